Background: an optimization exercise with open tools, aiming at small area and a short achievable clock period. Do not read the settings as production practice. RTL that was checked went through simulation tests only; none was proved equivalent to the original. The runs stand in the order in which they began. Some may have run side by side, so a run need not build on the results above it, and the first need not be the original design. The series may have gaps, and a smaller design here may also do less where the tests do not look. Only the layout flow was run in runs 2 to 5, 7, 15 and 19; the RTL was not checked for function there. Power is estimated from default activity; no workload was simulated.

[design/flow/constraint.sdc]
create_clock -name core_clock -period 8.0 [get_ports {clk}]
set_input_delay 1.6000 -clock core_clock [delete_from_list [all_inputs] [get_ports {clk}]]
set_output_delay 1.6000 -clock core_clock [all_outputs]
set_load 0.01 [all_outputs]
[design/flow/config.mk]
export PLATFORM = sky130hd
export DESIGN_NAME = ff_mult32appx
export DESIGN_NICKNAME = ff_mult32appx
export VERILOG_FILES = /design/flow/design.v
export SDC_FILE = /design/flow/constraint.sdc
export NUM_CORES = 4
export LEC_CHECK = 0
export CAP_MARGIN = 20
export CORE_MARGIN = 2
export CORE_UTILIZATION = 40
export SETUP_SLACK_MARGIN = 4
export SLEW_MARGIN = 20
[design/flow/run.sh]
#!/bin/bash
# synth_recipe.tcl (not shown) runs the flow's synth.tcl, then flattens the netlist and writes it again
# the make line also repeats each setting of config.mk as NAME=value (left out here)
make -C /OpenROAD-flow-scripts/flow DESIGN_CONFIG=/design/flow/config.mk WORK_HOME=/design/flow/orfs CLKGATE_MAP_FILE= SYNTH_SCRIPT=/design/flow/synth_recipe.tcl finish
[design/flow/design.v]
module signed_Mult32_3_Y21_final_4 (a,b,y);  
input [31:0] a,b;
output [63:0] y;
reg [63:0] out_y; 
always @(a or b)
begin
out_y=0;
if( (~|a) | (~|b) ) out_y = 0;
else
begin
if ( b == 32'b1)
out_y = a;
else  
out_y = a << 1;
end
end
assign y = out_y;
endmodule
module mult32exact (a,b,y); 
input [31:0] a;
input [31:0] b; 
output [63:0] y; 
assign y = a*b ;
endmodule 
module ff_mult32appx(clk,aa,bb,yy1,yy2);
input clk;
input [31:0] aa;
input [31:0] bb;
output [63:0] yy1,yy2;
reg [63:0] yy1;
reg [63:0] yy2;
reg [31:0] a1;
reg [31:0] b1;
wire [63:0] y1;
wire [63:0] y2;
always @(posedge clk)
begin
a1 <= aa;
b1 <= bb;
yy1 <= y1;
yy2 <= y2;
end
signed_Mult32_3_Y21_final_4 m1 (a1,b1,y1);
mult32exact m2 (a1,b1,y2);
endmodule
==> qor.yml, run 1 <==
status: "finished clean"
fin_crit_ns: 7.162
yosys-top-cells-count: "fa_1 (896), inv_1 (863), and2_1 (600)"
remaining_drc_errors: 0
fin_util: 0.5039
min_period_over_period: 0.8953
holdPathStages: 1
drt_pass1_iterations: 7
async_flop_share: 0
critPathMaxFanout: 6
post_drt_wl_per_cell_um: 21.33
synthTopCellsByArea: "fa_1 (48%), and2_1 (10%), ha_1 (8.8%)"
synth_ff_type: "dfxtp_1"
cp_data_required_time_ns: 8.40
setup-tns-final_ns: 0
finish.net_count: 5499
cts_tree: "yes"
path_class: "reg2reg"
rows: 111
port_buffers: 161
die_h_um: 308.9
cts_root_buf: "clkbuf_16"
worst_path_max_delay_cell: "fa_1"
yosysUniqueCellTypes: 66
start_util: 0.4046
fin_ws_ns: 0.8380
dp_slack_ns: 0.07757
clkLatencyLatePin_ns: 0.52
routed_wl_um: 118000
grt_pass1_wl_um: 175100
maxCapViolations: 0
reg2reg_from: "a1[14]$_DFF_P_"
hpwl_um: 87760
slew_headroom: 0.6073
rrSetupSlack_ns: 0.84
setup-violations-final: 0
syn_area_per_cell_um2: 9.388
drive_gt1_frac: 0.1908
ys_ff_latch: 161
fp.dieArea_um2: 95440
gp_congestion: 0.8578
ys.warnings.count: 2
clk_pin_slew_ns: 0.09
numCtsBuffers: 17
drtIter0Drc: 1648
num_io_pins: 193
synthCells: 3962
r2r_end: "yy2[51]$_DFF_P_"
clockBufferDepth: 2
hold_buffers: 0
cpMostUsedCell: "fa_1"
fp.dieW_um: 308.9
holdPathEnd: "yy1[4]$_SDFF_PP0_"
hold_viol_final: 0
drv_slew: 0
max_stage_delay_ns: 0.61
area.growth.synth_to_final_pct: 24.54
antenna_found_initial: 5
synth_seq_area_share: 0.08665
synth_area_leader_cell: "fa_1"
clock_skew_ns: 0.02371
crit_arrival_ns: 7.56
synth_top_area_share: 0.4822
timing.hold.ws_ns: 0.5656
viasPerCell: 5.038
worstSetupEndpointType: "flop"
syn_area_um2: 37200
rsz0062_at_grt: "yes"
clkSinkCount: 161
hold_path.class: "reg2reg"
grt_pass1_vias: 29850
track_usage: 0.2461
h-tree-depth: 4
synth_edf_count: 0
core_um2: 91940
hp-start: "a1[4]$_DFF_P_"
yosysMostFrequentCell: "fa_1"
ant_nets: 0
clock.fmax_mhz: 139.6
grt_overflow: 0
reg2regPathDepth: 28
worst_slew_pin_slew_ns: 0.5883
start_kind: "flop"
grt_max_degree: 36
vias: 27880
-- worst max-delay path: cells and delay by family (launching register included) --
| family | cells | cell delay, ns |
|---|---|---|
| AOI/OAI and AO/OA | 6 | 1.00 |
| adders and majority gates | 9 | 4.30 |
| xor gates and xnor gates | 1 | 0.16 |
| DFF | 1 | 0.39 |
| and+or+nand+nor | 1 | 0.13 |
| buffers and inverters | 11 | 1.06 |
-- layout by cell type (no fill, tap or decap), drive strengths merged, types with 40 or more instances in the layout --
cell	instances
o21ai	43
and2	600
fa	896
nor2	40
ha	263
buf	375
clkdlybuf4s50	161
nand2	477
inv	871
dfxtp	161
a21oi	73
-- stage by stage --
step | std cells | area [um^2]
after global routing | 5533 | 46320
after CTS | 5429 | 44530
after floorplan | 3992 | 38460
after global placement | 5257 | 41080
after detailed placement | 5257 | 41080
final | 5533 | 46320
-- cell type report --
type,instances,area [um^2]
multi-input cells,2684,31740
inverters,863,3239
clock inverters,14,165.2
well taps,1243,1555
clock buffers,18,439.2
fillers,8428,45620
flip-flops and latches,161,3427
repair buffers,548,5749
diodes,2,5.005
-- logic make-up (layout without fill, tap and decap cells) --
| logic type | after synthesis | count (layout) | share of synthesized area |
|---|---|---|---|
| simple gates | 1199 | 1199 | 0.1671 |
| fa+ha+maj | 1159 | 1159 | 0.5707 |
| xor+xnor | 62 | 62 | 0.01460 |
| mux | 1 | 1 | 0.0002691 |
| buf+inv | 1147 | 1443 | 0.1190 |
| compound gates | 232 | 232 | 0.04158 |
| other cells | 1 | 33 | 0.0001008 |
| flops | 161 | 161 | 0.08665 |
-- state kept, by name, indices dropped and copies added (netlist names) --
| register | count |
|---|---|
| yy1 | 33 |
| yy2 | 64 |
| a1 | 32 |
| b1 | 32 |
-- what timing repair did --
item / CTS / global route
endpoints found under the setup margin: 59 / 57
setup buffers: 131 / 93
resized for setup: 362 / 176
pin swaps: 105 / 138
gates cloned: 9 / 9
-- worst max path at each step --
stage / from / to / slack (ns)
6_report: a1[14]$_DFF_P_ / yy2[51]$_DFF_P_ / 0.84
5_1_grt: a1[14]$_DFF_P_ / yy2[48]$_DFF_P_ / 0.62
2_1_floorplan: a1[11]$_DFF_P_ / yy2[61]$_DFF_P_ / 1.08
3_3_place_gp: b1[16]$_DFF_P_ / yy2[63]$_DFF_P_ / 0.16
4_1_cts: a1[14]$_DFF_P_ / yy2[60]$_DFF_P_ / 0.85
3_5_place_dp: b1[16]$_DFF_P_ / yy2[63]$_DFF_P_ / 0.08
-- metal layers --
layer,global-route usage,wire [um]
met1,0.2869,43290
met2,0.4497,62750
met3,0.03364,6324
met4,0.1085,5623
met5,0,13
Power of run 1 is left out: the tool's default activity adds up to more than one toggle a clock period on the data nets, which glitch-free logic cannot reach.
--- run 2: outline of the changes from run 1 ---
design/flow/design.v: 45 -> 2222 lines; modules unchanged: 0
  signed_Mult32_3_Y21_final_4: edited, 18 -> 6 lines
  mult32_tree: new, 2139 lines, shown in part
  mult32_split: new, 17 lines
  mult32exact: edited, 6 -> 11 lines
  ff_mult32appx: edited, 21 -> 49 lines
==> module signed_Mult32_3_Y21_final_4 as of run 2 <==
module signed_Mult32_3_Y21_final_4(a, zero, one, y);
  input [31:0] a;
  input zero, one;
  output [63:0] y;
  assign y = zero ? 64'd0 : (one ? {32'd0, a} : {31'd0, a, 1'b0});
endmodule
==> module mult32_tree as of run 2, first 128 of 2139 lines <==
module mult32_tree(a1, a3, e1, e2, e3, e4, en, et, s0, pp, bg, bp);
  input [31:0] a1;
  input [33:0] a3;
  input [10:0] e1, e2, e3, e4, en;
  input et;
  output [63:0] s0, pp;
  output [7:0] bg, bp;
  wire pp1;
  wire pp2;
  wire pp3;
  wire pp4;
  wire pp5;
  wire pp6;
  wire pp7;
  wire pp8;
  wire pp9;
  wire pp10;
  wire pp11;
  wire pp12;
  wire pp13;
  wire pp14;
  wire pp15;
  wire pp16;
  wire pp17;
  wire pp18;
  wire pp19;
  wire pp20;
  wire pp21;
  wire pp22;
  wire pp23;
  wire pp24;
  wire pp25;
  wire pp26;
  wire pp27;
  wire pp28;
  wire pp29;
  wire pp30;
  wire pp31;
  wire pp32;
  wire pp33;
  wire pp34;
  wire sb35;
  wire pp36;
  wire pp37;
  wire pp38;
  wire pp39;
  wire pp40;
  wire pp41;
  wire pp42;
  wire pp43;
  wire pp44;
  wire pp45;
  wire pp46;
  wire pp47;
  wire pp48;
  wire pp49;
  wire pp50;
  wire pp51;
  wire pp52;
  wire pp53;
  wire pp54;
  wire pp55;
  wire pp56;
  wire pp57;
  wire pp58;
  wire pp59;
  wire pp60;
  wire pp61;
  wire pp62;
  wire pp63;
  wire pp64;
  wire pp65;
  wire pp66;
  wire pp67;
  wire pp68;
  wire pp69;
  wire sb70;
  wire pp71;
  wire pp72;
  wire pp73;
  wire pp74;
  wire pp75;
  wire pp76;
  wire pp77;
  wire pp78;
  wire pp79;
  wire pp80;
  wire pp81;
  wire pp82;
  wire pp83;
  wire pp84;
  wire pp85;
  wire pp86;
  wire pp87;
  wire pp88;
  wire pp89;
  wire pp90;
  wire pp91;
  wire pp92;
  wire pp93;
  wire pp94;
  wire pp95;
  wire pp96;
  wire pp97;
  wire pp98;
  wire pp99;
  wire pp100;
  wire pp101;
  wire pp102;
  wire pp103;
  wire pp104;
  wire sb105;
  wire pp106;
  wire pp107;
  wire pp108;
  wire pp109;
  wire pp110;
  wire pp111;
  wire pp112;
  wire pp113;
  wire pp114;
  wire pp115;
  wire pp116;
  wire pp117;
  wire pp118;
  wire pp119;
  wire pp120;
  wire pp121;
==> module mult32_split as of run 2 <==
module mult32_split(s, c, s0, pp, bg, bp);
  input [63:0] s, c;
  output [63:0] s0, pp;
  output [7:0] bg, bp;
  wire [63:0] p = s ^ c;
  genvar k, i;
  generate for (k = 0; k < 8; k = k + 1) begin : g_blk
    wire [8:0] sum = {1'b0, s[8*k+7:8*k]} + {1'b0, c[8*k+7:8*k]};
    assign s0[8*k+7:8*k] = sum[7:0];
    assign bg[k] = sum[8];
    assign bp[k] = &p[8*k+7:8*k];
    assign pp[8*k] = 1'b1;
    for (i = 1; i < 8; i = i + 1) begin : g_pp
      assign pp[8*k+i] = &p[8*k+i-1:8*k];
    end
  end endgenerate
endmodule
==> module mult32exact as of run 2 <==
module mult32exact(s0, pp, bg, bp, y);
  input [63:0] s0, pp;
  input [7:0] bg, bp;
  output [63:0] y;
  wire [8:0] t = {1'b0, bg} + {1'b0, bg | bp};
  wire [7:0] cin = {t[7:1] ^ (bp[7:1] & ~bg[7:1]), 1'b0};
  genvar k;
  generate for (k = 0; k < 8; k = k + 1) begin : g_blk
    assign y[8*k+7:8*k] = s0[8*k+7:8*k] ^ ({8{cin[k]}} & pp[8*k+7:8*k]);
  end endgenerate
endmodule
==> module ff_mult32appx as of run 2 <==
module ff_mult32appx(clk, aa, bb, yy1, yy2);
  input clk;
  input [31:0] aa;
  input [31:0] bb;
  output [63:0] yy1, yy2;
  reg [31:0] a1;
  wire [10:0] e1_d, e2_d, e3_d, e4_d, en_d;
  reg  [10:0] e1, e2, e3, e4, en;
  reg et;
  reg  [33:0] a3;
  reg za, zb, b1one;
  always @(posedge clk) begin
    a1 <= aa;
    e1 <= e1_d; e2 <= e2_d; e3 <= e3_d; e4 <= e4_d; en <= en_d; et <= bb[31];
    a3 <= a3_d;
    za <= ~|aa;
    zb <= ~|bb;
    b1one <= (bb == 32'd1);
  end
  wire [36:0] bx = {4'd0, bb, 1'b0};
  genvar j;
  generate for (j = 0; j < 11; j = j + 1) begin : g_enc
    wire [3:0] g = bx[3*j+3:3*j];
    wire [3:0] low = {1'b0, g[2:1]} + {3'd0, g[0]};
    wire [3:0] mag = g[3] ? (4'd4 - low) : low;
    assign e1_d[j] = (mag == 4'd1);
    assign e2_d[j] = (mag == 4'd2);
    assign e3_d[j] = (mag == 4'd3);
    assign e4_d[j] = (mag == 4'd4);
    assign en_d[j] = g[3];
  end endgenerate
  wire [33:0] a3_d = {2'b00, aa} + {1'b0, aa, 1'b0};
  wire [63:0] s0_d, pp_d;
  wire [7:0] bg_d, bp_d;
  reg  [63:0] s0, pp;
  reg  [7:0] bg, bp;
  mult32_tree u_tree (.a1(a1), .a3(a3), .e1(e1), .e2(e2), .e3(e3), .e4(e4), .en(en), .et(et), .s0(s0_d), .pp(pp_d), .bg(bg_d), .bp(bp_d));
  wire [63:0] y1_d;
  signed_Mult32_3_Y21_final_4 u_appx (.a(a1), .zero(za | zb), .one(b1one), .y(y1_d));
  reg [63:0] yy1;
  always @(posedge clk) begin
    s0 <= s0_d;
    pp <= pp_d;
    bg <= bg_d;
    bp <= bp_d;
    yy1 <= y1_d;
  end
  mult32exact u_add (.s0(s0), .pp(pp), .bg(bg), .bp(bp), .y(yy2));
endmodule
--- a/design/flow/config.mk
+++ b/design/flow/config.mk
@@ -6,7 +6,8 @@
 export NUM_CORES = 4
 export LEC_CHECK = 0
+export ABC_CLOCK_PERIOD_IN_PS = 3300
 export CAP_MARGIN = 20
 export CORE_MARGIN = 2
-export CORE_UTILIZATION = 40
-export SETUP_SLACK_MARGIN = 4
+export CORE_UTILIZATION = 50
+export SETUP_SLACK_MARGIN = 4.8
 export SLEW_MARGIN = 20
==> run 2 against run 1 <==
Net effect: still clean; synthesized cell count shrank 17%; sequential share of layout area up 7.2 points; sequential cell count increased by 113; core utilization up 15 points; setup slack better by 2.0 ns; global-route usage increased by 14 points; clock skew fell by 0.0039 ns; final cell count shrank 23%; highest routed layer unchanged.
==> qor.yml, run 2 <==
setup-tns-final_ns: 0  # unchanged
yosysMostFrequentCell: "inv_1"
reg_top3: "s0 x64, pp x42, a3 x34"
top_usage_layer: "met2"
ant_nets: 0  # unchanged
hpwl_um: 83200  # -5.2%
synth.mux.area_fraction: 0.001730  # +0.001461
maxCapViolations: 0  # unchanged
track_usage: 0.3849  # +0.1388
synth_area_leader_cell: "fa_1"
largest_reg_flops: 64  # unchanged
vias: 28360  # +1.7%
syn_area_um2: 30370  # -18%
gp_congestion: 1.046  # +22%
viasPerCell: 6.675  # +32%
grt_pass1_wl_um: 181000  # +3.4%
port_buffers: 161  # unchanged
drt_pass1_iterations: 14  # +7
hold_buffers: 0  # unchanged
post_drt_wl_per_cell_um: 29.61  # +39%
clock.fmax_mhz: 193.8  # +39%
crit_arrival_ns: 5.67  # -1.89 ns
synth-xor-area-share: 0.1360  # +0.1214
clkSinkCount: 274  # +70%
critPathMaxFanout: 5  # -1
syn_area_per_cell_um2: 9.195  # -2.1%
clockBufferDepth: 3  # +1
min_period_over_period: 0.6452  # -0.2501
fp.dieW_um: 250.5  # -19%
layout_common_cells: "inv_1 (353), a22o_1 (348), xnor2_1 (224)"
cpMostUsedCell: "inv_2"
grtUsageMet1: 0.5007  # +0.2138
die_h_um: 250.5  # -19%
rsz0062_at_grt: "yes"
remaining_drc_errors: 0  # unchanged
synth_top_area_share: 0.1951  # -0.2871
setup-violations-final: 0  # unchanged
synth-compound-area-share: 0.2538  # +0.2122
grt_use_met3: 0.1567  # +0.1231
async_flop_share: 0  # unchanged
synth_ff_type: "dfxtp_1"
worstSetupEndpointType: "flop"
grt_use_met2: 0.5437  # +0.09403
synth_top_family_by_area: "adder cells"
ys.warnings.count: 1  # -1
cts_root_buf: "clkbuf_16"
synth_seq_area_share: 0.1806  # +0.09396
synth_edf_count: 0  # unchanged
synth-simple-area-share: 0.05306  # -0.1141
final_common_cell: "inv_1"
drive_gt1_frac: 0.3257  # +0.1350
yosys-top-cells-count: "inv_1 (409), a22o_1 (349), clkbuf_1 (320)"
critPathTopFamily: "adder cells"
hold_viol_final: 0  # unchanged
clock_skew_ns: 0.01976  # -0.003949 ns
rows: 90  # -19%
core_um2: 60250  # -34%
cts_tree: "yes"
synthTopCellsByArea: "fa_1 (20%), dfxtp_1 (18%), a22o_1 (10%)"
hold_path.class: "reg2reg"
antenna_found_initial: 2  # -3
max_stage_delay_ns: 0.56  # -0.05 ns
cp_data_required_time_ns: 8.50  # +0.10 ns
regMostFlops: "s0"
grt_pass1_vias: 27760  # -7.0%
worst_slew_pin_slew_ns: 0.8278  # +0.2395 ns
fp.dieArea_um2: 62730  # -34%
synthAdderAreaFrac: 0.2680  # -0.3027
ys_ff_latch: 274  # +70%
grt_overflow: 0  # unchanged
finish.net_count: 3982  # -28%
routed_wl_um: 125800  # +6.6%
start_kind: "flop"
fin_crit_ns: 5.161  # -2.001 ns
yosysUniqueCellTypes: 69  # +4.5%
h-tree-depth: 2  # -2
status: "finished clean"
synthCells: 3303  # -17%
start_util: 0.5041  # +0.09955
num_io_pins: 193  # unchanged
clkLatencyLatePin_ns: 0.58  # +0.06 ns
drtIter0Drc: 4197  # +150%
area.growth.synth_to_final_pct: 30.05
path_class: "reg2reg"
grt_max_degree: 36  # unchanged
clk_pin_slew_ns: 0.06  # -0.03 ns
drv_slew: 0  # unchanged
cp.buffers_inverters: 5  # -6
numCtsBuffers: 34  # +17
slew_headroom: 0.4474  # -0.1599
crit_chain: "buf_12, a22o_1, a221oi_2, xnor2_1, ha_2, inv_2, fa_2, fa_1, inv_2, fa_1, inv_2, fa_1, inv_2, ha_4, fa_2, ha_4, and3_4, nand2_2, nor2_4, and2_4, nor2b_1"
worst_path_max_delay_cell: "fa_1"
==> run 2: changes by cell type after synthesis, sizes merged, moves of 52 or more <==
| cell | previous run | this run |
|---|---|---|
| xor2 | 26 | 207 |
| buf | 33 | 85 |
| a22o | 31 | 349 |
| ha | 263 | 177 |
| clkbuf | 251 | 321 |
| and2 | 600 | 24 |
| xnor2 | 36 | 262 |
| a221oi | 2 | 317 |
| inv | 863 | 412 |
| nand2 | 477 | 106 |
| fa | 896 | 296 |
| dfxtp | 161 | 274 |
==> run 2: cells by family (layout without fill, tap and decap cells) <==
family,count (synthesis),count (layout)
compound gates,926,926
buf+inv,818,951
fa+ha+maj,473,473
xor+xnor,470,470
simple gates,336,336
flops,274,274
mux,5,5
other cells,1,32
==> run 2: path summary, 6_finish.rpt <==
path | start | endpoint | slack (ns) | cells past startpoint
worst max-delay path | e4[3]$_DFF_P_ | bp[4]$_DFF_P_ | 2.84 | 21
worst min-delay path | a3[0]$_DFF_P_ | yy1[0]$_SDFF_PP0_ | 0.71 | 1
worst min register to register | a3[0]$_DFF_P_ | yy1[0]$_SDFF_PP0_ | 0.71 | 1
worst max register to register | e4[3]$_DFF_P_ | bp[4]$_DFF_P_ | 2.84 | 21
==> run 2: metrics by stage <==
step           instances  hold WS (ns)    util  setup slack, ns  instance area (um^2)
2_1_floorplan       3333        0.5775       -            3.197                 33350
3_3_place_gp        3986        0.8805  0.5671            2.322                 34160
3_5_place_dp        3986        0.8790  0.5671            2.279                 34170
4_1_cts             4179        0.6755  0.6285            2.859                 37860
5_1_grt             4248        0.6947  0.6555            2.714                 39490
6_report            4249        0.7052  0.6556            2.839                 39500
==> run 2: layer usage <==
layer  share of wire  vias up
met2            0.40     2133
li1                -    11810
met1            0.38    13780
met5         0.00082        -
met4           0.071        4
met3            0.15      632
==> run 2: what timing repair did <==
item / 4_1_cts / 5_1_grt
cloned: 5 / 5
pin swaps: 141 / 152
setup endpoints to repair: 197 / 199
buffers inserted: 130 / 64
resized for setup: 749 / 248
==> run 2: layout make-up <==
class / instances / area, um^2
well taps: 782 / 978.4
fillers: 4816 / 20750
diodes: 1 / 2.502
clock inverters: 16 / 195.2
clock buffers: 42 / 910.9
multi-input cells: 2241 / 25300
flip-flops and latches: 274 / 5747
repair buffers: 481 / 4793
inverters: 412 / 1572
Power of run 2 is left out for the same reason.
## Run 3: large edit since run 2, in outline
design/flow/design.v: 2222 -> 3344 lines; modules unchanged: 1
  mult32_tree: edited, 2139 -> 3266 lines, shown in part
  mult32_split: edited, 17 -> 17 lines
  mult32exact: edited, 11 -> 11 lines
  ff_mult32appx: edited, 49 -> 44 lines
==> module mult32_tree, changes in run 3, first 106 of 3797 lines <==
@@ -1,9 +1,8 @@
-module mult32_tree(a1, a3, e1, e2, e3, e4, en, et, s0, pp, bg, bp);
+module mult32_tree(a1, e1, e2, en, et, s0, pp, bg, bp);
   input [31:0] a1;
-  input [33:0] a3;
-  input [10:0] e1, e2, e3, e4, en;
+  input [15:0] e1, e2, en;
   input et;
   output [63:0] s0, pp;
-  output [7:0] bg, bp;
+  output [15:0] bg, bp;
   wire pp1;
   wire pp2;
@@ -39,6 +38,6 @@
   wire pp32;
   wire pp33;
-  wire pp34;
-  wire sb35;
+  wire sb34;
+  wire pp35;
   wire pp36;
   wire pp37;
@@ -73,7 +72,7 @@
   wire pp66;
   wire pp67;
-  wire pp68;
+  wire sb68;
   wire pp69;
-  wire sb70;
+  wire pp70;
   wire pp71;
   wire pp72;
@@ -107,8 +106,8 @@
   wire pp100;
   wire pp101;
-  wire pp102;
+  wire sb102;
   wire pp103;
   wire pp104;
-  wire sb105;
+  wire pp105;
   wire pp106;
   wire pp107;
@@ -141,9 +140,9 @@
   wire pp134;
   wire pp135;
-  wire pp136;
+  wire sb136;
   wire pp137;
   wire pp138;
   wire pp139;
-  wire sb140;
+  wire pp140;
   wire pp141;
   wire pp142;
@@ -175,10 +174,10 @@
   wire pp168;
   wire pp169;
-  wire pp170;
+  wire sb170;
   wire pp171;
   wire pp172;
   wire pp173;
   wire pp174;
-  wire sb175;
+  wire pp175;
   wire pp176;
   wire pp177;
@@ -209,5 +208,5 @@
   wire pp202;
   wire pp203;
-  wire pp204;
+  wire sb204;
   wire pp205;
   wire pp206;
@@ -215,5 +214,5 @@
   wire pp208;
   wire pp209;
-  wire sb210;
+  wire pp210;
   wire pp211;
   wire pp212;
@@ -243,5 +242,5 @@
   wire pp236;
   wire pp237;
-  wire pp238;
+  wire sb238;
   wire pp239;
   wire pp240;
@@ -250,5 +249,5 @@
   wire pp243;
   wire pp244;
-  wire sb245;
+  wire pp245;
   wire pp246;
   wire pp247;
@@ -277,5 +276,5 @@
   wire pp270;
   wire pp271;
-  wire pp272;
+  wire sb272;
   wire pp273;
   wire pp274;
@@ -285,5 +284,5 @@
   wire pp278;
   wire pp279;
==> module mult32_split as of run 3 <==
module mult32_split(s, c, s0, pp, bg, bp);
  input [63:0] s, c;
  output [63:0] s0, pp;
  output [15:0] bg, bp;
  wire [63:0] p = s ^ c;
  genvar k, i;
  generate for (k = 0; k < 16; k = k + 1) begin : g_blk
    wire [4:0] sum = {1'b0, s[4*k+3:4*k]} + {1'b0, c[4*k+3:4*k]};
    assign s0[4*k+3:4*k] = sum[3:0];
    assign bg[k] = sum[4];
    assign bp[k] = &p[4*k+3:4*k];
    assign pp[4*k] = 1'b1;
    for (i = 1; i < 4; i = i + 1) begin : g_pp
      assign pp[4*k+i] = &p[4*k+i-1:4*k];
    end
  end endgenerate
endmodule
==> module mult32exact as of run 3 <==
module mult32exact(s0, pp, bg, bp, y);
  input [63:0] s0, pp;
  input [15:0] bg, bp;
  output [63:0] y;
  wire [16:0] t = {1'b0, bg} + {1'b0, bg | bp};
  wire [15:0] cin = {t[15:1] ^ (bp[15:1] & ~bg[15:1]), 1'b0};
  genvar k;
  generate for (k = 0; k < 16; k = k + 1) begin : g_blk
    assign y[4*k+3:4*k] = s0[4*k+3:4*k] ^ ({4{cin[k]}} & pp[4*k+3:4*k]);
  end endgenerate
endmodule
==> module ff_mult32appx as of run 3 <==
module ff_mult32appx(clk, aa, bb, yy1, yy2);
  input clk;
  input [31:0] aa;
  input [31:0] bb;
  output [63:0] yy1, yy2;
  reg [31:0] a1;
  wire [15:0] e1_d, e2_d, en_d;
  reg  [15:0] e1, e2, en;
  reg et;
  reg za, zb, b1one;
  always @(posedge clk) begin
    a1 <= aa;
    e1 <= e1_d; e2 <= e2_d; en <= en_d; et <= bb[31];
    za <= ~|aa;
    zb <= ~|bb;
    b1one <= (bb == 32'd1);
  end
  wire [34:0] bx = {2'd0, bb, 1'b0};
  genvar j;
  generate for (j = 0; j < 16; j = j + 1) begin : g_enc
    wire [2:0] g = bx[2*j+2:2*j];
    wire [2:0] low = {1'b0, g[1:1]} + {2'd0, g[0]};
    wire [2:0] mag = g[2] ? (3'd2 - low) : low;
    assign e1_d[j] = (mag == 3'd1);
    assign e2_d[j] = (mag == 3'd2);
    assign en_d[j] = g[2];
  end endgenerate
  wire [63:0] s0_d, pp_d;
  wire [15:0] bg_d, bp_d;
  reg  [63:0] s0, pp;
  reg  [15:0] bg, bp;
  mult32_tree u_tree (.a1(a1), .e1(e1), .e2(e2), .en(en), .et(et), .s0(s0_d), .pp(pp_d), .bg(bg_d), .bp(bp_d));
  wire [63:0] y1_d;
  signed_Mult32_3_Y21_final_4 u_appx (.a(a1), .zero(za | zb), .one(b1one), .y(y1_d));
  reg [63:0] yy1;
  always @(posedge clk) begin
    s0 <= s0_d;
    pp <= pp_d;
    bg <= bg_d;
    bp <= bp_d;
    yy1 <= y1_d;
  end
  mult32exact u_add (.s0(s0), .pp(pp), .bg(bg), .bp(bp), .y(yy2));
endmodule
==> run 3 against run 2 <==
Net effect: routed wire length about the same; hold slack lost 0.18 ns; highest routed layer unchanged; critical path depth decreased by 6; register-to-register slack improved by 0.12 ns; synthesized cell count is 1.8% lower; sequential share of layout area is 2.4 points lower; global-route usage about the same; final area grew 5.8%; synthesized area increased by 2.4%; clock-buffer cell count fell by 10; largest cell class unchanged; die area is 2.4% higher.
==> qor.yml, run 3 <==
yosysUniqueCellTypes: 54  # -22%
reg_top3: "s0 x64, yy1 x33, a1 x32"
numCtsBuffers: 28  # -18%
worst_path_max_delay_cell: "fa_2"
setup-tns-final_ns: 0  # unchanged
gp_congestion: 0.9424  # -9.9%
remaining_drc_errors: 0  # unchanged
post_drt_wl_per_cell_um: 28.78  # -2.8%
track_usage: 0.3849  # about the same
rsz0062_at_grt: "yes"
min_period_over_period: 0.6300  # -0.01519
cts_tree: "yes"
h-tree-depth: 1  # -1
crit_arrival_ns: 5.51  # -0.16 ns
synth_seq_area_share: 0.1538  # -0.02680
antenna_found_initial: 1  # -1
cpMostUsedCell: "fa_2"
area.growth.synth_to_final_pct: 34.28
layout_common_cells: "inv_1 (488), xnor2_1 (368), a22oi_1 (355)"
synthTopCellsByArea: "fa_1 (31%), dfxtp_1 (15%), a22oi_1 (12%)"
rows: 91  # +1.1%
worstSetupEndpointType: "flop"
hold_viol_final: 0  # unchanged
cts_root_buf: "clkbuf_16"
maxCapViolations: 0  # unchanged
clkSinkCount: 239  # -13%
vias: 27080  # -4.5%
viasPerCell: 6.191  # -7.3%
cp_data_required_time_ns: 8.47  # -0.03 ns
clock_skew_ns: 0.07977  # +0.06000 ns
ys.warnings.count: 1  # unchanged
ys_ff_latch: 239  # -13%
syn_area_um2: 31110  # +2.4%
ant_nets: 0  # unchanged
slew_headroom: 0.4840  # +0.03668
clkLatencyLatePin_ns: 0.64  # +0.06 ns
start_kind: "flop"
final_common_cell: "inv_1"
hold_buffers: 0  # unchanged
critPathTopFamily: "adder cells"
fp.dieArea_um2: 64230  # +2.4%
start_util: 0.5050  # +0.0008948
yosys-top-cells-count: "inv_1 (563), a22oi_1 (496), fa_1 (485)"
finish.net_count: 4211  # +5.8%
synth_edf_count: 0  # unchanged
fp.dieW_um: 253.4  # +1.2%
path_class: "reg2reg"
yosysMostFrequentCell: "inv_1"
crit_chain: "buf_12, a22oi_1, xnor2_1, fa_2, fa_2, inv_1, fa_2, inv_1, fa_1, fa_2, fa_1, ha_4, inv_2, fa_2, inv_1"
grt_pass1_vias: 28500  # +2.7%
routed_wl_um: 125900  # about the same
critPathMaxFanout: 5  # unchanged
regMostFlops: "s0"
drtIter0Drc: 3853  # -8.2%
grt_pass1_wl_um: 181100  # about the same
port_buffers: 161  # unchanged
hold_path.class: "reg2reg"
hpwl_um: 73850  # -11%
drive_gt1_frac: 0.3389  # +0.01316
core_um2: 61600  # +2.2%
drt_pass1_iterations: 9  # -5
synth_area_leader_cell: "fa_1"
async_flop_share: 0  # unchanged
setup-violations-final: 0  # unchanged
worst_slew_pin_slew_ns: 0.7731  # -0.05472 ns
drv_slew: 0  # unchanged
die_h_um: 253.4  # +1.2%
largest_reg_flops: 64  # unchanged
grt_overflow: 0  # unchanged
synthCells: 3244  # -1.8%
max_stage_delay_ns: 0.55  # about the same
antenna_cells: 0  # -1
clock.fmax_mhz: 198.4  # +2.4%
clk_pin_slew_ns: 0.06  # about the same
synth_top_area_share: 0.3121  # +0.1170
cp.buffers_inverters: 5  # unchanged
syn_area_per_cell_um2: 9.589  # +4.3%
clockBufferDepth: 3  # unchanged
num_io_pins: 193  # unchanged
fill_cells: 4634  # -3.8%
status: "finished clean"
grt_max_degree: 51  # +42%
fin_crit_ns: 5.040  # -0.1215 ns
synth_ff_type: "dfxtp_1"
## run 3: logic make-up (layout without fill, tap and decap cells)
kind of cell,after synthesis,count (layout),synth area share
simple gates,243,243,0.04115
compound gates,622,622,0.1485
other cells,1,31,0.0001206
xor+xnor,604,604,0.1701
buf+inv,900,1164,0.1143
mux,5,5,0.001649
fa+ha+maj,630,630,0.3704
flops,239,239,0.1538
## run 3: final timing paths
check / start / endpoint / slack [ns] / cells after the start
max: a1[10]$_DFF_P_ / s0[33]$_DFF_P_ / 2.96 / 15
min: a1[0]$_DFF_P_ / yy1[0]$_SDFF_PP0_ / 0.53 / 1
max reg2reg: a1[10]$_DFF_P_ / s0[33]$_DFF_P_ / 2.96 / 15
min reg2reg: a1[0]$_DFF_P_ / yy1[0]$_SDFF_PP0_ / 0.53 / 1
## run 3: layout make-up
type                    count  area [um^2]  share of cell area
clock buffers              32        745.7             0.01785
repair inverters            1        8.758           0.0002097
well taps                 837         1047             0.02507
clock inverters            20        244.0            0.005841
multi-input cells        2135        25910              0.6203
flip-flops and latches    239         5060              0.1211
inverters                 570         2212             0.05296
repair buffers            541         6541              0.1566
## run 3: worst register-to-register path, cell delays in order, from the launching register on
cell and delay (ns):
dfxtp_4 0.49, buf_12 0.20, a22oi_1 0.10, xnor2_1 0.27, fa_2 0.55, fa_2 0.54
inv_1 0.05, fa_2 0.51, inv_1 0.05, fa_1 0.47, fa_2 0.38, fa_1 0.55
ha_4 0.15, inv_2 0.03, fa_2 0.51, inv_1 0.04
## run 3: timing repair
action                                  4_1_cts  5_1_grt
endpoints found under the hold margin         0        0
gates cloned                                 24        8
pin swaps                                   169      200
gates resized for setup                     875      309
buffers inserted                            207       58
endpoints found under the setup margin      175      169
## run 3: stage by stage
step                utilization  instances  worst slack (ns)  area [um^2]  hold WS, ns
finish                   0.6781       4375             2.960        41770       0.5284
global route             0.6781       4375             2.872        41770       0.5374
CTS                      0.6472       4309             3.086        39870       0.5301
detailed placement       0.5498       4026             2.188        33870       0.5148
global placement         0.5498       4026             2.294        33870       0.5044
floorplan                     -       3274             3.314        32950       0.5775
## run 3: layer usage
metal,global-route usage,up-vias,part of all wire,wire [um]
met4,0.2375,8,0.085,10640
met3,0.1656,750,0.15,19070
met1,0.4675,13330,0.35,43860
li1,-,10820,-,-
met2,0.5620,2181,0.41,52120
met5,0.001544,-,0.0018,224
Power of run 3 is left out for the same reason.
==> run 4: too many edits to list; what changed since run 3 <==
design/flow/design.v: 3344 -> 2408 lines; modules unchanged: 1
  mult32_low: new, 530 lines, not shown
  mult32_tree: edited, 3266 -> 1125 lines, shown in part
  mult32exact: edited, 11 -> 699 lines, not shown
  ff_mult32appx: edited, 44 -> 48 lines
  removed: mult32_split
==> module mult32_tree as of run 4, first 33 of 1125 lines <==
module mult32_tree(a1, e1, e2, en, cs, g, p);
  input [31:0] a1;
  input [16:6] e1, e2, en;
  input [68:0] cs;
  output [63:0] g;
  output [63:0] p;
  wire pp525 = ((e1[6] & a1[0])) ^ en[6];
  wire pp526 = ((e1[6] & a1[1]) | (e2[6] & a1[0])) ^ en[6];
  wire pp527 = ((e1[6] & a1[2]) | (e2[6] & a1[1])) ^ en[6];
  wire pp528 = ((e1[6] & a1[3]) | (e2[6] & a1[2])) ^ en[6];
  wire pp529 = ((e1[6] & a1[4]) | (e2[6] & a1[3])) ^ en[6];
  wire pp530 = ((e1[6] & a1[5]) | (e2[6] & a1[4])) ^ en[6];
  wire pp531 = ((e1[6] & a1[6]) | (e2[6] & a1[5])) ^ en[6];
  wire pp532 = ((e1[6] & a1[7]) | (e2[6] & a1[6])) ^ en[6];
  wire pp533 = ((e1[6] & a1[8]) | (e2[6] & a1[7])) ^ en[6];
  wire pp534 = ((e1[6] & a1[9]) | (e2[6] & a1[8])) ^ en[6];
  wire pp535 = ((e1[6] & a1[10]) | (e2[6] & a1[9])) ^ en[6];
  wire pp536 = ((e1[6] & a1[11]) | (e2[6] & a1[10])) ^ en[6];
  wire pp537 = ((e1[6] & a1[12]) | (e2[6] & a1[11])) ^ en[6];
  wire pp538 = ((e1[6] & a1[13]) | (e2[6] & a1[12])) ^ en[6];
  wire pp539 = ((e1[6] & a1[14]) | (e2[6] & a1[13])) ^ en[6];
  wire pp540 = ((e1[6] & a1[15]) | (e2[6] & a1[14])) ^ en[6];
  wire pp541 = ((e1[6] & a1[16]) | (e2[6] & a1[15])) ^ en[6];
  wire pp542 = ((e1[6] & a1[17]) | (e2[6] & a1[16])) ^ en[6];
  wire pp543 = ((e1[6] & a1[18]) | (e2[6] & a1[17])) ^ en[6];
  wire pp544 = ((e1[6] & a1[19]) | (e2[6] & a1[18])) ^ en[6];
  wire pp545 = ((e1[6] & a1[20]) | (e2[6] & a1[19])) ^ en[6];
  wire pp546 = ((e1[6] & a1[21]) | (e2[6] & a1[20])) ^ en[6];
  wire pp547 = ((e1[6] & a1[22]) | (e2[6] & a1[21])) ^ en[6];
  wire pp548 = ((e1[6] & a1[23]) | (e2[6] & a1[22])) ^ en[6];
  wire pp549 = ((e1[6] & a1[24]) | (e2[6] & a1[23])) ^ en[6];
  wire pp550 = ((e1[6] & a1[25]) | (e2[6] & a1[24])) ^ en[6];
  wire pp551 = ((e1[6] & a1[26]) | (e2[6] & a1[25])) ^ en[6];
==> module ff_mult32appx as of run 4 <==
module ff_mult32appx(clk, aa, bb, yy1, yy2);
  input clk;
  input [31:0] aa;
  input [31:0] bb;
  output [63:0] yy1, yy2;
  wire [33:0] bx = {1'b0, bb, 1'b0};
  wire [16:0] e1_d, e2_d, en_d;
  genvar j;
  generate for (j = 0; j < 16; j = j + 1) begin : g_enc
    wire hi = bx[2*j+2], mi = bx[2*j+1], lo = bx[2*j];
    assign e1_d[j] = mi ^ lo;
    assign e2_d[j] = (hi & ~mi & ~lo) | (~hi & mi & lo);
    assign en_d[j] = hi;
  end endgenerate
  assign e1_d[16] = bb[31];
  assign e2_d[16] = 1'b0;
  assign en_d[16] = 1'b0;
  wire [68:0] cs_d;
  mult32_low u_low (.aa(aa), .e1_d(e1_d[5:0]), .e2_d(e2_d[5:0]), .en_d(en_d[5:0]), .cs(cs_d));
  reg [31:0] a1;
  reg [16:6] e1, e2, en;
  reg [68:0] cs;
  reg za, zb, b1one;
  always @(posedge clk) begin
    a1 <= aa;
    e1 <= e1_d[16:6];
    e2 <= e2_d[16:6];
    en <= en_d[16:6];
    cs <= cs_d;
    za <= ~|aa;
    zb <= ~|bb;
    b1one <= (bb == 32'd1);
  end
  wire [63:0] g_d;
  wire [63:0] p_d;
  mult32_tree u_tree (.a1(a1), .e1(e1), .e2(e2), .en(en), .cs(cs), .g(g_d), .p(p_d));
  wire [63:0] y1_d;
  signed_Mult32_3_Y21_final_4 u_appx (.a(a1), .zero(za | zb), .one(b1one), .y(y1_d));
  reg  [63:0] g;
  reg  [63:0] p;
  reg [63:0] yy1;
  always @(posedge clk) begin
    g <= g_d;
    p <= p_d;
    yy1 <= y1_d;
  end
  mult32exact u_add (.g(g), .p(p), .y(yy2));
endmodule
--- a/design/flow/config.mk
+++ b/design/flow/config.mk
@@ -6,8 +6,7 @@
 export NUM_CORES = 4
 export LEC_CHECK = 0
-export ABC_CLOCK_PERIOD_IN_PS = 3300
 export CAP_MARGIN = 20
 export CORE_MARGIN = 2
-export CORE_UTILIZATION = 50
-export SETUP_SLACK_MARGIN = 4.8
+export CORE_UTILIZATION = 40
+export SETUP_SLACK_MARGIN = 3.6
 export SLEW_MARGIN = 20
==> run 4 against run 3 <==
Net effect: global-route usage is 12 points lower; die area is 44% higher; largest cell class unchanged; core utilization is 19 points lower; synthesized cell count is 30% higher; maximum frequency is 4.6% higher; final cell count is 24% higher; critical path depth is 2 lower; hold slack worse by 0.20 ns; synthesized area is 16% higher; sequential cell count is 39 higher; non-clock buffer count is 124 lower.
==> qor.yml, run 4 <==
synthCells: 4208  # +30%
rows: 110  # +21%
grt_max_degree: 82  # +61%
reg_top3: "cs x69, p x64, g x47"
synth_top_area_share: 0.2640  # -0.04812
hold_buffers: 0  # unchanged
multi_input_area_um2: 27820  # +7.4%
final_area_um2: 43370  # +3.8%
rsz0062_at_grt: "yes"
post_drt_wl_per_cell_um: 24.00  # -17%
synthTopCellsByArea: "fa_1 (26%), dfxtp_1 (15%), a22oi_1 (7.3%)"
path_class: "reg2out"
h-tree-depth: 1  # unchanged
start_util: 0.4020  # -0.1030
setup-violations-final: 0  # unchanged
routed_wl_um: 129700  # +3.0%
grt_overflow: 0  # unchanged
fp.dieW_um: 304.1  # +20%
gp_congestion: 0.8771  # -6.9%
final_common_cell: "inv_1"
drv_slew: 0  # unchanged
drive_gt1_frac: 0.1606  # -0.1783
yosys-top-cells-count: "inv_1 (570), fa_1 (475), clkbuf_1 (384)"
remaining_drc_errors: 0  # unchanged
grt_pass1_wl_um: 191800  # +5.9%
syn_area_um2: 36020  # +16%
cts_tree: "yes"
p_per_area_nw_per_um2: 411.8
hold_path.class: "reg2reg"
instances_no_fill: 5404  # +24%
critPathMaxFanout: 4  # -1
clkSinkCount: 278  # +16%
power.leakage_uw: 0.01845
grt_pass1_vias: 30390  # +6.6%
reg2regPathDepth: 12  # -3
status: "finished clean"
synth_ff_type: "dfxtp_1"
clock_skew_ns: 0.02922  # -0.05055 ns
core_um2: 89600  # +45%
async_flop_share: 0  # unchanged
maxCapViolations: 0  # unchanged
hpwl_um: 80100  # +8.5%
clk_pin_slew_ns: 0.06  # about the same
clock.fmax_mhz: 207.5  # +4.6%
peakVddDrop_uv: 418.5
yosysMostFrequentCell: "inv_1"
fp.dieArea_um2: 92460  # +44%
ys_ff_latch: 278  # +16%
seq_area_um2: 5708  # +13%
dp_cells: 5200  # +29%
clkLatencyLatePin_ns: 0.60  # -0.04 ns
worst_slew_pin_slew_ns: 0.7495  # -0.02365 ns
ys.warnings.count: 1  # unchanged
synth_seq_area_share: 0.1545  # +0.0006998
fill_cells: 8279  # +79%
finish.net_count: 4847  # +15%
layout_common_cells: "inv_1 (561), fa_1 (449), a22oi_1 (345)"
dpl-instance-area_um2: 38320  # +13%
setup-tns-final_ns: 0  # unchanged
cp_data_required_time_ns: 6.40  # -2.07 ns
crit_arrival_ns: 3.22  # -2.29 ns
syn_area_per_cell_um2: 8.560  # -11%
vias: 31940  # +18%
antenna_found_initial: 2  # +1
drtIter0Drc: 3476  # -9.8%
synth_area_leader_cell: "fa_1"
fin_crit_ns: 4.819  # -0.2212 ns
antenna_cells: 0  # unchanged
viasPerCell: 5.911  # -4.5%
largest_reg_flops: 69  # +7.8%
holdPathStages: 0  # -1
hold_viol_final: 0  # unchanged
cts_root_buf: "clkbuf_16"
drt_pass1_iterations: 7  # -2
synth_edf_count: 0  # unchanged
port_buffers: 161  # unchanged
track_usage: 0.2649  # -0.1200
yosysUniqueCellTypes: 74  # +37%
area.growth.synth_to_final_pct: 20.41
start_kind: "flop"
clockBufferDepth: 3  # unchanged
num_io_pins: 193  # unchanged
slew_headroom: 0.4958  # +0.01171
regMostFlops: "cs"
worstSetupEndpointType: "primary output"
die_h_um: 304.1  # +20%
min_period_over_period: 0.6023  # -0.02765
numCtsBuffers: 30  # +7.1%
ant_nets: 0  # unchanged
==> run 4: cell count changes in the layout (fill, tap and decap cells not counted), moves of 91 or more <==
cell	before	now
xnor2_1	368	173
fa_1	335	449
a21oi_1	22	193
o22ai_1	0	125
nor2_1	12	140
a22oi_2	141	6
maj3_1	0	91
fa_2	150	26
nand2_1	72	208
==> run 4: path summary, 6_finish.rpt <==
kind	from	endpoint	slack [ns]
setup / recovery	p[1]$_DFF_P_	yy2[44]	3.18
setup reg to reg	a1[11]$_DFF_P_	p[36]$_DFF_P_	3.70
hold / removal	cs[9]$_DFF_P_	p[6]$_DFF_P_	0.33
hold reg to reg	cs[9]$_DFF_P_	p[6]$_DFF_P_	0.33
==> run 4: timing repair <==
item	in CTS	in global routing
setup buffers	63	54
gates resized for setup	521	287
endpoints found under the setup margin	157	89
cloned	23	11
pin swaps	71	71
==> run 4: metal layers <==
layer / routed length (um) / track usage / up-vias
met4: 5052 / 0.08041 / 4
met3: 14380 / 0.04847 / 311
li1: - / - / 14090
met2: 57710 / 0.4120 / 1926
met5: 28 / 0 / -
met1: 52550 / 0.3740 / 15620
==> run 4: report_power, final <==
part,switching (uW),total (uW),internal (uW)
clock,610,1430,819
combinational,7680,13600,5950
sequential,574,2800,2220
total,8860,17900,9000
==> run 4: per-stage QoR <==
stage	hold slack, ns	setup slack, ns	util	power (uW)
6_report	0.3258	3.182	0.4841	17860
5_1_grt	0.3295	3.045	0.4841	20110
4_1_cts	0.3257	3.142	0.4655	17540
3_5_place_dp	0.3121	2.045	0.4277	15780
3_3_place_gp	0.3098	1.737	0.4276	15480
2_1_floorplan	0.3096	3.372	-	11190
==> run 4: cells by family after synthesis <==
family | synth area share
and+or+nand+nor | 0.08653
adders and majority gates | 0.3246
DFF | 0.1545
other | 0.0001041
xor gates and xnor gates | 0.09969
AOI/OAI and AO/OA | 0.2202
muxes | 0.0005905
buffers and inverters | 0.1138
==> run 4: layout make-up <==
class	instances	area share
sequential	278	0.1316
multi-input combinational	2906	0.6415
inverter	574	0.05022
tap	1176	0.03392
clock inverter	21	0.005221
timing repair buffer	417	0.1193
clock buffer	32	0.01820
==> run 4: worst max-delay path, stage by stage (launching register included) <==
cell	delay, ns
dfxtp_4	0.36
ha_4	0.13
nand4_1	0.08
buf_6	0.14
a211o_1	0.32
a211o_1	0.37
a21oi_4	0.16
buf_12	0.14
o21ai_4	0.08
a21boi_4	0.22
buf_6	0.13
nor4_2	0.04
a2111oi_2	0.24
buf_2	0.19
## Run 5: large edit since run 4, in outline
design/flow/design.v: 2408 -> 2253 lines; modules unchanged: 1
  mult32_low: edited, 530 -> 749 lines, not shown
  mult32_tree: edited, 1125 -> 1157 lines, shown in part
  mult32exact: edited, 699 -> 287 lines
  ff_mult32appx: edited, 48 -> 54 lines
==> module mult32_tree as of run 5, first 34 of 1157 lines <==
module mult32_tree(a1, e1, e2, en, cs, s0, pp, bg, bp);
  input [31:0] a1;
  input [16:8] e1, e2, en;
  input [102:0] cs;
  output [63:0] s0;
  output [63:0] pp;
  output [31:0] bg;
  output [31:0] bp;
  wire pp273 = ((e1[8] & a1[0])) ^ en[8];
  wire pp274 = ((e1[8] & a1[1]) | (e2[8] & a1[0])) ^ en[8];
  wire pp275 = ((e1[8] & a1[2]) | (e2[8] & a1[1])) ^ en[8];
  wire pp276 = ((e1[8] & a1[3]) | (e2[8] & a1[2])) ^ en[8];
  wire pp277 = ((e1[8] & a1[4]) | (e2[8] & a1[3])) ^ en[8];
  wire pp278 = ((e1[8] & a1[5]) | (e2[8] & a1[4])) ^ en[8];
  wire pp279 = ((e1[8] & a1[6]) | (e2[8] & a1[5])) ^ en[8];
  wire pp280 = ((e1[8] & a1[7]) | (e2[8] & a1[6])) ^ en[8];
  wire pp281 = ((e1[8] & a1[8]) | (e2[8] & a1[7])) ^ en[8];
  wire pp282 = ((e1[8] & a1[9]) | (e2[8] & a1[8])) ^ en[8];
  wire pp283 = ((e1[8] & a1[10]) | (e2[8] & a1[9])) ^ en[8];
  wire pp284 = ((e1[8] & a1[11]) | (e2[8] & a1[10])) ^ en[8];
  wire pp285 = ((e1[8] & a1[12]) | (e2[8] & a1[11])) ^ en[8];
  wire pp286 = ((e1[8] & a1[13]) | (e2[8] & a1[12])) ^ en[8];
  wire pp287 = ((e1[8] & a1[14]) | (e2[8] & a1[13])) ^ en[8];
  wire pp288 = ((e1[8] & a1[15]) | (e2[8] & a1[14])) ^ en[8];
  wire pp289 = ((e1[8] & a1[16]) | (e2[8] & a1[15])) ^ en[8];
  wire pp290 = ((e1[8] & a1[17]) | (e2[8] & a1[16])) ^ en[8];
  wire pp291 = ((e1[8] & a1[18]) | (e2[8] & a1[17])) ^ en[8];
  wire pp292 = ((e1[8] & a1[19]) | (e2[8] & a1[18])) ^ en[8];
  wire pp293 = ((e1[8] & a1[20]) | (e2[8] & a1[19])) ^ en[8];
  wire pp294 = ((e1[8] & a1[21]) | (e2[8] & a1[20])) ^ en[8];
  wire pp295 = ((e1[8] & a1[22]) | (e2[8] & a1[21])) ^ en[8];
  wire pp296 = ((e1[8] & a1[23]) | (e2[8] & a1[22])) ^ en[8];
  wire pp297 = ((e1[8] & a1[24]) | (e2[8] & a1[23])) ^ en[8];
  wire pp298 = ((e1[8] & a1[25]) | (e2[8] & a1[24])) ^ en[8];
==> module mult32exact as of run 5 <==
module mult32exact(s0, pp, bg, bp, y);
  input [63:0] s0;
  input [63:0] pp;
  input [31:0] bg;
  input [31:0] bp;
  output [63:0] y;
  wire xg0_1 = bg[1] | (bp[1] & bg[0]);
  wire xp0_1 = bp[1] & bp[0];
  wire xg0_2 = bg[2] | (bp[2] & bg[1]);
  wire xp0_2 = bp[2] & bp[1];
  wire xg0_3 = bg[3] | (bp[3] & bg[2]);
  wire xp0_3 = bp[3] & bp[2];
  wire xg0_4 = bg[4] | (bp[4] & bg[3]);
  wire xp0_4 = bp[4] & bp[3];
  wire xg0_5 = bg[5] | (bp[5] & bg[4]);
  wire xp0_5 = bp[5] & bp[4];
  wire xg0_6 = bg[6] | (bp[6] & bg[5]);
  wire xp0_6 = bp[6] & bp[5];
  wire xg0_7 = bg[7] | (bp[7] & bg[6]);
  wire xp0_7 = bp[7] & bp[6];
  wire xg0_8 = bg[8] | (bp[8] & bg[7]);
  wire xp0_8 = bp[8] & bp[7];
  wire xg0_9 = bg[9] | (bp[9] & bg[8]);
  wire xp0_9 = bp[9] & bp[8];
  wire xg0_10 = bg[10] | (bp[10] & bg[9]);
  wire xp0_10 = bp[10] & bp[9];
  wire xg0_11 = bg[11] | (bp[11] & bg[10]);
  wire xp0_11 = bp[11] & bp[10];
  wire xg0_12 = bg[12] | (bp[12] & bg[11]);
  wire xp0_12 = bp[12] & bp[11];
  wire xg0_13 = bg[13] | (bp[13] & bg[12]);
  wire xp0_13 = bp[13] & bp[12];
  wire xg0_14 = bg[14] | (bp[14] & bg[13]);
  wire xp0_14 = bp[14] & bp[13];
  wire xg0_15 = bg[15] | (bp[15] & bg[14]);
  wire xp0_15 = bp[15] & bp[14];
  wire xg0_16 = bg[16] | (bp[16] & bg[15]);
  wire xp0_16 = bp[16] & bp[15];
  wire xg0_17 = bg[17] | (bp[17] & bg[16]);
  wire xp0_17 = bp[17] & bp[16];
  wire xg0_18 = bg[18] | (bp[18] & bg[17]);
  wire xp0_18 = bp[18] & bp[17];
  wire xg0_19 = bg[19] | (bp[19] & bg[18]);
  wire xp0_19 = bp[19] & bp[18];
  wire xg0_20 = bg[20] | (bp[20] & bg[19]);
  wire xp0_20 = bp[20] & bp[19];
  wire xg0_21 = bg[21] | (bp[21] & bg[20]);
  wire xp0_21 = bp[21] & bp[20];
  wire xg0_22 = bg[22] | (bp[22] & bg[21]);
  wire xp0_22 = bp[22] & bp[21];
  wire xg0_23 = bg[23] | (bp[23] & bg[22]);
  wire xp0_23 = bp[23] & bp[22];
  wire xg0_24 = bg[24] | (bp[24] & bg[23]);
  wire xp0_24 = bp[24] & bp[23];
  wire xg0_25 = bg[25] | (bp[25] & bg[24]);
  wire xp0_25 = bp[25] & bp[24];
  wire xg0_26 = bg[26] | (bp[26] & bg[25]);
  wire xp0_26 = bp[26] & bp[25];
  wire xg0_27 = bg[27] | (bp[27] & bg[26]);
  wire xp0_27 = bp[27] & bp[26];
  wire xg0_28 = bg[28] | (bp[28] & bg[27]);
  wire xp0_28 = bp[28] & bp[27];
  wire xg0_29 = bg[29] | (bp[29] & bg[28]);
  wire xp0_29 = bp[29] & bp[28];
  wire xg0_30 = bg[30] | (bp[30] & bg[29]);
  wire xp0_30 = bp[30] & bp[29];
  wire xg1_2 = xg0_2 | (xp0_2 & bg[0]);
  wire xp1_2 = xp0_2 & bp[0];
  wire xg1_3 = xg0_3 | (xp0_3 & xg0_1);
  wire xp1_3 = xp0_3 & xp0_1;
  wire xg1_4 = xg0_4 | (xp0_4 & xg0_2);
  wire xp1_4 = xp0_4 & xp0_2;
  wire xg1_5 = xg0_5 | (xp0_5 & xg0_3);
  wire xp1_5 = xp0_5 & xp0_3;
  wire xg1_6 = xg0_6 | (xp0_6 & xg0_4);
  wire xp1_6 = xp0_6 & xp0_4;
  wire xg1_7 = xg0_7 | (xp0_7 & xg0_5);
  wire xp1_7 = xp0_7 & xp0_5;
  wire xg1_8 = xg0_8 | (xp0_8 & xg0_6);
  wire xp1_8 = xp0_8 & xp0_6;
  wire xg1_9 = xg0_9 | (xp0_9 & xg0_7);
  wire xp1_9 = xp0_9 & xp0_7;
  wire xg1_10 = xg0_10 | (xp0_10 & xg0_8);
  wire xp1_10 = xp0_10 & xp0_8;
  wire xg1_11 = xg0_11 | (xp0_11 & xg0_9);
  wire xp1_11 = xp0_11 & xp0_9;
  wire xg1_12 = xg0_12 | (xp0_12 & xg0_10);
  wire xp1_12 = xp0_12 & xp0_10;
  wire xg1_13 = xg0_13 | (xp0_13 & xg0_11);
  wire xp1_13 = xp0_13 & xp0_11;
  wire xg1_14 = xg0_14 | (xp0_14 & xg0_12);
  wire xp1_14 = xp0_14 & xp0_12;
  wire xg1_15 = xg0_15 | (xp0_15 & xg0_13);
  wire xp1_15 = xp0_15 & xp0_13;
  wire xg1_16 = xg0_16 | (xp0_16 & xg0_14);
  wire xp1_16 = xp0_16 & xp0_14;
  wire xg1_17 = xg0_17 | (xp0_17 & xg0_15);
  wire xp1_17 = xp0_17 & xp0_15;
  wire xg1_18 = xg0_18 | (xp0_18 & xg0_16);
  wire xp1_18 = xp0_18 & xp0_16;
  wire xg1_19 = xg0_19 | (xp0_19 & xg0_17);
  wire xp1_19 = xp0_19 & xp0_17;
  wire xg1_20 = xg0_20 | (xp0_20 & xg0_18);
  wire xp1_20 = xp0_20 & xp0_18;
  wire xg1_21 = xg0_21 | (xp0_21 & xg0_19);
  wire xp1_21 = xp0_21 & xp0_19;
  wire xg1_22 = xg0_22 | (xp0_22 & xg0_20);
  wire xp1_22 = xp0_22 & xp0_20;
  wire xg1_23 = xg0_23 | (xp0_23 & xg0_21);
  wire xp1_23 = xp0_23 & xp0_21;
  wire xg1_24 = xg0_24 | (xp0_24 & xg0_22);
  wire xp1_24 = xp0_24 & xp0_22;
  wire xg1_25 = xg0_25 | (xp0_25 & xg0_23);
  wire xp1_25 = xp0_25 & xp0_23;
  wire xg1_26 = xg0_26 | (xp0_26 & xg0_24);
  wire xp1_26 = xp0_26 & xp0_24;
  wire xg1_27 = xg0_27 | (xp0_27 & xg0_25);
  wire xp1_27 = xp0_27 & xp0_25;
  wire xg1_28 = xg0_28 | (xp0_28 & xg0_26);
  wire xp1_28 = xp0_28 & xp0_26;
  wire xg1_29 = xg0_29 | (xp0_29 & xg0_27);
  wire xp1_29 = xp0_29 & xp0_27;
  wire xg1_30 = xg0_30 | (xp0_30 & xg0_28);
  wire xp1_30 = xp0_30 & xp0_28;
  wire xg2_4 = xg1_4 | (xp1_4 & bg[0]);
  wire xp2_4 = xp1_4 & bp[0];
  wire xg2_5 = xg1_5 | (xp1_5 & xg0_1);
  wire xp2_5 = xp1_5 & xp0_1;
  wire xg2_6 = xg1_6 | (xp1_6 & xg1_2);
  wire xp2_6 = xp1_6 & xp1_2;
  wire xg2_7 = xg1_7 | (xp1_7 & xg1_3);
  wire xp2_7 = xp1_7 & xp1_3;
  wire xg2_8 = xg1_8 | (xp1_8 & xg1_4);
  wire xp2_8 = xp1_8 & xp1_4;
  wire xg2_9 = xg1_9 | (xp1_9 & xg1_5);
  wire xp2_9 = xp1_9 & xp1_5;
  wire xg2_10 = xg1_10 | (xp1_10 & xg1_6);
  wire xp2_10 = xp1_10 & xp1_6;
  wire xg2_11 = xg1_11 | (xp1_11 & xg1_7);
  wire xp2_11 = xp1_11 & xp1_7;
  wire xg2_12 = xg1_12 | (xp1_12 & xg1_8);
  wire xp2_12 = xp1_12 & xp1_8;
  wire xg2_13 = xg1_13 | (xp1_13 & xg1_9);
  wire xp2_13 = xp1_13 & xp1_9;
  wire xg2_14 = xg1_14 | (xp1_14 & xg1_10);
  wire xp2_14 = xp1_14 & xp1_10;
  wire xg2_15 = xg1_15 | (xp1_15 & xg1_11);
  wire xp2_15 = xp1_15 & xp1_11;
  wire xg2_16 = xg1_16 | (xp1_16 & xg1_12);
  wire xp2_16 = xp1_16 & xp1_12;
  wire xg2_17 = xg1_17 | (xp1_17 & xg1_13);
  wire xp2_17 = xp1_17 & xp1_13;
  wire xg2_18 = xg1_18 | (xp1_18 & xg1_14);
  wire xp2_18 = xp1_18 & xp1_14;
  wire xg2_19 = xg1_19 | (xp1_19 & xg1_15);
  wire xp2_19 = xp1_19 & xp1_15;
  wire xg2_20 = xg1_20 | (xp1_20 & xg1_16);
  wire xp2_20 = xp1_20 & xp1_16;
  wire xg2_21 = xg1_21 | (xp1_21 & xg1_17);
  wire xp2_21 = xp1_21 & xp1_17;
  wire xg2_22 = xg1_22 | (xp1_22 & xg1_18);
  wire xp2_22 = xp1_22 & xp1_18;
  wire xg2_23 = xg1_23 | (xp1_23 & xg1_19);
  wire xp2_23 = xp1_23 & xp1_19;
  wire xg2_24 = xg1_24 | (xp1_24 & xg1_20);
  wire xp2_24 = xp1_24 & xp1_20;
  wire xg2_25 = xg1_25 | (xp1_25 & xg1_21);
  wire xp2_25 = xp1_25 & xp1_21;
  wire xg2_26 = xg1_26 | (xp1_26 & xg1_22);
  wire xp2_26 = xp1_26 & xp1_22;
  wire xg2_27 = xg1_27 | (xp1_27 & xg1_23);
  wire xp2_27 = xp1_27 & xp1_23;
  wire xg2_28 = xg1_28 | (xp1_28 & xg1_24);
  wire xp2_28 = xp1_28 & xp1_24;
  wire xg2_29 = xg1_29 | (xp1_29 & xg1_25);
  wire xp2_29 = xp1_29 & xp1_25;
  wire xg2_30 = xg1_30 | (xp1_30 & xg1_26);
  wire xp2_30 = xp1_30 & xp1_26;
  wire xg3_8 = xg2_8 | (xp2_8 & bg[0]);
  wire xp3_8 = xp2_8 & bp[0];
  wire xg3_9 = xg2_9 | (xp2_9 & xg0_1);
  wire xp3_9 = xp2_9 & xp0_1;
  wire xg3_10 = xg2_10 | (xp2_10 & xg1_2);
  wire xp3_10 = xp2_10 & xp1_2;
  wire xg3_11 = xg2_11 | (xp2_11 & xg1_3);
  wire xp3_11 = xp2_11 & xp1_3;
  wire xg3_12 = xg2_12 | (xp2_12 & xg2_4);
  wire xp3_12 = xp2_12 & xp2_4;
  wire xg3_13 = xg2_13 | (xp2_13 & xg2_5);
  wire xp3_13 = xp2_13 & xp2_5;
  wire xg3_14 = xg2_14 | (xp2_14 & xg2_6);
  wire xp3_14 = xp2_14 & xp2_6;
  wire xg3_15 = xg2_15 | (xp2_15 & xg2_7);
  wire xp3_15 = xp2_15 & xp2_7;
  wire xg3_16 = xg2_16 | (xp2_16 & xg2_8);
  wire xp3_16 = xp2_16 & xp2_8;
  wire xg3_17 = xg2_17 | (xp2_17 & xg2_9);
  wire xp3_17 = xp2_17 & xp2_9;
  wire xg3_18 = xg2_18 | (xp2_18 & xg2_10);
  wire xp3_18 = xp2_18 & xp2_10;
  wire xg3_19 = xg2_19 | (xp2_19 & xg2_11);
  wire xp3_19 = xp2_19 & xp2_11;
  wire xg3_20 = xg2_20 | (xp2_20 & xg2_12);
  wire xp3_20 = xp2_20 & xp2_12;
  wire xg3_21 = xg2_21 | (xp2_21 & xg2_13);
  wire xp3_21 = xp2_21 & xp2_13;
  wire xg3_22 = xg2_22 | (xp2_22 & xg2_14);
  wire xp3_22 = xp2_22 & xp2_14;
  wire xg3_23 = xg2_23 | (xp2_23 & xg2_15);
  wire xp3_23 = xp2_23 & xp2_15;
  wire xg3_24 = xg2_24 | (xp2_24 & xg2_16);
  wire xp3_24 = xp2_24 & xp2_16;
  wire xg3_25 = xg2_25 | (xp2_25 & xg2_17);
  wire xp3_25 = xp2_25 & xp2_17;
  wire xg3_26 = xg2_26 | (xp2_26 & xg2_18);
  wire xp3_26 = xp2_26 & xp2_18;
  wire xg3_27 = xg2_27 | (xp2_27 & xg2_19);
  wire xp3_27 = xp2_27 & xp2_19;
  wire xg3_28 = xg2_28 | (xp2_28 & xg2_20);
  wire xp3_28 = xp2_28 & xp2_20;
  wire xg3_29 = xg2_29 | (xp2_29 & xg2_21);
  wire xp3_29 = xp2_29 & xp2_21;
  wire xg3_30 = xg2_30 | (xp2_30 & xg2_22);
  wire xp3_30 = xp2_30 & xp2_22;
  wire xg4_16 = xg3_16 | (xp3_16 & bg[0]);
  wire xp4_16 = xp3_16 & bp[0];
  wire xg4_17 = xg3_17 | (xp3_17 & xg0_1);
  wire xp4_17 = xp3_17 & xp0_1;
  wire xg4_18 = xg3_18 | (xp3_18 & xg1_2);
  wire xp4_18 = xp3_18 & xp1_2;
  wire xg4_19 = xg3_19 | (xp3_19 & xg1_3);
  wire xp4_19 = xp3_19 & xp1_3;
  wire xg4_20 = xg3_20 | (xp3_20 & xg2_4);
  wire xp4_20 = xp3_20 & xp2_4;
  wire xg4_21 = xg3_21 | (xp3_21 & xg2_5);
  wire xp4_21 = xp3_21 & xp2_5;
  wire xg4_22 = xg3_22 | (xp3_22 & xg2_6);
  wire xp4_22 = xp3_22 & xp2_6;
  wire xg4_23 = xg3_23 | (xp3_23 & xg2_7);
  wire xp4_23 = xp3_23 & xp2_7;
  wire xg4_24 = xg3_24 | (xp3_24 & xg3_8);
  wire xp4_24 = xp3_24 & xp3_8;
  wire xg4_25 = xg3_25 | (xp3_25 & xg3_9);
  wire xp4_25 = xp3_25 & xp3_9;
  wire xg4_26 = xg3_26 | (xp3_26 & xg3_10);
  wire xp4_26 = xp3_26 & xp3_10;
  wire xg4_27 = xg3_27 | (xp3_27 & xg3_11);
  wire xp4_27 = xp3_27 & xp3_11;
  wire xg4_28 = xg3_28 | (xp3_28 & xg3_12);
  wire xp4_28 = xp3_28 & xp3_12;
  wire xg4_29 = xg3_29 | (xp3_29 & xg3_13);
  wire xp4_29 = xp3_29 & xp3_13;
  wire xg4_30 = xg3_30 | (xp3_30 & xg3_14);
  wire xp4_30 = xp3_30 & xp3_14;
  assign y[1:0] = s0[1:0];
  assign y[3:2] = s0[3:2] ^ ({2{bg[0]}} & pp[3:2]);
  assign y[5:4] = s0[5:4] ^ ({2{xg0_1}} & pp[5:4]);
  assign y[7:6] = s0[7:6] ^ ({2{xg1_2}} & pp[7:6]);
  assign y[9:8] = s0[9:8] ^ ({2{xg1_3}} & pp[9:8]);
  assign y[11:10] = s0[11:10] ^ ({2{xg2_4}} & pp[11:10]);
  assign y[13:12] = s0[13:12] ^ ({2{xg2_5}} & pp[13:12]);
  assign y[15:14] = s0[15:14] ^ ({2{xg2_6}} & pp[15:14]);
  assign y[17:16] = s0[17:16] ^ ({2{xg2_7}} & pp[17:16]);
  assign y[19:18] = s0[19:18] ^ ({2{xg3_8}} & pp[19:18]);
  assign y[21:20] = s0[21:20] ^ ({2{xg3_9}} & pp[21:20]);
  assign y[23:22] = s0[23:22] ^ ({2{xg3_10}} & pp[23:22]);
  assign y[25:24] = s0[25:24] ^ ({2{xg3_11}} & pp[25:24]);
  assign y[27:26] = s0[27:26] ^ ({2{xg3_12}} & pp[27:26]);
  assign y[29:28] = s0[29:28] ^ ({2{xg3_13}} & pp[29:28]);
  assign y[31:30] = s0[31:30] ^ ({2{xg3_14}} & pp[31:30]);
  assign y[33:32] = s0[33:32] ^ ({2{xg3_15}} & pp[33:32]);
  assign y[35:34] = s0[35:34] ^ ({2{xg4_16}} & pp[35:34]);
  assign y[37:36] = s0[37:36] ^ ({2{xg4_17}} & pp[37:36]);
  assign y[39:38] = s0[39:38] ^ ({2{xg4_18}} & pp[39:38]);
  assign y[41:40] = s0[41:40] ^ ({2{xg4_19}} & pp[41:40]);
  assign y[43:42] = s0[43:42] ^ ({2{xg4_20}} & pp[43:42]);
  assign y[45:44] = s0[45:44] ^ ({2{xg4_21}} & pp[45:44]);
  assign y[47:46] = s0[47:46] ^ ({2{xg4_22}} & pp[47:46]);
  assign y[49:48] = s0[49:48] ^ ({2{xg4_23}} & pp[49:48]);
  assign y[51:50] = s0[51:50] ^ ({2{xg4_24}} & pp[51:50]);
  assign y[53:52] = s0[53:52] ^ ({2{xg4_25}} & pp[53:52]);
  assign y[55:54] = s0[55:54] ^ ({2{xg4_26}} & pp[55:54]);
  assign y[57:56] = s0[57:56] ^ ({2{xg4_27}} & pp[57:56]);
  assign y[59:58] = s0[59:58] ^ ({2{xg4_28}} & pp[59:58]);
  assign y[61:60] = s0[61:60] ^ ({2{xg4_29}} & pp[61:60]);
  assign y[63:62] = s0[63:62] ^ ({2{xg4_30}} & pp[63:62]);
endmodule
==> module ff_mult32appx as of run 5 <==
module ff_mult32appx(clk, aa, bb, yy1, yy2);
  input clk;
  input [31:0] aa;
  input [31:0] bb;
  output [63:0] yy1, yy2;
  wire [33:0] bx = {1'b0, bb, 1'b0};
  wire [16:0] e1_d, e2_d, en_d;
  genvar j;
  generate for (j = 0; j < 16; j = j + 1) begin : g_enc
    wire hi = bx[2*j+2], mi = bx[2*j+1], lo = bx[2*j];
    assign e1_d[j] = mi ^ lo;
    assign e2_d[j] = (hi & ~mi & ~lo) | (~hi & mi & lo);
    assign en_d[j] = hi;
  end endgenerate
  assign e1_d[16] = bb[31];
  assign e2_d[16] = 1'b0;
  assign en_d[16] = 1'b0;
  wire [102:0] cs_d;
  mult32_low u_low (.aa(aa), .e1_d(e1_d[7:0]), .e2_d(e2_d[7:0]), .en_d(en_d), .cs(cs_d));
  reg [31:0] a1;
  reg [16:8] e1, e2, en;
  reg [102:0] cs;
  reg za, zb, b1one;
  always @(posedge clk) begin
    a1 <= aa;
    e1 <= e1_d[16:8];
    e2 <= e2_d[16:8];
    en <= en_d[16:8];
    cs <= cs_d;
    za <= ~|aa;
    zb <= ~|bb;
    b1one <= (bb == 32'd1);
  end
  wire [63:0] s0_d;
  wire [63:0] pp_d;
  wire [31:0] bg_d;
  wire [31:0] bp_d;
  mult32_tree u_tree (.a1(a1), .e1(e1), .e2(e2), .en(en), .cs(cs), .s0(s0_d), .pp(pp_d), .bg(bg_d), .bp(bp_d));
  wire [63:0] y1_d;
  signed_Mult32_3_Y21_final_4 u_appx (.a(a1), .zero(za | zb), .one(b1one), .y(y1_d));
  reg  [63:0] s0;
  reg  [63:0] pp;
  reg  [31:0] bg;
  reg  [31:0] bp;
  reg [63:0] yy1;
  always @(posedge clk) begin
    s0 <= s0_d;
    pp <= pp_d;
    bg <= bg_d;
    bp <= bp_d;
    yy1 <= y1_d;
  end
  mult32exact u_add (.s0(s0), .pp(pp), .bg(bg), .bp(bp), .y(yy2));
endmodule
--- a/design/flow/config.mk
+++ b/design/flow/config.mk
@@ -9,4 +9,4 @@
 export CORE_MARGIN = 2
 export CORE_UTILIZATION = 40
-export SETUP_SLACK_MARGIN = 3.6
+export SETUP_SLACK_MARGIN = 4.0
 export SLEW_MARGIN = 20
==> run 5 against run 4 <==
Net effect: sequential cell count rose by 42; sequential power up 8.2%; combinational power increased by about 20%; setup slack better by 0.29 ns; first-iteration DRC count is 50% higher; sequential share of layout area up 0.20 points.
==> qor.yml, run 5 <==
vias: 35830  # +12%
drtIter0Drc: 5219  # +50%
layout_common_cells: "inv_1 (560), fa_1 (352), a21oi_1 (339)"
cts_root_buf: "clkbuf_16"
status: "finished clean"
setup-violations-final: 0  # unchanged
maxCapViolations: 0  # unchanged
synth_top_area_share: 0.2702  # +0.006215
holdPathStages: 1  # +1
syn_area_um2: 36970  # +2.6%
drt_pass1_iterations: 15  # +8
reg2regPathDepth: 17  # +5
cts_tree: "yes"
rrSetupSlack_ns: 3.72  # +0.02 ns
core_um2: 91660  # +2.3%
port_buffers: 161  # unchanged
rsz0062_at_grt: "yes"
comb_power_share: 0.769  # +0.006
crit_arrival_ns: 2.93  # -0.29 ns
clkLatencyLatePin_ns: 0.61  # about the same
regMostFlops: "cs"
yosysUniqueCellTypes: 56  # -24%
synth_top_family_by_area: "adder cells"
critPathTopFamily: "compound AO/OA/AOI/OAI gates"
grt_pass1_wl_um: 225800  # +18%
hold_path.class: "reg2reg"
r2r_end: "s0[37]$_DFF_P_"
max_stage_delay_ns: 0.43  # +0.06 ns
final_area_um2: 49520  # +14%
async_flop_share: 0  # unchanged
start_util: 0.4033  # +0.001306
clkSinkCount: 320  # +15%
synthCells: 4390  # +4.3%
hold_buffers: 0  # unchanged
hpwl_um: 86700  # +8.2%
fin_crit_ns: 4.526  # -0.2926 ns
synth-simple-area-share: 0.07212  # -0.01441
min_period_over_period: 0.5657  # -0.03657
fp.dieArea_um2: 94870  # +2.6%
yosys-top-cells-count: "inv_1 (666), fa_1 (499), a21oi_1 (386)"
cp_data_required_time_ns: 6.40  # about the same
fin_ws_ns: 3.474  # +0.2926 ns
synth-xor-area-share: 0.08363  # -0.01606
clk_pin_slew_ns: 0.06  # about the same
hold_viol_final: 0  # unchanged
grt_overflow: 0  # unchanged
p_clk_frac: 0.089  # +0.009
fp.dieW_um: 308.0  # +1.3%
die_h_um: 308.0  # +1.3%
ys.warnings.count: 1  # unchanged
p_int_uw: 11180  # +24%
instances_no_fill: 5762  # +6.6%
dp_slack_ns: 2.177  # +0.1316 ns
dp_cells: 5346  # +2.8%
rows: 111  # +0.91%
ant_nets: 0  # unchanged
synth_ff_type: "dfxtp_1"
synth_area_leader_cell: "fa_1"
slew_headroom: 0.4861  # -0.009613
worst_path_max_delay_cell: "a21oi_2"
seq_power_share: 0.143  # -0.014
peakVddDrop_uv: 496.5  # +19%
p_switching_uw: 10060  # +14%
syn_area_per_cell_um2: 8.421  # -1.6%
p_per_area_nw_per_um2: 429.1  # +4.2%
final_common_cell: "inv_1"
finish.net_count: 5251  # +8.3%
hp-start: "cs[1]$_DFF_P_"
antenna_cells: 0  # unchanged
track_usage: 0.3150  # +0.05012
crit_chain: "a21oi_1, o211ai_1, a21oi_2, a21oi_4, nand2b_4, a21bo_4, ha_4, xor2_1, buf_2"
num_io_pins: 193  # unchanged
ys_ff_latch: 320  # +15%
clock.fmax_mhz: 220.9  # +6.5%
worstSetupEndpointType: "primary output"
gp_congestion: 0.8944  # +2.0%
grt_pass1_vias: 34800  # +15%
antenna_found_initial: 6  # +4
worst_slew_pin_slew_ns: 0.7637  # +0.01429 ns
reg_top3: "cs x103, s0 x64, yy1 x33"
drv_slew: 0  # unchanged
largest_reg_flops: 103  # +49%
routed_wl_um: 157700  # +22%
start_kind: "flop"
h-tree-depth: 2  # +1
numCtsBuffers: 40  # +33%
synth_edf_count: 0  # unchanged
power.share.switching: 0.4736  # -0.02269
synthAdderAreaFrac: 0.3244  # about the same
setup-tns-final_ns: 0  # unchanged
synth.mux.area_fraction: 0.0002708  # -0.0003198
p_total_uw: 21250  # +19%
synth-compound-area-share: 0.2208  # +0.0005701
area.growth.synth_to_final_pct: 33.94
post_drt_wl_per_cell_um: 27.36  # +14%
clock_skew_ns: 0.03840  # +0.009180 ns
remaining_drc_errors: 0  # unchanged
yosysMostFrequentCell: "inv_1"
power.leakage_uw: 0.02100  # +14%
path_class: "reg2out"
drive_gt1_frac: 0.2872  # +0.1266
holdPathEnd: "s0[0]$_DFF_P_"
synth_seq_area_share: 0.1733  # +0.01877
clockBufferDepth: 3  # unchanged
fill_cells: 7803  # -5.7%
synthTopCellsByArea: "fa_1 (27%), dfxtp_1 (17%), inv_1 (6.8%)"
dpl-instance-area_um2: 39520  # +3.1%
viasPerCell: 6.219  # +5.2%
reg2reg_from: "e2[3]$_DFF_P_"
critPathMaxFanout: 4  # unchanged
grt_max_degree: 66  # -20%
cp.buffers_inverters: 1  # -3
[run 5: layer usage]
| layer | vias to the layer above | GRT usage | part of all wire |
|---|---|---|---|
| met3 | 822 | 0.1050 | 0.14 |
| met5 | - | 0 | 0.00039 |
| met4 | 4 | 0.1841 | 0.075 |
| met2 | 2853 | 0.4663 | 0.42 |
| li1 | 14800 | - | - |
| met1 | 17350 | 0.3996 | 0.37 |
[run 5: worst max path at each step]
stage,from,end,slack (ns),depth (start not counted)
floorplan,bb[5],cs[28]$_DFF_P_,3.51,14
global placement,bb[13],cs[42]$_DFF_P_,2.25,13
detailed placement,bb[13],cs[46]$_DFF_P_,2.18,13
CTS,bp[9]$_DFF_P_,yy2[55],3.47,11
global route,bp[14]$_DFF_P_,yy2[45],3.39,11
finish,bp[18]$_DFF_P_,yy2[47],3.47,9
[run 5: power by group through the flow]
stage / clock [uW] / combinational [uW] / sequential, uW
2_1_floorplan: 0 / 9530 / 2810
3_3_place_gp: 0 / 13700 / 3040
3_5_place_dp: 0 / 14000 / 3040
4_1_cts: 1910 / 15100 / 2990
5_1_grt: 1980 / 18400 / 3080
6_report: 1890 / 16300 / 3030
[run 5: cells by family (layout without fill, tap and decap cells)]
kind of cell	count (synthesis)	in the layout
compound gates	1245	1245
xor+xnor	353	353
fa+ha+maj	664	664
buf+inv	1194	1344
flops	320	320
mux	1	1
other cells	1	31
simple gates	612	618
[run 5: final cells by class]
type,instances,area (um^2),area share
Clock inverter,15,186.4,0.003765
Clock buffer,57,1177,0.02378
Sequential cell,320,6616,0.1336
Timing Repair Buffer,602,8208,0.1658
Tap cell,1186,1484,0.02997
Multi-Input combinational cell,2912,29250,0.5908
Inverter,670,2591,0.05233
[run 5: through the flow]
step / hold slack, ns / util
floorplan: 0.4200 / -
detailed placement: 0.4552 / 0.4312
CTS: 0.4683 / 0.5145
finish: 0.4603 / 0.5402
global placement: 0.4498 / 0.4309
global route: 0.4797 / 0.5402
[run 5: timing repair]
action                                  4_1_cts  5_1_grt
gates cloned                                 67        8
pin swaps                                   197      212
resized for setup                          1076      415
endpoints found under the setup margin      189      141
setup buffers                               189       80
==> run 6, diff against run 5 <==
--- a/design/flow/design.v
+++ b/design/flow/design.v
@@ -760,6 +760,6 @@
   output [63:0] s0;
   output [63:0] pp;
-  output [31:0] bg;
-  output [31:0] bp;
+  output [15:0] bg;
+  output [15:0] bp;
   wire pp273 = ((e1[8] & a1[0])) ^ en[8];
   wire pp274 = ((e1[8] & a1[1]) | (e2[8] & a1[0])) ^ en[8];
@@ -1656,264 +1656,328 @@
   wire b0_g0_1 = g[1] | (p[1] & g[0]);
   wire b0_p0_1 = p[1] & p[0];
+  wire b0_g0_2 = g[2] | (p[2] & g[1]);
+  wire b0_p0_2 = p[2] & p[1];
+  wire b0_g0_3 = g[3] | (p[3] & g[2]);
+  wire b0_p0_3 = p[3] & p[2];
+  wire b0_g1_2 = b0_g0_2 | (b0_p0_2 & g[0]);
+  wire b0_p1_2 = b0_p0_2 & p[0];
+  wire b0_g1_3 = b0_g0_3 | (b0_p0_3 & b0_g0_1);
+  wire b0_p1_3 = b0_p0_3 & b0_p0_1;
   assign s0[0] = p[0];
   assign pp[0] = 1'b1;
   assign s0[1] = p[1] ^ g[0];
   assign pp[1] = p[0];
-  assign bg[0] = b0_g0_1;
-  assign bp[0] = b0_p0_1;
-  wire b1_g0_1 = g[3] | (p[3] & g[2]);
-  wire b1_p0_1 = p[3] & p[2];
-  assign s0[2] = p[2];
-  assign pp[2] = 1'b1;
-  assign s0[3] = p[3] ^ g[2];
-  assign pp[3] = p[2];
-  assign bg[1] = b1_g0_1;
-  assign bp[1] = b1_p0_1;
-  wire b2_g0_1 = g[5] | (p[5] & g[4]);
-  wire b2_p0_1 = p[5] & p[4];
+  assign s0[2] = p[2] ^ b0_g0_1;
+  assign pp[2] = b0_p0_1;
+  assign s0[3] = p[3] ^ b0_g1_2;
+  assign pp[3] = b0_p1_2;
+  assign bg[0] = b0_g1_3;
+  assign bp[0] = b0_p1_3;
+  wire b1_g0_1 = g[5] | (p[5] & g[4]);
+  wire b1_p0_1 = p[5] & p[4];
+  wire b1_g0_2 = g[6] | (p[6] & g[5]);
+  wire b1_p0_2 = p[6] & p[5];
+  wire b1_g0_3 = g[7] | (p[7] & g[6]);
+  wire b1_p0_3 = p[7] & p[6];
+  wire b1_g1_2 = b1_g0_2 | (b1_p0_2 & g[4]);
+  wire b1_p1_2 = b1_p0_2 & p[4];
+  wire b1_g1_3 = b1_g0_3 | (b1_p0_3 & b1_g0_1);
+  wire b1_p1_3 = b1_p0_3 & b1_p0_1;
   assign s0[4] = p[4];
   assign pp[4] = 1'b1;
   assign s0[5] = p[5] ^ g[4];
   assign pp[5] = p[4];
-  assign bg[2] = b2_g0_1;
-  assign bp[2] = b2_p0_1;
-  wire b3_g0_1 = g[7] | (p[7] & g[6]);
-  wire b3_p0_1 = p[7] & p[6];
-  assign s0[6] = p[6];
-  assign pp[6] = 1'b1;
-  assign s0[7] = p[7] ^ g[6];
-  assign pp[7] = p[6];
-  assign bg[3] = b3_g0_1;
-  assign bp[3] = b3_p0_1;
-  wire b4_g0_1 = g[9] | (p[9] & g[8]);
-  wire b4_p0_1 = p[9] & p[8];
+  assign s0[6] = p[6] ^ b1_g0_1;
+  assign pp[6] = b1_p0_1;
+  assign s0[7] = p[7] ^ b1_g1_2;
+  assign pp[7] = b1_p1_2;
+  assign bg[1] = b1_g1_3;
+  assign bp[1] = b1_p1_3;
+  wire b2_g0_1 = g[9] | (p[9] & g[8]);
+  wire b2_p0_1 = p[9] & p[8];
+  wire b2_g0_2 = g[10] | (p[10] & g[9]);
+  wire b2_p0_2 = p[10] & p[9];
+  wire b2_g0_3 = g[11] | (p[11] & g[10]);
+  wire b2_p0_3 = p[11] & p[10];
+  wire b2_g1_2 = b2_g0_2 | (b2_p0_2 & g[8]);
+  wire b2_p1_2 = b2_p0_2 & p[8];
+  wire b2_g1_3 = b2_g0_3 | (b2_p0_3 & b2_g0_1);
+  wire b2_p1_3 = b2_p0_3 & b2_p0_1;
   assign s0[8] = p[8];
   assign pp[8] = 1'b1;
   assign s0[9] = p[9] ^ g[8];
   assign pp[9] = p[8];
-  assign bg[4] = b4_g0_1;
-  assign bp[4] = b4_p0_1;
-  wire b5_g0_1 = g[11] | (p[11] & g[10]);
-  wire b5_p0_1 = p[11] & p[10];
-  assign s0[10] = p[10];
-  assign pp[10] = 1'b1;
-  assign s0[11] = p[11] ^ g[10];
-  assign pp[11] = p[10];
-  assign bg[5] = b5_g0_1;
-  assign bp[5] = b5_p0_1;
-  wire b6_g0_1 = g[13] | (p[13] & g[12]);
-  wire b6_p0_1 = p[13] & p[12];
+  assign s0[10] = p[10] ^ b2_g0_1;
+  assign pp[10] = b2_p0_1;
+  assign s0[11] = p[11] ^ b2_g1_2;
+  assign pp[11] = b2_p1_2;
+  assign bg[2] = b2_g1_3;
+  assign bp[2] = b2_p1_3;
+  wire b3_g0_1 = g[13] | (p[13] & g[12]);
+  wire b3_p0_1 = p[13] & p[12];
+  wire b3_g0_2 = g[14] | (p[14] & g[13]);
+  wire b3_p0_2 = p[14] & p[13];
+  wire b3_g0_3 = g[15] | (p[15] & g[14]);
+  wire b3_p0_3 = p[15] & p[14];
+  wire b3_g1_2 = b3_g0_2 | (b3_p0_2 & g[12]);
+  wire b3_p1_2 = b3_p0_2 & p[12];
+  wire b3_g1_3 = b3_g0_3 | (b3_p0_3 & b3_g0_1);
+  wire b3_p1_3 = b3_p0_3 & b3_p0_1;
   assign s0[12] = p[12];
   assign pp[12] = 1'b1;
   assign s0[13] = p[13] ^ g[12];
   assign pp[13] = p[12];
-  assign bg[6] = b6_g0_1;
-  assign bp[6] = b6_p0_1;
-  wire b7_g0_1 = g[15] | (p[15] & g[14]);
-  wire b7_p0_1 = p[15] & p[14];
-  assign s0[14] = p[14];
-  assign pp[14] = 1'b1;
-  assign s0[15] = p[15] ^ g[14];
-  assign pp[15] = p[14];
-  assign bg[7] = b7_g0_1;
-  assign bp[7] = b7_p0_1;
-  wire b8_g0_1 = g[17] | (p[17] & g[16]);
-  wire b8_p0_1 = p[17] & p[16];
+  assign s0[14] = p[14] ^ b3_g0_1;
+  assign pp[14] = b3_p0_1;
+  assign s0[15] = p[15] ^ b3_g1_2;
+  assign pp[15] = b3_p1_2;
+  assign bg[3] = b3_g1_3;
+  assign bp[3] = b3_p1_3;
+  wire b4_g0_1 = g[17] | (p[17] & g[16]);
+  wire b4_p0_1 = p[17] & p[16];
+  wire b4_g0_2 = g[18] | (p[18] & g[17]);
+  wire b4_p0_2 = p[18] & p[17];
+  wire b4_g0_3 = g[19] | (p[19] & g[18]);
+  wire b4_p0_3 = p[19] & p[18];
+  wire b4_g1_2 = b4_g0_2 | (b4_p0_2 & g[16]);
+  wire b4_p1_2 = b4_p0_2 & p[16];
+  wire b4_g1_3 = b4_g0_3 | (b4_p0_3 & b4_g0_1);
+  wire b4_p1_3 = b4_p0_3 & b4_p0_1;
   assign s0[16] = p[16];
   assign pp[16] = 1'b1;
   assign s0[17] = p[17] ^ g[16];
   assign pp[17] = p[16];
-  assign bg[8] = b8_g0_1;
-  assign bp[8] = b8_p0_1;
-  wire b9_g0_1 = g[19] | (p[19] & g[18]);
-  wire b9_p0_1 = p[19] & p[18];
-  assign s0[18] = p[18];
-  assign pp[18] = 1'b1;
-  assign s0[19] = p[19] ^ g[18];
-  assign pp[19] = p[18];
-  assign bg[9] = b9_g0_1;
-  assign bp[9] = b9_p0_1;
-  wire b10_g0_1 = g[21] | (p[21] & g[20]);
-  wire b10_p0_1 = p[21] & p[20];
+  assign s0[18] = p[18] ^ b4_g0_1;
+  assign pp[18] = b4_p0_1;
+  assign s0[19] = p[19] ^ b4_g1_2;
+  assign pp[19] = b4_p1_2;
+  assign bg[4] = b4_g1_3;
+  assign bp[4] = b4_p1_3;
+  wire b5_g0_1 = g[21] | (p[21] & g[20]);
+  wire b5_p0_1 = p[21] & p[20];
+  wire b5_g0_2 = g[22] | (p[22] & g[21]);
+  wire b5_p0_2 = p[22] & p[21];
+  wire b5_g0_3 = g[23] | (p[23] & g[22]);
+  wire b5_p0_3 = p[23] & p[22];
+  wire b5_g1_2 = b5_g0_2 | (b5_p0_2 & g[20]);
+  wire b5_p1_2 = b5_p0_2 & p[20];
+  wire b5_g1_3 = b5_g0_3 | (b5_p0_3 & b5_g0_1);
+  wire b5_p1_3 = b5_p0_3 & b5_p0_1;
   assign s0[20] = p[20];
   assign pp[20] = 1'b1;
   assign s0[21] = p[21] ^ g[20];
   assign pp[21] = p[20];
-  assign bg[10] = b10_g0_1;
-  assign bp[10] = b10_p0_1;
-  wire b11_g0_1 = g[23] | (p[23] & g[22]);
-  wire b11_p0_1 = p[23] & p[22];
-  assign s0[22] = p[22];
-  assign pp[22] = 1'b1;
-  assign s0[23] = p[23] ^ g[22];
-  assign pp[23] = p[22];
-  assign bg[11] = b11_g0_1;
-  assign bp[11] = b11_p0_1;
-  wire b12_g0_1 = g[25] | (p[25] & g[24]);
-  wire b12_p0_1 = p[25] & p[24];
+  assign s0[22] = p[22] ^ b5_g0_1;
+  assign pp[22] = b5_p0_1;
+  assign s0[23] = p[23] ^ b5_g1_2;
+  assign pp[23] = b5_p1_2;
+  assign bg[5] = b5_g1_3;
+  assign bp[5] = b5_p1_3;
+  wire b6_g0_1 = g[25] | (p[25] & g[24]);
+  wire b6_p0_1 = p[25] & p[24];
+  wire b6_g0_2 = g[26] | (p[26] & g[25]);
+  wire b6_p0_2 = p[26] & p[25];
+  wire b6_g0_3 = g[27] | (p[27] & g[26]);
+  wire b6_p0_3 = p[27] & p[26];
+  wire b6_g1_2 = b6_g0_2 | (b6_p0_2 & g[24]);
+  wire b6_p1_2 = b6_p0_2 & p[24];
+  wire b6_g1_3 = b6_g0_3 | (b6_p0_3 & b6_g0_1);
+  wire b6_p1_3 = b6_p0_3 & b6_p0_1;
   assign s0[24] = p[24];
   assign pp[24] = 1'b1;
   assign s0[25] = p[25] ^ g[24];
   assign pp[25] = p[24];
-  assign bg[12] = b12_g0_1;
-  assign bp[12] = b12_p0_1;
-  wire b13_g0_1 = g[27] | (p[27] & g[26]);
-  wire b13_p0_1 = p[27] & p[26];
-  assign s0[26] = p[26];
-  assign pp[26] = 1'b1;
-  assign s0[27] = p[27] ^ g[26];
-  assign pp[27] = p[26];
-  assign bg[13] = b13_g0_1;
-  assign bp[13] = b13_p0_1;
-  wire b14_g0_1 = g[29] | (p[29] & g[28]);
-  wire b14_p0_1 = p[29] & p[28];
+  assign s0[26] = p[26] ^ b6_g0_1;
+  assign pp[26] = b6_p0_1;
+  assign s0[27] = p[27] ^ b6_g1_2;
+  assign pp[27] = b6_p1_2;
+  assign bg[6] = b6_g1_3;
+  assign bp[6] = b6_p1_3;
+  wire b7_g0_1 = g[29] | (p[29] & g[28]);
+  wire b7_p0_1 = p[29] & p[28];
+  wire b7_g0_2 = g[30] | (p[30] & g[29]);
+  wire b7_p0_2 = p[30] & p[29];
+  wire b7_g0_3 = g[31] | (p[31] & g[30]);
+  wire b7_p0_3 = p[31] & p[30];
+  wire b7_g1_2 = b7_g0_2 | (b7_p0_2 & g[28]);
+  wire b7_p1_2 = b7_p0_2 & p[28];
+  wire b7_g1_3 = b7_g0_3 | (b7_p0_3 & b7_g0_1);
+  wire b7_p1_3 = b7_p0_3 & b7_p0_1;
   assign s0[28] = p[28];
   assign pp[28] = 1'b1;
   assign s0[29] = p[29] ^ g[28];
   assign pp[29] = p[28];
-  assign bg[14] = b14_g0_1;
-  assign bp[14] = b14_p0_1;
-  wire b15_g0_1 = g[31] | (p[31] & g[30]);
-  wire b15_p0_1 = p[31] & p[30];
-  assign s0[30] = p[30];
-  assign pp[30] = 1'b1;
-  assign s0[31] = p[31] ^ g[30];
-  assign pp[31] = p[30];
-  assign bg[15] = b15_g0_1;
-  assign bp[15] = b15_p0_1;
-  wire b16_g0_1 = g[33] | (p[33] & g[32]);
-  wire b16_p0_1 = p[33] & p[32];
+  assign s0[30] = p[30] ^ b7_g0_1;
+  assign pp[30] = b7_p0_1;
+  assign s0[31] = p[31] ^ b7_g1_2;
+  assign pp[31] = b7_p1_2;
+  assign bg[7] = b7_g1_3;
+  assign bp[7] = b7_p1_3;
+  wire b8_g0_1 = g[33] | (p[33] & g[32]);
+  wire b8_p0_1 = p[33] & p[32];
+  wire b8_g0_2 = g[34] | (p[34] & g[33]);
+  wire b8_p0_2 = p[34] & p[33];
+  wire b8_g0_3 = g[35] | (p[35] & g[34]);
+  wire b8_p0_3 = p[35] & p[34];
+  wire b8_g1_2 = b8_g0_2 | (b8_p0_2 & g[32]);
+  wire b8_p1_2 = b8_p0_2 & p[32];
+  wire b8_g1_3 = b8_g0_3 | (b8_p0_3 & b8_g0_1);
+  wire b8_p1_3 = b8_p0_3 & b8_p0_1;
   assign s0[32] = p[32];
   assign pp[32] = 1'b1;
   assign s0[33] = p[33] ^ g[32];
   assign pp[33] = p[32];
-  assign bg[16] = b16_g0_1;
-  assign bp[16] = b16_p0_1;
-  wire b17_g0_1 = g[35] | (p[35] & g[34]);
-  wire b17_p0_1 = p[35] & p[34];
-  assign s0[34] = p[34];
-  assign pp[34] = 1'b1;
-  assign s0[35] = p[35] ^ g[34];
-  assign pp[35] = p[34];
-  assign bg[17] = b17_g0_1;
-  assign bp[17] = b17_p0_1;
-  wire b18_g0_1 = g[37] | (p[37] & g[36]);
-  wire b18_p0_1 = p[37] & p[36];
+  assign s0[34] = p[34] ^ b8_g0_1;
+  assign pp[34] = b8_p0_1;
+  assign s0[35] = p[35] ^ b8_g1_2;
+  assign pp[35] = b8_p1_2;
+  assign bg[8] = b8_g1_3;
+  assign bp[8] = b8_p1_3;
+  wire b9_g0_1 = g[37] | (p[37] & g[36]);
+  wire b9_p0_1 = p[37] & p[36];
+  wire b9_g0_2 = g[38] | (p[38] & g[37]);
+  wire b9_p0_2 = p[38] & p[37];
+  wire b9_g0_3 = g[39] | (p[39] & g[38]);
+  wire b9_p0_3 = p[39] & p[38];
+  wire b9_g1_2 = b9_g0_2 | (b9_p0_2 & g[36]);
+  wire b9_p1_2 = b9_p0_2 & p[36];
+  wire b9_g1_3 = b9_g0_3 | (b9_p0_3 & b9_g0_1);
+  wire b9_p1_3 = b9_p0_3 & b9_p0_1;
   assign s0[36] = p[36];
   assign pp[36] = 1'b1;
   assign s0[37] = p[37] ^ g[36];
   assign pp[37] = p[36];
-  assign bg[18] = b18_g0_1;
-  assign bp[18] = b18_p0_1;
-  wire b19_g0_1 = g[39] | (p[39] & g[38]);
-  wire b19_p0_1 = p[39] & p[38];
-  assign s0[38] = p[38];
-  assign pp[38] = 1'b1;
-  assign s0[39] = p[39] ^ g[38];
-  assign pp[39] = p[38];
-  assign bg[19] = b19_g0_1;
-  assign bp[19] = b19_p0_1;
-  wire b20_g0_1 = g[41] | (p[41] & g[40]);
-  wire b20_p0_1 = p[41] & p[40];
+  assign s0[38] = p[38] ^ b9_g0_1;
+  assign pp[38] = b9_p0_1;
+  assign s0[39] = p[39] ^ b9_g1_2;
+  assign pp[39] = b9_p1_2;
+  assign bg[9] = b9_g1_3;
+  assign bp[9] = b9_p1_3;
+  wire b10_g0_1 = g[41] | (p[41] & g[40]);
+  wire b10_p0_1 = p[41] & p[40];
+  wire b10_g0_2 = g[42] | (p[42] & g[41]);
+  wire b10_p0_2 = p[42] & p[41];
+  wire b10_g0_3 = g[43] | (p[43] & g[42]);
+  wire b10_p0_3 = p[43] & p[42];
+  wire b10_g1_2 = b10_g0_2 | (b10_p0_2 & g[40]);
+  wire b10_p1_2 = b10_p0_2 & p[40];
+  wire b10_g1_3 = b10_g0_3 | (b10_p0_3 & b10_g0_1);
+  wire b10_p1_3 = b10_p0_3 & b10_p0_1;
   assign s0[40] = p[40];
   assign pp[40] = 1'b1;
   assign s0[41] = p[41] ^ g[40];
   assign pp[41] = p[40];
-  assign bg[20] = b20_g0_1;
-  assign bp[20] = b20_p0_1;
-  wire b21_g0_1 = g[43] | (p[43] & g[42]);
-  wire b21_p0_1 = p[43] & p[42];
-  assign s0[42] = p[42];
-  assign pp[42] = 1'b1;
-  assign s0[43] = p[43] ^ g[42];
-  assign pp[43] = p[42];
-  assign bg[21] = b21_g0_1;
-  assign bp[21] = b21_p0_1;
-  wire b22_g0_1 = g[45] | (p[45] & g[44]);
-  wire b22_p0_1 = p[45] & p[44];
+  assign s0[42] = p[42] ^ b10_g0_1;
+  assign pp[42] = b10_p0_1;
+  assign s0[43] = p[43] ^ b10_g1_2;
+  assign pp[43] = b10_p1_2;
+  assign bg[10] = b10_g1_3;
+  assign bp[10] = b10_p1_3;
+  wire b11_g0_1 = g[45] | (p[45] & g[44]);
+  wire b11_p0_1 = p[45] & p[44];
+  wire b11_g0_2 = g[46] | (p[46] & g[45]);
+  wire b11_p0_2 = p[46] & p[45];
+  wire b11_g0_3 = g[47] | (p[47] & g[46]);
+  wire b11_p0_3 = p[47] & p[46];
+  wire b11_g1_2 = b11_g0_2 | (b11_p0_2 & g[44]);
+  wire b11_p1_2 = b11_p0_2 & p[44];
+  wire b11_g1_3 = b11_g0_3 | (b11_p0_3 & b11_g0_1);
+  wire b11_p1_3 = b11_p0_3 & b11_p0_1;
   assign s0[44] = p[44];
   assign pp[44] = 1'b1;
   assign s0[45] = p[45] ^ g[44];
   assign pp[45] = p[44];
-  assign bg[22] = b22_g0_1;
-  assign bp[22] = b22_p0_1;
-  wire b23_g0_1 = g[47] | (p[47] & g[46]);
-  wire b23_p0_1 = p[47] & p[46];
-  assign s0[46] = p[46];
-  assign pp[46] = 1'b1;
-  assign s0[47] = p[47] ^ g[46];
-  assign pp[47] = p[46];
-  assign bg[23] = b23_g0_1;
-  assign bp[23] = b23_p0_1;
-  wire b24_g0_1 = g[49] | (p[49] & g[48]);
-  wire b24_p0_1 = p[49] & p[48];
+  assign s0[46] = p[46] ^ b11_g0_1;
+  assign pp[46] = b11_p0_1;
+  assign s0[47] = p[47] ^ b11_g1_2;
+  assign pp[47] = b11_p1_2;
+  assign bg[11] = b11_g1_3;
+  assign bp[11] = b11_p1_3;
+  wire b12_g0_1 = g[49] | (p[49] & g[48]);
+  wire b12_p0_1 = p[49] & p[48];
+  wire b12_g0_2 = g[50] | (p[50] & g[49]);
+  wire b12_p0_2 = p[50] & p[49];
+  wire b12_g0_3 = g[51] | (p[51] & g[50]);
+  wire b12_p0_3 = p[51] & p[50];
+  wire b12_g1_2 = b12_g0_2 | (b12_p0_2 & g[48]);
+  wire b12_p1_2 = b12_p0_2 & p[48];
+  wire b12_g1_3 = b12_g0_3 | (b12_p0_3 & b12_g0_1);
+  wire b12_p1_3 = b12_p0_3 & b12_p0_1;
   assign s0[48] = p[48];
   assign pp[48] = 1'b1;
   assign s0[49] = p[49] ^ g[48];
   assign pp[49] = p[48];
-  assign bg[24] = b24_g0_1;
-  assign bp[24] = b24_p0_1;
-  wire b25_g0_1 = g[51] | (p[51] & g[50]);
-  wire b25_p0_1 = p[51] & p[50];
-  assign s0[50] = p[50];
-  assign pp[50] = 1'b1;
-  assign s0[51] = p[51] ^ g[50];
-  assign pp[51] = p[50];
-  assign bg[25] = b25_g0_1;
-  assign bp[25] = b25_p0_1;
-  wire b26_g0_1 = g[53] | (p[53] & g[52]);
-  wire b26_p0_1 = p[53] & p[52];
+  assign s0[50] = p[50] ^ b12_g0_1;
+  assign pp[50] = b12_p0_1;
+  assign s0[51] = p[51] ^ b12_g1_2;
+  assign pp[51] = b12_p1_2;
+  assign bg[12] = b12_g1_3;
+  assign bp[12] = b12_p1_3;
+  wire b13_g0_1 = g[53] | (p[53] & g[52]);
+  wire b13_p0_1 = p[53] & p[52];
+  wire b13_g0_2 = g[54] | (p[54] & g[53]);
+  wire b13_p0_2 = p[54] & p[53];
+  wire b13_g0_3 = g[55] | (p[55] & g[54]);
+  wire b13_p0_3 = p[55] & p[54];
+  wire b13_g1_2 = b13_g0_2 | (b13_p0_2 & g[52]);
+  wire b13_p1_2 = b13_p0_2 & p[52];
+  wire b13_g1_3 = b13_g0_3 | (b13_p0_3 & b13_g0_1);
+  wire b13_p1_3 = b13_p0_3 & b13_p0_1;
   assign s0[52] = p[52];
   assign pp[52] = 1'b1;
   assign s0[53] = p[53] ^ g[52];
   assign pp[53] = p[52];
-  assign bg[26] = b26_g0_1;
-  assign bp[26] = b26_p0_1;
-  wire b27_g0_1 = g[55] | (p[55] & g[54]);
-  wire b27_p0_1 = p[55] & p[54];
-  assign s0[54] = p[54];
-  assign pp[54] = 1'b1;
-  assign s0[55] = p[55] ^ g[54];
-  assign pp[55] = p[54];
-  assign bg[27] = b27_g0_1;
-  assign bp[27] = b27_p0_1;
-  wire b28_g0_1 = g[57] | (p[57] & g[56]);
-  wire b28_p0_1 = p[57] & p[56];
+  assign s0[54] = p[54] ^ b13_g0_1;
+  assign pp[54] = b13_p0_1;
+  assign s0[55] = p[55] ^ b13_g1_2;
+  assign pp[55] = b13_p1_2;
+  assign bg[13] = b13_g1_3;
+  assign bp[13] = b13_p1_3;
+  wire b14_g0_1 = g[57] | (p[57] & g[56]);
+  wire b14_p0_1 = p[57] & p[56];
+  wire b14_g0_2 = g[58] | (p[58] & g[57]);
+  wire b14_p0_2 = p[58] & p[57];
+  wire b14_g0_3 = g[59] | (p[59] & g[58]);
+  wire b14_p0_3 = p[59] & p[58];
+  wire b14_g1_2 = b14_g0_2 | (b14_p0_2 & g[56]);
+  wire b14_p1_2 = b14_p0_2 & p[56];
+  wire b14_g1_3 = b14_g0_3 | (b14_p0_3 & b14_g0_1);
+  wire b14_p1_3 = b14_p0_3 & b14_p0_1;
   assign s0[56] = p[56];
   assign pp[56] = 1'b1;
   assign s0[57] = p[57] ^ g[56];
   assign pp[57] = p[56];
-  assign bg[28] = b28_g0_1;
-  assign bp[28] = b28_p0_1;
-  wire b29_g0_1 = g[59] | (p[59] & g[58]);
-  wire b29_p0_1 = p[59] & p[58];
-  assign s0[58] = p[58];
-  assign pp[58] = 1'b1;
-  assign s0[59] = p[59] ^ g[58];
-  assign pp[59] = p[58];
-  assign bg[29] = b29_g0_1;
-  assign bp[29] = b29_p0_1;
-  wire b30_g0_1 = g[61] | (p[61] & g[60]);
-  wire b30_p0_1 = p[61] & p[60];
+  assign s0[58] = p[58] ^ b14_g0_1;
+  assign pp[58] = b14_p0_1;
+  assign s0[59] = p[59] ^ b14_g1_2;
+  assign pp[59] = b14_p1_2;
+  assign bg[14] = b14_g1_3;
+  assign bp[14] = b14_p1_3;
+  wire b15_g0_1 = g[61] | (p[61] & g[60]);
+  wire b15_p0_1 = p[61] & p[60];
+  wire b15_g0_2 = g[62] | (p[62] & g[61]);
+  wire b15_p0_2 = p[62] & p[61];
+  wire b15_g0_3 = g[63] | (p[63] & g[62]);
+  wire b15_p0_3 = p[63] & p[62];
+  wire b15_g1_2 = b15_g0_2 | (b15_p0_2 & g[60]);
+  wire b15_p1_2 = b15_p0_2 & p[60];
+  wire b15_g1_3 = b15_g0_3 | (b15_p0_3 & b15_g0_1);
+  wire b15_p1_3 = b15_p0_3 & b15_p0_1;
   assign s0[60] = p[60];
   assign pp[60] = 1'b1;
   assign s0[61] = p[61] ^ g[60];
   assign pp[61] = p[60];
-  assign bg[30] = b30_g0_1;
-  assign bp[30] = b30_p0_1;
-  wire b31_g0_1 = g[63] | (p[63] & g[62]);
-  wire b31_p0_1 = p[63] & p[62];
-  assign s0[62] = p[62];
-  assign pp[62] = 1'b1;
-  assign s0[63] = p[63] ^ g[62];
-  assign pp[63] = p[62];
-  assign bg[31] = b31_g0_1;
-  assign bp[31] = b31_p0_1;
+  assign s0[62] = p[62] ^ b15_g0_1;
+  assign pp[62] = b15_p0_1;
+  assign s0[63] = p[63] ^ b15_g1_2;
+  assign pp[63] = b15_p1_2;
+  assign bg[15] = b15_g1_3;
+  assign bp[15] = b15_p1_3;
 endmodule
 module mult32exact(s0, pp, bg, bp, y);
   input [63:0] s0;
   input [63:0] pp;
-  input [31:0] bg;
-  input [31:0] bp;
+  input [15:0] bg;
+  input [15:0] bp;
   output [63:0] y;
   wire xg0_1 = bg[1] | (bp[1] & bg[0]);
@@ -1945,36 +2009,4 @@
   wire xg0_14 = bg[14] | (bp[14] & bg[13]);
   wire xp0_14 = bp[14] & bp[13];
-  wire xg0_15 = bg[15] | (bp[15] & bg[14]);
-  wire xp0_15 = bp[15] & bp[14];
-  wire xg0_16 = bg[16] | (bp[16] & bg[15]);
-  wire xp0_16 = bp[16] & bp[15];
-  wire xg0_17 = bg[17] | (bp[17] & bg[16]);
-  wire xp0_17 = bp[17] & bp[16];
-  wire xg0_18 = bg[18] | (bp[18] & bg[17]);
-  wire xp0_18 = bp[18] & bp[17];
-  wire xg0_19 = bg[19] | (bp[19] & bg[18]);
-  wire xp0_19 = bp[19] & bp[18];
-  wire xg0_20 = bg[20] | (bp[20] & bg[19]);
-  wire xp0_20 = bp[20] & bp[19];
-  wire xg0_21 = bg[21] | (bp[21] & bg[20]);
-  wire xp0_21 = bp[21] & bp[20];
-  wire xg0_22 = bg[22] | (bp[22] & bg[21]);
-  wire xp0_22 = bp[22] & bp[21];
-  wire xg0_23 = bg[23] | (bp[23] & bg[22]);
-  wire xp0_23 = bp[23] & bp[22];
-  wire xg0_24 = bg[24] | (bp[24] & bg[23]);
-  wire xp0_24 = bp[24] & bp[23];
-  wire xg0_25 = bg[25] | (bp[25] & bg[24]);
-  wire xp0_25 = bp[25] & bp[24];
-  wire xg0_26 = bg[26] | (bp[26] & bg[25]);
-  wire xp0_26 = bp[26] & bp[25];
-  wire xg0_27 = bg[27] | (bp[27] & bg[26]);
-  wire xp0_27 = bp[27] & bp[26];
-  wire xg0_28 = bg[28] | (bp[28] & bg[27]);
-  wire xp0_28 = bp[28] & bp[27];
-  wire xg0_29 = bg[29] | (bp[29] & bg[28]);
-  wire xp0_29 = bp[29] & bp[28];
-  wire xg0_30 = bg[30] | (bp[30] & bg[29]);
-  wire xp0_30 = bp[30] & bp[29];
   wire xg1_2 = xg0_2 | (xp0_2 & bg[0]);
   wire xp1_2 = xp0_2 & bp[0];
@@ -2003,36 +2035,4 @@
   wire xg1_14 = xg0_14 | (xp0_14 & xg0_12);
   wire xp1_14 = xp0_14 & xp0_12;
-  wire xg1_15 = xg0_15 | (xp0_15 & xg0_13);
-  wire xp1_15 = xp0_15 & xp0_13;
-  wire xg1_16 = xg0_16 | (xp0_16 & xg0_14);
-  wire xp1_16 = xp0_16 & xp0_14;
-  wire xg1_17 = xg0_17 | (xp0_17 & xg0_15);
-  wire xp1_17 = xp0_17 & xp0_15;
-  wire xg1_18 = xg0_18 | (xp0_18 & xg0_16);
-  wire xp1_18 = xp0_18 & xp0_16;
-  wire xg1_19 = xg0_19 | (xp0_19 & xg0_17);
-  wire xp1_19 = xp0_19 & xp0_17;
-  wire xg1_20 = xg0_20 | (xp0_20 & xg0_18);
-  wire xp1_20 = xp0_20 & xp0_18;
-  wire xg1_21 = xg0_21 | (xp0_21 & xg0_19);
-  wire xp1_21 = xp0_21 & xp0_19;
-  wire xg1_22 = xg0_22 | (xp0_22 & xg0_20);
-  wire xp1_22 = xp0_22 & xp0_20;
-  wire xg1_23 = xg0_23 | (xp0_23 & xg0_21);
-  wire xp1_23 = xp0_23 & xp0_21;
-  wire xg1_24 = xg0_24 | (xp0_24 & xg0_22);
-  wire xp1_24 = xp0_24 & xp0_22;
-  wire xg1_25 = xg0_25 | (xp0_25 & xg0_23);
-  wire xp1_25 = xp0_25 & xp0_23;
-  wire xg1_26 = xg0_26 | (xp0_26 & xg0_24);
-  wire xp1_26 = xp0_26 & xp0_24;
-  wire xg1_27 = xg0_27 | (xp0_27 & xg0_25);
-  wire xp1_27 = xp0_27 & xp0_25;
-  wire xg1_28 = xg0_28 | (xp0_28 & xg0_26);
-  wire xp1_28 = xp0_28 & xp0_26;
-  wire xg1_29 = xg0_29 | (xp0_29 & xg0_27);
-  wire xp1_29 = xp0_29 & xp0_27;
-  wire xg1_30 = xg0_30 | (xp0_30 & xg0_28);
-  wire xp1_30 = xp0_30 & xp0_28;
   wire xg2_4 = xg1_4 | (xp1_4 & bg[0]);
   wire xp2_4 = xp1_4 & bp[0];
@@ -2057,36 +2057,4 @@
   wire xg2_14 = xg1_14 | (xp1_14 & xg1_10);
   wire xp2_14 = xp1_14 & xp1_10;
-  wire xg2_15 = xg1_15 | (xp1_15 & xg1_11);
-  wire xp2_15 = xp1_15 & xp1_11;
-  wire xg2_16 = xg1_16 | (xp1_16 & xg1_12);
-  wire xp2_16 = xp1_16 & xp1_12;
-  wire xg2_17 = xg1_17 | (xp1_17 & xg1_13);
-  wire xp2_17 = xp1_17 & xp1_13;
-  wire xg2_18 = xg1_18 | (xp1_18 & xg1_14);
-  wire xp2_18 = xp1_18 & xp1_14;
-  wire xg2_19 = xg1_19 | (xp1_19 & xg1_15);
-  wire xp2_19 = xp1_19 & xp1_15;
-  wire xg2_20 = xg1_20 | (xp1_20 & xg1_16);
-  wire xp2_20 = xp1_20 & xp1_16;
-  wire xg2_21 = xg1_21 | (xp1_21 & xg1_17);
-  wire xp2_21 = xp1_21 & xp1_17;
-  wire xg2_22 = xg1_22 | (xp1_22 & xg1_18);
-  wire xp2_22 = xp1_22 & xp1_18;
-  wire xg2_23 = xg1_23 | (xp1_23 & xg1_19);
-  wire xp2_23 = xp1_23 & xp1_19;
-  wire xg2_24 = xg1_24 | (xp1_24 & xg1_20);
-  wire xp2_24 = xp1_24 & xp1_20;
-  wire xg2_25 = xg1_25 | (xp1_25 & xg1_21);
-  wire xp2_25 = xp1_25 & xp1_21;
-  wire xg2_26 = xg1_26 | (xp1_26 & xg1_22);
-  wire xp2_26 = xp1_26 & xp1_22;
-  wire xg2_27 = xg1_27 | (xp1_27 & xg1_23);
-  wire xp2_27 = xp1_27 & xp1_23;
-  wire xg2_28 = xg1_28 | (xp1_28 & xg1_24);
-  wire xp2_28 = xp1_28 & xp1_24;
-  wire xg2_29 = xg1_29 | (xp1_29 & xg1_25);
-  wire xp2_29 = xp1_29 & xp1_25;
-  wire xg2_30 = xg1_30 | (xp1_30 & xg1_26);
-  wire xp2_30 = xp1_30 & xp1_26;
   wire xg3_8 = xg2_8 | (xp2_8 & bg[0]);
   wire xp3_8 = xp2_8 & bp[0];
@@ -2103,98 +2071,20 @@
   wire xg3_14 = xg2_14 | (xp2_14 & xg2_6);
   wire xp3_14 = xp2_14 & xp2_6;
-  wire xg3_15 = xg2_15 | (xp2_15 & xg2_7);
-  wire xp3_15 = xp2_15 & xp2_7;
-  wire xg3_16 = xg2_16 | (xp2_16 & xg2_8);
-  wire xp3_16 = xp2_16 & xp2_8;
-  wire xg3_17 = xg2_17 | (xp2_17 & xg2_9);
-  wire xp3_17 = xp2_17 & xp2_9;
-  wire xg3_18 = xg2_18 | (xp2_18 & xg2_10);
-  wire xp3_18 = xp2_18 & xp2_10;
-  wire xg3_19 = xg2_19 | (xp2_19 & xg2_11);
-  wire xp3_19 = xp2_19 & xp2_11;
-  wire xg3_20 = xg2_20 | (xp2_20 & xg2_12);
-  wire xp3_20 = xp2_20 & xp2_12;
-  wire xg3_21 = xg2_21 | (xp2_21 & xg2_13);
-  wire xp3_21 = xp2_21 & xp2_13;
-  wire xg3_22 = xg2_22 | (xp2_22 & xg2_14);
-  wire xp3_22 = xp2_22 & xp2_14;
-  wire xg3_23 = xg2_23 | (xp2_23 & xg2_15);
-  wire xp3_23 = xp2_23 & xp2_15;
-  wire xg3_24 = xg2_24 | (xp2_24 & xg2_16);
-  wire xp3_24 = xp2_24 & xp2_16;
-  wire xg3_25 = xg2_25 | (xp2_25 & xg2_17);
-  wire xp3_25 = xp2_25 & xp2_17;
-  wire xg3_26 = xg2_26 | (xp2_26 & xg2_18);
-  wire xp3_26 = xp2_26 & xp2_18;
-  wire xg3_27 = xg2_27 | (xp2_27 & xg2_19);
-  wire xp3_27 = xp2_27 & xp2_19;
-  wire xg3_28 = xg2_28 | (xp2_28 & xg2_20);
-  wire xp3_28 = xp2_28 & xp2_20;
-  wire xg3_29 = xg2_29 | (xp2_29 & xg2_21);
-  wire xp3_29 = xp2_29 & xp2_21;
-  wire xg3_30 = xg2_30 | (xp2_30 & xg2_22);
-  wire xp3_30 = xp2_30 & xp2_22;
-  wire xg4_16 = xg3_16 | (xp3_16 & bg[0]);
-  wire xp4_16 = xp3_16 & bp[0];
-  wire xg4_17 = xg3_17 | (xp3_17 & xg0_1);
-  wire xp4_17 = xp3_17 & xp0_1;
-  wire xg4_18 = xg3_18 | (xp3_18 & xg1_2);
-  wire xp4_18 = xp3_18 & xp1_2;
-  wire xg4_19 = xg3_19 | (xp3_19 & xg1_3);
-  wire xp4_19 = xp3_19 & xp1_3;
-  wire xg4_20 = xg3_20 | (xp3_20 & xg2_4);
-  wire xp4_20 = xp3_20 & xp2_4;
-  wire xg4_21 = xg3_21 | (xp3_21 & xg2_5);
-  wire xp4_21 = xp3_21 & xp2_5;
-  wire xg4_22 = xg3_22 | (xp3_22 & xg2_6);
-  wire xp4_22 = xp3_22 & xp2_6;
-  wire xg4_23 = xg3_23 | (xp3_23 & xg2_7);
-  wire xp4_23 = xp3_23 & xp2_7;
-  wire xg4_24 = xg3_24 | (xp3_24 & xg3_8);
-  wire xp4_24 = xp3_24 & xp3_8;
-  wire xg4_25 = xg3_25 | (xp3_25 & xg3_9);
-  wire xp4_25 = xp3_25 & xp3_9;
-  wire xg4_26 = xg3_26 | (xp3_26 & xg3_10);
-  wire xp4_26 = xp3_26 & xp3_10;
-  wire xg4_27 = xg3_27 | (xp3_27 & xg3_11);
-  wire xp4_27 = xp3_27 & xp3_11;
-  wire xg4_28 = xg3_28 | (xp3_28 & xg3_12);
-  wire xp4_28 = xp3_28 & xp3_12;
-  wire xg4_29 = xg3_29 | (xp3_29 & xg3_13);
-  wire xp4_29 = xp3_29 & xp3_13;
-  wire xg4_30 = xg3_30 | (xp3_30 & xg3_14);
-  wire xp4_30 = xp3_30 & xp3_14;
-  assign y[1:0] = s0[1:0];
-  assign y[3:2] = s0[3:2] ^ ({2{bg[0]}} & pp[3:2]);
-  assign y[5:4] = s0[5:4] ^ ({2{xg0_1}} & pp[5:4]);
-  assign y[7:6] = s0[7:6] ^ ({2{xg1_2}} & pp[7:6]);
-  assign y[9:8] = s0[9:8] ^ ({2{xg1_3}} & pp[9:8]);
-  assign y[11:10] = s0[11:10] ^ ({2{xg2_4}} & pp[11:10]);
-  assign y[13:12] = s0[13:12] ^ ({2{xg2_5}} & pp[13:12]);
-  assign y[15:14] = s0[15:14] ^ ({2{xg2_6}} & pp[15:14]);
-  assign y[17:16] = s0[17:16] ^ ({2{xg2_7}} & pp[17:16]);
-  assign y[19:18] = s0[19:18] ^ ({2{xg3_8}} & pp[19:18]);
-  assign y[21:20] = s0[21:20] ^ ({2{xg3_9}} & pp[21:20]);
-  assign y[23:22] = s0[23:22] ^ ({2{xg3_10}} & pp[23:22]);
-  assign y[25:24] = s0[25:24] ^ ({2{xg3_11}} & pp[25:24]);
-  assign y[27:26] = s0[27:26] ^ ({2{xg3_12}} & pp[27:26]);
-  assign y[29:28] = s0[29:28] ^ ({2{xg3_13}} & pp[29:28]);
-  assign y[31:30] = s0[31:30] ^ ({2{xg3_14}} & pp[31:30]);
-  assign y[33:32] = s0[33:32] ^ ({2{xg3_15}} & pp[33:32]);
-  assign y[35:34] = s0[35:34] ^ ({2{xg4_16}} & pp[35:34]);
-  assign y[37:36] = s0[37:36] ^ ({2{xg4_17}} & pp[37:36]);
-  assign y[39:38] = s0[39:38] ^ ({2{xg4_18}} & pp[39:38]);
-  assign y[41:40] = s0[41:40] ^ ({2{xg4_19}} & pp[41:40]);
-  assign y[43:42] = s0[43:42] ^ ({2{xg4_20}} & pp[43:42]);
-  assign y[45:44] = s0[45:44] ^ ({2{xg4_21}} & pp[45:44]);
-  assign y[47:46] = s0[47:46] ^ ({2{xg4_22}} & pp[47:46]);
-  assign y[49:48] = s0[49:48] ^ ({2{xg4_23}} & pp[49:48]);
-  assign y[51:50] = s0[51:50] ^ ({2{xg4_24}} & pp[51:50]);
-  assign y[53:52] = s0[53:52] ^ ({2{xg4_25}} & pp[53:52]);
-  assign y[55:54] = s0[55:54] ^ ({2{xg4_26}} & pp[55:54]);
-  assign y[57:56] = s0[57:56] ^ ({2{xg4_27}} & pp[57:56]);
-  assign y[59:58] = s0[59:58] ^ ({2{xg4_28}} & pp[59:58]);
-  assign y[61:60] = s0[61:60] ^ ({2{xg4_29}} & pp[61:60]);
-  assign y[63:62] = s0[63:62] ^ ({2{xg4_30}} & pp[63:62]);
+  assign y[3:0] = s0[3:0];
+  assign y[7:4] = s0[7:4] ^ ({4{bg[0]}} & pp[7:4]);
+  assign y[11:8] = s0[11:8] ^ ({4{xg0_1}} & pp[11:8]);
+  assign y[15:12] = s0[15:12] ^ ({4{xg1_2}} & pp[15:12]);
+  assign y[19:16] = s0[19:16] ^ ({4{xg1_3}} & pp[19:16]);
+  assign y[23:20] = s0[23:20] ^ ({4{xg2_4}} & pp[23:20]);
+  assign y[27:24] = s0[27:24] ^ ({4{xg2_5}} & pp[27:24]);
+  assign y[31:28] = s0[31:28] ^ ({4{xg2_6}} & pp[31:28]);
+  assign y[35:32] = s0[35:32] ^ ({4{xg2_7}} & pp[35:32]);
+  assign y[39:36] = s0[39:36] ^ ({4{xg3_8}} & pp[39:36]);
+  assign y[43:40] = s0[43:40] ^ ({4{xg3_9}} & pp[43:40]);
+  assign y[47:44] = s0[47:44] ^ ({4{xg3_10}} & pp[47:44]);
+  assign y[51:48] = s0[51:48] ^ ({4{xg3_11}} & pp[51:48]);
+  assign y[55:52] = s0[55:52] ^ ({4{xg3_12}} & pp[55:52]);
+  assign y[59:56] = s0[59:56] ^ ({4{xg3_13}} & pp[59:56]);
+  assign y[63:60] = s0[63:60] ^ ({4{xg3_14}} & pp[63:60]);
 endmodule
 module ff_mult32appx(clk, aa, bb, yy1, yy2);
@@ -2233,6 +2123,6 @@
   wire [63:0] s0_d;
   wire [63:0] pp_d;
-  wire [31:0] bg_d;
-  wire [31:0] bp_d;
+  wire [15:0] bg_d;
+  wire [15:0] bp_d;
   mult32_tree u_tree (.a1(a1), .e1(e1), .e2(e2), .en(en), .cs(cs), .s0(s0_d), .pp(pp_d), .bg(bg_d), .bp(bp_d));
   wire [63:0] y1_d;
@@ -2240,6 +2130,6 @@
   reg  [63:0] s0;
   reg  [63:0] pp;
-  reg  [31:0] bg;
-  reg  [31:0] bp;
+  reg  [15:0] bg;
+  reg  [15:0] bp;
   reg [63:0] yy1;
   always @(posedge clk) begin
==> run 6 against run 5 <==
Net effect: still clean on timing, DRC and antenna; die area up 4.0%; maximum frequency grew 4.8%; clock power rose by 8%; synthesized cell count is 4.1% higher; first-iteration DRC count increased by 21%; register-to-register slack got worse by 0.04 ns; clock skew shrank 0.016 ns; clock-buffer cell count down 6; critical endpoint is now bg[8]$_DFF_P_.
==> qor.yml, run 6 <==
worstSetupEndpointType: "flop"
clockBufferDepth: 3  # unchanged
drive_gt1_frac: 0.2906  # +0.003464
start_util: 0.4043  # +0.0009750
synthTopCellsByArea: "fa_1 (25%), dfxtp_1 (17%), a21oi_1 (6.4%)"
synth_top_area_share: 0.2519  # -0.01834
hp-start: "cs[1]$_DFF_P_"
port_buffers: 161  # unchanged
clock.fmax_mhz: 231.5  # +4.8%
h-tree-depth: 2  # unchanged
fin_crit_ns: 4.319  # -0.2068 ns
critPathMaxFanout: 19  # +15
start_kind: "flop"
area.growth.synth_to_final_pct: 34.55
drt_pass1_iterations: 12  # -3
power.share.switching: 0.4464  # -0.02720
setup-tns-final_ns: 0  # unchanged
p_clk_frac: 0.081  # -0.008
remaining_drc_errors: 0  # unchanged
seq_area_um2: 6555  # -0.93%
cts_tree: "yes"
rows: 113  # +1.8%
clkSinkCount: 318  # -0.63%
multi_input_area_um2: 30980  # +5.9%
fill_cells: 8113  # +4.0%
p_int_uw: 14100  # +26%
holdPathEnd: "s0[0]$_DFF_P_"
async_flop_share: 0  # unchanged
rrSetupSlack_ns: 3.68  # -0.04 ns
drv_slew: 0  # unchanged
power.leakage_uw: 0.02150  # +2.4%
r2r_end: "bg[8]$_DFF_P_"
regMostFlops: "cs"
fp.dieW_um: 314.1  # +2.0%
synth_edf_count: 0  # unchanged
gp_congestion: 0.8819  # -1.4%
clk_pin_slew_ns: 0.06  # about the same
synth_ff_type: "dfxtp_1"
syn_area_um2: 38470  # +4.1%
yosys-top-cells-count: "inv_1 (559), a21oi_1 (492), fa_1 (484)"
post_drt_wl_per_cell_um: 28.36  # +3.6%
yosysMostFrequentCell: "inv_1"
slew_headroom: 0.2960  # -0.1901
p_switching_uw: 11370  # +13%
ant_nets: 0  # unchanged
holdPathStages: 1  # unchanged
clock_skew_ns: 0.02228  # -0.01612 ns
cts_root_buf: "clkbuf_16"
num_io_pins: 193  # unchanged
rsz0062_at_grt: "yes"
worst_slew_pin_slew_ns: 1.051  # +0.2876 ns
antenna_found_initial: 9  # +3
ys.warnings.count: 1  # unchanged
comb_power_share: 0.802  # +0.033
syn_area_per_cell_um2: 8.414  # about the same
p_per_area_nw_per_um2: 491.9  # +15%
viasPerCell: 6.324  # +1.7%
hpwl_um: 88250  # +1.8%
path_class: "reg2reg"
die_h_um: 314.1  # +2.0%
reg2reg_from: "a1[15]$_DFF_P_"
finish.net_count: 5395  # +2.7%
maxCapViolations: 0  # unchanged
ys_ff_latch: 318  # -0.63%
grt_pass1_vias: 35960  # +3.3%
largest_reg_flops: 103  # unchanged
min_period_over_period: 0.5399  # -0.02585
peakVddDrop_uv: 829.8  # +67%
fp.dieArea_um2: 98670  # +4.0%
grt_pass1_wl_um: 233200  # +3.3%
vias: 38070  # +6.2%
seq_power_share: 0.118  # -0.025
grt_max_degree: 67  # +1.5%
synthCells: 4572  # +4.1%
hold_viol_final: 0  # unchanged
final_common_cell: "inv_1"
synth_seq_area_share: 0.1655  # -0.007798
reg_top3: "cs x103, s0 x64, yy1 x33"
synth_area_leader_cell: "fa_1"
routed_wl_um: 170700  # +8.3%
core_um2: 95150  # +3.8%
layout_common_cells: "inv_1 (461), a21oi_1 (418), fa_1 (339)"
crit_arrival_ns: 4.82  # +1.89 ns
grt_overflow: 0  # unchanged
reg2regPathDepth: 14  # -3
hold_buffers: 0  # unchanged
hold_path.class: "reg2reg"
final_area_um2: 51760  # +4.5%
status: "finished clean"
setup-violations-final: 0  # unchanged
drtIter0Drc: 6339  # +21%
dpl-instance-area_um2: 40780  # +3.2%
yosysUniqueCellTypes: 58  # +3.6%
numCtsBuffers: 41  # +2.5%
track_usage: 0.3111  # -0.003932
cp_data_required_time_ns: 8.50  # +2.10 ns
clkLatencyLatePin_ns: 0.62  # about the same
==> run 6: changes by cell type after synthesis, moves of 33 or more <==
cell      delta
o31ai_1     +47
o311a_1     +42
buf_2       +39
nor2_1     -140
nand2_1     +83
nor2b_1     +53
xnor2_1     +44
a21oi_1    +106
a221oi_1    -86
a211oi_1    +35
inv_1      -107
a21o_1      +33
maj3_1      +46
==> run 6: worst max path at each step <==
| stage | end | start | cells after the start |
|---|---|---|---|
| 2_1_floorplan | cs[54]$_DFF_P_ | bb[9] | 14 |
| 3_3_place_gp | cs[30]$_DFF_P_ | bb[2] | 11 |
| 3_5_place_dp | cs[30]$_DFF_P_ | bb[2] | 11 |
| 4_1_cts | yy2[61] | bg[3]$_DFF_P_ | 8 |
| 5_1_grt | bg[8]$_DFF_P_ | e2[0]$_DFF_P_ | 15 |
| 6_report | bg[8]$_DFF_P_ | a1[15]$_DFF_P_ | 14 |
==> run 6: cells by family after synthesis <==
group	Yosys count	synth area share
muxes	2	0.0005529
xor gates and xnor gates	396	0.09016
DFF	318	0.1655
buffers and inverters	1121	0.1149
other	1	0.00009748
adders and majority gates	679	0.3107
AOI/OAI and AO/OA	1426	0.2421
and+or+nand+nor	629	0.07598
==> run 6: area by class of cell <==
type                            instances  area share
Timing Repair Buffer                  624      0.1724
Inverter                              567     0.04337
Multi-Input combinational cell       3169      0.5986
Antenna cell                            2  0.00009669
Clock inverter                         23    0.006406
Sequential cell                       318      0.1266
Clock buffer                           51     0.02193
Tap cell                             1265     0.03058
==> run 6: critical path, cell delays in order (launching register included) <==
cell     delay, ns
dfxtp_4       0.54
a22oi_2       0.12
xor2_2        0.20
fa_1          0.53
fa_1          0.54
inv_2         0.05
fa_2          0.36
inv_2         0.06
fa_1          0.41
fa_1          0.50
inv_2         0.05
ha_4          0.15
fa_2          0.34
a21o_1        0.19
a21o_1        0.14
==> run 6: per-layer routing <==
layer  track usage  share of wire  vias up
li1              -              -    15700
met1        0.3976           0.36    18280
met2        0.4633           0.41     3089
met3        0.1027           0.15      982
met4        0.1702          0.077       14
met5             0         0.0014        -
==> run 6: power by group through the flow <==
stage,Sequential (uW),Combinational [uW],Clock [uW]
global placement,3010,16100,0
detailed placement,3010,16300,0
CTS,2980,19000,2080
global route,3040,22800,2140
finish,3000,20400,2050
floorplan,2780,12200,0
==> run 6: what timing repair did <==
item | CTS | global route
resized for setup | 971 | 456
gates cloned | 72 | 35
endpoints found under the setup margin | 193 | 129
pin swaps | 162 | 228
buffers inserted | 176 | 91
==> run 6: per-stage QoR <==
step	util	instances	hold slack [ns]	setup slack (ns)	total power (uW)
global placement	0.4285	5569	0.4427	1.997	19070
global route	0.5440	6019	0.4902	3.558	28010
finish	0.5440	6019	0.4632	3.681	25460
CTS	0.5100	5891	0.4713	3.649	24040
detailed placement	0.4285	5569	0.4491	1.962	19360
floorplan	-	4602	0.4200	3.569	14950
==> run 7, diff against run 6 <==
--- a/design/flow/design.v
+++ b/design/flow/design.v
@@ -754,7 +754,9 @@
   assign cs = {sb544, sb510, sb476, sb442, sb408, sb374, sb340, sb306, c1038, sb272, c1036, s1037, c1034, s1035, c1032, s1033, c1030, s1031, s1029, c1028, c1026, s1027, c1024, s1025, s1023, c1022, s1021, c1020, s1019, c1018, s1017, c1016, s1015, c1014, s1013, c1012, s1011, c1010, s1009, c1008, s1007, c1006, s1005, c1004, s1003, c1002, s1001, c1000, s999, c998, s997, c996, s995, c994, s993, c992, s991, c990, s989, c988, s987, c986, s985, c984, s983, c982, s981, c980, s979, c978, s977, c976, s975, c974, s973, c972, s971, c970, s969, c968, s967, c966, s965, c964, s963, c962, s961, c960, s959, c958, s957, c956, s955, c954, s953, c952, s951, c950, s949, pp35, pp2, pp1, en_d[0]};
 endmodule
-module mult32_tree(a1, e1, e2, en, cs, s0, pp, bg, bp);
+module mult32_tree(a1, e1, e2, en, a1n, e1n, e2n, enn, cs, s0, pp, bg, bp);
   input [31:0] a1;
   input [16:8] e1, e2, en;
+  input [31:0] a1n;
+  input [16:8] e1n, e2n, enn;
   input [102:0] cs;
   output [63:0] s0;
@@ -779,20 +781,20 @@
   wire pp288 = ((e1[8] & a1[15]) | (e2[8] & a1[14])) ^ en[8];
   wire pp289 = ((e1[8] & a1[16]) | (e2[8] & a1[15])) ^ en[8];
-  wire pp290 = ((e1[8] & a1[17]) | (e2[8] & a1[16])) ^ en[8];
-  wire pp291 = ((e1[8] & a1[18]) | (e2[8] & a1[17])) ^ en[8];
-  wire pp292 = ((e1[8] & a1[19]) | (e2[8] & a1[18])) ^ en[8];
-  wire pp293 = ((e1[8] & a1[20]) | (e2[8] & a1[19])) ^ en[8];
-  wire pp294 = ((e1[8] & a1[21]) | (e2[8] & a1[20])) ^ en[8];
-  wire pp295 = ((e1[8] & a1[22]) | (e2[8] & a1[21])) ^ en[8];
-  wire pp296 = ((e1[8] & a1[23]) | (e2[8] & a1[22])) ^ en[8];
-  wire pp297 = ((e1[8] & a1[24]) | (e2[8] & a1[23])) ^ en[8];
-  wire pp298 = ((e1[8] & a1[25]) | (e2[8] & a1[24])) ^ en[8];
-  wire pp299 = ((e1[8] & a1[26]) | (e2[8] & a1[25])) ^ en[8];
-  wire pp300 = ((e1[8] & a1[27]) | (e2[8] & a1[26])) ^ en[8];
-  wire pp301 = ((e1[8] & a1[28]) | (e2[8] & a1[27])) ^ en[8];
-  wire pp302 = ((e1[8] & a1[29]) | (e2[8] & a1[28])) ^ en[8];
-  wire pp303 = ((e1[8] & a1[30]) | (e2[8] & a1[29])) ^ en[8];
-  wire pp304 = ((e1[8] & a1[31]) | (e2[8] & a1[30])) ^ en[8];
-  wire pp305 = ((e2[8] & a1[31])) ^ en[8];
+  wire pp290 = ((~e1n[8] & a1[17]) | (~e2n[8] & a1[16])) ^ ~enn[8];
+  wire pp291 = ((~e1n[8] & a1[18]) | (~e2n[8] & a1[17])) ^ ~enn[8];
+  wire pp292 = ((~e1n[8] & a1[19]) | (~e2n[8] & a1[18])) ^ ~enn[8];
+  wire pp293 = ((~e1n[8] & a1[20]) | (~e2n[8] & a1[19])) ^ ~enn[8];
+  wire pp294 = ((~e1n[8] & a1[21]) | (~e2n[8] & a1[20])) ^ ~enn[8];
+  wire pp295 = ((~e1n[8] & a1[22]) | (~e2n[8] & a1[21])) ^ ~enn[8];
+  wire pp296 = ((~e1n[8] & a1[23]) | (~e2n[8] & a1[22])) ^ ~enn[8];
+  wire pp297 = ((~e1n[8] & a1[24]) | (~e2n[8] & a1[23])) ^ ~enn[8];
+  wire pp298 = ((~e1n[8] & a1[25]) | (~e2n[8] & a1[24])) ^ ~enn[8];
+  wire pp299 = ((~e1n[8] & a1[26]) | (~e2n[8] & a1[25])) ^ ~enn[8];
+  wire pp300 = ((~e1n[8] & a1[27]) | (~e2n[8] & a1[26])) ^ ~enn[8];
+  wire pp301 = ((~e1n[8] & a1[28]) | (~e2n[8] & a1[27])) ^ ~enn[8];
+  wire pp302 = ((~e1n[8] & a1[29]) | (~e2n[8] & a1[28])) ^ ~enn[8];
+  wire pp303 = ((~e1n[8] & a1[30]) | (~e2n[8] & a1[29])) ^ ~enn[8];
+  wire pp304 = ((~e1n[8] & a1[31]) | (~e2n[8] & a1[30])) ^ ~enn[8];
+  wire pp305 = ((~e2n[8] & a1[31])) ^ ~enn[8];
   wire pp307 = ((e1[9] & a1[0])) ^ en[9];
   wire pp308 = ((e1[9] & a1[1]) | (e2[9] & a1[0])) ^ en[9];
@@ -812,20 +814,20 @@
   wire pp322 = ((e1[9] & a1[15]) | (e2[9] & a1[14])) ^ en[9];
   wire pp323 = ((e1[9] & a1[16]) | (e2[9] & a1[15])) ^ en[9];
-  wire pp324 = ((e1[9] & a1[17]) | (e2[9] & a1[16])) ^ en[9];
-  wire pp325 = ((e1[9] & a1[18]) | (e2[9] & a1[17])) ^ en[9];
-  wire pp326 = ((e1[9] & a1[19]) | (e2[9] & a1[18])) ^ en[9];
-  wire pp327 = ((e1[9] & a1[20]) | (e2[9] & a1[19])) ^ en[9];
-  wire pp328 = ((e1[9] & a1[21]) | (e2[9] & a1[20])) ^ en[9];
-  wire pp329 = ((e1[9] & a1[22]) | (e2[9] & a1[21])) ^ en[9];
-  wire pp330 = ((e1[9] & a1[23]) | (e2[9] & a1[22])) ^ en[9];
-  wire pp331 = ((e1[9] & a1[24]) | (e2[9] & a1[23])) ^ en[9];
-  wire pp332 = ((e1[9] & a1[25]) | (e2[9] & a1[24])) ^ en[9];
-  wire pp333 = ((e1[9] & a1[26]) | (e2[9] & a1[25])) ^ en[9];
-  wire pp334 = ((e1[9] & a1[27]) | (e2[9] & a1[26])) ^ en[9];
-  wire pp335 = ((e1[9] & a1[28]) | (e2[9] & a1[27])) ^ en[9];
-  wire pp336 = ((e1[9] & a1[29]) | (e2[9] & a1[28])) ^ en[9];
-  wire pp337 = ((e1[9] & a1[30]) | (e2[9] & a1[29])) ^ en[9];
-  wire pp338 = ((e1[9] & a1[31]) | (e2[9] & a1[30])) ^ en[9];
-  wire pp339 = ((e2[9] & a1[31])) ^ en[9];
+  wire pp324 = ((~e1n[9] & a1[17]) | (~e2n[9] & a1[16])) ^ ~enn[9];
+  wire pp325 = ((~e1n[9] & a1[18]) | (~e2n[9] & a1[17])) ^ ~enn[9];
+  wire pp326 = ((~e1n[9] & a1[19]) | (~e2n[9] & a1[18])) ^ ~enn[9];
+  wire pp327 = ((~e1n[9] & a1[20]) | (~e2n[9] & a1[19])) ^ ~enn[9];
+  wire pp328 = ((~e1n[9] & a1[21]) | (~e2n[9] & a1[20])) ^ ~enn[9];
+  wire pp329 = ((~e1n[9] & a1[22]) | (~e2n[9] & a1[21])) ^ ~enn[9];
+  wire pp330 = ((~e1n[9] & a1[23]) | (~e2n[9] & a1[22])) ^ ~enn[9];
+  wire pp331 = ((~e1n[9] & a1[24]) | (~e2n[9] & a1[23])) ^ ~enn[9];
+  wire pp332 = ((~e1n[9] & a1[25]) | (~e2n[9] & a1[24])) ^ ~enn[9];
+  wire pp333 = ((~e1n[9] & a1[26]) | (~e2n[9] & a1[25])) ^ ~enn[9];
+  wire pp334 = ((~e1n[9] & a1[27]) | (~e2n[9] & a1[26])) ^ ~enn[9];
+  wire pp335 = ((~e1n[9] & a1[28]) | (~e2n[9] & a1[27])) ^ ~enn[9];
+  wire pp336 = ((~e1n[9] & a1[29]) | (~e2n[9] & a1[28])) ^ ~enn[9];
+  wire pp337 = ((~e1n[9] & a1[30]) | (~e2n[9] & a1[29])) ^ ~enn[9];
+  wire pp338 = ((~e1n[9] & a1[31]) | (~e2n[9] & a1[30])) ^ ~enn[9];
+  wire pp339 = ((~e2n[9] & a1[31])) ^ ~enn[9];
   wire pp341 = ((e1[10] & a1[0])) ^ en[10];
   wire pp342 = ((e1[10] & a1[1]) | (e2[10] & a1[0])) ^ en[10];
@@ -845,20 +847,20 @@
   wire pp356 = ((e1[10] & a1[15]) | (e2[10] & a1[14])) ^ en[10];
   wire pp357 = ((e1[10] & a1[16]) | (e2[10] & a1[15])) ^ en[10];
-  wire pp358 = ((e1[10] & a1[17]) | (e2[10] & a1[16])) ^ en[10];
-  wire pp359 = ((e1[10] & a1[18]) | (e2[10] & a1[17])) ^ en[10];
-  wire pp360 = ((e1[10] & a1[19]) | (e2[10] & a1[18])) ^ en[10];
-  wire pp361 = ((e1[10] & a1[20]) | (e2[10] & a1[19])) ^ en[10];
-  wire pp362 = ((e1[10] & a1[21]) | (e2[10] & a1[20])) ^ en[10];
-  wire pp363 = ((e1[10] & a1[22]) | (e2[10] & a1[21])) ^ en[10];
-  wire pp364 = ((e1[10] & a1[23]) | (e2[10] & a1[22])) ^ en[10];
-  wire pp365 = ((e1[10] & a1[24]) | (e2[10] & a1[23])) ^ en[10];
-  wire pp366 = ((e1[10] & a1[25]) | (e2[10] & a1[24])) ^ en[10];
-  wire pp367 = ((e1[10] & a1[26]) | (e2[10] & a1[25])) ^ en[10];
-  wire pp368 = ((e1[10] & a1[27]) | (e2[10] & a1[26])) ^ en[10];
-  wire pp369 = ((e1[10] & a1[28]) | (e2[10] & a1[27])) ^ en[10];
-  wire pp370 = ((e1[10] & a1[29]) | (e2[10] & a1[28])) ^ en[10];
-  wire pp371 = ((e1[10] & a1[30]) | (e2[10] & a1[29])) ^ en[10];
-  wire pp372 = ((e1[10] & a1[31]) | (e2[10] & a1[30])) ^ en[10];
-  wire pp373 = ((e2[10] & a1[31])) ^ en[10];
+  wire pp358 = ((~e1n[10] & a1[17]) | (~e2n[10] & a1[16])) ^ ~enn[10];
+  wire pp359 = ((~e1n[10] & a1[18]) | (~e2n[10] & a1[17])) ^ ~enn[10];
+  wire pp360 = ((~e1n[10] & a1[19]) | (~e2n[10] & a1[18])) ^ ~enn[10];
+  wire pp361 = ((~e1n[10] & a1[20]) | (~e2n[10] & a1[19])) ^ ~enn[10];
+  wire pp362 = ((~e1n[10] & a1[21]) | (~e2n[10] & a1[20])) ^ ~enn[10];
+  wire pp363 = ((~e1n[10] & a1[22]) | (~e2n[10] & a1[21])) ^ ~enn[10];
+  wire pp364 = ((~e1n[10] & a1[23]) | (~e2n[10] & a1[22])) ^ ~enn[10];
+  wire pp365 = ((~e1n[10] & a1[24]) | (~e2n[10] & a1[23])) ^ ~enn[10];
+  wire pp366 = ((~e1n[10] & a1[25]) | (~e2n[10] & a1[24])) ^ ~enn[10];
+  wire pp367 = ((~e1n[10] & a1[26]) | (~e2n[10] & a1[25])) ^ ~enn[10];
+  wire pp368 = ((~e1n[10] & a1[27]) | (~e2n[10] & a1[26])) ^ ~enn[10];
+  wire pp369 = ((~e1n[10] & a1[28]) | (~e2n[10] & a1[27])) ^ ~enn[10];
+  wire pp370 = ((~e1n[10] & a1[29]) | (~e2n[10] & a1[28])) ^ ~enn[10];
+  wire pp371 = ((~e1n[10] & a1[30]) | (~e2n[10] & a1[29])) ^ ~enn[10];
+  wire pp372 = ((~e1n[10] & a1[31]) | (~e2n[10] & a1[30])) ^ ~enn[10];
+  wire pp373 = ((~e2n[10] & a1[31])) ^ ~enn[10];
   wire pp375 = ((e1[11] & a1[0])) ^ en[11];
   wire pp376 = ((e1[11] & a1[1]) | (e2[11] & a1[0])) ^ en[11];
@@ -878,184 +880,184 @@
   wire pp390 = ((e1[11] & a1[15]) | (e2[11] & a1[14])) ^ en[11];
   wire pp391 = ((e1[11] & a1[16]) | (e2[11] & a1[15])) ^ en[11];
-  wire pp392 = ((e1[11] & a1[17]) | (e2[11] & a1[16])) ^ en[11];
-  wire pp393 = ((e1[11] & a1[18]) | (e2[11] & a1[17])) ^ en[11];
-  wire pp394 = ((e1[11] & a1[19]) | (e2[11] & a1[18])) ^ en[11];
-  wire pp395 = ((e1[11] & a1[20]) | (e2[11] & a1[19])) ^ en[11];
-  wire pp396 = ((e1[11] & a1[21]) | (e2[11] & a1[20])) ^ en[11];
-  wire pp397 = ((e1[11] & a1[22]) | (e2[11] & a1[21])) ^ en[11];
-  wire pp398 = ((e1[11] & a1[23]) | (e2[11] & a1[22])) ^ en[11];
-  wire pp399 = ((e1[11] & a1[24]) | (e2[11] & a1[23])) ^ en[11];
-  wire pp400 = ((e1[11] & a1[25]) | (e2[11] & a1[24])) ^ en[11];
-  wire pp401 = ((e1[11] & a1[26]) | (e2[11] & a1[25])) ^ en[11];
-  wire pp402 = ((e1[11] & a1[27]) | (e2[11] & a1[26])) ^ en[11];
-  wire pp403 = ((e1[11] & a1[28]) | (e2[11] & a1[27])) ^ en[11];
-  wire pp404 = ((e1[11] & a1[29]) | (e2[11] & a1[28])) ^ en[11];
-  wire pp405 = ((e1[11] & a1[30]) | (e2[11] & a1[29])) ^ en[11];
-  wire pp406 = ((e1[11] & a1[31]) | (e2[11] & a1[30])) ^ en[11];
-  wire pp407 = ((e2[11] & a1[31])) ^ en[11];
-  wire pp409 = ((e1[12] & a1[0])) ^ en[12];
-  wire pp410 = ((e1[12] & a1[1]) | (e2[12] & a1[0])) ^ en[12];
-  wire pp411 = ((e1[12] & a1[2]) | (e2[12] & a1[1])) ^ en[12];
-  wire pp412 = ((e1[12] & a1[3]) | (e2[12] & a1[2])) ^ en[12];
-  wire pp413 = ((e1[12] & a1[4]) | (e2[12] & a1[3])) ^ en[12];
-  wire pp414 = ((e1[12] & a1[5]) | (e2[12] & a1[4])) ^ en[12];
-  wire pp415 = ((e1[12] & a1[6]) | (e2[12] & a1[5])) ^ en[12];
-  wire pp416 = ((e1[12] & a1[7]) | (e2[12] & a1[6])) ^ en[12];
-  wire pp417 = ((e1[12] & a1[8]) | (e2[12] & a1[7])) ^ en[12];
-  wire pp418 = ((e1[12] & a1[9]) | (e2[12] & a1[8])) ^ en[12];
-  wire pp419 = ((e1[12] & a1[10]) | (e2[12] & a1[9])) ^ en[12];
-  wire pp420 = ((e1[12] & a1[11]) | (e2[12] & a1[10])) ^ en[12];
-  wire pp421 = ((e1[12] & a1[12]) | (e2[12] & a1[11])) ^ en[12];
-  wire pp422 = ((e1[12] & a1[13]) | (e2[12] & a1[12])) ^ en[12];
-  wire pp423 = ((e1[12] & a1[14]) | (e2[12] & a1[13])) ^ en[12];
-  wire pp424 = ((e1[12] & a1[15]) | (e2[12] & a1[14])) ^ en[12];
-  wire pp425 = ((e1[12] & a1[16]) | (e2[12] & a1[15])) ^ en[12];
-  wire pp426 = ((e1[12] & a1[17]) | (e2[12] & a1[16])) ^ en[12];
-  wire pp427 = ((e1[12] & a1[18]) | (e2[12] & a1[17])) ^ en[12];
-  wire pp428 = ((e1[12] & a1[19]) | (e2[12] & a1[18])) ^ en[12];
-  wire pp429 = ((e1[12] & a1[20]) | (e2[12] & a1[19])) ^ en[12];
-  wire pp430 = ((e1[12] & a1[21]) | (e2[12] & a1[20])) ^ en[12];
-  wire pp431 = ((e1[12] & a1[22]) | (e2[12] & a1[21])) ^ en[12];
-  wire pp432 = ((e1[12] & a1[23]) | (e2[12] & a1[22])) ^ en[12];
-  wire pp433 = ((e1[12] & a1[24]) | (e2[12] & a1[23])) ^ en[12];
-  wire pp434 = ((e1[12] & a1[25]) | (e2[12] & a1[24])) ^ en[12];
-  wire pp435 = ((e1[12] & a1[26]) | (e2[12] & a1[25])) ^ en[12];
-  wire pp436 = ((e1[12] & a1[27]) | (e2[12] & a1[26])) ^ en[12];
-  wire pp437 = ((e1[12] & a1[28]) | (e2[12] & a1[27])) ^ en[12];
-  wire pp438 = ((e1[12] & a1[29]) | (e2[12] & a1[28])) ^ en[12];
-  wire pp439 = ((e1[12] & a1[30]) | (e2[12] & a1[29])) ^ en[12];
-  wire pp440 = ((e1[12] & a1[31]) | (e2[12] & a1[30])) ^ en[12];
-  wire pp441 = ((e2[12] & a1[31])) ^ en[12];
-  wire pp443 = ((e1[13] & a1[0])) ^ en[13];
-  wire pp444 = ((e1[13] & a1[1]) | (e2[13] & a1[0])) ^ en[13];
-  wire pp445 = ((e1[13] & a1[2]) | (e2[13] & a1[1])) ^ en[13];
-  wire pp446 = ((e1[13] & a1[3]) | (e2[13] & a1[2])) ^ en[13];
-  wire pp447 = ((e1[13] & a1[4]) | (e2[13] & a1[3])) ^ en[13];
-  wire pp448 = ((e1[13] & a1[5]) | (e2[13] & a1[4])) ^ en[13];
-  wire pp449 = ((e1[13] & a1[6]) | (e2[13] & a1[5])) ^ en[13];
-  wire pp450 = ((e1[13] & a1[7]) | (e2[13] & a1[6])) ^ en[13];
-  wire pp451 = ((e1[13] & a1[8]) | (e2[13] & a1[7])) ^ en[13];
-  wire pp452 = ((e1[13] & a1[9]) | (e2[13] & a1[8])) ^ en[13];
-  wire pp453 = ((e1[13] & a1[10]) | (e2[13] & a1[9])) ^ en[13];
-  wire pp454 = ((e1[13] & a1[11]) | (e2[13] & a1[10])) ^ en[13];
-  wire pp455 = ((e1[13] & a1[12]) | (e2[13] & a1[11])) ^ en[13];
-  wire pp456 = ((e1[13] & a1[13]) | (e2[13] & a1[12])) ^ en[13];
-  wire pp457 = ((e1[13] & a1[14]) | (e2[13] & a1[13])) ^ en[13];
-  wire pp458 = ((e1[13] & a1[15]) | (e2[13] & a1[14])) ^ en[13];
-  wire pp459 = ((e1[13] & a1[16]) | (e2[13] & a1[15])) ^ en[13];
-  wire pp460 = ((e1[13] & a1[17]) | (e2[13] & a1[16])) ^ en[13];
-  wire pp461 = ((e1[13] & a1[18]) | (e2[13] & a1[17])) ^ en[13];
-  wire pp462 = ((e1[13] & a1[19]) | (e2[13] & a1[18])) ^ en[13];
-  wire pp463 = ((e1[13] & a1[20]) | (e2[13] & a1[19])) ^ en[13];
-  wire pp464 = ((e1[13] & a1[21]) | (e2[13] & a1[20])) ^ en[13];
-  wire pp465 = ((e1[13] & a1[22]) | (e2[13] & a1[21])) ^ en[13];
-  wire pp466 = ((e1[13] & a1[23]) | (e2[13] & a1[22])) ^ en[13];
-  wire pp467 = ((e1[13] & a1[24]) | (e2[13] & a1[23])) ^ en[13];
-  wire pp468 = ((e1[13] & a1[25]) | (e2[13] & a1[24])) ^ en[13];
-  wire pp469 = ((e1[13] & a1[26]) | (e2[13] & a1[25])) ^ en[13];
-  wire pp470 = ((e1[13] & a1[27]) | (e2[13] & a1[26])) ^ en[13];
-  wire pp471 = ((e1[13] & a1[28]) | (e2[13] & a1[27])) ^ en[13];
-  wire pp472 = ((e1[13] & a1[29]) | (e2[13] & a1[28])) ^ en[13];
-  wire pp473 = ((e1[13] & a1[30]) | (e2[13] & a1[29])) ^ en[13];
-  wire pp474 = ((e1[13] & a1[31]) | (e2[13] & a1[30])) ^ en[13];
-  wire pp475 = ((e2[13] & a1[31])) ^ en[13];
-  wire pp477 = ((e1[14] & a1[0])) ^ en[14];
-  wire pp478 = ((e1[14] & a1[1]) | (e2[14] & a1[0])) ^ en[14];
-  wire pp479 = ((e1[14] & a1[2]) | (e2[14] & a1[1])) ^ en[14];
-  wire pp480 = ((e1[14] & a1[3]) | (e2[14] & a1[2])) ^ en[14];
-  wire pp481 = ((e1[14] & a1[4]) | (e2[14] & a1[3])) ^ en[14];
-  wire pp482 = ((e1[14] & a1[5]) | (e2[14] & a1[4])) ^ en[14];
-  wire pp483 = ((e1[14] & a1[6]) | (e2[14] & a1[5])) ^ en[14];
-  wire pp484 = ((e1[14] & a1[7]) | (e2[14] & a1[6])) ^ en[14];
-  wire pp485 = ((e1[14] & a1[8]) | (e2[14] & a1[7])) ^ en[14];
-  wire pp486 = ((e1[14] & a1[9]) | (e2[14] & a1[8])) ^ en[14];
-  wire pp487 = ((e1[14] & a1[10]) | (e2[14] & a1[9])) ^ en[14];
-  wire pp488 = ((e1[14] & a1[11]) | (e2[14] & a1[10])) ^ en[14];
-  wire pp489 = ((e1[14] & a1[12]) | (e2[14] & a1[11])) ^ en[14];
-  wire pp490 = ((e1[14] & a1[13]) | (e2[14] & a1[12])) ^ en[14];
-  wire pp491 = ((e1[14] & a1[14]) | (e2[14] & a1[13])) ^ en[14];
-  wire pp492 = ((e1[14] & a1[15]) | (e2[14] & a1[14])) ^ en[14];
-  wire pp493 = ((e1[14] & a1[16]) | (e2[14] & a1[15])) ^ en[14];
-  wire pp494 = ((e1[14] & a1[17]) | (e2[14] & a1[16])) ^ en[14];
-  wire pp495 = ((e1[14] & a1[18]) | (e2[14] & a1[17])) ^ en[14];
-  wire pp496 = ((e1[14] & a1[19]) | (e2[14] & a1[18])) ^ en[14];
-  wire pp497 = ((e1[14] & a1[20]) | (e2[14] & a1[19])) ^ en[14];
-  wire pp498 = ((e1[14] & a1[21]) | (e2[14] & a1[20])) ^ en[14];
-  wire pp499 = ((e1[14] & a1[22]) | (e2[14] & a1[21])) ^ en[14];
-  wire pp500 = ((e1[14] & a1[23]) | (e2[14] & a1[22])) ^ en[14];
-  wire pp501 = ((e1[14] & a1[24]) | (e2[14] & a1[23])) ^ en[14];
-  wire pp502 = ((e1[14] & a1[25]) | (e2[14] & a1[24])) ^ en[14];
-  wire pp503 = ((e1[14] & a1[26]) | (e2[14] & a1[25])) ^ en[14];
-  wire pp504 = ((e1[14] & a1[27]) | (e2[14] & a1[26])) ^ en[14];
-  wire pp505 = ((e1[14] & a1[28]) | (e2[14] & a1[27])) ^ en[14];
-  wire pp506 = ((e1[14] & a1[29]) | (e2[14] & a1[28])) ^ en[14];
-  wire pp507 = ((e1[14] & a1[30]) | (e2[14] & a1[29])) ^ en[14];
-  wire pp508 = ((e1[14] & a1[31]) | (e2[14] & a1[30])) ^ en[14];
-  wire pp509 = ((e2[14] & a1[31])) ^ en[14];
-  wire pp511 = ((e1[15] & a1[0])) ^ en[15];
-  wire pp512 = ((e1[15] & a1[1]) | (e2[15] & a1[0])) ^ en[15];
-  wire pp513 = ((e1[15] & a1[2]) | (e2[15] & a1[1])) ^ en[15];
-  wire pp514 = ((e1[15] & a1[3]) | (e2[15] & a1[2])) ^ en[15];
-  wire pp515 = ((e1[15] & a1[4]) | (e2[15] & a1[3])) ^ en[15];
-  wire pp516 = ((e1[15] & a1[5]) | (e2[15] & a1[4])) ^ en[15];
-  wire pp517 = ((e1[15] & a1[6]) | (e2[15] & a1[5])) ^ en[15];
-  wire pp518 = ((e1[15] & a1[7]) | (e2[15] & a1[6])) ^ en[15];
-  wire pp519 = ((e1[15] & a1[8]) | (e2[15] & a1[7])) ^ en[15];
-  wire pp520 = ((e1[15] & a1[9]) | (e2[15] & a1[8])) ^ en[15];
-  wire pp521 = ((e1[15] & a1[10]) | (e2[15] & a1[9])) ^ en[15];
-  wire pp522 = ((e1[15] & a1[11]) | (e2[15] & a1[10])) ^ en[15];
-  wire pp523 = ((e1[15] & a1[12]) | (e2[15] & a1[11])) ^ en[15];
-  wire pp524 = ((e1[15] & a1[13]) | (e2[15] & a1[12])) ^ en[15];
-  wire pp525 = ((e1[15] & a1[14]) | (e2[15] & a1[13])) ^ en[15];
-  wire pp526 = ((e1[15] & a1[15]) | (e2[15] & a1[14])) ^ en[15];
-  wire pp527 = ((e1[15] & a1[16]) | (e2[15] & a1[15])) ^ en[15];
-  wire pp528 = ((e1[15] & a1[17]) | (e2[15] & a1[16])) ^ en[15];
-  wire pp529 = ((e1[15] & a1[18]) | (e2[15] & a1[17])) ^ en[15];
-  wire pp530 = ((e1[15] & a1[19]) | (e2[15] & a1[18])) ^ en[15];
-  wire pp531 = ((e1[15] & a1[20]) | (e2[15] & a1[19])) ^ en[15];
-  wire pp532 = ((e1[15] & a1[21]) | (e2[15] & a1[20])) ^ en[15];
-  wire pp533 = ((e1[15] & a1[22]) | (e2[15] & a1[21])) ^ en[15];
-  wire pp534 = ((e1[15] & a1[23]) | (e2[15] & a1[22])) ^ en[15];
-  wire pp535 = ((e1[15] & a1[24]) | (e2[15] & a1[23])) ^ en[15];
-  wire pp536 = ((e1[15] & a1[25]) | (e2[15] & a1[24])) ^ en[15];
-  wire pp537 = ((e1[15] & a1[26]) | (e2[15] & a1[25])) ^ en[15];
-  wire pp538 = ((e1[15] & a1[27]) | (e2[15] & a1[26])) ^ en[15];
-  wire pp539 = ((e1[15] & a1[28]) | (e2[15] & a1[27])) ^ en[15];
-  wire pp540 = ((e1[15] & a1[29]) | (e2[15] & a1[28])) ^ en[15];
-  wire pp541 = ((e1[15] & a1[30]) | (e2[15] & a1[29])) ^ en[15];
-  wire pp542 = ((e1[15] & a1[31]) | (e2[15] & a1[30])) ^ en[15];
-  wire pp543 = ((e2[15] & a1[31])) ^ en[15];
-  wire pp545 = a1[0] & e1[16];
-  wire pp546 = a1[1] & e1[16];
-  wire pp547 = a1[2] & e1[16];
-  wire pp548 = a1[3] & e1[16];
-  wire pp549 = a1[4] & e1[16];
-  wire pp550 = a1[5] & e1[16];
-  wire pp551 = a1[6] & e1[16];
-  wire pp552 = a1[7] & e1[16];
-  wire pp553 = a1[8] & e1[16];
-  wire pp554 = a1[9] & e1[16];
-  wire pp555 = a1[10] & e1[16];
-  wire pp556 = a1[11] & e1[16];
-  wire pp557 = a1[12] & e1[16];
-  wire pp558 = a1[13] & e1[16];
-  wire pp559 = a1[14] & e1[16];
-  wire pp560 = a1[15] & e1[16];
-  wire pp561 = a1[16] & e1[16];
-  wire pp562 = a1[17] & e1[16];
-  wire pp563 = a1[18] & e1[16];
-  wire pp564 = a1[19] & e1[16];
-  wire pp565 = a1[20] & e1[16];
-  wire pp566 = a1[21] & e1[16];
-  wire pp567 = a1[22] & e1[16];
-  wire pp568 = a1[23] & e1[16];
-  wire pp569 = a1[24] & e1[16];
-  wire pp570 = a1[25] & e1[16];
-  wire pp571 = a1[26] & e1[16];
-  wire pp572 = a1[27] & e1[16];
-  wire pp573 = a1[28] & e1[16];
-  wire pp574 = a1[29] & e1[16];
-  wire pp575 = a1[30] & e1[16];
-  wire pp576 = a1[31] & e1[16];
+  wire pp392 = ((~e1n[11] & a1[17]) | (~e2n[11] & a1[16])) ^ ~enn[11];
+  wire pp393 = ((~e1n[11] & a1[18]) | (~e2n[11] & a1[17])) ^ ~enn[11];
+  wire pp394 = ((~e1n[11] & a1[19]) | (~e2n[11] & a1[18])) ^ ~enn[11];
+  wire pp395 = ((~e1n[11] & a1[20]) | (~e2n[11] & a1[19])) ^ ~enn[11];
+  wire pp396 = ((~e1n[11] & a1[21]) | (~e2n[11] & a1[20])) ^ ~enn[11];
+  wire pp397 = ((~e1n[11] & a1[22]) | (~e2n[11] & a1[21])) ^ ~enn[11];
+  wire pp398 = ((~e1n[11] & a1[23]) | (~e2n[11] & a1[22])) ^ ~enn[11];
+  wire pp399 = ((~e1n[11] & a1[24]) | (~e2n[11] & a1[23])) ^ ~enn[11];
+  wire pp400 = ((~e1n[11] & a1[25]) | (~e2n[11] & a1[24])) ^ ~enn[11];
+  wire pp401 = ((~e1n[11] & a1[26]) | (~e2n[11] & a1[25])) ^ ~enn[11];
+  wire pp402 = ((~e1n[11] & a1[27]) | (~e2n[11] & a1[26])) ^ ~enn[11];
+  wire pp403 = ((~e1n[11] & a1[28]) | (~e2n[11] & a1[27])) ^ ~enn[11];
+  wire pp404 = ((~e1n[11] & a1[29]) | (~e2n[11] & a1[28])) ^ ~enn[11];
+  wire pp405 = ((~e1n[11] & a1[30]) | (~e2n[11] & a1[29])) ^ ~enn[11];
+  wire pp406 = ((~e1n[11] & a1[31]) | (~e2n[11] & a1[30])) ^ ~enn[11];
+  wire pp407 = ((~e2n[11] & a1[31])) ^ ~enn[11];
+  wire pp409 = ((e1[12] & ~a1n[0])) ^ en[12];
+  wire pp410 = ((e1[12] & ~a1n[1]) | (e2[12] & ~a1n[0])) ^ en[12];
+  wire pp411 = ((e1[12] & ~a1n[2]) | (e2[12] & ~a1n[1])) ^ en[12];
+  wire pp412 = ((e1[12] & ~a1n[3]) | (e2[12] & ~a1n[2])) ^ en[12];
+  wire pp413 = ((e1[12] & ~a1n[4]) | (e2[12] & ~a1n[3])) ^ en[12];
+  wire pp414 = ((e1[12] & ~a1n[5]) | (e2[12] & ~a1n[4])) ^ en[12];
+  wire pp415 = ((e1[12] & ~a1n[6]) | (e2[12] & ~a1n[5])) ^ en[12];
+  wire pp416 = ((e1[12] & ~a1n[7]) | (e2[12] & ~a1n[6])) ^ en[12];
+  wire pp417 = ((e1[12] & ~a1n[8]) | (e2[12] & ~a1n[7])) ^ en[12];
+  wire pp418 = ((e1[12] & ~a1n[9]) | (e2[12] & ~a1n[8])) ^ en[12];
+  wire pp419 = ((e1[12] & ~a1n[10]) | (e2[12] & ~a1n[9])) ^ en[12];
+  wire pp420 = ((e1[12] & ~a1n[11]) | (e2[12] & ~a1n[10])) ^ en[12];
+  wire pp421 = ((e1[12] & ~a1n[12]) | (e2[12] & ~a1n[11])) ^ en[12];
+  wire pp422 = ((e1[12] & ~a1n[13]) | (e2[12] & ~a1n[12])) ^ en[12];
+  wire pp423 = ((e1[12] & ~a1n[14]) | (e2[12] & ~a1n[13])) ^ en[12];
+  wire pp424 = ((e1[12] & ~a1n[15]) | (e2[12] & ~a1n[14])) ^ en[12];
+  wire pp425 = ((e1[12] & ~a1n[16]) | (e2[12] & ~a1n[15])) ^ en[12];
+  wire pp426 = ((~e1n[12] & ~a1n[17]) | (~e2n[12] & ~a1n[16])) ^ ~enn[12];
+  wire pp427 = ((~e1n[12] & ~a1n[18]) | (~e2n[12] & ~a1n[17])) ^ ~enn[12];
+  wire pp428 = ((~e1n[12] & ~a1n[19]) | (~e2n[12] & ~a1n[18])) ^ ~enn[12];
+  wire pp429 = ((~e1n[12] & ~a1n[20]) | (~e2n[12] & ~a1n[19])) ^ ~enn[12];
+  wire pp430 = ((~e1n[12] & ~a1n[21]) | (~e2n[12] & ~a1n[20])) ^ ~enn[12];
+  wire pp431 = ((~e1n[12] & ~a1n[22]) | (~e2n[12] & ~a1n[21])) ^ ~enn[12];
+  wire pp432 = ((~e1n[12] & ~a1n[23]) | (~e2n[12] & ~a1n[22])) ^ ~enn[12];
+  wire pp433 = ((~e1n[12] & ~a1n[24]) | (~e2n[12] & ~a1n[23])) ^ ~enn[12];
+  wire pp434 = ((~e1n[12] & ~a1n[25]) | (~e2n[12] & ~a1n[24])) ^ ~enn[12];
+  wire pp435 = ((~e1n[12] & ~a1n[26]) | (~e2n[12] & ~a1n[25])) ^ ~enn[12];
+  wire pp436 = ((~e1n[12] & ~a1n[27]) | (~e2n[12] & ~a1n[26])) ^ ~enn[12];
+  wire pp437 = ((~e1n[12] & ~a1n[28]) | (~e2n[12] & ~a1n[27])) ^ ~enn[12];
+  wire pp438 = ((~e1n[12] & ~a1n[29]) | (~e2n[12] & ~a1n[28])) ^ ~enn[12];
+  wire pp439 = ((~e1n[12] & ~a1n[30]) | (~e2n[12] & ~a1n[29])) ^ ~enn[12];
+  wire pp440 = ((~e1n[12] & ~a1n[31]) | (~e2n[12] & ~a1n[30])) ^ ~enn[12];
+  wire pp441 = ((~e2n[12] & ~a1n[31])) ^ ~enn[12];
+  wire pp443 = ((e1[13] & ~a1n[0])) ^ en[13];
+  wire pp444 = ((e1[13] & ~a1n[1]) | (e2[13] & ~a1n[0])) ^ en[13];
+  wire pp445 = ((e1[13] & ~a1n[2]) | (e2[13] & ~a1n[1])) ^ en[13];
+  wire pp446 = ((e1[13] & ~a1n[3]) | (e2[13] & ~a1n[2])) ^ en[13];
+  wire pp447 = ((e1[13] & ~a1n[4]) | (e2[13] & ~a1n[3])) ^ en[13];
+  wire pp448 = ((e1[13] & ~a1n[5]) | (e2[13] & ~a1n[4])) ^ en[13];
+  wire pp449 = ((e1[13] & ~a1n[6]) | (e2[13] & ~a1n[5])) ^ en[13];
+  wire pp450 = ((e1[13] & ~a1n[7]) | (e2[13] & ~a1n[6])) ^ en[13];
+  wire pp451 = ((e1[13] & ~a1n[8]) | (e2[13] & ~a1n[7])) ^ en[13];
+  wire pp452 = ((e1[13] & ~a1n[9]) | (e2[13] & ~a1n[8])) ^ en[13];
+  wire pp453 = ((e1[13] & ~a1n[10]) | (e2[13] & ~a1n[9])) ^ en[13];
+  wire pp454 = ((e1[13] & ~a1n[11]) | (e2[13] & ~a1n[10])) ^ en[13];
+  wire pp455 = ((e1[13] & ~a1n[12]) | (e2[13] & ~a1n[11])) ^ en[13];
+  wire pp456 = ((e1[13] & ~a1n[13]) | (e2[13] & ~a1n[12])) ^ en[13];
+  wire pp457 = ((e1[13] & ~a1n[14]) | (e2[13] & ~a1n[13])) ^ en[13];
+  wire pp458 = ((e1[13] & ~a1n[15]) | (e2[13] & ~a1n[14])) ^ en[13];
+  wire pp459 = ((e1[13] & ~a1n[16]) | (e2[13] & ~a1n[15])) ^ en[13];
+  wire pp460 = ((~e1n[13] & ~a1n[17]) | (~e2n[13] & ~a1n[16])) ^ ~enn[13];
+  wire pp461 = ((~e1n[13] & ~a1n[18]) | (~e2n[13] & ~a1n[17])) ^ ~enn[13];
+  wire pp462 = ((~e1n[13] & ~a1n[19]) | (~e2n[13] & ~a1n[18])) ^ ~enn[13];
+  wire pp463 = ((~e1n[13] & ~a1n[20]) | (~e2n[13] & ~a1n[19])) ^ ~enn[13];
+  wire pp464 = ((~e1n[13] & ~a1n[21]) | (~e2n[13] & ~a1n[20])) ^ ~enn[13];
+  wire pp465 = ((~e1n[13] & ~a1n[22]) | (~e2n[13] & ~a1n[21])) ^ ~enn[13];
+  wire pp466 = ((~e1n[13] & ~a1n[23]) | (~e2n[13] & ~a1n[22])) ^ ~enn[13];
+  wire pp467 = ((~e1n[13] & ~a1n[24]) | (~e2n[13] & ~a1n[23])) ^ ~enn[13];
+  wire pp468 = ((~e1n[13] & ~a1n[25]) | (~e2n[13] & ~a1n[24])) ^ ~enn[13];
+  wire pp469 = ((~e1n[13] & ~a1n[26]) | (~e2n[13] & ~a1n[25])) ^ ~enn[13];
+  wire pp470 = ((~e1n[13] & ~a1n[27]) | (~e2n[13] & ~a1n[26])) ^ ~enn[13];
+  wire pp471 = ((~e1n[13] & ~a1n[28]) | (~e2n[13] & ~a1n[27])) ^ ~enn[13];
+  wire pp472 = ((~e1n[13] & ~a1n[29]) | (~e2n[13] & ~a1n[28])) ^ ~enn[13];
+  wire pp473 = ((~e1n[13] & ~a1n[30]) | (~e2n[13] & ~a1n[29])) ^ ~enn[13];
+  wire pp474 = ((~e1n[13] & ~a1n[31]) | (~e2n[13] & ~a1n[30])) ^ ~enn[13];
+  wire pp475 = ((~e2n[13] & ~a1n[31])) ^ ~enn[13];
+  wire pp477 = ((e1[14] & ~a1n[0])) ^ en[14];
+  wire pp478 = ((e1[14] & ~a1n[1]) | (e2[14] & ~a1n[0])) ^ en[14];
+  wire pp479 = ((e1[14] & ~a1n[2]) | (e2[14] & ~a1n[1])) ^ en[14];
+  wire pp480 = ((e1[14] & ~a1n[3]) | (e2[14] & ~a1n[2])) ^ en[14];
+  wire pp481 = ((e1[14] & ~a1n[4]) | (e2[14] & ~a1n[3])) ^ en[14];
+  wire pp482 = ((e1[14] & ~a1n[5]) | (e2[14] & ~a1n[4])) ^ en[14];
+  wire pp483 = ((e1[14] & ~a1n[6]) | (e2[14] & ~a1n[5])) ^ en[14];
+  wire pp484 = ((e1[14] & ~a1n[7]) | (e2[14] & ~a1n[6])) ^ en[14];
+  wire pp485 = ((e1[14] & ~a1n[8]) | (e2[14] & ~a1n[7])) ^ en[14];
+  wire pp486 = ((e1[14] & ~a1n[9]) | (e2[14] & ~a1n[8])) ^ en[14];
+  wire pp487 = ((e1[14] & ~a1n[10]) | (e2[14] & ~a1n[9])) ^ en[14];
+  wire pp488 = ((e1[14] & ~a1n[11]) | (e2[14] & ~a1n[10])) ^ en[14];
+  wire pp489 = ((e1[14] & ~a1n[12]) | (e2[14] & ~a1n[11])) ^ en[14];
+  wire pp490 = ((e1[14] & ~a1n[13]) | (e2[14] & ~a1n[12])) ^ en[14];
+  wire pp491 = ((e1[14] & ~a1n[14]) | (e2[14] & ~a1n[13])) ^ en[14];
+  wire pp492 = ((e1[14] & ~a1n[15]) | (e2[14] & ~a1n[14])) ^ en[14];
+  wire pp493 = ((e1[14] & ~a1n[16]) | (e2[14] & ~a1n[15])) ^ en[14];
+  wire pp494 = ((~e1n[14] & ~a1n[17]) | (~e2n[14] & ~a1n[16])) ^ ~enn[14];
+  wire pp495 = ((~e1n[14] & ~a1n[18]) | (~e2n[14] & ~a1n[17])) ^ ~enn[14];
+  wire pp496 = ((~e1n[14] & ~a1n[19]) | (~e2n[14] & ~a1n[18])) ^ ~enn[14];
+  wire pp497 = ((~e1n[14] & ~a1n[20]) | (~e2n[14] & ~a1n[19])) ^ ~enn[14];
+  wire pp498 = ((~e1n[14] & ~a1n[21]) | (~e2n[14] & ~a1n[20])) ^ ~enn[14];
+  wire pp499 = ((~e1n[14] & ~a1n[22]) | (~e2n[14] & ~a1n[21])) ^ ~enn[14];
+  wire pp500 = ((~e1n[14] & ~a1n[23]) | (~e2n[14] & ~a1n[22])) ^ ~enn[14];
+  wire pp501 = ((~e1n[14] & ~a1n[24]) | (~e2n[14] & ~a1n[23])) ^ ~enn[14];
+  wire pp502 = ((~e1n[14] & ~a1n[25]) | (~e2n[14] & ~a1n[24])) ^ ~enn[14];
+  wire pp503 = ((~e1n[14] & ~a1n[26]) | (~e2n[14] & ~a1n[25])) ^ ~enn[14];
+  wire pp504 = ((~e1n[14] & ~a1n[27]) | (~e2n[14] & ~a1n[26])) ^ ~enn[14];
+  wire pp505 = ((~e1n[14] & ~a1n[28]) | (~e2n[14] & ~a1n[27])) ^ ~enn[14];
+  wire pp506 = ((~e1n[14] & ~a1n[29]) | (~e2n[14] & ~a1n[28])) ^ ~enn[14];
+  wire pp507 = ((~e1n[14] & ~a1n[30]) | (~e2n[14] & ~a1n[29])) ^ ~enn[14];
+  wire pp508 = ((~e1n[14] & ~a1n[31]) | (~e2n[14] & ~a1n[30])) ^ ~enn[14];
+  wire pp509 = ((~e2n[14] & ~a1n[31])) ^ ~enn[14];
+  wire pp511 = ((e1[15] & ~a1n[0])) ^ en[15];
+  wire pp512 = ((e1[15] & ~a1n[1]) | (e2[15] & ~a1n[0])) ^ en[15];
+  wire pp513 = ((e1[15] & ~a1n[2]) | (e2[15] & ~a1n[1])) ^ en[15];
+  wire pp514 = ((e1[15] & ~a1n[3]) | (e2[15] & ~a1n[2])) ^ en[15];
+  wire pp515 = ((e1[15] & ~a1n[4]) | (e2[15] & ~a1n[3])) ^ en[15];
+  wire pp516 = ((e1[15] & ~a1n[5]) | (e2[15] & ~a1n[4])) ^ en[15];
+  wire pp517 = ((e1[15] & ~a1n[6]) | (e2[15] & ~a1n[5])) ^ en[15];
+  wire pp518 = ((e1[15] & ~a1n[7]) | (e2[15] & ~a1n[6])) ^ en[15];
+  wire pp519 = ((e1[15] & ~a1n[8]) | (e2[15] & ~a1n[7])) ^ en[15];
+  wire pp520 = ((e1[15] & ~a1n[9]) | (e2[15] & ~a1n[8])) ^ en[15];
+  wire pp521 = ((e1[15] & ~a1n[10]) | (e2[15] & ~a1n[9])) ^ en[15];
+  wire pp522 = ((e1[15] & ~a1n[11]) | (e2[15] & ~a1n[10])) ^ en[15];
+  wire pp523 = ((e1[15] & ~a1n[12]) | (e2[15] & ~a1n[11])) ^ en[15];
+  wire pp524 = ((e1[15] & ~a1n[13]) | (e2[15] & ~a1n[12])) ^ en[15];
+  wire pp525 = ((e1[15] & ~a1n[14]) | (e2[15] & ~a1n[13])) ^ en[15];
+  wire pp526 = ((e1[15] & ~a1n[15]) | (e2[15] & ~a1n[14])) ^ en[15];
+  wire pp527 = ((e1[15] & ~a1n[16]) | (e2[15] & ~a1n[15])) ^ en[15];
+  wire pp528 = ((~e1n[15] & ~a1n[17]) | (~e2n[15] & ~a1n[16])) ^ ~enn[15];
+  wire pp529 = ((~e1n[15] & ~a1n[18]) | (~e2n[15] & ~a1n[17])) ^ ~enn[15];
+  wire pp530 = ((~e1n[15] & ~a1n[19]) | (~e2n[15] & ~a1n[18])) ^ ~enn[15];
+  wire pp531 = ((~e1n[15] & ~a1n[20]) | (~e2n[15] & ~a1n[19])) ^ ~enn[15];
+  wire pp532 = ((~e1n[15] & ~a1n[21]) | (~e2n[15] & ~a1n[20])) ^ ~enn[15];
+  wire pp533 = ((~e1n[15] & ~a1n[22]) | (~e2n[15] & ~a1n[21])) ^ ~enn[15];
+  wire pp534 = ((~e1n[15] & ~a1n[23]) | (~e2n[15] & ~a1n[22])) ^ ~enn[15];
+  wire pp535 = ((~e1n[15] & ~a1n[24]) | (~e2n[15] & ~a1n[23])) ^ ~enn[15];
+  wire pp536 = ((~e1n[15] & ~a1n[25]) | (~e2n[15] & ~a1n[24])) ^ ~enn[15];
+  wire pp537 = ((~e1n[15] & ~a1n[26]) | (~e2n[15] & ~a1n[25])) ^ ~enn[15];
+  wire pp538 = ((~e1n[15] & ~a1n[27]) | (~e2n[15] & ~a1n[26])) ^ ~enn[15];
+  wire pp539 = ((~e1n[15] & ~a1n[28]) | (~e2n[15] & ~a1n[27])) ^ ~enn[15];
+  wire pp540 = ((~e1n[15] & ~a1n[29]) | (~e2n[15] & ~a1n[28])) ^ ~enn[15];
+  wire pp541 = ((~e1n[15] & ~a1n[30]) | (~e2n[15] & ~a1n[29])) ^ ~enn[15];
+  wire pp542 = ((~e1n[15] & ~a1n[31]) | (~e2n[15] & ~a1n[30])) ^ ~enn[15];
+  wire pp543 = ((~e2n[15] & ~a1n[31])) ^ ~enn[15];
+  wire pp545 = ~a1n[0] & e1[16];
+  wire pp546 = ~a1n[1] & e1[16];
+  wire pp547 = ~a1n[2] & e1[16];
+  wire pp548 = ~a1n[3] & e1[16];
+  wire pp549 = ~a1n[4] & e1[16];
+  wire pp550 = ~a1n[5] & e1[16];
+  wire pp551 = ~a1n[6] & e1[16];
+  wire pp552 = ~a1n[7] & e1[16];
+  wire pp553 = ~a1n[8] & e1[16];
+  wire pp554 = ~a1n[9] & e1[16];
+  wire pp555 = ~a1n[10] & e1[16];
+  wire pp556 = ~a1n[11] & e1[16];
+  wire pp557 = ~a1n[12] & e1[16];
+  wire pp558 = ~a1n[13] & e1[16];
+  wire pp559 = ~a1n[14] & e1[16];
+  wire pp560 = ~a1n[15] & e1[16];
+  wire pp561 = ~a1n[16] & e1[16];
+  wire pp562 = ~a1n[17] & ~e1n[16];
+  wire pp563 = ~a1n[18] & ~e1n[16];
+  wire pp564 = ~a1n[19] & ~e1n[16];
+  wire pp565 = ~a1n[20] & ~e1n[16];
+  wire pp566 = ~a1n[21] & ~e1n[16];
+  wire pp567 = ~a1n[22] & ~e1n[16];
+  wire pp568 = ~a1n[23] & ~e1n[16];
+  wire pp569 = ~a1n[24] & ~e1n[16];
+  wire pp570 = ~a1n[25] & ~e1n[16];
+  wire pp571 = ~a1n[26] & ~e1n[16];
+  wire pp572 = ~a1n[27] & ~e1n[16];
+  wire pp573 = ~a1n[28] & ~e1n[16];
+  wire pp574 = ~a1n[29] & ~e1n[16];
+  wire pp575 = ~a1n[30] & ~e1n[16];
+  wire pp576 = ~a1n[31] & ~e1n[16];
   wire s1039 = cs[59] ^ cs[60];
   wire c1040 = cs[59] & cs[60];
@@ -2109,4 +2111,6 @@
   reg [31:0] a1;
   reg [16:8] e1, e2, en;
+  reg [31:0] a1n;
+  reg [16:8] e1n, e2n, enn;
   reg [102:0] cs;
   reg za, zb, b1one;
@@ -2116,4 +2120,8 @@
     e2 <= e2_d[16:8];
     en <= en_d[16:8];
+    a1n <= ~aa;
+    e1n <= ~e1_d[16:8];
+    e2n <= ~e2_d[16:8];
+    enn <= ~en_d[16:8];
     cs <= cs_d;
     za <= ~|aa;
@@ -2125,5 +2133,5 @@
   wire [15:0] bg_d;
   wire [15:0] bp_d;
-  mult32_tree u_tree (.a1(a1), .e1(e1), .e2(e2), .en(en), .cs(cs), .s0(s0_d), .pp(pp_d), .bg(bg_d), .bp(bp_d));
+  mult32_tree u_tree (.a1(a1), .e1(e1), .e2(e2), .en(en), .a1n(a1n), .e1n(e1n), .e2n(e2n), .enn(enn), .cs(cs), .s0(s0_d), .pp(pp_d), .bg(bg_d), .bp(bp_d));
   wire [63:0] y1_d;
   signed_Mult32_3_Y21_final_4 u_appx (.a(a1), .zero(za | zb), .one(b1one), .y(y1_d));
==> run 7 against run 6 <==
Net effect: non-clock buffer count rose by 25; critical endpoint is now bg[11]$_DFF_P_; sequential power grew 11%; clock skew is 0.014 ns higher; highest routed layer unchanged; register-to-register slack worse by 0.05 ns; hold slack worse by 0.0046 ns; final area is 3.0% higher.
==> qor.yml, run 7 <==
async_flop_share: 0  # unchanged
comb_power_share: 0.788  # -0.014
grt_pass1_wl_um: 246000  # +5.5%
setup-tns-final_ns: 0  # unchanged
drt_pass1_iterations: 14  # +2
routed_wl_um: 175300  # +2.7%
gp_congestion: 0.9078  # +2.9%
synth_ff_type: "dfxtp_1"
p_total_uw: 25160  # -1.2%
track_usage: 0.3204  # +0.009349
clock_skew_ns: 0.03666  # +0.01438 ns
rsz0062_at_grt: "yes"
crit_arrival_ns: 4.85  # +0.03 ns
slew_headroom: 0.4357  # +0.1397
numCtsBuffers: 40  # -2.4%
hpwl_um: 98340  # +11%
worst_path_max_delay_cell: "fa_1"
p_clk_frac: 0.080  # about the same
p_switching_uw: 11400  # +0.31%
regMostFlops: "cs"
worst_slew_pin_slew_ns: 0.8451  # -0.2063 ns
critPathTopFamily: "adder cells"
setup-violations-final: 0  # unchanged
drv_slew: 0  # unchanged
num_io_pins: 193  # unchanged
hold_buffers: 0  # unchanged
layout_common_cells: "inv_1 (493), a21oi_1 (477), fa_1 (341)"
fp.dieArea_um2: 100900  # +2.2%
syn_area_um2: 39340  # +2.3%
final_common_cell: "inv_1"
holdPathStages: 1  # unchanged
power.share.switching: 0.4531  # +0.006748
fill_cells: 8239  # +1.6%
critPathMaxFanout: 7  # -12
synth_edf_count: 0  # unchanged
post_drt_wl_per_cell_um: 28.11  # -0.86%
peakVddDrop_uv: 718.4  # -13%
grt_pass1_vias: 37130  # +3.3%
grt_overflow: 0  # unchanged
clockBufferDepth: 3  # unchanged
die_h_um: 317.6  # +1.1%
worstSetupEndpointType: "flop"
vias: 39950  # +5.0%
ys.warnings.count: 1  # unchanged
cp_data_required_time_ns: 8.48  # -0.02 ns
max_stage_delay_ns: 0.50  # -0.04 ns
rrSetupSlack_ns: 3.64  # -0.05 ns
hp-start: "cs[1]$_DFF_P_"
port_buffers: 161  # unchanged
clock.fmax_mhz: 229.1  # -1.0%
finish.net_count: 5593  # +3.7%
largest_reg_flops: 102  # -0.97%
clk_pin_slew_ns: 0.06  # about the same
yosysUniqueCellTypes: 63  # +8.6%
cts_root_buf: "clkbuf_16"
power.leakage_uw: 0.02204  # +2.5%
timing.hold.ws_ns: 0.4586  # -0.004640 ns
hold_viol_final: 0  # unchanged
clkLatencyLatePin_ns: 0.62  # about the same
path_class: "reg2reg"
clkSinkCount: 366  # +15%
antenna_found_initial: 8  # -1
drive_gt1_frac: 0.3076  # +0.01698
synth_top_area_share: 0.2463  # -0.005568
syn_area_per_cell_um2: 8.298  # -1.4%
drtIter0Drc: 6579  # +3.8%
synth_area_leader_cell: "fa_1"
fin_crit_ns: 4.365  # +0.04545 ns
r2r_end: "bg[11]$_DFF_P_"
reg2regPathDepth: 15  # +1
remaining_drc_errors: 0  # unchanged
dp_slack_ns: 2.250  # +0.2879 ns
synthCells: 4741  # +3.7%
ant_nets: 0  # unchanged
cp.buffers_inverters: 4  # +1
p_int_uw: 13760  # -2.4%
min_period_over_period: 0.5456  # +0.005681
core_um2: 97990  # +3.0%
holdPathEnd: "s0[0]$_DFF_P_"
yosysMostFrequentCell: "inv_1"
final_area_um2: 53330  # +3.0%
ys_ff_latch: 366  # +15%
hold_path.class: "reg2reg"
cts_tree: "yes"
start_kind: "flop"
fp.dieW_um: 317.6  # +1.1%
status: "finished clean"
reg2reg_from: "a1[21]$_DFF_P_"
fin_ws_ns: 3.635  # -0.04545 ns
area.growth.synth_to_final_pct: 35.57
p_per_area_nw_per_um2: 471.8  # -4.1%
maxCapViolations: 0  # unchanged
yosys-top-cells-count: "inv_1 (623), a21oi_1 (572), fa_1 (484)"
synth_seq_area_share: 0.1863  # +0.02077
dpl-instance-area_um2: 41490  # +1.7%
reg_top3: "cs x102, s0 x64, yy1 x33"
start_util: 0.4015  # -0.002824
h-tree-depth: 2  # unchanged
seq_power_share: 0.132  # +0.014
rows: 115  # +1.8%
grt_max_degree: 89  # +33%
synthTopCellsByArea: "fa_1 (25%), dfxtp_1 (19%), a21oi_1 (7.3%)"
viasPerCell: 6.407  # +1.3%
crit_chain: "clkinvlp_4, buf_4, o22ai_2, xnor2_1, fa_1, inv_1, fa_1, fa_2, fa_2, fa_1, inv_2, ha_4, fa_2, a21o_1, a21o_1"
==> run 7: cell count changes after synthesis, moves of 39 or more <==
| cell | before | now |
|---|---|---|
| a21oi_1 | 492 | 572 |
| a22oi_1 | 296 | 89 |
| buf_2 | 62 | 23 |
| clkbuf_1 | 349 | 403 |
| dfxtp_1 | 318 | 366 |
| inv_1 | 559 | 623 |
| maj3_1 | 70 | 1 |
| nor2_1 | 178 | 288 |
| nor2b_1 | 78 | 16 |
| o22ai_1 | 211 | 396 |
==> run 7: kinds of logic (layout without fill, tap and decap cells) <==
group,count (synthesis),in the layout,synth area share
compound gates,1514,1514,0.2470
buf+inv,1181,1352,0.1169
simple gates,680,686,0.07678
fa+ha+maj,610,610,0.2863
xor+xnor,389,389,0.08661
flops,366,366,0.1863
other cells,1,32,0.00009533
==> run 7: worst max path at each step <==
stage | start | to | slack [ns] | cells after the start
3_3_place_gp | bb[13] | cs[64]$_DFF_P_ | 2.29 | 12
5_1_grt | a1[21]$_DFF_P_ | bg[10]$_DFF_P_ | 3.54 | 14
2_1_floorplan | bb[5] | cs[62]$_DFF_P_ | 3.55 | 12
3_5_place_dp | bb[13] | cs[64]$_DFF_P_ | 2.25 | 12
6_report | a1[21]$_DFF_P_ | bg[11]$_DFF_P_ | 3.64 | 15
4_1_cts | a1[21]$_DFF_P_ | bg[10]$_DFF_P_ | 3.67 | 13
==> run 7: metal layers <==
metal / routed length, um / vias up / track usage
met5: 107 / - / 0
met1: 63710 / 19160 / 0.4222
met4: 12830 / 8 / 0.1592
met2: 71430 / 3436 / 0.4683
li1: - / 16330 / -
met3: 27230 / 1018 / 0.1079
==> run 7: cell type report <==
cell class | count | area (um^2) | area share
multi-input combinational | 3230 | 31280 | 0.5865
timing repair buffer | 649 | 8875 | 0.1664
sequential | 366 | 7527 | 0.1411
inverter | 629 | 2614 | 0.04901
tap | 1287 | 1610 | 0.03019
clock buffer | 49 | 1116 | 0.02093
clock inverter | 22 | 281.5 | 0.005279
timing repair inverter | 3 | 25.02 | 0.0004692
antenna | 1 | 2.502 | 0.00004692
==> run 7: power groups by stage <==
stage / registers [uW] / logic [uW] / clock network (uW)
2_1_floorplan: 3050 / 12000 / 0
3_3_place_gp: 3280 / 16000 / 0
3_5_place_dp: 3290 / 16300 / 0
4_1_cts: 3280 / 18000 / 2020
5_1_grt: 3370 / 22200 / 2090
6_report: 3320 / 19800 / 2010
==> run 7: through the flow <==
| step | instances | utilization |
|---|---|---|
| CTS | 6127 | 0.5102 |
| floorplan | 4771 | - |
| finish | 6236 | 0.5443 |
| global route | 6236 | 0.5443 |
| detailed placement | 5743 | 0.4234 |
| global placement | 5743 | 0.4234 |
==> run 7: worst reg2reg max path, delay by kind of cell, from the launching register on <==
family                   cells  cell delay [ns]
adder cells (fa/ha/maj)      7             2.72
AO/OA/AOI/OAI                3             0.51
XOR/XNOR                     1             0.16
flip-flops                   1             0.35
buffers and inverters        4             0.51
==> run 7: timing repair <==
action                                  4_1_cts  5_1_grt
resized for setup                          1106      563
hold endpoints to repair                      0        0
buffers inserted                            242       85
pin swaps                                   193      252
gates cloned                                 71       23
endpoints found under the setup margin      181      136
==> run 8, diff against run 7 <==
==> design/flow/design.v: back to that of run 6 <==
--- a/design/flow/config.mk
+++ b/design/flow/config.mk
@@ -11,2 +11,3 @@
 export SETUP_SLACK_MARGIN = 4.0
 export SLEW_MARGIN = 20
+export TNS_END_PERCENT = 10
==> run 8 against run 7 <==
Net effect: synthesized cell count fell by 3.6%; sequential power decreased by 11%; clock skew increased by 0.0072 ns.
==> qor.yml, run 8 <==
area.growth.synth_to_final_pct: 27.01
path_class: "reg2reg"
track_usage: 0.2836  # -0.03687
p_int_uw: 11990  # -13%
die_h_um: 314.1  # -1.1%
synth_edf_count: 0  # unchanged
ant_nets: 0  # unchanged
crit_arrival_ns: 4.85  # about the same
synthTopCellsByArea: "fa_1 (25%), dfxtp_1 (17%), a21oi_1 (6.4%)"
ys.warnings.count: 1  # unchanged
clkLatencyLatePin_ns: 0.64  # +0.02 ns
routed_wl_um: 157400  # -10%
gp_congestion: 0.8783  # -3.2%
power.share.switching: 0.4644  # +0.01123
clkSinkCount: 318  # -13%
num_io_pins: 193  # unchanged
clk_pin_slew_ns: 0.06  # about the same
status: "finished clean"
p_per_area_nw_per_um2: 458.0  # -2.9%
hold_path.class: "reg2reg"
yosysMostFrequentCell: "inv_1"
start_kind: "flop"
fp.dieW_um: 314.1  # -1.1%
h-tree-depth: 2  # unchanged
vias: 36590  # -8.4%
numCtsBuffers: 39  # -2.5%
drt_pass1_iterations: 7  # -7
synth_top_area_share: 0.2519  # +0.005568
synth_seq_area_share: 0.1655  # -0.02077
cts_tree: "yes"
viasPerCell: 6.159  # -3.9%
power.leakage_uw: 0.02055  # -6.8%
peakVddDrop_uv: 589.0  # -18%
reg2reg_from: "e2[2]$_DFF_P_"
cp-startpoint: "e2[2]$_DFF_P_"
worst_slew_pin_slew_ns: 0.8352  # -0.009936 ns
hp-start: "cs[1]$_DFF_P_"
dp_slack_ns: 1.892  # -0.3573 ns
critPathMaxFanout: 8  # +1
setup-tns-final_ns: 0  # unchanged
synth_area_leader_cell: "fa_1"
cp_data_required_time_ns: 8.52  # +0.04 ns
drtIter0Drc: 5549  # -16%
min_period_over_period: 0.5402  # -0.005413
clock_skew_ns: 0.04390  # +0.007241 ns
yosys-top-cells-count: "inv_1 (559), a21oi_1 (492), fa_1 (484)"
finish.net_count: 5313  # -5.0%
synthCells: 4572  # -3.6%
syn_area_per_cell_um2: 8.414  # +1.4%
comb_power_share: 0.785  # -0.003
hold_viol_final: 0  # unchanged
rsz0062_at_grt: "yes"
rows: 113  # -1.7%
grt_pass1_wl_um: 213800  # -13%
synth_ff_type: "dfxtp_1"
grt_pass1_vias: 33120  # -11%
fp.dieArea_um2: 98670  # -2.2%
clockBufferDepth: 3  # unchanged
drv_slew: 0  # unchanged
clock.fmax_mhz: 231.4  # +1.0%
antenna_found_initial: 10  # +2
hpwl_um: 86710  # -12%
fin_crit_ns: 4.321  # -0.04330 ns
fin_ws_ns: 3.679  # +0.04330 ns
start_util: 0.4043  # +0.002824
core_um2: 95150  # -2.9%
hold_buffers: 0  # unchanged
grt_overflow: 0  # unchanged
largest_reg_flops: 103  # +0.98%
yosysUniqueCellTypes: 58  # -7.9%
port_buffers: 161  # unchanged
async_flop_share: 0  # unchanged
ys_ff_latch: 318  # -13%
grt_max_degree: 109  # +22%
syn_area_um2: 38470  # -2.2%
worstSetupEndpointType: "flop"
setup-violations-final: 0  # unchanged
drive_gt1_frac: 0.2015  # -0.1061
remaining_drc_errors: 0  # unchanged
slew_headroom: 0.4402  # +0.004512
regMostFlops: "cs"
seq_power_share: 0.132  # about the same
post_drt_wl_per_cell_um: 26.49  # -5.8%
cts_root_buf: "clkbuf_16"
layout_common_cells: "inv_1 (515), a21oi_1 (447), fa_1 (410)"
reg_top3: "cs x103, s0 x64, yy1 x33"
p_clk_frac: 0.082  # +0.002
p_switching_uw: 10390  # -8.9%
final_common_cell: "inv_1"
maxCapViolations: 0  # unchanged
==> run 8: changes by cell type in the layout (fill, tap and decap cells not counted), sizes merged, moves of 69 or more <==
cell,delta
a21oi,-80
a22oi,+207
buf,-155
maj3,+69
nor2,-112
o22ai,-185
==> run 8: per-stage QoR <==
stage	utilization	instances	instance area (um^2)	hold slack, ns	power, uW
after floorplan	-	4602	39050	0.4200	14540
after global placement	0.4242	5563	40370	0.4450	18910
after detailed placement	0.4242	5563	40370	0.4434	19180
after CTS	0.4768	5778	45370	0.4530	21520
after global routing	0.5134	5936	48850	0.4593	24730
final	0.5135	5940	48860	0.4493	22380
==> run 8: path summary, 6_finish.rpt <==
kind                    end  slack, ns  cells after the start
min           s0[0]$_DFF_P_       0.45                      1
min reg2reg   s0[0]$_DFF_P_       0.45                      1
max          bg[11]$_DFF_P_       3.68                     14
max reg2reg  bg[11]$_DFF_P_       3.68                     14
==> run 8: routing by layer <==
layer	track usage	part of all wire	vias to the layer above
met2	0.4288	0.42	2757
met5	0	0.00036	-
met4	0.1161	0.065	10
met3	0.07246	0.13	669
li1	-	-	15530
met1	0.3855	0.38	17620
==> run 8: cell type report <==
class / instances / area (um^2)
Antenna cell: 6 / 15.01
Clock buffer: 49 / 1054
Clock inverter: 22 / 252.7
Fill cell: 8577 / 46290
Inverter: 567 / 2243
Multi-Input combinational cell: 3168 / 29450
Sequential cell: 318 / 6554
Tap cell: 1265 / 1583
Timing Repair Buffer: 544 / 7700
Timing Repair inverter: 1 / 5.005
==> run 8: kinds of logic after synthesis <==
family | count (synthesis) | synth area share
buffers and inverters | 1121 | 0.1149
AO/OA/AOI/OAI | 1426 | 0.2421
other | 1 | 0.00009748
adder cells (fa/ha/maj) | 679 | 0.3107
AND/OR/NAND/NOR | 629 | 0.07598
XOR/XNOR | 396 | 0.09016
multiplexers | 2 | 0.0005529
flip-flops | 318 | 0.1655
==> run 8: power groups by stage <==
stage	registers [uW]	clock network, uW	logic (uW)
2_1_floorplan	2780	0	11800
3_3_place_gp	3000	0	15900
3_5_place_dp	3000	0	16200
4_1_cts	2980	1880	16700
5_1_grt	3010	1940	19800
6_report	2960	1840	17600
==> run 8: critical path: stages (launching register included) <==
cell     delay (ns)
dfxtp_4        0.36
buf_12         0.14
a22oi_2        0.22
xnor2_2        0.11
fa_1           0.54
inv_1          0.05
fa_1           0.47
fa_2           0.40
fa_1           0.49
fa_1           0.56
inv_2          0.05
ha_4           0.16
fa_2           0.36
a21o_1         0.16
a21o_1         0.17
==> run 8: timing repair <==
item                       in CTS  in global routing
setup endpoints to repair     188                161
setup buffers                  98                113
pin swaps                      63                133
resized for setup             576                399
gates cloned                   46                 43
==> run 9, diff against run 8 <==
--- a/design/flow/config.mk
+++ b/design/flow/config.mk
@@ -11,3 +11,3 @@
 export SETUP_SLACK_MARGIN = 4.0
 export SLEW_MARGIN = 20
-export TNS_END_PERCENT = 10
+export TNS_END_PERCENT = 2
==> run 9 against run 8 <==
Net effect: clock-buffer cell count increased by 3; total power decreased by 3.9%; routed wire length decreased by 8.6%; die area unchanged; still clean on timing, DRC and antenna; first-iteration DRC count decreased by 18%.
==> qor.yml, run 9 <==
status: "finished clean"
dpl-instance-area_um2: 40420  # +0.13%
p_per_area_nw_per_um2: 472.1  # +3.1%
yosysUniqueCellTypes: 58  # unchanged
h-tree-depth: 2  # unchanged
worstSetupEndpointType: "flop"
drtIter0Drc: 4546  # -18%
final_area_um2: 45550  # -6.8%
maxCapViolations: 0  # unchanged
gp_congestion: 0.8898  # +1.3%
start_kind: "primary input"
path_class: "in2reg"
grt_pass1_vias: 32380  # -2.2%
fp.dieW_um: 314.1  # unchanged
synth_top_area_share: 0.2519  # unchanged
syn_area_um2: 38470  # unchanged
holdPathStages: 1  # unchanged
syn_area_per_cell_um2: 8.414  # unchanged
async_flop_share: 0  # unchanged
layout_common_cells: "inv_1 (536), a21oi_1 (485), fa_1 (443)"
synthTopCellsByArea: "fa_1 (25%), dfxtp_1 (17%), a21oi_1 (6.4%)"
synth_edf_count: 0  # unchanged
area.growth.synth_to_final_pct: 18.41
drv_slew: 0  # unchanged
yosysMostFrequentCell: "inv_1"
synth_area_leader_cell: "fa_1"
regMostFlops: "cs"
fp.dieArea_um2: 98670  # unchanged
clkSinkCount: 318  # unchanged
power.leakage_uw: 0.01925  # -6.3%
cpMostUsedCell: "fa_1"
critPathMaxFanout: 7  # -1
ys_ff_latch: 318  # unchanged
hold_viol_final: 0  # unchanged
p_total_uw: 21510  # -3.9%
routed_wl_um: 143800  # -8.6%
fin_crit_ns: 4.415  # +0.09355 ns
crit_arrival_ns: 4.90  # +0.05 ns
synth_ff_type: "dfxtp_1"
yosys-top-cells-count: "inv_1 (559), a21oi_1 (492), fa_1 (484)"
clk_pin_slew_ns: 0.06  # about the same
antenna_found_initial: 7  # -3
grt_overflow: 0  # unchanged
core_um2: 95150  # unchanged
die_h_um: 314.1  # unchanged
numCtsBuffers: 41  # +5.1%
instances_no_fill: 5807  # -2.2%
max_stage_delay_ns: 0.51  # -0.05 ns
hold_buffers: 0  # unchanged
setup-violations-final: 0  # unchanged
cp.buffers_inverters: 5  # +2
synthCells: 4572  # unchanged
ys.warnings.count: 1  # unchanged
grt_max_degree: 118  # +8.3%
hold_path.class: "reg2reg"
largest_reg_flops: 103  # unchanged
final_common_cell: "inv_1"
worst-path-stages: 13  # -1
cts_root_buf: "clkbuf_16"
clock.fmax_mhz: 226.5  # -2.1%
start_util: 0.4043  # unchanged
num_io_pins: 193  # unchanged
vias: 34820  # -4.8%
drt_pass1_iterations: 6  # -1
min_period_over_period: 0.5519  # +0.01169
setup-tns-final_ns: 0  # unchanged
synth_seq_area_share: 0.1655  # unchanged
post_drt_wl_per_cell_um: 24.76  # -6.5%
drive_gt1_frac: 0.1308  # -0.07071
rows: 113  # unchanged
fin_util: 0.4787  # -0.03479
track_usage: 0.2683  # -0.01527
rsz0062_at_grt: "yes"
critPathTopFamily: "adder cells"
slew_headroom: 0.3705  # -0.06973
dp_cells: 5575  # +0.22%
viasPerCell: 5.996  # -2.6%
remaining_drc_errors: 0  # unchanged
finish.net_count: 5182  # -2.5%
clock_skew_ns: 0.02832  # -0.01558 ns
rrSetupSlack_ns: 3.60  # -0.08 ns
crit_chain: "dlygate4sd2_1, clkinvlp_4, buf_4, nor2_1, a21oi_1, o22ai_1, a21oi_1, fa_1, fa_2, inv_2, fa_1, inv_1, fa_1"
reg_top3: "cs x103, s0 x64, yy1 x33"
ant_nets: 0  # unchanged
grt_pass1_wl_um: 205300  # -4.0%
fill_cells: 9036  # +5.4%
peakVddDrop_uv: 669.5  # +14%
cp_data_required_time_ns: 8.49  # -0.03 ns
worst_slew_pin_slew_ns: 0.9402  # +0.1050 ns
cts_tree: "yes"
worst_path_max_delay_cell: "fa_1"
clkLatencyLatePin_ns: 0.62  # -0.02 ns
reg2regPathDepth: 14  # unchanged
hpwl_um: 88340  # +1.9%
port_buffers: 161  # unchanged
clockBufferDepth: 3  # unchanged
-- run 9: cell counts after synthesis --
No cell type changed its count.
-- run 9: cell type report --
| type | instances | area (um^2) | share of cell area |
|---|---|---|---|
| multi-input combinational | 3168 | 28470 | 0.6249 |
| sequential | 318 | 6539 | 0.1436 |
| timing repair buffer | 412 | 5351 | 0.1175 |
| inverter | 567 | 2205 | 0.04840 |
| tap | 1265 | 1583 | 0.03475 |
| clock buffer | 52 | 1149 | 0.02522 |
| clock inverter | 23 | 252.7 | 0.005549 |
| antenna | 2 | 5.005 | 0.0001099 |
-- run 9: metal layers --
metal / vias to the layer above / track usage / wire (um)
li1: 15260 / - / -
met1: 16950 / 0.3759 / 57930
met2: 2213 / 0.4114 / 62380
met3: 394 / 0.06054 / 17070
met4: 10 / 0.08167 / 6342
met5: - / 0 / 60
-- run 9: what timing repair did --
action | CTS | global route
endpoints found under the setup margin | 185 | 164
gates resized for setup | 412 | 168
cloned | 22 | 31
buffers inserted | 75 | 27
pin swaps | 39 | 24
-- run 9: kinds of logic after synthesis --
kind of cell             after synthesis  share of synthesized area
buffers and inverters               1121                     0.1149
multiplexers                           2                  0.0005529
other                                  1                 0.00009748
flip-flops                           318                     0.1655
AND/OR/NAND/NOR                      629                    0.07598
AO/OA/AOI/OAI                       1426                     0.2421
adder cells (fa/ha/maj)              679                     0.3107
XOR/XNOR                             396                    0.09016
-- run 9: worst paths after layout --
| check | startpoint | to |
|---|---|---|
| hold / removal | cs[1]$_DFF_P_ | s0[0]$_DFF_P_ |
| setup / recovery | aa[11] | cs[34]$_DFF_P_ |
| hold reg to reg | cs[1]$_DFF_P_ | s0[0]$_DFF_P_ |
| setup reg to reg | e1[9]$_DFF_P_ | bg[12]$_DFF_P_ |
-- run 9: power breakdown --
part | internal (uW) | total [uW] | switching (uW)
registers | 2580 | 2970 | 388
logic | 7860 | 16600 | 8740
clock network | 1130 | 1940 | 813
total | 11600 | 21500 | 9940
-- run 9: through the flow --
step / hold slack [ns] / setup slack [ns]
finish: 0.4475 / 3.585
global route: 0.4751 / 3.523
floorplan: 0.4200 / 3.557
detailed placement: 0.4313 / 2.291
global placement: 0.4400 / 2.343
CTS: 0.4515 / 3.641
==> run 10, diff against run 9 <==
--- a/design/flow/config.mk
+++ b/design/flow/config.mk
@@ -8,5 +8,5 @@
 export CAP_MARGIN = 20
 export CORE_MARGIN = 2
-export CORE_UTILIZATION = 40
+export CORE_UTILIZATION = 50
 export SETUP_SLACK_MARGIN = 4.0
 export SLEW_MARGIN = 20
==> run 10 against run 9 <==
Net effect: still clean; hold slack better by 0.012 ns; combinational power rose by 3%; critical path depth up 1; first-iteration DRC count is 11% higher; sequential power increased by 3%; core utilization increased by 12 points; final area fell by 0.68%; global-route usage up 7.3 points; setup slack lost 0.039 ns; critical endpoint is now cs[28]$_DFF_P_; highest routed layer is now met4.
==> qor.yml, run 10 <==
setup-tns-final_ns: 0  # unchanged
routed_wl_um: 147900  # +2.9%
hold_viol_final: 0  # unchanged
finish.net_count: 5181  # -0.019%
ant_nets: 0  # unchanged
gp_congestion: 0.9149  # +2.8%
grt_pass1_wl_um: 206100  # +0.41%
grt_max_degree: 115  # -2.5%
layout_common_cells: "inv_1 (536), a21oi_1 (481), fa_1 (437)"
die_h_um: 281.4  # -10%
maxCapViolations: 0  # unchanged
min_period_over_period: 0.5568  # +0.004935
power.leakage_uw: 0.01916  # -0.46%
antenna_found_initial: 6  # -1
hpwl_um: 89250  # +1.0%
yosys-top-cells-count: "inv_1 (559), a21oi_1 (492), fa_1 (484)"
slew_headroom: 0.2936  # -0.07686
clk_pin_slew_ns: 0.06  # about the same
track_usage: 0.3413  # +0.07296
vias: 35400  # +1.7%
p_per_area_nw_per_um2: 487.5  # +3.2%
reg_top3: "cs x103, s0 x64, yy1 x33"
clock_skew_ns: 0.02789  # -0.0004332 ns
synth_seq_area_share: 0.1655  # unchanged
yosysMostFrequentCell: "inv_1"
viasPerCell: 6.353  # +5.9%
regMostFlops: "cs"
synthCells: 4572  # unchanged
crit_arrival_ns: 4.92  # +0.02 ns
syn_area_um2: 38470  # unchanged
worstSetupEndpointType: "flop"
grt_pass1_vias: 32560  # +0.55%
async_flop_share: 0  # unchanged
remaining_drc_errors: 0  # unchanged
path_class: "in2reg"
clockBufferDepth: 3  # unchanged
post_drt_wl_per_cell_um: 26.54  # +7.2%
core_um2: 76080  # -20%
rsz0062_at_grt: "yes"
h-tree-depth: 2  # unchanged
synth_edf_count: 0  # unchanged
drive_gt1_frac: 0.1338  # +0.002922
status: "finished clean"
hold_path.class: "reg2reg"
port_buffers: 161  # unchanged
fp.dieArea_um2: 79170  # -20%
drt_pass1_iterations: 9  # +3
final_common_cell: "inv_1"
peakVddDrop_uv: 609.2  # -9.0%
start_util: 0.5057  # +0.1014
synth_ff_type: "dfxtp_1"
clkSinkCount: 318  # unchanged
clkLatencyLatePin_ns: 0.60  # -0.02 ns
setup-violations-final: 0  # unchanged
start_kind: "primary input"
critPathMaxFanout: 15  # +8
ys.warnings.count: 1  # unchanged
syn_area_per_cell_um2: 8.414  # unchanged
area.growth.synth_to_final_pct: 17.60
num_io_pins: 193  # unchanged
drtIter0Drc: 5037  # +11%
fp.dieW_um: 281.4  # -10%
synth_top_area_share: 0.2519  # unchanged
largest_reg_flops: 103  # unchanged
cp_data_required_time_ns: 8.46  # -0.03 ns
cts_root_buf: "clkbuf_16"
yosysUniqueCellTypes: 58  # unchanged
cts_tree: "yes"
drv_slew: 0  # unchanged
ys_ff_latch: 318  # unchanged
rows: 101  # -11%
synthTopCellsByArea: "fa_1 (25%), dfxtp_1 (17%), a21oi_1 (6.4%)"
grt_overflow: 0  # unchanged
clock.fmax_mhz: 224.5  # -0.89%
synth_area_leader_cell: "fa_1"
fin_crit_ns: 4.454  # +0.03948 ns
timing.hold.ws_ns: 0.4590  # +0.01152 ns
numCtsBuffers: 39  # -4.9%
worst_slew_pin_slew_ns: 1.055  # +0.1148 ns
run 10: cell counts after synthesis:
Identical to the previous run, type by type.
run 10: routing by layer:
layer / vias up / wire length, um / track usage
li1: 15250 / - / -
met2: 2476 / 64990 / 0.5280
met4: 0 / 9104 / 0.1514
met1: 17110 / 55640 / 0.4619
met5: - / 0 / 0
met3: 561 / 18170 / 0.07019
run 10: worst max-delay path, stage by stage:
cell	delay [ns]
clkdlybuf4s15_2	0.33
buf_12	0.22
clkinvlp_4	0.21
buf_4	0.20
nor2_1	0.12
a21oi_1	0.05
o22ai_1	0.13
a21oi_1	0.10
ha_1	0.41
fa_1	0.49
inv_1	0.05
fa_1	0.49
inv_1	0.05
fa_1	0.43
run 10: final timing paths:
kind            startpoint              to  slack [ns]  cells after the start
max                 aa[11]  cs[28]$_DFF_P_        3.55                     14
min          cs[1]$_DFF_P_   s0[0]$_DFF_P_        0.46                      1
max reg2reg  e2[2]$_DFF_P_  bg[13]$_DFF_P_        3.61                     13
min reg2reg  cs[1]$_DFF_P_   s0[0]$_DFF_P_        0.46                      1
run 10: logic make-up (layout without fill, tap and decap cells):
logic type	count (synthesis)	after routing	synth area share
AOI/OAI and AO/OA	1426	1426	0.2421
buffers and inverters	1121	1048	0.1149
adders and majority gates	679	679	0.3107
and+or+nand+nor	629	638	0.07598
xor gates and xnor gates	396	396	0.09016
DFF	318	318	0.1655
muxes	2	2	0.0005529
other	1	36	0.00009748
run 10: per-stage QoR:
step | worst slack [ns] | instances | utilization | total power [uW] | cell area [um^2]
final | 3.546 | 5573 | 0.5947 | 22050 | 45240
after global routing | 3.515 | 5568 | 0.5945 | 24250 | 45230
after CTS | 3.583 | 5471 | 0.5678 | 21850 | 43200
after detailed placement | 2.193 | 5332 | 0.5269 | 19580 | 40080
after global placement | 2.152 | 5332 | 0.5269 | 19290 | 40080
after floorplan | 3.557 | 4602 | - | 14530 | 38940
run 10: final cells by class:
| cell class | instances | area, um^2 |
|---|---|---|
| clock buffer | 52 | 1095 |
| multi-input combinational | 3172 | 28630 |
| sequential | 318 | 6545 |
| timing repair buffer | 409 | 5175 |
| clock inverter | 20 | 286.5 |
| fill | 6851 | 30840 |
| inverter | 567 | 2205 |
| antenna | 5 | 12.51 |
| tap | 1030 | 1289 |
run 10: report_power, final:
group	internal (uW)	switching, uW	total [uW]
logic	7940	9130	17100
clock network	1140	772	1910
registers	2580	489	3070
run 10: what timing repair did:
| action | in CTS | in global routing |
|---|---|---|
| pin swaps | 24 | 37 |
| hold buffers | 0 | 0 |
| endpoints found under the setup margin | 196 | 162 |
| gates resized for setup | 353 | 234 |
| hold endpoints to repair | 0 | 0 |
| buffers inserted | 56 | 59 |
| gates cloned | 11 | 38 |
--- run 11: outline of the changes from run 10 ---
design/flow/design.v: 2143 -> 2005 lines; modules unchanged: 1
  mult32_low: edited, 749 -> 941 lines, shown in part
  mult32_tree: edited, 1221 -> 960 lines, not shown
  mult32exact: edited, 113 -> 38 lines
  ff_mult32appx: edited, 54 -> 60 lines
==> module mult32_low, changes in run 11, first 42 of 1151 lines <==
@@ -1,7 +1,7 @@
-module mult32_low(aa, e1_d, e2_d, en_d, cs);
-  input [31:0] aa;
-  input [7:0] e1_d, e2_d;
+module mult32_low(aa, bb, e1_d, e2_d, en_d, cs);
+  input [31:0] aa, bb;
+  input [11:0] e1_d, e2_d;
   input [16:0] en_d;
-  output [102:0] cs;
+  output [208:0] cs;
   wire sb34 = ~en_d[0];
   wire sb68 = ~en_d[1];
@@ -12,4 +12,8 @@
   wire sb238 = ~en_d[6];
   wire sb272 = ~en_d[7];
+  wire sb306 = ~en_d[8];
+  wire sb340 = ~en_d[9];
+  wire sb374 = ~en_d[10];
+  wire sb408 = ~en_d[11];
   wire pp1 = ((e1_d[0] & aa[0])) ^ en_d[0];
   wire pp2 = ((e1_d[0] & aa[1]) | (e2_d[0] & aa[0])) ^ en_d[0];
@@ -276,474 +280,662 @@
   wire pp270 = ((e1_d[7] & aa[31]) | (e2_d[7] & aa[30])) ^ en_d[7];
   wire pp271 = ((e2_d[7] & aa[31])) ^ en_d[7];
-  wire sb306 = ~en_d[8];
-  wire sb340 = ~en_d[9];
-  wire sb374 = ~en_d[10];
-  wire sb408 = ~en_d[11];
+  wire pp273 = ((e1_d[8] & aa[0])) ^ en_d[8];
+  wire pp274 = ((e1_d[8] & aa[1]) | (e2_d[8] & aa[0])) ^ en_d[8];
+  wire pp275 = ((e1_d[8] & aa[2]) | (e2_d[8] & aa[1])) ^ en_d[8];
+  wire pp276 = ((e1_d[8] & aa[3]) | (e2_d[8] & aa[2])) ^ en_d[8];
+  wire pp277 = ((e1_d[8] & aa[4]) | (e2_d[8] & aa[3])) ^ en_d[8];
+  wire pp278 = ((e1_d[8] & aa[5]) | (e2_d[8] & aa[4])) ^ en_d[8];
+  wire pp279 = ((e1_d[8] & aa[6]) | (e2_d[8] & aa[5])) ^ en_d[8];
+  wire pp280 = ((e1_d[8] & aa[7]) | (e2_d[8] & aa[6])) ^ en_d[8];
+  wire pp281 = ((e1_d[8] & aa[8]) | (e2_d[8] & aa[7])) ^ en_d[8];
+  wire pp282 = ((e1_d[8] & aa[9]) | (e2_d[8] & aa[8])) ^ en_d[8];
+  wire pp283 = ((e1_d[8] & aa[10]) | (e2_d[8] & aa[9])) ^ en_d[8];
+  wire pp284 = ((e1_d[8] & aa[11]) | (e2_d[8] & aa[10])) ^ en_d[8];
+  wire pp285 = ((e1_d[8] & aa[12]) | (e2_d[8] & aa[11])) ^ en_d[8];
+  wire pp286 = ((e1_d[8] & aa[13]) | (e2_d[8] & aa[12])) ^ en_d[8];
==> module mult32exact as of run 11 <==
module mult32exact(ylo, cl, s0, pp, bg, bp, y);
  input [23:0] ylo;
  input cl;
  input [39:0] s0;
  input [39:0] pp;
  input [5:0] bg;
  input [5:0] bp;
  output [63:0] y;
  wire xg0_1 = bg[0] | (bp[0] & cl);
  wire xp0_1 = bp[0] & 1'b0;
  wire xg0_2 = bg[1] | (bp[1] & bg[0]);
  wire xp0_2 = bp[1] & bp[0];
  wire xg0_3 = bg[2] | (bp[2] & bg[1]);
  wire xp0_3 = bp[2] & bp[1];
  wire xg0_4 = bg[3] | (bp[3] & bg[2]);
  wire xp0_4 = bp[3] & bp[2];
  wire xg0_5 = bg[4] | (bp[4] & bg[3]);
  wire xp0_5 = bp[4] & bp[3];
  wire xg1_2 = xg0_2 | (xp0_2 & cl);
  wire xp1_2 = xp0_2 & 1'b0;
  wire xg1_3 = xg0_3 | (xp0_3 & xg0_1);
  wire xp1_3 = xp0_3 & xp0_1;
  wire xg1_4 = xg0_4 | (xp0_4 & xg0_2);
  wire xp1_4 = xp0_4 & xp0_2;
  wire xg1_5 = xg0_5 | (xp0_5 & xg0_3);
  wire xp1_5 = xp0_5 & xp0_3;
  wire xg2_4 = xg1_4 | (xp1_4 & cl);
  wire xp2_4 = xp1_4 & 1'b0;
  wire xg2_5 = xg1_5 | (xp1_5 & xg0_1);
  wire xp2_5 = xp1_5 & xp0_1;
  assign y[23:0] = ylo;
  assign y[29:24] = s0[5:0] ^ ({6{cl}} & pp[5:0]);
  assign y[35:30] = s0[11:6] ^ ({6{xg0_1}} & pp[11:6]);
  assign y[42:36] = s0[18:12] ^ ({7{xg1_2}} & pp[18:12]);
  assign y[49:43] = s0[25:19] ^ ({7{xg1_3}} & pp[25:19]);
  assign y[56:50] = s0[32:26] ^ ({7{xg2_4}} & pp[32:26]);
  assign y[63:57] = s0[39:33] ^ ({7{xg2_5}} & pp[39:33]);
endmodule
==> module ff_mult32appx as of run 11 <==
module ff_mult32appx(clk, aa, bb, yy1, yy2);
  input clk;
  input [31:0] aa;
  input [31:0] bb;
  output [63:0] yy1, yy2;
  wire [33:0] bx = {1'b0, bb, 1'b0};
  wire [16:0] e1_d, e2_d, en_d;
  genvar j;
  generate for (j = 0; j < 16; j = j + 1) begin : g_enc
    wire hi = bx[2*j+2], mi = bx[2*j+1], lo = bx[2*j];
    assign e1_d[j] = mi ^ lo;
    assign e2_d[j] = (hi & ~mi & ~lo) | (~hi & mi & lo);
    assign en_d[j] = hi;
  end endgenerate
  assign e1_d[16] = bb[31];
  assign e2_d[16] = 1'b0;
  assign en_d[16] = 1'b0;
  wire [208:0] cs_d;
  mult32_low u_low (.aa(aa), .bb(bb), .e1_d(e1_d[11:0]), .e2_d(e2_d[11:0]), .en_d(en_d), .cs(cs_d));
  reg [31:0] a1;
  reg [16:12] e1, e2, en;
  reg [208:0] cs;
  reg za, zb, b1one;
  always @(posedge clk) begin
    a1 <= aa;
    e1 <= e1_d[16:12];
    e2 <= e2_d[16:12];
    en <= en_d[16:12];
    cs <= cs_d;
    za <= ~|aa;
    zb <= ~|bb;
    b1one <= (bb == 32'd1);
  end
  wire [23:0] ylo_d;
  wire cl_d;
  wire [39:0] s0_d;
  wire [39:0] pp_d;
  wire [5:0] bg_d;
  wire [5:0] bp_d;
  mult32_tree u_tree (.a1(a1), .e1(e1), .e2(e2), .en(en), .cs(cs), .ylo(ylo_d), .cl(cl_d), .s0(s0_d), .pp(pp_d), .bg(bg_d), .bp(bp_d));
  wire [63:0] y1_d;
  signed_Mult32_3_Y21_final_4 u_appx (.a(a1), .zero(za | zb), .one(b1one), .y(y1_d));
  reg  [23:0] ylo;
  reg  cl;
  reg  [39:0] s0;
  reg  [39:0] pp;
  reg  [5:0] bg;
  reg  [5:0] bp;
  reg [63:0] yy1;
  always @(posedge clk) begin
    ylo <= ylo_d;
    cl <= cl_d;
    s0 <= s0_d;
    pp <= pp_d;
    bg <= bg_d;
    bp <= bp_d;
    yy1 <= y1_d;
  end
  mult32exact u_add (.ylo(ylo), .cl(cl), .s0(s0), .pp(pp), .bg(bg), .bp(bp), .y(yy2));
endmodule
--- a/design/flow/config.mk
+++ b/design/flow/config.mk
@@ -8,6 +8,6 @@
 export CAP_MARGIN = 20
 export CORE_MARGIN = 2
-export CORE_UTILIZATION = 50
+export CORE_UTILIZATION = 40
 export SETUP_SLACK_MARGIN = 4.0
 export SLEW_MARGIN = 20
-export TNS_END_PERCENT = 2
+export TNS_END_PERCENT = 5
==> run 11 against run 10 <==
Net effect: still clean on timing, DRC and antenna; first-iteration DRC count is 8.3% lower; global-route usage fell by 7.3 points; clock-buffer cell count increased by 7; core utilization shrank 14 points; maximum frequency is 4.1% higher; largest cell class unchanged.
==> qor.yml, run 11 <==
drt_pass1_iterations: 6  # -3
crit_arrival_ns: 4.74  # -0.18 ns
hold_buffers: 0  # unchanged
worst-path-stages: 8  # -6
synth_top_area_share: 0.2279  # -0.02401
rrSetupSlack_ns: 3.81  # +0.20 ns
die_h_um: 326.7  # +16%
cpMostUsedCell: "fa_1"
gp_congestion: 0.9025  # -1.4%
worstSetupEndpointType: "flop"
track_usage: 0.2680  # -0.07322
reg2reg_from: "e1[12]$_DFF_P_"
drtIter0Drc: 4618  # -8.3%
synth_area_leader_cell: "fa_1"
hpwl_um: 99890  # +12%
start_util: 0.4029  # -0.1027
setup-violations-final: 0  # unchanged
start_kind: "primary input"
setup-tns-final_ns: 0  # unchanged
hold_path.class: "reg2reg"
final_common_cell: "nand2_1"
num_io_pins: 193  # unchanged
port_buffers: 161  # unchanged
max_stage_delay_ns: 0.58  # +0.09 ns
area.growth.synth_to_final_pct: 12.47
clkLatencyLatePin_ns: 0.64  # +0.04 ns
maxCapViolations: 0  # unchanged
fp.dieW_um: 326.7  # +16%
worst_path_max_delay_cell: "fa_1"
drv_slew: 0  # unchanged
yosys-top-cells-count: "a21oi_1 (497), nand2_1 (492), fa_1 (474)"
ys_ff_latch: 392  # +23%
rsz0062_at_grt: "yes"
async_flop_share: 0  # unchanged
syn_area_um2: 41640  # +8.3%
cp-startpoint: "bb[5]"
largest_reg_flops: 209  # +100%
regMostFlops: "cs"
reg_top3: "cs x209, s0 x40, yy1 x33"
viasPerCell: 5.930  # -6.6%
syn_area_per_cell_um2: 8.121  # -3.5%
crit_end: "cs[74]$_DFF_P_"
yosysUniqueCellTypes: 61  # +5.2%
fin_crit_ns: 4.279  # -0.1753 ns
synthCells: 5128  # +12%
remaining_drc_errors: 0  # unchanged
ant_nets: 0  # unchanged
crit_chain: "buf_6, buf_16, xor2_1, and2_1, a221oi_2, fa_1, fa_1, fa_1"
numCtsBuffers: 46  # +18%
yosysMostFrequentCell: "a21oi_1"
hold_viol_final: 0  # unchanged
status: "finished clean"
rows: 118  # +17%
synth_seq_area_share: 0.1884  # +0.02296
slew_headroom: 0.3191  # +0.02548
clock.fmax_mhz: 233.7  # +4.1%
ys.warnings.count: 1  # unchanged
critPathTopFamily: "adder cells"
synthTopCellsByArea: "fa_1 (23%), dfxtp_1 (19%), a21oi_1 (6.0%)"
drive_gt1_frac: 0.1021  # -0.03168
core_um2: 103300  # +36%
synth_edf_count: 0  # unchanged
routed_wl_um: 148600  # +0.50%
layout_common_cells: "nand2_1 (488), a21oi_1 (484), inv_1 (455)"
vias: 37540  # +6.0%
clock_skew_ns: 0.04952  # +0.02162 ns
grt_pass1_wl_um: 221600  # +7.5%
min_period_over_period: 0.5349  # -0.02191
r2r_end: "s0[25]$_DFF_P_"
grt_pass1_vias: 34640  # +6.4%
antenna_found_initial: 9  # +3
cp_data_required_time_ns: 8.47  # about the same
h-tree-depth: 2  # unchanged
clk_pin_slew_ns: 0.05  # about the same
grt_max_degree: 103  # -10%
path_class: "in2reg"
critPathMaxFanout: 57  # +42
clockBufferDepth: 3  # unchanged
synth_ff_type: "dfxtp_1"
fp.dieArea_um2: 106700  # +35%
reg2regPathDepth: 15  # +2
cts_root_buf: "clkbuf_16"
cts_tree: "yes"
finish.net_count: 5577  # +7.6%
worst_slew_pin_slew_ns: 1.011  # -0.04428 ns
post_drt_wl_per_cell_um: 23.48  # -12%
cp.buffers_inverters: 2  # -4
grt_overflow: 0  # unchanged
clkSinkCount: 392  # +23%
==> run 11: cell count changes after synthesis, moves of 33 or more <==
cell	previous run	this run
xnor2_1	201	168
inv_1	559	468
dfxtp_1	318	392
a22oi_1	296	224
o21ai_0	76	216
nor2_1	178	293
a221oi_1	21	82
buf_2	62	29
nand2_1	223	492
xor2_1	195	103
maj3_1	70	138
clkbuf_1	349	430
==> run 11: worst min path at each step <==
stage	from	to	slack, ns	cells after the start
after floorplan	cs[1]$_DFF_P_	ylo[0]$_DFF_P_	0.42	1
after global placement	cs[0]$_DFF_P_	ylo[0]$_DFF_P_	0.44	1
after detailed placement	cs[1]$_DFF_P_	ylo[0]$_DFF_P_	0.44	1
after CTS	cs[0]$_DFF_P_	ylo[0]$_DFF_P_	0.46	1
after global routing	cs[0]$_DFF_P_	ylo[0]$_DFF_P_	0.48	1
final	cs[0]$_DFF_P_	ylo[0]$_DFF_P_	0.45	1
==> run 11: kinds of logic (layout without fill, tap and decap cells) <==
family | after synthesis | after routing | synth area share
AO/OA/AOI/OAI | 1582 | 1582 | 0.2446
buffers and inverters | 1096 | 881 | 0.1025
AND/OR/NAND/NOR | 1052 | 1056 | 0.1098
adder cells (fa/ha/maj) | 732 | 732 | 0.2971
flip-flops | 392 | 392 | 0.1884
XOR/XNOR | 271 | 271 | 0.05700
multiplexers | 2 | 2 | 0.0005108
other | 1 | 34 | 0.00009005
==> run 11: repair_timing <==
| action | CTS | global route |
|---|---|---|
| setup endpoints to repair | 218 | 138 |
| setup buffers | 27 | 26 |
| cloned | 10 | 8 |
| resized for setup | 235 | 172 |
| pin swaps | 15 | 49 |
==> run 11: area by class of cell <==
cell class | instances | area (um^2)
fill | 10040 | 56510
multi-input combinational | 3674 | 30320
sequential | 392 | 7929
timing repair buffer | 328 | 3526
inverter | 475 | 1849
tap | 1380 | 1727
clock buffer | 59 | 1260
clock inverter | 18 | 214.0
antenna | 3 | 7.507
timing repair inverter | 1 | 5.005
==> run 11: metal layers <==
metal	global-route usage	vias up	routed length, um
met5	0	-	52
met1	0.3890	18260	64140
li1	-	16960	-
met4	0.07688	8	4485
met2	0.3954	2069	63350
met3	0.06255	245	16620
==> run 11: per-stage QoR <==
step | hold WS, ns | setup WS (ns) | cell area (um^2) | cells | util
2_1_floorplan | 0.4200 | 3.874 | 42620 | 5158 | -
3_3_place_gp | 0.4428 | 2.341 | 43360 | 6179 | 0.4196
3_5_place_dp | 0.4425 | 2.332 | 43360 | 6179 | 0.4196
4_1_cts | 0.4613 | 3.726 | 45820 | 6293 | 0.4433
5_1_grt | 0.4759 | 3.633 | 46840 | 6330 | 0.4532
6_report | 0.4535 | 3.721 | 46840 | 6330 | 0.4532
Power of run 11 is not shown: the default activity estimate is doubtful for this run.
==> run 12, diff against run 11 <==
--- a/design/flow/config.mk
+++ b/design/flow/config.mk
@@ -9,5 +9,5 @@
 export CORE_MARGIN = 2
 export CORE_UTILIZATION = 40
-export SETUP_SLACK_MARGIN = 4.0
+export SETUP_SLACK_MARGIN = 4.4
 export SLEW_MARGIN = 20
 export TNS_END_PERCENT = 5
==> run 12 against run 11 <==
Net effect: clock skew fell by 0.0022 ns; register-to-register slack barely moved; final cell count up 2.2%; highest routed layer unchanged; sequential share of layout area fell by 1.2 points; final area increased by 7.6%.
==> qor.yml, run 12 <==
rsz0062_at_grt: "yes"
cp_data_required_time_ns: 8.53  # +0.06 ns
regMostFlops: "cs"
drtIter0Drc: 5518  # +19%
slew_headroom: 0.2376  # -0.08143
grt_pass1_vias: 36620  # +5.7%
highest_layer: "met5"
wl_met1_um: 65600  # +2.3%
dp_cells: 6175  # -0.065%
cp-startpoint: "e2[0]$_DFF_P_"
die_h_um: 326.7  # unchanged
clkLatencyLatePin_ns: 0.63  # about the same
hold_path.class: "reg2reg"
antenna_found_initial: 6  # -3
ant_nets: 0  # unchanged
fp.dieW_um: 326.7  # unchanged
reg2regPathDepth: 16  # +1
num_io_pins: 193  # unchanged
rows: 118  # unchanged
synth_seq_area_share: 0.1884  # unchanged
area.growth.synth_to_final_pct: 20.97
start_util: 0.4029  # unchanged
cts_root_buf: "clkbuf_16"
crit_end: "s0[18]$_DFF_P_"
r2r_end: "s0[18]$_DFF_P_"
rrSetupSlack_ns: 3.81  # about the same
setup-tns-final_ns: 0  # unchanged
routed_wl_um: 162600  # +9.4%
synth_edf_count: 0  # unchanged
dr_wl_met3_um: 20930  # +26%
fp.dieArea_um2: 106700  # unchanged
path_class: "reg2reg"
final_common_cell: "nand2_1"
synthTopCellsByArea: "fa_1 (23%), dfxtp_1 (19%), a21oi_1 (6.0%)"
synth_ff_type: "dfxtp_1"
crit_arrival_ns: 4.72  # -0.02 ns
reg_top3: "cs x209, s0 x40, yy1 x33"
grt_overflow: 0  # unchanged
reg2reg_from: "e2[0]$_DFF_P_"
clkSinkCount: 392  # unchanged
core_um2: 103300  # unchanged
port_buffers: 161  # unchanged
vias: 39350  # +4.8%
hpwl_um: 100500  # +0.57%
drive_gt1_frac: 0.1431  # +0.04103
critPathMaxFanout: 8  # -86%
antenna_cells: 0  # -3
layout_common_cells: "nand2_1 (487), a21oi_1 (481), inv_1 (440)"
setup-violations-final: 0  # unchanged
worst_slew_pin_slew_ns: 1.132  # +0.1209 ns
fin_util: 0.4875  # +0.03426
drt_pass1_iterations: 8  # +2
syn_area_per_cell_um2: 8.121  # unchanged
start_kind: "flop"
cts_tree: "yes"
grt_pass1_wl_um: 239000  # +7.8%
maxCapViolations: 0  # unchanged
clockBufferDepth: 3  # unchanged
largest_reg_flops: 209  # unchanged
drv_slew: 0  # unchanged
hold_buffers: 0  # unchanged
gp_congestion: 0.9065  # +0.44%
synth_top_area_share: 0.2279  # unchanged
clock.fmax_mhz: 238.7  # +2.1%
viasPerCell: 6.084  # +2.6%
fin_crit_ns: 4.189  # -0.08969 ns
synthCells: 5128  # unchanged
synth_area_leader_cell: "fa_1"
clk_pin_slew_ns: 0.06  # about the same
yosys-top-cells-count: "a21oi_1 (497), nand2_1 (492), fa_1 (474)"
hold_viol_final: 0  # unchanged
status: "finished clean"
ys_ff_latch: 392  # unchanged
worstSetupEndpointType: "flop"
post_drt_wl_per_cell_um: 25.14  # +7.1%
numCtsBuffers: 45  # -2.2%
async_flop_share: 0  # unchanged
instances_no_fill: 6467  # +2.2%
wl_met2_um: 67670  # +6.8%
min_period_over_period: 0.5237  # -0.01121
fill_cells: 9581  # -4.6%
ys.warnings.count: 1  # unchanged
finish.net_count: 5711  # +2.4%
h-tree-depth: 2  # unchanged
track_usage: 0.2920  # +0.02397
syn_area_um2: 41640  # unchanged
clock_skew_ns: 0.04733  # -0.002187 ns
remaining_drc_errors: 0  # unchanged
yosysUniqueCellTypes: 61  # unchanged
grt_max_degree: 95  # -7.8%
yosysMostFrequentCell: "a21oi_1"
-- run 12: cell counts after synthesis --
Identical to the previous run, type by type.
-- run 12: worst min path at each step --
stage                  start        endpoint  cells after the start
2_1_floorplan  cs[1]$_DFF_P_  ylo[0]$_DFF_P_                      1
4_1_cts        cs[1]$_DFF_P_  ylo[0]$_DFF_P_                      1
3_5_place_dp   cs[1]$_DFF_P_  ylo[0]$_DFF_P_                      1
6_report       cs[1]$_DFF_P_  ylo[0]$_DFF_P_                      1
3_3_place_gp   cs[0]$_DFF_P_  ylo[0]$_DFF_P_                      1
5_1_grt        cs[1]$_DFF_P_  ylo[0]$_DFF_P_                      1
-- run 12: timing repair --
item	in CTS	in global routing
cloned	63	13
pin swaps	59	81
setup endpoints to repair	258	211
setup buffers	91	43
endpoints found under the hold margin	0	0
resized for setup	509	138
-- run 12: final cells by class --
| cell class | instances | area [um^2] | share of cell area |
|---|---|---|---|
| multi-input cells | 3679 | 30820 | 0.6118 |
| clock inverters | 26 | 285.3 | 0.005663 |
| clock buffers | 56 | 1239 | 0.02459 |
| repair buffers | 458 | 6481 | 0.1287 |
| inverters | 475 | 1878 | 0.03728 |
| flip-flops and latches | 392 | 7940 | 0.1576 |
| repair inverters | 1 | 5.005 | 0.00009934 |
| well taps | 1380 | 1727 | 0.03427 |
-- run 12: layer usage --
metal / up-vias / track usage
li1: 17250 / -
met1: 18910 / 0.4058
met2: 2622 / 0.4269
met3: 553 / 0.08192
met4: 4 / 0.1161
met5: - / 0
-- run 12: kinds of logic (layout without fill, tap and decap cells) --
| kind of cell | after synthesis | after routing | synth area share |
|---|---|---|---|
| simple gates | 1052 | 1061 | 0.1098 |
| buf+inv | 1096 | 1016 | 0.1025 |
| xor+xnor | 271 | 271 | 0.05700 |
| other cells | 1 | 31 | 0.00009005 |
| mux | 2 | 2 | 0.0005108 |
| compound gates | 1582 | 1582 | 0.2446 |
| flops | 392 | 392 | 0.1884 |
| fa+ha+maj | 732 | 732 | 0.2971 |
-- run 12: stage by stage --
step,setup slack (ns),instance area [um^2],hold WS (ns)
CTS,3.835,49170,0.4553
detailed placement,2.097,43340,0.4423
finish,3.811,50380,0.4468
global route,3.673,50380,0.4685
floorplan,3.874,42680,0.4200
global placement,2.184,43340,0.4412
-- run 12: critical path: stages, from the launching register on --
cell	delay (ns)
dfxtp_4	0.37
buf_12	0.15
a22oi_2	0.21
xnor2_2	0.10
fa_2	0.54
inv_2	0.04
fa_2	0.35
fa_1	0.47
fa_1	0.51
inv_2	0.05
ha_4	0.16
fa_2	0.38
a21o_1	0.17
a21oi_2	0.16
o21bai_1	0.08
a21oi_1	0.18
xnor2_1	0.15
Power of run 12 is not shown: the default activity estimate is doubtful for this run.
==> run 13, diff against run 12 <==
--- a/design/flow/config.mk
+++ b/design/flow/config.mk
@@ -9,5 +9,5 @@
 export CORE_MARGIN = 2
 export CORE_UTILIZATION = 40
-export SETUP_SLACK_MARGIN = 4.4
+export SETUP_SLACK_MARGIN = 4.0
 export SLEW_MARGIN = 20
-export TNS_END_PERCENT = 5
+export TNS_END_PERCENT = 25
==> run 13 against run 12 <==
Net effect: still clean on timing, DRC and antenna; setup slack gained 0.050 ns; clock-buffer cell count increased by 9; routed wire length shrank 7.6%; synthesized area stayed put; die area unchanged; non-clock buffer count shrank 106; first-iteration DRC count down 10%; largest cell class unchanged; highest routed layer unchanged.
==> qor.yml, run 13 <==
status: "finished clean"
area.growth.synth_to_final_pct: 14.73
finish.net_count: 5602  # -1.9%
synth_top_area_share: 0.2279  # unchanged
core_um2: 103300  # unchanged
yosys-top-cells-count: "a21oi_1 (497), nand2_1 (492), fa_1 (474)"
critPathTopFamily: "adder cells"
grt_max_degree: 110  # +16%
post_drt_wl_per_cell_um: 23.61  # -6.1%
synth_area_leader_cell: "fa_1"
clock.fmax_mhz: 241.6  # +1.2%
syn_area_um2: 41640  # unchanged
cp_data_required_time_ns: 8.38  # -0.15 ns
fin_crit_ns: 4.140  # -0.04980 ns
hold_path.class: "reg2reg"
final_common_cell: "nand2_1"
track_usage: 0.2740  # -0.01806
clkLatencyLatePin_ns: 0.63  # about the same
start_kind: "flop"
cts_root_buf: "clkbuf_16"
synth_edf_count: 0  # unchanged
h-tree-depth: 2  # unchanged
port_buffers: 161  # unchanged
regMostFlops: "cs"
clkSinkCount: 392  # unchanged
layout_common_cells: "nand2_1 (487), a21oi_1 (484), inv_1 (455)"
viasPerCell: 5.978  # -1.7%
crit_chain: "fa_1, inv_1, fa_1, inv_1, ha_1, nand2_1, nor2_1, o211ai_2, nand4b_1, a21oi_1, o21ai_0"
grt_overflow: 0  # unchanged
clock_skew_ns: 0.02348  # -0.02385 ns
critPathMaxFanout: 7  # -1
slew_headroom: 0.1783  # -0.05938
multi_input_area_um2: 30670  # -0.51%
max_stage_delay_ns: 0.97  # +0.43 ns
rsz0062_at_grt: "yes"
drt_pass1_iterations: 7  # -1
hpwl_um: 99920  # -0.54%
hold_viol_final: 0  # unchanged
cp-startpoint: "cs[15]$_DFF_P_"
clockBufferDepth: 3  # unchanged
die_h_um: 326.7  # unchanged
maxCapViolations: 0  # unchanged
worst_path_max_delay_cell: "o21ai_0"
yosysUniqueCellTypes: 61  # unchanged
reg2reg_from: "cs[15]$_DFF_P_"
remaining_drc_errors: 0  # unchanged
vias: 38040  # -3.3%
syn_area_per_cell_um2: 8.121  # unchanged
grt_pass1_wl_um: 225100  # -5.8%
num_io_pins: 193  # unchanged
ys.warnings.count: 1  # unchanged
hp-start: "cs[1]$_DFF_P_"
fp.dieW_um: 326.7  # unchanged
numCtsBuffers: 47  # +4.4%
async_flop_share: 0  # unchanged
cts_tree: "yes"
synth_seq_area_share: 0.1884  # unchanged
drv_slew: 0  # unchanged
synthTopCellsByArea: "fa_1 (23%), dfxtp_1 (19%), a21oi_1 (6.0%)"
worst_slew_pin_slew_ns: 1.220  # +0.08814 ns
synth_ff_type: "dfxtp_1"
largest_reg_flops: 209  # unchanged
path_class: "reg2reg"
yosysMostFrequentCell: "a21oi_1"
worstSetupEndpointType: "flop"
gp_congestion: 0.9130  # +0.72%
crit_arrival_ns: 4.52  # -0.20 ns
cp.buffers_inverters: 2  # -1
start_util: 0.4029  # unchanged
routed_wl_um: 150200  # -7.6%
clk_pin_slew_ns: 0.06  # about the same
reg_top3: "cs x209, s0 x40, yy1 x33"
ys_ff_latch: 392  # unchanged
drtIter0Drc: 4954  # -10%
seq_area_um2: 7936  # about the same
setup-violations-final: 0  # unchanged
ant_nets: 0  # unchanged
min_period_over_period: 0.5174  # -0.006225
fill_cells: 9902  # +3.4%
grt_pass1_vias: 34870  # -4.8%
fp.dieArea_um2: 106700  # unchanged
antenna_found_initial: 8  # +2
synthCells: 5128  # unchanged
setup-tns-final_ns: 0  # unchanged
fin_util: 0.4623  # -0.02516
drive_gt1_frac: 0.1228  # -0.02027
rows: 118  # unchanged
[run 13: cell counts after synthesis]
Identical to the previous run, type by type.
[run 13: per-layer routing]
layer | vias up | track usage | wire length, um
li1 | 17010 | - | -
met1 | 18310 | 0.3994 | 63840
met2 | 2352 | 0.3930 | 62560
met3 | 360 | 0.06613 | 17930
met4 | 8 | 0.09444 | 5856
met5 | - | 0 | 57
[run 13: worst paths after layout]
path,endpoint,slack [ns],cells past startpoint
max reg2reg,cl$_DFF_P_,3.86,11
min reg2reg,ylo[0]$_DFF_P_,0.44,1
max,cl$_DFF_P_,3.86,11
min,ylo[0]$_DFF_P_,0.44,1
[run 13: stage by stage]
step                      hold WS [ns]  cells  instance area (um^2)  worst slack [ns]
after detailed placement        0.4375   6177                 43400             2.447
after CTS                       0.4528   6330                 46770             3.820
after global placement          0.4414   6177                 43400             2.504
final                           0.4435   6364                 47780             3.860
after global routing            0.4767   6363                 47780             3.700
after floorplan                 0.4200   5158                 42890             3.903
[run 13: kinds of logic after synthesis]
group	Yosys count	share of synthesized area
AOI/OAI and AO/OA	1582	0.2446
buffers and inverters	1096	0.1025
and+or+nand+nor	1052	0.1098
adders and majority gates	732	0.2971
DFF	392	0.1884
xor gates and xnor gates	271	0.05700
muxes	2	0.0005108
other	1	0.00009005
[run 13: cell type report]
type                            instances  share of cell area
Multi-Input combinational cell       3674              0.6419
Sequential cell                       392              0.1661
Timing Repair Buffer                  352             0.08027
Inverter                              475             0.03868
Tap cell                             1380             0.03614
Clock buffer                           65             0.02878
Clock inverter                         23            0.007961
Timing Repair inverter                  1           0.0001048
Antenna cell                            2           0.0001048
[run 13: timing repair]
item	in CTS	in global routing
pin swaps	46	68
setup buffers	50	29
resized for setup	344	162
endpoints found under the setup margin	202	117
cloned	15	3
hold buffers	0	0
Power of run 13 is not shown: the default activity estimate is doubtful for this run.
==> run 14, diff against run 13 <==
--- a/design/flow/config.mk
+++ b/design/flow/config.mk
@@ -11,3 +11,3 @@
 export SETUP_SLACK_MARGIN = 4.0
 export SLEW_MARGIN = 20
-export TNS_END_PERCENT = 25
+export TNS_END_PERCENT = 10
==> run 14 against run 13 <==
Net effect: sequential share of layout area is 0.24 points higher; maximum frequency shrank 1.1%; clock-buffer cell count decreased by 4; highest routed layer unchanged; still clean; sequential cell count unchanged; setup slack worse by 0.044 ns.
==> qor.yml, run 14 <==
async_flop_share: 0  # unchanged
yosysMostFrequentCell: "a21oi_1"
gp_congestion: 0.9162  # +0.35%
synth-xor-area-share: 0.05700  # unchanged
highest_layer: "met5"
ant_nets: 0  # unchanged
clk_pin_slew_ns: 0.07  # about the same
grt_max_degree: 120  # +9.1%
synth_area_leader_cell: "fa_1"
clockBufferDepth: 3  # unchanged
synth_ff_type: "dfxtp_1"
drive_gt1_frac: 0.1152  # -0.007636
area.growth.synth_to_final_pct: 13.08
ys_ff_latch: 392  # unchanged
drt_pass1_iterations: 7  # unchanged
fin_util: 0.4556  # -0.006670
syn_area_um2: 41640  # unchanged
port_buffers: 161  # unchanged
setup-violations-final: 0  # unchanged
grt_overflow: 0  # unchanged
post_drt_wl_per_cell_um: 23.44  # -0.74%
numCtsBuffers: 46  # -2.1%
antenna_found_initial: 7  # -1
setup-tns-final_ns: 0  # unchanged
track_usage: 0.2717  # -0.002211
vias: 37540  # -1.3%
yosysUniqueCellTypes: 61  # unchanged
wl_met2_um: 62100  # -0.72%
clkLatencyLatePin_ns: 0.62  # about the same
path_class: "in2reg"
start_util: 0.4029  # unchanged
synth-simple-area-share: 0.1098  # unchanged
reg_top3: "cs x209, s0 x40, yy1 x33"
synthAdderAreaFrac: 0.2971  # unchanged
hpwl_um: 100300  # +0.35%
finish.net_count: 5587  # -0.27%
viasPerCell: 5.915  # -1.0%
syn_area_per_cell_um2: 8.121  # unchanged
layout_common_cells: "nand2_1 (488), a21oi_1 (487), inv_1 (450)"
clkSinkCount: 392  # unchanged
remaining_drc_errors: 0  # unchanged
num_io_pins: 193  # unchanged
largest_reg_flops: 209  # unchanged
fill_cells: 10140  # +2.4%
synth_top_family_by_area: "adder cells"
clock.fmax_mhz: 239.0  # -1.1%
h-tree-depth: 2  # unchanged
synthCells: 5128  # unchanged
synth_seq_area_share: 0.1884  # unchanged
dpl-instance-area_um2: 43370  # about the same
crit_arrival_ns: 4.69  # +0.17 ns
synth.mux.area_fraction: 0.0005108  # unchanged
synth_top_area_share: 0.2279  # unchanged
cp_data_required_time_ns: 8.50  # +0.12 ns
fp.dieW_um: 326.7  # unchanged
start_kind: "primary input"
synth_edf_count: 0  # unchanged
worst_slew_pin_slew_ns: 1.096  # -0.1238 ns
final_common_cell: "nand2_1"
synthTopCellsByArea: "fa_1 (23%), dfxtp_1 (19%), a21oi_1 (6.0%)"
rows: 118  # unchanged
final_area_um2: 47090  # -1.4%
hold_path.class: "reg2reg"
regMostFlops: "cs"
core_um2: 103300  # unchanged
yosys-top-cells-count: "a21oi_1 (497), nand2_1 (492), fa_1 (474)"
cts_tree: "yes"
drv_slew: 0  # unchanged
dr_wl_met3_um: 17220  # -4.0%
routed_wl_um: 148700  # -1.0%
grt_pass1_vias: 34810  # -0.15%
die_h_um: 326.7  # unchanged
wl_met1_um: 64070  # +0.35%
worstSetupEndpointType: "flop"
fin_crit_ns: 4.184  # +0.04403 ns
rsz0062_at_grt: "yes"
synth-compound-area-share: 0.2446  # unchanged
critPathMaxFanout: 21  # +14
slew_headroom: 0.2617  # +0.08339
fp.dieArea_um2: 106700  # unchanged
cts_root_buf: "clkbuf_16"
clock_skew_ns: 0.03135  # +0.007867 ns
min_period_over_period: 0.5230  # +0.005504
ys.warnings.count: 1  # unchanged
status: "finished clean"
grt_pass1_wl_um: 223600  # -0.69%
maxCapViolations: 0  # unchanged
drtIter0Drc: 4564  # -7.9%
hold_viol_final: 0  # unchanged
run 14: cell count changes in the layout (fill, tap and decap cells not counted), sizes merged:
cell | previous run | this run
inv | 465 | 470
bufinv | 9 | 4
clkinvlp | 15 | 13
clkdlybuf4s15 | 3 | 5
clkinv | 10 | 13
clkbuf | 72 | 69
buf | 243 | 229
dlygate4sd2 | 6 | 7
bufbuf | 8 | 4
run 14: cells by family (layout without fill, tap and decap cells):
logic type / after synthesis / in the layout
buffers and inverters: 1096 / 899
flip-flops: 392 / 392
AND/OR/NAND/NOR: 1052 / 1056
multiplexers: 2 / 2
adder cells (fa/ha/maj): 732 / 732
XOR/XNOR: 271 / 271
AO/OA/AOI/OAI: 1582 / 1582
other: 1 / 33
run 14: layout make-up:
| class | count | area, um^2 | area share |
|---|---|---|---|
| clock buffer | 61 | 1299 | 0.02758 |
| tap | 1380 | 1727 | 0.03667 |
| timing repair buffer | 338 | 3455 | 0.07336 |
| antenna | 2 | 5.005 | 0.0001063 |
| timing repair inverter | 1 | 5.005 | 0.0001063 |
| inverter | 475 | 1831 | 0.03887 |
| clock inverter | 24 | 277.8 | 0.005899 |
| sequential | 392 | 7936 | 0.1685 |
| multi-input combinational | 3674 | 30550 | 0.6489 |
run 14: worst paths after layout:
| kind | startpoint | slack [ns] | cells after the start | endpoint |
|---|---|---|---|---|
| max | aa[21] | 3.82 | 10 | cs[110]$_DFF_P_ |
| min | cs[1]$_DFF_P_ | 0.45 | 1 | ylo[0]$_DFF_P_ |
| max reg2reg | e1[12]$_DFF_P_ | 3.83 | 16 | s0[25]$_DFF_P_ |
| min reg2reg | cs[1]$_DFF_P_ | 0.45 | 1 | ylo[0]$_DFF_P_ |
run 14: what timing repair did:
item | in CTS | in global routing
gates cloned | 12 | 3
hold endpoints to repair | 0 | 0
hold buffers | 0 | 0
gates resized for setup | 317 | 133
setup endpoints to repair | 216 | 138
pin swaps | 50 | 58
setup buffers | 51 | 15
run 14: stage by stage:
step	std cells	worst slack (ns)	hold WS, ns
after global placement	6179	2.380	0.4402
after global routing	6347	3.699	0.4800
after detailed placement	6179	2.336	0.4466
after CTS	6327	3.816	0.4581
after floorplan	5158	3.875	0.4200
final	6347	3.816	0.4500
run 14: per-layer routing:
layer / vias to the layer above / track usage
li1: 16970 / -
met1: 18230 / 0.3939
met2: 2032 / 0.3892
met3: 299 / 0.07184
met4: 6 / 0.09075
met5: - / 0
run 14: worst max-delay path, stage by stage:
cell and delay, ns:
buf_2 0.40, buf_4 0.40, nor2b_1 0.22, nand2_1 0.07, o311a_1 0.14, o22ai_1 0.27, fa_1 0.50, fa_1 0.55
inv_1 0.05, fa_1 0.43
Power of run 14 is not shown: the default activity estimate is doubtful for this run.
==> run 15, diff against run 14 <==
--- a/design/flow/design.v
+++ b/design/flow/design.v
@@ -946,14 +946,12 @@
   assign cs = {sb544, sb510, sb476, sb442, sb408, pp407, pp406, sb374, pp405, pp373, c1098, pp404, pp372, sb340, c1096, s1097, pp403, pp371, s1095, c1092, c1094, pp402, c1090, s1091, c1088, s1093, c1086, s1089, s1087, c1084, s1085, c1082, s1083, c1080, s1081, c1078, c1076, s1079, s1077, c1074, c1072, s1075, s1073, c1070, s1071, c1068, c1066, s1069, s1067, c1064, s1065, c1062, s1063, c1060, s1061, c1058, s1059, c1056, s1057, c1054, c1052, s1055, s1053, c1050, s1051, c1048, s1049, c1046, s1047, c1044, s1045, c1042, s1043, c1040, s1041, c1038, s1039, c1036, s1037, s1035, c1034, c1032, s1033, s1031, c1030, c1028, s1029, c1026, s1027, c1024, s1025, s1023, c1022, c1020, s1021, s1019, c1018, c1016, s1017, s1015, c1014, c1012, s1013, s1011, c1010, c1008, s1009, s1007, c1006, c1004, s1005, s1003, c1002, c1000, s1001, s999, c998, c996, s997, s995, c994, c992, s993, c990, s991, c988, s989, c986, s987, c984, s985, c982, s983, c980, s981, c978, s979, c976, s977, c974, s975, c972, s973, c970, s971, c968, s969, c966, s967, c964, s965, s963, c962, c960, s961, s959, c958, c956, s957, c954, s955, c952, s953, c950, s951, c948, s949, c946, s947, c944, s945, c942, s943, c940, s941, s939, c936, c938, s935, c932, s937, c934, s931, s933, c930, pp9, s929, c928, pp8, pp72, s927, pp71, pp7, pp39, pp70, pp6, pp38, pp69, pp5, pp37, en_d[2], pp4, pp36, pp35, pp3, en_d[1], pp2, pp1, en_d[0]};
 endmodule
-module mult32_tree(a1, e1, e2, en, cs, ylo, cl, s0, pp, bg, bp);
+module mult32_tree(a1, e1, e2, en, cs, s0, pp, bg, bp);
   input [31:0] a1;
   input [16:12] e1, e2, en;
   input [208:0] cs;
-  output [23:0] ylo;
-  output cl;
-  output [39:0] s0;
-  output [39:0] pp;
-  output [5:0] bg;
-  output [5:0] bp;
+  output [63:0] s0;
+  output [63:0] pp;
+  output [7:0] bg;
+  output [7:0] bp;
   wire pp409 = ((e1[12] & a1[0])) ^ en[12];
   wire pp410 = ((e1[12] & a1[1]) | (e2[12] & a1[0])) ^ en[12];
@@ -1654,19 +1652,22 @@
   wire [63:0] rs = {s1629, s1627, s1625, c1622, s1621, s1619, c1616, c1614, c1612, c1610, c1608, c1606, c1604, c1602, c1600, c1598, c1596, c1594, c1592, c1590, c1588, c1586, c1584, c1582, c1580, c1578, c1576, c1574, c1572, c1570, c1568, c1566, c1564, c1562, c1560, c1558, c1556, c1554, c1552, c1550, c1548, c1546, c1544, c1542, c1540, c1538, c1536, c1534, c1532, c1530, c1528, c1526, c1524, c1522, c1520, c1518, c1516, c1514, c1512, c1510, c1508, cs[5], cs[2], cs[0]};
   wire [63:0] rc = {c1628, c1626, c1624, s1623, c1620, c1618, s1617, s1615, s1613, s1611, s1609, s1607, s1605, s1603, s1601, s1599, s1597, s1595, s1593, s1591, s1589, s1587, s1585, s1583, s1581, s1579, s1577, s1575, s1573, s1571, s1569, s1567, s1565, s1563, s1561, s1559, s1557, s1555, s1553, s1551, s1549, s1547, s1545, s1543, s1541, s1539, s1537, s1535, s1533, s1531, s1529, s1527, s1525, s1523, s1521, s1519, s1517, s1515, s1513, s1511, s1509, s1507, 1'b0, cs[1]};
-  assign {cl, ylo} = {1'b0, rs[23:0]} + {1'b0, rc[23:0]};
   wire [63:0] g = rs & rc;
   wire [63:0] p = rs ^ rc;
-  wire b0_g0_1 = g[25] | (p[25] & g[24]);
-  wire b0_p0_1 = p[25] & p[24];
-  wire b0_g0_2 = g[26] | (p[26] & g[25]);
-  wire b0_p0_2 = p[26] & p[25];
-  wire b0_g0_3 = g[27] | (p[27] & g[26]);
-  wire b0_p0_3 = p[27] & p[26];
-  wire b0_g0_4 = g[28] | (p[28] & g[27]);
-  wire b0_p0_4 = p[28] & p[27];
-  wire b0_g0_5 = g[29] | (p[29] & g[28]);
-  wire b0_p0_5 = p[29] & p[28];
-  wire b0_g1_2 = b0_g0_2 | (b0_p0_2 & g[24]);
-  wire b0_p1_2 = b0_p0_2 & p[24];
+  wire b0_g0_1 = g[1] | (p[1] & g[0]);
+  wire b0_p0_1 = p[1] & p[0];
+  wire b0_g0_2 = g[2] | (p[2] & g[1]);
+  wire b0_p0_2 = p[2] & p[1];
+  wire b0_g0_3 = g[3] | (p[3] & g[2]);
+  wire b0_p0_3 = p[3] & p[2];
+  wire b0_g0_4 = g[4] | (p[4] & g[3]);
+  wire b0_p0_4 = p[4] & p[3];
+  wire b0_g0_5 = g[5] | (p[5] & g[4]);
+  wire b0_p0_5 = p[5] & p[4];
+  wire b0_g0_6 = g[6] | (p[6] & g[5]);
+  wire b0_p0_6 = p[6] & p[5];
+  wire b0_g0_7 = g[7] | (p[7] & g[6]);
+  wire b0_p0_7 = p[7] & p[6];
+  wire b0_g1_2 = b0_g0_2 | (b0_p0_2 & g[0]);
+  wire b0_p1_2 = b0_p0_2 & p[0];
   wire b0_g1_3 = b0_g0_3 | (b0_p0_3 & b0_g0_1);
   wire b0_p1_3 = b0_p0_3 & b0_p0_1;
@@ -1675,34 +1676,50 @@
   wire b0_g1_5 = b0_g0_5 | (b0_p0_5 & b0_g0_3);
   wire b0_p1_5 = b0_p0_5 & b0_p0_3;
-  wire b0_g2_4 = b0_g1_4 | (b0_p1_4 & g[24]);
-  wire b0_p2_4 = b0_p1_4 & p[24];
+  wire b0_g1_6 = b0_g0_6 | (b0_p0_6 & b0_g0_4);
+  wire b0_p1_6 = b0_p0_6 & b0_p0_4;
+  wire b0_g1_7 = b0_g0_7 | (b0_p0_7 & b0_g0_5);
+  wire b0_p1_7 = b0_p0_7 & b0_p0_5;
+  wire b0_g2_4 = b0_g1_4 | (b0_p1_4 & g[0]);
+  wire b0_p2_4 = b0_p1_4 & p[0];
   wire b0_g2_5 = b0_g1_5 | (b0_p1_5 & b0_g0_1);
   wire b0_p2_5 = b0_p1_5 & b0_p0_1;
-  assign s0[0] = p[24];
+  wire b0_g2_6 = b0_g1_6 | (b0_p1_6 & b0_g1_2);
+  wire b0_p2_6 = b0_p1_6 & b0_p1_2;
+  wire b0_g2_7 = b0_g1_7 | (b0_p1_7 & b0_g1_3);
+  wire b0_p2_7 = b0_p1_7 & b0_p1_3;
+  assign s0[0] = p[0];
   assign pp[0] = 1'b1;
-  assign s0[1] = p[25] ^ g[24];
-  assign pp[1] = p[24];
-  assign s0[2] = p[26] ^ b0_g0_1;
+  assign s0[1] = p[1] ^ g[0];
+  assign pp[1] = p[0];
+  assign s0[2] = p[2] ^ b0_g0_1;
   assign pp[2] = b0_p0_1;
-  assign s0[3] = p[27] ^ b0_g1_2;
+  assign s0[3] = p[3] ^ b0_g1_2;
   assign pp[3] = b0_p1_2;
-  assign s0[4] = p[28] ^ b0_g1_3;
+  assign s0[4] = p[4] ^ b0_g1_3;
   assign pp[4] = b0_p1_3;
-  assign s0[5] = p[29] ^ b0_g2_4;
+  assign s0[5] = p[5] ^ b0_g2_4;
   assign pp[5] = b0_p2_4;
-  assign bg[0] = b0_g2_5;
-  assign bp[0] = b0_p2_5;
-  wire b1_g0_1 = g[31] | (p[31] & g[30]);
-  wire b1_p0_1 = p[31] & p[30];
-  wire b1_g0_2 = g[32] | (p[32] & g[31]);
-  wire b1_p0_2 = p[32] & p[31];
-  wire b1_g0_3 = g[33] | (p[33] & g[32]);
-  wire b1_p0_3 = p[33] & p[32];
-  wire b1_g0_4 = g[34] | (p[34] & g[33]);
-  wire b1_p0_4 = p[34] & p[33];
-  wire b1_g0_5 = g[35] | (p[35] & g[34]);
-  wire b1_p0_5 = p[35] & p[34];
-  wire b1_g1_2 = b1_g0_2 | (b1_p0_2 & g[30]);
-  wire b1_p1_2 = b1_p0_2 & p[30];
+  assign s0[6] = p[6] ^ b0_g2_5;
+  assign pp[6] = b0_p2_5;
+  assign s0[7] = p[7] ^ b0_g2_6;
+  assign pp[7] = b0_p2_6;
+  assign bg[0] = b0_g2_7;
+  assign bp[0] = b0_p2_7;
+  wire b1_g0_1 = g[9] | (p[9] & g[8]);
+  wire b1_p0_1 = p[9] & p[8];
+  wire b1_g0_2 = g[10] | (p[10] & g[9]);
+  wire b1_p0_2 = p[10] & p[9];
+  wire b1_g0_3 = g[11] | (p[11] & g[10]);
+  wire b1_p0_3 = p[11] & p[10];
+  wire b1_g0_4 = g[12] | (p[12] & g[11]);
+  wire b1_p0_4 = p[12] & p[11];
+  wire b1_g0_5 = g[13] | (p[13] & g[12]);
+  wire b1_p0_5 = p[13] & p[12];
+  wire b1_g0_6 = g[14] | (p[14] & g[13]);
+  wire b1_p0_6 = p[14] & p[13];
+  wire b1_g0_7 = g[15] | (p[15] & g[14]);
+  wire b1_p0_7 = p[15] & p[14];
+  wire b1_g1_2 = b1_g0_2 | (b1_p0_2 & g[8]);
+  wire b1_p1_2 = b1_p0_2 & p[8];
   wire b1_g1_3 = b1_g0_3 | (b1_p0_3 & b1_g0_1);
   wire b1_p1_3 = b1_p0_3 & b1_p0_1;
@@ -1711,36 +1728,50 @@
   wire b1_g1_5 = b1_g0_5 | (b1_p0_5 & b1_g0_3);
   wire b1_p1_5 = b1_p0_5 & b1_p0_3;
-  wire b1_g2_4 = b1_g1_4 | (b1_p1_4 & g[30]);
-  wire b1_p2_4 = b1_p1_4 & p[30];
+  wire b1_g1_6 = b1_g0_6 | (b1_p0_6 & b1_g0_4);
+  wire b1_p1_6 = b1_p0_6 & b1_p0_4;
+  wire b1_g1_7 = b1_g0_7 | (b1_p0_7 & b1_g0_5);
+  wire b1_p1_7 = b1_p0_7 & b1_p0_5;
+  wire b1_g2_4 = b1_g1_4 | (b1_p1_4 & g[8]);
+  wire b1_p2_4 = b1_p1_4 & p[8];
   wire b1_g2_5 = b1_g1_5 | (b1_p1_5 & b1_g0_1);
   wire b1_p2_5 = b1_p1_5 & b1_p0_1;
-  assign s0[6] = p[30];
-  assign pp[6] = 1'b1;
-  assign s0[7] = p[31] ^ g[30];
-  assign pp[7] = p[30];
-  assign s0[8] = p[32] ^ b1_g0_1;
-  assign pp[8] = b1_p0_1;
-  assign s0[9] = p[33] ^ b1_g1_2;
-  assign pp[9] = b1_p1_2;
-  assign s0[10] = p[34] ^ b1_g1_3;
-  assign pp[10] = b1_p1_3;
-  assign s0[11] = p[35] ^ b1_g2_4;
-  assign pp[11] = b1_p2_4;
-  assign bg[1] = b1_g2_5;
-  assign bp[1] = b1_p2_5;
-  wire b2_g0_1 = g[37] | (p[37] & g[36]);
-  wire b2_p0_1 = p[37] & p[36];
-  wire b2_g0_2 = g[38] | (p[38] & g[37]);
-  wire b2_p0_2 = p[38] & p[37];
-  wire b2_g0_3 = g[39] | (p[39] & g[38]);
-  wire b2_p0_3 = p[39] & p[38];
-  wire b2_g0_4 = g[40] | (p[40] & g[39]);
-  wire b2_p0_4 = p[40] & p[39];
-  wire b2_g0_5 = g[41] | (p[41] & g[40]);
-  wire b2_p0_5 = p[41] & p[40];
-  wire b2_g0_6 = g[42] | (p[42] & g[41]);
-  wire b2_p0_6 = p[42] & p[41];
-  wire b2_g1_2 = b2_g0_2 | (b2_p0_2 & g[36]);
-  wire b2_p1_2 = b2_p0_2 & p[36];
+  wire b1_g2_6 = b1_g1_6 | (b1_p1_6 & b1_g1_2);
+  wire b1_p2_6 = b1_p1_6 & b1_p1_2;
+  wire b1_g2_7 = b1_g1_7 | (b1_p1_7 & b1_g1_3);
+  wire b1_p2_7 = b1_p1_7 & b1_p1_3;
+  assign s0[8] = p[8];
+  assign pp[8] = 1'b1;
+  assign s0[9] = p[9] ^ g[8];
+  assign pp[9] = p[8];
+  assign s0[10] = p[10] ^ b1_g0_1;
+  assign pp[10] = b1_p0_1;
+  assign s0[11] = p[11] ^ b1_g1_2;
+  assign pp[11] = b1_p1_2;
+  assign s0[12] = p[12] ^ b1_g1_3;
+  assign pp[12] = b1_p1_3;
+  assign s0[13] = p[13] ^ b1_g2_4;
+  assign pp[13] = b1_p2_4;
+  assign s0[14] = p[14] ^ b1_g2_5;
+  assign pp[14] = b1_p2_5;
+  assign s0[15] = p[15] ^ b1_g2_6;
+  assign pp[15] = b1_p2_6;
+  assign bg[1] = b1_g2_7;
+  assign bp[1] = b1_p2_7;
+  wire b2_g0_1 = g[17] | (p[17] & g[16]);
+  wire b2_p0_1 = p[17] & p[16];
+  wire b2_g0_2 = g[18] | (p[18] & g[17]);
+  wire b2_p0_2 = p[18] & p[17];
+  wire b2_g0_3 = g[19] | (p[19] & g[18]);
+  wire b2_p0_3 = p[19] & p[18];
+  wire b2_g0_4 = g[20] | (p[20] & g[19]);
+  wire b2_p0_4 = p[20] & p[19];
+  wire b2_g0_5 = g[21] | (p[21] & g[20]);
+  wire b2_p0_5 = p[21] & p[20];
+  wire b2_g0_6 = g[22] | (p[22] & g[21]);
+  wire b2_p0_6 = p[22] & p[21];
+  wire b2_g0_7 = g[23] | (p[23] & g[22]);
+  wire b2_p0_7 = p[23] & p[22];
+  wire b2_g1_2 = b2_g0_2 | (b2_p0_2 & g[16]);
+  wire b2_p1_2 = b2_p0_2 & p[16];
   wire b2_g1_3 = b2_g0_3 | (b2_p0_3 & b2_g0_1);
   wire b2_p1_3 = b2_p0_3 & b2_p0_1;
@@ -1751,40 +1782,48 @@
   wire b2_g1_6 = b2_g0_6 | (b2_p0_6 & b2_g0_4);
   wire b2_p1_6 = b2_p0_6 & b2_p0_4;
-  wire b2_g2_4 = b2_g1_4 | (b2_p1_4 & g[36]);
-  wire b2_p2_4 = b2_p1_4 & p[36];
+  wire b2_g1_7 = b2_g0_7 | (b2_p0_7 & b2_g0_5);
+  wire b2_p1_7 = b2_p0_7 & b2_p0_5;
+  wire b2_g2_4 = b2_g1_4 | (b2_p1_4 & g[16]);
+  wire b2_p2_4 = b2_p1_4 & p[16];
   wire b2_g2_5 = b2_g1_5 | (b2_p1_5 & b2_g0_1);
   wire b2_p2_5 = b2_p1_5 & b2_p0_1;
   wire b2_g2_6 = b2_g1_6 | (b2_p1_6 & b2_g1_2);
   wire b2_p2_6 = b2_p1_6 & b2_p1_2;
-  assign s0[12] = p[36];
-  assign pp[12] = 1'b1;
-  assign s0[13] = p[37] ^ g[36];
-  assign pp[13] = p[36];
-  assign s0[14] = p[38] ^ b2_g0_1;
-  assign pp[14] = b2_p0_1;
-  assign s0[15] = p[39] ^ b2_g1_2;
-  assign pp[15] = b2_p1_2;
-  assign s0[16] = p[40] ^ b2_g1_3;
-  assign pp[16] = b2_p1_3;
-  assign s0[17] = p[41] ^ b2_g2_4;
-  assign pp[17] = b2_p2_4;
-  assign s0[18] = p[42] ^ b2_g2_5;
-  assign pp[18] = b2_p2_5;
-  assign bg[2] = b2_g2_6;
-  assign bp[2] = b2_p2_6;
-  wire b3_g0_1 = g[44] | (p[44] & g[43]);
-  wire b3_p0_1 = p[44] & p[43];
-  wire b3_g0_2 = g[45] | (p[45] & g[44]);
-  wire b3_p0_2 = p[45] & p[44];
-  wire b3_g0_3 = g[46] | (p[46] & g[45]);
-  wire b3_p0_3 = p[46] & p[45];
-  wire b3_g0_4 = g[47] | (p[47] & g[46]);
-  wire b3_p0_4 = p[47] & p[46];
-  wire b3_g0_5 = g[48] | (p[48] & g[47]);
-  wire b3_p0_5 = p[48] & p[47];
-  wire b3_g0_6 = g[49] | (p[49] & g[48]);
-  wire b3_p0_6 = p[49] & p[48];
-  wire b3_g1_2 = b3_g0_2 | (b3_p0_2 & g[43]);
-  wire b3_p1_2 = b3_p0_2 & p[43];
+  wire b2_g2_7 = b2_g1_7 | (b2_p1_7 & b2_g1_3);
+  wire b2_p2_7 = b2_p1_7 & b2_p1_3;
+  assign s0[16] = p[16];
+  assign pp[16] = 1'b1;
+  assign s0[17] = p[17] ^ g[16];
+  assign pp[17] = p[16];
+  assign s0[18] = p[18] ^ b2_g0_1;
+  assign pp[18] = b2_p0_1;
+  assign s0[19] = p[19] ^ b2_g1_2;
+  assign pp[19] = b2_p1_2;
+  assign s0[20] = p[20] ^ b2_g1_3;
+  assign pp[20] = b2_p1_3;
+  assign s0[21] = p[21] ^ b2_g2_4;
+  assign pp[21] = b2_p2_4;
+  assign s0[22] = p[22] ^ b2_g2_5;
+  assign pp[22] = b2_p2_5;
+  assign s0[23] = p[23] ^ b2_g2_6;
+  assign pp[23] = b2_p2_6;
+  assign bg[2] = b2_g2_7;
+  assign bp[2] = b2_p2_7;
+  wire b3_g0_1 = g[25] | (p[25] & g[24]);
+  wire b3_p0_1 = p[25] & p[24];
+  wire b3_g0_2 = g[26] | (p[26] & g[25]);
+  wire b3_p0_2 = p[26] & p[25];
+  wire b3_g0_3 = g[27] | (p[27] & g[26]);
+  wire b3_p0_3 = p[27] & p[26];
+  wire b3_g0_4 = g[28] | (p[28] & g[27]);
+  wire b3_p0_4 = p[28] & p[27];
+  wire b3_g0_5 = g[29] | (p[29] & g[28]);
+  wire b3_p0_5 = p[29] & p[28];
+  wire b3_g0_6 = g[30] | (p[30] & g[29]);
+  wire b3_p0_6 = p[30] & p[29];
+  wire b3_g0_7 = g[31] | (p[31] & g[30]);
+  wire b3_p0_7 = p[31] & p[30];
+  wire b3_g1_2 = b3_g0_2 | (b3_p0_2 & g[24]);
+  wire b3_p1_2 = b3_p0_2 & p[24];
   wire b3_g1_3 = b3_g0_3 | (b3_p0_3 & b3_g0_1);
   wire b3_p1_3 = b3_p0_3 & b3_p0_1;
@@ -1795,40 +1834,48 @@
   wire b3_g1_6 = b3_g0_6 | (b3_p0_6 & b3_g0_4);
   wire b3_p1_6 = b3_p0_6 & b3_p0_4;
-  wire b3_g2_4 = b3_g1_4 | (b3_p1_4 & g[43]);
-  wire b3_p2_4 = b3_p1_4 & p[43];
+  wire b3_g1_7 = b3_g0_7 | (b3_p0_7 & b3_g0_5);
+  wire b3_p1_7 = b3_p0_7 & b3_p0_5;
+  wire b3_g2_4 = b3_g1_4 | (b3_p1_4 & g[24]);
+  wire b3_p2_4 = b3_p1_4 & p[24];
   wire b3_g2_5 = b3_g1_5 | (b3_p1_5 & b3_g0_1);
   wire b3_p2_5 = b3_p1_5 & b3_p0_1;
   wire b3_g2_6 = b3_g1_6 | (b3_p1_6 & b3_g1_2);
   wire b3_p2_6 = b3_p1_6 & b3_p1_2;
-  assign s0[19] = p[43];
-  assign pp[19] = 1'b1;
-  assign s0[20] = p[44] ^ g[43];
-  assign pp[20] = p[43];
-  assign s0[21] = p[45] ^ b3_g0_1;
-  assign pp[21] = b3_p0_1;
-  assign s0[22] = p[46] ^ b3_g1_2;
-  assign pp[22] = b3_p1_2;
-  assign s0[23] = p[47] ^ b3_g1_3;
-  assign pp[23] = b3_p1_3;
-  assign s0[24] = p[48] ^ b3_g2_4;
-  assign pp[24] = b3_p2_4;
-  assign s0[25] = p[49] ^ b3_g2_5;
-  assign pp[25] = b3_p2_5;
-  assign bg[3] = b3_g2_6;
-  assign bp[3] = b3_p2_6;
-  wire b4_g0_1 = g[51] | (p[51] & g[50]);
-  wire b4_p0_1 = p[51] & p[50];
-  wire b4_g0_2 = g[52] | (p[52] & g[51]);
-  wire b4_p0_2 = p[52] & p[51];
-  wire b4_g0_3 = g[53] | (p[53] & g[52]);
-  wire b4_p0_3 = p[53] & p[52];
-  wire b4_g0_4 = g[54] | (p[54] & g[53]);
-  wire b4_p0_4 = p[54] & p[53];
-  wire b4_g0_5 = g[55] | (p[55] & g[54]);
-  wire b4_p0_5 = p[55] & p[54];
-  wire b4_g0_6 = g[56] | (p[56] & g[55]);
-  wire b4_p0_6 = p[56] & p[55];
-  wire b4_g1_2 = b4_g0_2 | (b4_p0_2 & g[50]);
-  wire b4_p1_2 = b4_p0_2 & p[50];
+  wire b3_g2_7 = b3_g1_7 | (b3_p1_7 & b3_g1_3);
+  wire b3_p2_7 = b3_p1_7 & b3_p1_3;
+  assign s0[24] = p[24];
+  assign pp[24] = 1'b1;
+  assign s0[25] = p[25] ^ g[24];
+  assign pp[25] = p[24];
+  assign s0[26] = p[26] ^ b3_g0_1;
+  assign pp[26] = b3_p0_1;
+  assign s0[27] = p[27] ^ b3_g1_2;
+  assign pp[27] = b3_p1_2;
+  assign s0[28] = p[28] ^ b3_g1_3;
+  assign pp[28] = b3_p1_3;
+  assign s0[29] = p[29] ^ b3_g2_4;
+  assign pp[29] = b3_p2_4;
+  assign s0[30] = p[30] ^ b3_g2_5;
+  assign pp[30] = b3_p2_5;
+  assign s0[31] = p[31] ^ b3_g2_6;
+  assign pp[31] = b3_p2_6;
+  assign bg[3] = b3_g2_7;
+  assign bp[3] = b3_p2_7;
+  wire b4_g0_1 = g[33] | (p[33] & g[32]);
+  wire b4_p0_1 = p[33] & p[32];
+  wire b4_g0_2 = g[34] | (p[34] & g[33]);
+  wire b4_p0_2 = p[34] & p[33];
+  wire b4_g0_3 = g[35] | (p[35] & g[34]);
+  wire b4_p0_3 = p[35] & p[34];
+  wire b4_g0_4 = g[36] | (p[36] & g[35]);
+  wire b4_p0_4 = p[36] & p[35];
+  wire b4_g0_5 = g[37] | (p[37] & g[36]);
+  wire b4_p0_5 = p[37] & p[36];
+  wire b4_g0_6 = g[38] | (p[38] & g[37]);
+  wire b4_p0_6 = p[38] & p[37];
+  wire b4_g0_7 = g[39] | (p[39] & g[38]);
+  wire b4_p0_7 = p[39] & p[38];
+  wire b4_g1_2 = b4_g0_2 | (b4_p0_2 & g[32]);
+  wire b4_p1_2 = b4_p0_2 & p[32];
   wire b4_g1_3 = b4_g0_3 | (b4_p0_3 & b4_g0_1);
   wire b4_p1_3 = b4_p0_3 & b4_p0_1;
@@ -1839,40 +1886,48 @@
   wire b4_g1_6 = b4_g0_6 | (b4_p0_6 & b4_g0_4);
   wire b4_p1_6 = b4_p0_6 & b4_p0_4;
-  wire b4_g2_4 = b4_g1_4 | (b4_p1_4 & g[50]);
-  wire b4_p2_4 = b4_p1_4 & p[50];
+  wire b4_g1_7 = b4_g0_7 | (b4_p0_7 & b4_g0_5);
+  wire b4_p1_7 = b4_p0_7 & b4_p0_5;
+  wire b4_g2_4 = b4_g1_4 | (b4_p1_4 & g[32]);
+  wire b4_p2_4 = b4_p1_4 & p[32];
   wire b4_g2_5 = b4_g1_5 | (b4_p1_5 & b4_g0_1);
   wire b4_p2_5 = b4_p1_5 & b4_p0_1;
   wire b4_g2_6 = b4_g1_6 | (b4_p1_6 & b4_g1_2);
   wire b4_p2_6 = b4_p1_6 & b4_p1_2;
-  assign s0[26] = p[50];
-  assign pp[26] = 1'b1;
-  assign s0[27] = p[51] ^ g[50];
-  assign pp[27] = p[50];
-  assign s0[28] = p[52] ^ b4_g0_1;
-  assign pp[28] = b4_p0_1;
-  assign s0[29] = p[53] ^ b4_g1_2;
-  assign pp[29] = b4_p1_2;
-  assign s0[30] = p[54] ^ b4_g1_3;
-  assign pp[30] = b4_p1_3;
-  assign s0[31] = p[55] ^ b4_g2_4;
-  assign pp[31] = b4_p2_4;
-  assign s0[32] = p[56] ^ b4_g2_5;
-  assign pp[32] = b4_p2_5;
-  assign bg[4] = b4_g2_6;
-  assign bp[4] = b4_p2_6;
-  wire b5_g0_1 = g[58] | (p[58] & g[57]);
-  wire b5_p0_1 = p[58] & p[57];
-  wire b5_g0_2 = g[59] | (p[59] & g[58]);
-  wire b5_p0_2 = p[59] & p[58];
-  wire b5_g0_3 = g[60] | (p[60] & g[59]);
-  wire b5_p0_3 = p[60] & p[59];
-  wire b5_g0_4 = g[61] | (p[61] & g[60]);
-  wire b5_p0_4 = p[61] & p[60];
-  wire b5_g0_5 = g[62] | (p[62] & g[61]);
-  wire b5_p0_5 = p[62] & p[61];
-  wire b5_g0_6 = g[63] | (p[63] & g[62]);
-  wire b5_p0_6 = p[63] & p[62];
-  wire b5_g1_2 = b5_g0_2 | (b5_p0_2 & g[57]);
-  wire b5_p1_2 = b5_p0_2 & p[57];
+  wire b4_g2_7 = b4_g1_7 | (b4_p1_7 & b4_g1_3);
+  wire b4_p2_7 = b4_p1_7 & b4_p1_3;
+  assign s0[32] = p[32];
+  assign pp[32] = 1'b1;
+  assign s0[33] = p[33] ^ g[32];
+  assign pp[33] = p[32];
+  assign s0[34] = p[34] ^ b4_g0_1;
+  assign pp[34] = b4_p0_1;
+  assign s0[35] = p[35] ^ b4_g1_2;
+  assign pp[35] = b4_p1_2;
+  assign s0[36] = p[36] ^ b4_g1_3;
+  assign pp[36] = b4_p1_3;
+  assign s0[37] = p[37] ^ b4_g2_4;
+  assign pp[37] = b4_p2_4;
+  assign s0[38] = p[38] ^ b4_g2_5;
+  assign pp[38] = b4_p2_5;
+  assign s0[39] = p[39] ^ b4_g2_6;
+  assign pp[39] = b4_p2_6;
+  assign bg[4] = b4_g2_7;
+  assign bp[4] = b4_p2_7;
+  wire b5_g0_1 = g[41] | (p[41] & g[40]);
+  wire b5_p0_1 = p[41] & p[40];
+  wire b5_g0_2 = g[42] | (p[42] & g[41]);
+  wire b5_p0_2 = p[42] & p[41];
+  wire b5_g0_3 = g[43] | (p[43] & g[42]);
+  wire b5_p0_3 = p[43] & p[42];
+  wire b5_g0_4 = g[44] | (p[44] & g[43]);
+  wire b5_p0_4 = p[44] & p[43];
+  wire b5_g0_5 = g[45] | (p[45] & g[44]);
+  wire b5_p0_5 = p[45] & p[44];
+  wire b5_g0_6 = g[46] | (p[46] & g[45]);
+  wire b5_p0_6 = p[46] & p[45];
+  wire b5_g0_7 = g[47] | (p[47] & g[46]);
+  wire b5_p0_7 = p[47] & p[46];
+  wire b5_g1_2 = b5_g0_2 | (b5_p0_2 & g[40]);
+  wire b5_p1_2 = b5_p0_2 & p[40];
   wire b5_g1_3 = b5_g0_3 | (b5_p0_3 & b5_g0_1);
   wire b5_p1_3 = b5_p0_3 & b5_p0_1;
@@ -1883,47 +1938,157 @@
   wire b5_g1_6 = b5_g0_6 | (b5_p0_6 & b5_g0_4);
   wire b5_p1_6 = b5_p0_6 & b5_p0_4;
-  wire b5_g2_4 = b5_g1_4 | (b5_p1_4 & g[57]);
-  wire b5_p2_4 = b5_p1_4 & p[57];
+  wire b5_g1_7 = b5_g0_7 | (b5_p0_7 & b5_g0_5);
+  wire b5_p1_7 = b5_p0_7 & b5_p0_5;
+  wire b5_g2_4 = b5_g1_4 | (b5_p1_4 & g[40]);
+  wire b5_p2_4 = b5_p1_4 & p[40];
   wire b5_g2_5 = b5_g1_5 | (b5_p1_5 & b5_g0_1);
   wire b5_p2_5 = b5_p1_5 & b5_p0_1;
   wire b5_g2_6 = b5_g1_6 | (b5_p1_6 & b5_g1_2);
   wire b5_p2_6 = b5_p1_6 & b5_p1_2;
-  assign s0[33] = p[57];
-  assign pp[33] = 1'b1;
-  assign s0[34] = p[58] ^ g[57];
-  assign pp[34] = p[57];
-  assign s0[35] = p[59] ^ b5_g0_1;
-  assign pp[35] = b5_p0_1;
-  assign s0[36] = p[60] ^ b5_g1_2;
-  assign pp[36] = b5_p1_2;
-  assign s0[37] = p[61] ^ b5_g1_3;
-  assign pp[37] = b5_p1_3;
-  assign s0[38] = p[62] ^ b5_g2_4;
-  assign pp[38] = b5_p2_4;
-  assign s0[39] = p[63] ^ b5_g2_5;
-  assign pp[39] = b5_p2_5;
-  assign bg[5] = b5_g2_6;
-  assign bp[5] = b5_p2_6;
+  wire b5_g2_7 = b5_g1_7 | (b5_p1_7 & b5_g1_3);
+  wire b5_p2_7 = b5_p1_7 & b5_p1_3;
+  assign s0[40] = p[40];
+  assign pp[40] = 1'b1;
+  assign s0[41] = p[41] ^ g[40];
+  assign pp[41] = p[40];
+  assign s0[42] = p[42] ^ b5_g0_1;
+  assign pp[42] = b5_p0_1;
+  assign s0[43] = p[43] ^ b5_g1_2;
+  assign pp[43] = b5_p1_2;
+  assign s0[44] = p[44] ^ b5_g1_3;
+  assign pp[44] = b5_p1_3;
+  assign s0[45] = p[45] ^ b5_g2_4;
+  assign pp[45] = b5_p2_4;
+  assign s0[46] = p[46] ^ b5_g2_5;
+  assign pp[46] = b5_p2_5;
+  assign s0[47] = p[47] ^ b5_g2_6;
+  assign pp[47] = b5_p2_6;
+  assign bg[5] = b5_g2_7;
+  assign bp[5] = b5_p2_7;
+  wire b6_g0_1 = g[49] | (p[49] & g[48]);
+  wire b6_p0_1 = p[49] & p[48];
+  wire b6_g0_2 = g[50] | (p[50] & g[49]);
+  wire b6_p0_2 = p[50] & p[49];
+  wire b6_g0_3 = g[51] | (p[51] & g[50]);
+  wire b6_p0_3 = p[51] & p[50];
+  wire b6_g0_4 = g[52] | (p[52] & g[51]);
+  wire b6_p0_4 = p[52] & p[51];
+  wire b6_g0_5 = g[53] | (p[53] & g[52]);
+  wire b6_p0_5 = p[53] & p[52];
+  wire b6_g0_6 = g[54] | (p[54] & g[53]);
+  wire b6_p0_6 = p[54] & p[53];
+  wire b6_g0_7 = g[55] | (p[55] & g[54]);
+  wire b6_p0_7 = p[55] & p[54];
+  wire b6_g1_2 = b6_g0_2 | (b6_p0_2 & g[48]);
+  wire b6_p1_2 = b6_p0_2 & p[48];
+  wire b6_g1_3 = b6_g0_3 | (b6_p0_3 & b6_g0_1);
+  wire b6_p1_3 = b6_p0_3 & b6_p0_1;
+  wire b6_g1_4 = b6_g0_4 | (b6_p0_4 & b6_g0_2);
+  wire b6_p1_4 = b6_p0_4 & b6_p0_2;
+  wire b6_g1_5 = b6_g0_5 | (b6_p0_5 & b6_g0_3);
+  wire b6_p1_5 = b6_p0_5 & b6_p0_3;
+  wire b6_g1_6 = b6_g0_6 | (b6_p0_6 & b6_g0_4);
+  wire b6_p1_6 = b6_p0_6 & b6_p0_4;
+  wire b6_g1_7 = b6_g0_7 | (b6_p0_7 & b6_g0_5);
+  wire b6_p1_7 = b6_p0_7 & b6_p0_5;
+  wire b6_g2_4 = b6_g1_4 | (b6_p1_4 & g[48]);
+  wire b6_p2_4 = b6_p1_4 & p[48];
+  wire b6_g2_5 = b6_g1_5 | (b6_p1_5 & b6_g0_1);
+  wire b6_p2_5 = b6_p1_5 & b6_p0_1;
+  wire b6_g2_6 = b6_g1_6 | (b6_p1_6 & b6_g1_2);
+  wire b6_p2_6 = b6_p1_6 & b6_p1_2;
+  wire b6_g2_7 = b6_g1_7 | (b6_p1_7 & b6_g1_3);
+  wire b6_p2_7 = b6_p1_7 & b6_p1_3;
+  assign s0[48] = p[48];
+  assign pp[48] = 1'b1;
+  assign s0[49] = p[49] ^ g[48];
+  assign pp[49] = p[48];
+  assign s0[50] = p[50] ^ b6_g0_1;
+  assign pp[50] = b6_p0_1;
+  assign s0[51] = p[51] ^ b6_g1_2;
+  assign pp[51] = b6_p1_2;
+  assign s0[52] = p[52] ^ b6_g1_3;
+  assign pp[52] = b6_p1_3;
+  assign s0[53] = p[53] ^ b6_g2_4;
+  assign pp[53] = b6_p2_4;
+  assign s0[54] = p[54] ^ b6_g2_5;
+  assign pp[54] = b6_p2_5;
+  assign s0[55] = p[55] ^ b6_g2_6;
+  assign pp[55] = b6_p2_6;
+  assign bg[6] = b6_g2_7;
+  assign bp[6] = b6_p2_7;
+  wire b7_g0_1 = g[57] | (p[57] & g[56]);
+  wire b7_p0_1 = p[57] & p[56];
+  wire b7_g0_2 = g[58] | (p[58] & g[57]);
+  wire b7_p0_2 = p[58] & p[57];
+  wire b7_g0_3 = g[59] | (p[59] & g[58]);
+  wire b7_p0_3 = p[59] & p[58];
+  wire b7_g0_4 = g[60] | (p[60] & g[59]);
+  wire b7_p0_4 = p[60] & p[59];
+  wire b7_g0_5 = g[61] | (p[61] & g[60]);
+  wire b7_p0_5 = p[61] & p[60];
+  wire b7_g0_6 = g[62] | (p[62] & g[61]);
+  wire b7_p0_6 = p[62] & p[61];
+  wire b7_g0_7 = g[63] | (p[63] & g[62]);
+  wire b7_p0_7 = p[63] & p[62];
+  wire b7_g1_2 = b7_g0_2 | (b7_p0_2 & g[56]);
+  wire b7_p1_2 = b7_p0_2 & p[56];
+  wire b7_g1_3 = b7_g0_3 | (b7_p0_3 & b7_g0_1);
+  wire b7_p1_3 = b7_p0_3 & b7_p0_1;
+  wire b7_g1_4 = b7_g0_4 | (b7_p0_4 & b7_g0_2);
+  wire b7_p1_4 = b7_p0_4 & b7_p0_2;
+  wire b7_g1_5 = b7_g0_5 | (b7_p0_5 & b7_g0_3);
+  wire b7_p1_5 = b7_p0_5 & b7_p0_3;
+  wire b7_g1_6 = b7_g0_6 | (b7_p0_6 & b7_g0_4);
+  wire b7_p1_6 = b7_p0_6 & b7_p0_4;
+  wire b7_g1_7 = b7_g0_7 | (b7_p0_7 & b7_g0_5);
+  wire b7_p1_7 = b7_p0_7 & b7_p0_5;
+  wire b7_g2_4 = b7_g1_4 | (b7_p1_4 & g[56]);
+  wire b7_p2_4 = b7_p1_4 & p[56];
+  wire b7_g2_5 = b7_g1_5 | (b7_p1_5 & b7_g0_1);
+  wire b7_p2_5 = b7_p1_5 & b7_p0_1;
+  wire b7_g2_6 = b7_g1_6 | (b7_p1_6 & b7_g1_2);
+  wire b7_p2_6 = b7_p1_6 & b7_p1_2;
+  wire b7_g2_7 = b7_g1_7 | (b7_p1_7 & b7_g1_3);
+  wire b7_p2_7 = b7_p1_7 & b7_p1_3;
+  assign s0[56] = p[56];
+  assign pp[56] = 1'b1;
+  assign s0[57] = p[57] ^ g[56];
+  assign pp[57] = p[56];
+  assign s0[58] = p[58] ^ b7_g0_1;
+  assign pp[58] = b7_p0_1;
+  assign s0[59] = p[59] ^ b7_g1_2;
+  assign pp[59] = b7_p1_2;
+  assign s0[60] = p[60] ^ b7_g1_3;
+  assign pp[60] = b7_p1_3;
+  assign s0[61] = p[61] ^ b7_g2_4;
+  assign pp[61] = b7_p2_4;
+  assign s0[62] = p[62] ^ b7_g2_5;
+  assign pp[62] = b7_p2_5;
+  assign s0[63] = p[63] ^ b7_g2_6;
+  assign pp[63] = b7_p2_6;
+  assign bg[7] = b7_g2_7;
+  assign bp[7] = b7_p2_7;
 endmodule
-module mult32exact(ylo, cl, s0, pp, bg, bp, y);
-  input [23:0] ylo;
-  input cl;
-  input [39:0] s0;
-  input [39:0] pp;
-  input [5:0] bg;
-  input [5:0] bp;
+module mult32exact(s0, pp, bg, bp, y);
+  input [63:0] s0;
+  input [63:0] pp;
+  input [7:0] bg;
+  input [7:0] bp;
   output [63:0] y;
-  wire xg0_1 = bg[0] | (bp[0] & cl);
-  wire xp0_1 = bp[0] & 1'b0;
-  wire xg0_2 = bg[1] | (bp[1] & bg[0]);
-  wire xp0_2 = bp[1] & bp[0];
-  wire xg0_3 = bg[2] | (bp[2] & bg[1]);
-  wire xp0_3 = bp[2] & bp[1];
-  wire xg0_4 = bg[3] | (bp[3] & bg[2]);
-  wire xp0_4 = bp[3] & bp[2];
-  wire xg0_5 = bg[4] | (bp[4] & bg[3]);
-  wire xp0_5 = bp[4] & bp[3];
-  wire xg1_2 = xg0_2 | (xp0_2 & cl);
-  wire xp1_2 = xp0_2 & 1'b0;
+  wire xg0_1 = bg[1] | (bp[1] & bg[0]);
+  wire xp0_1 = bp[1] & bp[0];
+  wire xg0_2 = bg[2] | (bp[2] & bg[1]);
+  wire xp0_2 = bp[2] & bp[1];
+  wire xg0_3 = bg[3] | (bp[3] & bg[2]);
+  wire xp0_3 = bp[3] & bp[2];
+  wire xg0_4 = bg[4] | (bp[4] & bg[3]);
+  wire xp0_4 = bp[4] & bp[3];
+  wire xg0_5 = bg[5] | (bp[5] & bg[4]);
+  wire xp0_5 = bp[5] & bp[4];
+  wire xg0_6 = bg[6] | (bp[6] & bg[5]);
+  wire xp0_6 = bp[6] & bp[5];
+  wire xg1_2 = xg0_2 | (xp0_2 & bg[0]);
+  wire xp1_2 = xp0_2 & bp[0];
   wire xg1_3 = xg0_3 | (xp0_3 & xg0_1);
   wire xp1_3 = xp0_3 & xp0_1;
@@ -1932,15 +2097,20 @@
   wire xg1_5 = xg0_5 | (xp0_5 & xg0_3);
   wire xp1_5 = xp0_5 & xp0_3;
-  wire xg2_4 = xg1_4 | (xp1_4 & cl);
-  wire xp2_4 = xp1_4 & 1'b0;
+  wire xg1_6 = xg0_6 | (xp0_6 & xg0_4);
+  wire xp1_6 = xp0_6 & xp0_4;
+  wire xg2_4 = xg1_4 | (xp1_4 & bg[0]);
+  wire xp2_4 = xp1_4 & bp[0];
   wire xg2_5 = xg1_5 | (xp1_5 & xg0_1);
   wire xp2_5 = xp1_5 & xp0_1;
-  assign y[23:0] = ylo;
-  assign y[29:24] = s0[5:0] ^ ({6{cl}} & pp[5:0]);
-  assign y[35:30] = s0[11:6] ^ ({6{xg0_1}} & pp[11:6]);
-  assign y[42:36] = s0[18:12] ^ ({7{xg1_2}} & pp[18:12]);
-  assign y[49:43] = s0[25:19] ^ ({7{xg1_3}} & pp[25:19]);
-  assign y[56:50] = s0[32:26] ^ ({7{xg2_4}} & pp[32:26]);
-  assign y[63:57] = s0[39:33] ^ ({7{xg2_5}} & pp[39:33]);
+  wire xg2_6 = xg1_6 | (xp1_6 & xg1_2);
+  wire xp2_6 = xp1_6 & xp1_2;
+  assign y[7:0] = s0[7:0] ^ ({8{1'b0}} & pp[7:0]);
+  assign y[15:8] = s0[15:8] ^ ({8{bg[0]}} & pp[15:8]);
+  assign y[23:16] = s0[23:16] ^ ({8{xg0_1}} & pp[23:16]);
+  assign y[31:24] = s0[31:24] ^ ({8{xg1_2}} & pp[31:24]);
+  assign y[39:32] = s0[39:32] ^ ({8{xg1_3}} & pp[39:32]);
+  assign y[47:40] = s0[47:40] ^ ({8{xg2_4}} & pp[47:40]);
+  assign y[55:48] = s0[55:48] ^ ({8{xg2_5}} & pp[55:48]);
+  assign y[63:56] = s0[63:56] ^ ({8{xg2_6}} & pp[63:56]);
 endmodule
 module ff_mult32appx(clk, aa, bb, yy1, yy2);
@@ -1977,23 +2147,17 @@
     b1one <= (bb == 32'd1);
   end
-  wire [23:0] ylo_d;
-  wire cl_d;
-  wire [39:0] s0_d;
-  wire [39:0] pp_d;
-  wire [5:0] bg_d;
-  wire [5:0] bp_d;
-  mult32_tree u_tree (.a1(a1), .e1(e1), .e2(e2), .en(en), .cs(cs), .ylo(ylo_d), .cl(cl_d), .s0(s0_d), .pp(pp_d), .bg(bg_d), .bp(bp_d));
+  wire [63:0] s0_d;
+  wire [63:0] pp_d;
+  wire [7:0] bg_d;
+  wire [7:0] bp_d;
+  mult32_tree u_tree (.a1(a1), .e1(e1), .e2(e2), .en(en), .cs(cs), .s0(s0_d), .pp(pp_d), .bg(bg_d), .bp(bp_d));
   wire [63:0] y1_d;
   signed_Mult32_3_Y21_final_4 u_appx (.a(a1), .zero(za | zb), .one(b1one), .y(y1_d));
-  reg  [23:0] ylo;
-  reg  cl;
-  reg  [39:0] s0;
-  reg  [39:0] pp;
-  reg  [5:0] bg;
-  reg  [5:0] bp;
+  reg  [63:0] s0;
+  reg  [63:0] pp;
+  reg  [7:0] bg;
+  reg  [7:0] bp;
   reg [63:0] yy1;
   always @(posedge clk) begin
-    ylo <= ylo_d;
-    cl <= cl_d;
     s0 <= s0_d;
     pp <= pp_d;
@@ -2002,4 +2166,4 @@
     yy1 <= y1_d;
   end
-  mult32exact u_add (.ylo(ylo), .cl(cl), .s0(s0), .pp(pp), .bg(bg), .bp(bp), .y(yy2));
+  mult32exact u_add (.s0(s0), .pp(pp), .bg(bg), .bp(bp), .y(yy2));
 endmodule
==> run 15 against run 14 <==
Net effect: critical path depth down 3; die area up 0.97%; clock-buffer cell count grew 3; synthesized cell count is 0.76% lower; sequential share of layout area is 0.37 points higher; core utilization is 0.56 points higher; sequential cell count increased by 16; critical endpoint is now yy2[62]; hold slack got worse by 0.0081 ns; global-route usage increased by 0.83 points; final cell count down 0.60%; routed wire length grew 5.0%; via count is 1.8% higher.
==> qor.yml, run 15 <==
status: "finished clean"
synth_top_area_share: 0.2261  # -0.001741
critPathMaxFanout: 4  # -81%
start_util: 0.4046  # +0.001647
synthTopCellsByArea: "fa_1 (23%), dfxtp_1 (19%), a21oi_1 (5.6%)"
setup-violations-final: 0  # unchanged
r2r_end: "bg[4]$_DFF_P_"
multi_input_area_um2: 30630  # +0.24%
fin_crit_ns: 4.311  # +0.1271 ns
hold_buffers: 0  # unchanged
maxCapViolations: 0  # unchanged
cts_root_buf: "clkbuf_16"
reg2reg_from: "e1[12]$_DFF_P_"
numCtsBuffers: 48  # +4.3%
dpl-instance-area_um2: 43870  # +1.1%
finish.net_count: 5550  # -0.66%
clock_skew_ns: 0.03386  # +0.002515 ns
h-tree-depth: 2  # unchanged
syn_area_per_cell_um2: 8.263  # +1.8%
routed_wl_um: 156200  # +5.0%
crit_chain: "a21o_4, a2111o_2, a31o_4, buf_12, nand2_4, xnor2_1, buf_2"
hold_path.class: "reg2reg"
grt_overflow: 0  # unchanged
cts_tree: "yes"
gp_congestion: 0.9614  # +4.9%
grt_pass1_vias: 34920  # +0.32%
min_period_over_period: 0.5388  # +0.01589
final_area_um2: 47940  # +1.8%
post_drt_wl_per_cell_um: 24.76  # +5.7%
drive_gt1_frac: 0.1192  # +0.003957
clkLatencyLatePin_ns: 0.63  # about the same
grt_pass1_wl_um: 229800  # +2.8%
area.growth.synth_to_final_pct: 14.00
start_kind: "flop"
ys_ff_latch: 408  # +4.1%
worst_slew_pin_slew_ns: 0.9467  # -0.1492 ns
fill_cells: 10020  # -1.2%
reg_top3: "cs x209, s0 x64, pp x42"
drtIter0Drc: 4817  # +5.5%
die_h_um: 328.2  # +0.48%
synth_ff_type: "dfxtp_1"
syn_area_um2: 42050  # +0.98%
path_class: "reg2out"
synthCells: 5089  # -0.76%
viasPerCell: 6.056  # +2.4%
reg2regPathDepth: 16  # unchanged
port_buffers: 161  # unchanged
clock.fmax_mhz: 232.0  # -2.9%
largest_reg_flops: 209  # unchanged
worst_path_max_delay_cell: "a2111o_2"
synth_area_leader_cell: "fa_1"
clockBufferDepth: 3  # unchanged
hpwl_um: 106300  # +6.0%
track_usage: 0.2800  # +0.008305
yosysMostFrequentCell: "nand2_1"
yosys-top-cells-count: "nand2_1 (491), fa_1 (475), a21oi_1 (468)"
rows: 118  # unchanged
num_io_pins: 193  # unchanged
final_common_cell: "nand2_1"
async_flop_share: 0  # unchanged
seq_area_um2: 8257  # +4.0%
grt_max_degree: 92  # -23%
drv_slew: 0  # unchanged
synth_edf_count: 0  # unchanged
regMostFlops: "cs"
hold_viol_final: 0  # unchanged
max_stage_delay_ns: 0.65  # +0.10 ns
remaining_drc_errors: 0  # unchanged
hp-start: "cs[1]$_DFF_P_"
rrSetupSlack_ns: 3.76  # -0.07 ns
holdPathEnd: "s0[0]$_DFF_P_"
fp.dieArea_um2: 107700  # +0.97%
slew_headroom: 0.3665  # +0.1049
clk_pin_slew_ns: 0.06  # about the same
critPathTopFamily: "compound AO/OA/AOI/OAI gates"
rsz0062_at_grt: "yes"
worstSetupEndpointType: "primary output"
cp_data_required_time_ns: 6.40  # -2.10 ns
cp.buffers_inverters: 2  # -1
ys.warnings.count: 1  # unchanged
fp.dieW_um: 328.2  # +0.48%
crit_arrival_ns: 2.71  # -1.98 ns
antenna_found_initial: 5  # -2
clkSinkCount: 408  # +4.1%
vias: 38210  # +1.8%
setup-tns-final_ns: 0  # unchanged
holdPathStages: 1  # unchanged
ant_nets: 0  # unchanged
layout_common_cells: "nand2_1 (481), fa_1 (458), inv_1 (456)"
core_um2: 103900  # +0.57%
yosysUniqueCellTypes: 59  # -3.3%
drt_pass1_iterations: 6  # -1
synth_seq_area_share: 0.1942  # +0.005783
-- run 15: cell count changes after synthesis, sizes merged, moves of 13 or more --
cell,change
nor2,-84
a21oi,-30
xor2,-13
dfxtp,+16
nor2b,+16
xnor2,+29
o21ai,-25
o211ai,-15
a22oi,+25
o31ai,-26
o221ai,+17
buf,+17
-- run 15: kinds of logic after synthesis --
| family | Yosys count | synth area share |
|---|---|---|
| DFF | 408 | 0.1942 |
| and+or+nand+nor | 1022 | 0.1098 |
| buffers and inverters | 1100 | 0.1034 |
| muxes | 1 | 0.0002380 |
| adders and majority gates | 737 | 0.2957 |
| xor gates and xnor gates | 287 | 0.05977 |
| AOI/OAI and AO/OA | 1533 | 0.2368 |
| other | 1 | 0.00008917 |
-- run 15: layout make-up --
| class | instances | area share |
|---|---|---|
| repair buffers | 345 | 0.07856 |
| clock inverters | 23 | 0.008038 |
| repair inverters | 1 | 0.0001044 |
| well taps | 1380 | 0.03602 |
| diodes | 3 | 0.0001566 |
| inverters | 471 | 0.03787 |
| flip-flops and latches | 408 | 0.1722 |
| clock buffers | 64 | 0.02819 |
| multi-input cells | 3614 | 0.6388 |
-- run 15: stage by stage --
step / utilization / worst slack, ns / hold WS, ns / instances
6_report: 0.4612 / 3.689 / 0.4419 / 6309
5_1_grt: 0.4612 / 3.605 / 0.4552 / 6309
4_1_cts: 0.4538 / 3.663 / 0.4518 / 6279
3_5_place_dp: 0.4221 / 2.163 / 0.4376 / 6135
3_3_place_gp: 0.4221 / 2.189 / 0.4286 / 6135
2_1_floorplan: - / 3.926 / 0.4200 / 5119
-- run 15: how the worst max path moves through the flow --
stage,start,endpoint,cells past startpoint
final,bg[0]$_DFF_P_,yy2[62],7
after global placement,bb[18],cs[98]$_DFF_P_,10
after CTS,bg[0]$_DFF_P_,yy2[60],7
after global routing,e2[0]$_DFF_P_,s0[53]$_DFF_P_,15
after detailed placement,bb[18],cs[98]$_DFF_P_,10
after floorplan,bb[8],cs[102]$_DFF_P_,10
-- run 15: repair_timing --
action | in CTS | in global routing
gates resized for setup | 347 | 107
endpoints found under the setup margin | 241 | 151
pin swaps | 44 | 21
setup buffers | 43 | 20
gates cloned | 14 | 7
-- run 15: routing by layer --
layer | routed length (um) | share of wire | up-vias | global-route usage
li1 | - | - | 16870 | -
met1 | 64790 | 0.41 | 18640 | 0.4059
met2 | 65960 | 0.42 | 2396 | 0.4098
met3 | 19800 | 0.13 | 301 | 0.06419
met4 | 5663 | 0.036 | 2 | 0.09043
met5 | 13 | 0.000083 | - | 0
Power of run 15 is not shown: the default activity estimate is doubtful for this run.
==> run 16, diff against run 15 <==
--- a/design/flow/design.v
+++ b/design/flow/design.v
@@ -946,12 +946,14 @@
   assign cs = {sb544, sb510, sb476, sb442, sb408, pp407, pp406, sb374, pp405, pp373, c1098, pp404, pp372, sb340, c1096, s1097, pp403, pp371, s1095, c1092, c1094, pp402, c1090, s1091, c1088, s1093, c1086, s1089, s1087, c1084, s1085, c1082, s1083, c1080, s1081, c1078, c1076, s1079, s1077, c1074, c1072, s1075, s1073, c1070, s1071, c1068, c1066, s1069, s1067, c1064, s1065, c1062, s1063, c1060, s1061, c1058, s1059, c1056, s1057, c1054, c1052, s1055, s1053, c1050, s1051, c1048, s1049, c1046, s1047, c1044, s1045, c1042, s1043, c1040, s1041, c1038, s1039, c1036, s1037, s1035, c1034, c1032, s1033, s1031, c1030, c1028, s1029, c1026, s1027, c1024, s1025, s1023, c1022, c1020, s1021, s1019, c1018, c1016, s1017, s1015, c1014, c1012, s1013, s1011, c1010, c1008, s1009, s1007, c1006, c1004, s1005, s1003, c1002, c1000, s1001, s999, c998, c996, s997, s995, c994, c992, s993, c990, s991, c988, s989, c986, s987, c984, s985, c982, s983, c980, s981, c978, s979, c976, s977, c974, s975, c972, s973, c970, s971, c968, s969, c966, s967, c964, s965, s963, c962, c960, s961, s959, c958, c956, s957, c954, s955, c952, s953, c950, s951, c948, s949, c946, s947, c944, s945, c942, s943, c940, s941, s939, c936, c938, s935, c932, s937, c934, s931, s933, c930, pp9, s929, c928, pp8, pp72, s927, pp71, pp7, pp39, pp70, pp6, pp38, pp69, pp5, pp37, en_d[2], pp4, pp36, pp35, pp3, en_d[1], pp2, pp1, en_d[0]};
 endmodule
-module mult32_tree(a1, e1, e2, en, cs, s0, pp, bg, bp);
+module mult32_tree(a1, e1, e2, en, cs, ylo, cl, s0, pp, bg, bp);
   input [31:0] a1;
   input [16:12] e1, e2, en;
   input [208:0] cs;
-  output [63:0] s0;
-  output [63:0] pp;
-  output [7:0] bg;
-  output [7:0] bp;
+  output [23:0] ylo;
+  output cl;
+  output [39:0] s0;
+  output [39:0] pp;
+  output [5:0] bg;
+  output [5:0] bp;
   wire pp409 = ((e1[12] & a1[0])) ^ en[12];
   wire pp410 = ((e1[12] & a1[1]) | (e2[12] & a1[0])) ^ en[12];
@@ -1652,22 +1654,19 @@
   wire [63:0] rs = {s1629, s1627, s1625, c1622, s1621, s1619, c1616, c1614, c1612, c1610, c1608, c1606, c1604, c1602, c1600, c1598, c1596, c1594, c1592, c1590, c1588, c1586, c1584, c1582, c1580, c1578, c1576, c1574, c1572, c1570, c1568, c1566, c1564, c1562, c1560, c1558, c1556, c1554, c1552, c1550, c1548, c1546, c1544, c1542, c1540, c1538, c1536, c1534, c1532, c1530, c1528, c1526, c1524, c1522, c1520, c1518, c1516, c1514, c1512, c1510, c1508, cs[5], cs[2], cs[0]};
   wire [63:0] rc = {c1628, c1626, c1624, s1623, c1620, c1618, s1617, s1615, s1613, s1611, s1609, s1607, s1605, s1603, s1601, s1599, s1597, s1595, s1593, s1591, s1589, s1587, s1585, s1583, s1581, s1579, s1577, s1575, s1573, s1571, s1569, s1567, s1565, s1563, s1561, s1559, s1557, s1555, s1553, s1551, s1549, s1547, s1545, s1543, s1541, s1539, s1537, s1535, s1533, s1531, s1529, s1527, s1525, s1523, s1521, s1519, s1517, s1515, s1513, s1511, s1509, s1507, 1'b0, cs[1]};
+  assign {cl, ylo} = {1'b0, rs[23:0]} + {1'b0, rc[23:0]};
   wire [63:0] g = rs & rc;
   wire [63:0] p = rs ^ rc;
-  wire b0_g0_1 = g[1] | (p[1] & g[0]);
-  wire b0_p0_1 = p[1] & p[0];
-  wire b0_g0_2 = g[2] | (p[2] & g[1]);
-  wire b0_p0_2 = p[2] & p[1];
-  wire b0_g0_3 = g[3] | (p[3] & g[2]);
-  wire b0_p0_3 = p[3] & p[2];
-  wire b0_g0_4 = g[4] | (p[4] & g[3]);
-  wire b0_p0_4 = p[4] & p[3];
-  wire b0_g0_5 = g[5] | (p[5] & g[4]);
-  wire b0_p0_5 = p[5] & p[4];
-  wire b0_g0_6 = g[6] | (p[6] & g[5]);
-  wire b0_p0_6 = p[6] & p[5];
-  wire b0_g0_7 = g[7] | (p[7] & g[6]);
-  wire b0_p0_7 = p[7] & p[6];
-  wire b0_g1_2 = b0_g0_2 | (b0_p0_2 & g[0]);
-  wire b0_p1_2 = b0_p0_2 & p[0];
+  wire b0_g0_1 = g[25] | (p[25] & g[24]);
+  wire b0_p0_1 = p[25] & p[24];
+  wire b0_g0_2 = g[26] | (p[26] & g[25]);
+  wire b0_p0_2 = p[26] & p[25];
+  wire b0_g0_3 = g[27] | (p[27] & g[26]);
+  wire b0_p0_3 = p[27] & p[26];
+  wire b0_g0_4 = g[28] | (p[28] & g[27]);
+  wire b0_p0_4 = p[28] & p[27];
+  wire b0_g0_5 = g[29] | (p[29] & g[28]);
+  wire b0_p0_5 = p[29] & p[28];
+  wire b0_g1_2 = b0_g0_2 | (b0_p0_2 & g[24]);
+  wire b0_p1_2 = b0_p0_2 & p[24];
   wire b0_g1_3 = b0_g0_3 | (b0_p0_3 & b0_g0_1);
   wire b0_p1_3 = b0_p0_3 & b0_p0_1;
@@ -1676,50 +1675,34 @@
   wire b0_g1_5 = b0_g0_5 | (b0_p0_5 & b0_g0_3);
   wire b0_p1_5 = b0_p0_5 & b0_p0_3;
-  wire b0_g1_6 = b0_g0_6 | (b0_p0_6 & b0_g0_4);
-  wire b0_p1_6 = b0_p0_6 & b0_p0_4;
-  wire b0_g1_7 = b0_g0_7 | (b0_p0_7 & b0_g0_5);
-  wire b0_p1_7 = b0_p0_7 & b0_p0_5;
-  wire b0_g2_4 = b0_g1_4 | (b0_p1_4 & g[0]);
-  wire b0_p2_4 = b0_p1_4 & p[0];
+  wire b0_g2_4 = b0_g1_4 | (b0_p1_4 & g[24]);
+  wire b0_p2_4 = b0_p1_4 & p[24];
   wire b0_g2_5 = b0_g1_5 | (b0_p1_5 & b0_g0_1);
   wire b0_p2_5 = b0_p1_5 & b0_p0_1;
-  wire b0_g2_6 = b0_g1_6 | (b0_p1_6 & b0_g1_2);
-  wire b0_p2_6 = b0_p1_6 & b0_p1_2;
-  wire b0_g2_7 = b0_g1_7 | (b0_p1_7 & b0_g1_3);
-  wire b0_p2_7 = b0_p1_7 & b0_p1_3;
-  assign s0[0] = p[0];
+  assign s0[0] = p[24];
   assign pp[0] = 1'b1;
-  assign s0[1] = p[1] ^ g[0];
-  assign pp[1] = p[0];
-  assign s0[2] = p[2] ^ b0_g0_1;
+  assign s0[1] = p[25] ^ g[24];
+  assign pp[1] = p[24];
+  assign s0[2] = p[26] ^ b0_g0_1;
   assign pp[2] = b0_p0_1;
-  assign s0[3] = p[3] ^ b0_g1_2;
+  assign s0[3] = p[27] ^ b0_g1_2;
   assign pp[3] = b0_p1_2;
-  assign s0[4] = p[4] ^ b0_g1_3;
+  assign s0[4] = p[28] ^ b0_g1_3;
   assign pp[4] = b0_p1_3;
-  assign s0[5] = p[5] ^ b0_g2_4;
+  assign s0[5] = p[29] ^ b0_g2_4;
   assign pp[5] = b0_p2_4;
-  assign s0[6] = p[6] ^ b0_g2_5;
-  assign pp[6] = b0_p2_5;
-  assign s0[7] = p[7] ^ b0_g2_6;
-  assign pp[7] = b0_p2_6;
-  assign bg[0] = b0_g2_7;
-  assign bp[0] = b0_p2_7;
-  wire b1_g0_1 = g[9] | (p[9] & g[8]);
-  wire b1_p0_1 = p[9] & p[8];
-  wire b1_g0_2 = g[10] | (p[10] & g[9]);
-  wire b1_p0_2 = p[10] & p[9];
-  wire b1_g0_3 = g[11] | (p[11] & g[10]);
-  wire b1_p0_3 = p[11] & p[10];
-  wire b1_g0_4 = g[12] | (p[12] & g[11]);
-  wire b1_p0_4 = p[12] & p[11];
-  wire b1_g0_5 = g[13] | (p[13] & g[12]);
-  wire b1_p0_5 = p[13] & p[12];
-  wire b1_g0_6 = g[14] | (p[14] & g[13]);
-  wire b1_p0_6 = p[14] & p[13];
-  wire b1_g0_7 = g[15] | (p[15] & g[14]);
-  wire b1_p0_7 = p[15] & p[14];
-  wire b1_g1_2 = b1_g0_2 | (b1_p0_2 & g[8]);
-  wire b1_p1_2 = b1_p0_2 & p[8];
+  assign bg[0] = b0_g2_5;
+  assign bp[0] = b0_p2_5;
+  wire b1_g0_1 = g[31] | (p[31] & g[30]);
+  wire b1_p0_1 = p[31] & p[30];
+  wire b1_g0_2 = g[32] | (p[32] & g[31]);
+  wire b1_p0_2 = p[32] & p[31];
+  wire b1_g0_3 = g[33] | (p[33] & g[32]);
+  wire b1_p0_3 = p[33] & p[32];
+  wire b1_g0_4 = g[34] | (p[34] & g[33]);
+  wire b1_p0_4 = p[34] & p[33];
+  wire b1_g0_5 = g[35] | (p[35] & g[34]);
+  wire b1_p0_5 = p[35] & p[34];
+  wire b1_g1_2 = b1_g0_2 | (b1_p0_2 & g[30]);
+  wire b1_p1_2 = b1_p0_2 & p[30];
   wire b1_g1_3 = b1_g0_3 | (b1_p0_3 & b1_g0_1);
   wire b1_p1_3 = b1_p0_3 & b1_p0_1;
@@ -1728,50 +1711,36 @@
   wire b1_g1_5 = b1_g0_5 | (b1_p0_5 & b1_g0_3);
   wire b1_p1_5 = b1_p0_5 & b1_p0_3;
-  wire b1_g1_6 = b1_g0_6 | (b1_p0_6 & b1_g0_4);
-  wire b1_p1_6 = b1_p0_6 & b1_p0_4;
-  wire b1_g1_7 = b1_g0_7 | (b1_p0_7 & b1_g0_5);
-  wire b1_p1_7 = b1_p0_7 & b1_p0_5;
-  wire b1_g2_4 = b1_g1_4 | (b1_p1_4 & g[8]);
-  wire b1_p2_4 = b1_p1_4 & p[8];
+  wire b1_g2_4 = b1_g1_4 | (b1_p1_4 & g[30]);
+  wire b1_p2_4 = b1_p1_4 & p[30];
   wire b1_g2_5 = b1_g1_5 | (b1_p1_5 & b1_g0_1);
   wire b1_p2_5 = b1_p1_5 & b1_p0_1;
-  wire b1_g2_6 = b1_g1_6 | (b1_p1_6 & b1_g1_2);
-  wire b1_p2_6 = b1_p1_6 & b1_p1_2;
-  wire b1_g2_7 = b1_g1_7 | (b1_p1_7 & b1_g1_3);
-  wire b1_p2_7 = b1_p1_7 & b1_p1_3;
-  assign s0[8] = p[8];
-  assign pp[8] = 1'b1;
-  assign s0[9] = p[9] ^ g[8];
-  assign pp[9] = p[8];
-  assign s0[10] = p[10] ^ b1_g0_1;
-  assign pp[10] = b1_p0_1;
-  assign s0[11] = p[11] ^ b1_g1_2;
-  assign pp[11] = b1_p1_2;
-  assign s0[12] = p[12] ^ b1_g1_3;
-  assign pp[12] = b1_p1_3;
-  assign s0[13] = p[13] ^ b1_g2_4;
-  assign pp[13] = b1_p2_4;
-  assign s0[14] = p[14] ^ b1_g2_5;
-  assign pp[14] = b1_p2_5;
-  assign s0[15] = p[15] ^ b1_g2_6;
-  assign pp[15] = b1_p2_6;
-  assign bg[1] = b1_g2_7;
-  assign bp[1] = b1_p2_7;
-  wire b2_g0_1 = g[17] | (p[17] & g[16]);
-  wire b2_p0_1 = p[17] & p[16];
-  wire b2_g0_2 = g[18] | (p[18] & g[17]);
-  wire b2_p0_2 = p[18] & p[17];
-  wire b2_g0_3 = g[19] | (p[19] & g[18]);
-  wire b2_p0_3 = p[19] & p[18];
-  wire b2_g0_4 = g[20] | (p[20] & g[19]);
-  wire b2_p0_4 = p[20] & p[19];
-  wire b2_g0_5 = g[21] | (p[21] & g[20]);
-  wire b2_p0_5 = p[21] & p[20];
-  wire b2_g0_6 = g[22] | (p[22] & g[21]);
-  wire b2_p0_6 = p[22] & p[21];
-  wire b2_g0_7 = g[23] | (p[23] & g[22]);
-  wire b2_p0_7 = p[23] & p[22];
-  wire b2_g1_2 = b2_g0_2 | (b2_p0_2 & g[16]);
-  wire b2_p1_2 = b2_p0_2 & p[16];
+  assign s0[6] = p[30];
+  assign pp[6] = 1'b1;
+  assign s0[7] = p[31] ^ g[30];
+  assign pp[7] = p[30];
+  assign s0[8] = p[32] ^ b1_g0_1;
+  assign pp[8] = b1_p0_1;
+  assign s0[9] = p[33] ^ b1_g1_2;
+  assign pp[9] = b1_p1_2;
+  assign s0[10] = p[34] ^ b1_g1_3;
+  assign pp[10] = b1_p1_3;
+  assign s0[11] = p[35] ^ b1_g2_4;
+  assign pp[11] = b1_p2_4;
+  assign bg[1] = b1_g2_5;
+  assign bp[1] = b1_p2_5;
+  wire b2_g0_1 = g[37] | (p[37] & g[36]);
+  wire b2_p0_1 = p[37] & p[36];
+  wire b2_g0_2 = g[38] | (p[38] & g[37]);
+  wire b2_p0_2 = p[38] & p[37];
+  wire b2_g0_3 = g[39] | (p[39] & g[38]);
+  wire b2_p0_3 = p[39] & p[38];
+  wire b2_g0_4 = g[40] | (p[40] & g[39]);
+  wire b2_p0_4 = p[40] & p[39];
+  wire b2_g0_5 = g[41] | (p[41] & g[40]);
+  wire b2_p0_5 = p[41] & p[40];
+  wire b2_g0_6 = g[42] | (p[42] & g[41]);
+  wire b2_p0_6 = p[42] & p[41];
+  wire b2_g1_2 = b2_g0_2 | (b2_p0_2 & g[36]);
+  wire b2_p1_2 = b2_p0_2 & p[36];
   wire b2_g1_3 = b2_g0_3 | (b2_p0_3 & b2_g0_1);
   wire b2_p1_3 = b2_p0_3 & b2_p0_1;
@@ -1782,48 +1751,40 @@
   wire b2_g1_6 = b2_g0_6 | (b2_p0_6 & b2_g0_4);
   wire b2_p1_6 = b2_p0_6 & b2_p0_4;
-  wire b2_g1_7 = b2_g0_7 | (b2_p0_7 & b2_g0_5);
-  wire b2_p1_7 = b2_p0_7 & b2_p0_5;
-  wire b2_g2_4 = b2_g1_4 | (b2_p1_4 & g[16]);
-  wire b2_p2_4 = b2_p1_4 & p[16];
+  wire b2_g2_4 = b2_g1_4 | (b2_p1_4 & g[36]);
+  wire b2_p2_4 = b2_p1_4 & p[36];
   wire b2_g2_5 = b2_g1_5 | (b2_p1_5 & b2_g0_1);
   wire b2_p2_5 = b2_p1_5 & b2_p0_1;
   wire b2_g2_6 = b2_g1_6 | (b2_p1_6 & b2_g1_2);
   wire b2_p2_6 = b2_p1_6 & b2_p1_2;
-  wire b2_g2_7 = b2_g1_7 | (b2_p1_7 & b2_g1_3);
-  wire b2_p2_7 = b2_p1_7 & b2_p1_3;
-  assign s0[16] = p[16];
-  assign pp[16] = 1'b1;
-  assign s0[17] = p[17] ^ g[16];
-  assign pp[17] = p[16];
-  assign s0[18] = p[18] ^ b2_g0_1;
-  assign pp[18] = b2_p0_1;
-  assign s0[19] = p[19] ^ b2_g1_2;
-  assign pp[19] = b2_p1_2;
-  assign s0[20] = p[20] ^ b2_g1_3;
-  assign pp[20] = b2_p1_3;
-  assign s0[21] = p[21] ^ b2_g2_4;
-  assign pp[21] = b2_p2_4;
-  assign s0[22] = p[22] ^ b2_g2_5;
-  assign pp[22] = b2_p2_5;
-  assign s0[23] = p[23] ^ b2_g2_6;
-  assign pp[23] = b2_p2_6;
-  assign bg[2] = b2_g2_7;
-  assign bp[2] = b2_p2_7;
-  wire b3_g0_1 = g[25] | (p[25] & g[24]);
-  wire b3_p0_1 = p[25] & p[24];
-  wire b3_g0_2 = g[26] | (p[26] & g[25]);
-  wire b3_p0_2 = p[26] & p[25];
-  wire b3_g0_3 = g[27] | (p[27] & g[26]);
-  wire b3_p0_3 = p[27] & p[26];
-  wire b3_g0_4 = g[28] | (p[28] & g[27]);
-  wire b3_p0_4 = p[28] & p[27];
-  wire b3_g0_5 = g[29] | (p[29] & g[28]);
-  wire b3_p0_5 = p[29] & p[28];
-  wire b3_g0_6 = g[30] | (p[30] & g[29]);
-  wire b3_p0_6 = p[30] & p[29];
-  wire b3_g0_7 = g[31] | (p[31] & g[30]);
-  wire b3_p0_7 = p[31] & p[30];
-  wire b3_g1_2 = b3_g0_2 | (b3_p0_2 & g[24]);
-  wire b3_p1_2 = b3_p0_2 & p[24];
+  assign s0[12] = p[36];
+  assign pp[12] = 1'b1;
+  assign s0[13] = p[37] ^ g[36];
+  assign pp[13] = p[36];
+  assign s0[14] = p[38] ^ b2_g0_1;
+  assign pp[14] = b2_p0_1;
+  assign s0[15] = p[39] ^ b2_g1_2;
+  assign pp[15] = b2_p1_2;
+  assign s0[16] = p[40] ^ b2_g1_3;
+  assign pp[16] = b2_p1_3;
+  assign s0[17] = p[41] ^ b2_g2_4;
+  assign pp[17] = b2_p2_4;
+  assign s0[18] = p[42] ^ b2_g2_5;
+  assign pp[18] = b2_p2_5;
+  assign bg[2] = b2_g2_6;
+  assign bp[2] = b2_p2_6;
+  wire b3_g0_1 = g[44] | (p[44] & g[43]);
+  wire b3_p0_1 = p[44] & p[43];
+  wire b3_g0_2 = g[45] | (p[45] & g[44]);
+  wire b3_p0_2 = p[45] & p[44];
+  wire b3_g0_3 = g[46] | (p[46] & g[45]);
+  wire b3_p0_3 = p[46] & p[45];
+  wire b3_g0_4 = g[47] | (p[47] & g[46]);
+  wire b3_p0_4 = p[47] & p[46];
+  wire b3_g0_5 = g[48] | (p[48] & g[47]);
+  wire b3_p0_5 = p[48] & p[47];
+  wire b3_g0_6 = g[49] | (p[49] & g[48]);
+  wire b3_p0_6 = p[49] & p[48];
+  wire b3_g1_2 = b3_g0_2 | (b3_p0_2 & g[43]);
+  wire b3_p1_2 = b3_p0_2 & p[43];
   wire b3_g1_3 = b3_g0_3 | (b3_p0_3 & b3_g0_1);
   wire b3_p1_3 = b3_p0_3 & b3_p0_1;
@@ -1834,48 +1795,40 @@
   wire b3_g1_6 = b3_g0_6 | (b3_p0_6 & b3_g0_4);
   wire b3_p1_6 = b3_p0_6 & b3_p0_4;
-  wire b3_g1_7 = b3_g0_7 | (b3_p0_7 & b3_g0_5);
-  wire b3_p1_7 = b3_p0_7 & b3_p0_5;
-  wire b3_g2_4 = b3_g1_4 | (b3_p1_4 & g[24]);
-  wire b3_p2_4 = b3_p1_4 & p[24];
+  wire b3_g2_4 = b3_g1_4 | (b3_p1_4 & g[43]);
+  wire b3_p2_4 = b3_p1_4 & p[43];
   wire b3_g2_5 = b3_g1_5 | (b3_p1_5 & b3_g0_1);
   wire b3_p2_5 = b3_p1_5 & b3_p0_1;
   wire b3_g2_6 = b3_g1_6 | (b3_p1_6 & b3_g1_2);
   wire b3_p2_6 = b3_p1_6 & b3_p1_2;
-  wire b3_g2_7 = b3_g1_7 | (b3_p1_7 & b3_g1_3);
-  wire b3_p2_7 = b3_p1_7 & b3_p1_3;
-  assign s0[24] = p[24];
-  assign pp[24] = 1'b1;
-  assign s0[25] = p[25] ^ g[24];
-  assign pp[25] = p[24];
-  assign s0[26] = p[26] ^ b3_g0_1;
-  assign pp[26] = b3_p0_1;
-  assign s0[27] = p[27] ^ b3_g1_2;
-  assign pp[27] = b3_p1_2;
-  assign s0[28] = p[28] ^ b3_g1_3;
-  assign pp[28] = b3_p1_3;
-  assign s0[29] = p[29] ^ b3_g2_4;
-  assign pp[29] = b3_p2_4;
-  assign s0[30] = p[30] ^ b3_g2_5;
-  assign pp[30] = b3_p2_5;
-  assign s0[31] = p[31] ^ b3_g2_6;
-  assign pp[31] = b3_p2_6;
-  assign bg[3] = b3_g2_7;
-  assign bp[3] = b3_p2_7;
-  wire b4_g0_1 = g[33] | (p[33] & g[32]);
-  wire b4_p0_1 = p[33] & p[32];
-  wire b4_g0_2 = g[34] | (p[34] & g[33]);
-  wire b4_p0_2 = p[34] & p[33];
-  wire b4_g0_3 = g[35] | (p[35] & g[34]);
-  wire b4_p0_3 = p[35] & p[34];
-  wire b4_g0_4 = g[36] | (p[36] & g[35]);
-  wire b4_p0_4 = p[36] & p[35];
-  wire b4_g0_5 = g[37] | (p[37] & g[36]);
-  wire b4_p0_5 = p[37] & p[36];
-  wire b4_g0_6 = g[38] | (p[38] & g[37]);
-  wire b4_p0_6 = p[38] & p[37];
-  wire b4_g0_7 = g[39] | (p[39] & g[38]);
-  wire b4_p0_7 = p[39] & p[38];
-  wire b4_g1_2 = b4_g0_2 | (b4_p0_2 & g[32]);
-  wire b4_p1_2 = b4_p0_2 & p[32];
+  assign s0[19] = p[43];
+  assign pp[19] = 1'b1;
+  assign s0[20] = p[44] ^ g[43];
+  assign pp[20] = p[43];
+  assign s0[21] = p[45] ^ b3_g0_1;
+  assign pp[21] = b3_p0_1;
+  assign s0[22] = p[46] ^ b3_g1_2;
+  assign pp[22] = b3_p1_2;
+  assign s0[23] = p[47] ^ b3_g1_3;
+  assign pp[23] = b3_p1_3;
+  assign s0[24] = p[48] ^ b3_g2_4;
+  assign pp[24] = b3_p2_4;
+  assign s0[25] = p[49] ^ b3_g2_5;
+  assign pp[25] = b3_p2_5;
+  assign bg[3] = b3_g2_6;
+  assign bp[3] = b3_p2_6;
+  wire b4_g0_1 = g[51] | (p[51] & g[50]);
+  wire b4_p0_1 = p[51] & p[50];
+  wire b4_g0_2 = g[52] | (p[52] & g[51]);
+  wire b4_p0_2 = p[52] & p[51];
+  wire b4_g0_3 = g[53] | (p[53] & g[52]);
+  wire b4_p0_3 = p[53] & p[52];
+  wire b4_g0_4 = g[54] | (p[54] & g[53]);
+  wire b4_p0_4 = p[54] & p[53];
+  wire b4_g0_5 = g[55] | (p[55] & g[54]);
+  wire b4_p0_5 = p[55] & p[54];
+  wire b4_g0_6 = g[56] | (p[56] & g[55]);
+  wire b4_p0_6 = p[56] & p[55];
+  wire b4_g1_2 = b4_g0_2 | (b4_p0_2 & g[50]);
+  wire b4_p1_2 = b4_p0_2 & p[50];
   wire b4_g1_3 = b4_g0_3 | (b4_p0_3 & b4_g0_1);
   wire b4_p1_3 = b4_p0_3 & b4_p0_1;
@@ -1886,48 +1839,40 @@
   wire b4_g1_6 = b4_g0_6 | (b4_p0_6 & b4_g0_4);
   wire b4_p1_6 = b4_p0_6 & b4_p0_4;
-  wire b4_g1_7 = b4_g0_7 | (b4_p0_7 & b4_g0_5);
-  wire b4_p1_7 = b4_p0_7 & b4_p0_5;
-  wire b4_g2_4 = b4_g1_4 | (b4_p1_4 & g[32]);
-  wire b4_p2_4 = b4_p1_4 & p[32];
+  wire b4_g2_4 = b4_g1_4 | (b4_p1_4 & g[50]);
+  wire b4_p2_4 = b4_p1_4 & p[50];
   wire b4_g2_5 = b4_g1_5 | (b4_p1_5 & b4_g0_1);
   wire b4_p2_5 = b4_p1_5 & b4_p0_1;
   wire b4_g2_6 = b4_g1_6 | (b4_p1_6 & b4_g1_2);
   wire b4_p2_6 = b4_p1_6 & b4_p1_2;
-  wire b4_g2_7 = b4_g1_7 | (b4_p1_7 & b4_g1_3);
-  wire b4_p2_7 = b4_p1_7 & b4_p1_3;
-  assign s0[32] = p[32];
-  assign pp[32] = 1'b1;
-  assign s0[33] = p[33] ^ g[32];
-  assign pp[33] = p[32];
-  assign s0[34] = p[34] ^ b4_g0_1;
-  assign pp[34] = b4_p0_1;
-  assign s0[35] = p[35] ^ b4_g1_2;
-  assign pp[35] = b4_p1_2;
-  assign s0[36] = p[36] ^ b4_g1_3;
-  assign pp[36] = b4_p1_3;
-  assign s0[37] = p[37] ^ b4_g2_4;
-  assign pp[37] = b4_p2_4;
-  assign s0[38] = p[38] ^ b4_g2_5;
-  assign pp[38] = b4_p2_5;
-  assign s0[39] = p[39] ^ b4_g2_6;
-  assign pp[39] = b4_p2_6;
-  assign bg[4] = b4_g2_7;
-  assign bp[4] = b4_p2_7;
-  wire b5_g0_1 = g[41] | (p[41] & g[40]);
-  wire b5_p0_1 = p[41] & p[40];
-  wire b5_g0_2 = g[42] | (p[42] & g[41]);
-  wire b5_p0_2 = p[42] & p[41];
-  wire b5_g0_3 = g[43] | (p[43] & g[42]);
-  wire b5_p0_3 = p[43] & p[42];
-  wire b5_g0_4 = g[44] | (p[44] & g[43]);
-  wire b5_p0_4 = p[44] & p[43];
-  wire b5_g0_5 = g[45] | (p[45] & g[44]);
-  wire b5_p0_5 = p[45] & p[44];
-  wire b5_g0_6 = g[46] | (p[46] & g[45]);
-  wire b5_p0_6 = p[46] & p[45];
-  wire b5_g0_7 = g[47] | (p[47] & g[46]);
-  wire b5_p0_7 = p[47] & p[46];
-  wire b5_g1_2 = b5_g0_2 | (b5_p0_2 & g[40]);
-  wire b5_p1_2 = b5_p0_2 & p[40];
+  assign s0[26] = p[50];
+  assign pp[26] = 1'b1;
+  assign s0[27] = p[51] ^ g[50];
+  assign pp[27] = p[50];
+  assign s0[28] = p[52] ^ b4_g0_1;
+  assign pp[28] = b4_p0_1;
+  assign s0[29] = p[53] ^ b4_g1_2;
+  assign pp[29] = b4_p1_2;
+  assign s0[30] = p[54] ^ b4_g1_3;
+  assign pp[30] = b4_p1_3;
+  assign s0[31] = p[55] ^ b4_g2_4;
+  assign pp[31] = b4_p2_4;
+  assign s0[32] = p[56] ^ b4_g2_5;
+  assign pp[32] = b4_p2_5;
+  assign bg[4] = b4_g2_6;
+  assign bp[4] = b4_p2_6;
+  wire b5_g0_1 = g[58] | (p[58] & g[57]);
+  wire b5_p0_1 = p[58] & p[57];
+  wire b5_g0_2 = g[59] | (p[59] & g[58]);
+  wire b5_p0_2 = p[59] & p[58];
+  wire b5_g0_3 = g[60] | (p[60] & g[59]);
+  wire b5_p0_3 = p[60] & p[59];
+  wire b5_g0_4 = g[61] | (p[61] & g[60]);
+  wire b5_p0_4 = p[61] & p[60];
+  wire b5_g0_5 = g[62] | (p[62] & g[61]);
+  wire b5_p0_5 = p[62] & p[61];
+  wire b5_g0_6 = g[63] | (p[63] & g[62]);
+  wire b5_p0_6 = p[63] & p[62];
+  wire b5_g1_2 = b5_g0_2 | (b5_p0_2 & g[57]);
+  wire b5_p1_2 = b5_p0_2 & p[57];
   wire b5_g1_3 = b5_g0_3 | (b5_p0_3 & b5_g0_1);
   wire b5_p1_3 = b5_p0_3 & b5_p0_1;
@@ -1938,157 +1883,47 @@
   wire b5_g1_6 = b5_g0_6 | (b5_p0_6 & b5_g0_4);
   wire b5_p1_6 = b5_p0_6 & b5_p0_4;
-  wire b5_g1_7 = b5_g0_7 | (b5_p0_7 & b5_g0_5);
-  wire b5_p1_7 = b5_p0_7 & b5_p0_5;
-  wire b5_g2_4 = b5_g1_4 | (b5_p1_4 & g[40]);
-  wire b5_p2_4 = b5_p1_4 & p[40];
+  wire b5_g2_4 = b5_g1_4 | (b5_p1_4 & g[57]);
+  wire b5_p2_4 = b5_p1_4 & p[57];
   wire b5_g2_5 = b5_g1_5 | (b5_p1_5 & b5_g0_1);
   wire b5_p2_5 = b5_p1_5 & b5_p0_1;
   wire b5_g2_6 = b5_g1_6 | (b5_p1_6 & b5_g1_2);
   wire b5_p2_6 = b5_p1_6 & b5_p1_2;
-  wire b5_g2_7 = b5_g1_7 | (b5_p1_7 & b5_g1_3);
-  wire b5_p2_7 = b5_p1_7 & b5_p1_3;
-  assign s0[40] = p[40];
-  assign pp[40] = 1'b1;
-  assign s0[41] = p[41] ^ g[40];
-  assign pp[41] = p[40];
-  assign s0[42] = p[42] ^ b5_g0_1;
-  assign pp[42] = b5_p0_1;
-  assign s0[43] = p[43] ^ b5_g1_2;
-  assign pp[43] = b5_p1_2;
-  assign s0[44] = p[44] ^ b5_g1_3;
-  assign pp[44] = b5_p1_3;
-  assign s0[45] = p[45] ^ b5_g2_4;
-  assign pp[45] = b5_p2_4;
-  assign s0[46] = p[46] ^ b5_g2_5;
-  assign pp[46] = b5_p2_5;
-  assign s0[47] = p[47] ^ b5_g2_6;
-  assign pp[47] = b5_p2_6;
-  assign bg[5] = b5_g2_7;
-  assign bp[5] = b5_p2_7;
-  wire b6_g0_1 = g[49] | (p[49] & g[48]);
-  wire b6_p0_1 = p[49] & p[48];
-  wire b6_g0_2 = g[50] | (p[50] & g[49]);
-  wire b6_p0_2 = p[50] & p[49];
-  wire b6_g0_3 = g[51] | (p[51] & g[50]);
-  wire b6_p0_3 = p[51] & p[50];
-  wire b6_g0_4 = g[52] | (p[52] & g[51]);
-  wire b6_p0_4 = p[52] & p[51];
-  wire b6_g0_5 = g[53] | (p[53] & g[52]);
-  wire b6_p0_5 = p[53] & p[52];
-  wire b6_g0_6 = g[54] | (p[54] & g[53]);
-  wire b6_p0_6 = p[54] & p[53];
-  wire b6_g0_7 = g[55] | (p[55] & g[54]);
-  wire b6_p0_7 = p[55] & p[54];
-  wire b6_g1_2 = b6_g0_2 | (b6_p0_2 & g[48]);
-  wire b6_p1_2 = b6_p0_2 & p[48];
-  wire b6_g1_3 = b6_g0_3 | (b6_p0_3 & b6_g0_1);
-  wire b6_p1_3 = b6_p0_3 & b6_p0_1;
-  wire b6_g1_4 = b6_g0_4 | (b6_p0_4 & b6_g0_2);
-  wire b6_p1_4 = b6_p0_4 & b6_p0_2;
-  wire b6_g1_5 = b6_g0_5 | (b6_p0_5 & b6_g0_3);
-  wire b6_p1_5 = b6_p0_5 & b6_p0_3;
-  wire b6_g1_6 = b6_g0_6 | (b6_p0_6 & b6_g0_4);
-  wire b6_p1_6 = b6_p0_6 & b6_p0_4;
-  wire b6_g1_7 = b6_g0_7 | (b6_p0_7 & b6_g0_5);
-  wire b6_p1_7 = b6_p0_7 & b6_p0_5;
-  wire b6_g2_4 = b6_g1_4 | (b6_p1_4 & g[48]);
-  wire b6_p2_4 = b6_p1_4 & p[48];
-  wire b6_g2_5 = b6_g1_5 | (b6_p1_5 & b6_g0_1);
-  wire b6_p2_5 = b6_p1_5 & b6_p0_1;
-  wire b6_g2_6 = b6_g1_6 | (b6_p1_6 & b6_g1_2);
-  wire b6_p2_6 = b6_p1_6 & b6_p1_2;
-  wire b6_g2_7 = b6_g1_7 | (b6_p1_7 & b6_g1_3);
-  wire b6_p2_7 = b6_p1_7 & b6_p1_3;
-  assign s0[48] = p[48];
-  assign pp[48] = 1'b1;
-  assign s0[49] = p[49] ^ g[48];
-  assign pp[49] = p[48];
-  assign s0[50] = p[50] ^ b6_g0_1;
-  assign pp[50] = b6_p0_1;
-  assign s0[51] = p[51] ^ b6_g1_2;
-  assign pp[51] = b6_p1_2;
-  assign s0[52] = p[52] ^ b6_g1_3;
-  assign pp[52] = b6_p1_3;
-  assign s0[53] = p[53] ^ b6_g2_4;
-  assign pp[53] = b6_p2_4;
-  assign s0[54] = p[54] ^ b6_g2_5;
-  assign pp[54] = b6_p2_5;
-  assign s0[55] = p[55] ^ b6_g2_6;
-  assign pp[55] = b6_p2_6;
-  assign bg[6] = b6_g2_7;
-  assign bp[6] = b6_p2_7;
-  wire b7_g0_1 = g[57] | (p[57] & g[56]);
-  wire b7_p0_1 = p[57] & p[56];
-  wire b7_g0_2 = g[58] | (p[58] & g[57]);
-  wire b7_p0_2 = p[58] & p[57];
-  wire b7_g0_3 = g[59] | (p[59] & g[58]);
-  wire b7_p0_3 = p[59] & p[58];
-  wire b7_g0_4 = g[60] | (p[60] & g[59]);
-  wire b7_p0_4 = p[60] & p[59];
-  wire b7_g0_5 = g[61] | (p[61] & g[60]);
-  wire b7_p0_5 = p[61] & p[60];
-  wire b7_g0_6 = g[62] | (p[62] & g[61]);
-  wire b7_p0_6 = p[62] & p[61];
-  wire b7_g0_7 = g[63] | (p[63] & g[62]);
-  wire b7_p0_7 = p[63] & p[62];
-  wire b7_g1_2 = b7_g0_2 | (b7_p0_2 & g[56]);
-  wire b7_p1_2 = b7_p0_2 & p[56];
-  wire b7_g1_3 = b7_g0_3 | (b7_p0_3 & b7_g0_1);
-  wire b7_p1_3 = b7_p0_3 & b7_p0_1;
-  wire b7_g1_4 = b7_g0_4 | (b7_p0_4 & b7_g0_2);
-  wire b7_p1_4 = b7_p0_4 & b7_p0_2;
-  wire b7_g1_5 = b7_g0_5 | (b7_p0_5 & b7_g0_3);
-  wire b7_p1_5 = b7_p0_5 & b7_p0_3;
-  wire b7_g1_6 = b7_g0_6 | (b7_p0_6 & b7_g0_4);
-  wire b7_p1_6 = b7_p0_6 & b7_p0_4;
-  wire b7_g1_7 = b7_g0_7 | (b7_p0_7 & b7_g0_5);
-  wire b7_p1_7 = b7_p0_7 & b7_p0_5;
-  wire b7_g2_4 = b7_g1_4 | (b7_p1_4 & g[56]);
-  wire b7_p2_4 = b7_p1_4 & p[56];
-  wire b7_g2_5 = b7_g1_5 | (b7_p1_5 & b7_g0_1);
-  wire b7_p2_5 = b7_p1_5 & b7_p0_1;
-  wire b7_g2_6 = b7_g1_6 | (b7_p1_6 & b7_g1_2);
-  wire b7_p2_6 = b7_p1_6 & b7_p1_2;
-  wire b7_g2_7 = b7_g1_7 | (b7_p1_7 & b7_g1_3);
-  wire b7_p2_7 = b7_p1_7 & b7_p1_3;
-  assign s0[56] = p[56];
-  assign pp[56] = 1'b1;
-  assign s0[57] = p[57] ^ g[56];
-  assign pp[57] = p[56];
-  assign s0[58] = p[58] ^ b7_g0_1;
-  assign pp[58] = b7_p0_1;
-  assign s0[59] = p[59] ^ b7_g1_2;
-  assign pp[59] = b7_p1_2;
-  assign s0[60] = p[60] ^ b7_g1_3;
-  assign pp[60] = b7_p1_3;
-  assign s0[61] = p[61] ^ b7_g2_4;
-  assign pp[61] = b7_p2_4;
-  assign s0[62] = p[62] ^ b7_g2_5;
-  assign pp[62] = b7_p2_5;
-  assign s0[63] = p[63] ^ b7_g2_6;
-  assign pp[63] = b7_p2_6;
-  assign bg[7] = b7_g2_7;
-  assign bp[7] = b7_p2_7;
+  assign s0[33] = p[57];
+  assign pp[33] = 1'b1;
+  assign s0[34] = p[58] ^ g[57];
+  assign pp[34] = p[57];
+  assign s0[35] = p[59] ^ b5_g0_1;
+  assign pp[35] = b5_p0_1;
+  assign s0[36] = p[60] ^ b5_g1_2;
+  assign pp[36] = b5_p1_2;
+  assign s0[37] = p[61] ^ b5_g1_3;
+  assign pp[37] = b5_p1_3;
+  assign s0[38] = p[62] ^ b5_g2_4;
+  assign pp[38] = b5_p2_4;
+  assign s0[39] = p[63] ^ b5_g2_5;
+  assign pp[39] = b5_p2_5;
+  assign bg[5] = b5_g2_6;
+  assign bp[5] = b5_p2_6;
 endmodule
-module mult32exact(s0, pp, bg, bp, y);
-  input [63:0] s0;
-  input [63:0] pp;
-  input [7:0] bg;
-  input [7:0] bp;
+module mult32exact(ylo, cl, s0, pp, bg, bp, y);
+  input [23:0] ylo;
+  input cl;
+  input [39:0] s0;
+  input [39:0] pp;
+  input [5:0] bg;
+  input [5:0] bp;
   output [63:0] y;
-  wire xg0_1 = bg[1] | (bp[1] & bg[0]);
-  wire xp0_1 = bp[1] & bp[0];
-  wire xg0_2 = bg[2] | (bp[2] & bg[1]);
-  wire xp0_2 = bp[2] & bp[1];
-  wire xg0_3 = bg[3] | (bp[3] & bg[2]);
-  wire xp0_3 = bp[3] & bp[2];
-  wire xg0_4 = bg[4] | (bp[4] & bg[3]);
-  wire xp0_4 = bp[4] & bp[3];
-  wire xg0_5 = bg[5] | (bp[5] & bg[4]);
-  wire xp0_5 = bp[5] & bp[4];
-  wire xg0_6 = bg[6] | (bp[6] & bg[5]);
-  wire xp0_6 = bp[6] & bp[5];
-  wire xg1_2 = xg0_2 | (xp0_2 & bg[0]);
-  wire xp1_2 = xp0_2 & bp[0];
+  wire xg0_1 = bg[0] | (bp[0] & cl);
+  wire xp0_1 = bp[0] & 1'b0;
+  wire xg0_2 = bg[1] | (bp[1] & bg[0]);
+  wire xp0_2 = bp[1] & bp[0];
+  wire xg0_3 = bg[2] | (bp[2] & bg[1]);
+  wire xp0_3 = bp[2] & bp[1];
+  wire xg0_4 = bg[3] | (bp[3] & bg[2]);
+  wire xp0_4 = bp[3] & bp[2];
+  wire xg0_5 = bg[4] | (bp[4] & bg[3]);
+  wire xp0_5 = bp[4] & bp[3];
+  wire xg1_2 = xg0_2 | (xp0_2 & cl);
+  wire xp1_2 = xp0_2 & 1'b0;
   wire xg1_3 = xg0_3 | (xp0_3 & xg0_1);
   wire xp1_3 = xp0_3 & xp0_1;
@@ -2097,20 +1932,15 @@
   wire xg1_5 = xg0_5 | (xp0_5 & xg0_3);
   wire xp1_5 = xp0_5 & xp0_3;
-  wire xg1_6 = xg0_6 | (xp0_6 & xg0_4);
-  wire xp1_6 = xp0_6 & xp0_4;
-  wire xg2_4 = xg1_4 | (xp1_4 & bg[0]);
-  wire xp2_4 = xp1_4 & bp[0];
+  wire xg2_4 = xg1_4 | (xp1_4 & cl);
+  wire xp2_4 = xp1_4 & 1'b0;
   wire xg2_5 = xg1_5 | (xp1_5 & xg0_1);
   wire xp2_5 = xp1_5 & xp0_1;
-  wire xg2_6 = xg1_6 | (xp1_6 & xg1_2);
-  wire xp2_6 = xp1_6 & xp1_2;
-  assign y[7:0] = s0[7:0] ^ ({8{1'b0}} & pp[7:0]);
-  assign y[15:8] = s0[15:8] ^ ({8{bg[0]}} & pp[15:8]);
-  assign y[23:16] = s0[23:16] ^ ({8{xg0_1}} & pp[23:16]);
-  assign y[31:24] = s0[31:24] ^ ({8{xg1_2}} & pp[31:24]);
-  assign y[39:32] = s0[39:32] ^ ({8{xg1_3}} & pp[39:32]);
-  assign y[47:40] = s0[47:40] ^ ({8{xg2_4}} & pp[47:40]);
-  assign y[55:48] = s0[55:48] ^ ({8{xg2_5}} & pp[55:48]);
-  assign y[63:56] = s0[63:56] ^ ({8{xg2_6}} & pp[63:56]);
+  assign y[23:0] = ylo;
+  assign y[29:24] = s0[5:0] ^ ({6{cl}} & pp[5:0]);
+  assign y[35:30] = s0[11:6] ^ ({6{xg0_1}} & pp[11:6]);
+  assign y[42:36] = s0[18:12] ^ ({7{xg1_2}} & pp[18:12]);
+  assign y[49:43] = s0[25:19] ^ ({7{xg1_3}} & pp[25:19]);
+  assign y[56:50] = s0[32:26] ^ ({7{xg2_4}} & pp[32:26]);
+  assign y[63:57] = s0[39:33] ^ ({7{xg2_5}} & pp[39:33]);
 endmodule
 module ff_mult32appx(clk, aa, bb, yy1, yy2);
@@ -2124,6 +1954,7 @@
   generate for (j = 0; j < 16; j = j + 1) begin : g_enc
     wire hi = bx[2*j+2], mi = bx[2*j+1], lo = bx[2*j];
-    assign e1_d[j] = mi ^ lo;
-    assign e2_d[j] = (hi & ~mi & ~lo) | (~hi & mi & lo);
+    wire one = mi ^ lo, both = mi & lo;
+    assign e1_d[j] = one;
+    assign e2_d[j] = hi ? ~(one | both) : both;
     assign en_d[j] = hi;
   end endgenerate
@@ -2147,17 +1978,23 @@
     b1one <= (bb == 32'd1);
   end
-  wire [63:0] s0_d;
-  wire [63:0] pp_d;
-  wire [7:0] bg_d;
-  wire [7:0] bp_d;
-  mult32_tree u_tree (.a1(a1), .e1(e1), .e2(e2), .en(en), .cs(cs), .s0(s0_d), .pp(pp_d), .bg(bg_d), .bp(bp_d));
+  wire [23:0] ylo_d;
+  wire cl_d;
+  wire [39:0] s0_d;
+  wire [39:0] pp_d;
+  wire [5:0] bg_d;
+  wire [5:0] bp_d;
+  mult32_tree u_tree (.a1(a1), .e1(e1), .e2(e2), .en(en), .cs(cs), .ylo(ylo_d), .cl(cl_d), .s0(s0_d), .pp(pp_d), .bg(bg_d), .bp(bp_d));
   wire [63:0] y1_d;
   signed_Mult32_3_Y21_final_4 u_appx (.a(a1), .zero(za | zb), .one(b1one), .y(y1_d));
-  reg  [63:0] s0;
-  reg  [63:0] pp;
-  reg  [7:0] bg;
-  reg  [7:0] bp;
+  reg  [23:0] ylo;
+  reg  cl;
+  reg  [39:0] s0;
+  reg  [39:0] pp;
+  reg  [5:0] bg;
+  reg  [5:0] bp;
   reg [63:0] yy1;
   always @(posedge clk) begin
+    ylo <= ylo_d;
+    cl <= cl_d;
     s0 <= s0_d;
     pp <= pp_d;
@@ -2166,4 +2003,4 @@
     yy1 <= y1_d;
   end
-  mult32exact u_add (.s0(s0), .pp(pp), .bg(bg), .bp(bp), .y(yy2));
+  mult32exact u_add (.ylo(ylo), .cl(cl), .s0(s0), .pp(pp), .bg(bg), .bp(bp), .y(yy2));
 endmodule
==> run 16 against run 15 <==
Net effect: setup slack improved by 0.12 ns; final area decreased by 15%; global-route usage decreased by 0.91 points.
==> qor.yml, run 16 <==
setup-tns-final_ns: 0  # unchanged
seq_area_um2: 7953  # -3.7%
grt_pass1_wl_um: 175000  # -24%
worst_slew_pin_slew_ns: 1.153  # +0.2064 ns
clkLatencyLatePin_ns: 0.62  # about the same
clock.fmax_mhz: 238.5  # +2.8%
synth-xor-area-share: 0.1538  # +0.09406
num_io_pins: 193  # unchanged
status: "finished clean"
clk_pin_slew_ns: 0.06  # about the same
rsz0062_at_grt: "yes"
worst_path_max_delay_cell: "dlygate4sd2_1"
drive_gt1_frac: 0.1741  # +0.05495
min_period_over_period: 0.5241  # -0.01476
antenna_found_initial: 5  # unchanged
fin_crit_ns: 4.193  # -0.1181 ns
port_buffers: 161  # unchanged
drtIter0Drc: 2641  # -45%
multi_input_area_um2: 24590  # -20%
drt_pass1_iterations: 6  # unchanged
finish.net_count: 4123  # -26%
numCtsBuffers: 49  # +2.1%
fp.dieArea_um2: 87180  # -19%
path_class: "in2reg"
die_h_um: 295.3  # -10%
async_flop_share: 0  # unchanged
start_kind: "primary input"
gp_congestion: 0.8589  # -11%
yosys-top-cells-count: "xnor2_1 (503), inv_1 (476), fa_1 (474)"
remaining_drc_errors: 0  # unchanged
synth_seq_area_share: 0.2313  # +0.03704
synth_ff_type: "dfxtp_1"
regMostFlops: "cs"
rows: 106  # -10%
timing.hold.ws_ns: 0.4582  # +0.01631 ns
hpwl_um: 73580  # -31%
dp_cells: 4405  # -28%
clock_skew_ns: 0.03429  # +0.0004277 ns
synthAdderAreaFrac: 0.3350  # +0.03927
synth_top_area_share: 0.2796  # +0.05352
post_drt_wl_per_cell_um: 25.77  # +4.1%
syn_area_per_cell_um2: 10.10  # +22%
crit_chain: "dlygate4sd2_1, a22oi_2, xnor2_1, fa_2, fa_1, inv_1, fa_1"
rrSetupSlack_ns: 3.83  # +0.07 ns
clkSinkCount: 392  # -3.9%
layout_common_cells: "xnor2_1 (492), inv_1 (461), fa_1 (443)"
vias: 25710  # -33%
start_util: 0.4048  # about the same
slew_headroom: 0.2312  # -0.1353
ant_nets: 0  # unchanged
hold_viol_final: 0  # unchanged
final_common_cell: "xnor2_1"
holdPathStages: 1  # unchanged
critPathMaxFanout: 15  # +11
worstSetupEndpointType: "flop"
cp_data_required_time_ns: 8.49  # +2.09 ns
track_usage: 0.2710  # -0.009073
grt_pass1_vias: 26430  # -24%
max_stage_delay_ns: 0.95  # +0.30 ns
ys.warnings.count: 1  # unchanged
hp-start: "cs[1]$_DFF_P_"
maxCapViolations: 0  # unchanged
ys_ff_latch: 392  # -3.9%
largest_reg_flops: 209  # unchanged
viasPerCell: 5.584  # -7.8%
syn_area_um2: 33930  # -19%
drv_slew: 0  # unchanged
setup-violations-final: 0  # unchanged
crit_arrival_ns: 4.68  # +1.97 ns
grt_use_met3: 0.06292  # -0.001268
cts_tree: "yes"
grt_overflow: 0  # unchanged
synth_edf_count: 0  # unchanged
fp.dieW_um: 295.3  # -10%
reg_top3: "cs x209, s0 x40, yy1 x33"
grtUsageMet1: 0.3557  # -0.05028
synth_area_leader_cell: "fa_1"
instances_no_fill: 4604  # -27%
h-tree-depth: 2  # unchanged
top_usage_layer: "met2"
reg2reg_from: "e2[3]$_DFF_P_"
cts_root_buf: "clkbuf_16"
core_um2: 83820  # -19%
yosysMostFrequentCell: "xnor2_1"
r2r_end: "s0[25]$_DFF_P_"
routed_wl_um: 118700  # -24%
hold_path.class: "reg2reg"
grt_use_met2: 0.4210  # +0.01121
synth.mux.area_fraction: 0.005900  # +0.005662
fill_cells: 7768  # -22%
synthTopCellsByArea: "fa_1 (28%), dfxtp_1 (23%), xnor2_1 (13%)"
synth-simple-area-share: 0.03381  # -0.07598
holdPathEnd: "ylo[0]$_DFF_P_"
synthCells: 3359  # -34%
area.growth.synth_to_final_pct: 20.69
synth-compound-area-share: 0.1454  # -0.09148
yosysUniqueCellTypes: 54  # -8.5%
grt_max_degree: 62  # -33%
clockBufferDepth: 3  # unchanged
reg2regPathDepth: 16  # unchanged
cpMostUsedCell: "fa_1"
synth_top_family_by_area: "adder cells"
run 16: how the worst max path moves through the flow:
| stage | slack (ns) | to | start |
|---|---|---|---|
| floorplan | 3.60 | s0[32]$_DFF_P_ | en[3]$_DFF_P_ |
| global placement | 2.38 | cs[90]$_DFF_P_ | bb[17] |
| detailed placement | 2.31 | cs[98]$_DFF_P_ | bb[17] |
| CTS | 3.86 | s0[32]$_DFF_P_ | e1[14]$_DFF_P_ |
| global route | 3.72 | s0[25]$_DFF_P_ | e1[15]$_DFF_P_ |
| finish | 3.81 | cs[126]$_DFF_P_ | aa[25] |
run 16: per-stage QoR:
stage	util	instance area, um^2	setup WS (ns)
after floorplan	-	35190	3.598
after global placement	0.4370	36630	2.383
after detailed placement	0.4370	36630	2.309
after CTS	0.4833	40510	3.858
after global routing	0.4886	40950	3.725
final	0.4886	40950	3.807
run 16: kinds of logic after synthesis:
logic type      count (synthesis)
buf+inv                       820
compound gates                675
fa+ha+maj                     624
xor+xnor                      596
flops                         392
simple gates                  233
mux                            18
other cells                     1
run 16: worst max-delay path: cells and delay by family:
| family | cells | cell delay (ns) |
|---|---|---|
| xor+xnor | 1 | 0.36 |
| compound gates | 1 | 0.21 |
| buf+inv | 2 | 1.00 |
| fa+ha+maj | 3 | 1.49 |
run 16: cell type report:
| cell class | count | share of cell area |
|---|---|---|
| tap | 1134 | 0.03465 |
| sequential | 392 | 0.1942 |
| clock inverter | 23 | 0.007210 |
| multi-input combinational | 2193 | 0.6005 |
| timing repair buffer | 312 | 0.08377 |
| antenna | 1 | 0.00006110 |
| clock buffer | 63 | 0.03342 |
| inverter | 486 | 0.04619 |
run 16: routing by layer:
layer  vias to the layer above  wire (um)
met2                      1483      52250
met1                     12840      47710
met5                         -         32
met3                       398      11980
met4                         6       6678
li1                      10990          -
run 16: timing repair:
action / 4_1_cts / 5_1_grt
buffers inserted: 75 / 9
endpoints found under the hold margin: 0 / 0
pin swaps: 62 / 82
gates resized for setup: 337 / 92
setup endpoints to repair: 232 / 108
hold buffers: 0 / 0
cloned: 28 / 0
Power of run 16 is not shown: the default activity estimate is doubtful for this run.
==> run 17, diff against run 16 <==
==> design/flow/flow/run.sh (new file) <==
#!/bin/bash
# The standard layout (standard.sh, unchanged synthesis and steps),
# with one change: the buffer on every input and output port is a
# sky130_fd_sc_hd__buf_4 instead of the buffer OpenROAD picks by default,
# which on this platform is a slow delay buffer (clkdlybuf4s50_1).
# All of standard.sh's output goes to standard.log here; ORFS keeps each
# step's full log under orfs/logs/.
set -euo pipefail
export BUFFER_PORTS_ARGS="-buffer_cell sky130_fd_sc_hd__buf_4"
bash standard.sh > standard.log 2>&1
==> design/flow/standard.sh (new file) <==
#!/bin/bash
# synth_recipe.tcl (not shown) runs the flow's synth.tcl, then flattens the netlist and writes it again
# the make line also repeats each setting of config.mk as NAME=value (left out here)
make -C /OpenROAD-flow-scripts/flow DESIGN_CONFIG=/design/flow/config.mk WORK_HOME=/design/flow/orfs CLKGATE_MAP_FILE= SYNTH_SCRIPT=/design/flow/synth_recipe.tcl "${@:-finish}"
removed: design/flow/run.sh
==> run 17 against run 16 <==
Net effect: still clean on timing, DRC and antenna; first-iteration DRC count is 0.72% lower; sequential share of layout area is 0.55 points higher; non-clock buffer count down 59; critical path depth increased by 8; die area is the same; global-route usage decreased by 1.1 points; synthesized cell count unchanged; via count fell by 2.0%; sequential cell count is the same; synthesized area unchanged; setup slack gained 0.0063 ns; maximum frequency rose by 0.15%; highest routed layer unchanged.
==> qor.yml, run 17 <==
clkLatencyLatePin_ns: 0.62  # about the same
cp-startpoint: "e2[2]$_DFF_P_"
synth_top_area_share: 0.2796  # unchanged
reg2reg_from: "e2[2]$_DFF_P_"
synthTopCellsByArea: "fa_1 (28%), dfxtp_1 (23%), xnor2_1 (13%)"
critPathMaxFanout: 4  # -11
synth_edf_count: 0  # unchanged
viasPerCell: 5.549  # -0.62%
drtIter0Drc: 2622  # -0.72%
setup-violations-final: 0  # unchanged
rsz0062_at_grt: "yes"
cp_data_required_time_ns: 8.48  # about the same
synth_ff_type: "dfxtp_1"
ant_nets: 0  # unchanged
numCtsBuffers: 48  # -2.0%
layout_common_cells: "xnor2_1 (496), inv_1 (473), fa_1 (455)"
clock_skew_ns: 0.02922  # -0.005068 ns
setup-tns-final_ns: 0  # unchanged
path_class: "reg2reg"
async_flop_share: 0  # unchanged
finish.net_count: 4055  # -1.6%
vias: 25210  # -2.0%
post_drt_wl_per_cell_um: 24.87  # -3.5%
hold_path.class: "reg2reg"
track_usage: 0.2595  # -0.01147
worstSetupEndpointType: "flop"
hpwl_um: 71460  # -2.9%
fp.dieArea_um2: 87180  # unchanged
max_stage_delay_ns: 0.51  # -0.44 ns
clockBufferDepth: 3  # unchanged
maxCapViolations: 0  # unchanged
yosysUniqueCellTypes: 54  # unchanged
start_kind: "flop"
clock.fmax_mhz: 238.9  # +0.15%
gp_congestion: 0.8412  # -2.1%
num_io_pins: 193  # unchanged
cp.buffers_inverters: 4  # +2
largest_reg_flops: 209  # unchanged
h-tree-depth: 2  # unchanged
final_common_cell: "xnor2_1"
synth_seq_area_share: 0.2313  # unchanged
syn_area_per_cell_um2: 10.10  # unchanged
regMostFlops: "cs"
min_period_over_period: 0.5233  # -0.0007875
hp-start: "cs[1]$_DFF_P_"
fp.dieW_um: 295.3  # unchanged
start_util: 0.4048  # unchanged
hold_viol_final: 0  # unchanged
yosysMostFrequentCell: "xnor2_1"
critPathTopFamily: "adder cells"
crit_arrival_ns: 4.67  # about the same
area.growth.synth_to_final_pct: 17.23
grt_pass1_wl_um: 168800  # -3.5%
port_buffers: 161  # unchanged
slew_headroom: 0.5616  # +0.3304
ys.warnings.count: 1  # unchanged
core_um2: 83820  # unchanged
remaining_drc_errors: 0  # unchanged
worst_slew_pin_slew_ns: 0.6516  # -0.5016 ns
drv_slew: 0  # unchanged
worst_path_max_delay_cell: "fa_1"
clkSinkCount: 392  # unchanged
grt_overflow: 0  # unchanged
antenna_found_initial: 8  # +3
cpMostUsedCell: "fa_1"
routed_wl_um: 113000  # -4.8%
synth_area_leader_cell: "fa_1"
status: "finished clean"
syn_area_um2: 33930  # unchanged
die_h_um: 295.3  # unchanged
drt_pass1_iterations: 6  # unchanged
grt_pass1_vias: 26030  # -1.5%
ys_ff_latch: 392  # unchanged
reg_top3: "cs x209, s0 x40, yy1 x33"
cts_root_buf: "clkbuf_16"
crit_chain: "buf_12, buf_4, a22oi_1, xnor2_1, fa_1, fa_1, inv_1, fa_1, fa_1, inv_1, ha_1, and3_1, and2_1, and3_1, and2_1"
clk_pin_slew_ns: 0.06  # about the same
drive_gt1_frac: 0.1727  # -0.001426
cts_tree: "yes"
grt_max_degree: 62  # unchanged
rows: 106  # unchanged
fin_crit_ns: 4.186  # -0.006300 ns
yosys-top-cells-count: "xnor2_1 (503), inv_1 (476), fa_1 (474)"
synthCells: 3359  # unchanged
==> run 17: cell counts after synthesis <==
Identical to the previous run, type by type.
==> run 17: kinds of logic (layout without fill, tap and decap cells) <==
group                    count (synthesis)  count (layout)  share of synthesized area
multiplexers                            18              26                   0.005900
flip-flops                             392             392                     0.2313
buffers and inverters                  820             828                    0.09476
adder cells (fa/ha/maj)                624             624                     0.3350
AND/OR/NAND/NOR                        233             233                    0.03381
other                                    1              34                  0.0001105
XOR/XNOR                               596             596                     0.1538
AO/OA/AOI/OAI                          675             675                     0.1454
==> run 17: routing by layer <==
layer / wire [um] / global-route usage / up-vias
li1: - / - / 10840
met1: 46260 / 0.3479 / 12590
met2: 49840 / 0.4063 / 1434
met3: 11130 / 0.05338 / 332
met4: 5660 / 0.1129 / 10
met5: 65 / 0 / -
==> run 17: what timing repair did <==
item,in CTS,in global routing
hold buffers,0,0
resized for setup,181,43
setup endpoints to repair,222,80
pin swaps,29,25
cloned,16,0
setup buffers,54,8
==> run 17: cell type report <==
class	instances	area, um^2
Antenna cell	3	7.507
Clock buffer	58	1330
Clock inverter	31	459.2
Tap cell	1134	1419
Timing Repair Buffer	253	2597
Inverter	486	1906
Fill cell	7860	44040
Multi-Input combinational cell	2185	24120
Sequential cell	392	7944
==> run 17: final timing paths <==
path                                        to  slack (ns)  depth (start not counted)
worst max-delay path             bp[3]$_DFF_P_        3.81                         15
worst min-delay path            ylo[0]$_DFF_P_        0.46                          1
worst max register to register   bp[3]$_DFF_P_        3.81                         15
worst min register to register  ylo[0]$_DFF_P_        0.46                          1
==> run 17: per-stage QoR <==
stage	setup slack [ns]	std cells	area (um^2)	util	hold slack [ns]
6_report	3.814	4542	39780	0.4746	0.4564
2_1_floorplan	3.598	3389	35190	-	0.4200
4_1_cts	3.854	4531	39520	0.4715	0.4565
3_5_place_dp	2.252	4372	36050	0.4300	0.4367
3_3_place_gp	2.358	4372	36050	0.4300	0.4324
5_1_grt	3.664	4541	39780	0.4746	0.4993
Power of run 17 is not shown: the default activity estimate is doubtful for this run.
==> run 18, diff against run 17 <==
--- a/design/flow/config.mk
+++ b/design/flow/config.mk
@@ -11,3 +11,3 @@
 export SETUP_SLACK_MARGIN = 4.0
 export SLEW_MARGIN = 20
-export TNS_END_PERCENT = 10
+export TNS_END_PERCENT = 20
==> run 18 against run 17 <==
Net effect: still clean; routed wire length rose by 0.55%; core utilization rose by 0.39 points; clock-buffer cell count up 7; synthesized cell count unchanged; sequential cell count is the same; global-route usage about the same; critical path depth is the same; via count up 0.38%; critical endpoint is now s0[25]$_DFF_P_; largest cell class unchanged.
==> qor.yml, run 18 <==
reg2reg_from: "e1[14]$_DFF_P_"
cts_tree: "yes"
finish.net_count: 4064  # +0.22%
hold_path.class: "reg2reg"
layout_common_cells: "xnor2_1 (491), inv_1 (458), fa_1 (441)"
start_kind: "flop"
die_h_um: 295.3  # unchanged
clock_skew_ns: 0.04323  # +0.01401 ns
largest_reg_flops: 209  # unchanged
status: "finished clean"
worst_path_max_delay_cell: "fa_1"
synthTopCellsByArea: "fa_1 (28%), dfxtp_1 (23%), xnor2_1 (13%)"
multi_input_area_um2: 24450  # +1.4%
crit_chain: "buf_4, buf_4, a22oi_1, xnor2_1, fa_1, fa_1, fa_1, fa_2, ha_4, fa_2, a21o_1, a21oi_2, o21bai_1, a21oi_1, xnor2_1"
cpMostUsedCell: "fa_1"
worst_slew_pin_slew_ns: 0.6374  # -0.01419 ns
synth_ff_type: "dfxtp_1"
grt_overflow: 0  # unchanged
hpwl_um: 71270  # -0.26%
h-tree-depth: 2  # unchanged
dp_slack_ns: 2.329  # +0.07627 ns
setup-tns-final_ns: 0  # unchanged
final_common_cell: "xnor2_1"
fp.dieArea_um2: 87180  # unchanged
reg2regPathDepth: 15  # unchanged
ys.warnings.count: 1  # unchanged
clkLatencyLatePin_ns: 0.64  # +0.02 ns
drv_slew: 0  # unchanged
clockBufferDepth: 3  # unchanged
viasPerCell: 5.558  # +0.16%
clock.fmax_mhz: 238.9  # about the same
async_flop_share: 0  # unchanged
syn_area_um2: 33930  # unchanged
core_um2: 83820  # unchanged
min_period_over_period: 0.5233  # about the same
syn_area_per_cell_um2: 10.10  # unchanged
grt_max_degree: 62  # unchanged
post_drt_wl_per_cell_um: 24.95  # +0.33%
max_stage_delay_ns: 0.50  # about the same
worstSetupEndpointType: "flop"
regMostFlops: "cs"
numCtsBuffers: 48  # unchanged
ant_nets: 0  # unchanged
cts_root_buf: "clkbuf_16"
drtIter0Drc: 2437  # -7.1%
hold_buffers: 0  # unchanged
drive_gt1_frac: 0.1947  # +0.02204
fin_ws_ns: 3.813  # -0.0002100 ns
fin_crit_ns: 4.187  # +0.0002100 ns
rsz0062_at_grt: "yes"
yosysMostFrequentCell: "xnor2_1"
num_io_pins: 193  # unchanged
synth_top_area_share: 0.2796  # unchanged
antenna_found_initial: 6  # -2
cp-startpoint: "e1[14]$_DFF_P_"
synth_seq_area_share: 0.2313  # unchanged
synthCells: 3359  # unchanged
clk_pin_slew_ns: 0.06  # about the same
hp-start: "cs[1]$_DFF_P_"
area.growth.synth_to_final_pct: 18.19
yosys-top-cells-count: "xnor2_1 (503), inv_1 (476), fa_1 (474)"
yosysUniqueCellTypes: 54  # unchanged
clkSinkCount: 392  # unchanged
crit_arrival_ns: 4.75  # +0.08 ns
drt_pass1_iterations: 7  # +1
hold_viol_final: 0  # unchanged
fp.dieW_um: 295.3  # unchanged
path_class: "reg2reg"
vias: 25300  # +0.38%
cp_data_required_time_ns: 8.57  # +0.09 ns
grt_pass1_wl_um: 168400  # -0.24%
synth_area_leader_cell: "fa_1"
holdPathStages: 1  # unchanged
track_usage: 0.2592  # -0.0002849
start_util: 0.4048  # unchanged
seq_area_um2: 7954  # +0.13%
routed_wl_um: 113600  # +0.55%
maxCapViolations: 0  # unchanged
fill_cells: 7788  # -0.92%
rows: 106  # unchanged
ys_ff_latch: 392  # unchanged
critPathMaxFanout: 5  # +1
remaining_drc_errors: 0  # unchanged
grt_pass1_vias: 26080  # +0.18%
gp_congestion: 0.8437  # +0.30%
slew_headroom: 0.5712  # +0.009544
port_buffers: 161  # unchanged
reg_top3: "cs x209, s0 x40, yy1 x33"
synth_edf_count: 0  # unchanged
setup-violations-final: 0  # unchanged
run 18: through the flow:
step | hold WS (ns) | std cells | util | instance area [um^2]
after floorplan | 0.4200 | 3389 | - | 35270
after global placement | 0.4338 | 4368 | 0.4305 | 36080
after detailed placement | 0.4318 | 4368 | 0.4305 | 36080
after CTS | 0.4409 | 4528 | 0.4708 | 39460
after global routing | 0.4642 | 4551 | 0.4784 | 40100
final | 0.4385 | 4552 | 0.4785 | 40100
run 18: metal layers:
layer,up-vias,wire length (um),global-route usage
met4,10,5997,0.1195
met5,-,110,0
li1,10850,-,-
met2,1427,49950,0.3999
met3,355,11740,0.06255
met1,12660,45790,0.3439
run 18: kinds of logic after synthesis:
family | count (synthesis) | share of synthesized area
AO/OA/AOI/OAI | 675 | 0.1454
XOR/XNOR | 596 | 0.1538
adder cells (fa/ha/maj) | 624 | 0.3350
buffers and inverters | 820 | 0.09476
flip-flops | 392 | 0.2313
multiplexers | 18 | 0.005900
other | 1 | 0.0001105
AND/OR/NAND/NOR | 233 | 0.03381
run 18: worst max-delay path: cells and delay by family, from the launching register on:
family / cells / cell delay [ns]
adders and majority gates: 6 / 2.41
buffers and inverters: 2 / 0.31
AOI/OAI and AO/OA: 5 / 0.73
DFF: 1 / 0.34
xor gates and xnor gates: 2 / 0.31
run 18: what timing repair did:
item | in CTS | in global routing
gates resized for setup | 208 | 98
pin swaps | 57 | 93
gates cloned | 14 | 4
setup endpoints to repair | 203 | 89
buffers inserted | 56 | 17
run 18: final timing paths:
check	slack, ns	endpoint
setup / recovery	3.81	s0[25]$_DFF_P_
hold / removal	0.44	ylo[0]$_DFF_P_
setup reg to reg	3.81	s0[25]$_DFF_P_
hold reg to reg	0.44	ylo[0]$_DFF_P_
run 18: area by class of cell:
class                           count  share of cell area
Antenna cell                        3           0.0001872
Multi-Input combinational cell   2186              0.6096
Sequential cell                   392              0.1983
Clock buffer                       65             0.03329
Tap cell                         1134             0.03538
Timing Repair Buffer              261             0.06754
Inverter                          486             0.04792
Clock inverter                     25            0.007800
Power of run 18 is not shown: default switching activity piles up to over one toggle a cycle in this logic, so the estimate is an artifact.
==> run 19, diff against run 18 <==
--- a/design/flow/design.v
+++ b/design/flow/design.v
@@ -946,14 +946,12 @@
   assign cs = {sb544, sb510, sb476, sb442, sb408, pp407, pp406, sb374, pp405, pp373, c1098, pp404, pp372, sb340, c1096, s1097, pp403, pp371, s1095, c1092, c1094, pp402, c1090, s1091, c1088, s1093, c1086, s1089, s1087, c1084, s1085, c1082, s1083, c1080, s1081, c1078, c1076, s1079, s1077, c1074, c1072, s1075, s1073, c1070, s1071, c1068, c1066, s1069, s1067, c1064, s1065, c1062, s1063, c1060, s1061, c1058, s1059, c1056, s1057, c1054, c1052, s1055, s1053, c1050, s1051, c1048, s1049, c1046, s1047, c1044, s1045, c1042, s1043, c1040, s1041, c1038, s1039, c1036, s1037, s1035, c1034, c1032, s1033, s1031, c1030, c1028, s1029, c1026, s1027, c1024, s1025, s1023, c1022, c1020, s1021, s1019, c1018, c1016, s1017, s1015, c1014, c1012, s1013, s1011, c1010, c1008, s1009, s1007, c1006, c1004, s1005, s1003, c1002, c1000, s1001, s999, c998, c996, s997, s995, c994, c992, s993, c990, s991, c988, s989, c986, s987, c984, s985, c982, s983, c980, s981, c978, s979, c976, s977, c974, s975, c972, s973, c970, s971, c968, s969, c966, s967, c964, s965, s963, c962, c960, s961, s959, c958, c956, s957, c954, s955, c952, s953, c950, s951, c948, s949, c946, s947, c944, s945, c942, s943, c940, s941, s939, c936, c938, s935, c932, s937, c934, s931, s933, c930, pp9, s929, c928, pp8, pp72, s927, pp71, pp7, pp39, pp70, pp6, pp38, pp69, pp5, pp37, en_d[2], pp4, pp36, pp35, pp3, en_d[1], pp2, pp1, en_d[0]};
 endmodule
-module mult32_tree(a1, e1, e2, en, cs, ylo, cl, s0, pp, bg, bp);
+module mult32_tree(a1, e1, e2, en, cs, s0, pp, bg, bp);
   input [31:0] a1;
   input [16:12] e1, e2, en;
   input [208:0] cs;
-  output [23:0] ylo;
-  output cl;
-  output [39:0] s0;
-  output [39:0] pp;
-  output [5:0] bg;
-  output [5:0] bp;
+  output [63:0] s0;
+  output [63:0] pp;
+  output [7:0] bg;
+  output [7:0] bp;
   wire pp409 = ((e1[12] & a1[0])) ^ en[12];
   wire pp410 = ((e1[12] & a1[1]) | (e2[12] & a1[0])) ^ en[12];
@@ -1654,19 +1652,22 @@
   wire [63:0] rs = {s1629, s1627, s1625, c1622, s1621, s1619, c1616, c1614, c1612, c1610, c1608, c1606, c1604, c1602, c1600, c1598, c1596, c1594, c1592, c1590, c1588, c1586, c1584, c1582, c1580, c1578, c1576, c1574, c1572, c1570, c1568, c1566, c1564, c1562, c1560, c1558, c1556, c1554, c1552, c1550, c1548, c1546, c1544, c1542, c1540, c1538, c1536, c1534, c1532, c1530, c1528, c1526, c1524, c1522, c1520, c1518, c1516, c1514, c1512, c1510, c1508, cs[5], cs[2], cs[0]};
   wire [63:0] rc = {c1628, c1626, c1624, s1623, c1620, c1618, s1617, s1615, s1613, s1611, s1609, s1607, s1605, s1603, s1601, s1599, s1597, s1595, s1593, s1591, s1589, s1587, s1585, s1583, s1581, s1579, s1577, s1575, s1573, s1571, s1569, s1567, s1565, s1563, s1561, s1559, s1557, s1555, s1553, s1551, s1549, s1547, s1545, s1543, s1541, s1539, s1537, s1535, s1533, s1531, s1529, s1527, s1525, s1523, s1521, s1519, s1517, s1515, s1513, s1511, s1509, s1507, 1'b0, cs[1]};
-  assign {cl, ylo} = {1'b0, rs[23:0]} + {1'b0, rc[23:0]};
   wire [63:0] g = rs & rc;
   wire [63:0] p = rs ^ rc;
-  wire b0_g0_1 = g[25] | (p[25] & g[24]);
-  wire b0_p0_1 = p[25] & p[24];
-  wire b0_g0_2 = g[26] | (p[26] & g[25]);
-  wire b0_p0_2 = p[26] & p[25];
-  wire b0_g0_3 = g[27] | (p[27] & g[26]);
-  wire b0_p0_3 = p[27] & p[26];
-  wire b0_g0_4 = g[28] | (p[28] & g[27]);
-  wire b0_p0_4 = p[28] & p[27];
-  wire b0_g0_5 = g[29] | (p[29] & g[28]);
-  wire b0_p0_5 = p[29] & p[28];
-  wire b0_g1_2 = b0_g0_2 | (b0_p0_2 & g[24]);
-  wire b0_p1_2 = b0_p0_2 & p[24];
+  wire b0_g0_1 = g[1] | (p[1] & g[0]);
+  wire b0_p0_1 = p[1] & p[0];
+  wire b0_g0_2 = g[2] | (p[2] & g[1]);
+  wire b0_p0_2 = p[2] & p[1];
+  wire b0_g0_3 = g[3] | (p[3] & g[2]);
+  wire b0_p0_3 = p[3] & p[2];
+  wire b0_g0_4 = g[4] | (p[4] & g[3]);
+  wire b0_p0_4 = p[4] & p[3];
+  wire b0_g0_5 = g[5] | (p[5] & g[4]);
+  wire b0_p0_5 = p[5] & p[4];
+  wire b0_g0_6 = g[6] | (p[6] & g[5]);
+  wire b0_p0_6 = p[6] & p[5];
+  wire b0_g0_7 = g[7] | (p[7] & g[6]);
+  wire b0_p0_7 = p[7] & p[6];
+  wire b0_g1_2 = b0_g0_2 | (b0_p0_2 & g[0]);
+  wire b0_p1_2 = b0_p0_2 & p[0];
   wire b0_g1_3 = b0_g0_3 | (b0_p0_3 & b0_g0_1);
   wire b0_p1_3 = b0_p0_3 & b0_p0_1;
@@ -1675,34 +1676,50 @@
   wire b0_g1_5 = b0_g0_5 | (b0_p0_5 & b0_g0_3);
   wire b0_p1_5 = b0_p0_5 & b0_p0_3;
-  wire b0_g2_4 = b0_g1_4 | (b0_p1_4 & g[24]);
-  wire b0_p2_4 = b0_p1_4 & p[24];
+  wire b0_g1_6 = b0_g0_6 | (b0_p0_6 & b0_g0_4);
+  wire b0_p1_6 = b0_p0_6 & b0_p0_4;
+  wire b0_g1_7 = b0_g0_7 | (b0_p0_7 & b0_g0_5);
+  wire b0_p1_7 = b0_p0_7 & b0_p0_5;
+  wire b0_g2_4 = b0_g1_4 | (b0_p1_4 & g[0]);
+  wire b0_p2_4 = b0_p1_4 & p[0];
   wire b0_g2_5 = b0_g1_5 | (b0_p1_5 & b0_g0_1);
   wire b0_p2_5 = b0_p1_5 & b0_p0_1;
-  assign s0[0] = p[24];
+  wire b0_g2_6 = b0_g1_6 | (b0_p1_6 & b0_g1_2);
+  wire b0_p2_6 = b0_p1_6 & b0_p1_2;
+  wire b0_g2_7 = b0_g1_7 | (b0_p1_7 & b0_g1_3);
+  wire b0_p2_7 = b0_p1_7 & b0_p1_3;
+  assign s0[0] = p[0];
   assign pp[0] = 1'b1;
-  assign s0[1] = p[25] ^ g[24];
-  assign pp[1] = p[24];
-  assign s0[2] = p[26] ^ b0_g0_1;
+  assign s0[1] = p[1] ^ g[0];
+  assign pp[1] = p[0];
+  assign s0[2] = p[2] ^ b0_g0_1;
   assign pp[2] = b0_p0_1;
-  assign s0[3] = p[27] ^ b0_g1_2;
+  assign s0[3] = p[3] ^ b0_g1_2;
   assign pp[3] = b0_p1_2;
-  assign s0[4] = p[28] ^ b0_g1_3;
+  assign s0[4] = p[4] ^ b0_g1_3;
   assign pp[4] = b0_p1_3;
-  assign s0[5] = p[29] ^ b0_g2_4;
+  assign s0[5] = p[5] ^ b0_g2_4;
   assign pp[5] = b0_p2_4;
-  assign bg[0] = b0_g2_5;
-  assign bp[0] = b0_p2_5;
-  wire b1_g0_1 = g[31] | (p[31] & g[30]);
-  wire b1_p0_1 = p[31] & p[30];
-  wire b1_g0_2 = g[32] | (p[32] & g[31]);
-  wire b1_p0_2 = p[32] & p[31];
-  wire b1_g0_3 = g[33] | (p[33] & g[32]);
-  wire b1_p0_3 = p[33] & p[32];
-  wire b1_g0_4 = g[34] | (p[34] & g[33]);
-  wire b1_p0_4 = p[34] & p[33];
-  wire b1_g0_5 = g[35] | (p[35] & g[34]);
-  wire b1_p0_5 = p[35] & p[34];
-  wire b1_g1_2 = b1_g0_2 | (b1_p0_2 & g[30]);
-  wire b1_p1_2 = b1_p0_2 & p[30];
+  assign s0[6] = p[6] ^ b0_g2_5;
+  assign pp[6] = b0_p2_5;
+  assign s0[7] = p[7] ^ b0_g2_6;
+  assign pp[7] = b0_p2_6;
+  assign bg[0] = b0_g2_7;
+  assign bp[0] = b0_p2_7;
+  wire b1_g0_1 = g[9] | (p[9] & g[8]);
+  wire b1_p0_1 = p[9] & p[8];
+  wire b1_g0_2 = g[10] | (p[10] & g[9]);
+  wire b1_p0_2 = p[10] & p[9];
+  wire b1_g0_3 = g[11] | (p[11] & g[10]);
+  wire b1_p0_3 = p[11] & p[10];
+  wire b1_g0_4 = g[12] | (p[12] & g[11]);
+  wire b1_p0_4 = p[12] & p[11];
+  wire b1_g0_5 = g[13] | (p[13] & g[12]);
+  wire b1_p0_5 = p[13] & p[12];
+  wire b1_g0_6 = g[14] | (p[14] & g[13]);
+  wire b1_p0_6 = p[14] & p[13];
+  wire b1_g0_7 = g[15] | (p[15] & g[14]);
+  wire b1_p0_7 = p[15] & p[14];
+  wire b1_g1_2 = b1_g0_2 | (b1_p0_2 & g[8]);
+  wire b1_p1_2 = b1_p0_2 & p[8];
   wire b1_g1_3 = b1_g0_3 | (b1_p0_3 & b1_g0_1);
   wire b1_p1_3 = b1_p0_3 & b1_p0_1;
@@ -1711,36 +1728,50 @@
   wire b1_g1_5 = b1_g0_5 | (b1_p0_5 & b1_g0_3);
   wire b1_p1_5 = b1_p0_5 & b1_p0_3;
-  wire b1_g2_4 = b1_g1_4 | (b1_p1_4 & g[30]);
-  wire b1_p2_4 = b1_p1_4 & p[30];
+  wire b1_g1_6 = b1_g0_6 | (b1_p0_6 & b1_g0_4);
+  wire b1_p1_6 = b1_p0_6 & b1_p0_4;
+  wire b1_g1_7 = b1_g0_7 | (b1_p0_7 & b1_g0_5);
+  wire b1_p1_7 = b1_p0_7 & b1_p0_5;
+  wire b1_g2_4 = b1_g1_4 | (b1_p1_4 & g[8]);
+  wire b1_p2_4 = b1_p1_4 & p[8];
   wire b1_g2_5 = b1_g1_5 | (b1_p1_5 & b1_g0_1);
   wire b1_p2_5 = b1_p1_5 & b1_p0_1;
-  assign s0[6] = p[30];
-  assign pp[6] = 1'b1;
-  assign s0[7] = p[31] ^ g[30];
-  assign pp[7] = p[30];
-  assign s0[8] = p[32] ^ b1_g0_1;
-  assign pp[8] = b1_p0_1;
-  assign s0[9] = p[33] ^ b1_g1_2;
-  assign pp[9] = b1_p1_2;
-  assign s0[10] = p[34] ^ b1_g1_3;
-  assign pp[10] = b1_p1_3;
-  assign s0[11] = p[35] ^ b1_g2_4;
-  assign pp[11] = b1_p2_4;
-  assign bg[1] = b1_g2_5;
-  assign bp[1] = b1_p2_5;
-  wire b2_g0_1 = g[37] | (p[37] & g[36]);
-  wire b2_p0_1 = p[37] & p[36];
-  wire b2_g0_2 = g[38] | (p[38] & g[37]);
-  wire b2_p0_2 = p[38] & p[37];
-  wire b2_g0_3 = g[39] | (p[39] & g[38]);
-  wire b2_p0_3 = p[39] & p[38];
-  wire b2_g0_4 = g[40] | (p[40] & g[39]);
-  wire b2_p0_4 = p[40] & p[39];
-  wire b2_g0_5 = g[41] | (p[41] & g[40]);
-  wire b2_p0_5 = p[41] & p[40];
-  wire b2_g0_6 = g[42] | (p[42] & g[41]);
-  wire b2_p0_6 = p[42] & p[41];
-  wire b2_g1_2 = b2_g0_2 | (b2_p0_2 & g[36]);
-  wire b2_p1_2 = b2_p0_2 & p[36];
+  wire b1_g2_6 = b1_g1_6 | (b1_p1_6 & b1_g1_2);
+  wire b1_p2_6 = b1_p1_6 & b1_p1_2;
+  wire b1_g2_7 = b1_g1_7 | (b1_p1_7 & b1_g1_3);
+  wire b1_p2_7 = b1_p1_7 & b1_p1_3;
+  assign s0[8] = p[8];
+  assign pp[8] = 1'b1;
+  assign s0[9] = p[9] ^ g[8];
+  assign pp[9] = p[8];
+  assign s0[10] = p[10] ^ b1_g0_1;
+  assign pp[10] = b1_p0_1;
+  assign s0[11] = p[11] ^ b1_g1_2;
+  assign pp[11] = b1_p1_2;
+  assign s0[12] = p[12] ^ b1_g1_3;
+  assign pp[12] = b1_p1_3;
+  assign s0[13] = p[13] ^ b1_g2_4;
+  assign pp[13] = b1_p2_4;
+  assign s0[14] = p[14] ^ b1_g2_5;
+  assign pp[14] = b1_p2_5;
+  assign s0[15] = p[15] ^ b1_g2_6;
+  assign pp[15] = b1_p2_6;
+  assign bg[1] = b1_g2_7;
+  assign bp[1] = b1_p2_7;
+  wire b2_g0_1 = g[17] | (p[17] & g[16]);
+  wire b2_p0_1 = p[17] & p[16];
+  wire b2_g0_2 = g[18] | (p[18] & g[17]);
+  wire b2_p0_2 = p[18] & p[17];
+  wire b2_g0_3 = g[19] | (p[19] & g[18]);
+  wire b2_p0_3 = p[19] & p[18];
+  wire b2_g0_4 = g[20] | (p[20] & g[19]);
+  wire b2_p0_4 = p[20] & p[19];
+  wire b2_g0_5 = g[21] | (p[21] & g[20]);
+  wire b2_p0_5 = p[21] & p[20];
+  wire b2_g0_6 = g[22] | (p[22] & g[21]);
+  wire b2_p0_6 = p[22] & p[21];
+  wire b2_g0_7 = g[23] | (p[23] & g[22]);
+  wire b2_p0_7 = p[23] & p[22];
+  wire b2_g1_2 = b2_g0_2 | (b2_p0_2 & g[16]);
+  wire b2_p1_2 = b2_p0_2 & p[16];
   wire b2_g1_3 = b2_g0_3 | (b2_p0_3 & b2_g0_1);
   wire b2_p1_3 = b2_p0_3 & b2_p0_1;
@@ -1751,40 +1782,48 @@
   wire b2_g1_6 = b2_g0_6 | (b2_p0_6 & b2_g0_4);
   wire b2_p1_6 = b2_p0_6 & b2_p0_4;
-  wire b2_g2_4 = b2_g1_4 | (b2_p1_4 & g[36]);
-  wire b2_p2_4 = b2_p1_4 & p[36];
+  wire b2_g1_7 = b2_g0_7 | (b2_p0_7 & b2_g0_5);
+  wire b2_p1_7 = b2_p0_7 & b2_p0_5;
+  wire b2_g2_4 = b2_g1_4 | (b2_p1_4 & g[16]);
+  wire b2_p2_4 = b2_p1_4 & p[16];
   wire b2_g2_5 = b2_g1_5 | (b2_p1_5 & b2_g0_1);
   wire b2_p2_5 = b2_p1_5 & b2_p0_1;
   wire b2_g2_6 = b2_g1_6 | (b2_p1_6 & b2_g1_2);
   wire b2_p2_6 = b2_p1_6 & b2_p1_2;
-  assign s0[12] = p[36];
-  assign pp[12] = 1'b1;
-  assign s0[13] = p[37] ^ g[36];
-  assign pp[13] = p[36];
-  assign s0[14] = p[38] ^ b2_g0_1;
-  assign pp[14] = b2_p0_1;
-  assign s0[15] = p[39] ^ b2_g1_2;
-  assign pp[15] = b2_p1_2;
-  assign s0[16] = p[40] ^ b2_g1_3;
-  assign pp[16] = b2_p1_3;
-  assign s0[17] = p[41] ^ b2_g2_4;
-  assign pp[17] = b2_p2_4;
-  assign s0[18] = p[42] ^ b2_g2_5;
-  assign pp[18] = b2_p2_5;
-  assign bg[2] = b2_g2_6;
-  assign bp[2] = b2_p2_6;
-  wire b3_g0_1 = g[44] | (p[44] & g[43]);
-  wire b3_p0_1 = p[44] & p[43];
-  wire b3_g0_2 = g[45] | (p[45] & g[44]);
-  wire b3_p0_2 = p[45] & p[44];
-  wire b3_g0_3 = g[46] | (p[46] & g[45]);
-  wire b3_p0_3 = p[46] & p[45];
-  wire b3_g0_4 = g[47] | (p[47] & g[46]);
-  wire b3_p0_4 = p[47] & p[46];
-  wire b3_g0_5 = g[48] | (p[48] & g[47]);
-  wire b3_p0_5 = p[48] & p[47];
-  wire b3_g0_6 = g[49] | (p[49] & g[48]);
-  wire b3_p0_6 = p[49] & p[48];
-  wire b3_g1_2 = b3_g0_2 | (b3_p0_2 & g[43]);
-  wire b3_p1_2 = b3_p0_2 & p[43];
+  wire b2_g2_7 = b2_g1_7 | (b2_p1_7 & b2_g1_3);
+  wire b2_p2_7 = b2_p1_7 & b2_p1_3;
+  assign s0[16] = p[16];
+  assign pp[16] = 1'b1;
+  assign s0[17] = p[17] ^ g[16];
+  assign pp[17] = p[16];
+  assign s0[18] = p[18] ^ b2_g0_1;
+  assign pp[18] = b2_p0_1;
+  assign s0[19] = p[19] ^ b2_g1_2;
+  assign pp[19] = b2_p1_2;
+  assign s0[20] = p[20] ^ b2_g1_3;
+  assign pp[20] = b2_p1_3;
+  assign s0[21] = p[21] ^ b2_g2_4;
+  assign pp[21] = b2_p2_4;
+  assign s0[22] = p[22] ^ b2_g2_5;
+  assign pp[22] = b2_p2_5;
+  assign s0[23] = p[23] ^ b2_g2_6;
+  assign pp[23] = b2_p2_6;
+  assign bg[2] = b2_g2_7;
+  assign bp[2] = b2_p2_7;
+  wire b3_g0_1 = g[25] | (p[25] & g[24]);
+  wire b3_p0_1 = p[25] & p[24];
+  wire b3_g0_2 = g[26] | (p[26] & g[25]);
+  wire b3_p0_2 = p[26] & p[25];
+  wire b3_g0_3 = g[27] | (p[27] & g[26]);
+  wire b3_p0_3 = p[27] & p[26];
+  wire b3_g0_4 = g[28] | (p[28] & g[27]);
+  wire b3_p0_4 = p[28] & p[27];
+  wire b3_g0_5 = g[29] | (p[29] & g[28]);
+  wire b3_p0_5 = p[29] & p[28];
+  wire b3_g0_6 = g[30] | (p[30] & g[29]);
+  wire b3_p0_6 = p[30] & p[29];
+  wire b3_g0_7 = g[31] | (p[31] & g[30]);
+  wire b3_p0_7 = p[31] & p[30];
+  wire b3_g1_2 = b3_g0_2 | (b3_p0_2 & g[24]);
+  wire b3_p1_2 = b3_p0_2 & p[24];
   wire b3_g1_3 = b3_g0_3 | (b3_p0_3 & b3_g0_1);
   wire b3_p1_3 = b3_p0_3 & b3_p0_1;
@@ -1795,40 +1834,48 @@
   wire b3_g1_6 = b3_g0_6 | (b3_p0_6 & b3_g0_4);
   wire b3_p1_6 = b3_p0_6 & b3_p0_4;
-  wire b3_g2_4 = b3_g1_4 | (b3_p1_4 & g[43]);
-  wire b3_p2_4 = b3_p1_4 & p[43];
+  wire b3_g1_7 = b3_g0_7 | (b3_p0_7 & b3_g0_5);
+  wire b3_p1_7 = b3_p0_7 & b3_p0_5;
+  wire b3_g2_4 = b3_g1_4 | (b3_p1_4 & g[24]);
+  wire b3_p2_4 = b3_p1_4 & p[24];
   wire b3_g2_5 = b3_g1_5 | (b3_p1_5 & b3_g0_1);
   wire b3_p2_5 = b3_p1_5 & b3_p0_1;
   wire b3_g2_6 = b3_g1_6 | (b3_p1_6 & b3_g1_2);
   wire b3_p2_6 = b3_p1_6 & b3_p1_2;
-  assign s0[19] = p[43];
-  assign pp[19] = 1'b1;
-  assign s0[20] = p[44] ^ g[43];
-  assign pp[20] = p[43];
-  assign s0[21] = p[45] ^ b3_g0_1;
-  assign pp[21] = b3_p0_1;
-  assign s0[22] = p[46] ^ b3_g1_2;
-  assign pp[22] = b3_p1_2;
-  assign s0[23] = p[47] ^ b3_g1_3;
-  assign pp[23] = b3_p1_3;
-  assign s0[24] = p[48] ^ b3_g2_4;
-  assign pp[24] = b3_p2_4;
-  assign s0[25] = p[49] ^ b3_g2_5;
-  assign pp[25] = b3_p2_5;
-  assign bg[3] = b3_g2_6;
-  assign bp[3] = b3_p2_6;
-  wire b4_g0_1 = g[51] | (p[51] & g[50]);
-  wire b4_p0_1 = p[51] & p[50];
-  wire b4_g0_2 = g[52] | (p[52] & g[51]);
-  wire b4_p0_2 = p[52] & p[51];
-  wire b4_g0_3 = g[53] | (p[53] & g[52]);
-  wire b4_p0_3 = p[53] & p[52];
-  wire b4_g0_4 = g[54] | (p[54] & g[53]);
-  wire b4_p0_4 = p[54] & p[53];
-  wire b4_g0_5 = g[55] | (p[55] & g[54]);
-  wire b4_p0_5 = p[55] & p[54];
-  wire b4_g0_6 = g[56] | (p[56] & g[55]);
-  wire b4_p0_6 = p[56] & p[55];
-  wire b4_g1_2 = b4_g0_2 | (b4_p0_2 & g[50]);
-  wire b4_p1_2 = b4_p0_2 & p[50];
+  wire b3_g2_7 = b3_g1_7 | (b3_p1_7 & b3_g1_3);
+  wire b3_p2_7 = b3_p1_7 & b3_p1_3;
+  assign s0[24] = p[24];
+  assign pp[24] = 1'b1;
+  assign s0[25] = p[25] ^ g[24];
+  assign pp[25] = p[24];
+  assign s0[26] = p[26] ^ b3_g0_1;
+  assign pp[26] = b3_p0_1;
+  assign s0[27] = p[27] ^ b3_g1_2;
+  assign pp[27] = b3_p1_2;
+  assign s0[28] = p[28] ^ b3_g1_3;
+  assign pp[28] = b3_p1_3;
+  assign s0[29] = p[29] ^ b3_g2_4;
+  assign pp[29] = b3_p2_4;
+  assign s0[30] = p[30] ^ b3_g2_5;
+  assign pp[30] = b3_p2_5;
+  assign s0[31] = p[31] ^ b3_g2_6;
+  assign pp[31] = b3_p2_6;
+  assign bg[3] = b3_g2_7;
+  assign bp[3] = b3_p2_7;
+  wire b4_g0_1 = g[33] | (p[33] & g[32]);
+  wire b4_p0_1 = p[33] & p[32];
+  wire b4_g0_2 = g[34] | (p[34] & g[33]);
+  wire b4_p0_2 = p[34] & p[33];
+  wire b4_g0_3 = g[35] | (p[35] & g[34]);
+  wire b4_p0_3 = p[35] & p[34];
+  wire b4_g0_4 = g[36] | (p[36] & g[35]);
+  wire b4_p0_4 = p[36] & p[35];
+  wire b4_g0_5 = g[37] | (p[37] & g[36]);
+  wire b4_p0_5 = p[37] & p[36];
+  wire b4_g0_6 = g[38] | (p[38] & g[37]);
+  wire b4_p0_6 = p[38] & p[37];
+  wire b4_g0_7 = g[39] | (p[39] & g[38]);
+  wire b4_p0_7 = p[39] & p[38];
+  wire b4_g1_2 = b4_g0_2 | (b4_p0_2 & g[32]);
+  wire b4_p1_2 = b4_p0_2 & p[32];
   wire b4_g1_3 = b4_g0_3 | (b4_p0_3 & b4_g0_1);
   wire b4_p1_3 = b4_p0_3 & b4_p0_1;
@@ -1839,40 +1886,48 @@
   wire b4_g1_6 = b4_g0_6 | (b4_p0_6 & b4_g0_4);
   wire b4_p1_6 = b4_p0_6 & b4_p0_4;
-  wire b4_g2_4 = b4_g1_4 | (b4_p1_4 & g[50]);
-  wire b4_p2_4 = b4_p1_4 & p[50];
+  wire b4_g1_7 = b4_g0_7 | (b4_p0_7 & b4_g0_5);
+  wire b4_p1_7 = b4_p0_7 & b4_p0_5;
+  wire b4_g2_4 = b4_g1_4 | (b4_p1_4 & g[32]);
+  wire b4_p2_4 = b4_p1_4 & p[32];
   wire b4_g2_5 = b4_g1_5 | (b4_p1_5 & b4_g0_1);
   wire b4_p2_5 = b4_p1_5 & b4_p0_1;
   wire b4_g2_6 = b4_g1_6 | (b4_p1_6 & b4_g1_2);
   wire b4_p2_6 = b4_p1_6 & b4_p1_2;
-  assign s0[26] = p[50];
-  assign pp[26] = 1'b1;
-  assign s0[27] = p[51] ^ g[50];
-  assign pp[27] = p[50];
-  assign s0[28] = p[52] ^ b4_g0_1;
-  assign pp[28] = b4_p0_1;
-  assign s0[29] = p[53] ^ b4_g1_2;
-  assign pp[29] = b4_p1_2;
-  assign s0[30] = p[54] ^ b4_g1_3;
-  assign pp[30] = b4_p1_3;
-  assign s0[31] = p[55] ^ b4_g2_4;
-  assign pp[31] = b4_p2_4;
-  assign s0[32] = p[56] ^ b4_g2_5;
-  assign pp[32] = b4_p2_5;
-  assign bg[4] = b4_g2_6;
-  assign bp[4] = b4_p2_6;
-  wire b5_g0_1 = g[58] | (p[58] & g[57]);
-  wire b5_p0_1 = p[58] & p[57];
-  wire b5_g0_2 = g[59] | (p[59] & g[58]);
-  wire b5_p0_2 = p[59] & p[58];
-  wire b5_g0_3 = g[60] | (p[60] & g[59]);
-  wire b5_p0_3 = p[60] & p[59];
-  wire b5_g0_4 = g[61] | (p[61] & g[60]);
-  wire b5_p0_4 = p[61] & p[60];
-  wire b5_g0_5 = g[62] | (p[62] & g[61]);
-  wire b5_p0_5 = p[62] & p[61];
-  wire b5_g0_6 = g[63] | (p[63] & g[62]);
-  wire b5_p0_6 = p[63] & p[62];
-  wire b5_g1_2 = b5_g0_2 | (b5_p0_2 & g[57]);
-  wire b5_p1_2 = b5_p0_2 & p[57];
+  wire b4_g2_7 = b4_g1_7 | (b4_p1_7 & b4_g1_3);
+  wire b4_p2_7 = b4_p1_7 & b4_p1_3;
+  assign s0[32] = p[32];
+  assign pp[32] = 1'b1;
+  assign s0[33] = p[33] ^ g[32];
+  assign pp[33] = p[32];
+  assign s0[34] = p[34] ^ b4_g0_1;
+  assign pp[34] = b4_p0_1;
+  assign s0[35] = p[35] ^ b4_g1_2;
+  assign pp[35] = b4_p1_2;
+  assign s0[36] = p[36] ^ b4_g1_3;
+  assign pp[36] = b4_p1_3;
+  assign s0[37] = p[37] ^ b4_g2_4;
+  assign pp[37] = b4_p2_4;
+  assign s0[38] = p[38] ^ b4_g2_5;
+  assign pp[38] = b4_p2_5;
+  assign s0[39] = p[39] ^ b4_g2_6;
+  assign pp[39] = b4_p2_6;
+  assign bg[4] = b4_g2_7;
+  assign bp[4] = b4_p2_7;
+  wire b5_g0_1 = g[41] | (p[41] & g[40]);
+  wire b5_p0_1 = p[41] & p[40];
+  wire b5_g0_2 = g[42] | (p[42] & g[41]);
+  wire b5_p0_2 = p[42] & p[41];
+  wire b5_g0_3 = g[43] | (p[43] & g[42]);
+  wire b5_p0_3 = p[43] & p[42];
+  wire b5_g0_4 = g[44] | (p[44] & g[43]);
+  wire b5_p0_4 = p[44] & p[43];
+  wire b5_g0_5 = g[45] | (p[45] & g[44]);
+  wire b5_p0_5 = p[45] & p[44];
+  wire b5_g0_6 = g[46] | (p[46] & g[45]);
+  wire b5_p0_6 = p[46] & p[45];
+  wire b5_g0_7 = g[47] | (p[47] & g[46]);
+  wire b5_p0_7 = p[47] & p[46];
+  wire b5_g1_2 = b5_g0_2 | (b5_p0_2 & g[40]);
+  wire b5_p1_2 = b5_p0_2 & p[40];
   wire b5_g1_3 = b5_g0_3 | (b5_p0_3 & b5_g0_1);
   wire b5_p1_3 = b5_p0_3 & b5_p0_1;
@@ -1883,47 +1938,157 @@
   wire b5_g1_6 = b5_g0_6 | (b5_p0_6 & b5_g0_4);
   wire b5_p1_6 = b5_p0_6 & b5_p0_4;
-  wire b5_g2_4 = b5_g1_4 | (b5_p1_4 & g[57]);
-  wire b5_p2_4 = b5_p1_4 & p[57];
+  wire b5_g1_7 = b5_g0_7 | (b5_p0_7 & b5_g0_5);
+  wire b5_p1_7 = b5_p0_7 & b5_p0_5;
+  wire b5_g2_4 = b5_g1_4 | (b5_p1_4 & g[40]);
+  wire b5_p2_4 = b5_p1_4 & p[40];
   wire b5_g2_5 = b5_g1_5 | (b5_p1_5 & b5_g0_1);
   wire b5_p2_5 = b5_p1_5 & b5_p0_1;
   wire b5_g2_6 = b5_g1_6 | (b5_p1_6 & b5_g1_2);
   wire b5_p2_6 = b5_p1_6 & b5_p1_2;
-  assign s0[33] = p[57];
-  assign pp[33] = 1'b1;
-  assign s0[34] = p[58] ^ g[57];
-  assign pp[34] = p[57];
-  assign s0[35] = p[59] ^ b5_g0_1;
-  assign pp[35] = b5_p0_1;
-  assign s0[36] = p[60] ^ b5_g1_2;
-  assign pp[36] = b5_p1_2;
-  assign s0[37] = p[61] ^ b5_g1_3;
-  assign pp[37] = b5_p1_3;
-  assign s0[38] = p[62] ^ b5_g2_4;
-  assign pp[38] = b5_p2_4;
-  assign s0[39] = p[63] ^ b5_g2_5;
-  assign pp[39] = b5_p2_5;
-  assign bg[5] = b5_g2_6;
-  assign bp[5] = b5_p2_6;
+  wire b5_g2_7 = b5_g1_7 | (b5_p1_7 & b5_g1_3);
+  wire b5_p2_7 = b5_p1_7 & b5_p1_3;
+  assign s0[40] = p[40];
+  assign pp[40] = 1'b1;
+  assign s0[41] = p[41] ^ g[40];
+  assign pp[41] = p[40];
+  assign s0[42] = p[42] ^ b5_g0_1;
+  assign pp[42] = b5_p0_1;
+  assign s0[43] = p[43] ^ b5_g1_2;
+  assign pp[43] = b5_p1_2;
+  assign s0[44] = p[44] ^ b5_g1_3;
+  assign pp[44] = b5_p1_3;
+  assign s0[45] = p[45] ^ b5_g2_4;
+  assign pp[45] = b5_p2_4;
+  assign s0[46] = p[46] ^ b5_g2_5;
+  assign pp[46] = b5_p2_5;
+  assign s0[47] = p[47] ^ b5_g2_6;
+  assign pp[47] = b5_p2_6;
+  assign bg[5] = b5_g2_7;
+  assign bp[5] = b5_p2_7;
+  wire b6_g0_1 = g[49] | (p[49] & g[48]);
+  wire b6_p0_1 = p[49] & p[48];
+  wire b6_g0_2 = g[50] | (p[50] & g[49]);
+  wire b6_p0_2 = p[50] & p[49];
+  wire b6_g0_3 = g[51] | (p[51] & g[50]);
+  wire b6_p0_3 = p[51] & p[50];
+  wire b6_g0_4 = g[52] | (p[52] & g[51]);
+  wire b6_p0_4 = p[52] & p[51];
+  wire b6_g0_5 = g[53] | (p[53] & g[52]);
+  wire b6_p0_5 = p[53] & p[52];
+  wire b6_g0_6 = g[54] | (p[54] & g[53]);
+  wire b6_p0_6 = p[54] & p[53];
+  wire b6_g0_7 = g[55] | (p[55] & g[54]);
+  wire b6_p0_7 = p[55] & p[54];
+  wire b6_g1_2 = b6_g0_2 | (b6_p0_2 & g[48]);
+  wire b6_p1_2 = b6_p0_2 & p[48];
+  wire b6_g1_3 = b6_g0_3 | (b6_p0_3 & b6_g0_1);
+  wire b6_p1_3 = b6_p0_3 & b6_p0_1;
+  wire b6_g1_4 = b6_g0_4 | (b6_p0_4 & b6_g0_2);
+  wire b6_p1_4 = b6_p0_4 & b6_p0_2;
+  wire b6_g1_5 = b6_g0_5 | (b6_p0_5 & b6_g0_3);
+  wire b6_p1_5 = b6_p0_5 & b6_p0_3;
+  wire b6_g1_6 = b6_g0_6 | (b6_p0_6 & b6_g0_4);
+  wire b6_p1_6 = b6_p0_6 & b6_p0_4;
+  wire b6_g1_7 = b6_g0_7 | (b6_p0_7 & b6_g0_5);
+  wire b6_p1_7 = b6_p0_7 & b6_p0_5;
+  wire b6_g2_4 = b6_g1_4 | (b6_p1_4 & g[48]);
+  wire b6_p2_4 = b6_p1_4 & p[48];
+  wire b6_g2_5 = b6_g1_5 | (b6_p1_5 & b6_g0_1);
+  wire b6_p2_5 = b6_p1_5 & b6_p0_1;
+  wire b6_g2_6 = b6_g1_6 | (b6_p1_6 & b6_g1_2);
+  wire b6_p2_6 = b6_p1_6 & b6_p1_2;
+  wire b6_g2_7 = b6_g1_7 | (b6_p1_7 & b6_g1_3);
+  wire b6_p2_7 = b6_p1_7 & b6_p1_3;
+  assign s0[48] = p[48];
+  assign pp[48] = 1'b1;
+  assign s0[49] = p[49] ^ g[48];
+  assign pp[49] = p[48];
+  assign s0[50] = p[50] ^ b6_g0_1;
+  assign pp[50] = b6_p0_1;
+  assign s0[51] = p[51] ^ b6_g1_2;
+  assign pp[51] = b6_p1_2;
+  assign s0[52] = p[52] ^ b6_g1_3;
+  assign pp[52] = b6_p1_3;
+  assign s0[53] = p[53] ^ b6_g2_4;
+  assign pp[53] = b6_p2_4;
+  assign s0[54] = p[54] ^ b6_g2_5;
+  assign pp[54] = b6_p2_5;
+  assign s0[55] = p[55] ^ b6_g2_6;
+  assign pp[55] = b6_p2_6;
+  assign bg[6] = b6_g2_7;
+  assign bp[6] = b6_p2_7;
+  wire b7_g0_1 = g[57] | (p[57] & g[56]);
+  wire b7_p0_1 = p[57] & p[56];
+  wire b7_g0_2 = g[58] | (p[58] & g[57]);
+  wire b7_p0_2 = p[58] & p[57];
+  wire b7_g0_3 = g[59] | (p[59] & g[58]);
+  wire b7_p0_3 = p[59] & p[58];
+  wire b7_g0_4 = g[60] | (p[60] & g[59]);
+  wire b7_p0_4 = p[60] & p[59];
+  wire b7_g0_5 = g[61] | (p[61] & g[60]);
+  wire b7_p0_5 = p[61] & p[60];
+  wire b7_g0_6 = g[62] | (p[62] & g[61]);
+  wire b7_p0_6 = p[62] & p[61];
+  wire b7_g0_7 = g[63] | (p[63] & g[62]);
+  wire b7_p0_7 = p[63] & p[62];
+  wire b7_g1_2 = b7_g0_2 | (b7_p0_2 & g[56]);
+  wire b7_p1_2 = b7_p0_2 & p[56];
+  wire b7_g1_3 = b7_g0_3 | (b7_p0_3 & b7_g0_1);
+  wire b7_p1_3 = b7_p0_3 & b7_p0_1;
+  wire b7_g1_4 = b7_g0_4 | (b7_p0_4 & b7_g0_2);
+  wire b7_p1_4 = b7_p0_4 & b7_p0_2;
+  wire b7_g1_5 = b7_g0_5 | (b7_p0_5 & b7_g0_3);
+  wire b7_p1_5 = b7_p0_5 & b7_p0_3;
+  wire b7_g1_6 = b7_g0_6 | (b7_p0_6 & b7_g0_4);
+  wire b7_p1_6 = b7_p0_6 & b7_p0_4;
+  wire b7_g1_7 = b7_g0_7 | (b7_p0_7 & b7_g0_5);
+  wire b7_p1_7 = b7_p0_7 & b7_p0_5;
+  wire b7_g2_4 = b7_g1_4 | (b7_p1_4 & g[56]);
+  wire b7_p2_4 = b7_p1_4 & p[56];
+  wire b7_g2_5 = b7_g1_5 | (b7_p1_5 & b7_g0_1);
+  wire b7_p2_5 = b7_p1_5 & b7_p0_1;
+  wire b7_g2_6 = b7_g1_6 | (b7_p1_6 & b7_g1_2);
+  wire b7_p2_6 = b7_p1_6 & b7_p1_2;
+  wire b7_g2_7 = b7_g1_7 | (b7_p1_7 & b7_g1_3);
+  wire b7_p2_7 = b7_p1_7 & b7_p1_3;
+  assign s0[56] = p[56];
+  assign pp[56] = 1'b1;
+  assign s0[57] = p[57] ^ g[56];
+  assign pp[57] = p[56];
+  assign s0[58] = p[58] ^ b7_g0_1;
+  assign pp[58] = b7_p0_1;
+  assign s0[59] = p[59] ^ b7_g1_2;
+  assign pp[59] = b7_p1_2;
+  assign s0[60] = p[60] ^ b7_g1_3;
+  assign pp[60] = b7_p1_3;
+  assign s0[61] = p[61] ^ b7_g2_4;
+  assign pp[61] = b7_p2_4;
+  assign s0[62] = p[62] ^ b7_g2_5;
+  assign pp[62] = b7_p2_5;
+  assign s0[63] = p[63] ^ b7_g2_6;
+  assign pp[63] = b7_p2_6;
+  assign bg[7] = b7_g2_7;
+  assign bp[7] = b7_p2_7;
 endmodule
-module mult32exact(ylo, cl, s0, pp, bg, bp, y);
-  input [23:0] ylo;
-  input cl;
-  input [39:0] s0;
-  input [39:0] pp;
-  input [5:0] bg;
-  input [5:0] bp;
+module mult32exact(s0, pp, bg, bp, y);
+  input [63:0] s0;
+  input [63:0] pp;
+  input [7:0] bg;
+  input [7:0] bp;
   output [63:0] y;
-  wire xg0_1 = bg[0] | (bp[0] & cl);
-  wire xp0_1 = bp[0] & 1'b0;
-  wire xg0_2 = bg[1] | (bp[1] & bg[0]);
-  wire xp0_2 = bp[1] & bp[0];
-  wire xg0_3 = bg[2] | (bp[2] & bg[1]);
-  wire xp0_3 = bp[2] & bp[1];
-  wire xg0_4 = bg[3] | (bp[3] & bg[2]);
-  wire xp0_4 = bp[3] & bp[2];
-  wire xg0_5 = bg[4] | (bp[4] & bg[3]);
-  wire xp0_5 = bp[4] & bp[3];
-  wire xg1_2 = xg0_2 | (xp0_2 & cl);
-  wire xp1_2 = xp0_2 & 1'b0;
+  wire xg0_1 = bg[1] | (bp[1] & bg[0]);
+  wire xp0_1 = bp[1] & bp[0];
+  wire xg0_2 = bg[2] | (bp[2] & bg[1]);
+  wire xp0_2 = bp[2] & bp[1];
+  wire xg0_3 = bg[3] | (bp[3] & bg[2]);
+  wire xp0_3 = bp[3] & bp[2];
+  wire xg0_4 = bg[4] | (bp[4] & bg[3]);
+  wire xp0_4 = bp[4] & bp[3];
+  wire xg0_5 = bg[5] | (bp[5] & bg[4]);
+  wire xp0_5 = bp[5] & bp[4];
+  wire xg0_6 = bg[6] | (bp[6] & bg[5]);
+  wire xp0_6 = bp[6] & bp[5];
+  wire xg1_2 = xg0_2 | (xp0_2 & bg[0]);
+  wire xp1_2 = xp0_2 & bp[0];
   wire xg1_3 = xg0_3 | (xp0_3 & xg0_1);
   wire xp1_3 = xp0_3 & xp0_1;
@@ -1932,15 +2097,20 @@
   wire xg1_5 = xg0_5 | (xp0_5 & xg0_3);
   wire xp1_5 = xp0_5 & xp0_3;
-  wire xg2_4 = xg1_4 | (xp1_4 & cl);
-  wire xp2_4 = xp1_4 & 1'b0;
+  wire xg1_6 = xg0_6 | (xp0_6 & xg0_4);
+  wire xp1_6 = xp0_6 & xp0_4;
+  wire xg2_4 = xg1_4 | (xp1_4 & bg[0]);
+  wire xp2_4 = xp1_4 & bp[0];
   wire xg2_5 = xg1_5 | (xp1_5 & xg0_1);
   wire xp2_5 = xp1_5 & xp0_1;
-  assign y[23:0] = ylo;
-  assign y[29:24] = s0[5:0] ^ ({6{cl}} & pp[5:0]);
-  assign y[35:30] = s0[11:6] ^ ({6{xg0_1}} & pp[11:6]);
-  assign y[42:36] = s0[18:12] ^ ({7{xg1_2}} & pp[18:12]);
-  assign y[49:43] = s0[25:19] ^ ({7{xg1_3}} & pp[25:19]);
-  assign y[56:50] = s0[32:26] ^ ({7{xg2_4}} & pp[32:26]);
-  assign y[63:57] = s0[39:33] ^ ({7{xg2_5}} & pp[39:33]);
+  wire xg2_6 = xg1_6 | (xp1_6 & xg1_2);
+  wire xp2_6 = xp1_6 & xp1_2;
+  assign y[7:0] = s0[7:0] ^ ({8{1'b0}} & pp[7:0]);
+  assign y[15:8] = s0[15:8] ^ ({8{bg[0]}} & pp[15:8]);
+  assign y[23:16] = s0[23:16] ^ ({8{xg0_1}} & pp[23:16]);
+  assign y[31:24] = s0[31:24] ^ ({8{xg1_2}} & pp[31:24]);
+  assign y[39:32] = s0[39:32] ^ ({8{xg1_3}} & pp[39:32]);
+  assign y[47:40] = s0[47:40] ^ ({8{xg2_4}} & pp[47:40]);
+  assign y[55:48] = s0[55:48] ^ ({8{xg2_5}} & pp[55:48]);
+  assign y[63:56] = s0[63:56] ^ ({8{xg2_6}} & pp[63:56]);
 endmodule
 module ff_mult32appx(clk, aa, bb, yy1, yy2);
@@ -1978,23 +2148,17 @@
     b1one <= (bb == 32'd1);
   end
-  wire [23:0] ylo_d;
-  wire cl_d;
-  wire [39:0] s0_d;
-  wire [39:0] pp_d;
-  wire [5:0] bg_d;
-  wire [5:0] bp_d;
-  mult32_tree u_tree (.a1(a1), .e1(e1), .e2(e2), .en(en), .cs(cs), .ylo(ylo_d), .cl(cl_d), .s0(s0_d), .pp(pp_d), .bg(bg_d), .bp(bp_d));
+  wire [63:0] s0_d;
+  wire [63:0] pp_d;
+  wire [7:0] bg_d;
+  wire [7:0] bp_d;
+  mult32_tree u_tree (.a1(a1), .e1(e1), .e2(e2), .en(en), .cs(cs), .s0(s0_d), .pp(pp_d), .bg(bg_d), .bp(bp_d));
   wire [63:0] y1_d;
   signed_Mult32_3_Y21_final_4 u_appx (.a(a1), .zero(za | zb), .one(b1one), .y(y1_d));
-  reg  [23:0] ylo;
-  reg  cl;
-  reg  [39:0] s0;
-  reg  [39:0] pp;
-  reg  [5:0] bg;
-  reg  [5:0] bp;
+  reg  [63:0] s0;
+  reg  [63:0] pp;
+  reg  [7:0] bg;
+  reg  [7:0] bp;
   reg [63:0] yy1;
   always @(posedge clk) begin
-    ylo <= ylo_d;
-    cl <= cl_d;
     s0 <= s0_d;
     pp <= pp_d;
@@ -2003,4 +2167,4 @@
     yy1 <= y1_d;
   end
-  mult32exact u_add (.ylo(ylo), .cl(cl), .s0(s0), .pp(pp), .bg(bg), .bp(bp), .y(yy2));
+  mult32exact u_add (.s0(s0), .pp(pp), .bg(bg), .bp(bp), .y(yy2));
 endmodule
--- a/design/flow/config.mk
+++ b/design/flow/config.mk
@@ -11,3 +11,3 @@
 export SETUP_SLACK_MARGIN = 4.0
 export SLEW_MARGIN = 20
-export TNS_END_PERCENT = 20
+export TNS_END_PERCENT = 10
==> run 19 against run 18 <==
Net effect: first-iteration DRC count grew 6.6%; global-route usage decreased by 0.79 points; sequential cell count up 16; sequential share of layout area grew 0.90 points; critical path depth did not move; critical path type unchanged.
==> qor.yml, run 19 <==
hold_viol_final: 0  # unchanged
crit_arrival_ns: 4.76  # about the same
setup-tns-final_ns: 0  # unchanged
critPathMaxFanout: 6  # +1
fill_cells: 7999  # +2.7%
grt_pass1_vias: 26140  # +0.25%
post_drt_wl_per_cell_um: 24.46  # -2.0%
hold_path.class: "reg2reg"
grt_pass1_wl_um: 168500  # about the same
path_class: "reg2reg"
remaining_drc_errors: 0  # unchanged
synth_edf_count: 0  # unchanged
drv_slew: 0  # unchanged
fp.dieArea_um2: 88550  # +1.6%
area.growth.synth_to_final_pct: 15.78
clkLatencyLatePin_ns: 0.61  # -0.03 ns
finish.net_count: 4088  # +0.59%
vias: 25400  # +0.40%
cp_data_required_time_ns: 8.54  # -0.03 ns
timing.hold.ws_ns: 0.4529  # +0.01444 ns
start_util: 0.4042  # -0.0005932
die_h_um: 297.6  # +0.78%
layout_common_cells: "xnor2_1 (514), inv_1 (450), fa_1 (450)"
worstSetupEndpointType: "flop"
start_kind: "flop"
ys_ff_latch: 408  # +4.1%
async_flop_share: 0  # unchanged
drive_gt1_frac: 0.1759  # -0.01884
final_common_cell: "xnor2_1"
grt_max_degree: 49  # -21%
slew_headroom: 0.4503  # -0.1208
fin_crit_ns: 4.219  # +0.03282 ns
num_io_pins: 193  # unchanged
gp_congestion: 0.8613  # +2.1%
seq_area_um2: 8275  # +4.0%
rows: 107  # +0.94%
track_usage: 0.2513  # -0.007944
syn_area_per_cell_um2: 10.09  # about the same
yosys-top-cells-count: "xnor2_1 (524), fa_1 (475), a22oi_1 (464), inv_1 (464), dfxtp_1 (408)"
ant_nets: 0  # unchanged
synth_top_area_share: 0.2758  # -0.003804
clock.fmax_mhz: 237.0  # -0.78%
reg_top3: "cs x209, s0 x64, pp x42"
syn_area_um2: 34470  # +1.6%
numCtsBuffers: 48  # unchanged
grt_overflow: 0  # unchanged
drtIter0Drc: 2598  # +6.6%
synthTopCellsByArea: "fa_1 (28%), dfxtp_1 (24%), xnor2_1 (13%)"
largest_reg_flops: 209  # unchanged
ys.warnings.count: 1  # unchanged
routed_wl_um: 112000  # -1.4%
maxCapViolations: 0  # unchanged
drt_pass1_iterations: 6  # -1
status: "finished clean"
multi_input_area_um2: 24380  # -0.26%
cts_root_buf: "clkbuf_16"
port_buffers: 161  # unchanged
synthCells: 3415  # +1.7%
hpwl_um: 75080  # +5.3%
core_um2: 85280  # +1.7%
viasPerCell: 5.547  # -0.20%
min_period_over_period: 0.5274  # +0.004103
regMostFlops: "cs"
synth_ff_type: "dfxtp_1"
hold_buffers: 0  # unchanged
synth_seq_area_share: 0.2369  # +0.005665
h-tree-depth: 2  # unchanged
fp.dieW_um: 297.6  # +0.78%
worst_slew_pin_slew_ns: 0.8182  # +0.1808 ns
yosysMostFrequentCell: "xnor2_1"
clkSinkCount: 408  # +4.1%
antenna_found_initial: 5  # -1
clockBufferDepth: 3  # unchanged
clk_pin_slew_ns: 0.06  # about the same
synth_area_leader_cell: "fa_1"
clock_skew_ns: 0.03199  # -0.01124 ns
yosysUniqueCellTypes: 54  # unchanged
setup-violations-final: 0  # unchanged
rsz0062_at_grt: "yes"
cts_tree: "yes"
run 19: cell types whose count changed after synthesis, sizes merged, moves of 12 or more:
cell    before  now
clkbuf     253  221
xnor2      503  524
o21ai       17   32
dfxtp      392  408
nand3        7   31
xor2        93   59
nand2       93  135
inv        485  473
o31ai       20    2
buf         81  118
a21oi       65   45
and2        37   53
run 19: final timing paths:
kind / cells past startpoint / slack, ns / end / startpoint
worst max register to register: 15 / 3.78 / s0[54]$_DFF_P_ / e2[0]$_DFF_P_
worst min register to register: 1 / 0.45 / s0[0]$_DFF_P_ / cs[0]$_DFF_P_
worst max-delay path: 15 / 3.78 / s0[54]$_DFF_P_ / e2[0]$_DFF_P_
worst min-delay path: 1 / 0.45 / s0[0]$_DFF_P_ / cs[0]$_DFF_P_
run 19: kinds of logic after synthesis:
kind of cell	Yosys count	share of synthesized area
flops	408	0.2369
xor+xnor	583	0.1481
other cells	1	0.0001088
buf+inv	813	0.09611
simple gates	328	0.04675
compound gates	639	0.1353
fa+ha+maj	626	0.3306
mux	17	0.006061
run 19: what timing repair did:
item                       CTS  global route
setup buffers               42             4
resized for setup          223            56
setup endpoints to repair  218            94
gates cloned                13             0
pin swaps                   60            58
run 19: layer usage:
metal / vias up / routed length, um / global-route usage
li1: 10940 / - / -
met1: 12720 / 46470 / 0.3432
met2: 1411 / 49570 / 0.3878
met3: 327 / 11030 / 0.05237
met4: 4 / 4924 / 0.1028
met5: - / 21 / 0
run 19: area by class of cell:
| type | instances | area share |
|---|---|---|
| antenna | 1 | 0.00006270 |
| tap | 1144 | 0.03586 |
| inverter | 474 | 0.04655 |
| sequential | 408 | 0.2073 |
| clock inverter | 20 | 0.006207 |
| clock buffer | 67 | 0.03439 |
| timing repair buffer | 235 | 0.05871 |
| multi-input combinational | 2230 | 0.6109 |
run 19: per-stage QoR:
stage	instance area [um^2]	setup slack, ns	std cells	util
after CTS	39640	3.740	4574	0.4648
after floorplan	35520	3.606	3445	-
after global placement	36380	2.449	4432	0.4266
after detailed placement	36380	2.372	4432	0.4266
final	39910	3.781	4579	0.4680
after global routing	39910	3.679	4579	0.4680
run 19: critical path, cell delays in order (launching register included):
cell	delay [ns]
dfxtp_4	0.38
buf_4	0.15
a22oi_2	0.31
xnor2_2	0.19
fa_2	0.49
fa_2	0.39
inv_2	0.06
fa_2	0.42
fa_1	0.50
inv_2	0.06
fa_2	0.40
a21o_1	0.23
a21oi_4	0.20
o21ai_2	0.09
nor2_1	0.14
xnor2_1	0.12
Power of run 19 is left out for the same reason.
==> run 20, diff against run 19 <==
==> design/flow/design.v: back to that of run 16 <==
--- a/design/flow/config.mk
+++ b/design/flow/config.mk
@@ -8,5 +8,5 @@
 export CAP_MARGIN = 20
 export CORE_MARGIN = 2
-export CORE_UTILIZATION = 40
+export CORE_UTILIZATION = 45
 export SETUP_SLACK_MARGIN = 4.0
 export SLEW_MARGIN = 20
==> run 20 against run 19 <==
Net effect: still clean on timing, DRC and antenna; maximum frequency is 2.7% lower; critical path type is now in2reg; final area fell by 1.7%; critical endpoint is now cs[134]$_DFF_P_; clock skew hardly changed; largest cell class unchanged; synthesized area is 1.6% lower; register-to-register slack got worse by 0.07 ns.
==> qor.yml, run 20 <==
setup-violations-final: 0  # unchanged
holdPathEnd: "ylo[0]$_DFF_P_"
status: "finished clean"
finish.net_count: 4027  # -1.5%
core_um2: 74570  # -13%
final_common_cell: "xnor2_1"
start_util: 0.4550  # +0.05080
regMostFlops: "cs"
numCtsBuffers: 48  # unchanged
grt_overflow: 0  # unchanged
vias: 25520  # +0.48%
r2r_end: "s0[25]$_DFF_P_"
reg_top3: "cs x209, s0 x40, yy1 x33"
multi_input_area_um2: 24200  # -0.74%
fill_cells: 6618  # -17%
drv_slew: 0  # unchanged
seq_area_um2: 7933  # -4.1%
cp_data_required_time_ns: 8.49  # -0.05 ns
post_drt_wl_per_cell_um: 25.66  # +4.9%
layout_common_cells: "xnor2_1 (491), inv_1 (464), fa_1 (450)"
rows: 100  # -6.5%
routed_wl_um: 111500  # -0.43%
ys_ff_latch: 392  # -3.9%
fin_crit_ns: 4.334  # +0.1149 ns
gp_congestion: 0.9014  # +4.7%
grt_max_degree: 62  # +27%
track_usage: 0.2880  # +0.03673
h-tree-depth: 2  # unchanged
hpwl_um: 73260  # -2.4%
rrSetupSlack_ns: 3.71  # -0.07 ns
ys.warnings.count: 1  # unchanged
hp-start: "cs[1]$_DFF_P_"
holdPathStages: 1  # unchanged
remaining_drc_errors: 0  # unchanged
synthTopCellsByArea: "fa_1 (28%), dfxtp_1 (23%), xnor2_1 (13%)"
synth_seq_area_share: 0.2313  # -0.005665
fp.dieArea_um2: 77620  # -12%
antenna_found_initial: 4  # -1
clock.fmax_mhz: 230.7  # -2.7%
worst_slew_pin_slew_ns: 0.8706  # +0.05244 ns
clkSinkCount: 392  # -3.9%
reg2regPathDepth: 16  # +1
hold_viol_final: 0  # unchanged
min_period_over_period: 0.5418  # +0.01436
clk_pin_slew_ns: 0.06  # about the same
synth_top_area_share: 0.2796  # +0.003804
syn_area_um2: 33930  # -1.6%
fp.dieW_um: 278.6  # -6.4%
die_h_um: 278.6  # -6.4%
rsz0062_at_grt: "yes"
crit_arrival_ns: 4.82  # +0.06 ns
critPathMaxFanout: 32  # +26
synthCells: 3359  # -1.6%
num_io_pins: 193  # unchanged
worstSetupEndpointType: "flop"
clock_skew_ns: 0.03197  # -0.00001530 ns
start_kind: "primary input"
cts_tree: "yes"
yosys-top-cells-count: "xnor2_1 (503), inv_1 (476), fa_1 (474)"
area.growth.synth_to_final_pct: 15.63
slew_headroom: 0.4142  # -0.03612
drtIter0Drc: 2581  # -0.65%
drive_gt1_frac: 0.1721  # -0.003740
largest_reg_flops: 209  # unchanged
hold_path.class: "reg2reg"
grt_pass1_wl_um: 169500  # +0.60%
synth_ff_type: "dfxtp_1"
ant_nets: 0  # unchanged
syn_area_per_cell_um2: 10.10  # about the same
grt_pass1_vias: 27050  # +3.5%
reg2reg_from: "e2[0]$_DFF_P_"
clkLatencyLatePin_ns: 0.62  # about the same
viasPerCell: 5.873  # +5.9%
path_class: "in2reg"
setup-tns-final_ns: 0  # unchanged
yosysUniqueCellTypes: 54  # unchanged
maxCapViolations: 0  # unchanged
cts_root_buf: "clkbuf_16"
synth_area_leader_cell: "fa_1"
drt_pass1_iterations: 6  # unchanged
port_buffers: 161  # unchanged
async_flop_share: 0  # unchanged
synth_edf_count: 0  # unchanged
yosysMostFrequentCell: "xnor2_1"
clockBufferDepth: 3  # unchanged
==> run 20: cell count changes in the layout (fill, tap and decap cells not counted), sizes merged, moves of 16 or more <==
| cell | before | now |
|---|---|---|
| xnor2 | 524 | 503 |
| nand3 | 31 | 7 |
| dfxtp | 408 | 392 |
| and2 | 53 | 37 |
| nand2 | 135 | 93 |
| o31ai | 2 | 20 |
| a21oi | 45 | 65 |
| xor2 | 59 | 93 |
==> run 20: worst max path at each step <==
stage,start,to,slack [ns]
2_1_floorplan,en[3]$_DFF_P_,s0[32]$_DFF_P_,3.60
3_3_place_gp,bb[1],cs[84]$_DFF_P_,2.29
3_5_place_dp,bb[1],cs[84]$_DFF_P_,2.15
4_1_cts,e2[0]$_DFF_P_,s0[25]$_DFF_P_,3.73
5_1_grt,e2[1]$_DFF_P_,s0[32]$_DFF_P_,3.60
6_report,bb[3],cs[134]$_DFF_P_,3.67
==> run 20: kinds of logic (layout without fill, tap and decap cells) <==
group	count (synthesis)	count (layout)	synth area share
and+or+nand+nor	233	233	0.03381
muxes	18	23	0.005900
xor gates and xnor gates	596	596	0.1538
DFF	392	392	0.2313
adders and majority gates	624	624	0.3350
other	1	33	0.0001105
buffers and inverters	820	801	0.09476
AOI/OAI and AO/OA	675	675	0.1454
==> run 20: area by class of cell <==
type	instances	share of cell area
well taps	969	0.03090
inverters	486	0.04863
clock inverters	29	0.008546
diodes	2	0.0001276
repair buffers	228	0.05998
clock buffers	58	0.03288
flip-flops and latches	392	0.2022
multi-input cells	2182	0.6168
==> run 20: worst max-delay path, stage by stage <==
cell	delay [ns]
buf_12	0.26
inv_4	0.19
ha_1	0.26
mux2_4	0.48
a22oi_1	0.26
xnor2_1	0.16
fa_1	0.53
inv_1	0.06
fa_1	0.57
fa_1	0.42
==> run 20: metal layers <==
metal  wire (um)  global-route usage  up-vias  part of all wire
li1            -                   -    10790                 -
met3       10720             0.06313      367             0.096
met4        4866              0.1191        4             0.044
met5          23                   0        -           0.00021
met1       45700              0.3871    12950              0.41
met2       50230              0.4505     1412              0.45
==> run 20: per-stage QoR <==
step	util	cells	hold slack [ns]	setup slack, ns	area (um^2)
final	0.5262	4346	0.4455	3.666	39240
after global routing	0.5261	4345	0.4605	3.601	39240
after CTS	0.5230	4338	0.4501	3.725	39000
after detailed placement	0.4804	4205	0.4373	2.154	35820
after global placement	0.4804	4205	0.4326	2.290	35820
after floorplan	-	3389	0.4200	3.598	35190
==> run 20: repair_timing <==
action                                  4_1_cts  5_1_grt
hold buffers                                  0        0
buffers inserted                             32        6
gates cloned                                 14        0
endpoints found under the setup margin      229       86
pin swaps                                    52       31
gates resized for setup                     208       43
Power of run 20 is left out for the same reason.

[port drivers added, routing unchanged]
Ports are ideal in the flow. The routed layouts listed here were re-timed in OpenROAD. Step 1 assumes that a clkbuf_16 drives the clock port and a buf_2 every other input. Step 2 times the ports against the registers' clock, not the clock port: input delays grow and output delays shrink by t, the midpoint of the rising clock arrivals with the driver on. Slacks: ideal ports / drivers / drivers and shift; pairs: ideal ports / drivers.
| run | t (ns) | slack for setup (ns) | hold slack, ns | worst setup path after step 2 |
|---|---|---|---|---|
| run 1 | 0.579 | 0.838 / 0.838 / 0.838 | 0.566 / 0.566 / 0.566 | register to register |
| run 2 | 0.639 | 2.839 / 2.839 / 2.839 | 0.705 / 0.705 / 0.705 | register to register |
| run 3 | 0.673 | 2.960 / 2.960 / 2.960 | 0.528 / 0.528 / 0.528 | register to register |
| run 4 | 0.658 | 3.182 / 3.111 / 2.930 | 0.326 / 0.326 / 0.326 | input to register |
| run 5 | 0.663 | 3.474 / 3.401 / 3.004 | 0.460 / 0.460 / 0.460 | input to register |
| run 6 | 0.679 | 3.681 / 3.547 / 2.868 | 0.463 / 0.463 / 0.463 | input to register |
| run 7 | 0.671 | 3.635 / 3.635 / 2.982 | 0.459 / 0.459 / 0.459 | input to register |
| run 8 | 0.684 | 3.679 / 3.619 / 3.006 | 0.449 / 0.449 / 0.449 | input to register |
| run 9 | 0.680 | 3.585 / 3.601 / 2.945 | 0.447 / 0.447 / 0.447 | input to register |
| run 10 | 0.657 | 3.546 / 3.538 / 2.895 | 0.459 / 0.459 / 0.459 | input to register |
| run 11 | 0.682 | 3.721 / 3.742 / 3.067 | 0.454 / 0.454 / 0.454 | input to register |
| run 12 | 0.689 | 3.811 / 3.811 / 3.171 | 0.447 / 0.447 / 0.447 | input to register |
| run 13 | 0.691 | 3.860 / 3.811 / 3.213 | 0.444 / 0.444 / 0.444 | input to register |
| run 14 | 0.679 | 3.816 / 3.827 / 3.155 | 0.450 / 0.450 / 0.450 | input to register |
| run 15 | 0.682 | 3.689 / 3.621 / 3.123 | 0.442 / 0.442 / 0.442 | input to register |
| run 16 | 0.669 | 3.807 / 3.834 / 3.179 | 0.458 / 0.458 / 0.458 | input to register |
| run 17 | 0.668 | 3.814 / 3.810 / 3.142 | 0.456 / 0.456 / 0.456 | input to register |
| run 18 | 0.687 | 3.813 / 3.813 / 3.176 | 0.438 / 0.438 / 0.438 | input to register |
| run 19 | 0.665 | 3.781 / 3.781 / 3.156 | 0.453 / 0.453 / 0.453 | input to register |
| run 20 | 0.667 | 3.666 / 3.668 / 3.001 | 0.446 / 0.446 / 0.446 | input to register |
After both steps setup and hold are still met in every run listed. The setup slack of run 6, which loses most, moves by -0.134 ns with the drivers and by -0.813 ns with both steps.
